What follows belongs to an exercise in optimizing a design on an open flow for small area and a short achievable clock period; a production flow would make more cautious choices. At most, simulation tests tie the RTL to the original design; equivalence was not proved. The runs stand in the order in which they began. Some may have run side by side, so a run need not build on the results above it, and the first need not be the original design. Not every run is shown, and edits may drop behaviour that the tests do not exercise. Function not checked in runs 7 to 12 and 16 to 19: the RTL went through the layout flow alone.

File: flow/design.v
module ADC	#(parameter CODING = 1'b1, parameter RANGE = 1'b0) 
	(clock, reset, ADC_CS_N, ADC_DIN, ADC_SCLK, ADC_DOUT,serial_parallel_data); 
	input clock, reset;
	reg [11:0] data;         
	output reg ADC_CS_N;          
	output reg ADC_DIN;           
	output reg ADC_SCLK;          
	input ADC_DOUT;               
	integer temp;
	output reg [11:0] serial_parallel_data;
	parameter QUIET0 = 3'b000, QUIET1 = 3'b001, QUIET2 = 3'b010;
	parameter CYCLE0 = 3'b100, CYCLE1 = 3'b101, CYCLE2 = 3'b110, CYCLE3 = 3'b111;
	reg [2:0] state;    
	reg [2:0] addr;     
	reg [3:0] count;    
	reg [14:0] buffer;  
	integer counter_clk;
	reg clk;
	wire [3:0] count_incr;  
	reg ctrl;               
	assign count_incr = count + 1'b1;
	always @(*)
		case (count)
			4'b0000:  
				ctrl = 1'b1;
			4'b0001:  
				ctrl = 1'b0;
			4'b0010:  
				ctrl = 1'b0;
			4'b0011:  
				ctrl = 0;  
			4'b0100:  
				ctrl = 0;  
			4'b0101:  
				ctrl = 0;  
			4'b0110:  
				ctrl = 1'b1;
			4'b0111:  
				ctrl = 1'b1;
			4'b1000:  
				ctrl = 1'b0;
			4'b1001:  
				ctrl = 1'b0;
			4'b1010:  
				ctrl = RANGE;
			4'b1011:  
				ctrl = CODING;
			default:  
				ctrl = 1'b0;
		endcase
	always @(posedge clock) begin
		if (reset) begin
			counter_clk <= 'd0;
			clk <= 1'b0;
		end else if(counter_clk == 'd4) begin
			counter_clk <= 'd0;
			clk <= 1;
		end else begin
			counter_clk <= counter_clk + 1;
			clk <= 0;
		end
	end
	always @(posedge clock)
		if (reset)
			begin
				ADC_CS_N <= 1'b1;
				ADC_DIN <= 1'b0;
				ADC_SCLK <= 1'b1;
				state <= QUIET0;
				addr <= 3'b0;
				count <= 4'b0;
				buffer <= 15'b0;
				data <= 12'b0;
				serial_parallel_data <= 12'b0;
			end
		else if (clk)
			begin
				case (state)
					QUIET0:  
						begin
							state <= QUIET1;
							data <= buffer[11:0];
							serial_parallel_data <= data[11:0];
						end
					QUIET1:
						begin
							state <= QUIET2;
						end
					QUIET2:  
						begin
							state <= CYCLE0;
							ADC_CS_N <= 1'b0;
							ADC_DIN <= ctrl;
							count <= count_incr;
						end
					CYCLE0:  
						begin
							state <= CYCLE1;
							ADC_SCLK <= 1'b0;
						end
					CYCLE1:
						begin
							state <= CYCLE2;
						end
					CYCLE2:  
						begin
							state <= CYCLE3;
							ADC_SCLK <= 1'b1;
						end
					CYCLE3:  
						begin
							if (count == 4'b1111)  
								begin
									state <= QUIET0;
									ADC_CS_N <= 1'b1;
									addr <= addr + 1'b1;
								end
							else
								begin
									state <= CYCLE0;
								end
							ADC_DIN <= ctrl;
							buffer <= {buffer[13:0], ADC_DOUT};
							count <= count_incr;
						end
				endcase
			end
endmodule
module magnitude(voltage,clk,reset,amp,dc_offset);
input reset;
input [11:0] voltage; 
input clk;
output reg [11:0] amp;
integer counter;
output reg [11:0] dc_offset;
reg [11:0] max;
reg [11:0] min;
always @(posedge clk)
if (reset) begin
	amp <= 12'b0;
	max <= 12'b0;
	min <= 12'b111111111111;
	dc_offset <= 12'b0;
	counter <= 'd0;
end else
begin
	if(max<voltage) max<=voltage;
	else max<=max;
	if(min>voltage) min<=voltage;
	else min<=min;
	amp<=(max-min);
	dc_offset<=(max+min)/2;
	counter<=counter+1;
	if(counter==999999)
	begin
		amp <= 12'b0;
		max <= 12'b0;
		min <= 12'b111111111111;
		counter <= 'd0;
	end
end
endmodule
module frequency(clk,reset,data,mean,freq_out);
	input clk;
	input reset;
	input [11:0] mean;
	input [11:0] data;
	output reg [31:0] freq_out;
	reg [1:0] mode;
	integer counter;
	integer freq_int;
	wire signed [31:0] freq_const = 'd100000;   
	integer counter_clk;
	reg clk_en;
	always @(posedge clk) begin
		if (reset) begin
			counter <= 'd0;
			mode <= 2'b00;
			freq_out <= 32'b0;
			freq_int <= 'd0;
		end else if(data < mean && mode == 2'b00) begin
			counter <= counter + 'd1;
		end else if(data > mean && mode == 2'b00) begin
			freq_int <= (counter == 0) ? 'd0 : freq_const / counter;
			freq_out <= freq_int[31:0]; 
			counter <= 'd1;
			mode <= 2'b11;
		end else if(data > mean && mode == 2'b11) begin
			counter <= counter + 'd1;
			mode <= 2'b01;
		end else if(data > mean && mode == 2'b01) begin
			counter <= counter + 'd1;
		end else if(data < mean && mode == 2'b01) begin
			counter <= counter + 'd1;
			mode <= 2'b00;
		end
	end
endmodule
module hvsync_generator(
    input clk,
    input en,
    input reset,
    output vga_h_sync,
    output vga_v_sync,
    output reg inDisplayArea,
    output reg [9:0] CounterX,
    output reg [8:0] CounterY
  );
    reg vga_HS, vga_VS;
    wire CounterXmaxed = (CounterX == 800);  
    wire CounterYmaxed = (CounterY == 525);  
    always @(posedge clk)
    if (reset)
      CounterX <= 0;
    else if (!en)
      CounterX <= CounterX;
    else if (CounterXmaxed)
      CounterX <= 0;
    else
      CounterX <= CounterX + 1;
    always @(posedge clk)
    if (reset)
      CounterY <= 0;
    else if (en)
    begin
      if (CounterXmaxed)
      begin
        if(CounterYmaxed)
          CounterY <= 0;
        else
          CounterY <= CounterY + 1;
      end
    end
    always @(posedge clk)
    if (reset)
    begin
      vga_HS <= 1'b0;
      vga_VS <= 1'b0;
    end
    else if (en)
    begin
      vga_HS <= (CounterX > (640 + 16) && (CounterX < (640 + 16 + 96)));    
      vga_VS <= (CounterY > (480 + 10) && (CounterY < (480 + 10 + 2)));    
    end
    always @(posedge clk)
    if (reset)
        inDisplayArea <= 1'b0;
    else if (en)
    begin
        inDisplayArea <= (CounterX < 640) && (CounterY < 480);
    end
    assign vga_h_sync = ~vga_HS;
    assign vga_v_sync = ~vga_VS;
endmodule
module vga(vpp,offset,freq,clk,reset, vga_h_sync, vga_v_sync, vga_R, vga_G, vga_B, vga_clk, vga_blank, vga_sync);
input clk;
input reset;
input wire [11:0] vpp,offset,freq;
output vga_h_sync, vga_v_sync, vga_clk, vga_blank, vga_sync;
output reg [7:0] vga_R,vga_G,vga_B;
wire inDisplayArea;
wire [9:0] CounterX;
wire [8:0] CounterY;
reg bal;
reg [7:0] red,blue,green;
reg clk_25;
wire pix_en = ~clk_25;
integer vpp_sayi1;
integer vpp_sayi2;
integer vrms_sayi1;
integer vrms_sayi2;
integer offset_sayi1;
integer offset_sayi2;
integer freq_sayi1;
integer freq_sayi2;
integer freq_sayi3;
integer freq_sayi4;
integer freq_sayi5;
integer voltdiv1;
integer voltdiv2;
integer timediv1;
integer timediv2;
integer timediv3;
integer timediv4;
integer timediv5;
integer timediv6;
reg [31:0] vpp_reg;
reg [31:0] offset_reg;
reg [31:0] freq_reg;
integer a1, a2, a3,a4,a5,a6,a7,a8;
integer b1,b2,b3,b4,b5,b6,b7;
integer c1,c2,c3,c4,c5,c6,c7,c8;
integer d1,d2,d3,d4,d5,d6,d7;
integer e1,e2,e3,e4,e5,e6,e7,e8;
integer f1,f2,f3,f4,f5,f6,f7;
integer k1,k2,k3,k4,k5,k6,k7;
integer m1,m2,m3,m4,m5,m6,m7;
integer n1,n2,n3,n4,n5,n6,n7;
integer p1,p2,p3,p4,p5,p6,p7;
integer r1,r2,r3,r4,r5,r6,r7;
integer v1,v2,v3,v4,v5,v6,v7,v8;
integer S1,S2,S3,S4,S5,S6,S7;
integer t1,t2,t3,t4,t5,t6,t7;
integer g1,g2,g3,g4,g5,g6,g7;
integer h1,h2,h3,h4,h5,h6,h7;
integer y1,y2,y3,y4,y5,y6,y7;
integer l1,l2,l3,l4,l5,l6,l7;
integer u1,u2,u3,u4,u5,u6,u7;
integer dalgalar;
always @(posedge clk)
begin
	if (reset) clk_25 <= 1'b0;
	else clk_25 <= ~clk_25;
end
hvsync_generator sync_gen(.clk(clk), .en(pix_en), .reset(reset), .vga_h_sync(vga_h_sync), .vga_v_sync(vga_v_sync), 
                            .inDisplayArea(inDisplayArea), .CounterX(CounterX), .CounterY(CounterY));
always @(*) begin
	vrms_sayi1 = 0;
	vrms_sayi2 = 0;
	dalgalar = 0;
	{v1,v2,v3,v4,v5,v6,v7,v8} = 0;
	{S1,S2,S3,S4,S5,S6,S7} = 0;
	{t1,t2,t3,t4,t5,t6,t7} = 0;
	{g1,g2,g3,g4,g5,g6,g7} = 0;
	{h1,h2,h3,h4,h5,h6,h7} = 0;
	{y1,y2,y3,y4,y5,y6,y7} = 0;
	{l1,l2,l3,l4,l5,l6,l7} = 0;
	{u1,u2,u3,u4,u5,u6,u7} = 0;
	vpp_reg =(50*vpp)/4096;
	vpp_sayi1 = vpp_reg/10;
	vpp_sayi2 = vpp_reg%10;
	offset_reg = (50*offset)/4096;
	offset_sayi1 = offset_reg/10;
	offset_sayi2 = offset_reg%10;
	freq_sayi5 = freq%10;
	freq_sayi4 = (freq/10)%10;
	freq_sayi3 = (freq/100)%10;
	freq_sayi2 = (freq/1000);
	freq_sayi1 = (freq/10000);								 
end
always @(posedge clk)
if (reset) begin
  red <= 8'h00;green <= 8'h00;blue <= 8'h00;
  vga_R <= 8'h00;
  vga_G <= 8'h00;
  vga_B <= 8'h00;
end else if (pix_en)
begin
  if(inDisplayArea)begin
		if(CounterY==0 || CounterY==479) begin
			if(0<=CounterX && CounterX<680) begin
				green <= 8'h00;red <= 8'hFF;blue <= 8'h00;		 
			end
			else begin
				red <= 8'h00;green <= 8'h00;blue <= 8'h00;  end
		end
		if(CounterX==0 || CounterX==679) begin 					 
			if(0<=CounterY && CounterY<480) begin
				green <= 8'h00;red <= 8'hFF;blue <= 8'h00;
				end
			end
		else begin
			red <= 8'h00;green <= 8'h00;blue <= 8'h00;  end	
		if((CounterY ==439))
			begin
			if(50 < CounterX && CounterX< 601) begin
				green <= 8'hFF;red <= 8'hFF;blue <= 8'h00;
				end
			else begin
				red <= 8'h00;green <= 8'h00;blue <= 8'h00;
				end
			end
		if((CounterX == 41))		 
			begin
			if(40<CounterY && CounterY<440)
				begin
				green <= 8'hFF;red <= 8'hFF;blue <= 8'h00;
				end
			else begin
				red <= 8'h00;green <= 8'h00;blue <= 8'h00;  end
			end
		if(41<CounterX && CounterX<51)    
			begin
			if(CounterY==41 || CounterY==80 || CounterY==120 || CounterY==160 || CounterY==200 || CounterY==240 || CounterY==280
						|| CounterY==320 || CounterY==360 || CounterY==400 || CounterY==439)
						begin
						green <= 8'hFF;red <= 8'h00;blue <= 8'h00;
						end
			else begin
					red <= 8'h00;green <= 8'h00;blue <= 8'h00;
					end
			end
		if(430<CounterY && CounterY<439) begin    
			if(CounterX==41 || CounterX==80 || CounterX==120 || CounterX==160 || CounterX==200 || CounterX==240 || CounterX==280 ||
						CounterX==320 || CounterX==360 || CounterX==400 || CounterX==440 || CounterX==480 || CounterX==520 || CounterX==560 || CounterX==600)
						begin
							green <= 8'hFF;red <= 8'h00;blue <= 8'h00;
						end
				else begin
					red <= 8'h00;green <= 8'h00;blue <= 8'h00;
				end
		end
			case(vpp_sayi1)
			0: begin
				a1 = (CounterY==450 && (CounterX>79  && CounterX<91));
				a2 = (CounterX==90  && (CounterY>449 && CounterY<460));
				a3 = (CounterX==90  && (CounterY>459 && CounterY<471));
				a4 = (CounterY==470 && (CounterX>79  && CounterX<91));
				a5 = (CounterX==79  && (CounterY>459 && CounterY<471));
				a6 = (CounterX==79  && (CounterY>449 && CounterY<460));
				a7 = 0;
				a8 = ((468<CounterY && CounterY<471) && (CounterX>93 && CounterX<96));
			end
			1: begin
				a1 = 0;
				a2 = (CounterX==90  && (CounterY>449 && CounterY<460));
				a3 = (CounterX==90  && (CounterY>459 && CounterY<471));
				a4 = 0;
				a5 = 0;
				a6 = 0;
				a7 = 0;
				a8 = ((468<CounterY && CounterY<471) && (CounterX>93 && CounterX<96));
			end
			2: begin
				a1 = (CounterY==450 && (CounterX>79  && CounterX<91));
				a2 = (CounterX==90  && (CounterY>449 && CounterY<460));
				a3 = 0;
				a4 = (CounterY==470 && (CounterX>79  && CounterX<91));
				a5 = (CounterX==79  && (CounterY>459 && CounterY<471));
				a6 = 0;
				a7 = (CounterY==460 && (CounterX>79  && CounterX<91));
				a8 = ((468<CounterY && CounterY<471) && (CounterX>93 && CounterX<96));
			end
			3: begin
				a1 = (CounterY==450 && (CounterX>79  && CounterX<91));
				a2 = (CounterX==90  && (CounterY>449 && CounterY<460));
				a3 = (CounterX==90  && (CounterY>459 && CounterY<471));
				a4 = (CounterY==470 && (CounterX>79  && CounterX<91));
				a5 = 0;
				a6 = 0;
				a7 = (CounterY==460 && (CounterX>79  && CounterX<91));
				a8 = ((468<CounterY && CounterY<471) && (CounterX>93 && CounterX<96));
			end
			4: begin
				a1 = 0;
				a2 = (CounterX==90  && (CounterY>449 && CounterY<460));
				a3 = (CounterX==90  && (CounterY>459 && CounterY<471));
				a4 = 0;
				a5 = 0;
				a6 = (CounterX==79  && (CounterY>449 && CounterY<460));
				a7 = (CounterY==460 && (CounterX>79  && CounterX<91));
				a8 = ((468<CounterY && CounterY<471) && (CounterX>93 && CounterX<96));
			end
			5: begin
				a1 = (CounterY==450 && (CounterX>79  && CounterX<91));
				a2 = 0;
				a3 = (CounterX==90  && (CounterY>459 && CounterY<471));
				a4 = (CounterY==470 && (CounterX>79  && CounterX<91));
				a5 = 0;
				a6 = (CounterX==79  && (CounterY>449 && CounterY<460));
				a7 = (CounterY==460 && (CounterX>79  && CounterX<91));
				a8 = ((468<CounterY && CounterY<471) && (CounterX>93 && CounterX<96));
			end
			6: begin
				a1 = (CounterY==450 && (CounterX>79  && CounterX<91));
				a2 = 0;
				a3 = (CounterX==90  && (CounterY>459 && CounterY<471));
				a4 = (CounterY==470 && (CounterX>79  && CounterX<91));
				a5 = (CounterX==79  && (CounterY>459 && CounterY<471));
				a6 = (CounterX==79  && (CounterY>449 && CounterY<460));
				a7 = (CounterY==460 && (CounterX>79  && CounterX<91));
				a8 = ((468<CounterY && CounterY<471) && (CounterX>93 && CounterX<96));
			end
			7: begin
				a1 = (CounterY==450 && (CounterX>79  && CounterX<91));
				a2 = (CounterX==90  && (CounterY>449 && CounterY<460));
				a3 = (CounterX==90  && (CounterY>459 && CounterY<471));
				a4 = 0;
				a5 = 0;
				a6 = 0;
				a7 = 0;
				a8 = ((468<CounterY && CounterY<471) && (CounterX>93 && CounterX<96));
			end
			8: begin
				a1 = (CounterY==450 && (CounterX>79  && CounterX<91));
				a2 = (CounterX==90  && (CounterY>449 && CounterY<460));
				a3 = (CounterX==90  && (CounterY>459 && CounterY<471));
				a4 = (CounterY==470 && (CounterX>79  && CounterX<91));
				a5 = (CounterX==79  && (CounterY>459 && CounterY<471));
				a6 = (CounterX==79  && (CounterY>449 && CounterY<460));
				a7 = (CounterY==460 && (CounterX>79  && CounterX<91));
				a8 = ((468<CounterY && CounterY<471) && (CounterX>93 && CounterX<96));
			end
			9: begin
				a1 = (CounterY==450 && (CounterX>79 && CounterX<91));
				a2 = (CounterX==90 && (CounterY>449 && CounterY<460));
				a3 = (CounterX==90 && (CounterY>459 && CounterY<471));
				a4 = (CounterY==470 && (CounterX>79 && CounterX<91));
				a5 = 0;
				a6 = (CounterX==79 && (CounterY>449 && CounterY<460));
				a7 = (CounterY==460 && (CounterX>79  && CounterX<91));
				a8 = ((468<CounterY && CounterY<471) && (CounterX>93 && CounterX<96));
			end
			default: begin
				a1 = (CounterY==450 && (CounterX>79 && CounterX<91));
				a2 = (CounterX==90 && (CounterY>449 && CounterY<460));
				a3 = (CounterX==90 && (CounterY>459 && CounterY<471));
				a4 = (CounterY==470 && (CounterX>79 && CounterX<91));
				a5 = (CounterX==79 && (CounterY>459 && CounterY<471));
				a6 = (CounterX==79 && (CounterY>449 && CounterY<460));
				a7 = 0;
				a8 = ((468<CounterY && CounterY<471) && (CounterX>93 && CounterX<96));			
			end
		endcase
			case(vpp_sayi2)
			0: begin
				b1 = (CounterY==450 && (CounterX>98  && CounterX<108));
				b2 = (CounterX==108 && (CounterY>449 && CounterY<460));
				b3 = (CounterX==108 && (CounterY>459 && CounterY<471));
				b4 = (CounterY==470 && (CounterX>98 && CounterX<108));
				b5 = (CounterX==98 && (CounterY>459 && CounterY<471));
				b6 = (CounterX==98 && (CounterY>449 && CounterY<460));
				b7 = 0;
			end
			1: begin
				b1 = 0;
				b2 = (CounterX==108 && (CounterY>449 && CounterY<460));
				b3 = (CounterX==108 && (CounterY>459 && CounterY<471));
				b4 = 0;
				b5 = 0;
				b6 = 0;
				b7 = 0;
			end
			2: begin
				b1 = (CounterY==450 && (CounterX>98  && CounterX<108));
				b2 = (CounterX==108 && (CounterY>449 && CounterY<460));
				b3 = 0;
				b4 = (CounterY==470 && (CounterX>98 && CounterX<108));
				b5 = (CounterX==98 && (CounterY>459 && CounterY<471));
				b6 = 0;
				b7 = (CounterY==460 && (CounterX>98  && CounterX<108));
			end
			3: begin
				b1 = (CounterY==450 && (CounterX>98  && CounterX<108));
				b2 = (CounterX==108 && (CounterY>449 && CounterY<460));
				b3 = (CounterX==108 && (CounterY>459 && CounterY<471));
				b4 = (CounterY==470 && (CounterX>98 && CounterX<108));
				b5 = 0;
				b6 = 0;
				b7 = (CounterY==460 && (CounterX>98  && CounterX<108));
			end
			4: begin
				b1 = 0;
				b2 = (CounterX==108 && (CounterY>449 && CounterY<460));
				b3 = (CounterX==108 && (CounterY>459 && CounterY<471));
				b4 = 0;
				b5 = 0;
				b6 = (CounterX==98 && (CounterY>449 && CounterY<460));
				b7 = (CounterY==460 && (CounterX>98  && CounterX<108));
			end
			5: begin
				b1 = (CounterY==450 && (CounterX>98  && CounterX<108));
				b2 = 0;
				b3 = (CounterX==108 && (CounterY>459 && CounterY<471));
				b4 = (CounterY==470 && (CounterX>98 && CounterX<108));
				b5 = 0;
				b6 = (CounterX==98 && (CounterY>449 && CounterY<460));
				b7 = (CounterY==460 && (CounterX>98  && CounterX<108));
			end
			6: begin
				b1 = (CounterY==450 && (CounterX>98  && CounterX<108));
				b2 = 0;
				b3 = (CounterX==108 && (CounterY>459 && CounterY<471));
				b4 = (CounterY==470 && (CounterX>98 && CounterX<108));
				b5 = (CounterX==98 && (CounterY>459 && CounterY<471));
				b6 = (CounterX==98 && (CounterY>449 && CounterY<460));
				b7 = (CounterY==460 && (CounterX>98  && CounterX<108));
			end
			7: begin
				b1 = (CounterY==450 && (CounterX>98  && CounterX<108));
				b2 = (CounterX==108 && (CounterY>449 && CounterY<460));
				b3 = (CounterX==108 && (CounterY>459 && CounterY<471));
				b4 = 0;
				b5 = 0;
				b6 = 0;
				b7 = 0;
			end
			8: begin
				b1 = (CounterY==450 && (CounterX>98  && CounterX<108));
				b2 = (CounterX==108 && (CounterY>449 && CounterY<460));
				b3 = (CounterX==108 && (CounterY>459 && CounterY<471));
				b4 = (CounterY==470 && (CounterX>98 && CounterX<108));
				b5 = (CounterX==98 && (CounterY>459 && CounterY<471));
				b6 = (CounterX==98 && (CounterY>449 && CounterY<460));
				b7 = (CounterY==460 && (CounterX>98  && CounterX<108));
			end
			9: begin
				b1 = (CounterY==450 && (CounterX>98  && CounterX<108));
				b2 = (CounterX==108 && (CounterY>449 && CounterY<460));
				b3 = (CounterX==108 && (CounterY>459 && CounterY<471));
				b4 = (CounterY==470 && (CounterX>98 && CounterX<108));
				b5 = 0;
				b6 = (CounterX==98 && (CounterY>449 && CounterY<460));
				b7 = (CounterY==460 && (CounterX>98  && CounterX<108));
			end 
			default: begin
				b1 = (CounterY==450 && (CounterX>98  && CounterX<108));
				b2 = (CounterX==108 && (CounterY>449 && CounterY<460));
				b3 = (CounterX==108 && (CounterY>459 && CounterY<471));
				b4 = (CounterY==470 && (CounterX>98 && CounterX<108));
				b5 = (CounterX==98 && (CounterY>459 && CounterY<471));
				b6 = (CounterX==98 && (CounterY>449 && CounterY<460));
				b7 = (CounterY==460 && (CounterX>98  && CounterX<108));
			end
		endcase
		case(vrms_sayi1)
			0:begin
				c1 = (CounterY==450 && (CounterX>158  && CounterX<168));
				c2 = (CounterX==168 && (CounterY>449 && CounterY<460));
				c3 = (CounterX==168 && (CounterY>459 && CounterY<471));
				c4 = (CounterY==470 && (CounterX>158 && CounterX<168));
				c5 = (CounterX==158 && (CounterY>459 && CounterY<471));
				c6 = (CounterX==158 && (CounterY>449 && CounterY<460));
				c7 = 0;
				c8 = ((468<CounterY && CounterY<471) && (CounterX>170 && CounterX<173));						
			end
			1:begin
				c1 = 0;
				c2 = (CounterX==168 && (CounterY>449 && CounterY<460));
				c3 = (CounterX==168 && (CounterY>459 && CounterY<471));
				c4 = 0;
				c5 = 0;
				c6 = 0;
				c7 = 0;
				c8 = ((468<CounterY && CounterY<471) && (CounterX>170 && CounterX<173));						
			end
			2:begin
				c1 = (CounterY==450 && (CounterX>158  && CounterX<168));
				c2 = (CounterX==168 && (CounterY>449 && CounterY<460));
				c3 = 0;
				c4 = (CounterY==470 && (CounterX>158 && CounterX<168));
				c5 = (CounterX==158 && (CounterY>459 && CounterY<471));
				c6 = 0;
				c7 = (CounterY==460 && (CounterX>158  && CounterX<168));
				c8 = ((468<CounterY && CounterY<471) && (CounterX>170 && CounterX<173));						
			end
			3:begin
				c1 = (CounterY==450 && (CounterX>158  && CounterX<168));
				c2 = (CounterX==168 && (CounterY>449 && CounterY<460));
				c3 = (CounterX==168 && (CounterY>459 && CounterY<471));
				c4 = (CounterY==470 && (CounterX>158 && CounterX<168));
				c5 = 0;
				c6 = 0;
				c7 = (CounterY==460 && (CounterX>158  && CounterX<168));
				c8 = ((468<CounterY && CounterY<471) && (CounterX>170 && CounterX<173));						
			end
			4:begin
				c1 = 0;
				c2 = (CounterX==168 && (CounterY>449 && CounterY<460));
				c3 = (CounterX==168 && (CounterY>459 && CounterY<471));
				c4 = 0;
				c5 = 0;
				c6 = (CounterX==158 && (CounterY>449 && CounterY<460));
				c7 = (CounterY==460 && (CounterX>158  && CounterX<168));
				c8 = ((468<CounterY && CounterY<471) && (CounterX>170 && CounterX<173));						
			end			
			5:begin
				c1 = (CounterY==450 && (CounterX>158  && CounterX<168));
				c2 = 0;
				c3 = (CounterX==168 && (CounterY>459 && CounterY<471));
				c4 = (CounterY==470 && (CounterX>158 && CounterX<168));
				c5 = 0;
				c6 = (CounterX==158 && (CounterY>449 && CounterY<460));
				c7 = (CounterY==460 && (CounterX>158  && CounterX<168));
				c8 = ((468<CounterY && CounterY<471) && (CounterX>170 && CounterX<173));						
			end
			6:begin
				c1 = (CounterY==450 && (CounterX>158  && CounterX<168));
				c2 = 0;
				c3 = (CounterX==168 && (CounterY>459 && CounterY<471));
				c4 = (CounterY==470 && (CounterX>158 && CounterX<168));
				c5 = (CounterX==158 && (CounterY>459 && CounterY<471));
				c6 = (CounterX==158 && (CounterY>449 && CounterY<460));
				c7 = (CounterY==460 && (CounterX>158  && CounterX<168));
				c8 = ((468<CounterY && CounterY<471) && (CounterX>170 && CounterX<173));						
			end			
			7:begin
				c1 = (CounterY==450 && (CounterX>158  && CounterX<168));
				c2 = (CounterX==168 && (CounterY>449 && CounterY<460));
				c3 = (CounterX==168 && (CounterY>459 && CounterY<471));
				c4 = 0;
				c5 = 0;
				c6 = 0;
				c7 = 0;
				c8 = ((468<CounterY && CounterY<471) && (CounterX>170 && CounterX<173));						
			end			
			8:begin
				c1 = (CounterY==450 && (CounterX>158  && CounterX<168));
				c2 = (CounterX==168 && (CounterY>449 && CounterY<460));
				c3 = (CounterX==168 && (CounterY>459 && CounterY<471));
				c4 = (CounterY==470 && (CounterX>158 && CounterX<168));
				c5 = (CounterX==158 && (CounterY>459 && CounterY<471));
				c6 = (CounterX==158 && (CounterY>449 && CounterY<460));
				c7 = (CounterY==460 && (CounterX>158  && CounterX<168));
				c8 = ((468<CounterY && CounterY<471) && (CounterX>170 && CounterX<173));						
			end
			9:begin
				c1 = (CounterY==450 && (CounterX>158  && CounterX<168));
				c2 = (CounterX==168 && (CounterY>449 && CounterY<460));
				c3 = (CounterX==168 && (CounterY>459 && CounterY<471));
				c4 = (CounterY==470 && (CounterX>158 && CounterX<168));
				c5 = 0;
				c6 = (CounterX==158 && (CounterY>449 && CounterY<460));
				c7 = (CounterY==460 && (CounterX>158  && CounterX<168));
				c8 = ((468<CounterY && CounterY<471) && (CounterX>170 && CounterX<173));						
			end			
			default: begin
				c1 = (CounterY==450 && (CounterX>158  && CounterX<168));
				c2 = (CounterX==168 && (CounterY>449 && CounterY<460));
				c3 = (CounterX==168 && (CounterY>459 && CounterY<471));
				c4 = (CounterY==470 && (CounterX>158 && CounterX<168));
				c5 = (CounterX==158 && (CounterY>459 && CounterY<471));
				c6 = (CounterX==158 && (CounterY>449 && CounterY<460));
				c7 = 0;
				c8 = ((468<CounterY && CounterY<471) && (CounterX>170 && CounterX<173));				
				end		
		endcase
		case(vrms_sayi2)
			0: begin
				d1 = (CounterY==450 && (CounterX>177  && CounterX<187));
				d2 = (CounterX==187 && (CounterY>449  && CounterY<460));
				d3 = (CounterX==187 && (CounterY>459  && CounterY<471));
				d4 = (CounterY==470 && (CounterX>177  && CounterX<187));
				d5 = (CounterX==177 && (CounterY>459  && CounterY<471));
				d6 = (CounterX==177 && (CounterY>449  && CounterY<460));
				d7 = 0;			
				end
			1: begin
				d1 = 0;
				d2 = (CounterX==187 && (CounterY>449  && CounterY<460));
				d3 = (CounterX==187 && (CounterY>459  && CounterY<471));
				d4 = 0;
				d5 = 0;
				d6 = 0;
				d7 = 0;			
				end	
			2: begin
				d1 = (CounterY==450 && (CounterX>177  && CounterX<187));
				d2 = (CounterX==187 && (CounterY>449  && CounterY<460));
				d3 = 0;
				d4 = (CounterY==470 && (CounterX>177  && CounterX<187));
				d5 = (CounterX==177 && (CounterY>459  && CounterY<471));
				d6 = 0;
				d7 = (CounterY==460 && (CounterX>177  && CounterX<187));			
				end			
			3: begin
				d1 = (CounterY==450 && (CounterX>177  && CounterX<187));
				d2 = (CounterX==187 && (CounterY>449  && CounterY<460));
				d3 = (CounterX==187 && (CounterY>459  && CounterY<471));
				d4 = (CounterY==470 && (CounterX>177  && CounterX<187));
				d5 = 0;
				d6 = 0;
				d7 = (CounterY==460 && (CounterX>177  && CounterX<187));			
				end	
			4: begin
				d1 = 0;
				d2 = (CounterX==187 && (CounterY>449  && CounterY<460));
				d3 = (CounterX==187 && (CounterY>459  && CounterY<471));
				d4 = 0;
				d5 = 0;
				d6 = (CounterX==177 && (CounterY>449  && CounterY<460));
				d7 = (CounterY==460 && (CounterX>177  && CounterX<187));			
				end	
			5: begin
				d1 = (CounterY==450 && (CounterX>177  && CounterX<187));
				d2 = 0;
				d3 = (CounterX==187 && (CounterY>459  && CounterY<471));
				d4 = (CounterY==470 && (CounterX>177  && CounterX<187));
				d5 = 0;
				d6 = (CounterX==177 && (CounterY>449  && CounterY<460));
				d7 = (CounterY==460 && (CounterX>177  && CounterX<187));			
				end	
			6: begin
				d1 = (CounterY==450 && (CounterX>177  && CounterX<187));
				d2 = 0;
				d3 = (CounterX==187 && (CounterY>459  && CounterY<471));
				d4 = (CounterY==470 && (CounterX>177  && CounterX<187));
				d5 = (CounterX==177 && (CounterY>459  && CounterY<471));
				d6 = (CounterX==177 && (CounterY>449  && CounterY<460));
				d7 = (CounterY==460 && (CounterX>177  && CounterX<187));			
				end			
			7: begin
				d1 = (CounterY==450 && (CounterX>177  && CounterX<187));
				d2 = (CounterX==187 && (CounterY>449  && CounterY<460));
				d3 = (CounterX==187 && (CounterY>459  && CounterY<471));
				d4 = 0;
				d5 = 0;
				d6 = 0;
				d7 = 0;			
				end	
			8: begin
				d1 = (CounterY==450 && (CounterX>177  && CounterX<187));
				d2 = (CounterX==187 && (CounterY>449  && CounterY<460));
				d3 = (CounterX==187 && (CounterY>459  && CounterY<471));
				d4 = (CounterY==470 && (CounterX>177  && CounterX<187));
				d5 = (CounterX==177 && (CounterY>459  && CounterY<471));
				d6 = (CounterX==177 && (CounterY>449  && CounterY<460));
				d7 = (CounterY==460 && (CounterX>177  && CounterX<187));			
				end	
			9: begin
				d1 = (CounterY==450 && (CounterX>177  && CounterX<187));
				d2 = (CounterX==187 && (CounterY>449  && CounterY<460));
				d3 = (CounterX==187 && (CounterY>459  && CounterY<471));
				d4 = (CounterY==470 && (CounterX>177  && CounterX<187));
				d5 = 0;
				d6 = (CounterX==177 && (CounterY>449  && CounterY<460));
				d7 = (CounterY==460 && (CounterX>177  && CounterX<187));			
				end	
			default: begin
				d1 = (CounterY==450 && (CounterX>177  && CounterX<187));
				d2 = (CounterX==187 && (CounterY>449  && CounterY<460));
				d3 = (CounterX==187 && (CounterY>459  && CounterY<471));
				d4 = (CounterY==470 && (CounterX>177  && CounterX<187));
				d5 = (CounterX==177 && (CounterY>459  && CounterY<471));
				d6 = (CounterX==177 && (CounterY>449  && CounterY<460));
				d7 = (CounterY==460 && (CounterX>177  && CounterX<187));			
				end
		endcase
		case(offset_sayi1)
			0: begin
				e1 = (CounterY==450 && (CounterX>247  && CounterX<257));
				e2 = (CounterX==257 && (CounterY>449  && CounterY<460));
				e3 = (CounterX==257 && (CounterY>459  && CounterY<471));
				e4 = (CounterY==470 && (CounterX>247  && CounterX<257));
				e5 = (CounterX==247 && (CounterY>459  && CounterY<471));
				e6 = (CounterX==247 && (CounterY>449  && CounterY<460));
				e7 = 0;
				e8 = ((468<CounterY && CounterY<471)  && (CounterX>260 && CounterX<263));
			end
			1: begin
				e1 = 0;
				e2 = (CounterX==257 && (CounterY>449  && CounterY<460));
				e3 = (CounterX==257 && (CounterY>459  && CounterY<471));
				e4 = 0;
				e5 = 0;
				e6 = 0;
				e7 = 0;
				e8 = ((468<CounterY && CounterY<471)  && (CounterX>260 && CounterX<263));
			end
			2: begin
				e1 = (CounterY==450 && (CounterX>247  && CounterX<257));
				e2 = (CounterX==257 && (CounterY>449  && CounterY<460));
				e3 = 0;
				e4 = (CounterY==470 && (CounterX>247  && CounterX<257));
				e5 = (CounterX==247 && (CounterY>459  && CounterY<471));
				e6 = 0;
				e7 = (CounterY==460 && (CounterX>247  && CounterX<257));
				e8 = ((468<CounterY && CounterY<471)  && (CounterX>260 && CounterX<263));
			end
			3: begin
				e1 = (CounterY==450 && (CounterX>247  && CounterX<257));
				e2 = (CounterX==257 && (CounterY>449  && CounterY<460));
				e3 = (CounterX==257 && (CounterY>459  && CounterY<471));
				e4 = (CounterY==470 && (CounterX>247  && CounterX<257));
				e5 = 0;
				e6 = 0;
				e7 = (CounterY==460 && (CounterX>247  && CounterX<257));
				e8 = ((468<CounterY && CounterY<471)  && (CounterX>260 && CounterX<263));
			end			
			4: begin
				e1 = 0;
				e2 = (CounterX==257 && (CounterY>449  && CounterY<460));
				e3 = (CounterX==257 && (CounterY>459  && CounterY<471));
				e4 = 0;
				e5 = 0;
				e6 = (CounterX==247 && (CounterY>449  && CounterY<460));
				e7 = (CounterY==460 && (CounterX>247  && CounterX<257));
				e8 = ((468<CounterY && CounterY<471)  && (CounterX>260 && CounterX<263));
			end		
			5: begin
				e1 = (CounterY==450 && (CounterX>247  && CounterX<257));
				e2 = 0;
				e3 = (CounterX==257 && (CounterY>459  && CounterY<471));
				e4 = (CounterY==470 && (CounterX>247  && CounterX<257));
				e5 = 0;
				e6 = (CounterX==247 && (CounterY>449  && CounterY<460));
				e7 = (CounterY==460 && (CounterX>247  && CounterX<257));
				e8 = ((468<CounterY && CounterY<471)  && (CounterX>260 && CounterX<263));
			end		
			6: begin
				e1 = (CounterY==450 && (CounterX>247  && CounterX<257));
				e2 = 0;
				e3 = (CounterX==257 && (CounterY>459  && CounterY<471));
				e4 = (CounterY==470 && (CounterX>247  && CounterX<257));
				e5 = (CounterX==247 && (CounterY>459  && CounterY<471));
				e6 = (CounterX==247 && (CounterY>449  && CounterY<460));
				e7 = (CounterY==460 && (CounterX>247  && CounterX<257));
				e8 = ((468<CounterY && CounterY<471)  && (CounterX>260 && CounterX<263));
			end				
			7: begin
				e1 = (CounterY==450 && (CounterX>247  && CounterX<257));
				e2 = (CounterX==257 && (CounterY>449  && CounterY<460));
				e3 = (CounterX==257 && (CounterY>459  && CounterY<471));
				e4 = 0;
				e5 = 0;
				e6 = 0;
				e7 = 0;
				e8 = ((468<CounterY && CounterY<471)  && (CounterX>260 && CounterX<263));
			end			
			8: begin
				e1 = (CounterY==450 && (CounterX>247  && CounterX<257));
				e2 = (CounterX==257 && (CounterY>449  && CounterY<460));
				e3 = (CounterX==257 && (CounterY>459  && CounterY<471));
				e4 = (CounterY==470 && (CounterX>247  && CounterX<257));
				e5 = (CounterX==247 && (CounterY>459  && CounterY<471));
				e6 = (CounterX==247 && (CounterY>449  && CounterY<460));
				e7 = (CounterY==460 && (CounterX>247  && CounterX<257));
				e8 = ((468<CounterY && CounterY<471)  && (CounterX>260 && CounterX<263));
			end		
			9: begin
				e1 = (CounterY==450 && (CounterX>247  && CounterX<257));
				e2 = (CounterX==257 && (CounterY>449  && CounterY<460));
				e3 = (CounterX==257 && (CounterY>459  && CounterY<471));
				e4 = (CounterY==470 && (CounterX>247  && CounterX<257));
				e5 = 0;
				e6 = (CounterX==247 && (CounterY>449  && CounterY<460));
				e7 = (CounterY==460 && (CounterX>247  && CounterX<257));
				e8 = ((468<CounterY && CounterY<471)  && (CounterX>260 && CounterX<263));
			end			
			default: begin
				e1 = (CounterY==450 && (CounterX>247  && CounterX<257));
				e2 = (CounterX==257 && (CounterY>449  && CounterY<460));
				e3 = (CounterX==257 && (CounterY>459  && CounterY<471));
				e4 = (CounterY==470 && (CounterX>247  && CounterX<257));
				e5 = (CounterX==247 && (CounterY>459  && CounterY<471));
				e6 = (CounterX==247 && (CounterY>449  && CounterY<460));
				e7 = (CounterY==460 && (CounterX>247  && CounterX<257));
				e8 = ((468<CounterY && CounterY<471)  && (CounterX>260 && CounterX<263));
			end
		endcase
		case(offset_sayi2)
			0: begin
				f1 = (CounterY==450 && (CounterX>268  && CounterX<278));
				f2 = (CounterX==278 && (CounterY>449  && CounterY<460));
				f3 = (CounterX==278 && (CounterY>459  && CounterY<471));
				f4 = (CounterY==470 && (CounterX>268  && CounterX<278));
				f5 = (CounterX==268 && (CounterY>459  && CounterY<471));
				f6 = (CounterX==268 && (CounterY>449  && CounterY<460));
				f7 = 0;		
			end
			1: begin
				f1 = 0;
				f2 = (CounterX==278 && (CounterY>449  && CounterY<460));
				f3 = (CounterX==278 && (CounterY>459  && CounterY<471));
				f4 = 0;
				f5 = 0;
				f6 = 0;
				f7 = 0;		
			end		
			2: begin
				f1 = (CounterY==450 && (CounterX>268  && CounterX<278));
				f2 = (CounterX==278 && (CounterY>449  && CounterY<460));
				f3 = 0;
				f4 = (CounterY==470 && (CounterX>268  && CounterX<278));
				f5 = (CounterX==268 && (CounterY>459  && CounterY<471));
				f6 = 0;
				f7 = (CounterY==460 && (CounterX>268  && CounterX<278));		
			end		
			3: begin
				f1 = (CounterY==450 && (CounterX>268  && CounterX<278));
				f2 = (CounterX==278 && (CounterY>449  && CounterY<460));
				f3 = (CounterX==278 && (CounterY>459  && CounterY<471));
				f4 = 0;
				f5 = 0;
				f6 = (CounterX==268 && (CounterY>449  && CounterY<460));
				f7 = (CounterY==460 && (CounterX>268  && CounterX<278));		
			end		
			4: begin
				f1 = 0;
				f2 = (CounterX==278 && (CounterY>449  && CounterY<460));
				f3 = (CounterX==278 && (CounterY>459  && CounterY<471));
				f4 = 0;
				f5 = 0;
				f6 = (CounterX==268 && (CounterY>449  && CounterY<460));
				f7 = (CounterY==460 && (CounterX>268  && CounterX<278));		
			end		
			5: begin
				f1 = (CounterY==450 && (CounterX>268  && CounterX<278));
				f2 = 0;
				f3 = (CounterX==278 && (CounterY>459  && CounterY<471));
				f4 = (CounterY==470 && (CounterX>268  && CounterX<278));
				f5 = 0;
				f6 = (CounterX==268 && (CounterY>449  && CounterY<460));
				f7 = (CounterY==460 && (CounterX>268  && CounterX<278));		
			end		
			6: begin
				f1 = (CounterY==450 && (CounterX>268  && CounterX<278));
				f2 = 0;
				f3 = (CounterX==278 && (CounterY>459  && CounterY<471));
				f4 = (CounterY==470 && (CounterX>268  && CounterX<278));
				f5 = (CounterX==268 && (CounterY>459  && CounterY<471));
				f6 = (CounterX==268 && (CounterY>449  && CounterY<460));
				f7 = (CounterY==460 && (CounterX>268  && CounterX<278));		
			end		
			7: begin
				f1 = (CounterY==450 && (CounterX>268  && CounterX<278));
				f2 = (CounterX==278 && (CounterY>449  && CounterY<460));
				f3 = (CounterX==278 && (CounterY>459  && CounterY<471));
				f4 = 0;
				f5 = 0;
				f6 = 0;
				f7 = 0;		
			end		
			8: begin
				f1 = (CounterY==450 && (CounterX>268  && CounterX<278));
				f2 = (CounterX==278 && (CounterY>449  && CounterY<460));
				f3 = (CounterX==278 && (CounterY>459  && CounterY<471));
				f4 = (CounterY==470 && (CounterX>268  && CounterX<278));
				f5 = (CounterX==268 && (CounterY>459  && CounterY<471));
				f6 = (CounterX==268 && (CounterY>449  && CounterY<460));
				f7 = (CounterY==460 && (CounterX>268  && CounterX<278));		
			end		
			9: begin
				f1 = (CounterY==450 && (CounterX>268  && CounterX<278));
				f2 = (CounterX==278 && (CounterY>449  && CounterY<460));
				f3 = (CounterX==278 && (CounterY>459  && CounterY<471));
				f4 = (CounterY==470 && (CounterX>268  && CounterX<278));
				f5 = 0;
				f6 = (CounterX==268 && (CounterY>449  && CounterY<460));
				f7 = (CounterY==460 && (CounterX>268  && CounterX<278));		
			end		
			default: begin
				f1 = (CounterY==450 && (CounterX>268  && CounterX<278));
				f2 = (CounterX==278 && (CounterY>449  && CounterY<460));
				f3 = (CounterX==278 && (CounterY>459  && CounterY<471));
				f4 = (CounterY==470 && (CounterX>268  && CounterX<278));
				f5 = (CounterX==268 && (CounterY>459  && CounterY<471));
				f6 = (CounterX==268 && (CounterY>449  && CounterY<460));
				f7 = (CounterY==460 && (CounterX>268  && CounterX<278));		
			end
		endcase
		case(freq_sayi1)
	0:begin
		k1 = (CounterY==450 && (CounterX>398 && CounterX<411));	
		k2 = (CounterX==410 && (CounterY>449 && CounterY<460));
		k3 = (CounterX==410 && (CounterY>459 && CounterY<471));
		k4 = (CounterY==470 && (CounterX>398 && CounterX<411));
		k5 = (CounterX==399 && (CounterY>459 && CounterY<471));
		k6 = (CounterX==399 && (CounterY>449 && CounterY<460));
		k7 = 0;
		end
	1:begin
		k1 = 0;	
		k2 = (CounterX==410 && (CounterY>449 && CounterY<460));
		k3 = (CounterX==410 && (CounterY>459 && CounterY<471));
		k4 = 0;
		k5 = 0;
		k6 = 0;
		k7 = 0;
		end
	2:begin
		k1 = (CounterY==450 && (CounterX>398 && CounterX<411));	
		k2 = (CounterX==410 && (CounterY>449 && CounterY<460));
		k3 = 0;
		k4 = (CounterY==470 && (CounterX>398 && CounterX<411));
		k5 = (CounterX==399 && (CounterY>459 && CounterY<471));
		k6 = 0;
		k7 = (CounterY==460 && (CounterX>398 && CounterX<411));
		end
	3:begin
		k1 = (CounterY==450 && (CounterX>398 && CounterX<411));	
		k2 = (CounterX==410 && (CounterY>449 && CounterY<460));
		k3 = (CounterX==410 && (CounterY>459 && CounterY<471));
		k4 = (CounterY==470 && (CounterX>398 && CounterX<411));
		k5 = 0;
		k6 = 0;
		k7 = (CounterY==460 && (CounterX>398 && CounterX<411));
		end		
	default : begin
		k1 = (CounterY==450 && (CounterX>398 && CounterX<411));	
		k2 = (CounterX==410 && (CounterY>449 && CounterY<460));
		k3 = (CounterX==410 && (CounterY>459 && CounterY<471));
		k4 = (CounterY==470 && (CounterX>398 && CounterX<411));
		k5 = (CounterX==399 && (CounterY>459 && CounterY<471));
		k6 = (CounterX==399 && (CounterY>449 && CounterY<460));
		k7 = 0;
		end
endcase
		case(freq_sayi2)
	0:begin
		m1 = (CounterY==450 && (CounterX>413 && CounterX<425));	
		m2 = (CounterX==425 && (CounterY>449 && CounterY<460));
		m3 = (CounterX==425 && (CounterY>459 && CounterY<471));
		m4 = (CounterY==470 && (CounterX>413 && CounterX<425));
		m5 = (CounterX==413 && (CounterY>459 && CounterY<471));
		m6 = (CounterX==413 && (CounterY>449 && CounterY<460));
		m7 = 0;
		end
	1:begin
		m1 = 0;	
		m2 = (CounterX==425 && (CounterY>449 && CounterY<460));
		m3 = (CounterX==425 && (CounterY>459 && CounterY<471));
		m4 = 0;
		m5 = 0;
		m6 = 0;
		m7 = 0;		
		end
	2:begin
		m1 = (CounterY==450 && (CounterX>413 && CounterX<425));	
		m2 = (CounterX==425 && (CounterY>449 && CounterY<460));
		m3 = 0;
		m4 = (CounterY==470 && (CounterX>413 && CounterX<425));
		m5 = (CounterX==413 && (CounterY>459 && CounterY<471));
		m6 = 0;
		m7 = (CounterY==460 && (CounterX>413 && CounterX<425));
		end
	3:begin
		m1 = (CounterY==450 && (CounterX>413 && CounterX<425));	
		m2 = (CounterX==425 && (CounterY>449 && CounterY<460));
		m3 = (CounterX==425 && (CounterY>459 && CounterY<471));
		m4 = (CounterY==470 && (CounterX>413 && CounterX<425));
		m5 = 0;
		m6 = 0;
		m7 = (CounterY==460 && (CounterX>413 && CounterX<425));
		end
	4:begin
		m1 = 0;	
		m2 = (CounterX==425 && (CounterY>449 && CounterY<460));
		m3 = (CounterX==425 && (CounterY>459 && CounterY<471));
		m4 = 0;
		m5 = (CounterX==413 && (CounterY>459 && CounterY<471));
		m6 = 0;
		m7 = (CounterY==460 && (CounterX>413 && CounterX<425));
		end
	5:begin
		m1 = (CounterY==450 && (CounterX>413 && CounterX<425));	
		m2 = 0;
		m3 = (CounterX==425 && (CounterY>459 && CounterY<471));
		m4 = (CounterY==470 && (CounterX>413 && CounterX<425));
		m5 = 0;
		m6 = (CounterX==413 && (CounterY>449 && CounterY<460));
		m7 = (CounterY==460 && (CounterX>413 && CounterX<425));
		end
	6:begin
		m1 = (CounterY==450 && (CounterX>413 && CounterX<425));	
		m2 = 0;
		m3 = (CounterX==425 && (CounterY>459 && CounterY<471));
		m4 = (CounterY==470 && (CounterX>413 && CounterX<425));
		m5 = (CounterX==413 && (CounterY>459 && CounterY<471));
		m6 = (CounterX==413 && (CounterY>449 && CounterY<460));
		m7 = (CounterY==460 && (CounterX>413 && CounterX<425));
		end
	7:begin
		m1 = (CounterY==450 && (CounterX>413 && CounterX<425));	
		m2 = (CounterX==425 && (CounterY>449 && CounterY<460));
		m3 = (CounterX==425 && (CounterY>459 && CounterY<471));
		m4 = 0;
		m5 = 0;
		m6 = 0;
		m7 = 0;
		end
	8:begin
		m1 = (CounterY==450 && (CounterX>413 && CounterX<425));	
		m2 = (CounterX==425 && (CounterY>449 && CounterY<460));
		m3 = (CounterX==425 && (CounterY>459 && CounterY<471));
		m4 = (CounterY==470 && (CounterX>413 && CounterX<425));
		m5 = (CounterX==413 && (CounterY>459 && CounterY<471));
		m6 = (CounterX==413 && (CounterY>449 && CounterY<460));
		m7 = (CounterY==460 && (CounterX>413 && CounterX<425));
		end	
	9:begin
		m1 = (CounterY==450 && (CounterX>413 && CounterX<425));	
		m2 = (CounterX==425 && (CounterY>449 && CounterY<460));
		m3 = (CounterX==425 && (CounterY>459 && CounterY<471));
		m4 = (CounterY==470 && (CounterX>413 && CounterX<425));
		m5 = 0;
		m6 = (CounterX==413 && (CounterY>449 && CounterY<460));
		m7 = (CounterY==460 && (CounterX>413 && CounterX<425));
		end
	default:begin
		m1 = (CounterY==450 && (CounterX>413 && CounterX<425));	
		m2 = (CounterX==425 && (CounterY>449 && CounterY<460));
		m3 = (CounterX==425 && (CounterY>459 && CounterY<471));
		m4 = (CounterY==470 && (CounterX>413 && CounterX<425));
		m5 = (CounterX==413 && (CounterY>459 && CounterY<471));
		m6 = (CounterX==413 && (CounterY>449 && CounterY<460));
		m7 = 0;
		end
endcase		
		case(freq_sayi3)
	0:begin
		n1 = (CounterY==450 && (CounterX>428 && CounterX<440));	
		n2 = (CounterX==440 && (CounterY>449 && CounterY<460));
		n3 = (CounterX==440 && (CounterY>459 && CounterY<471));
		n4 = (CounterY==470 && (CounterX>428 && CounterX<440));
		n5 = (CounterX==428 && (CounterY>459 && CounterY<471));
		n6 = (CounterX==428 && (CounterY>449 && CounterY<460));
		n7 = 0;
		end
	1:begin
		n1 = 0;	
		n2 = (CounterX==440 && (CounterY>449 && CounterY<460));
		n3 = (CounterX==440 && (CounterY>459 && CounterY<471));
		n4 = 0;
		n5 = 0;
		n6 = 0;
		n7 = 0;
		end	
	2:begin
		n1 = (CounterY==450 && (CounterX>428 && CounterX<440));	
		n2 = (CounterX==440 && (CounterY>449 && CounterY<460));
		n3 = 0;
		n4 = (CounterY==470 && (CounterX>428 && CounterX<440));
		n5 = (CounterX==428 && (CounterY>459 && CounterY<471));
		n6 = 0;
		n7 = (CounterY==460 && (CounterX>428 && CounterX<440));
		end	
	3:begin
		n1 = (CounterY==450 && (CounterX>428 && CounterX<440));	
		n2 = (CounterX==440 && (CounterY>449 && CounterY<460));
		n3 = (CounterX==440 && (CounterY>459 && CounterY<471));
		n4 = (CounterY==470 && (CounterX>428 && CounterX<440));
		n5 = 0;
		n6 = 0;
		n7 = (CounterY==460 && (CounterX>428 && CounterX<440));
		end	
	4:begin
		n1 = 0;	
		n2 = (CounterX==440 && (CounterY>449 && CounterY<460));
		n3 = (CounterX==440 && (CounterY>459 && CounterY<471));
		n4 = 0;
		n5 = 0;
		n6 = (CounterX==428 && (CounterY>449 && CounterY<460));
		n7 = (CounterY==460 && (CounterX>428 && CounterX<440));
		end	
	5:begin
		n1 = (CounterY==450 && (CounterX>428 && CounterX<440));	
		n2 = 0;
		n3 = (CounterX==440 && (CounterY>459 && CounterY<471));
		n4 = (CounterY==470 && (CounterX>428 && CounterX<440));
		n5 = 0;
		n6 = (CounterX==428 && (CounterY>449 && CounterY<460));
		n7 = (CounterY==460 && (CounterX>428 && CounterX<440));
		end	
	6:begin
		n1 = (CounterY==450 && (CounterX>428 && CounterX<440));	
		n2 = 0;
		n3 = (CounterX==440 && (CounterY>459 && CounterY<471));
		n4 = (CounterY==470 && (CounterX>428 && CounterX<440));
		n5 = (CounterX==428 && (CounterY>459 && CounterY<471));
		n6 = (CounterX==428 && (CounterY>449 && CounterY<460));
		n7 = (CounterY==460 && (CounterX>428 && CounterX<440));
		end	
	7:begin
		n1 = (CounterY==450 && (CounterX>428 && CounterX<440));	
		n2 = (CounterX==440 && (CounterY>449 && CounterY<460));
		n3 = (CounterX==440 && (CounterY>459 && CounterY<471));
		n4 = 0;
		n5 = 0;
		n6 = 0;
		n7 = 0;
		end	
	8:begin
		n1 = (CounterY==450 && (CounterX>428 && CounterX<440));	
		n2 = (CounterX==440 && (CounterY>449 && CounterY<460));
		n3 = (CounterX==440 && (CounterY>459 && CounterY<471));
		n4 = (CounterY==470 && (CounterX>428 && CounterX<440));
		n5 = (CounterX==428 && (CounterY>459 && CounterY<471));
		n6 = (CounterX==428 && (CounterY>449 && CounterY<460));
		n7 = (CounterY==460 && (CounterX>428 && CounterX<440));
		end	
	9:begin
		n1 = (CounterY==450 && (CounterX>428 && CounterX<440));	
		n2 = (CounterX==440 && (CounterY>449 && CounterY<460));
		n3 = (CounterX==440 && (CounterY>459 && CounterY<471));
		n4 = (CounterY==470 && (CounterX>428 && CounterX<440));
		n5 = 0;
		n6 = (CounterX==428 && (CounterY>449 && CounterY<460));
		n7 = (CounterY==460 && (CounterX>428 && CounterX<440));
		end	
	default:begin
		n1 = (CounterY==450 && (CounterX>428 && CounterX<440));	
		n2 = (CounterX==440 && (CounterY>449 && CounterY<460));
		n3 = (CounterX==440 && (CounterY>459 && CounterY<471));
		n4 = (CounterY==470 && (CounterX>428 && CounterX<440));
		n5 = (CounterX==428 && (CounterY>459 && CounterY<471));
		n6 = (CounterX==428 && (CounterY>449 && CounterY<460));
		n7 = 0;
		end	
endcase	
		case(freq_sayi4)
		0:begin
			p1 = (CounterY==450 && (CounterX>444 && CounterX<456));	
			p2 = (CounterX==456 && (CounterY>449 && CounterY<460));
			p3 = (CounterX==456 && (CounterY>459 && CounterY<471));
			p4 = (CounterY==470 && (CounterX>444 && CounterX<456));
			p5 = (CounterX==444 && (CounterY>459 && CounterY<471));
			p6 = (CounterX==444 && (CounterY>449 && CounterY<460));
			p7 = 0;
		end					
		1:begin
			p1 = 0;	
			p2 = (CounterX==456 && (CounterY>449 && CounterY<460));
			p3 = (CounterX==456 && (CounterY>459 && CounterY<471));
			p4 = 0;
			p5 = 0;
			p6 = 0;
			p7 = 0;
		end					
		2:begin
			p1 = (CounterY==450 && (CounterX>444 && CounterX<456));	
			p2 = (CounterX==456 && (CounterY>449 && CounterY<460));
			p3 = 0;
			p4 = (CounterY==470 && (CounterX>444 && CounterX<456));
			p5 = (CounterX==444 && (CounterY>459 && CounterY<471));
			p6 = 0;
			p7 = (CounterY==460 && (CounterX>444 && CounterX<456));
		end					
		3:begin
			p1 = (CounterY==450 && (CounterX>444 && CounterX<456));	
			p2 = (CounterX==456 && (CounterY>449 && CounterY<460));
			p3 = (CounterX==456 && (CounterY>459 && CounterY<471));
			p4 = (CounterY==470 && (CounterX>444 && CounterX<456));
			p5 = 0;
			p6 = 0;
			p7 = (CounterY==460 && (CounterX>444 && CounterX<456));
		end					
		4:begin
			p1 = 0;	
			p2 = (CounterX==456 && (CounterY>449 && CounterY<460));
			p3 = (CounterX==456 && (CounterY>459 && CounterY<471));
			p4 = 0;
			p5 = 0;
			p6 = (CounterX==444 && (CounterY>449 && CounterY<460));
			p7 = (CounterY==460 && (CounterX>444 && CounterX<456));
		end					
		5:begin
			p1 = (CounterY==450 && (CounterX>444 && CounterX<456));	
			p2 = 0;
			p3 = (CounterX==456 && (CounterY>459 && CounterY<471));
			p4 = (CounterY==470 && (CounterX>444 && CounterX<456));
			p5 = 0;
			p6 = (CounterX==444 && (CounterY>449 && CounterY<460));
			p7 = (CounterY==460 && (CounterX>444 && CounterX<456));
		end	
		6:begin
			p1 = (CounterY==450 && (CounterX>444 && CounterX<456));	
			p2 = 0;
			p3 = (CounterX==456 && (CounterY>459 && CounterY<471));
			p4 = (CounterY==470 && (CounterX>444 && CounterX<456));
			p5 = (CounterX==444 && (CounterY>459 && CounterY<471));
			p6 = (CounterX==444 && (CounterY>449 && CounterY<460));
			p7 = (CounterY==460 && (CounterX>444 && CounterX<456));
		end			
		7:begin
			p1 = (CounterY==450 && (CounterX>444 && CounterX<456));	
			p2 = (CounterX==456 && (CounterY>449 && CounterY<460));
			p3 = (CounterX==456 && (CounterY>459 && CounterY<471));
			p4 = 0;
			p5 = 0;
			p6 = 0;
			p7 = 0;
		end			
		8:begin
			p1 = (CounterY==450 && (CounterX>444 && CounterX<456));	
			p2 = (CounterX==456 && (CounterY>449 && CounterY<460));
			p3 = (CounterX==456 && (CounterY>459 && CounterY<471));
			p4 = (CounterY==470 && (CounterX>444 && CounterX<456));
			p5 = (CounterX==444 && (CounterY>459 && CounterY<471));
			p6 = (CounterX==444 && (CounterY>449 && CounterY<460));
			p7 = (CounterY==460 && (CounterX>444 && CounterX<456));
		end			
		9:begin
			p1 = (CounterY==450 && (CounterX>444 && CounterX<456));	
			p2 = (CounterX==456 && (CounterY>449 && CounterY<460));
			p3 = (CounterX==456 && (CounterY>459 && CounterY<471));
			p4 = (CounterY==470 && (CounterX>444 && CounterX<456));
			p5 = 0;
			p6 = (CounterX==444 && (CounterY>449 && CounterY<460));
			p7 = (CounterY==460 && (CounterX>444 && CounterX<456));
		end			
		default:begin
			p1 = (CounterY==450 && (CounterX>444 && CounterX<456));	
			p2 = (CounterX==456 && (CounterY>449 && CounterY<460));
			p3 = (CounterX==456 && (CounterY>459 && CounterY<471));
			p4 = (CounterY==470 && (CounterX>444 && CounterX<456));
			p5 = (CounterX==444 && (CounterY>459 && CounterY<471));
			p6 = (CounterX==444 && (CounterY>449 && CounterY<460));
			p7 = 0;
		end				
		endcase
		case(freq_sayi5)
		0:begin
			r1 = (CounterY==450 && (CounterX>458 && CounterX<470));	
			r2 = (CounterX==470 && (CounterY>449 && CounterY<460));
			r3 = (CounterX==470 && (CounterY>459 && CounterY<471));
			r4 = (CounterY==470 && (CounterX>458 && CounterX<470));
			r5 = (CounterX==458 && (CounterY>459 && CounterY<471));
			r6 = (CounterX==458 && (CounterY>449 && CounterY<460));
			r7 = 0;
		end
		1:begin
			r1 = 0;	
			r2 = (CounterX==470 && (CounterY>449 && CounterY<460));
			r3 = (CounterX==470 && (CounterY>459 && CounterY<471));
			r4 = 0;
			r5 = 0;
			r6 = 0;
			r7 = 0;
		end					
		2:begin
			r1 = (CounterY==450 && (CounterX>458 && CounterX<470));	
			r2 = (CounterX==470 && (CounterY>449 && CounterY<460));
			r3 = 0;
			r4 = (CounterY==470 && (CounterX>458 && CounterX<470));
			r5 = (CounterX==458 && (CounterY>459 && CounterY<471));
			r6 = 0;
			r7 = (CounterY==460 && (CounterX>458 && CounterX<470));
		end					
		3:begin
			r1 = (CounterY==450 && (CounterX>458 && CounterX<470));	
			r2 = (CounterX==470 && (CounterY>449 && CounterY<460));
			r3 = (CounterX==470 && (CounterY>459 && CounterY<471));
			r4 = (CounterY==470 && (CounterX>458 && CounterX<470));
			r5 = 0;
			r6 = 0;
			r7 = (CounterY==460 && (CounterX>458 && CounterX<470));
		end					
		4:begin
			r1 = 0;	
			r2 = (CounterX==470 && (CounterY>449 && CounterY<460));
			r3 = (CounterX==470 && (CounterY>459 && CounterY<471));
			r4 = 0;
			r5 = 0;
			r6 = (CounterX==458 && (CounterY>449 && CounterY<460));
			r7 = (CounterY==460 && (CounterX>458 && CounterX<470));
		end					
		5:begin
			r1 = (CounterY==450 && (CounterX>458 && CounterX<470));	
			r2 = 0;
			r3 = (CounterX==470 && (CounterY>459 && CounterY<471));
			r4 = (CounterY==470 && (CounterX>458 && CounterX<470));
			r5 = 0;
			r6 = (CounterX==458 && (CounterY>449 && CounterY<460));
			r7 = (CounterY==460 && (CounterX>458 && CounterX<470));
		end					
		6:begin
			r1 = (CounterY==450 && (CounterX>458 && CounterX<470));	
			r2 = 0;
			r3 = (CounterX==470 && (CounterY>459 && CounterY<471));
			r4 = (CounterY==470 && (CounterX>458 && CounterX<470));
			r5 = (CounterX==458 && (CounterY>459 && CounterY<471));
			r6 = (CounterX==458 && (CounterY>449 && CounterY<460));
			r7 = (CounterY==460 && (CounterX>458 && CounterX<470));
		end					
		7:begin
			r1 = (CounterY==450 && (CounterX>458 && CounterX<470));	
			r2 = (CounterX==470 && (CounterY>449 && CounterY<460));
			r3 = (CounterX==470 && (CounterY>459 && CounterY<471));
			r4 = 0;
			r5 = 0;
			r6 = 0;
			r7 = 0;
		end					
		8:begin
			r1 = (CounterY==450 && (CounterX>458 && CounterX<470));	
			r2 = (CounterX==470 && (CounterY>449 && CounterY<460));
			r3 = (CounterX==470 && (CounterY>459 && CounterY<471));
			r4 = (CounterY==470 && (CounterX>458 && CounterX<470));
			r5 = (CounterX==458 && (CounterY>459 && CounterY<471));
			r6 = (CounterX==458 && (CounterY>449 && CounterY<460));
			r7 = (CounterY==460 && (CounterX>458 && CounterX<470));
		end					
		9:begin
			r1 = (CounterY==450 && (CounterX>458 && CounterX<470));	
			r2 = (CounterX==470 && (CounterY>449 && CounterY<460));
			r3 = (CounterX==470 && (CounterY>459 && CounterY<471));
			r4 = (CounterY==470 && (CounterX>458 && CounterX<470));
			r5 = 0;
			r6 = (CounterX==458 && (CounterY>449 && CounterY<460));
			r7 = (CounterY==460 && (CounterX>458 && CounterX<470));
		end							
		default:begin
			r1 = (CounterY==450 && (CounterX>458 && CounterX<470));	
			r2 = (CounterX==470 && (CounterY>449 && CounterY<460));
			r3 = (CounterX==470 && (CounterY>459 && CounterY<471));
			r4 = (CounterY==470 && (CounterX>458 && CounterX<470));
			r5 = (CounterX==458 && (CounterY>459 && CounterY<471));
			r6 = (CounterX==458 && (CounterY>449 && CounterY<460));
			r7 = 0;
		end					
		endcase
		case(dalgalar)
		1:begin
		if((CounterX == 80)||(CounterX==240)||(CounterX==400)||(CounterX==560))		
			begin
			if((121<CounterY && CounterY<279))
				begin
				green <= 8'hFF;red <= 8'h00;blue <= 8'h00;
				end
			end
		if((CounterY==121 ))		
			begin
			if((80 < CounterX && CounterX< 240)||(400< CounterX && CounterX< 560))begin
				green <= 8'hFF;red <= 8'h00;blue <= 8'h00;
				end
			end
		if((CounterY==279))
			begin
			if((52 < CounterX && CounterX< 80)||(240 < CounterX && CounterX< 400)||(560< CounterX && CounterX< 590))
				begin
				green <= 8'hFF;red <= 8'h00;blue <= 8'h00;
				end
		end		
		end
		2: begin 
			if(59<CounterX && CounterX<141 && 119< CounterY && CounterY<281) begin
				if(CounterY==(-2*CounterX+400)) begin
				green <= 8'hFF;red <= 8'h00;blue <= 8'h00; end
			end
			if(140<CounterX && CounterX<221 && 119< CounterY && CounterY<281)begin
				if(CounterY==(2*CounterX-160)) begin
				green <= 8'hFF;red <= 8'h00;blue <= 8'h00; end
			end
			if(220<CounterX && CounterX<301 && 119< CounterY && CounterY<281) begin
				if(CounterY==(-2*(CounterX-160)+400)) begin
				green <= 8'hFF;red <= 8'h00;blue <= 8'h00; end
			end
			if(300<CounterX && CounterX<381 && 119< CounterY && CounterY<281)begin
				if(CounterY==(2*(CounterX-160)-160))begin
				green <= 8'hFF;red <= 8'h00;blue <= 8'h00; end
			end
			if(380<CounterX && CounterX<461 && 119< CounterY && CounterY<281) begin
				if(CounterY==(-2*(CounterX-320)+400)) begin
				green <= 8'hFF;red <= 8'h00;blue <= 8'h00; end
			end
			if(460<CounterX && CounterX<541 && 119< CounterY && CounterY<281)begin
				if(CounterY==(2*(CounterX-320)-160))begin
				green <= 8'hFF;red <= 8'h00;blue <= 8'h00; end
			end
end
		3:begin 
			if(59<CounterX && CounterX<221 && 119< CounterY && CounterY<281) begin
				if(CounterY==(-CounterX+340)) begin
				green <= 8'hFF;red <= 8'h00;blue <= 8'h00; end
			end
			if(220<CounterX && CounterX<381 && 119< CounterY && CounterY<281)begin
				if(CounterY==(CounterX-100)) begin
				green <= 8'hFF;red <= 8'h00;blue <= 8'h00; end
			end
			if(380<CounterX && CounterX<541 && 119< CounterY && CounterY<281) begin
				if(CounterY==(-(CounterX-320)+340)) begin
				green <= 8'hFF;red <= 8'h00;blue <= 8'h00; end
			end
			if(540<CounterX && CounterX<580 && 119< CounterY && CounterY<281)begin
				if(CounterY==(2*(CounterX-320)-100))begin
				green <= 8'hFF;red <= 8'h00;blue <= 8'h00; end
			end
end	
		endcase
		vga_B <= (blue) ? 8'hFF : 0;
		vga_R <= (a1||a2||a3||a4||a5||a6||a7||a8||b1||b2||b3||b4||b5||b6||b7||c1||c2||c3||c4||c5||c6||c7||c8||d1||d2||d3||d4||d5||d6||d7
					||e1||e2||e3||e4||e5||e6||e7||e8||f1||f2||f3||f4||f5||f6||f7||k1||k2||k3||k4||k5||k6||k7||m1||m2||m3||m4||m5||m6||m7
					||n1||n2||n3||n4||n5||n6||n7||p1||p2||p3||p4||p5||p6||p7||r1||r2||r3||r4||r5||r6||r7||v1||v2||v3||v4||v5||v6||v7||v8
					||S1||S2||S3||S4||S5||S6||S7||t1||t2||t3||t4||t5||t6||t7||g1||g2||g3||g4||g5||g6||g7||h1||h2||h3||h4||h5||h6||h7
					||y1||y2||y3||y4||y5||y6||y7||l1||l2||l3||l4||l5||l6||l7||u1||u2||u3||u4||u5||u6||u7||red) ? 8'hFF : 0;
		vga_G <= (green) ? 8'hFF : 0;
  end else begin
  vga_R <= 8'h00;
  vga_G <= 8'h00;
  vga_B <= 8'h00;
  end
end
assign vga_blank = vga_h_sync&vga_v_sync;
assign vga_sync = (vga_h_sync&vga_v_sync);
assign vga_clk = clk_25;
endmodule 
module adc_to_vga(clock, reset, ADC_CS_N, ADC_DIN, ADC_SCLK, ADC_DOUT, vga_R, vga_G,
vga_B, vga_clk, vga_blank, vga_sync, vga_h_sync, vga_v_sync);
	output [7:0] vga_R, vga_G, vga_B;
	output wire vga_clk, vga_blank, vga_sync, vga_h_sync, vga_v_sync;
	input clock, reset;
	output wire ADC_CS_N;          
	output wire  ADC_DIN;           
	output wire ADC_SCLK;          
	input ADC_DOUT;               
	wire [11:0] serial_parallel_data;
	wire [11:0] signal_amp;
	wire  [11:0] signal_offset;
	wire  [31:0] signal_frequency;
ADC system_1(.clock(clock), .reset(reset), .ADC_CS_N(ADC_CS_N), .ADC_DIN(ADC_DIN), .ADC_SCLK(ADC_SCLK), .ADC_DOUT(ADC_DOUT), .serial_parallel_data(serial_parallel_data));
magnitude system_2(.voltage(serial_parallel_data), .clk(clock), .reset(reset), .dc_offset(signal_offset), .amp(signal_amp));
frequency system_3(.clk(clock), .reset(reset), .data(serial_parallel_data), .freq_out(signal_frequency),.mean(signal_offset));
vga system_4(.vpp(signal_amp), .offset(signal_offset), .freq(signal_frequency[11:0]),.clk(clock), .reset(reset), .vga_h_sync(vga_h_sync), .vga_v_sync(vga_v_sync),
.vga_R(vga_R), .vga_G(vga_G), .vga_B(vga_B), .vga_clk(vga_clk), .vga_blank(vga_blank), .vga_sync(vga_sync));
endmodule
File: flow/run.sh
#!/bin/bash
# synth_recipe.tcl (not shown) runs the flow's synth.tcl, then flattens the netlist and writes it again
# the make line also repeats each setting of config.mk as NAME=value (left out here)
make -C /OpenROAD-flow-scripts/flow DESIGN_CONFIG=/design/flow/config.mk WORK_HOME=/design/flow/orfs CLKGATE_MAP_FILE= SYNTH_SCRIPT=/design/flow/synth_recipe.tcl finish
File: flow/config.mk
export PLATFORM = sky130hd
export DESIGN_NAME = adc_to_vga
export DESIGN_NICKNAME = adc_to_vga
export VERILOG_FILES = /design/flow/design.v
export SDC_FILE = /design/flow/constraint.sdc
export NUM_CORES = 4
export LEC_CHECK = 0
export CAP_MARGIN = 20
export CORE_MARGIN = 2
export CORE_UTILIZATION = 40
export SLEW_MARGIN = 20
File: flow/constraint.sdc
create_clock -name core_clock -period 110.0 [get_ports {clock}]
set_input_delay 22.0000 -clock core_clock [delete_from_list [all_inputs] [get_ports {clock}]]
set_output_delay 22.0000 -clock core_clock [all_outputs]
set_load 0.01 [all_outputs]
==> key figures, run 1 <==
Die
  – Overall die height: ~360 um
  – Die area: ~0.13 mm2
  – Horiz. Die Dim: about 360 um
  – Starting density of the core: 40.16%
  – Top-Level Pins: 35
  – Num rows: between 100 and 150
  – Std-Cell Core Area: 0.1270 mm2

Final layout
  – Fraction of final layout cells sized beyond drive strength 1: under 10%
  – Signed area change from the synthesized netlist to the final layout: 6.311%
  – Antenna diode count: 0
  – Commonest cells after routing, fill and taps aside: nor2_1 (885), nand2_1 (726), ha_1 (678)
  – Filler instances: roughly 13000
  – Net total in the final layout: roughly 8000
  – Share of the core filled with cells: between 40% and 50%
  – Commonest non-fill, non-tap cell in the layout: nor2_1
  – Final instance area: between 0.05 and 0.06 mm2

Clocking
  – Reg clk slew, reported paths: approximately 60 ps
  – Hold-fix buffers, CTS: 0
  – CTS Buf Count: 31
  – Clock tree from TritonCTS: built
  – Buffer type at the clock tree root: clkbuf_16
  – Clock tree buffer depth: 3
  – Clock Sinks: 244
  – Clock latency at the later pin of the worst-skew pair: between 600 and 700 ps
  – H-tree depth reported by CTS: 1

Worst setup path
  – Cell family with most CP delay: compound AO/OA/AOI/OAI gates
  – Worst setup path category: flip-flop to flip-flop
  – Crit path top cell by count: o21ai_0
  – Largest stage delay on the critical path: roughly 650 ps
  – R2R Setup Slk: 10180 ps
  – Critical path fanouts, max: between 40 and 50
  – Cell with the biggest individual delay on the critical path: or4_1
  – Worst endpoint data arrival time: ~100000 ps
  – Path depth of the worst reg2reg path: just under 500
  – Critical Path Source Type: flip-flop
  – Origin of the worst setup path: system_3.counter[30]$_SDFFE_PP0P_
  – Startpoint of the worst-slack reg-to-reg timing path: system_3.counter[30]$_SDFFE_PP0P_
  – Critical Path Sink Type: flip-flop
  – Levels on crit path: approximately 500
  – Critical path data required time: around 110000 ps
  – Capture point of the worst path: system_3.freq_int[0]$_SDFFE_PP0P_
  – Number of buffer and inverter stages on the critical path: 14
  – Reg-to-reg endpoint: system_3.freq_int[0]$_SDFFE_PP0P_

Yosys
  – Count of flip-flops with a built-in enable after synthesis: 0
  – Yosys warning count: 5
  – Synth Area in Compound Gates: 29.48%
  – Most used flip-flop cell after synthesis: dfxtp_1
  – Post-synthesis simple-gate area fraction: between 20% and 30%
  – Flops & latches, synth: between 200 and 250
  – Fraction of synthesized cell area in xor and xnor cells: approximately 6%
  – Number of unique standard cell types used by synthesis: between 100 and 150
  – Fraction of registers with async set or reset after synthesis: 0%
  – Post-Synth Adder-Cell Area: between 10% and 20%
  – Post-synthesis instance area: 0.05101 mm2
  – Top-area cell type share of the netlist area: between 15 and 20%
  – Dominant combinational cell family by area after synthesis: compound AO/OA/AOI/OAI gates
  – Top area cells in the synthesized netlist: ha_1 (17%), dfxtp_1 (9.6%), nor2_1 (6.5%), o21ai_0 (5.8%), nand2_1 (5.3%)
  – Fraction of synthesized area in multiplexers: 4.768%
  – Cell taking the most area after synthesis: ha_1
  – Synthesized instance count: about 7500
  – Synthesized area per cell: about 6.8 um2
  – Sequential area share after synthesis: under 10%

Placed design
  – Port Buf Inserts: 26
  – Final RePlAce weighted congestion: 0.9356
  – Placed standard-cell area: 0.05285 mm2
  – Final HPWL DP: around 120000 um
  – Worst slack, placed: just over 7000 ps

Global routing
  – Pin count of the biggest net entering global routing: 67
  – Vias in the first global route: slightly below 50000
  – Total congestion overflow: 0
  – GRT Util Overall: between 20% and 30%
  – Antenna violations before repair: 0
  – First-pass GRT wire length: 260400 um

STA
  – Setup WS post-layout: between 10000 and 15000 ps
  – Worst Tran Pin Value: roughly 1100 ps
  – Minimum clock period: between 90000 and 100000 ps
  – Setup violation total in the final timing report: 0
  – Max Transition Viols Final: 0
  – Hold Vio Cnt, Final: 0
  – Maximum frequency from static timing analysis: 0.01002 GHz
  – Fin crit share: between 90% and 100%
  – Max transition margin: about 25%
  – Worst setup skew after layout: about 26 ps

Routing
  – Drt wl/cell: 18.21 um
  – Count of vias placed by the detailed router: 53643
  – Total Wirelength: around 160000 um
  – Pre-antenna DRT Iters: 6
  – Antenna-violating nets left: 0
  – Per-cell via count in the routed design: between 5 and 6
  – Post-route DRC: 0
  – Iteration-0 DRC count of the detailed router: between 4000 and 5000

Hold path
  – Hold Crit Start: system_1.data[7]$_SDFFE_PP0P_
  – Path type of the worst min-delay path: flip-flop to flip-flop
  – Cells on Worst Hold Path: 2
  – Hold worst-path end: system_1.serial_parallel_data[7]$_SDFFE_PP0P_

Status
  – Run status: complete, no violations

Flow run
  – MaxCap Viol Count: 0
[Yosys cell counts, types with 36 or more instances]
library cell / number
inv_1: 568
a211oi_1: 62
nand3_1: 228
o21a_1: 164
and2_1: 59
o31ai_1: 65
a31oi_1: 110
a21oi_1: 458
xnor2_1: 253
xor2_1: 105
nor2b_1: 73
nor4_1: 36
or2_2: 57
nand4_1: 90
and3_1: 83
o211ai_1: 73
nor2_1: 888
o21ai_0: 588
mux2_2: 128
nand2b_1: 98
dfxtp_1: 244
a21o_1: 126
mux2i_1: 93
clkbuf_1: 220
or3_1: 81
nand2_1: 726
a21boi_0: 161
ha_1: 678
nor3_1: 228
[through the flow]
| stage | hold slack, ps | setup TNS (ps) | std cells |
|---|---|---|---|
| floorplan | 424.8 | 0 | 7472 |
| global placement | 438.4 | 0 | 8944 |
| detailed placement | 445.0 | 0 | 8944 |
| CTS | 445.0 | 0 | 9000 |
| global route | 472.5 | -320.1 | 9023 |
| finish | 437.2 | 0 | 9023 |
[timing repair]
action	CTS	global route
resized for setup	0	52
setup buffers	0	21
endpoints found under the setup margin	0	2
[registers in the layout (all words and copies together) (netlist names), 2 cells and up]
| register | cells |
|---|---|
| system_1.counter_clk | 32 |
| system_2.counter | 32 |
| system_3.counter | 32 |
| system_1.buffer | 12 |
| system_1.data | 12 |
| system_1.serial_parallel_data | 12 |
| system_2.amp | 12 |
| system_2.dc_offset | 12 |
| system_2.max | 12 |
| system_2.min | 12 |
| system_3.freq_int | 12 |
| system_3.freq_out | 12 |
| system_4.sync_gen.CounterX | 10 |
| system_4.sync_gen.CounterY | 9 |
| system_1.count | 4 |
| system_1.state | 3 |
| system_3.mode | 2 |
[kinds of logic (layout without fill, tap and decap cells)]
family	Yosys count	count (layout)
buf+inv	885	773
other cells	1	8
fa+ha+maj	700	700
flops	244	244
compound gates	2269	2270
xor+xnor	358	358
simple gates	2784	2784
mux	224	224
[layer usage]
| metal | global-route usage (%) | share of wire (%) | vias to the layer above |
|---|---|---|---|
| li1 | - | - | 26761 |
| met1 | 33.97 | 47 | 24981 |
| met2 | 38.77 | 44 | 1637 |
| met3 | 1.586 | 5.6 | 264 |
| met4 | 6.949 | 3.1 | 0 |
| met5 | 0 | 0 | - |
[layout make-up]
cell class / instances / area (um2) / area share [%]
Inverter: 577 / 2172 / 4.005
Clock inverter: 12 / 136.4 / 0.2515
Timing Repair Buffer: 140 / 1126 / 2.076
Sequential cell: 244 / 4886 / 9.010
Clock buffer: 44 / 904.6 / 1.668
Tap cell: 1662 / 2079 / 3.835
Multi-Input combinational cell: 6344 / 42930 / 79.15
[worst max-delay path by stage]
stage / end / slack (ps) / cells past startpoint
after CTS: system_3.freq_int[0]$_SDFFE_PP0P_ / 6600 / 492
after global placement: system_3.freq_int[0]$_SDFFE_PP0P_ / 10120 / 492
after detailed placement: system_3.freq_int[0]$_SDFFE_PP0P_ / 7280 / 491
after floorplan: system_3.freq_int[0]$_SDFFE_PP0P_ / 15920 / 517
Power of run 1 is not shown: the default activity estimate is doubtful for this run.
==> run 2: changes to the inputs <==
==> flow/design.v (replaced) <==
module ADC(clock, reset, ADC_CS_N, ADC_DIN, ADC_SCLK, ADC_DOUT, serial_parallel_data, pre_last);
	input clock, reset;
	output reg ADC_CS_N;
	output reg ADC_DIN;
	output reg ADC_SCLK;
	input ADC_DOUT;
	output reg [11:0] serial_parallel_data;
	output pre_last;
	reg [2:0] pre;
	reg [5:0] j;
	reg [11:0] buffer;
	reg [11:0] data;
	wire tick = pre[2] & pre[0];
	assign pre_last = pre[2] & ~pre[0];
	wire [6:0] j_inc = {1'b0, j} + 7'd1;
	wire [5:0] j_next = j_inc[5:0] | {5'b0, j_inc[6]};
	wire [3:0] cnt_next = j_next[5:2];
	wire quiet_next = (cnt_next == 4'd0);
	always @(posedge clock)
		if (reset) pre <= 3'd0;
		else if (pre_last) pre <= 3'd5;
		else if (tick) pre <= 3'd1;
		else pre <= pre + 3'd1;
	always @(posedge clock)
		if (reset) begin
			j <= 6'd1;
			ADC_CS_N <= 1'b1;
			ADC_SCLK <= 1'b1;
			ADC_DIN <= 1'b0;
			buffer <= 12'd0;
			data <= 12'd0;
			serial_parallel_data <= 12'd0;
		end else if (tick) begin
			j <= j_next;
			ADC_CS_N <= quiet_next;
			ADC_SCLK <= quiet_next | ~(j_next[1] ^ j_next[0]);
			ADC_DIN <= (cnt_next == 4'd1) | (cnt_next == 4'd7) | (cnt_next == 4'd8) | (cnt_next == 4'd12);
			if (j == 6'd1) begin
				data <= buffer;
				serial_parallel_data <= data;
			end
			if (j[1:0] == 2'b11 && j[5:2] != 4'd0)
				buffer <= {buffer[10:0], ADC_DOUT};
		end
endmodule
module magnitude(voltage, clk, reset, pre_last, amp_t, amp_u, dc_offset);
input reset;
input [11:0] voltage;
input clk;
input pre_last;
output reg [2:0] amp_t;    
output reg [3:0] amp_u;    
output reg [11:0] dc_offset;
reg [11:0] max;
reg [11:0] min;
reg [17:0] T;
wire wend = pre_last & (T == 18'd199999);
wire [11:0] diff = max - min;
wire [2:0] dt;
wire [3:0] du;
conv50 cv(.x(diff), .t(dt), .u(du));
always @(posedge clk)
if (reset) begin
	amp_t <= 3'd0;
	amp_u <= 4'd0;
	max <= 12'd0;
	min <= 12'hFFF;
	dc_offset <= 12'd0;
	T <= 18'd0;
end else begin
	dc_offset <= ({1'b0, max} + {1'b0, min}) >> 1;
	if (wend) begin
		amp_t <= 3'd0;
		amp_u <= 4'd0;
		max <= 12'd0;
		min <= 12'hFFF;
		T <= 18'd0;
	end else begin
		amp_t <= dt;
		amp_u <= du;
		if (max < voltage) max <= voltage;
		if (min > voltage) min <= voltage;
		if (pre_last) T <= T + 18'd1;
	end
end
endmodule
module conv50(x, t, u);
input [11:0] x;
output [2:0] t;
output [3:0] u;
wire [16:0] p = {5'b0, x} * 17'd25;
wire [5:0] v = p[16:11];
assign t = v / 6'd10;
assign u = v % 6'd10;
endmodule
module frequency(clk, reset, data, mean, f_th, f_h, f_t, f_u);
	input clk;
	input reset;
	input [11:0] mean;
	input [11:0] data;
	output [2:0] f_th;
	output [3:0] f_h, f_t, f_u;
	reg [1:0] mode;
	reg [16:0] e;
	reg [16:0] D;
	reg [16:0] R;
	reg [4:0] s;
	reg [14:0] Q;
	reg [14:0] fout;
	assign f_th = fout[14:12];
	assign f_h = fout[11:8];
	assign f_t = fout[7:4];
	assign f_u = fout[3:0];
	wire lt = data < mean;
	wire gt = data > mean;
	wire xing = gt & ~mode[0];
	wire inc = (lt & ~mode[1]) | (gt & mode[0]);
	wire sat = e[16] & e[15] & ~e[14] & e[13];
	localparam [16:0] N = 17'd100000;
	wire nb = N[5'd16 - s];
	wire [17:0] rs = {R, nb};
	wire [18:0] sub = {1'b0, rs} + {2'b01, ~D};
	wire ge = sub[18];
	wire busy = (s != 5'd17);
	function [3:0] adj(input [3:0] d);
		adj = (d >= 4'd5) ? d + 4'd3 : d;
	endfunction
	wire [3:0] au = adj(Q[3:0]);
	wire [3:0] at = adj(Q[7:4]);
	wire [3:0] ah = adj(Q[11:8]);
	wire [14:0] Qn = {Q[13:12], ah[3], ah[2:0], at[3], at[2:0], au[3], au[2:0], ge};
	always @(posedge clk) begin
		if (reset) begin
			mode <= 2'b00;
			e <= 17'h1FFFF;
			s <= 5'd17;
			Q <= 15'd0;
			fout <= 15'd0;
		end else begin
			if (xing) begin
				fout <= Q;
				Q <= 15'd0;
				D <= e;
				R <= 17'd0;
				s <= 5'd0;
				e <= 17'd0;
				mode <= 2'b11;
			end else begin
				if (inc & ~sat) e <= e + 17'd1;
				if (gt & mode == 2'b11) mode <= 2'b01;
				if (lt & mode == 2'b01) mode <= 2'b00;
				if (busy) begin
					R <= ge ? sub[16:0] : rs[16:0];
					if (s >= 5'd5) Q <= Qn;
					s <= s + 5'd1;
				end
			end
		end
	end
endmodule
module hvsync_generator(
    input clk,
    input en,
    input reset,
    output vga_h_sync,
    output vga_v_sync,
    output reg [9:0] CounterX,
    output reg [8:0] CounterY
  );
    reg vga_HS, vga_VS;
    wire CounterXmaxed = (CounterX == 10'd800);
    always @(posedge clk)
    if (reset) begin
      CounterX <= 10'd0;
      CounterY <= 9'd0;
      vga_HS <= 1'b0;
      vga_VS <= 1'b0;
    end else if (en) begin
      CounterX <= CounterXmaxed ? 10'd0 : CounterX + 10'd1;
      if (CounterXmaxed) CounterY <= CounterY + 9'd1;
      vga_HS <= (CounterX > 10'd656) && (CounterX < 10'd752);
      vga_VS <= (CounterY == 9'd491);
    end
    assign vga_h_sync = ~vga_HS;
    assign vga_v_sync = ~vga_VS;
endmodule
module vga(vpp_t, vpp_u, off, f_th, f_h, f_t, f_u, clk, reset, vga_h_sync, vga_v_sync, vga_R, vga_G, vga_B, vga_clk, vga_blank, vga_sync);
input clk;
input reset;
input [2:0] vpp_t;
input [3:0] vpp_u;
input [11:0] off;
input [2:0] f_th;
input [3:0] f_h, f_t, f_u;
output vga_h_sync, vga_v_sync, vga_clk, vga_blank, vga_sync;
output [7:0] vga_R, vga_G, vga_B;
wire [9:0] X;
wire [8:0] Y;
reg clk_25;
reg r_q, g_q;
wire pix_en = ~clk_25;
always @(posedge clk)
	if (reset) clk_25 <= 1'b0;
	else clk_25 <= ~clk_25;
hvsync_generator sync_gen(.clk(clk), .en(pix_en), .reset(reset), .vga_h_sync(vga_h_sync), .vga_v_sync(vga_v_sync),
                            .CounterX(X), .CounterY(Y));
wire [2:0] off_t;
wire [3:0] off_u;
conv50 cvo(.x(off), .t(off_t), .u(off_u));
wire y40 = (Y == 9'd41) || (Y == 9'd80) || (Y == 9'd120) || (Y == 9'd160) || (Y == 9'd200) || (Y == 9'd240) ||
           (Y == 9'd280) || (Y == 9'd320) || (Y == 9'd360) || (Y == 9'd400) || (Y == 9'd439);
wire x40 = (X == 10'd42) || (X == 10'd81) || (X == 10'd121) || (X == 10'd161) || (X == 10'd201) || (X == 10'd241) ||
           (X == 10'd281) || (X == 10'd321) || (X == 10'd361) || (X == 10'd401) || (X == 10'd441) || (X == 10'd481) ||
           (X == 10'd521) || (X == 10'd561) || (X == 10'd601);
wire yellow = ((X == 10'd42) && (((Y >= 9'd41) && (Y <= 9'd430)) || (Y == 9'd439))) ||
              ((Y == 9'd439) && (X >= 10'd52) && (X <= 10'd601));
wire gonly = ((X >= 10'd43) && (X <= 10'd51) && y40) ||
             ((Y >= 9'd431) && (Y <= 9'd438) && x40);
reg isL, isR, inH;
reg [3:0] dg;
reg qf, qm;
always @(*) begin
	isL = 1'b0; isR = 1'b0; inH = 1'b0; dg = 4'd0; qf = 1'b0; qm = 1'b0;
	if (X < 10'd96) begin
		isL = (X == 10'd79); isR = (X == 10'd90); inH = (X >= 10'd80) && (X <= 10'd90); dg = {1'b0, vpp_t};
	end else if (X < 10'd128) begin
		isL = (X == 10'd98); isR = (X == 10'd108); inH = (X > 10'd98) && (X < 10'd108); dg = vpp_u;
	end else if (X < 10'd176) begin
		isL = (X == 10'd158); isR = (X == 10'd168); inH = (X > 10'd158) && (X < 10'd168);
	end else if (X < 10'd224) begin
		isL = (X == 10'd177); isR = (X == 10'd187); inH = (X > 10'd177) && (X < 10'd187);
	end else if (X < 10'd264) begin
		isL = (X == 10'd247); isR = (X == 10'd257); inH = (X > 10'd247) && (X < 10'd257); dg = {1'b0, off_t};
	end else if (X < 10'd320) begin
		isL = (X == 10'd268); isR = (X == 10'd278); inH = (X > 10'd268) && (X < 10'd278); dg = off_u; qf = 1'b1;
	end else if (X < 10'd412) begin
		isL = (X == 10'd399); isR = (X == 10'd410); inH = (X > 10'd399) && (X < 10'd410);
	end else if (X < 10'd427) begin
		isL = (X == 10'd413); isR = (X == 10'd425); inH = (X > 10'd413) && (X < 10'd425); dg = {1'b0, f_th}; qm = 1'b1;
	end else if (X < 10'd442) begin
		isL = (X == 10'd428); isR = (X == 10'd440); inH = (X > 10'd428) && (X < 10'd440); dg = f_h;
	end else if (X < 10'd457) begin
		isL = (X == 10'd444); isR = (X == 10'd456); inH = (X > 10'd444) && (X < 10'd456); dg = f_t;
	end else begin
		isL = (X == 10'd458); isR = (X == 10'd470); inH = (X > 10'd458) && (X < 10'd470); dg = f_u;
	end
end
reg [6:0] sg;
always @(*) begin
	case (dg)
		4'd0: sg = 7'b1111110;
		4'd1: sg = 7'b0110000;
		4'd2: sg = 7'b1101101;
		4'd3: sg = qf ? 7'b1110011 : 7'b1111001;
		4'd4: sg = qm ? 7'b0110101 : 7'b0110011;
		4'd5: sg = 7'b1011011;
		4'd6: sg = 7'b1011111;
		4'd7: sg = 7'b1110000;
		4'd8: sg = 7'b1111111;
		default: sg = 7'b1111011;
	endcase
end
wire yup = (Y >= 9'd450) && (Y <= 9'd459);
wire ylo = (Y >= 9'd460) && (Y <= 9'd470);
wire dp = ((Y == 9'd469) || (Y == 9'd470)) &&
          (((X == 10'd94) || (X == 10'd95)) || ((X == 10'd171) || (X == 10'd172)) || ((X == 10'd261) || (X == 10'd262)));
wire seg = (inH && (Y == 9'd450) && sg[6]) || (isR && yup && sg[5]) || (isR && ylo && sg[4]) ||
           (inH && (Y == 9'd470) && sg[3]) || (isL && ylo && sg[2]) || (isL && yup && sg[1]) ||
           (inH && (Y == 9'd460) && sg[0]) || dp;
always @(posedge clk)
	if (reset) begin
		r_q <= 1'b0;
		g_q <= 1'b0;
	end else if (pix_en) begin
		r_q <= seg | yellow;
		g_q <= yellow | gonly;
	end
assign vga_R = {8{r_q}};
assign vga_G = {8{g_q}};
assign vga_B = 8'h00;
assign vga_blank = vga_h_sync & vga_v_sync;
assign vga_sync = vga_h_sync & vga_v_sync;
assign vga_clk = clk_25;
endmodule
module adc_to_vga(clock, reset, ADC_CS_N, ADC_DIN, ADC_SCLK, ADC_DOUT, vga_R, vga_G,
vga_B, vga_clk, vga_blank, vga_sync, vga_h_sync, vga_v_sync);
	output [7:0] vga_R, vga_G, vga_B;
	output wire vga_clk, vga_blank, vga_sync, vga_h_sync, vga_v_sync;
	input clock, reset;
	output wire ADC_CS_N;
	output wire ADC_DIN;
	output wire ADC_SCLK;
	input ADC_DOUT;
	wire [11:0] serial_parallel_data;
	wire pre_last;
	wire [2:0] amp_t;
	wire [3:0] amp_u;
	wire [11:0] signal_offset;
	wire [2:0] f_th;
	wire [3:0] f_h, f_t, f_u;
ADC system_1(.clock(clock), .reset(reset), .ADC_CS_N(ADC_CS_N), .ADC_DIN(ADC_DIN), .ADC_SCLK(ADC_SCLK), .ADC_DOUT(ADC_DOUT),
	.serial_parallel_data(serial_parallel_data), .pre_last(pre_last));
magnitude system_2(.voltage(serial_parallel_data), .clk(clock), .reset(reset), .pre_last(pre_last),
	.amp_t(amp_t), .amp_u(amp_u), .dc_offset(signal_offset));
frequency system_3(.clk(clock), .reset(reset), .data(serial_parallel_data), .mean(signal_offset),
	.f_th(f_th), .f_h(f_h), .f_t(f_t), .f_u(f_u));
vga system_4(.vpp_t(amp_t), .vpp_u(amp_u), .off(signal_offset), .f_th(f_th), .f_h(f_h), .f_t(f_t), .f_u(f_u),
	.clk(clock), .reset(reset), .vga_h_sync(vga_h_sync), .vga_v_sync(vga_v_sync),
	.vga_R(vga_R), .vga_G(vga_G), .vga_B(vga_B), .vga_clk(vga_clk), .vga_blank(vga_blank), .vga_sync(vga_sync));
endmodule
==> key figures, run 2 <==
Status
  – Run status: complete, no violations

Yosys
  – Fraction of registers with async set or reset after synthesis: 0% (unchanged)
  – Number of unique standard cell types used by synthesis: 85 (-36%)
  – Post-synthesis instance area: 0.01622 mm2 (-68%)
  – Top area cells in the synthesized netlist: dfxtp_1 (23%), ha_1 (14%), edfxtp_1 (6.3%), nand2_1 (5.1%), a21oi_1 (4.8%)
  – Top-area cell type share of the netlist area: 23.08% (+6.4 points)
  – Synthesized area per cell: 8.051 um2 (+18%)
  – Most frequent cells after synthesis: nand2_1 (220), nor2_1 (208), dfxtp_1 (187), ha_1 (179)
  – Sequential area share after synthesis: 29.37% (+20 points)
  – Synthesized instance count: 2015 (-73%)
  – Flops & latches, synth: 221 (-9.4%)
  – Count leader, synth: nand2_1
  – Most used flip-flop cell after synthesis: dfxtp_1
  – Count of flip-flops with a built-in enable after synthesis: 34 (+34)
  – Cell taking the most area after synthesis: dfxtp_1
  – Yosys warning count: 5 (unchanged)

Worst setup path
  – Critical path data required time: 88000 ps (-22500 ps)
  – R2R Setup Slk: 102630 ps (+92450 ps)
  – Number of buffer and inverter stages on the critical path: 1 (-13)
  – Critical path fanouts, max: 13 (-72%)
  – Critical Path Sink Type: output pin
  – Worst endpoint data arrival time: 1870 ps (-98450 ps)
  – Largest stage delay on the critical path: 680 ps (+30 ps)
  – Reg-to-reg endpoint: system_2.amp_u[2]$_SDFF_PP0_
  – Path depth of the worst reg2reg path: 32 (-94%)
  – Cell-by-cell trace of the critical path: clkdlybuf4s50_1
  – Cell with the biggest individual delay on the critical path: dfxtp_1
  – Critical Path Source Type: flip-flop
  – Worst setup path category: flip-flop to output pin
  – Cell family with most CP delay: flip-flops
  – Startpoint of the worst-slack reg-to-reg timing path: system_2.min[1]$_SDFFE_PP1N_

Die
  – Starting density of the core: 40.64% (+0.49 points)
  – Top-Level Pins: 35 (unchanged)
  – Overall die height: 205.4 um (-43%)
  – Num rows: 73 (-44%)
  – Horiz. Die Dim: 205.4 um (-43%)
  – Die area: 0.04219 mm2 (-68%)
  – Std-Cell Core Area: 0.03991 mm2 (-69%)

Hold path
  – Path type of the worst min-delay path: flip-flop to flip-flop
  – Hold Crit Start: system_3.e[10]$_SDFFE_PP1P_
  – Hold worst-path end: system_3.D[10]$_DFFE_PP_
  – Cells on Worst Hold Path: 0 (-2)

Routing
  – Iteration-0 DRC count of the detailed router: 896 (-82%)
  – Count of vias placed by the detailed router: 13619 (-75%)
  – Antenna-violating nets left: 0 (unchanged)
  – Total Wirelength: 35970 um (-78%)
  – Drt wl/cell: 14.25 um (-22%)
  – Per-cell via count in the routed design: 5.396 (-9.2%)
  – Post-route DRC: 0 (unchanged)
  – Pre-antenna DRT Iters: 5 (-1)

Clocking
  – CTS Buf Count: 28 (-9.7%)
  – Clock tree from TritonCTS: built
  – Buffer type at the clock tree root: clkbuf_16
  – Post-CTS resize count: 0 (unchanged)
  – Reg clk slew, reported paths: 60 ps (about the same)
  – Clock tree buffer depth: 3 (unchanged)
  – Clock Sinks: 221 (-9.4%)
  – H-tree depth reported by CTS: 1 (unchanged)
  – Post-CTS setup buffer count: 0 (unchanged)
  – Clock latency at the later pin of the worst-skew pair: 550 ps (-80 ps)
  – Hold-fix buffers, CTS: 0 (unchanged)

STA
  – Max transition margin: 36.86% (+12 points)
  – Setup violation total in the final timing report: 0 (unchanged)
  – Worst Tran Pin Value: 923.2 ps (-192.3 ps)
  – Hold Vio Cnt, Final: 0 (unchanged)
  – Unrepaired setup endpoints after global routing: no
  – Setup TNS after final layout: 0 ps (unchanged)
  – Worst setup skew after layout: 14.54 ps (-11.93 ps)
  – Fin crit share: 21.70% (-69 points)
  – Hold_ws: 429.3 ps (-7.899 ps)
  – Minimum clock period: 23870 ps (-75950 ps)
  – Max Transition Viols Final: 0 (unchanged)
  – Maximum frequency from static timing analysis: 0.04189 GHz (+320%)

Final layout
  – Commonest non-fill, non-tap cell in the layout: nand2_1
  – Commonest cells after routing, fill and taps aside: nand2_1 (220), nor2_1 (207), dfxtp_1 (187)
  – Net total in the final layout: 2174 (-73%)
  – Fraction of final layout cells sized beyond drive strength 1: 4.852% (-2.0 points)
  – Signed area change from the synthesized netlist to the final layout: 9.587%
  – Antenna diode count: 0 (unchanged)
  – Register bank with the most flops: system_2.T
  – Flip-flop count of the largest register, all copies and words added: 18

Global routing
  – Pin count of the biggest net entering global routing: 72 (+7.5%)
  – GRT Util Overall: 17.32% (-6.6 points)
  – First-pass GRT wire length: 62310 um (-76%)
  – Antenna violations before repair: 0 (unchanged)
  – Vias in the first global route: 13013 (-73%)
  – Total congestion overflow: 0 (unchanged)

Flow run
  – MaxCap Viol Count: 0 (unchanged)

Placed design
  – Final RePlAce weighted congestion: 0.9244 (-1.2%)
  – Port Buf Inserts: 26 (unchanged)
  – Final HPWL DP: 25790 um (-79%)
## run 2: cell types whose count changed in the layout (fill, tap and decap cells not counted), sizes merged, moves of 103 or more
cell | previous run | this run
nand3 | 229 | 50
xnor2 | 253 | 55
o21ai | 607 | 73
nor2 | 890 | 209
inv | 573 | 158
nand2 | 731 | 220
mux2 | 129 | 1
a31oi | 113 | 10
a21boi | 167 | 5
o21a | 164 | 11
ha | 678 | 179
nor3 | 233 | 46
a21oi | 461 | 156
## run 2: worst max path at each step
| stage | startpoint | endpoint | cells past startpoint |
|---|---|---|---|
| floorplan | reset | system_3.R[0]$_SDFFCE_PP0P_ | 4 |
| global placement | reset | system_2.amp_t[1]$_SDFF_PP0_ | 4 |
| detailed placement | reset | system_2.amp_u[0]$_SDFF_PP0_ | 4 |
| CTS | system_4.clk_25$_SDFF_PP0_ | vga_clk | 1 |
| global route | reset | system_2.amp_u[0]$_SDFF_PP0_ | 4 |
| finish | system_4.clk_25$_SDFF_PP0_ | vga_clk | 1 |
## run 2: final cells by class
class	count	area, um2
multi-input cells	1525	10360
flip-flops and latches	221	4765
repair buffers	44	396.6
clock inverters	17	221.5
clock buffers	35	788.3
well taps	525	656.9
fillers	3915	22140
inverters	157	589.3
## run 2: cells by family after synthesis
| kind of cell | count (synthesis) | share of synthesized area (%) |
|---|---|---|
| compound gates | 464 | 18.70 |
| xor+xnor | 104 | 5.615 |
| flops | 221 | 29.37 |
| other cells | 1 | 0.02312 |
| fa+ha+maj | 194 | 15.66 |
| buf+inv | 276 | 7.126 |
| mux | 55 | 3.401 |
| simple gates | 700 | 20.11 |
## run 2: routing by layer
| metal | up-vias | wire [um] | track usage (%) |
|---|---|---|---|
| met5 | - | 0 | 0 |
| met4 | 0 | 922 | 5.190 |
| met2 | 287 | 16260 | 28.50 |
| li1 | 6960 | - | - |
| met1 | 6308 | 17120 | 23.58 |
| met3 | 64 | 1661 | 2.344 |
## run 2: metrics by stage
step | setup slack (ps) | std cells | instance area [um2] | utilization [%]
2_1_floorplan | 86220 | 2022 | 16250 | -
3_3_place_gp | 85700 | 2471 | 16750 | 41.96
3_5_place_dp | 85610 | 2472 | 16760 | 41.99
4_1_cts | 86110 | 2524 | 17770 | 44.52
5_1_grt | 86040 | 2524 | 17780 | 44.54
6_report | 86130 | 2524 | 17780 | 44.54
Power of run 2 is not shown: the default activity estimate is doubtful for this run.
==> run 3: changes to the inputs <==
--- a/flow/design.v
+++ b/flow/design.v
@@ -43,22 +43,61 @@
 				buffer <= {buffer[10:0], ADC_DOUT};
 		end
 endmodule
-module magnitude(voltage, clk, reset, pre_last, amp_t, amp_u, dc_offset);
+module magnitude(voltage, clk, reset, pre_last, sel, cv_x, cv_t, cv_u, amp_t, amp_u, dc_offset);
 input reset;
 input [11:0] voltage;
 input clk;
 input pre_last;
-output reg [2:0] amp_t;    
-output reg [3:0] amp_u;    
+input sel;
+output [11:0] cv_x;
+input [2:0] cv_t;
+input [3:0] cv_u;
+output reg [2:0] amp_t;
+output reg [3:0] amp_u;
 output reg [11:0] dc_offset;
 reg [11:0] max;
 reg [11:0] min;
 reg [17:0] T;
-wire wend = pre_last & (T == 18'd199999);
-wire [11:0] diff = max - min;
-wire [2:0] dt;
-wire [3:0] du;
-conv50 cv(.x(diff), .t(dt), .u(du));
+function lt12(input [11:0] a, input [11:0] b);
+	integer i;
+	reg l;
+	begin
+		l = 1'b0;
+		for (i = 0; i < 12; i = i + 1)
+			l = (~a[i] & b[i]) | (~(a[i] ^ b[i]) & l);
+		lt12 = l;
+	end
+endfunction
+function [12:0] add12(input [11:0] a, input [11:0] b, input ci);
+	integer i;
+	reg c;
+	begin
+		c = ci;
+		for (i = 0; i < 12; i = i + 1) begin
+			add12[i] = a[i] ^ b[i] ^ c;
+			c = (a[i] & b[i]) | (c & (a[i] ^ b[i]));
+		end
+		add12[12] = c;
+	end
+endfunction
+function [18:0] inc18(input [17:0] x, input ci);
+	integer i;
+	reg c;
+	begin
+		c = ci;
+		for (i = 0; i < 18; i = i + 1) begin
+			inc18[i] = x[i] ^ c;
+			c = c & x[i];
+		end
+		inc18[18] = c;
+	end
+endfunction
+localparam [17:0] T0 = 18'd62144;    
+wire [18:0] Tn = inc18(T, 1'b1);
+wire wend = pre_last & Tn[18];
+wire [12:0] sum = add12(max, min, 1'b0);
+wire [12:0] dif = add12(max, ~min, 1'b1);
+assign cv_x = sel ? dc_offset : dif[11:0];
 always @(posedge clk)
 if (reset) begin
 	amp_t <= 3'd0;
@@ -66,21 +105,23 @@
 	max <= 12'd0;
 	min <= 12'hFFF;
 	dc_offset <= 12'd0;
-	T <= 18'd0;
+	T <= T0;
 end else begin
-	dc_offset <= ({1'b0, max} + {1'b0, min}) >> 1;
+	dc_offset <= sum[12:1];
 	if (wend) begin
 		amp_t <= 3'd0;
 		amp_u <= 4'd0;
 		max <= 12'd0;
 		min <= 12'hFFF;
-		T <= 18'd0;
+		T <= T0;
 	end else begin
-		amp_t <= dt;
-		amp_u <= du;
-		if (max < voltage) max <= voltage;
-		if (min > voltage) min <= voltage;
-		if (pre_last) T <= T + 18'd1;
+		if (~sel) begin
+			amp_t <= cv_t;
+			amp_u <= cv_u;
+		end
+		if (lt12(max, voltage)) max <= voltage;
+		if (lt12(voltage, min)) min <= voltage;
+		if (pre_last) T <= Tn[17:0];
 	end
 end
 endmodule
@@ -88,10 +129,36 @@
 input [11:0] x;
 output [2:0] t;
 output [3:0] u;
-wire [16:0] p = {5'b0, x} * 17'd25;
-wire [5:0] v = p[16:11];
-assign t = v / 6'd10;
-assign u = v % 6'd10;
+function [13:0] add14(input [13:0] a, input [13:0] b);
+	integer i;
+	reg c;
+	begin
+		c = 1'b0;
+		for (i = 0; i < 14; i = i + 1) begin
+			add14[i] = a[i] ^ b[i] ^ c;
+			c = (a[i] & b[i]) | (c & (a[i] ^ b[i]));
+		end
+	end
+endfunction
+wire [13:0] p = add14(add14({1'b0, x, 1'b0}, {2'b0, x}), {5'b0, x[11:3]});
+wire [5:0] v = p[13:8];
+reg [6:0] tu;
+always @(*) begin
+	case (v)
+		6'd0: tu = 7'h00; 6'd1: tu = 7'h01; 6'd2: tu = 7'h02; 6'd3: tu = 7'h03; 6'd4: tu = 7'h04;
+		6'd5: tu = 7'h05; 6'd6: tu = 7'h06; 6'd7: tu = 7'h07; 6'd8: tu = 7'h08; 6'd9: tu = 7'h09;
+		6'd10: tu = 7'h10; 6'd11: tu = 7'h11; 6'd12: tu = 7'h12; 6'd13: tu = 7'h13; 6'd14: tu = 7'h14;
+		6'd15: tu = 7'h15; 6'd16: tu = 7'h16; 6'd17: tu = 7'h17; 6'd18: tu = 7'h18; 6'd19: tu = 7'h19;
+		6'd20: tu = 7'h20; 6'd21: tu = 7'h21; 6'd22: tu = 7'h22; 6'd23: tu = 7'h23; 6'd24: tu = 7'h24;
+		6'd25: tu = 7'h25; 6'd26: tu = 7'h26; 6'd27: tu = 7'h27; 6'd28: tu = 7'h28; 6'd29: tu = 7'h29;
+		6'd30: tu = 7'h30; 6'd31: tu = 7'h31; 6'd32: tu = 7'h32; 6'd33: tu = 7'h33; 6'd34: tu = 7'h34;
+		6'd35: tu = 7'h35; 6'd36: tu = 7'h36; 6'd37: tu = 7'h37; 6'd38: tu = 7'h38; 6'd39: tu = 7'h39;
+		6'd40: tu = 7'h40; 6'd41: tu = 7'h41; 6'd42: tu = 7'h42; 6'd43: tu = 7'h43; 6'd44: tu = 7'h44;
+		6'd45: tu = 7'h45; 6'd46: tu = 7'h46; 6'd47: tu = 7'h47; 6'd48: tu = 7'h48; default: tu = 7'h49;
+	endcase
+end
+assign t = tu[6:4];
+assign u = tu[3:0];
 endmodule
 module frequency(clk, reset, data, mean, f_th, f_h, f_t, f_u);
 	input clk;
@@ -102,7 +169,7 @@
 	output [3:0] f_h, f_t, f_u;
 	reg [1:0] mode;
 	reg [16:0] e;
-	reg [16:0] D;
+	reg [4:0] aux;
 	reg [16:0] R;
 	reg [4:0] s;
 	reg [14:0] Q;
@@ -111,24 +178,78 @@
 	assign f_h = fout[11:8];
 	assign f_t = fout[7:4];
 	assign f_u = fout[3:0];
-	wire lt = data < mean;
-	wire gt = data > mean;
+	function lt12(input [11:0] a, input [11:0] b);
+		integer i;
+		reg l;
+		begin
+			l = 1'b0;
+			for (i = 0; i < 12; i = i + 1)
+				l = (~a[i] & b[i]) | (~(a[i] ^ b[i]) & l);
+			lt12 = l;
+		end
+	endfunction
+	function [17:0] inc17(input [16:0] x, input ci);
+		integer i;
+		reg c;
+		begin
+			c = ci;
+			for (i = 0; i < 17; i = i + 1) begin
+				inc17[i] = x[i] ^ c;
+				c = c & x[i];
+			end
+			inc17[17] = c;
+		end
+	endfunction
+	function [18:0] sub18(input [17:0] a, input [17:0] b);
+		integer i;
+		reg c;
+		begin
+			c = 1'b0;
+			for (i = 0; i < 18; i = i + 1) begin
+				sub18[i] = a[i] ^ ~b[i] ^ c;
+				c = (a[i] & ~b[i]) | (c & (a[i] ^ ~b[i]));
+			end
+			sub18[18] = c;
+		end
+	endfunction
+	wire lt = lt12(data, mean);
+	wire eq = (data == mean);
+	wire gt = ~lt & ~eq;
 	wire xing = gt & ~mode[0];
 	wire inc = (lt & ~mode[1]) | (gt & mode[0]);
 	wire sat = e[16] & e[15] & ~e[14] & e[13];
-	localparam [16:0] N = 17'd100000;
-	wire nb = N[5'd16 - s];
+	wire [17:0] e1x = inc17(e, 1'b1);
+	wire [16:0] e1 = e1x[16:0];
+	wire [17:0] a1x = inc17({12'd0, aux}, inc);
+	wire [4:0] aux1 = a1x[4:0];
+	reg nb;
+	always @(*) begin
+		case (s)
+			5'd0, 5'd1, 5'd6, 5'd7, 5'd9, 5'd11: nb = 1'b1;
+			default: nb = 1'b0;
+		endcase
+	end
 	wire [17:0] rs = {R, nb};
-	wire [18:0] sub = {1'b0, rs} + {2'b01, ~D};
-	wire ge = sub[18];
-	wire busy = (s != 5'd17);
+	wire [18:0] dfx = sub18(rs, {1'b0, e});
+	wire [17:0] df = dfx[17:0];
+	wire ge = dfx[18];
+	wire busy = ~(s[4] & s[0]);    
+	wire last = s[4];
 	function [3:0] adj(input [3:0] d);
-		adj = (d >= 4'd5) ? d + 4'd3 : d;
+		case (d)
+			4'd5: adj = 4'd8;
+			4'd6: adj = 4'd9;
+			4'd7: adj = 4'd10;
+			4'd8: adj = 4'd11;
+			4'd9: adj = 4'd12;
+			default: adj = d;
+		endcase
 	endfunction
 	wire [3:0] au = adj(Q[3:0]);
 	wire [3:0] at = adj(Q[7:4]);
 	wire [3:0] ah = adj(Q[11:8]);
 	wire [14:0] Qn = {Q[13:12], ah[3], ah[2:0], at[3], at[2:0], au[3], au[2:0], ge};
+	wire qstep = (s >= 5'd5);
 	always @(posedge clk) begin
 		if (reset) begin
 			mode <= 2'b00;
@@ -140,20 +261,21 @@
 			if (xing) begin
 				fout <= Q;
 				Q <= 15'd0;
-				D <= e;
 				R <= 17'd0;
 				s <= 5'd0;
-				e <= 17'd0;
+				aux <= 5'd0;
 				mode <= 2'b11;
 			end else begin
-				if (inc & ~sat) e <= e + 17'd1;
 				if (gt & mode == 2'b11) mode <= 2'b01;
 				if (lt & mode == 2'b01) mode <= 2'b00;
 				if (busy) begin
-					R <= ge ? sub[16:0] : rs[16:0];
-					if (s >= 5'd5) Q <= Qn;
+					R <= ge ? df[16:0] : rs[16:0];
+					if (qstep) Q <= Qn;
 					s <= s + 5'd1;
-				end
+					aux <= aux1;
+					if (last) e <= {12'd0, aux1};
+				end else if (inc & ~sat)
+					e <= e1;
 			end
 		end
 	end
@@ -168,7 +290,20 @@
     output reg [8:0] CounterY
   );
     reg vga_HS, vga_VS;
+    function [9:0] inc10(input [9:0] x);
+      integer i;
+      reg c;
+      begin
+        c = 1'b1;
+        for (i = 0; i < 10; i = i + 1) begin
+          inc10[i] = x[i] ^ c;
+          c = c & x[i];
+        end
+      end
+    endfunction
     wire CounterXmaxed = (CounterX == 10'd800);
+    wire [9:0] xn = inc10(CounterX);
+    wire [9:0] yn = inc10({1'b0, CounterY});
     always @(posedge clk)
     if (reset) begin
       CounterX <= 10'd0;
@@ -176,20 +311,22 @@
       vga_HS <= 1'b0;
       vga_VS <= 1'b0;
     end else if (en) begin
-      CounterX <= CounterXmaxed ? 10'd0 : CounterX + 10'd1;
-      if (CounterXmaxed) CounterY <= CounterY + 9'd1;
+      CounterX <= CounterXmaxed ? 10'd0 : xn;
+      if (CounterXmaxed) CounterY <= yn[8:0];
       vga_HS <= (CounterX > 10'd656) && (CounterX < 10'd752);
       vga_VS <= (CounterY == 9'd491);
     end
     assign vga_h_sync = ~vga_HS;
     assign vga_v_sync = ~vga_VS;
 endmodule
-module vga(vpp_t, vpp_u, off, f_th, f_h, f_t, f_u, clk, reset, vga_h_sync, vga_v_sync, vga_R, vga_G, vga_B, vga_clk, vga_blank, vga_sync);
+module vga(vpp_t, vpp_u, off_t, off_u, sel, f_th, f_h, f_t, f_u, clk, reset, vga_h_sync, vga_v_sync, vga_R, vga_G, vga_B, vga_clk, vga_blank, vga_sync);
 input clk;
 input reset;
 input [2:0] vpp_t;
 input [3:0] vpp_u;
-input [11:0] off;
+input [2:0] off_t;
+input [3:0] off_u;
+output sel;
 input [2:0] f_th;
 input [3:0] f_h, f_t, f_u;
 output vga_h_sync, vga_v_sync, vga_clk, vga_blank, vga_sync;
@@ -204,9 +341,7 @@
 	else clk_25 <= ~clk_25;
 hvsync_generator sync_gen(.clk(clk), .en(pix_en), .reset(reset), .vga_h_sync(vga_h_sync), .vga_v_sync(vga_v_sync),
                             .CounterX(X), .CounterY(Y));
-wire [2:0] off_t;
-wire [3:0] off_u;
-conv50 cvo(.x(off), .t(off_t), .u(off_u));
+assign sel = (X >= 10'd240) && (X < 10'd320);
 wire y40 = (Y == 9'd41) || (Y == 9'd80) || (Y == 9'd120) || (Y == 9'd160) || (Y == 9'd200) || (Y == 9'd240) ||
            (Y == 9'd280) || (Y == 9'd320) || (Y == 9'd360) || (Y == 9'd400) || (Y == 9'd439);
 wire x40 = (X == 10'd42) || (X == 10'd81) || (X == 10'd121) || (X == 10'd161) || (X == 10'd201) || (X == 10'd241) ||
@@ -296,15 +431,20 @@
 	wire [2:0] amp_t;
 	wire [3:0] amp_u;
 	wire [11:0] signal_offset;
+	wire sel;
+	wire [11:0] cv_x;
+	wire [2:0] cv_t;
+	wire [3:0] cv_u;
 	wire [2:0] f_th;
 	wire [3:0] f_h, f_t, f_u;
 ADC system_1(.clock(clock), .reset(reset), .ADC_CS_N(ADC_CS_N), .ADC_DIN(ADC_DIN), .ADC_SCLK(ADC_SCLK), .ADC_DOUT(ADC_DOUT),
 	.serial_parallel_data(serial_parallel_data), .pre_last(pre_last));
-magnitude system_2(.voltage(serial_parallel_data), .clk(clock), .reset(reset), .pre_last(pre_last),
+magnitude system_2(.voltage(serial_parallel_data), .clk(clock), .reset(reset), .pre_last(pre_last), .sel(sel), .cv_x(cv_x), .cv_t(cv_t), .cv_u(cv_u),
 	.amp_t(amp_t), .amp_u(amp_u), .dc_offset(signal_offset));
+conv50 cv(.x(cv_x), .t(cv_t), .u(cv_u));
 frequency system_3(.clk(clock), .reset(reset), .data(serial_parallel_data), .mean(signal_offset),
 	.f_th(f_th), .f_h(f_h), .f_t(f_t), .f_u(f_u));
-vga system_4(.vpp_t(amp_t), .vpp_u(amp_u), .off(signal_offset), .f_th(f_th), .f_h(f_h), .f_t(f_t), .f_u(f_u),
+vga system_4(.vpp_t(amp_t), .vpp_u(amp_u), .off_t(cv_t), .off_u(cv_u), .sel(sel), .f_th(f_th), .f_h(f_h), .f_t(f_t), .f_u(f_u),
 	.clk(clock), .reset(reset), .vga_h_sync(vga_h_sync), .vga_v_sync(vga_v_sync),
 	.vga_R(vga_R), .vga_G(vga_G), .vga_B(vga_B), .vga_clk(vga_clk), .vga_blank(vga_blank), .vga_sync(vga_sync));
 endmodule
--- a/flow/config.mk
+++ b/flow/config.mk
@@ -5,6 +5,7 @@
 export SDC_FILE = /design/flow/constraint.sdc
 export NUM_CORES = 4
 export LEC_CHECK = 0
+export ABC_AREA = 1
 export CAP_MARGIN = 20
 export CORE_MARGIN = 2
 export CORE_UTILIZATION = 40
==> key figures, run 3 <==
Worst setup path
  – Critical Path Source Type: flip-flop
  – Cell-by-cell trace of the critical path: clkdlybuf4s50_1
  – Cell with the biggest individual delay on the critical path: dfxtp_1
  – Critical path fanouts, max: 22 (+9)
  – Cell family with most CP delay: flip-flops
  – Worst setup path category: flip-flop to output pin
  – Path depth of the worst reg2reg path: 27 (-16%)
  – Critical Path Sink Type: output pin
  – Levels on crit path: 1 (unchanged)
  – Worst endpoint data arrival time: 2160 ps (+290 ps)
  – Startpoint of the worst-slack reg-to-reg timing path: system_3.s[0]$_SDFFE_PP1N_
  – Critical path data required time: 88000 ps (about the same)
  – Origin of the worst setup path: system_4.clk_25$_SDFF_PP0_
  – Largest stage delay on the critical path: 950 ps (+270 ps)
  – Number of buffer and inverter stages on the critical path: 1 (unchanged)

Yosys
  – Post-Synth Adder-Cell Area: 17.46% (+1.8 points)
  – Count of flip-flops with a built-in enable after synthesis: 22 (-35%)
  – Most frequent cells after synthesis: nand2_1 (366), inv_1 (259), dfxtp_1 (187), nor2_1 (172), nand3_1 (131)
  – Most used flip-flop cell after synthesis: dfxtp_1
  – Cell taking the most area after synthesis: dfxtp_1
  – Synthesized instance count: 1901 (-5.7%)
  – Top area cells in the synthesized netlist: dfxtp_1 (27%), ha_1 (10%), nand2_1 (9.9%), fa_1 (7.0%), inv_1 (7.0%)
  – Yosys warning count: 6 (+1)
  – Top-area cell type share of the netlist area: 26.88% (+3.8 points)
  – Sequential area share after synthesis: 31.62% (+2.3 points)
  – Post-synthesis instance area: 0.01393 mm2 (-14%)
  – Flops & latches, synth: 209 (-5.4%)
  – Number of unique standard cell types used by synthesis: 55 (-35%)
  – Fraction of registers with async set or reset after synthesis: 0% (unchanged)
  – Synthesized area per cell: 7.326 um2 (-9.0%)
  – Synth Area in Compound Gates: 13.96% (-4.7 points)
  – Fraction of synthesized area in multiplexers: 0% (-3.4 points)
  – Post-synthesis simple-gate area fraction: 25.16% (+5.1 points)
  – Fraction of synthesized cell area in xor and xnor cells: 0.6918% (-4.9 points)
  – Count leader, synth: nand2_1
  – Dominant combinational cell family by area after synthesis: simple AND/OR/NAND/NOR gates

STA
  – Hold Vio Cnt, Final: 0 (unchanged)
  – Worst Tran Pin Value: 1080 ps (+156.6 ps)
  – Unrepaired setup endpoints after global routing: no
  – Setup TNS after final layout: 0 ps (unchanged)
  – Maximum frequency from static timing analysis: 0.04139 GHz (-1.2%)
  – Max transition margin: 26.15% (-11 points)
  – Setup violation total in the final timing report: 0 (unchanged)
  – Max Transition Viols Final: 0 (unchanged)
  – Minimum clock period: 24160 ps (+288.5 ps)
  – Worst setup skew after layout: 20.35 ps (+5.808 ps)
  – Fin crit share: 21.96% (+0.26 points)

Clocking
  – Reg clk slew, reported paths: 60 ps (about the same)
  – Clock latency at the later pin of the worst-skew pair: 540 ps (about the same)
  – Post-CTS setup buffer count: 0 (unchanged)
  – Post-CTS resize count: 0 (unchanged)
  – Clock tree from TritonCTS: built
  – Buffer type at the clock tree root: clkbuf_16
  – Hold-fix buffers, CTS: 0 (unchanged)
  – Clock Sinks: 209 (-5.4%)
  – Clock tree buffer depth: 3 (unchanged)
  – H-tree depth reported by CTS: 1 (unchanged)
  – CTS Buf Count: 26 (-7.1%)

Final layout
  – Signed area change from the synthesized netlist to the final layout: 9.334%
  – Registers with the most flip-flops: system_2.T x18, system_3.R x17, system_3.e x17
  – Flip-flop count of the largest register, all copies and words added: 18 (unchanged)
  – Register bank with the most flops: system_2.T
  – Commonest non-fill, non-tap cell in the layout: nand2_1
  – Commonest cells after routing, fill and taps aside: nand2_1 (365), inv_1 (258), dfxtp_1 (187)
  – Share of the core filled with cells: 44.30% (-0.24 points)
  – Antenna diode count: 0 (unchanged)
  – Fraction of final layout cells sized beyond drive strength 1: 6.589% (+1.7 points)
  – Net total in the final layout: 2047 (-5.8%)

Routing
  – Total Wirelength: 34630 um (-3.7%)
  – Routed length on met1: 16610 um (-3.0%)
  – Count of vias placed by the detailed router: 12186 (-11%)
  – Post-route DRC: 0 (unchanged)
  – Metal3 WL: 1753 um (+5.5%)
  – Pre-antenna DRT Iters: 5 (unchanged)
  – Met2 wire length: 15560 um (-4.3%)
  – Iteration-0 DRC count of the detailed router: 673 (-25%)
  – Per-cell via count in the routed design: 5.181 (-4.0%)
  – Drt wl/cell: 14.72 um (+3.3%)
  – Highest routed layer: met4
  – Antenna-violating nets left: 0 (unchanged)

Die
  – Top-Level Pins: 35 (unchanged)
  – Horiz. Die Dim: 190.6 um (-7.2%)
  – Starting density of the core: 40.52% (-0.13 points)
  – Num rows: 68 (-6.8%)
  – Die area: 0.03633 mm2 (-14%)
  – Overall die height: 190.6 um (-7.2%)
  – Std-Cell Core Area: 0.03437 mm2 (-14%)

Placed design
  – Final HPWL DP: 25080 um (-2.7%)
  – Final RePlAce weighted congestion: 0.9948 (+7.6%)
  – Port Buf Inserts: 26 (unchanged)

Hold path
  – Cells on Worst Hold Path: 1 (+1)
  – Path type of the worst min-delay path: flip-flop to flip-flop
  – Hold Crit Start: system_1.pre[2]$_SDFF_PP0_

Global routing
  – Antenna violations before repair: 0 (unchanged)
  – Total congestion overflow: 0 (unchanged)
  – Pin count of the biggest net entering global routing: 87 (+21%)
  – Vias in the first global route: 11559 (-11%)
  – First-pass GRT wire length: 57620 um (-7.5%)
  – GRT Util Overall: 19.09% (+1.8 points)

Status
  – Run status: complete, no violations

Flow run
  – MaxCap Viol Count: 0 (unchanged)
-- run 3: cell count changes after synthesis, sizes merged, moves of 41 or more --
cell   change
a21o      -48
ha        -63
inv      +122
mux2i     -54
nand2    +167
nand3     +85
o21ai     +57
xnor2     -52
xor2      -41
-- run 3: path summary, 6_finish.rpt --
| kind | end | slack (ps) |
|---|---|---|
| min reg2reg | system_1.pre[1]$_SDFF_PP0_ | 460 |
| min | system_1.pre[1]$_SDFF_PP0_ | 460 |
| max | vga_clk | 85840 |
| max reg2reg | system_3.R[6]$_SDFFCE_PP0P_ | 100320 |
-- run 3: logic make-up (layout without fill, tap and decap cells) --
| group | Yosys count | after routing |
|---|---|---|
| compound gates | 339 | 339 |
| xor+xnor | 11 | 11 |
| fa+ha+maj | 165 | 165 |
| buf+inv | 379 | 368 |
| flops | 209 | 209 |
| other cells | 1 | 8 |
| simple gates | 797 | 797 |
-- run 3: final cells by class --
class                           count  area (um2)
Fill cell                        3527       19150
Clock inverter                      8       82.58
Tap cell                          455       569.3
Sequential cell                   209        4404
Inverter                          287        1080
Timing Repair Buffer               35       322.8
Clock buffer                       38       745.7
Multi-Input combinational cell   1320        8023
-- run 3: routing by layer --
metal | up-vias | track usage, %
li1 | 6185 | -
met1 | 5688 | 26.20
met2 | 265 | 31.50
met3 | 48 | 2.926
met4 | 0 | 4.621
met5 | - | 0
-- run 3: stage by stage --
stage	area, um2	worst slack [ps]	std cells	hold WS (ps)
floorplan	13950	86260	1908	426.3
global placement	14390	85590	2306	436.3
detailed placement	14400	85480	2306	445.6
CTS	15230	85810	2352	464.3
global route	15230	85740	2352	492.3
finish	15230	85840	2352	461.2
Power of run 3 is not shown: the default activity estimate is doubtful for this run.
==> run 4: changes to the inputs <==
--- a/flow/design.v
+++ b/flow/design.v
@@ -12,8 +12,19 @@
 	reg [11:0] data;
 	wire tick = pre[2] & pre[0];
 	assign pre_last = pre[2] & ~pre[0];
-	wire [6:0] j_inc = {1'b0, j} + 7'd1;
-	wire [5:0] j_next = j_inc[5:0] | {5'b0, j_inc[6]};
+	function [5:0] jstep(input [5:0] x, input ci);
+		integer i;
+		reg c;
+		begin
+			c = ci;
+			for (i = 0; i < 6; i = i + 1) begin
+				jstep[i] = x[i] ^ c;
+				c = c & x[i];
+			end
+			jstep[0] = jstep[0] | c;
+		end
+	endfunction
+	wire [5:0] j_next = jstep(j, tick);
 	wire [3:0] cnt_next = j_next[5:2];
 	wire quiet_next = (cnt_next == 4'd0);
 	always @(posedge clock)
@@ -30,8 +41,9 @@
 			buffer <= 12'd0;
 			data <= 12'd0;
 			serial_parallel_data <= 12'd0;
-		end else if (tick) begin
+		end else begin
 			j <= j_next;
+			if (tick) begin
 			ADC_CS_N <= quiet_next;
 			ADC_SCLK <= quiet_next | ~(j_next[1] ^ j_next[0]);
 			ADC_DIN <= (cnt_next == 4'd1) | (cnt_next == 4'd7) | (cnt_next == 4'd8) | (cnt_next == 4'd12);
@@ -41,6 +53,7 @@
 			end
 			if (j[1:0] == 2'b11 && j[5:2] != 4'd0)
 				buffer <= {buffer[10:0], ADC_DOUT};
+			end
 		end
 endmodule
 module magnitude(voltage, clk, reset, pre_last, sel, cv_x, cv_t, cv_u, amp_t, amp_u, dc_offset);
@@ -93,8 +106,8 @@
 	end
 endfunction
 localparam [17:0] T0 = 18'd62144;    
-wire [18:0] Tn = inc18(T, 1'b1);
-wire wend = pre_last & Tn[18];
+wire [18:0] Tn = inc18(T, pre_last);
+wire wend = Tn[18];
 wire [12:0] sum = add12(max, min, 1'b0);
 wire [12:0] dif = add12(max, ~min, 1'b1);
 assign cv_x = sel ? dc_offset : dif[11:0];
@@ -121,7 +134,7 @@
 		end
 		if (lt12(max, voltage)) max <= voltage;
 		if (lt12(voltage, min)) min <= voltage;
-		if (pre_last) T <= Tn[17:0];
+		T <= Tn[17:0];
 	end
 end
 endmodule
@@ -218,7 +231,9 @@
 	wire xing = gt & ~mode[0];
 	wire inc = (lt & ~mode[1]) | (gt & mode[0]);
 	wire sat = e[16] & e[15] & ~e[14] & e[13];
-	wire [17:0] e1x = inc17(e, 1'b1);
+	wire busy = ~(s[4] & s[0]);    
+	wire last = s[4] & ~s[0];
+	wire [17:0] e1x = inc17(e, ~busy & inc & ~sat);
 	wire [16:0] e1 = e1x[16:0];
 	wire [17:0] a1x = inc17({12'd0, aux}, inc);
 	wire [4:0] aux1 = a1x[4:0];
@@ -233,8 +248,6 @@
 	wire [18:0] dfx = sub18(rs, {1'b0, e});
 	wire [17:0] df = dfx[17:0];
 	wire ge = dfx[18];
-	wire busy = ~(s[4] & s[0]);    
-	wire last = s[4];
 	function [3:0] adj(input [3:0] d);
 		case (d)
 			4'd5: adj = 4'd8;
@@ -271,53 +284,63 @@
 				if (busy) begin
 					R <= ge ? df[16:0] : rs[16:0];
 					if (qstep) Q <= Qn;
-					s <= s + 5'd1;
+					s <= s + 5'd1;   
 					aux <= aux1;
 					if (last) e <= {12'd0, aux1};
-				end else if (inc & ~sat)
-					e <= e1;
+				end
+				if (~last) e <= e1;
 			end
 		end
 	end
 endmodule
 module hvsync_generator(
     input clk,
-    input en,
     input reset,
-    output vga_h_sync,
-    output vga_v_sync,
+    output en,
+    output reg vga_h_sync,
+    output reg vga_v_sync,
+    output reg vga_blank,
     output reg [9:0] CounterX,
     output reg [8:0] CounterY
   );
-    reg vga_HS, vga_VS;
-    function [9:0] inc10(input [9:0] x);
+    reg b;
+    assign en = b;
+    function [9:0] inc10(input [9:0] x, input ci);
       integer i;
       reg c;
       begin
-        c = 1'b1;
+        c = ci;
         for (i = 0; i < 10; i = i + 1) begin
           inc10[i] = x[i] ^ c;
           c = c & x[i];
         end
       end
     endfunction
-    wire CounterXmaxed = (CounterX == 10'd800);
-    wire [9:0] xn = inc10(CounterX);
-    wire [9:0] yn = inc10({1'b0, CounterY});
+    wire wrap = b & (CounterX == 10'd800);
+    wire [9:0] xn = inc10(CounterX, b);
+    wire [9:0] yn = inc10({1'b0, CounterY}, wrap);
+    wire hs_n = ~((CounterX > 10'd656) && (CounterX < 10'd752));
+    wire vs_n = ~(CounterY == 9'd491);
     always @(posedge clk)
     if (reset) begin
+      b <= 1'b1;
       CounterX <= 10'd0;
       CounterY <= 9'd0;
-      vga_HS <= 1'b0;
-      vga_VS <= 1'b0;
-    end else if (en) begin
-      CounterX <= CounterXmaxed ? 10'd0 : xn;
-      if (CounterXmaxed) CounterY <= yn[8:0];
-      vga_HS <= (CounterX > 10'd656) && (CounterX < 10'd752);
-      vga_VS <= (CounterY == 9'd491);
+    end else begin
+      b <= ~b;
+      CounterX <= wrap ? 10'd0 : xn;
+      CounterY <= yn[8:0];
+    end
+    always @(posedge clk)
+    if (reset) begin
+      vga_h_sync <= 1'b1;
+      vga_v_sync <= 1'b1;
+      vga_blank <= 1'b1;
+    end else if (b) begin
+      vga_h_sync <= hs_n;
+      vga_v_sync <= vs_n;
+      vga_blank <= hs_n & vs_n;
     end
-    assign vga_h_sync = ~vga_HS;
-    assign vga_v_sync = ~vga_VS;
 endmodule
 module vga(vpp_t, vpp_u, off_t, off_u, sel, f_th, f_h, f_t, f_u, clk, reset, vga_h_sync, vga_v_sync, vga_R, vga_G, vga_B, vga_clk, vga_blank, vga_sync);
 input clk;
@@ -335,12 +358,13 @@
 wire [8:0] Y;
 reg clk_25;
 reg r_q, g_q;
-wire pix_en = ~clk_25;
+wire pix_en;
+wire blank;
 always @(posedge clk)
 	if (reset) clk_25 <= 1'b0;
 	else clk_25 <= ~clk_25;
-hvsync_generator sync_gen(.clk(clk), .en(pix_en), .reset(reset), .vga_h_sync(vga_h_sync), .vga_v_sync(vga_v_sync),
-                            .CounterX(X), .CounterY(Y));
+hvsync_generator sync_gen(.clk(clk), .reset(reset), .en(pix_en), .vga_h_sync(vga_h_sync), .vga_v_sync(vga_v_sync),
+                            .vga_blank(blank), .CounterX(X), .CounterY(Y));
 assign sel = (X >= 10'd240) && (X < 10'd320);
 wire y40 = (Y == 9'd41) || (Y == 9'd80) || (Y == 9'd120) || (Y == 9'd160) || (Y == 9'd200) || (Y == 9'd240) ||
            (Y == 9'd280) || (Y == 9'd320) || (Y == 9'd360) || (Y == 9'd400) || (Y == 9'd439);
@@ -351,34 +375,31 @@
               ((Y == 9'd439) && (X >= 10'd52) && (X <= 10'd601));
 wire gonly = ((X >= 10'd43) && (X <= 10'd51) && y40) ||
              ((Y >= 9'd431) && (Y <= 9'd438) && x40);
-reg isL, isR, inH;
+reg box;
+wire colL = (X == 10'd79) || (X == 10'd98) || (X == 10'd158) || (X == 10'd177) || (X == 10'd247) || (X == 10'd268) ||
+            (X == 10'd399) || (X == 10'd413) || (X == 10'd428) || (X == 10'd444) || (X == 10'd458);
+wire colRb = (X == 10'd108) || (X == 10'd168) || (X == 10'd187) || (X == 10'd257) || (X == 10'd278) ||
+            (X == 10'd410) || (X == 10'd425) || (X == 10'd440) || (X == 10'd456) || (X == 10'd470);
+wire colR = colRb || (X == 10'd90);
+wire isL = colL, isR = colR;
+wire inH = box & ~colRb;
+always @(posedge clk)
+	if (reset) box <= 1'b0;
+	else if (pix_en) box <= colL | (box & ~colR);
 reg [3:0] dg;
 reg qf, qm;
 always @(*) begin
-	isL = 1'b0; isR = 1'b0; inH = 1'b0; dg = 4'd0; qf = 1'b0; qm = 1'b0;
-	if (X < 10'd96) begin
-		isL = (X == 10'd79); isR = (X == 10'd90); inH = (X >= 10'd80) && (X <= 10'd90); dg = {1'b0, vpp_t};
-	end else if (X < 10'd128) begin
-		isL = (X == 10'd98); isR = (X == 10'd108); inH = (X > 10'd98) && (X < 10'd108); dg = vpp_u;
-	end else if (X < 10'd176) begin
-		isL = (X == 10'd158); isR = (X == 10'd168); inH = (X > 10'd158) && (X < 10'd168);
-	end else if (X < 10'd224) begin
-		isL = (X == 10'd177); isR = (X == 10'd187); inH = (X > 10'd177) && (X < 10'd187);
-	end else if (X < 10'd264) begin
-		isL = (X == 10'd247); isR = (X == 10'd257); inH = (X > 10'd247) && (X < 10'd257); dg = {1'b0, off_t};
-	end else if (X < 10'd320) begin
-		isL = (X == 10'd268); isR = (X == 10'd278); inH = (X > 10'd268) && (X < 10'd278); dg = off_u; qf = 1'b1;
-	end else if (X < 10'd412) begin
-		isL = (X == 10'd399); isR = (X == 10'd410); inH = (X > 10'd399) && (X < 10'd410);
-	end else if (X < 10'd427) begin
-		isL = (X == 10'd413); isR = (X == 10'd425); inH = (X > 10'd413) && (X < 10'd425); dg = {1'b0, f_th}; qm = 1'b1;
-	end else if (X < 10'd442) begin
-		isL = (X == 10'd428); isR = (X == 10'd440); inH = (X > 10'd428) && (X < 10'd440); dg = f_h;
-	end else if (X < 10'd457) begin
-		isL = (X == 10'd444); isR = (X == 10'd456); inH = (X > 10'd444) && (X < 10'd456); dg = f_t;
-	end else begin
-		isL = (X == 10'd458); isR = (X == 10'd470); inH = (X > 10'd458) && (X < 10'd470); dg = f_u;
-	end
+	dg = 4'd0; qf = 1'b0; qm = 1'b0;
+	if (X < 10'd96) dg = {1'b0, vpp_t};
+	else if (X < 10'd128) dg = vpp_u;
+	else if (X < 10'd240) dg = 4'd0;
+	else if (X < 10'd264) dg = {1'b0, off_t};
+	else if (X < 10'd320) begin dg = off_u; qf = 1'b1; end
+	else if (X < 10'd412) dg = 4'd0;
+	else if (X < 10'd427) begin dg = {1'b0, f_th}; qm = 1'b1; end
+	else if (X < 10'd442) dg = f_h;
+	else if (X < 10'd457) dg = f_t;
+	else dg = f_u;
 end
 reg [6:0] sg;
 always @(*) begin
@@ -413,8 +434,8 @@
 assign vga_R = {8{r_q}};
 assign vga_G = {8{g_q}};
 assign vga_B = 8'h00;
-assign vga_blank = vga_h_sync & vga_v_sync;
-assign vga_sync = vga_h_sync & vga_v_sync;
+assign vga_blank = blank;
+assign vga_sync = blank;
 assign vga_clk = clk_25;
 endmodule
 module adc_to_vga(clock, reset, ADC_CS_N, ADC_DIN, ADC_SCLK, ADC_DOUT, vga_R, vga_G,
==> key figures, run 4 <==
Yosys
  – Synthesized instance count: 1748 (-8.0%)
  – Synth Area in Compound Gates: 12.20% (-1.8 points)
  – Count of flip-flops with a built-in enable after synthesis: 22 (unchanged)
  – Post-Synth Adder-Cell Area: 18.99% (+1.5 points)
  – Most used flip-flop cell after synthesis: dfxtp_1
  – Post-synthesis simple-gate area fraction: 22.72% (-2.4 points)
  – Sequential area share after synthesis: 34.33% (+2.7 points)
  – Synthesized area per cell: 7.440 um2 (+1.6%)
  – Cell taking the most area after synthesis: dfxtp_1
  – Yosys warning count: 6 (unchanged)
  – Count leader, synth: nand2_1
  – Fraction of registers with async set or reset after synthesis: 0% (unchanged)
  – Fraction of synthesized cell area in xor and xnor cells: 0.4714% (-0.22 points)
  – Fraction of synthesized area in multiplexers: 0.08659% (+0.087 points)
  – Post-synthesis instance area: 0.01300 mm2 (-6.6%)
  – Flops & latches, synth: 212 (+1.4%)
  – Dominant combinational cell family by area after synthesis: simple AND/OR/NAND/NOR gates
  – Top-area cell type share of the netlist area: 29.25% (+2.4 points)
  – Top area cells in the synthesized netlist: dfxtp_1 (29%), ha_1 (11%), nand2_1 (9.2%), inv_1 (7.7%), fa_1 (7.5%)
  – Number of unique standard cell types used by synthesis: 53 (-3.6%)
  – Most frequent cells after synthesis: nand2_1 (318), inv_1 (267), nor2_1 (215), dfxtp_1 (190), o21ai_0 (128)

Global routing
  – Pin count of the biggest net entering global routing: 63 (-28%)
  – Total congestion overflow: 0 (unchanged)
  – GRT Util Overall: 16.52% (-2.6 points)
  – First-pass GRT wire length: 47130 um (-18%)
  – Vias in the first global route: 10185 (-12%)
  – Antenna violations before repair: 0 (unchanged)

Worst setup path
  – Critical Path Source Type: flip-flop
  – Cell-by-cell trace of the critical path: clkdlybuf4s50_1
  – Worst endpoint data arrival time: 1620 ps (-540 ps)
  – Critical Path Sink Type: output pin
  – Critical path fanouts, max: 9 (-59%)
  – Critical path data required time: 88000 ps (about the same)
  – Cell with the biggest individual delay on the critical path: clkdlybuf4s50_1
  – Startpoint of the worst-slack reg-to-reg timing path: system_2.max[0]$_SDFFE_PP0P_
  – Path depth of the worst reg2reg path: 42 (+56%)
  – Cell family with most CP delay: buffers and inverters
  – Worst setup path category: flip-flop to output pin
  – Reg-to-reg endpoint: system_4.r_q$_SDFFE_PP0P_
  – R2R Setup Slk: 101680 ps (+1360 ps)
  – Number of buffer and inverter stages on the critical path: 1 (unchanged)
  – Largest stage delay on the critical path: 600 ps (-350 ps)

Routing
  – Post-route DRC: 0 (unchanged)
  – Antenna-violating nets left: 0 (unchanged)
  – Total Wirelength: 27230 um (-21%)
  – Pre-antenna DRT Iters: 6 (+1)
  – Per-cell via count in the routed design: 4.818 (-7.0%)
  – Drt wl/cell: 12.38 um (-16%)
  – Iteration-0 DRC count of the detailed router: 574 (-15%)
  – Count of vias placed by the detailed router: 10595 (-13%)

Hold path
  – Hold worst-path end: system_4.clk_25$_SDFF_PP0_
  – Path type of the worst min-delay path: flip-flop to flip-flop
  – Cells on Worst Hold Path: 1 (unchanged)
  – Hold Crit Start: system_4.clk_25$_SDFF_PP0_

Die
  – Num rows: 66 (-2.9%)
  – Die area: 0.03397 mm2 (-6.5%)
  – Top-Level Pins: 35 (unchanged)
  – Horiz. Die Dim: 184.3 um (-3.3%)
  – Std-Cell Core Area: 0.03229 mm2 (-6.1%)
  – Overall die height: 184.3 um (-3.3%)
  – Starting density of the core: 40.28% (-0.24 points)

Final layout
  – Antenna diode count: 0 (unchanged)
  – Register bank with the most flops: system_2.T
  – Net total in the final layout: 1909 (-6.7%)
  – Signed area change from the synthesized netlist to the final layout: 10.16%
  – Flip-flop count of the largest register, all copies and words added: 18 (unchanged)
  – Fraction of final layout cells sized beyond drive strength 1: 4.781% (-1.8 points)
  – Share of the core filled with cells: 44.37% (+0.070 points)
  – Registers with the most flip-flops: system_2.T x18, system_3.R x17, system_3.e x17
  – Area occupied by multi-input gates: 0.007131 mm2 (-11%)
  – Filler instances: 3237 (-8.2%)
  – Area of all sequential standard cells: 0.004464 mm2 (+1.4%)
  – Commonest cells after routing, fill and taps aside: nand2_1 (318), inv_1 (267), nor2_1 (212)
  – Commonest non-fill, non-tap cell in the layout: nand2_1

STA
  – Minimum clock period: 23620 ps (-537.9 ps)
  – Hold Vio Cnt, Final: 0 (unchanged)
  – Worst Tran Pin Value: 805.6 ps (-274.2 ps)
  – Setup violation total in the final timing report: 0 (unchanged)
  – Max Transition Viols Final: 0 (unchanged)
  – Worst setup skew after layout: 18.42 ps (-1.931 ps)
  – Hold_ws: 408.6 ps (-52.65 ps)
  – Setup TNS after final layout: 0 ps (unchanged)
  – Unrepaired setup endpoints after global routing: no
  – Fin crit share: 21.47% (-0.49 points)
  – Max transition margin: 45.96% (+20 points)
  – Maximum frequency from static timing analysis: 0.04233 GHz (+2.3%)

Flow run
  – MaxCap Viol Count: 0 (unchanged)

Clocking
  – CTS Buf Count: 25 (-3.8%)
  – Post-CTS resize count: 0 (unchanged)
  – Post-CTS setup buffer count: 0 (unchanged)
  – Clock tree from TritonCTS: built
  – Buffer type at the clock tree root: clkbuf_16
  – Hold-fix buffers, CTS: 0 (unchanged)
  – Clock latency at the later pin of the worst-skew pair: 530 ps (about the same)
  – Clock Sinks: 212 (+1.4%)
  – H-tree depth reported by CTS: 1 (unchanged)
  – Reg clk slew, reported paths: 60 ps (about the same)
  – Clock tree buffer depth: 3 (unchanged)

Status
  – Run status: complete, no violations

Placed design
  – Final HPWL DP: 19900 um (-21%)
  – Final RePlAce weighted congestion: 0.8431 (-15%)
  – Port Buf Inserts: 26 (unchanged)
-- run 4: changes by cell type after synthesis, moves of 13 or more --
cell      delta
a21oi_1     -18
nand2_1     -48
nand2_2     -13
nand3_1     -21
nand4_1     -18
nor2_1      +43
nor3_1      -13
o211ai_1    -22
-- run 4: cells by family after synthesis --
family | after synthesis
compound gates | 287
xor+xnor | 7
fa+ha+maj | 168
buf+inv | 362
flops | 212
mux | 1
other cells | 1
simple gates | 710
-- run 4: worst reg2reg max path: cells and delay by family (launching register included) --
kind,cells,cell delay (ps)
and+or+nand+nor,15,1470
buffers and inverters,8,640
adders and majority gates,14,4960
AOI/OAI and AO/OA,5,840
DFF,1,310
-- run 4: worst max path at each step --
| stage | cells past startpoint | end | slack, ps | startpoint |
|---|---|---|---|---|
| global placement | 6 | system_2.T[7]$_SDFF_PP1_ | 86270 | reset |
| global route | 1 | vga_G[3] | 86290 | system_4.g_q$_SDFFE_PP0P_ |
| finish | 1 | vga_G[7] | 86380 | system_4.g_q$_SDFFE_PP0P_ |
| CTS | 1 | vga_G[3] | 86320 | system_4.g_q$_SDFFE_PP0P_ |
| floorplan | 3 | system_3.R[0]$_SDFFCE_PP0P_ | 86080 | reset |
| detailed placement | 6 | system_2.T[7]$_SDFF_PP1_ | 86240 | reset |
-- run 4: cell type report --
| cell class | count | share of cell area, % |
|---|---|---|
| clock buffers | 40 | 5.109 |
| clock inverters | 6 | 0.4541 |
| inverters | 284 | 7.441 |
| multi-input cells | 1181 | 49.77 |
| flip-flops and latches | 212 | 31.16 |
| well taps | 442 | 3.860 |
| repair buffers | 34 | 2.201 |
-- run 4: layer usage --
| layer | global-route usage (%) | vias up | wire, um |
|---|---|---|---|
| met4 | 4.736 | 0 | 697 |
| met2 | 28.81 | 198 | 12800 |
| met5 | 0 | - | 0 |
| li1 | - | 5572 | - |
| met3 | 2.055 | 48 | 975 |
| met1 | 21.41 | 4777 | 12760 |
-- run 4: metrics by stage --
step / cells / cell area (um2) / setup WS [ps]
6_report: 2199 / 14330 / 86380
5_1_grt: 2199 / 14330 / 86290
2_1_floorplan: 1755 / 13030 / 86080
4_1_cts: 2199 / 14330 / 86320
3_3_place_gp: 2153 / 13520 / 86270
3_5_place_dp: 2153 / 13530 / 86240
Power of run 4 is not shown: the default activity estimate is doubtful for this run.
==> run 5: changes to the inputs <==
--- a/flow/config.mk
+++ b/flow/config.mk
@@ -9,4 +9,5 @@
 export CAP_MARGIN = 20
 export CORE_MARGIN = 2
 export CORE_UTILIZATION = 40
+export CTS_BUF_LIST = sky130_fd_sc_hd__clkbuf_4
 export SLEW_MARGIN = 20
==> key figures, run 5 <==
Status
  – Run status: complete, no violations

Hold path
  – Path type of the worst min-delay path: flip-flop to flip-flop

STA
  – Maximum frequency from static timing analysis: 0.04208 GHz (-0.61%)
  – Fin crit share: 21.61% (+0.13 points)
  – Max transition margin: 46.09% (+0.12 points)
  – Worst setup skew after layout: 59.25 ps (+40.83 ps)
  – Minimum clock period: 23770 ps (+144.9 ps)
  – Setup violation total in the final timing report: 0 (unchanged)
  – Setup TNS after final layout: 0 ps (unchanged)
  – Unrepaired setup endpoints after global routing: no
  – Hold Vio Cnt, Final: 0 (unchanged)
  – Max Transition Viols Final: 0 (unchanged)
  – Worst Tran Pin Value: 803.7 ps (-1.837 ps)

Routing
  – Total Wirelength: 27540 um (+1.1%)
  – Count of vias placed by the detailed router: 10828 (+2.2%)
  – Post-route DRC: 0 (unchanged)
  – Per-cell via count in the routed design: 4.793 (-0.52%)
  – Pre-antenna DRT Iters: 6 (unchanged)
  – Iteration-0 DRC count of the detailed router: 540 (-5.9%)
  – Drt wl/cell: 12.19 um (-1.5%)
  – Antenna-violating nets left: 0 (unchanged)

Worst setup path
  – Critical path data required time: 88000 ps (about the same)
  – Worst setup path category: flip-flop to output pin
  – Origin of the worst setup path: system_4.g_q$_SDFFE_PP0P_
  – R2R Setup Slk: 101720 ps (+40 ps)
  – Largest stage delay on the critical path: 600 ps (about the same)
  – Capture point of the worst path: vga_G[7]
  – Reg-to-reg endpoint: system_4.r_q$_SDFFE_PP0P_
  – Cell with the biggest individual delay on the critical path: clkdlybuf4s50_1
  – Startpoint of the worst-slack reg-to-reg timing path: system_2.max[0]$_SDFFE_PP0P_
  – Critical Path Sink Type: output pin
  – Cell-by-cell trace of the critical path: clkdlybuf4s50_1
  – Critical Path Source Type: flip-flop
  – Worst endpoint data arrival time: 1770 ps (+150 ps)
  – Levels on crit path: 1 (unchanged)
  – Number of buffer and inverter stages on the critical path: 1 (unchanged)
  – Critical path fanouts, max: 9 (unchanged)
  – Cell family with most CP delay: buffers and inverters
  – Path depth of the worst reg2reg path: 42 (unchanged)

Global routing
  – Busiest metal layer after global routing: met2
  – Total congestion overflow: 0 (unchanged)
  – Met2 Usage GRT: 28.84% (+0.030 points)
  – First-pass GRT wire length: 47290 um (+0.34%)
  – Met3 usage: 2.707% (+0.65 points)
  – GRT Util Overall: 16.64% (+0.12 points)
  – Vias in the first global route: 10460 (+2.7%)
  – Met1 track demand over resource: 20.71% (-0.70 points)
  – Pin count of the biggest net entering global routing: 63 (unchanged)
  – Antenna violations before repair: 1 (+1)

Clocking
  – H-tree depth reported by CTS: 2 (+1)
  – Clock tree from TritonCTS: built
  – Reg clk slew, reported paths: 70 ps (about the same)
  – CTS Buf Count: 58 (+130%)
  – Buffer type at the clock tree root: clkbuf_4
  – Clock tree buffer depth: 3 (unchanged)
  – Hold-fix buffers, CTS: 0 (unchanged)
  – Post-CTS resize count: 0 (unchanged)
  – Clock Sinks: 212 (unchanged)
  – Clock latency at the later pin of the worst-skew pair: 700 ps (+170 ps)
  – Post-CTS setup buffer count: 0 (unchanged)

Die
  – Overall die height: 184.3 um (unchanged)
  – Top-Level Pins: 35 (unchanged)
  – Starting density of the core: 40.28% (unchanged)
  – Horiz. Die Dim: 184.3 um (unchanged)
  – Num rows: 66 (unchanged)
  – Std-Cell Core Area: 0.03229 mm2 (unchanged)
  – Die area: 0.03397 mm2 (unchanged)

Yosys
  – Sequential area share after synthesis: 34.33% (unchanged)
  – Number of unique standard cell types used by synthesis: 53 (unchanged)
  – Synthesized instance count: 1748 (unchanged)
  – Post-synthesis instance area: 0.01300 mm2 (unchanged)
  – Fraction of registers with async set or reset after synthesis: 0% (unchanged)
  – Yosys warning count: 6 (unchanged)
  – Count leader, synth: nand2_1
  – Synthesized area per cell: 7.440 um2 (unchanged)
  – Top-area cell type share of the netlist area: 29.25% (unchanged)
  – Cell taking the most area after synthesis: dfxtp_1
  – Most frequent cells after synthesis: nand2_1 (318), inv_1 (267), nor2_1 (215), dfxtp_1 (190), o21ai_0 (128)
  – Top area cells in the synthesized netlist: dfxtp_1 (29%), ha_1 (11%), nand2_1 (9.2%), inv_1 (7.7%), fa_1 (7.5%)
  – Count of flip-flops with a built-in enable after synthesis: 22 (unchanged)
  – Most used flip-flop cell after synthesis: dfxtp_1
  – Flops & latches, synth: 212 (unchanged)

Final layout
  – Fraction of final layout cells sized beyond drive strength 1: 7.819% (+3.0 points)
  – Register bank with the most flops: system_2.T
  – Commonest non-fill, non-tap cell in the layout: nand2_1
  – Signed area change from the synthesized netlist to the final layout: 9.707%
  – Share of the core filled with cells: 44.19% (-0.18 points)
  – Net total in the final layout: 1942 (+1.7%)
  – Final std cells w/o fill: 2259 (+2.7%)
  – Registers with the most flip-flops: system_2.T x18, system_3.R x17, system_3.e x17
  – Flip-flop count of the largest register, all copies and words added: 18 (unchanged)
  – Commonest cells after routing, fill and taps aside: nand2_1 (318), inv_1 (267), nor2_1 (212)

Flow run
  – MaxCap Viol Count: 0 (unchanged)

Placed design
  – Final HPWL DP: 19900 um (unchanged)
  – Final RePlAce weighted congestion: 0.8431 (unchanged)
  – Total instance count after detailed placement: 2153 (unchanged)
  – Port Buf Inserts: 26 (unchanged)
-- run 5: cell counts after synthesis --
No cell type changed its count.
-- run 5: cell type report --
| class | count | area (um2) |
|---|---|---|
| antenna | 1 | 2.502 |
| clock buffer | 87 | 653.1 |
| clock inverter | 18 | 82.58 |
| fill | 3272 | 18020 |
| inverter | 284 | 1066 |
| multi-input combinational | 1181 | 7131 |
| sequential | 212 | 4464 |
| tap | 442 | 553.0 |
| timing repair buffer | 34 | 315.3 |
-- run 5: worst reg2reg max path, delay by kind of cell, from the launching register on --
kind | cells | cell delay (ps)
compound gates | 5 | 840
fa+ha+maj | 14 | 4930
buf+inv | 8 | 630
flops | 1 | 310
simple gates | 15 | 1470
-- run 5: cells by family after synthesis --
family,share of synthesized area (%)
xor gates and xnor gates,0.4714
muxes,0.08658
buffers and inverters,11.17
AOI/OAI and AO/OA,12.20
other,0.02884
adders and majority gates,18.99
DFF,34.33
and+or+nand+nor,22.72
-- run 5: per-stage QoR --
stage,hold slack [ps],area (um2),worst slack [ps]
CTS,409.0,14260,86150
global route,425.0,14270,86110
global placement,398.4,13520,86270
finish,407.8,14270,86230
floorplan,426.3,13030,86080
detailed placement,399.3,13530,86240
-- run 5: per-layer routing --
layer / wire length, um / up-vias
met5: 0 / -
met4: 728 / 0
met3: 1068 / 61
met2: 12990 / 214
met1: 12760 / 4876
li1: - / 5677
-- run 5: how the worst min path moves through the flow --
stage	startpoint	endpoint	slack, ps	depth (start not counted)
2_1_floorplan	system_1.pre[2]$_SDFF_PP0_	system_1.pre[1]$_SDFF_PP0_	430	1
3_3_place_gp	system_4.clk_25$_SDFF_PP0_	system_4.clk_25$_SDFF_PP0_	400	1
3_5_place_dp	system_4.clk_25$_SDFF_PP0_	system_4.clk_25$_SDFF_PP0_	400	1
4_1_cts	system_4.clk_25$_SDFF_PP0_	system_4.clk_25$_SDFF_PP0_	410	1
5_1_grt	system_4.clk_25$_SDFF_PP0_	system_4.clk_25$_SDFF_PP0_	420	1
6_report	system_4.clk_25$_SDFF_PP0_	system_4.clk_25$_SDFF_PP0_	410	1
Power of run 5 is not shown: the default activity estimate is doubtful for this run.
==> run 6: changes to the inputs <==
--- a/flow/config.mk
+++ b/flow/config.mk
@@ -9,5 +9,6 @@
 export CAP_MARGIN = 20
 export CORE_MARGIN = 2
 export CORE_UTILIZATION = 40
-export CTS_BUF_LIST = sky130_fd_sc_hd__clkbuf_4
+export CTS_BUF_LIST = sky130_fd_sc_hd__clkbuf_2
+export CTS_CLUSTER_SIZE = 30
 export SLEW_MARGIN = 20
==> key figures, run 6 <==
STA
  – Max transition margin: 46.19% (+0.11 points)
  – Maximum frequency from static timing analysis: 0.04181 GHz (-0.64%)
  – Setup TNS after final layout: 0 ps (unchanged)
  – Setup violation total in the final timing report: 0 (unchanged)
  – Fin crit share: 21.75% (+0.14 points)
  – Hold Vio Cnt, Final: 0 (unchanged)
  – Unrepaired setup endpoints after global routing: no
  – Worst Tran Pin Value: 802.2 ps (-1.582 ps)
  – Worst setup skew after layout: 72.63 ps (+13.37 ps)
  – Max Transition Viols Final: 0 (unchanged)
  – Minimum clock period: 23920 ps (+153.4 ps)

Die
  – Die area: 0.03397 mm2 (unchanged)
  – Starting density of the core: 40.28% (unchanged)
  – Num rows: 66 (unchanged)
  – Top-Level Pins: 35 (unchanged)
  – Overall die height: 184.3 um (unchanged)
  – Horiz. Die Dim: 184.3 um (unchanged)
  – Std-Cell Core Area: 0.03229 mm2 (unchanged)

Worst setup path
  – Critical path fanouts, max: 9 (unchanged)
  – Cell family with most CP delay: buffers and inverters
  – Path depth of the worst reg2reg path: 42 (unchanged)
  – Number of buffer and inverter stages on the critical path: 1 (unchanged)
  – Cell-by-cell trace of the critical path: clkdlybuf4s50_1
  – Startpoint of the worst-slack reg-to-reg timing path: system_2.max[0]$_SDFFE_PP0P_
  – Worst setup path category: flip-flop to output pin
  – Largest stage delay on the critical path: 600 ps (about the same)
  – Worst endpoint data arrival time: 1920 ps (+150 ps)
  – Critical Path Sink Type: output pin
  – Critical Path Source Type: flip-flop
  – Critical path data required time: 88000 ps (about the same)
  – Cell with the biggest individual delay on the critical path: clkdlybuf4s50_1
  – Levels on crit path: 1 (unchanged)
  – Origin of the worst setup path: system_4.g_q$_SDFFE_PP0P_

Final layout
  – Registers with the most flip-flops: system_2.T x18, system_3.R x17, system_3.e x17
  – Net total in the final layout: 1941 (-0.051%)
  – Signed area change from the synthesized netlist to the final layout: 8.063%
  – Commonest cells after routing, fill and taps aside: nand2_1 (318), inv_1 (267), nor2_1 (212)
  – Commonest non-fill, non-tap cell in the layout: nand2_1
  – Flip-flop count of the largest register, all copies and words added: 18 (unchanged)
  – Share of the core filled with cells: 43.52% (-0.66 points)
  – Register bank with the most flops: system_2.T
  – Fraction of final layout cells sized beyond drive strength 1: 7.671% (-0.15 points)

Global routing
  – GRT Util Overall: 16.66% (+0.021 points)
  – Antenna violations before repair: 1 (unchanged)
  – First-pass GRT wire length: 47430 um (+0.31%)
  – Pin count of the biggest net entering global routing: 63 (unchanged)
  – Total congestion overflow: 0 (unchanged)
  – Vias in the first global route: 10463 (+0.029%)

Clocking
  – CTS Buf Count: 57 (-1.7%)
  – Clock tree buffer depth: 3 (unchanged)
  – Clock latency at the later pin of the worst-skew pair: 860 ps (+160 ps)
  – Buffer type at the clock tree root: clkbuf_2
  – Post-CTS resize count: 0 (unchanged)
  – Clock Sinks: 212 (unchanged)
  – H-tree depth reported by CTS: 2 (unchanged)
  – Clock tree from TritonCTS: built
  – Post-CTS setup buffer count: 0 (unchanged)
  – Reg clk slew, reported paths: 110 ps (+40 ps)
  – Hold-fix buffers, CTS: 0 (unchanged)

Hold path
  – Path type of the worst min-delay path: flip-flop to flip-flop
  – Cells on Worst Hold Path: 1 (unchanged)
  – Hold Crit Start: system_4.clk_25$_SDFF_PP0_

Routing
  – Metal3 WL: 1153 um (+8.0%)
  – Per-cell via count in the routed design: 4.795 (about the same)
  – Met2 wire length: 13020 um (+0.24%)
  – Routed length on met1: 12680 um (-0.67%)
  – Iteration-0 DRC count of the detailed router: 548 (+1.5%)
  – Drt wl/cell: 12.23 um (+0.28%)
  – Total Wirelength: 27570 um (+0.11%)
  – Antenna-violating nets left: 0 (unchanged)
  – Highest routed layer: met4
  – Count of vias placed by the detailed router: 10812 (-0.15%)
  – Pre-antenna DRT Iters: 5 (-1)
  – Post-route DRC: 0 (unchanged)

Yosys
  – Most frequent cells after synthesis: nand2_1 (318), inv_1 (267), nor2_1 (215), dfxtp_1 (190), o21ai_0 (128)
  – Fraction of registers with async set or reset after synthesis: 0% (unchanged)
  – Count leader, synth: nand2_1
  – Flops & latches, synth: 212 (unchanged)
  – Most used flip-flop cell after synthesis: dfxtp_1
  – Yosys warning count: 6 (unchanged)
  – Cell taking the most area after synthesis: dfxtp_1
  – Number of unique standard cell types used by synthesis: 53 (unchanged)
  – Top-area cell type share of the netlist area: 29.25% (unchanged)
  – Synthesized area per cell: 7.440 um2 (unchanged)
  – Post-synthesis instance area: 0.01300 mm2 (unchanged)
  – Synthesized instance count: 1748 (unchanged)
  – Top area cells in the synthesized netlist: dfxtp_1 (29%), ha_1 (11%), nand2_1 (9.2%), inv_1 (7.7%), fa_1 (7.5%)
  – Count of flip-flops with a built-in enable after synthesis: 22 (unchanged)
  – Sequential area share after synthesis: 34.33% (unchanged)

Placed design
  – Port Buf Inserts: 26 (unchanged)
  – Final RePlAce weighted congestion: 0.8431 (unchanged)
  – Final HPWL DP: 19900 um (unchanged)

Status
  – Run status: complete, no violations

Flow run
  – MaxCap Viol Count: 0 (unchanged)
[run 6: changes by cell type in the layout (fill, tap and decap cells not counted), sizes merged]
cell and change:
clkbuf -2, bufinv +1, clkinv -1, clkinvlp -1, inv -1
[run 6: final timing paths]
kind / end / slack (ps)
worst min-delay path: system_4.clk_25$_SDFF_PP0_ / 420
worst min register to register: system_4.clk_25$_SDFF_PP0_ / 420
worst max register to register: system_4.r_q$_SDFFE_PP0P_ / 101710
worst max-delay path: vga_G[7] / 86080
[run 6: metrics by stage]
stage	hold WS (ps)	worst slack, ps	instances	cell area [um2]
after floorplan	426.3	86080	1755	13030
after global placement	398.4	86270	2153	13520
after detailed placement	399.3	86240	2153	13530
after CTS	414.5	85970	2254	14050
after global routing	430.8	85940	2255	14050
final	415.5	86080	2255	14050
[run 6: final cells by class]
type	instances	area, um2
Sequential cell	212	4464
Multi-Input combinational cell	1181	7131
Inverter	284	1066
Fill cell	3320	18240
Tap cell	442	553.0
Antenna cell	1	2.502
Timing Repair Buffer	34	315.3
Clock inverter	16	96.34
Clock buffer	85	425.4
[run 6: cells by family after synthesis]
logic type      Yosys count  synth area share (%)
xor+xnor                  7                0.4714
fa+ha+maj               168                 18.99
mux                       1               0.08658
compound gates          287                 12.20
simple gates            710                 22.72
other cells               1               0.02884
buf+inv                 362                 11.17
flops                   212                 34.33
[run 6: routing by layer]
metal / global-route usage (%) / up-vias
met5: 0 / -
met4: 6.016 / 0
met3: 2.905 / 66
met2: 28.74 / 209
met1: 20.86 / 4871
li1: - / 5666
Power of run 6 is not shown: the default activity estimate is doubtful for this run.
==> run 7: changes to the inputs <==
--- a/flow/design.v
+++ b/flow/design.v
@@ -281,8 +281,8 @@
 			end else begin
 				if (gt & mode == 2'b11) mode <= 2'b01;
 				if (lt & mode == 2'b01) mode <= 2'b00;
+				R <= ge ? df[16:0] : rs[16:0];    
 				if (busy) begin
-					R <= ge ? df[16:0] : rs[16:0];
 					if (qstep) Q <= Qn;
 					s <= s + 5'd1;   
 					aux <= aux1;
==> flow/flow/run.sh (new file) <==
#!/bin/bash
# Standard layout; the only change is the cell used for the port buffers
# (a plain buf_2 instead of the one the resizer picks), so that the output
# and input paths are not slowed by a delay cell.
set -o pipefail
export BUFFER_PORTS_ARGS="-buffer_cell sky130_fd_sc_hd__buf_2"
bash standard.sh > standard.log 2>&1
==> flow/standard.sh (new file) <==
#!/bin/bash
# synth_recipe.tcl (not shown) runs the flow's synth.tcl, then flattens the netlist and writes it again
# the make line also repeats each setting of config.mk as NAME=value (left out here)
make -C /OpenROAD-flow-scripts/flow DESIGN_CONFIG=/design/flow/config.mk WORK_HOME=/design/flow/orfs CLKGATE_MAP_FILE= SYNTH_SCRIPT=/design/flow/synth_recipe.tcl "${@:-finish}"
--- a/flow/config.mk
+++ b/flow/config.mk
@@ -9,6 +9,5 @@
 export CAP_MARGIN = 20
 export CORE_MARGIN = 2
 export CORE_UTILIZATION = 40
-export CTS_BUF_LIST = sky130_fd_sc_hd__clkbuf_2
-export CTS_CLUSTER_SIZE = 30
+export CTS_BUF_LIST = sky130_fd_sc_hd__clkbuf_4
 export SLEW_MARGIN = 20
removed: flow/run.sh
==> key figures, run 7 <==
Clocking
  – Clock Sinks: 212 (unchanged)
  – Clock tree buffer depth: 3 (unchanged)
  – CTS Buf Count: 56 (-1.8%)
  – Reg clk slew, reported paths: 60 ps (-50 ps)
  – Hold-fix buffers, CTS: 0 (unchanged)
  – Buffer type at the clock tree root: clkbuf_4
  – Post-CTS resize count: 0 (unchanged)
  – Clock latency at the later pin of the worst-skew pair: 710 ps (-150 ps)
  – Post-CTS setup buffer count: 0 (unchanged)
  – H-tree depth reported by CTS: 2 (unchanged)
  – Clock tree from TritonCTS: built

Routing
  – Iteration-0 DRC count of the detailed router: 774 (+41%)
  – Pre-antenna DRT Iters: 6 (+1)
  – Post-route DRC: 0 (unchanged)
  – Per-cell via count in the routed design: 4.761 (-0.70%)
  – Total Wirelength: 27210 um (-1.3%)
  – Count of vias placed by the detailed router: 10717 (-0.88%)
  – Antenna-violating nets left: 0 (unchanged)
  – Drt wl/cell: 12.09 um (-1.1%)

Yosys
  – Yosys warning count: 6 (unchanged)
  – Number of unique standard cell types used by synthesis: 47 (-11%)
  – Flops & latches, synth: 212 (unchanged)
  – Cell taking the most area after synthesis: dfxtp_1
  – Count of flip-flops with a built-in enable after synthesis: 22 (unchanged)
  – Most used flip-flop cell after synthesis: dfxtp_1
  – Count leader, synth: nand2_1
  – Synthesized area per cell: 7.495 um2 (+0.74%)
  – Post-synthesis instance area: 0.01312 mm2 (+0.91%)
  – Fraction of registers with async set or reset after synthesis: 0% (unchanged)
  – Synthesized instance count: 1751 (+0.17%)
  – Sequential area share after synthesis: 34.02% (-0.31 points)
  – Most frequent cells after synthesis: nand2_1 (339), inv_1 (307), dfxtp_1 (190), nor2_1 (156), nand3_1 (130)
  – Top area cells in the synthesized netlist: dfxtp_1 (29%), ha_1 (11%), nand2_1 (9.7%), inv_1 (8.8%), fa_1 (7.5%)
  – Top-area cell type share of the netlist area: 28.98% (-0.26 points)

Worst setup path
  – Reg-to-reg endpoint: system_3.R[11]$_SDFFCE_PP0N_
  – Capture point of the worst path: system_3.Q[7]$_SDFFE_PP0P_
  – Worst setup path category: input pin to flip-flop
  – R2R Setup Slk: 101450 ps (-260 ps)
  – Critical Path Sink Type: flip-flop
  – Path depth of the worst reg2reg path: 27 (-36%)
  – Critical path fanouts, max: 58 (+49)
  – Origin of the worst setup path: reset
  – Worst endpoint data arrival time: 24860 ps (+22940 ps)
  – Startpoint of the worst-slack reg-to-reg timing path: system_3.s[0]$_SDFFE_PP1N_
  – Critical path data required time: 110540 ps (+22540 ps)
  – Critical Path Source Type: input pin

Global routing
  – Vias in the first global route: 9799 (-6.3%)
  – Antenna violations before repair: 1 (unchanged)
  – Pin count of the biggest net entering global routing: 65 (+3.2%)
  – First-pass GRT wire length: 46660 um (-1.6%)
  – Total congestion overflow: 0 (unchanged)
  – GRT Util Overall: 16.43% (-0.23 points)

Die
  – Starting density of the core: 40.44% (+0.16 points)
  – Overall die height: 185.1 um (+0.45%)
  – Std-Cell Core Area: 0.03245 mm2 (+0.51%)
  – Die area: 0.03428 mm2 (+0.90%)
  – Num rows: 66 (unchanged)
  – Horiz. Die Dim: 185.1 um (+0.45%)
  – Top-Level Pins: 35 (unchanged)

Hold path
  – Path type of the worst min-delay path: flip-flop to flip-flop
  – Cells on Worst Hold Path: 1 (unchanged)

STA
  – Setup violation total in the final timing report: 0 (unchanged)
  – Max transition margin: 37.00% (-9.2 points)
  – Worst setup skew after layout: 63.14 ps (-9.487 ps)
  – Setup TNS after final layout: 0 ps (unchanged)
  – Maximum frequency from static timing analysis: 0.04111 GHz (-1.7%)
  – Minimum clock period: 24320 ps (+403.1 ps)
  – Worst Tran Pin Value: 944.0 ps (+141.8 ps)
  – Max Transition Viols Final: 0 (unchanged)
  – Hold Vio Cnt, Final: 0 (unchanged)
  – Fin crit share: 22.11% (+0.37 points)
  – Unrepaired setup endpoints after global routing: no

Placed design
  – Port Buf Inserts: 26 (unchanged)
  – Final RePlAce weighted congestion: 0.8914 (+5.7%)
  – Final HPWL DP: 20030 um (+0.65%)

Final layout
  – Filler instances: 3279 (-1.2%)
  – Commonest cells after routing, fill and taps aside: nand2_1 (339), inv_1 (307), dfxtp_1 (190)
  – Fraction of final layout cells sized beyond drive strength 1: 8.794% (+1.1 points)
  – Registers with the most flip-flops: system_2.T x18, system_3.R x17, system_3.e x17
  – Net total in the final layout: 1941 (unchanged)
  – Signed area change from the synthesized netlist to the final layout: 8.151% (about the same)
  – Flip-flop count of the largest register, all copies and words added: 18 (unchanged)
  – Register bank with the most flops: system_2.T
  – Commonest non-fill, non-tap cell in the layout: nand2_1

Flow run
  – MaxCap Viol Count: 0 (unchanged)

Status
  – Run status: complete, no violations
run 7: per-layer routing:
layer / vias up / wire length (um) / track usage, %
met5: - / 0 / 0
met4: 0 / 684 / 5.841
met3: 56 / 1149 / 2.831
met2: 209 / 11580 / 25.09
met1: 4772 / 13790 / 23.30
li1: 5680 / - / -
run 7: cells by family after synthesis:
| family | count (synthesis) | share of synthesized area, % |
|---|---|---|
| buffers and inverters | 402 | 12.24 |
| AND/OR/NAND/NOR | 693 | 22.39 |
| adder cells (fa/ha/maj) | 168 | 18.82 |
| XOR/XNOR | 8 | 0.5338 |
| flip-flops | 212 | 34.02 |
| AO/OA/AOI/OAI | 267 | 11.97 |
| other | 1 | 0.02857 |
run 7: worst min-delay path by stage:
stage	from	slack, ps	endpoint
2_1_floorplan	system_1.pre[2]$_SDFF_PP0_	430	system_1.pre[1]$_SDFF_PP0_
3_3_place_gp	system_4.clk_25$_SDFF_PP0_	400	system_4.clk_25$_SDFF_PP0_
3_5_place_dp	system_4.clk_25$_SDFF_PP0_	390	system_4.clk_25$_SDFF_PP0_
4_1_cts	system_4.clk_25$_SDFF_PP0_	400	system_4.clk_25$_SDFF_PP0_
5_1_grt	system_4.clk_25$_SDFF_PP0_	420	system_4.clk_25$_SDFF_PP0_
6_report	system_4.clk_25$_SDFF_PP0_	400	system_4.clk_25$_SDFF_PP0_
run 7: stage by stage:
step | area (um2) | util (%) | worst slack, ps | std cells | hold slack [ps]
6_report | 14190 | 43.74 | 85680 | 2251 | 396.7
5_1_grt | 14190 | 43.74 | 85360 | 2251 | 422.3
4_1_cts | 14190 | 43.72 | 86050 | 2250 | 398.4
3_5_place_dp | 13490 | 41.57 | 85280 | 2154 | 389.7
3_3_place_gp | 13490 | 41.57 | 85300 | 2154 | 396.3
2_1_floorplan | 13150 | - | 86680 | 1758 | 426.3
run 7: layout make-up:
type / count / area, um2 / share of cell area [%]
repair buffers: 31 / 167.7 / 1.181
multi-input cells: 1144 / 7086 / 49.92
clock buffers: 82 / 615.6 / 4.337
well taps: 442 / 553.0 / 3.896
inverters: 325 / 1221 / 8.604
clock inverters: 14 / 83.83 / 0.5906
flip-flops and latches: 212 / 4464 / 31.45
diodes: 1 / 2.502 / 0.01763
run 7: worst max-delay path: stages:
cell,delay [ps]
buf_2,550
buf_4,560
clkinv_2,800
nand2_1,830
a21oi_1,90
Power of run 7 is not shown: the default activity estimate is doubtful for this run.
==> run 8: changes to the inputs <==
==> flow/run.sh (new file) <==
#!/bin/bash
# synth_recipe.tcl (not shown) runs the flow's synth.tcl, then flattens the netlist and writes it again
# the make line also repeats each setting of config.mk as NAME=value (left out here)
make -C /OpenROAD-flow-scripts/flow DESIGN_CONFIG=/design/flow/config.mk WORK_HOME=/design/flow/orfs CLKGATE_MAP_FILE= SYNTH_SCRIPT=/design/flow/synth_recipe.tcl finish
--- a/flow/config.mk
+++ b/flow/config.mk
@@ -9,5 +9,4 @@
 export CAP_MARGIN = 20
 export CORE_MARGIN = 2
 export CORE_UTILIZATION = 40
-export CTS_BUF_LIST = sky130_fd_sc_hd__clkbuf_4
 export SLEW_MARGIN = 20
removed: flow/flow/run.sh
removed: flow/standard.sh
==> key figures, run 8 <==
STA
  – Hold Vio Cnt, Final: 0 (unchanged)
  – Setup TNS after final layout: 0 ps (unchanged)
  – Minimum clock period: 23680 ps (-646.1 ps)
  – Setup WS post-layout: 86320 ps (+646.1 ps)
  – Worst Tran Pin Value: 1033 ps (+89.19 ps)
  – Max transition margin: 31.12% (-5.9 points)
  – Fin crit share: 21.52% (-0.59 points)
  – Hold_ws: 417.0 ps (+20.29 ps)
  – Worst setup skew after layout: 9.685 ps (-53.45 ps)
  – Maximum frequency from static timing analysis: 0.04223 GHz (+2.7%)
  – Setup violation total in the final timing report: 0 (unchanged)
  – Unrepaired setup endpoints after global routing: no
  – Max Transition Viols Final: 0 (unchanged)

Worst setup path
  – Cell family with most CP delay: buffers and inverters
  – Cell-by-cell trace of the critical path: clkdlybuf4s50_1
  – Critical path fanouts, max: 9 (-84%)
  – Critical path data required time: 88000 ps (-22540 ps)
  – Cell with the biggest individual delay on the critical path: clkdlybuf4s50_1
  – Reg-to-reg endpoint: system_3.R[11]$_SDFFCE_PP0N_
  – Startpoint of the worst-slack reg-to-reg timing path: system_3.s[0]$_SDFFE_PP1N_
  – Worst endpoint data arrival time: 1680 ps (-23180 ps)
  – Path depth of the worst reg2reg path: 27 (unchanged)
  – Origin of the worst setup path: system_4.r_q$_SDFFE_PP0P_
  – Critical Path Sink Type: output pin
  – Largest stage delay on the critical path: 610 ps (-220 ps)
  – R2R Setup Slk: 101410 ps (-40 ps)
  – Number of buffer and inverter stages on the critical path: 1 (-2)
  – Worst setup path category: flip-flop to output pin
  – Critical Path Source Type: flip-flop

Placed design
  – Worst slack, placed: 85920 ps (+633.2 ps)
  – Port Buf Inserts: 26 (unchanged)
  – Final RePlAce weighted congestion: 0.8880 (-0.38%)
  – Final HPWL DP: 20240 um (+1.1%)

Clocking
  – Clock latency at the later pin of the worst-skew pair: 520 ps (-190 ps)
  – H-tree depth reported by CTS: 1 (-1)
  – Buffer type at the clock tree root: clkbuf_16
  – Clock Sinks: 212 (unchanged)
  – Post-CTS resize count: 0 (unchanged)
  – Post-CTS setup buffer count: 0 (unchanged)
  – Reg clk slew, reported paths: 60 ps (about the same)
  – Clock tree from TritonCTS: built
  – Hold-fix buffers, CTS: 0 (unchanged)
  – Clock tree buffer depth: 3 (unchanged)
  – CTS Buf Count: 23 (-59%)

Routing
  – Total Wirelength: 27380 um (+0.62%)
  – Post-route DRC: 0 (unchanged)
  – Count of vias placed by the detailed router: 10623 (-0.88%)
  – Iteration-0 DRC count of the detailed router: 723 (-6.6%)
  – Drt wl/cell: 12.47 um (+3.1%)
  – Per-cell via count in the routed design: 4.837 (+1.6%)
  – Antenna-violating nets left: 0 (unchanged)
  – Pre-antenna DRT Iters: 5 (-1)

Flow run
  – MaxCap Viol Count: 0 (unchanged)

Global routing
  – GRT Util Overall: 16.50% (+0.066 points)
  – Antenna violations before repair: 0 (-1)
  – Vias in the first global route: 9894 (+0.97%)
  – Total congestion overflow: 0 (unchanged)
  – Pin count of the biggest net entering global routing: 69 (+6.2%)
  – First-pass GRT wire length: 47000 um (+0.72%)

Die
  – Starting density of the core: 40.44% (unchanged)
  – Num rows: 66 (unchanged)
  – Top-Level Pins: 35 (unchanged)
  – Horiz. Die Dim: 185.1 um (unchanged)
  – Std-Cell Core Area: 0.03245 mm2 (unchanged)
  – Die area: 0.03428 mm2 (unchanged)
  – Overall die height: 185.1 um (unchanged)

Yosys
  – Top-area cell type share of the netlist area: 28.98% (unchanged)
  – Yosys warning count: 6 (unchanged)
  – Flops & latches, synth: 212 (unchanged)
  – Cell taking the most area after synthesis: dfxtp_1
  – Most frequent cells after synthesis: nand2_1 (339), inv_1 (307), dfxtp_1 (190), nor2_1 (156), nand3_1 (130)
  – Fraction of registers with async set or reset after synthesis: 0% (unchanged)
  – Synthesized instance count: 1751 (unchanged)
  – Sequential area share after synthesis: 34.02% (unchanged)
  – Synthesized area per cell: 7.495 um2 (unchanged)
  – Post-synthesis instance area: 0.01312 mm2 (unchanged)
  – Count leader, synth: nand2_1
  – Number of unique standard cell types used by synthesis: 47 (unchanged)
  – Most used flip-flop cell after synthesis: dfxtp_1
  – Count of flip-flops with a built-in enable after synthesis: 22 (unchanged)
  – Top area cells in the synthesized netlist: dfxtp_1 (29%), ha_1 (11%), nand2_1 (9.7%), inv_1 (8.8%), fa_1 (7.5%)

Final layout
  – Signed area change from the synthesized netlist to the final layout: 9.133%
  – Antenna diode count: 0 (-1)
  – Flip-flop count of the largest register, all copies and words added: 18 (unchanged)
  – Commonest cells after routing, fill and taps aside: nand2_1 (339), inv_1 (307), dfxtp_1 (190)
  – Register bank with the most flops: system_2.T
  – Share of the core filled with cells: 44.13% (+0.40 points)
  – Filler instances: 3272 (-0.21%)
  – Net total in the final layout: 1908 (-1.7%)
  – Fraction of final layout cells sized beyond drive strength 1: 4.789% (-4.0 points)
  – Registers with the most flip-flops: system_2.T x18, system_3.R x17, system_3.e x17
  – Commonest non-fill, non-tap cell in the layout: nand2_1

Hold path
  – Path type of the worst min-delay path: flip-flop to flip-flop
  – Hold worst-path end: system_4.clk_25$_SDFF_PP0_
  – Hold Crit Start: system_4.clk_25$_SDFF_PP0_
  – Cells on Worst Hold Path: 1 (unchanged)

Status
  – Run status: complete, no violations
==> run 8: cell count changes in the layout (fill, tap and decap cells not counted), sizes merged <==
cell and change:
clkinv -5, diode -1, clkdlybuf4s50 +25, clkbuf -52, buf -25, bufinv -1, clkinvlp +3, inv +1
==> run 8: per-stage QoR <==
step	area (um2)	cells
after global placement	13620	2154
after global routing	14320	2196
final	14320	2196
after CTS	14320	2196
after detailed placement	13620	2154
after floorplan	13150	1758
==> run 8: logic make-up after synthesis <==
group / synth area share (%)
other: 0.02857
adders and majority gates: 18.82
AOI/OAI and AO/OA: 11.97
and+or+nand+nor: 22.39
xor gates and xnor gates: 0.5338
DFF: 34.02
buffers and inverters: 12.24
==> run 8: per-layer routing <==
| metal | GRT usage [%] | share of wire, % | wire [um] | vias to the layer above |
|---|---|---|---|---|
| li1 | - | - | - | 5577 |
| met1 | 23.23 | 50 | 13750 | 4812 |
| met2 | 26.32 | 44 | 11940 | 185 |
| met3 | 2.438 | 3.8 | 1049 | 49 |
| met4 | 4.571 | 2.3 | 641 | 0 |
| met5 | 0 | 0 | 0 | - |
==> run 8: worst max path at each step <==
stage               cells after the start                     endpoint  slack [ps]
finish                                  1                     vga_R[2]       86320
global route                            1                     vga_R[4]       86250
CTS                                     1                     vga_R[2]       86290
detailed placement                      4  system_3.Q[11]$_SDFFE_PP0P_       85920
global placement                        4   system_3.Q[9]$_SDFFE_PP0P_       85940
floorplan                               3  system_3.R[0]$_SDFFCE_PP0N_       86680
==> run 8: final cells by class <==
cell class	instances	area, um2	area share [%]
clock buffers	30	631.9	4.412
clock inverters	12	75.07	0.5242
inverters	325	1220	8.518
multi-input cells	1144	7086	49.47
flip-flops and latches	212	4464	31.17
well taps	442	553.0	3.861
repair buffers	31	292.8	2.044
Power of run 8 is not shown: the default activity estimate is doubtful for this run.
==> run 9: changes to the inputs <==
--- a/flow/config.mk
+++ b/flow/config.mk
@@ -6,7 +6,7 @@
 export NUM_CORES = 4
 export LEC_CHECK = 0
 export ABC_AREA = 1
-export CAP_MARGIN = 20
+export CAP_MARGIN = 50
 export CORE_MARGIN = 2
 export CORE_UTILIZATION = 40
-export SLEW_MARGIN = 20
+export SLEW_MARGIN = 70
==> key figures, run 9 <==
Yosys
  – Sequential area share after synthesis: 34.02% (unchanged)
  – Post-synthesis instance area: 0.01312 mm2 (unchanged)
  – Count leader, synth: nand2_1
  – Number of unique standard cell types used by synthesis: 47 (unchanged)
  – Top area cells in the synthesized netlist: dfxtp_1 (29%), ha_1 (11%), nand2_1 (9.7%), inv_1 (8.8%), fa_1 (7.5%)
  – Yosys warning count: 6 (unchanged)
  – Count of flip-flops with a built-in enable after synthesis: 22 (unchanged)
  – Synthesized area per cell: 7.495 um2 (unchanged)
  – Synthesized instance count: 1751 (unchanged)
  – Cell taking the most area after synthesis: dfxtp_1
  – Fraction of registers with async set or reset after synthesis: 0% (unchanged)
  – Most used flip-flop cell after synthesis: dfxtp_1
  – Top-area cell type share of the netlist area: 28.98% (unchanged)
  – Flops & latches, synth: 212 (unchanged)
  – Most frequent cells after synthesis: nand2_1 (339), inv_1 (307), dfxtp_1 (190), nor2_1 (156), nand3_1 (130)

Placed design
  – Final HPWL DP: 20410 um (+0.84%)
  – Port Buf Inserts: 26 (unchanged)
  – Final RePlAce weighted congestion: 0.8880 (unchanged)

STA
  – Max Transition Viols Final: 0 (unchanged)
  – Minimum clock period: 23640 ps (-38.20 ps)
  – Maximum frequency from static timing analysis: 0.04230 GHz (+0.16%)
  – Setup TNS after final layout: 0 ps (unchanged)
  – Unrepaired setup endpoints after global routing: no
  – Hold Vio Cnt, Final: 0 (unchanged)
  – Setup violation total in the final timing report: 0 (unchanged)
  – Fin crit share: 21.49% (-0.035 points)
  – Worst setup skew after layout: 9.250 ps (-0.4352 ps)

Status
  – Run status: complete, no violations

Clocking
  – H-tree depth reported by CTS: 1 (unchanged)
  – Post-CTS setup buffer count: 0 (unchanged)
  – Clock tree buffer depth: 3 (unchanged)
  – Post-CTS resize count: 0 (unchanged)
  – Buffer type at the clock tree root: clkbuf_16
  – Reg clk slew, reported paths: 60 ps (about the same)
  – CTS Buf Count: 24 (+4.3%)
  – Clock Sinks: 212 (unchanged)
  – Clock latency at the later pin of the worst-skew pair: 520 ps (about the same)
  – Hold-fix buffers, CTS: 0 (unchanged)
  – Clock tree from TritonCTS: built

Final layout
  – Signed area change from the synthesized netlist to the final layout: 10.51%
  – Fraction of final layout cells sized beyond drive strength 1: 5.805% (+1.0 points)
  – Net total in the final layout: 1912 (+0.21%)
  – Commonest non-fill, non-tap cell in the layout: nand2_1
  – Commonest cells after routing, fill and taps aside: nand2_1 (335), inv_1 (305), dfxtp_1 (189)
  – Filler instances: 3264 (-0.24%)
  – Registers with the most flip-flops: system_2.T x18, system_3.R x17, system_3.e x17
  – Register bank with the most flops: system_2.T
  – Share of the core filled with cells: 44.69% (+0.56 points)
  – Antenna diode count: 0 (unchanged)
  – Flip-flop count of the largest register, all copies and words added: 18 (unchanged)

Routing
  – Post-route DRC: 0 (unchanged)
  – Pre-antenna DRT Iters: 6 (+1)
  – Iteration-0 DRC count of the detailed router: 689 (-4.7%)
  – Per-cell via count in the routed design: 4.796 (-0.86%)
  – Count of vias placed by the detailed router: 10546 (-0.72%)
  – Total Wirelength: 27170 um (-0.74%)
  – Antenna-violating nets left: 0 (unchanged)
  – Drt wl/cell: 12.36 um (-0.88%)

Worst setup path
  – Number of buffer and inverter stages on the critical path: 1 (unchanged)
  – Critical Path Source Type: flip-flop
  – Cell-by-cell trace of the critical path: clkdlybuf4s50_1
  – Cell family with most CP delay: buffers and inverters
  – Critical Path Sink Type: output pin
  – Cell with the biggest individual delay on the critical path: clkdlybuf4s50_1
  – Critical path data required time: 88000 ps (about the same)
  – Worst endpoint data arrival time: 1640 ps (-40 ps)
  – Worst setup path category: flip-flop to output pin
  – Largest stage delay on the critical path: 610 ps (about the same)
  – Critical path fanouts, max: 9 (unchanged)

Global routing
  – Pin count of the biggest net entering global routing: 65 (-5.8%)
  – Total congestion overflow: 0 (unchanged)
  – Antenna violations before repair: 0 (unchanged)
  – First-pass GRT wire length: 46630 um (-0.78%)
  – GRT Util Overall: 16.32% (-0.17 points)
  – Vias in the first global route: 9915 (+0.21%)

Die
  – Horiz. Die Dim: 185.1 um (unchanged)
  – Die area: 0.03428 mm2 (unchanged)
  – Starting density of the core: 40.44% (unchanged)
  – Overall die height: 185.1 um (unchanged)
  – Std-Cell Core Area: 0.03245 mm2 (unchanged)
  – Num rows: 66 (unchanged)
  – Top-Level Pins: 35 (unchanged)

Hold path
  – Path type of the worst min-delay path: flip-flop to flip-flop

Flow run
  – MaxCap Viol Count: 0 (unchanged)
[run 9: per-stage QoR]
step / setup slack, ps / hold slack, ps / instances / instance area (um2)
floorplan: 86680 / 426.3 / 1758 / 13150
global placement: 85940 / 400.6 / 2154 / 13620
detailed placement: 86730 / 401.7 / 2157 / 13700
CTS: 86310 / 415.5 / 2199 / 14490
global route: 86270 / 442.3 / 2199 / 14500
finish: 86360 / 415.0 / 2199 / 14500
[run 9: worst reg2reg max path, delay by kind of cell (launching register included)]
family | cells | cell delay [ps]
adder cells (fa/ha/maj) | 14 | 4980
AND/OR/NAND/NOR | 12 | 1310
buffers and inverters | 10 | 890
AO/OA/AOI/OAI | 4 | 560
flip-flops | 1 | 400
[run 9: worst paths after layout]
path / start / end / slack (ps) / depth (start not counted)
worst max register to register: system_2.min[0]$_SDFFE_PP1P_ / system_4.r_q$_SDFFE_PP0P_ / 101730 / 40
worst max-delay path: system_4.r_q$_SDFFE_PP0P_ / vga_R[5] / 86360 / 1
worst min-delay path: system_4.clk_25$_SDFF_PP0_ / system_4.clk_25$_SDFF_PP0_ / 420 / 1
worst min register to register: system_4.clk_25$_SDFF_PP0_ / system_4.clk_25$_SDFF_PP0_ / 420 / 1
[run 9: cell type report]
class | instances | area [um2] | area share, %
clock inverters | 6 | 72.57 | 0.5004
multi-input cells | 1144 | 7116 | 49.06
flip-flops and latches | 212 | 4466 | 30.79
repair buffers | 34 | 341.6 | 2.355
clock buffers | 36 | 715.7 | 4.935
inverters | 325 | 1239 | 8.541
well taps | 442 | 553.0 | 3.813
[run 9: kinds of logic after synthesis]
group | after synthesis | share of synthesized area (%)
xor+xnor | 8 | 0.5338
other cells | 1 | 0.02857
flops | 212 | 34.02
fa+ha+maj | 168 | 18.82
simple gates | 693 | 22.39
compound gates | 267 | 11.97
buf+inv | 402 | 12.24
[run 9: routing by layer]
metal	up-vias	global-route usage (%)	share of wire (%)
met3	35	2.418	4.2
met1	4759	23.08	51
met5	-	0	0
li1	5579	-	-
met4	0	4.190	1.6
met2	173	26.08	43
Power of run 9 is not shown: the default activity estimate is doubtful for this run.
==> run 10: changes to the inputs <==
==> flow/flow/run.sh (new file) <==
#!/bin/bash
# Standard layout; the only change is the cell used for the port buffers
# (a plain buf_8 instead of the one the resizer picks), so that the output
# and input paths are not slowed by a delay cell.
set -o pipefail
export BUFFER_PORTS_ARGS="-buffer_cell sky130_fd_sc_hd__buf_8"
bash standard.sh > standard.log 2>&1
==> flow/standard.sh (new file) <==
#!/bin/bash
# synth_recipe.tcl (not shown) runs the flow's synth.tcl, then flattens the netlist and writes it again
# the make line also repeats each setting of config.mk as NAME=value (left out here)
make -C /OpenROAD-flow-scripts/flow DESIGN_CONFIG=/design/flow/config.mk WORK_HOME=/design/flow/orfs CLKGATE_MAP_FILE= SYNTH_SCRIPT=/design/flow/synth_recipe.tcl "${@:-finish}"
--- a/flow/config.mk
+++ b/flow/config.mk
@@ -6,7 +6,7 @@
 export NUM_CORES = 4
 export LEC_CHECK = 0
 export ABC_AREA = 1
-export CAP_MARGIN = 50
+export CAP_MARGIN = 20
 export CORE_MARGIN = 2
 export CORE_UTILIZATION = 40
-export SLEW_MARGIN = 70
+export SLEW_MARGIN = 20
removed: flow/run.sh
==> key figures, run 10 <==
Worst setup path
  – Cell with the biggest individual delay on the critical path: dfxtp_1
  – Critical path data required time: 88000 ps (about the same)
  – Reg-to-reg endpoint: system_3.R[12]$_SDFFCE_PP0N_
  – Largest stage delay on the critical path: 770 ps (+160 ps)
  – Cell-by-cell trace of the critical path: buf_8
  – Critical path fanouts, max: 9 (unchanged)
  – Cell family with most CP delay: flip-flops
  – Critical Path Sink Type: output pin
  – Worst endpoint data arrival time: 1470 ps (-170 ps)
  – Path depth of the worst reg2reg path: 27 (-33%)
  – R2R Setup Slk: 101360 ps (-370 ps)
  – Critical Path Source Type: flip-flop
  – Startpoint of the worst-slack reg-to-reg timing path: system_3.s[0]$_SDFFE_PP1N_
  – Worst setup path category: flip-flop to output pin
  – Number of buffer and inverter stages on the critical path: 1 (unchanged)

STA
  – Minimum clock period: 23470 ps (-164.6 ps)
  – Hold Vio Cnt, Final: 0 (unchanged)
  – Setup violation total in the final timing report: 0 (unchanged)
  – Fin crit share: 21.34% (-0.15 points)
  – Max Transition Viols Final: 0 (unchanged)
  – Worst setup skew after layout: 8.917 ps (-0.3333 ps)
  – Worst Tran Pin Value: between 900 and 1000 ps
  – Maximum frequency from static timing analysis: 0.04260 GHz (+0.70%)
  – Setup TNS after final layout: 0 ps (unchanged)
  – Max transition margin: between 30% and 40%
  – Unrepaired setup endpoints after global routing: no

Yosys
  – Synthesized area per cell: 7.495 um2 (unchanged)
  – Count of flip-flops with a built-in enable after synthesis: 22 (unchanged)
  – Top-area cell type share of the netlist area: 28.98% (unchanged)
  – Most used flip-flop cell after synthesis: dfxtp_1
  – Most frequent cells after synthesis: nand2_1 (339), inv_1 (307), dfxtp_1 (190), nor2_1 (156), nand3_1 (130)
  – Sequential area share after synthesis: 34.02% (unchanged)
  – Count leader, synth: nand2_1
  – Fraction of registers with async set or reset after synthesis: 0% (unchanged)
  – Flops & latches, synth: 212 (unchanged)
  – Synthesized instance count: 1751 (unchanged)
  – Cell taking the most area after synthesis: dfxtp_1
  – Post-synthesis instance area: 0.01312 mm2 (unchanged)
  – Number of unique standard cell types used by synthesis: 47 (unchanged)
  – Top area cells in the synthesized netlist: dfxtp_1 (29%), ha_1 (11%), nand2_1 (9.7%), inv_1 (8.8%), fa_1 (7.5%)
  – Yosys warning count: 6 (unchanged)

Clocking
  – CTS Buf Count: 25 (+4.2%)
  – Post-CTS setup buffer count: 0 (unchanged)
  – Post-CTS resize count: 0 (unchanged)
  – Clock Sinks: 212 (unchanged)
  – Clock tree from TritonCTS: built
  – Clock tree buffer depth: 3 (unchanged)
  – Clock latency at the later pin of the worst-skew pair: 520 ps (about the same)
  – Buffer type at the clock tree root: clkbuf_16
  – Hold-fix buffers, CTS: 0 (unchanged)
  – Reg clk slew, reported paths: 60 ps (about the same)
  – H-tree depth reported by CTS: 1 (unchanged)

Die
  – Horiz. Die Dim: 185.1 um (unchanged)
  – Die area: 0.03428 mm2 (unchanged)
  – Std-Cell Core Area: 0.03245 mm2 (unchanged)
  – Top-Level Pins: 35 (unchanged)
  – Starting density of the core: 40.44% (unchanged)
  – Num rows: 66 (unchanged)
  – Overall die height: 185.1 um (unchanged)

Global routing
  – Vias in the first global route: 10069 (+1.6%)
  – GRT Util Overall: 16.51% (+0.19 points)
  – Pin count of the biggest net entering global routing: 80 (+23%)
  – Antenna violations before repair: 0 (unchanged)
  – First-pass GRT wire length: 47470 um (+1.8%)
  – Total congestion overflow: 0 (unchanged)

Routing
  – Pre-antenna DRT Iters: 5 (-1)
  – Iteration-0 DRC count of the detailed router: 781 (+13%)
  – Count of vias placed by the detailed router: 10609 (+0.60%)
  – Post-route DRC: 0 (unchanged)
  – Drt wl/cell: 12.43 um (+0.58%)
  – Per-cell via count in the routed design: 4.822 (+0.55%)
  – Total Wirelength: 27340 um (+0.62%)
  – Antenna-violating nets left: 0 (unchanged)

Final layout
  – Filler instances: 3259 (-0.15%)
  – Commonest non-fill, non-tap cell in the layout: nand2_1
  – Signed area change from the synthesized netlist to the final layout: 11.10%
  – Commonest cells after routing, fill and taps aside: nand2_1 (339), inv_1 (307), dfxtp_1 (190)
  – Flip-flop count of the largest register, all copies and words added: 18 (unchanged)
  – Antenna diode count: 0 (unchanged)
  – Registers with the most flip-flops: system_2.T x18, system_3.R x17, system_3.e x17
  – Register bank with the most flops: system_2.T
  – Net total in the final layout: 1910 (-0.10%)
  – Fraction of final layout cells sized beyond drive strength 1: 6.655% (+0.85 points)

Placed design
  – Final HPWL DP: 20200 um (-1.1%)
  – Final RePlAce weighted congestion: 0.9331 (+5.1%)
  – Port Buf Inserts: 26 (unchanged)

Hold path
  – Hold Crit Start: system_4.clk_25$_SDFF_PP0_
  – Cells on Worst Hold Path: 1 (unchanged)
  – Path type of the worst min-delay path: flip-flop to flip-flop
  – Hold worst-path end: system_4.clk_25$_SDFF_PP0_

Flow run
  – MaxCap Viol Count: 0 (unchanged)

Status
  – Run status: complete, no violations
-- run 10: cells by family (layout without fill, tap and decap cells) --
group | Yosys count | in the layout | share of synthesized area (%)
DFF | 212 | 212 | 34.02
other | 1 | 8 | 0.02857
adders and majority gates | 168 | 168 | 18.82
xor gates and xnor gates | 8 | 8 | 0.5338
and+or+nand+nor | 693 | 693 | 22.39
AOI/OAI and AO/OA | 267 | 267 | 11.97
buffers and inverters | 402 | 402 | 12.24
-- run 10: routing by layer --
metal  GRT usage (%)  wire, um  vias to the layer above
met5               0         0                        -
met4           4.254       558                        0
met3           2.104      1126                       47
met2           26.44     11870                      202
met1           23.49     13790                     4780
li1                -         -                     5580
-- run 10: how the worst max path moves through the flow --
stage | startpoint | to | slack [ps] | cells past startpoint
2_1_floorplan | reset | system_3.R[0]$_SDFFCE_PP0N_ | 86680 | 3
3_3_place_gp | reset | system_3.Q[7]$_SDFFE_PP0P_ | 86150 | 5
3_5_place_dp | reset | system_3.Q[6]$_SDFFE_PP0P_ | 86120 | 5
4_1_cts | system_4.r_q$_SDFFE_PP0P_ | vga_R[7] | 86490 | 1
5_1_grt | system_4.r_q$_SDFFE_PP0P_ | vga_R[7] | 86460 | 1
6_report | system_4.g_q$_SDFFE_PP0P_ | vga_G[2] | 86530 | 1
-- run 10: cell type report --
type                            instances  area, um2  area share [%]
Sequential cell                       212       4464           30.62
Timing Repair Buffer                   31      427.9           2.935
Multi-Input combinational cell       1144       7086           48.60
Clock buffer                           31      688.2           4.720
Clock inverter                         15      141.4          0.9697
Inverter                              325       1220           8.367
Tap cell                              442      553.0           3.793
-- run 10: metrics by stage --
stage                     std cells  hold slack (ps)  worst slack (ps)  util [%]  area [um2]
after floorplan                1758            426.3             86680         -       13150
after global placement         2154            429.8             86150     42.37       13750
after detailed placement       2154            436.0             86120     42.37       13750
after CTS                      2200            448.9             86490     44.93       14580
after global routing           2200            464.7             86460     44.93       14580
final                          2200            438.4             86530     44.93       14580
Power of run 10 is not shown: the default activity estimate is doubtful for this run.
==> run 11: changes to the inputs <==
==> flow/flow/run.sh (replaced) <==
#!/bin/bash
# Standard layout; the only change is the cell used for the port buffers
# (a plain buf_4 instead of the one the resizer picks), so that the output
# and input paths are not slowed by a delay cell.
set -o pipefail
export BUFFER_PORTS_ARGS="-buffer_cell sky130_fd_sc_hd__buf_4"
bash standard.sh > standard.log 2>&1
==> key figures, run 11 <==
Final layout
  – Area of all sequential standard cells: 0.004464 mm2 (unchanged)
  – Fraction of final layout cells sized beyond drive strength 1: 6.424% (-0.23 points)
  – Register bank with the most flops: system_2.T
  – Registers with the most flip-flops: system_2.T x18, system_3.R x17, system_3.e x17
  – Filler instances: 3262 (+0.092%)
  – Net total in the final layout: 1911 (+0.052%)
  – Commonest cells after routing, fill and taps aside: nand2_1 (339), inv_1 (307), dfxtp_1 (190)
  – Commonest non-fill, non-tap cell in the layout: nand2_1
  – Area occupied by multi-input gates: 0.007086 mm2 (unchanged)
  – Antenna diode count: 0 (unchanged)
  – Flip-flop count of the largest register, all copies and words added: 18 (unchanged)
  – Signed area change from the synthesized netlist to the final layout: 9.457%

Worst setup path
  – Cell with the biggest individual delay on the critical path: buf_4
  – Critical Path Sink Type: flip-flop
  – Number of buffer and inverter stages on the critical path: 4 (+3)
  – Critical path fanouts, max: 58 (+49)
  – Worst endpoint data arrival time: 24020 ps (+22550 ps)
  – Cell family with most CP delay: buffers and inverters
  – Crit path top cell by count: buf_4
  – Worst setup path category: input pin to flip-flop
  – R2R Setup Slk: 101450 ps (+90 ps)
  – Cell-by-cell trace of the critical path: buf_4, buf_4, inv_2, buf_4, nand2_1, a21oi_1
  – Largest stage delay on the critical path: 530 ps (-240 ps)
  – Critical path data required time: 110430 ps (+22430 ps)
  – Critical Path Source Type: input pin

Yosys
  – Synthesized instance count: 1751 (unchanged)
  – Cell taking the most area after synthesis: dfxtp_1
  – Count of flip-flops with a built-in enable after synthesis: 22 (unchanged)
  – Fraction of registers with async set or reset after synthesis: 0% (unchanged)
  – Number of unique standard cell types used by synthesis: 47 (unchanged)
  – Top-area cell type share of the netlist area: 28.98% (unchanged)
  – Most used flip-flop cell after synthesis: dfxtp_1
  – Sequential area share after synthesis: 34.02% (unchanged)
  – Post-synthesis instance area: 0.01312 mm2 (unchanged)
  – Yosys warning count: 6 (unchanged)
  – Flops & latches, synth: 212 (unchanged)
  – Count leader, synth: nand2_1
  – Most frequent cells after synthesis: nand2_1 (339), inv_1 (307), dfxtp_1 (190), nor2_1 (156), nand3_1 (130)
  – Top area cells in the synthesized netlist: dfxtp_1 (29%), ha_1 (11%), nand2_1 (9.7%), inv_1 (8.8%), fa_1 (7.5%)
  – Synthesized area per cell: 7.495 um2 (unchanged)

Placed design
  – Port Buf Inserts: 26 (unchanged)
  – Final HPWL DP: 20440 um (+1.2%)
  – Final RePlAce weighted congestion: 0.8941 (-4.2%)

Global routing
  – Pin count of the biggest net entering global routing: 65 (-19%)
  – Total congestion overflow: 0 (unchanged)
  – Antenna violations before repair: 0 (unchanged)
  – Busiest metal layer after global routing: met2
  – Met2 Usage GRT: 27.70% (+1.3 points)
  – Met3 usage: 2.340% (+0.24 points)
  – Vias in the first global route: 10235 (+1.6%)
  – GRT Util Overall: 16.76% (+0.26 points)
  – Met1 track demand over resource: 23.22% (-0.27 points)
  – First-pass GRT wire length: 48000 um (+1.1%)

Routing
  – Drt wl/cell: 12.47 um (+0.36%)
  – Antenna-violating nets left: 0 (unchanged)
  – Post-route DRC: 0 (unchanged)
  – Iteration-0 DRC count of the detailed router: 632 (-19%)
  – Count of vias placed by the detailed router: 10562 (-0.44%)
  – Total Wirelength: 27460 um (+0.41%)
  – Pre-antenna DRT Iters: 5 (unchanged)
  – Per-cell via count in the routed design: 4.799 (-0.49%)

STA
  – Hold Vio Cnt, Final: 0 (unchanged)
  – Unrepaired setup endpoints after global routing: no
  – Setup violation total in the final timing report: 0 (unchanged)
  – Setup TNS after final layout: 0 ps (unchanged)
  – Max Transition Viols Final: 0 (unchanged)
  – Fin crit share: 21.45% (+0.11 points)
  – Minimum clock period: 23600 ps (+121.5 ps)
  – Worst Tran Pin Value: 934.1 ps (-10.36 ps)
  – Worst setup skew after layout: 14.23 ps (+5.317 ps)
  – Max transition margin: 37.65% (+0.69 points)
  – Maximum frequency from static timing analysis: 0.04238 GHz (-0.51%)

Status
  – Run status: complete, no violations

Clocking
  – Clock latency at the later pin of the worst-skew pair: 520 ps (about the same)
  – Hold-fix buffers, CTS: 0 (unchanged)
  – Post-CTS resize count: 0 (unchanged)
  – Clock tree buffer depth: 3 (unchanged)
  – H-tree depth reported by CTS: 1 (unchanged)
  – CTS Buf Count: 25 (unchanged)
  – Clock Sinks: 212 (unchanged)
  – Reg clk slew, reported paths: 50 ps (about the same)
  – Buffer type at the clock tree root: clkbuf_16
  – Clock tree from TritonCTS: built
  – Post-CTS setup buffer count: 0 (unchanged)

Die
  – Starting density of the core: 40.44% (unchanged)
  – Overall die height: 185.1 um (unchanged)
  – Die area: 0.03428 mm2 (unchanged)
  – Num rows: 66 (unchanged)
  – Horiz. Die Dim: 185.1 um (unchanged)
  – Std-Cell Core Area: 0.03245 mm2 (unchanged)
  – Top-Level Pins: 35 (unchanged)

Hold path
  – Path type of the worst min-delay path: flip-flop to flip-flop

Flow run
  – MaxCap Viol Count: 0 (unchanged)
[run 11: path summary, 6_finish.rpt]
path | start | to | cells after the start
worst max-delay path | reset | system_3.Q[8]$_SDFFE_PP0P_ | 6
worst min-delay path | system_4.clk_25$_SDFF_PP0_ | system_4.clk_25$_SDFF_PP0_ | 1
worst max register to register | system_3.s[0]$_SDFFE_PP1N_ | system_3.R[11]$_SDFFCE_PP0N_ | 27
worst min register to register | system_4.clk_25$_SDFF_PP0_ | system_4.clk_25$_SDFF_PP0_ | 1
[run 11: cells by family (layout without fill, tap and decap cells)]
| kind of cell | after synthesis | after routing | synth area share, % |
|---|---|---|---|
| DFF | 212 | 212 | 34.02 |
| AOI/OAI and AO/OA | 267 | 267 | 11.97 |
| xor gates and xnor gates | 8 | 8 | 0.5338 |
| adders and majority gates | 168 | 168 | 18.82 |
| other | 1 | 8 | 0.02857 |
| and+or+nand+nor | 693 | 693 | 22.39 |
| buffers and inverters | 402 | 403 | 12.24 |
[run 11: metal layers]
layer,part of all wire [%],vias up
met5,0,-
met1,50,4754
met2,44,194
li1,-,5575
met3,4.5,39
met4,1.7,0
[run 11: cell type report]
class	instances	share of cell area (%)
Clock inverter	6	0.2787
Multi-Input combinational cell	1144	49.33
Inverter	325	8.492
Timing Repair Buffer	32	1.672
Tap cell	442	3.850
Sequential cell	212	31.08
Clock buffer	40	5.304
[run 11: worst reg2reg max path: stages (launching register included)]
cell and delay (ps):
dfxtp_1 420, ha_1 260, o31ai_1 100, o21ai_0 260, ha_1 230, fa_1 170, inv_1 50, fa_1 400
fa_1 400, fa_1 390, fa_1 390, fa_1 400, fa_1 390, fa_1 390, fa_1 390, fa_1 390
fa_1 390, fa_1 390, fa_1 390, fa_1 400, fa_1 380, inv_1 80, fa_1 160, nor2_1 90
inv_1 680, nand2_1 130, o211ai_1 160, inv_1 70
[run 11: through the flow]
| stage | utilization, % | std cells | setup WS [ps] | area (um2) | hold WS (ps) |
|---|---|---|---|---|---|
| after floorplan | - | 1758 | 86680 | 13150 | 426.3 |
| after global placement | 41.79 | 2155 | 85880 | 13560 | 402.7 |
| after detailed placement | 41.79 | 2155 | 85810 | 13560 | 400.9 |
| after CTS | 44.26 | 2201 | 86350 | 14370 | 408.3 |
| after global routing | 44.26 | 2201 | 86140 | 14370 | 420.2 |
| final | 44.26 | 2201 | 86400 | 14370 | 405.0 |
Power of run 11 is not shown: the default activity estimate is doubtful for this run.
==> run 12: changes to the inputs <==
--- a/flow/design.v
+++ b/flow/design.v
@@ -70,7 +70,7 @@
 output reg [11:0] dc_offset;
 reg [11:0] max;
 reg [11:0] min;
-reg [17:0] T;
+reg [19:0] T;
 function lt12(input [11:0] a, input [11:0] b);
 	integer i;
 	reg l;
@@ -93,21 +93,9 @@
 		add12[12] = c;
 	end
 endfunction
-function [18:0] inc18(input [17:0] x, input ci);
-	integer i;
-	reg c;
-	begin
-		c = ci;
-		for (i = 0; i < 18; i = i + 1) begin
-			inc18[i] = x[i] ^ c;
-			c = c & x[i];
-		end
-		inc18[18] = c;
-	end
-endfunction
-localparam [17:0] T0 = 18'd62144;    
-wire [18:0] Tn = inc18(T, pre_last);
-wire wend = Tn[18];
+localparam [19:0] T0 = 20'd1;
+localparam [19:0] TEND = 20'h44F1F;
+wire wend = (T == TEND);
 wire [12:0] sum = add12(max, min, 1'b0);
 wire [12:0] dif = add12(max, ~min, 1'b1);
 assign cv_x = sel ? dc_offset : dif[11:0];
@@ -134,7 +122,7 @@
 		end
 		if (lt12(max, voltage)) max <= voltage;
 		if (lt12(voltage, min)) min <= voltage;
-		T <= Tn[17:0];
+		T <= {T[18:0], T[19] ^ T[16]};
 	end
 end
 endmodule
==> flow/run.sh (new file) <==
#!/bin/bash
# synth_recipe.tcl (not shown) runs the flow's synth.tcl, then flattens the netlist and writes it again
# the make line also repeats each setting of config.mk as NAME=value (left out here)
make -C /OpenROAD-flow-scripts/flow DESIGN_CONFIG=/design/flow/config.mk WORK_HOME=/design/flow/orfs CLKGATE_MAP_FILE= SYNTH_SCRIPT=/design/flow/synth_recipe.tcl finish
removed: flow/flow/run.sh
removed: flow/standard.sh
==> key figures, run 12 <==
Status
  – Run status: complete, no violations

Worst setup path
  – Critical path fanouts, max: 76 (+31%)
  – Worst endpoint data arrival time: 24980 ps (+960 ps)
  – Critical Path Source Type: input pin
  – Path depth of the worst reg2reg path: 27 (unchanged)
  – Critical Path Sink Type: flip-flop
  – Critical path data required time: 110440 ps (about the same)
  – Worst setup path category: input pin to flip-flop

Die
  – Num rows: 66 (unchanged)
  – Top-Level Pins: 35 (unchanged)
  – Starting density of the core: 40.30% (-0.14 points)
  – Overall die height: 184.4 um (-0.42%)
  – Die area: 0.03399 mm2 (-0.83%)
  – Std-Cell Core Area: 0.03229 mm2 (-0.51%)
  – Horiz. Die Dim: 184.4 um (-0.42%)

Final layout
  – Antenna diode count: 0 (unchanged)
  – Fraction of final layout cells sized beyond drive strength 1: 5.191% (-1.2 points)
  – Commonest cells after routing, fill and taps aside: nand2_1 (327), inv_1 (299), nor2_1 (195)
  – Net total in the final layout: 1887 (-1.3%)
  – Registers with the most flip-flops: system_2.T x20, system_3.R x17, system_3.e x17
  – Flip-flop count of the largest register, all copies and words added: 20 (+2)
  – Commonest non-fill, non-tap cell in the layout: nand2_1
  – Register bank with the most flops: system_2.T
  – Signed area change from the synthesized netlist to the final layout: 10.05%

STA
  – Setup violation total in the final timing report: 0 (unchanged)
  – Maximum frequency from static timing analysis: 0.04075 GHz (-3.9%)
  – Worst setup skew after layout: 15.27 ps (+1.040 ps)
  – Hold Vio Cnt, Final: 0 (unchanged)
  – Max Transition Viols Final: 0 (unchanged)
  – Worst Tran Pin Value: 948.9 ps (+14.70 ps)
  – Max transition margin: 36.67% (-0.98 points)
  – Hold_ws: 415.6 ps (+10.61 ps)
  – Fin crit share: 22.31% (+0.86 points)
  – Minimum clock period: 24540 ps (+945.8 ps)
  – Unrepaired setup endpoints after global routing: no
  – Setup TNS after final layout: 0 ps (unchanged)

Global routing
  – Vias in the first global route: 10018 (-2.1%)
  – First-pass GRT wire length: 47470 um (-1.1%)
  – Total congestion overflow: 0 (unchanged)
  – Antenna violations before repair: 0 (unchanged)
  – GRT Util Overall: 16.71% (-0.053 points)
  – Pin count of the biggest net entering global routing: 77 (+18%)

Yosys
  – Count of flip-flops with a built-in enable after synthesis: 22 (unchanged)
  – Post-synthesis instance area: 0.01301 mm2 (-0.85%)
  – Most used flip-flop cell after synthesis: dfxtp_1
  – Count leader, synth: nand2_1
  – Yosys warning count: 6 (unchanged)
  – Synthesized instance count: 1744 (-0.40%)
  – Cell taking the most area after synthesis: dfxtp_1
  – Number of unique standard cell types used by synthesis: 53 (+13%)
  – Most frequent cells after synthesis: nand2_1 (327), inv_1 (300), nor2_1 (196), dfxtp_1 (192), nand3_1 (106)
  – Sequential area share after synthesis: 34.62% (+0.60 points)
  – Fraction of registers with async set or reset after synthesis: 0% (unchanged)
  – Synthesized area per cell: 7.461 um2 (-0.45%)
  – Top area cells in the synthesized netlist: dfxtp_1 (30%), ha_1 (9.7%), nand2_1 (9.4%), inv_1 (8.7%), fa_1 (7.5%)
  – Flops & latches, synth: 214 (+0.94%)
  – Top-area cell type share of the netlist area: 29.54% (+0.56 points)

Routing
  – Pre-antenna DRT Iters: 4 (-1)
  – Per-cell via count in the routed design: 4.786 (-0.27%)
  – Antenna-violating nets left: 0 (unchanged)
  – Iteration-0 DRC count of the detailed router: 550 (-13%)
  – Post-route DRC: 0 (unchanged)
  – Drt wl/cell: 12.57 um (+0.80%)
  – Total Wirelength: 27600 um (+0.53%)
  – Count of vias placed by the detailed router: 10505 (-0.54%)

Clocking
  – Reg clk slew, reported paths: 60 ps (about the same)
  – Clock tree buffer depth: 3 (unchanged)
  – Clock tree from TritonCTS: built
  – Post-CTS resize count: 0 (unchanged)
  – Clock Sinks: 214 (+0.94%)
  – Post-CTS setup buffer count: 0 (unchanged)
  – CTS Buf Count: 25 (unchanged)
  – Clock latency at the later pin of the worst-skew pair: 520 ps (about the same)
  – Hold-fix buffers, CTS: 0 (unchanged)
  – Buffer type at the clock tree root: clkbuf_16
  – H-tree depth reported by CTS: 1 (unchanged)

Placed design
  – Port Buf Inserts: 26 (unchanged)
  – Final HPWL DP: 20260 um (-0.89%)
  – Final RePlAce weighted congestion: 0.8605 (-3.8%)

Hold path
  – Path type of the worst min-delay path: flip-flop to flip-flop
  – Cells on Worst Hold Path: 1 (unchanged)

Flow run
  – MaxCap Viol Count: 0 (unchanged)
[run 12: per-stage QoR]
step	utilization [%]	std cells	worst slack (ps)	instance area [um2]
3_5_place_dp	41.85	2149	84920	13510
2_1_floorplan	-	1751	86800	13040
3_3_place_gp	41.85	2149	84950	13510
5_1_grt	44.35	2195	85130	14320
4_1_cts	44.35	2195	85440	14320
6_report	44.35	2195	85460	14320
[run 12: worst max-delay path: stages]
cell     delay [ps]
buf_2            90
buf_4           370
inv_2           110
buf_4           530
nand2_1         550
inv_1           870
o21ai_0         230
a21oi_1         160
[run 12: cell type report]
type / instances / area [um2]
clock buffer: 35 / 693.2
clock inverter: 11 / 113.9
fill: 3245 / 17970
inverter: 317 / 1192
multi-input combinational: 1144 / 6963
sequential: 214 / 4504
tap: 442 / 553.0
timing repair buffer: 32 / 300.3
[run 12: cell families (layout without fill, tap and decap cells)]
family | Yosys count | count (layout) | share of synthesized area, %
simple gates | 703 | 703 | 22.96
compound gates | 274 | 274 | 12.39
fa+ha+maj | 150 | 150 | 17.25
buf+inv | 393 | 395 | 12.14
xor+xnor | 9 | 9 | 0.6057
flops | 214 | 214 | 34.62
other cells | 1 | 8 | 0.02882
[run 12: metal layers]
metal	vias up	track usage [%]	share of wire, %
li1	5521	-	-
met1	4758	23.11	50
met2	172	27.53	45
met3	54	1.857	3.4
met4	0	4.832	2.5
met5	-	0	0
[run 12: worst paths after layout]
path,start,to,slack [ps]
min reg2reg,system_4.clk_25$_SDFF_PP0_,system_4.clk_25$_SDFF_PP0_,420
max,reset,system_2.amp_t[1]$_SDFFE_PP0N_,85460
min,system_4.clk_25$_SDFF_PP0_,system_4.clk_25$_SDFF_PP0_,420
max reg2reg,system_3.s[0]$_SDFFE_PP1N_,system_3.R[13]$_SDFFCE_PP0N_,101460
Power of run 12 is not shown: the default activity estimate is doubtful for this run.
==> run 13: changes to the inputs <==
--- a/flow/design.v
+++ b/flow/design.v
@@ -94,8 +94,8 @@
 	end
 endfunction
 localparam [19:0] T0 = 20'd1;
-localparam [19:0] TEND = 20'h44F1F;
-wire wend = (T == TEND);
+localparam [19:0] TPRE = 20'hA278F;
+reg wend;
 wire [12:0] sum = add12(max, min, 1'b0);
 wire [12:0] dif = add12(max, ~min, 1'b1);
 assign cv_x = sel ? dc_offset : dif[11:0];
@@ -107,7 +107,9 @@
 	min <= 12'hFFF;
 	dc_offset <= 12'd0;
 	T <= T0;
+	wend <= 1'b0;
 end else begin
+	wend <= (T == TPRE);
 	dc_offset <= sum[12:1];
 	if (wend) begin
 		amp_t <= 3'd0;
==> key figures, run 13 <==
Status
  – Run status: complete, no violations

Hold path
  – Hold Crit Start: system_4.clk_25$_SDFF_PP0_
  – Path type of the worst min-delay path: flip-flop to flip-flop

Worst setup path
  – Critical path data required time: 110380 ps (-60 ps)
  – Startpoint of the worst-slack reg-to-reg timing path: system_3.s[0]$_SDFFE_PP1N_
  – Worst setup path category: input pin to flip-flop
  – Critical path fanouts, max: 44 (-42%)
  – Number of buffer and inverter stages on the critical path: 3 (-2)
  – Critical Path Source Type: input pin
  – Origin of the worst setup path: reset
  – Critical Path Sink Type: flip-flop
  – Cell with the biggest individual delay on the critical path: buf_4
  – Worst endpoint data arrival time: 24030 ps (-950 ps)
  – Cell-by-cell trace of the critical path: buf_2, buf_4, inv_2, nand2_1, a21oi_1
  – Cell family with most CP delay: buffers and inverters
  – Largest stage delay on the critical path: 590 ps (-280 ps)

Clocking
  – H-tree depth reported by CTS: 1 (unchanged)
  – Hold-fix buffers, CTS: 0 (unchanged)
  – Reg clk slew, reported paths: 60 ps (about the same)
  – Clock latency at the later pin of the worst-skew pair: 520 ps (about the same)
  – Buffer type at the clock tree root: clkbuf_16
  – Post-CTS setup buffer count: 0 (unchanged)
  – Clock Sinks: 215 (+0.47%)
  – Post-CTS resize count: 0 (unchanged)
  – Clock tree from TritonCTS: built
  – CTS Buf Count: 25 (unchanged)
  – Clock tree buffer depth: 3 (unchanged)

Yosys
  – Flops & latches, synth: 215 (+0.47%)
  – Post-synthesis instance area: 0.01306 mm2 (+0.38%)
  – Sequential area share after synthesis: 34.64% (about the same)
  – Number of unique standard cell types used by synthesis: 50 (-5.7%)
  – Synthesized instance count: 1770 (+1.5%)
  – Cell taking the most area after synthesis: dfxtp_1
  – Most frequent cells after synthesis: nand2_1 (336), inv_1 (310), nor2_1 (217), dfxtp_1 (193), nand3_1 (111)
  – Top area cells in the synthesized netlist: dfxtp_1 (30%), ha_1 (9.7%), nand2_1 (9.7%), inv_1 (8.9%), fa_1 (7.5%)
  – Fraction of registers with async set or reset after synthesis: 0% (unchanged)
  – Top-area cell type share of the netlist area: 29.58% (+0.040 points)
  – Count of flip-flops with a built-in enable after synthesis: 22 (unchanged)
  – Yosys warning count: 6 (unchanged)
  – Count leader, synth: nand2_1
  – Synthesized area per cell: 7.380 um2 (-1.1%)
  – Most used flip-flop cell after synthesis: dfxtp_1

Routing
  – Antenna-violating nets left: 0 (unchanged)
  – Pre-antenna DRT Iters: 5 (+1)
  – Count of vias placed by the detailed router: 10790 (+2.7%)
  – Iteration-0 DRC count of the detailed router: 613 (+11%)
  – Total Wirelength: 27680 um (+0.28%)
  – Per-cell via count in the routed design: 4.863 (+1.6%)
  – Drt wl/cell: 12.47 um (-0.81%)
  – Post-route DRC: 0 (unchanged)

Final layout
  – Registers with the most flip-flops: system_2.T x20, system_3.R x17, system_3.e x17
  – Flip-flop count of the largest register, all copies and words added: 20 (unchanged)
  – Antenna diode count: 0 (unchanged)
  – Commonest non-fill, non-tap cell in the layout: nand2_1
  – Register bank with the most flops: system_2.T
  – Commonest cells after routing, fill and taps aside: nand2_1 (336), inv_1 (310), nor2_1 (216)
  – Fraction of final layout cells sized beyond drive strength 1: 4.558% (-0.63 points)
  – Net total in the final layout: 1912 (+1.3%)
  – Signed area change from the synthesized netlist to the final layout: 9.866%

Die
  – Die area: 0.03412 mm2 (+0.37%)
  – Starting density of the core: 40.35% (+0.052 points)
  – Top-Level Pins: 35 (unchanged)
  – Num rows: 66 (unchanged)
  – Overall die height: 184.7 um (+0.19%)
  – Horiz. Die Dim: 184.7 um (+0.19%)
  – Std-Cell Core Area: 0.03237 mm2 (+0.26%)

Global routing
  – Pin count of the biggest net entering global routing: 49 (-36%)
  – First-pass GRT wire length: 48810 um (+2.8%)
  – GRT Util Overall: 17.01% (+0.30 points)
  – Vias in the first global route: 10374 (+3.6%)
  – Total congestion overflow: 0 (unchanged)
  – Antenna violations before repair: 0 (unchanged)

STA
  – Setup violation total in the final timing report: 0 (unchanged)
  – Maximum frequency from static timing analysis: 0.04228 GHz (+3.8%)
  – Fin crit share: 21.50% (-0.81 points)
  – Max transition margin: 37.77% (+1.1 points)
  – Worst setup skew after layout: 9.601 ps (-5.672 ps)
  – Worst Tran Pin Value: 932.4 ps (-16.45 ps)
  – Max Transition Viols Final: 0 (unchanged)
  – Minimum clock period: 23650 ps (-887.7 ps)
  – Hold Vio Cnt, Final: 0 (unchanged)
  – Setup TNS after final layout: 0 ps (unchanged)
  – Unrepaired setup endpoints after global routing: no

Placed design
  – Final RePlAce weighted congestion: 0.8386 (-2.5%)
  – Final HPWL DP: 20370 um (+0.53%)
  – Port Buf Inserts: 26 (unchanged)

Flow run
  – MaxCap Viol Count: 0 (unchanged)
run 13: cell types whose count changed in the layout (fill, tap and decap cells not counted), moves of 4 or more:
cell / change
nor2_1: +21
a21oi_1: -15
inv_1: +11
nand2_1: +9
o21ai_0: +6
o31ai_1: -6
nand3_1: +5
a31oi_1: +4
clkinv_1: -4
nor2_2: -4
run 13: layer usage:
metal	part of all wire [%]	vias up	global-route usage, %
li1	-	5605	-
met1	47	4978	22.41
met2	47	169	29.41
met3	3.2	38	2.075
met4	2.0	0	4.603
met5	0	-	0
run 13: layout make-up:
cell class,instances,area [um2]
Sequential cell,215,4524
Timing Repair Buffer,33,307.8
Clock inverter,12,118.9
Multi-Input combinational cell,1164,6970
Clock buffer,33,675.6
Fill cell,3317,18020
Inverter,320,1201
Tap cell,442,553.0
run 13: worst register-to-register path: stages, from the launching register on:
cell      delay (ps)
dfxtp_1          450
ha_1             270
o31ai_1           90
o21ai_0          230
ha_1             230
fa_1             170
inv_1             50
fa_1             380
fa_1             390
fa_1             390
fa_1             390
fa_1             400
fa_1             400
fa_1             400
fa_1             400
fa_1             410
fa_1             400
fa_1             400
fa_1             420
fa_1             390
fa_1             370
inv_1             80
fa_1             160
nor2_1            80
inv_1            690
nand2_1          130
o211ai_1         140
inv_1             60
run 13: stage by stage:
step	util [%]	setup slack, ps	cells	area, um2	hold WS, ps
global route	44.33	86080	2219	14350	423.9
detailed placement	41.88	85760	2174	13560	398.8
finish	44.33	86350	2219	14350	404.6
CTS	44.33	86310	2219	14350	408.1
global placement	41.88	85830	2174	13560	392.5
floorplan	-	86820	1777	13090	408.0
run 13: logic make-up (layout without fill, tap and decap cells):
family | Yosys count | count (layout) | share of synthesized area, %
other cells | 1 | 8 | 0.02871
xor+xnor | 8 | 8 | 0.5364
flops | 215 | 215 | 34.64
buf+inv | 398 | 398 | 12.27
simple gates | 731 | 731 | 23.40
fa+ha+maj | 150 | 150 | 17.18
compound gates | 267 | 267 | 11.94
run 13: final timing paths:
check / to / slack [ps] / cells past startpoint
setup reg to reg: system_3.R[12]$_SDFFCE_PP0N_ / 101380 / 27
hold / removal: system_4.clk_25$_SDFF_PP0_ / 400 / 1
hold reg to reg: system_4.clk_25$_SDFF_PP0_ / 400 / 1
setup / recovery: system_3.Q[14]$_SDFFE_PP0P_ / 86350 / 5
Power of run 13 is not shown: the default activity estimate is doubtful for this run.
==> run 14: changes to the inputs <==
==> flow/flow/run.sh (new file) <==
#!/bin/bash
# Standard layout; the only change is the cell used for the port buffers
# (a plain buf_4 instead of the one the resizer picks), so that the output
# and input paths are not slowed by a delay cell.
set -o pipefail
export BUFFER_PORTS_ARGS="-buffer_cell sky130_fd_sc_hd__buf_4"
bash standard.sh > standard.log 2>&1
==> flow/standard.sh (new file) <==
#!/bin/bash
# synth_recipe.tcl (not shown) runs the flow's synth.tcl, then flattens the netlist and writes it again
# the make line also repeats each setting of config.mk as NAME=value (left out here)
make -C /OpenROAD-flow-scripts/flow DESIGN_CONFIG=/design/flow/config.mk WORK_HOME=/design/flow/orfs CLKGATE_MAP_FILE= SYNTH_SCRIPT=/design/flow/synth_recipe.tcl "${@:-finish}"
--- a/flow/config.mk
+++ b/flow/config.mk
@@ -6,7 +6,7 @@
 export NUM_CORES = 4
 export LEC_CHECK = 0
 export ABC_AREA = 1
-export CAP_MARGIN = 20
+export CAP_MARGIN = 50
 export CORE_MARGIN = 2
 export CORE_UTILIZATION = 40
-export SLEW_MARGIN = 20
+export SLEW_MARGIN = 70
removed: flow/run.sh
==> key figures, run 14 <==
Worst setup path
  – Startpoint of the worst-slack reg-to-reg timing path: system_2.max[0]$_SDFFE_PP0P_
  – Critical Path Sink Type: output pin
  – Cell family with most CP delay: flip-flops
  – Cell-by-cell trace of the critical path: buf_4
  – Largest stage delay on the critical path: 480 ps (-110 ps)
  – Critical Path Source Type: flip-flop
  – Reg-to-reg endpoint: system_4.r_q$_SDFFE_PP0P_
  – R2R Setup Slk: 101890 ps (+510 ps)
  – Critical path fanouts, max: 9 (-80%)
  – Critical path data required time: 88000 ps (-22380 ps)
  – Worst setup path category: flip-flop to output pin
  – Worst endpoint data arrival time: 1200 ps (-22830 ps)
  – Cell with the biggest individual delay on the critical path: dfxtp_1
  – Number of buffer and inverter stages on the critical path: 1 (-2)
  – Path depth of the worst reg2reg path: 41 (+52%)

Status
  – Run status: complete, no violations

Routing
  – Iteration-0 DRC count of the detailed router: 501 (-18%)
  – Antenna-violating nets left: 0 (unchanged)
  – Per-cell via count in the routed design: 4.825 (-0.76%)
  – Count of vias placed by the detailed router: 10722 (-0.63%)
  – Post-route DRC: 0 (unchanged)
  – Pre-antenna DRT Iters: 5 (unchanged)
  – Total Wirelength: 27850 um (+0.62%)
  – Drt wl/cell: 12.53 um (+0.49%)

Placed design
  – Final RePlAce weighted congestion: 0.8758 (+4.4%)
  – Port Buf Inserts: 26 (unchanged)
  – Final HPWL DP: 20450 um (+0.40%)

Yosys
  – Fraction of registers with async set or reset after synthesis: 0% (unchanged)
  – Number of unique standard cell types used by synthesis: 50 (unchanged)
  – Top area cells in the synthesized netlist: dfxtp_1 (30%), ha_1 (9.7%), nand2_1 (9.7%), inv_1 (8.9%), fa_1 (7.5%)
  – Synthesized area per cell: 7.380 um2 (unchanged)
  – Yosys warning count: 6 (unchanged)
  – Top-area cell type share of the netlist area: 29.58% (unchanged)
  – Flops & latches, synth: 215 (unchanged)
  – Synthesized instance count: 1770 (unchanged)
  – Most frequent cells after synthesis: nand2_1 (336), inv_1 (310), nor2_1 (217), dfxtp_1 (193), nand3_1 (111)
  – Cell taking the most area after synthesis: dfxtp_1
  – Post-synthesis instance area: 0.01306 mm2 (unchanged)
  – Count leader, synth: nand2_1
  – Most used flip-flop cell after synthesis: dfxtp_1
  – Sequential area share after synthesis: 34.64% (unchanged)
  – Count of flip-flops with a built-in enable after synthesis: 22 (unchanged)

STA
  – Hold Vio Cnt, Final: 0 (unchanged)
  – Setup TNS after final layout: 0 ps (unchanged)
  – Worst setup skew after layout: 14.60 ps (+4.998 ps)
  – Hold_ws: 407.7 ps (+3.126 ps)
  – Unrepaired setup endpoints after global routing: no
  – Minimum clock period: 23200 ps (-452.7 ps)
  – Setup violation total in the final timing report: 0 (unchanged)
  – Maximum frequency from static timing analysis: 0.04310 GHz (+2.0%)
  – Fin crit share: 21.09% (-0.41 points)
  – Max Transition Viols Final: 0 (unchanged)

Clocking
  – Buffer type at the clock tree root: clkbuf_16
  – Post-CTS resize count: 0 (unchanged)
  – Clock latency at the later pin of the worst-skew pair: 540 ps (+20 ps)
  – H-tree depth reported by CTS: 1 (unchanged)
  – Reg clk slew, reported paths: 60 ps (about the same)
  – Clock tree buffer depth: 3 (unchanged)
  – Hold-fix buffers, CTS: 0 (unchanged)
  – Clock Sinks: 215 (unchanged)
  – CTS Buf Count: 25 (unchanged)
  – Clock tree from TritonCTS: built
  – Post-CTS setup buffer count: 0 (unchanged)

Final layout
  – Flip-flop count of the largest register, all copies and words added: 20 (unchanged)
  – Commonest non-fill, non-tap cell in the layout: nand2_1
  – Registers with the most flip-flops: system_2.T x20, system_3.R x17, system_3.e x17
  – Net total in the final layout: 1915 (+0.16%)
  – Commonest cells after routing, fill and taps aside: nand2_1 (331), inv_1 (305), nor2_1 (214)
  – Antenna diode count: 0 (unchanged)
  – Register bank with the most flops: system_2.T
  – Fraction of final layout cells sized beyond drive strength 1: 7.360% (+2.8 points)
  – Signed area change from the synthesized netlist to the final layout: 10.18%

Die
  – Horiz. Die Dim: 184.7 um (unchanged)
  – Starting density of the core: 40.35% (unchanged)
  – Die area: 0.03412 mm2 (unchanged)
  – Overall die height: 184.7 um (unchanged)
  – Std-Cell Core Area: 0.03237 mm2 (unchanged)
  – Num rows: 66 (unchanged)
  – Top-Level Pins: 35 (unchanged)

Hold path
  – Hold worst-path end: system_4.clk_25$_SDFF_PP0_
  – Path type of the worst min-delay path: flip-flop to flip-flop
  – Cells on Worst Hold Path: 1 (unchanged)
  – Hold Crit Start: system_4.clk_25$_SDFF_PP0_

Global routing
  – GRT Util Overall: 16.84% (-0.17 points)
  – Vias in the first global route: 10270 (-1.0%)
  – Pin count of the biggest net entering global routing: 61 (+24%)
  – Antenna violations before repair: 0 (unchanged)
  – Total congestion overflow: 0 (unchanged)
  – First-pass GRT wire length: 48110 um (-1.4%)

Flow run
  – MaxCap Viol Count: 0 (unchanged)
-- run 14: logic make-up (layout without fill, tap and decap cells) --
logic type	after synthesis	count (layout)	synth area share [%]
AND/OR/NAND/NOR	731	731	23.40
buffers and inverters	398	401	12.27
AO/OA/AOI/OAI	267	267	11.94
flip-flops	215	215	34.64
adder cells (fa/ha/maj)	150	150	17.18
XOR/XNOR	8	8	0.5364
other	1	8	0.02871
-- run 14: cell type report --
class                      instances  area (um2)
fill                            3352       17980
clock inverter                    10       96.34
inverter                         320        1206
tap                              442       553.0
timing repair buffer              36       287.8
clock buffer                      35       713.2
sequential                       215        4524
multi-input combinational       1164        7012
-- run 14: per-layer routing --
metal,GRT usage [%],wire (um)
met5,0,0
met4,3.905,588
met2,30.08,13360
met3,2.213,914
met1,21.56,12990
-- run 14: how the worst max path moves through the flow --
stage | startpoint | end | slack [ps] | depth (start not counted)
finish | system_4.r_q$_SDFFE_PP0P_ | vga_R[6] | 86800 | 1
global route | system_4.r_q$_SDFFE_PP0P_ | vga_R[5] | 86730 | 1
CTS | system_4.r_q$_SDFFE_PP0P_ | vga_R[5] | 86770 | 1
detailed placement | reset | system_2.amp_u[1]$_SDFFE_PP0N_ | 86540 | 6
global placement | reset | system_2.T[0]$_SDFF_PP1_ | 86340 | 6
floorplan | reset | system_3.R[0]$_SDFFCE_PP0N_ | 86820 | 2
-- run 14: through the flow --
step | instances | worst slack (ps) | util [%] | cell area (um2)
global placement | 2174 | 86340 | 41.69 | 13500
floorplan | 1777 | 86820 | - | 13090
finish | 2222 | 86800 | 44.46 | 14390
global route | 2222 | 86730 | 44.46 | 14390
CTS | 2222 | 86770 | 44.40 | 14370
detailed placement | 2177 | 86540 | 41.90 | 13560
Power of run 14 is not shown: the default activity estimate is doubtful for this run.
==> run 15: changes to the inputs <==
==> flow/flow/run.sh (replaced) <==
#!/bin/bash
# Standard layout; the only change is the cell used for the port buffers
# (a plain buf_2 instead of the one the resizer picks), so that the output
# and input paths are not slowed by a delay cell.
set -o pipefail
export BUFFER_PORTS_ARGS="-buffer_cell sky130_fd_sc_hd__buf_2"
bash standard.sh > standard.log 2>&1
==> key figures, run 15 <==
Placed design
  – Final RePlAce weighted congestion: 0.8775 (+0.19%)
  – Port Buf Inserts: 26 (unchanged)
  – Final HPWL DP: 20300 um (-0.71%)

Final layout
  – Area occupied by multi-input gates: 0.007017 mm2 (about the same)
  – Net total in the final layout: 1918 (+0.16%)
  – Fraction of final layout cells sized beyond drive strength 1: 7.235% (-0.12 points)
  – Registers with the most flip-flops: system_2.T x20, system_3.R x17, system_3.e x17
  – Area of all sequential standard cells: 0.004524 mm2 (unchanged)
  – Antenna diode count: 0 (unchanged)
  – Filler instances: 3318 (-1.0%)
  – Signed area change from the synthesized netlist to the final layout: 10.05%
  – Commonest cells after routing, fill and taps aside: nand2_1 (331), inv_1 (306), nor2_1 (215)
  – Commonest non-fill, non-tap cell in the layout: nand2_1
  – Register bank with the most flops: system_2.T
  – Flip-flop count of the largest register, all copies and words added: 20 (unchanged)

Clocking
  – Reg clk slew, reported paths: 60 ps (about the same)
  – Clock tree from TritonCTS: built
  – CTS Buf Count: 26 (+4.0%)
  – Clock Sinks: 215 (unchanged)
  – Post-CTS resize count: 0 (unchanged)
  – Buffer type at the clock tree root: clkbuf_16
  – Clock latency at the later pin of the worst-skew pair: 520 ps (-20 ps)
  – Clock tree buffer depth: 3 (unchanged)
  – Hold-fix buffers, CTS: 0 (unchanged)
  – H-tree depth reported by CTS: 1 (unchanged)
  – Post-CTS setup buffer count: 0 (unchanged)

Yosys
  – Number of unique standard cell types used by synthesis: 50 (unchanged)
  – Cell taking the most area after synthesis: dfxtp_1
  – Count of flip-flops with a built-in enable after synthesis: 22 (unchanged)
  – Post-synthesis simple-gate area fraction: 23.40% (unchanged)
  – Fraction of synthesized cell area in xor and xnor cells: 0.5364% (unchanged)
  – Post-synthesis instance area: 0.01306 mm2 (unchanged)
  – Synthesized area per cell: 7.380 um2 (unchanged)
  – Dominant combinational cell family by area after synthesis: simple AND/OR/NAND/NOR gates
  – Top area cells in the synthesized netlist: dfxtp_1 (30%), ha_1 (9.7%), nand2_1 (9.7%), inv_1 (8.9%), fa_1 (7.5%)
  – Fraction of synthesized area in multiplexers: 0% (unchanged)
  – Fraction of registers with async set or reset after synthesis: 0% (unchanged)
  – Synthesized instance count: 1770 (unchanged)
  – Yosys warning count: 6 (unchanged)
  – Count leader, synth: nand2_1
  – Most used flip-flop cell after synthesis: dfxtp_1
  – Sequential area share after synthesis: 34.64% (unchanged)
  – Synth Area in Compound Gates: 11.94% (unchanged)
  – Most frequent cells after synthesis: nand2_1 (336), inv_1 (310), nor2_1 (217), dfxtp_1 (193), nand3_1 (111)
  – Top-area cell type share of the netlist area: 29.58% (unchanged)
  – Post-Synth Adder-Cell Area: 17.18% (unchanged)
  – Flops & latches, synth: 215 (unchanged)

STA
  – Hold_ws: 400.5 ps (-7.197 ps)
  – Maximum frequency from static timing analysis: 0.04320 GHz (+0.22%)
  – Setup violation total in the final timing report: 0 (unchanged)
  – Fin crit share: 21.05% (-0.047 points)
  – Minimum clock period: 23150 ps (-51.60 ps)
  – Setup TNS after final layout: 0 ps (unchanged)
  – Unrepaired setup endpoints after global routing: no
  – Worst setup skew after layout: 9.532 ps (-5.066 ps)
  – Hold Vio Cnt, Final: 0 (unchanged)
  – Max Transition Viols Final: 0 (unchanged)

Worst setup path
  – Critical path fanouts, max: 9 (unchanged)
  – Startpoint of the worst-slack reg-to-reg timing path: system_3.s[0]$_SDFFE_PP1N_
  – Path depth of the worst reg2reg path: 27 (-34%)
  – Number of buffer and inverter stages on the critical path: 1 (unchanged)
  – Origin of the worst setup path: system_4.r_q$_SDFFE_PP0P_
  – Worst endpoint data arrival time: 1150 ps (-50 ps)
  – Worst setup path category: flip-flop to output pin
  – Critical Path Sink Type: output pin
  – Critical Path Source Type: flip-flop
  – Critical path data required time: 88000 ps (about the same)
  – Levels on crit path: 1 (unchanged)
  – Cell with the biggest individual delay on the critical path: dfxtp_1
  – Capture point of the worst path: vga_R[3]
  – Cell-by-cell trace of the critical path: buf_2
  – R2R Setup Slk: 101800 ps (-90 ps)
  – Cell family with most CP delay: flip-flops
  – Largest stage delay on the critical path: 450 ps (-30 ps)
  – Reg-to-reg endpoint: system_3.R[3]$_SDFFCE_PP0N_

Die
  – Starting density of the core: 40.35% (unchanged)
  – Num rows: 66 (unchanged)
  – Top-Level Pins: 35 (unchanged)
  – Std-Cell Core Area: 0.03237 mm2 (unchanged)
  – Die area: 0.03412 mm2 (unchanged)
  – Overall die height: 184.7 um (unchanged)
  – Horiz. Die Dim: 184.7 um (unchanged)

Global routing
  – Antenna violations before repair: 0 (unchanged)
  – First-pass GRT wire length: 48000 um (-0.21%)
  – Pin count of the biggest net entering global routing: 48 (-21%)
  – GRT Util Overall: 16.71% (-0.13 points)
  – Vias in the first global route: 10417 (+1.4%)
  – Total congestion overflow: 0 (unchanged)

Flow run
  – MaxCap Viol Count: 0 (unchanged)

Routing
  – Pre-antenna DRT Iters: 5 (unchanged)
  – Per-cell via count in the routed design: 4.817 (-0.17%)
  – Iteration-0 DRC count of the detailed router: 473 (-5.6%)
  – Post-route DRC: 0 (unchanged)
  – Antenna-violating nets left: 0 (unchanged)
  – Count of vias placed by the detailed router: 10718 (-0.037%)
  – Drt wl/cell: 12.42 um (-0.91%)
  – Total Wirelength: 27630 um (-0.78%)

Hold path
  – Path type of the worst min-delay path: flip-flop to flip-flop
  – Hold Crit Start: system_4.clk_25$_SDFF_PP0_

Status
  – Run status: complete, no violations
-- run 15: layout make-up --
cell class	instances	area share [%]
multi-input combinational	1164	48.81
tap	442	3.847
inverter	320	8.391
sequential	215	31.47
clock inverter	6	0.3917
clock buffer	40	5.388
timing repair buffer	38	1.697
-- run 15: kinds of logic (layout without fill, tap and decap cells) --
group           Yosys count  in the layout
simple gates            731            731
buf+inv                 398            404
compound gates          267            267
flops                   215            215
fa+ha+maj               150            150
xor+xnor                  8              8
other cells               1              8
-- run 15: worst min-delay path by stage --
| stage | slack [ps] | cells past startpoint | endpoint |
|---|---|---|---|
| after global placement | 410 | 1 | system_4.clk_25$_SDFF_PP0_ |
| after detailed placement | 400 | 1 | system_4.clk_25$_SDFF_PP0_ |
| after global routing | 440 | 1 | system_4.clk_25$_SDFF_PP0_ |
| after floorplan | 410 | 2 | system_2.T[7]$_SDFF_PP0_ |
| after CTS | 410 | 1 | system_4.clk_25$_SDFF_PP0_ |
| final | 400 | 1 | system_4.clk_25$_SDFF_PP0_ |
-- run 15: worst reg2reg max path: stages, from the launching register on --
cell	delay (ps)
dfxtp_1	440
ha_1	260
o31ai_1	90
o21ai_0	240
ha_1	220
fa_1	170
inv_1	50
fa_1	380
fa_1	390
fa_1	390
fa_1	410
fa_1	400
fa_1	400
fa_1	390
fa_1	400
fa_1	420
fa_1	410
fa_1	410
fa_1	420
fa_1	420
fa_1	370
inv_1	70
fa_1	160
nor2_1	100
inv_4	260
nand2_1	90
o211ai_1	120
inv_1	60
-- run 15: stage by stage --
step                      setup WS, ps  instance area (um2)  utilization (%)  std cells
after floorplan                  86820                13090                -       1777
after global routing             86770                14380            44.41       2225
final                            86850                14380            44.41       2225
after global placement           86420                13440            41.52       2175
after CTS                        86820                14360            44.37       2225
after detailed placement         86560                13530            41.80       2179
-- run 15: routing by layer --
metal | up-vias | track usage, % | wire length, um
met2 | 180 | 29.44 | 12970
met5 | - | 0 | 0
li1 | 5613 | - | -
met4 | 0 | 4.698 | 590
met1 | 4882 | 21.59 | 13180
met3 | 43 | 1.897 | 892
Power of run 15 is not shown: the default activity estimate is doubtful for this run.
==> run 16: changes to the inputs <==
--- a/flow/design.v
+++ b/flow/design.v
@@ -132,36 +132,21 @@
 input [11:0] x;
 output [2:0] t;
 output [3:0] u;
-function [13:0] add14(input [13:0] a, input [13:0] b);
+function [14:0] add15(input [14:0] a, input [14:0] b);
 	integer i;
 	reg c;
 	begin
 		c = 1'b0;
-		for (i = 0; i < 14; i = i + 1) begin
-			add14[i] = a[i] ^ b[i] ^ c;
+		for (i = 0; i < 15; i = i + 1) begin
+			add15[i] = a[i] ^ b[i] ^ c;
 			c = (a[i] & b[i]) | (c & (a[i] ^ b[i]));
 		end
 	end
 endfunction
-wire [13:0] p = add14(add14({1'b0, x, 1'b0}, {2'b0, x}), {5'b0, x[11:3]});
-wire [5:0] v = p[13:8];
-reg [6:0] tu;
-always @(*) begin
-	case (v)
-		6'd0: tu = 7'h00; 6'd1: tu = 7'h01; 6'd2: tu = 7'h02; 6'd3: tu = 7'h03; 6'd4: tu = 7'h04;
-		6'd5: tu = 7'h05; 6'd6: tu = 7'h06; 6'd7: tu = 7'h07; 6'd8: tu = 7'h08; 6'd9: tu = 7'h09;
-		6'd10: tu = 7'h10; 6'd11: tu = 7'h11; 6'd12: tu = 7'h12; 6'd13: tu = 7'h13; 6'd14: tu = 7'h14;
-		6'd15: tu = 7'h15; 6'd16: tu = 7'h16; 6'd17: tu = 7'h17; 6'd18: tu = 7'h18; 6'd19: tu = 7'h19;
-		6'd20: tu = 7'h20; 6'd21: tu = 7'h21; 6'd22: tu = 7'h22; 6'd23: tu = 7'h23; 6'd24: tu = 7'h24;
-		6'd25: tu = 7'h25; 6'd26: tu = 7'h26; 6'd27: tu = 7'h27; 6'd28: tu = 7'h28; 6'd29: tu = 7'h29;
-		6'd30: tu = 7'h30; 6'd31: tu = 7'h31; 6'd32: tu = 7'h32; 6'd33: tu = 7'h33; 6'd34: tu = 7'h34;
-		6'd35: tu = 7'h35; 6'd36: tu = 7'h36; 6'd37: tu = 7'h37; 6'd38: tu = 7'h38; 6'd39: tu = 7'h39;
-		6'd40: tu = 7'h40; 6'd41: tu = 7'h41; 6'd42: tu = 7'h42; 6'd43: tu = 7'h43; 6'd44: tu = 7'h44;
-		6'd45: tu = 7'h45; 6'd46: tu = 7'h46; 6'd47: tu = 7'h47; 6'd48: tu = 7'h48; default: tu = 7'h49;
-	endcase
-end
-assign t = tu[6:4];
-assign u = tu[3:0];
+wire [14:0] p = add15({1'b0, x, 2'b0}, {3'b0, x});
+wire [14:0] q = add15({1'b0, p[11:0], 2'b0}, {3'b0, p[11:0]});
+assign t = p[14:12];
+assign u = q[14:11];
 endmodule
 module frequency(clk, reset, data, mean, f_th, f_h, f_t, f_u);
 	input clk;
==> key figures, run 16 <==
Routing
  – Antenna-violating nets left: 0 (unchanged)
  – Per-cell via count in the routed design: 4.866 (+1.0%)
  – Iteration-0 DRC count of the detailed router: 626 (+32%)
  – Total Wirelength: 26700 um (-3.4%)
  – Drt wl/cell: 12.79 um (+3.0%)
  – Count of vias placed by the detailed router: 10160 (-5.2%)
  – Pre-antenna DRT Iters: 5 (unchanged)
  – Post-route DRC: 0 (unchanged)

Global routing
  – Antenna violations before repair: 0 (unchanged)
  – Total congestion overflow: 0 (unchanged)
  – Pin count of the biggest net entering global routing: 65 (+35%)
  – GRT Util Overall: 16.38% (-0.34 points)
  – First-pass GRT wire length: 45860 um (-4.5%)
  – Vias in the first global route: 9666 (-7.2%)

Worst setup path
  – Worst setup path category: flip-flop to output pin
  – Critical path fanouts, max: 9 (unchanged)
  – Critical Path Source Type: flip-flop
  – Critical path data required time: 88000 ps (about the same)
  – Cell family with most CP delay: flip-flops
  – Cell-by-cell trace of the critical path: buf_2
  – R2R Setup Slk: 101400 ps (-400 ps)
  – Cell with the biggest individual delay on the critical path: dfxtp_1
  – Largest stage delay on the critical path: 470 ps (+20 ps)
  – Path depth of the worst reg2reg path: 39 (+44%)
  – Startpoint of the worst-slack reg-to-reg timing path: system_4.sync_gen.CounterX[5]$_SDFF_PP0_
  – Number of buffer and inverter stages on the critical path: 1 (unchanged)
  – Reg-to-reg endpoint: system_4.r_q$_SDFFE_PP0P_
  – Worst endpoint data arrival time: 1180 ps (+30 ps)
  – Critical Path Sink Type: output pin

STA
  – Setup violation total in the final timing report: 0 (unchanged)
  – Maximum frequency from static timing analysis: 0.04315 GHz (-0.11%)
  – Unrepaired setup endpoints after global routing: no
  – Hold Vio Cnt, Final: 0 (unchanged)
  – Setup TNS after final layout: 0 ps (unchanged)
  – Worst setup skew after layout: 16.80 ps (+7.264 ps)
  – Minimum clock period: 23180 ps (+26.50 ps)
  – Fin crit share: 21.07% (+0.024 points)
  – Max Transition Viols Final: 0 (unchanged)

Clocking
  – Clock tree buffer depth: 3 (unchanged)
  – CTS Buf Count: 24 (-7.7%)
  – H-tree depth reported by CTS: 1 (unchanged)
  – Post-CTS setup buffer count: 0 (unchanged)
  – Reg clk slew, reported paths: 60 ps (about the same)
  – Buffer type at the clock tree root: clkbuf_16
  – Clock Sinks: 215 (unchanged)
  – Clock tree from TritonCTS: built
  – Clock latency at the later pin of the worst-skew pair: 520 ps (about the same)
  – Post-CTS resize count: 0 (unchanged)
  – Hold-fix buffers, CTS: 0 (unchanged)

Flow run
  – MaxCap Viol Count: 0 (unchanged)

Die
  – Horiz. Die Dim: 182.4 um (-1.3%)
  – Std-Cell Core Area: 0.03147 mm2 (-2.8%)
  – Num rows: 65 (-1.5%)
  – Overall die height: 182.4 um (-1.3%)
  – Top-Level Pins: 35 (unchanged)
  – Starting density of the core: 40.43% (+0.081 points)
  – Die area: 0.03326 mm2 (-2.5%)

Yosys
  – Number of unique standard cell types used by synthesis: 52 (+4.0%)
  – Flops & latches, synth: 215 (unchanged)
  – Cell taking the most area after synthesis: dfxtp_1
  – Post-synthesis instance area: 0.01273 mm2 (-2.6%)
  – Synthesized area per cell: 7.584 um2 (+2.8%)
  – Yosys warning count: 6 (unchanged)
  – Count leader, synth: inv_1
  – Sequential area share after synthesis: 35.55% (+0.92 points)
  – Most frequent cells after synthesis: inv_1 (296), nand2_1 (276), dfxtp_1 (193), nor2_1 (183), ha_1 (100)
  – Top-area cell type share of the netlist area: 30.36% (+0.78 points)
  – Count of flip-flops with a built-in enable after synthesis: 22 (unchanged)
  – Fraction of registers with async set or reset after synthesis: 0% (unchanged)
  – Synthesized instance count: 1678 (-5.2%)
  – Most used flip-flop cell after synthesis: dfxtp_1
  – Top area cells in the synthesized netlist: dfxtp_1 (30%), ha_1 (9.8%), inv_1 (8.7%), nand2_1 (8.1%), fa_1 (7.4%)

Final layout
  – Register bank with the most flops: system_2.T
  – Registers with the most flip-flops: system_2.T x20, system_3.R x17, system_3.e x17
  – Net total in the final layout: 1818 (-5.2%)
  – Signed area change from the synthesized netlist to the final layout: 9.960% (about the same)
  – Commonest cells after routing, fill and taps aside: inv_1 (289), nand2_1 (271), dfxtp_1 (192)
  – Fraction of final layout cells sized beyond drive strength 1: 8.304% (+1.1 points)
  – Flip-flop count of the largest register, all copies and words added: 20 (unchanged)
  – Commonest non-fill, non-tap cell in the layout: inv_1
  – Antenna diode count: 0 (unchanged)

Placed design
  – Final HPWL DP: 19730 um (-2.8%)
  – Port Buf Inserts: 26 (unchanged)
  – Final RePlAce weighted congestion: 0.8969 (+2.2%)

Status
  – Run status: complete, no violations

Hold path
  – Hold worst-path end: system_4.clk_25$_SDFF_PP0_
  – Path type of the worst min-delay path: flip-flop to flip-flop
  – Cells on Worst Hold Path: 1 (unchanged)
  – Hold Crit Start: system_4.clk_25$_SDFF_PP0_
-- run 16: cell count changes after synthesis, moves of 4 or more --
| cell | previous run | this run |
|---|---|---|
| nor2_1 | 217 | 183 |
| nand2_1 | 336 | 276 |
| nand4_1 | 21 | 25 |
| o211ai_1 | 27 | 33 |
| buf_2 | 6 | 1 |
| a31oi_1 | 7 | 2 |
| o21ai_0 | 90 | 96 |
| inv_1 | 310 | 296 |
| clkbuf_1 | 44 | 50 |
| a21oi_1 | 87 | 95 |
| inv_2 | 6 | 10 |
| nand3_1 | 111 | 88 |
-- run 16: area by class of cell --
class,instances,area [um2]
Clock buffer,26,608.1
Inverter,313,1179
Sequential cell,215,4526
Tap cell,402,503.0
Clock inverter,18,227.7
Multi-Input combinational cell,1076,6703
Timing Repair Buffer,38,247.7
Fill cell,3145,17480
-- run 16: per-layer routing --
metal	vias to the layer above	global-route usage [%]	wire length [um]
li1	5338	-	-
met1	4604	22.84	13290
met2	182	26.61	11720
met3	36	2.594	1130
met4	0	4.000	554
met5	-	0	0
-- run 16: how the worst max path moves through the flow --
stage                     slack (ps)                       from                        endpoint  cells after the start
after global placement         86460                      reset        system_2.T[0]$_SDFF_PP1_                      7
final                          86820  system_4.r_q$_SDFFE_PP0P_                        vga_R[1]                      1
after detailed placement       86650                      reset  system_2.amp_u[1]$_SDFFE_PP0N_                      6
after CTS                      86790  system_4.r_q$_SDFFE_PP0P_                        vga_R[1]                      1
after floorplan                86440                      reset     system_3.R[0]$_SDFFCE_PP0N_                      4
after global routing           86750  system_4.r_q$_SDFFE_PP0P_                        vga_R[4]                      1
-- run 16: stage by stage --
stage          hold WS, ps  utilization (%)  instance area (um2)  std cells  setup slack (ps)
4_1_cts              400.7            44.36                13960       2087             86790
5_1_grt              432.9            44.46                13990       2088             86750
6_report             398.7            44.46                13990       2088             86820
3_3_place_gp         389.5            41.44                13040       2039             86460
2_1_floorplan        408.0                -                12750       1685             86440
3_5_place_dp         392.4            41.71                13130       2043             86650
-- run 16: cells by family (layout without fill, tap and decap cells) --
kind of cell | Yosys count | in the layout | share of synthesized area [%]
AOI/OAI and AO/OA | 288 | 288 | 13.34
DFF | 215 | 215 | 35.55
xor gates and xnor gates | 8 | 8 | 0.5505
adders and majority gates | 147 | 147 | 17.23
and+or+nand+nor | 625 | 625 | 20.90
other | 1 | 8 | 0.02947
buffers and inverters | 394 | 395 | 12.40
Power of run 16 is not shown: the default activity estimate is doubtful for this run.
==> run 17: changes to the inputs <==
--- a/flow/config.mk
+++ b/flow/config.mk
@@ -9,4 +9,5 @@
 export CAP_MARGIN = 50
 export CORE_MARGIN = 2
 export CORE_UTILIZATION = 40
+export CTS_BUF_LIST = sky130_fd_sc_hd__clkbuf_8
 export SLEW_MARGIN = 70
==> key figures, run 17 <==
Routing
  – Antenna-violating nets left: 0 (unchanged)
  – Pre-antenna DRT Iters: 5 (unchanged)
  – Count of vias placed by the detailed router: 10297 (+1.3%)
  – Drt wl/cell: 12.82 um (+0.27%)
  – Per-cell via count in the routed design: 4.869 (about the same)
  – Total Wirelength: 27120 um (+1.6%)
  – Post-route DRC: 0 (unchanged)
  – Iteration-0 DRC count of the detailed router: 566 (-9.6%)

Worst setup path
  – Worst setup path category: flip-flop to output pin
  – Critical Path Source Type: flip-flop
  – Cell family with most CP delay: flip-flops
  – Cell with the biggest individual delay on the critical path: dfxtp_1
  – Largest stage delay on the critical path: 470 ps (about the same)
  – Critical Path Sink Type: output pin
  – Number of buffer and inverter stages on the critical path: 1 (unchanged)
  – Cell-by-cell trace of the critical path: buf_2
  – Worst endpoint data arrival time: 1190 ps (about the same)
  – Critical path fanouts, max: 9 (unchanged)
  – Critical path data required time: 88000 ps (about the same)

Global routing
  – Met2 Usage GRT: 26.67% (+0.061 points)
  – GRT Util Overall: 16.67% (+0.29 points)
  – Antenna violations before repair: 0 (unchanged)
  – Total congestion overflow: 0 (unchanged)
  – Met3 usage: 3.373% (+0.78 points)
  – Busiest metal layer after global routing: met2
  – First-pass GRT wire length: 46360 um (+1.1%)
  – Pin count of the biggest net entering global routing: 65 (unchanged)
  – Met1 track demand over resource: 22.75% (-0.094 points)
  – Vias in the first global route: 9807 (+1.5%)

Clocking
  – Reg clk slew, reported paths: 60 ps (about the same)
  – Clock tree from TritonCTS: built
  – Buffer type at the clock tree root: clkbuf_8
  – H-tree depth reported by CTS: 2 (+1)
  – CTS Buf Count: 40 (+67%)
  – Clock tree buffer depth: 3 (unchanged)
  – Post-CTS resize count: 0 (unchanged)
  – Hold-fix buffers, CTS: 0 (unchanged)
  – Clock Sinks: 215 (unchanged)
  – Clock latency at the later pin of the worst-skew pair: 550 ps (+30 ps)
  – Post-CTS setup buffer count: 0 (unchanged)

STA
  – Unrepaired setup endpoints after global routing: no
  – Hold Vio Cnt, Final: 0 (unchanged)
  – Max Transition Viols Final: 0 (unchanged)
  – Minimum clock period: 23190 ps (+18.60 ps)
  – Setup TNS after final layout: 0 ps (unchanged)
  – Setup violation total in the final timing report: 0 (unchanged)
  – Setup WS post-layout: 86810 ps (-18.60 ps)
  – Fin crit share: 21.09% (about the same)
  – Maximum frequency from static timing analysis: 0.04311 GHz (about the same)
  – Worst setup skew after layout: 30.07 ps (+13.27 ps)

Final layout
  – Registers with the most flip-flops: system_2.T x20, system_3.R x17, system_3.e x17
  – Register bank with the most flops: system_2.T
  – Commonest non-fill, non-tap cell in the layout: inv_1
  – Antenna diode count: 0 (unchanged)
  – Fraction of final layout cells sized beyond drive strength 1: 9.282% (+0.98 points)
  – Signed area change from the synthesized netlist to the final layout: 9.527%
  – Net total in the final layout: 1834 (+0.88%)
  – Flip-flop count of the largest register, all copies and words added: 20 (unchanged)
  – Final instance area: 0.01394 mm2 (-0.39%)
  – Commonest cells after routing, fill and taps aside: inv_1 (297), nand2_1 (271), dfxtp_1 (192)

Die
  – Top-Level Pins: 35 (unchanged)
  – Horiz. Die Dim: 182.4 um (unchanged)
  – Std-Cell Core Area: 0.03147 mm2 (unchanged)
  – Starting density of the core: 40.43% (unchanged)
  – Overall die height: 182.4 um (unchanged)
  – Num rows: 65 (unchanged)
  – Die area: 0.03326 mm2 (unchanged)

Yosys
  – Top area cells in the synthesized netlist: dfxtp_1 (30%), ha_1 (9.8%), inv_1 (8.7%), nand2_1 (8.1%), fa_1 (7.4%)
  – Most frequent cells after synthesis: inv_1 (296), nand2_1 (276), dfxtp_1 (193), nor2_1 (183), ha_1 (100)
  – Fraction of registers with async set or reset after synthesis: 0% (unchanged)
  – Sequential area share after synthesis: 35.55% (unchanged)
  – Yosys warning count: 6 (unchanged)
  – Number of unique standard cell types used by synthesis: 52 (unchanged)
  – Cell taking the most area after synthesis: dfxtp_1
  – Flops & latches, synth: 215 (unchanged)
  – Synthesized instance count: 1678 (unchanged)
  – Most used flip-flop cell after synthesis: dfxtp_1
  – Count leader, synth: inv_1
  – Count of flip-flops with a built-in enable after synthesis: 22 (unchanged)
  – Top-area cell type share of the netlist area: 30.36% (unchanged)
  – Post-synthesis instance area: 0.01273 mm2 (unchanged)
  – Synthesized area per cell: 7.584 um2 (unchanged)

Status
  – Run status: complete, no violations

Placed design
  – Final RePlAce weighted congestion: 0.8969 (unchanged)
  – Final HPWL DP: 19730 um (unchanged)
  – Placed standard-cell area: 0.01313 mm2 (unchanged)
  – Worst slack, placed: 86650 ps (unchanged)
  – Port Buf Inserts: 26 (unchanged)

Flow run
  – MaxCap Viol Count: 0 (unchanged)

Hold path
  – Path type of the worst min-delay path: flip-flop to flip-flop
-- run 17: cells by family (layout without fill, tap and decap cells) --
group	after synthesis	count (layout)	synth area share, %
and+or+nand+nor	625	625	20.90
buffers and inverters	394	422	12.40
AOI/OAI and AO/OA	288	288	13.34
other	1	8	0.02947
xor gates and xnor gates	8	8	0.5505
adders and majority gates	147	147	17.23
DFF	215	215	35.55
-- run 17: final cells by class --
class,instances,area [um2]
well taps,402,503.0
flip-flops and latches,215,4526
clock inverters,22,106.4
fillers,3167,17540
multi-input cells,1076,6703
inverters,313,1179
clock buffers,49,674.4
repair buffers,38,247.7
-- run 17: routing by layer --
metal,vias up,part of all wire [%]
li1,5386,-
met1,4680,50
met2,186,44
met3,45,4.8
met4,0,2.2
met5,-,0
-- run 17: final timing paths --
kind	cells past startpoint	startpoint	endpoint	slack [ps]
max	1	system_4.r_q$_SDFFE_PP0P_	vga_R[2]	86810
min	1	system_4.clk_25$_SDFF_PP0_	system_4.clk_25$_SDFF_PP0_	400
max reg2reg	39	system_4.sync_gen.CounterX[5]$_SDFF_PP0_	system_4.r_q$_SDFFE_PP0P_	101410
min reg2reg	1	system_4.clk_25$_SDFF_PP0_	system_4.clk_25$_SDFF_PP0_	400
-- run 17: worst register-to-register path: cells and delay by family (launching register included) --
family                     cells  cell delay [ps]
adders and majority gates     12             4610
and+or+nand+nor               17             1990
buffers and inverters          6              770
DFF                            1              530
AOI/OAI and AO/OA              3              390
xor gates and xnor gates       1              220
-- run 17: metrics by stage --
step	hold WS, ps	util [%]	instances
3_5_place_dp	392.4	41.71	2043
3_3_place_gp	389.5	41.44	2039
4_1_cts	400.7	44.19	2114
5_1_grt	433.0	44.29	2115
6_report	397.4	44.29	2115
2_1_floorplan	408.0	-	1685
Power of run 17 is not shown: the default activity estimate is doubtful for this run.
==> run 18: changes to the inputs <==
--- a/flow/design.v
+++ b/flow/design.v
@@ -98,7 +98,7 @@
 reg wend;
 wire [12:0] sum = add12(max, min, 1'b0);
 wire [12:0] dif = add12(max, ~min, 1'b1);
-assign cv_x = sel ? dc_offset : dif[11:0];
+assign cv_x = sel ? sum[12:1] : dif[11:0];
 always @(posedge clk)
 if (reset) begin
 	amp_t <= 3'd0;
@@ -111,17 +111,18 @@
 end else begin
 	wend <= (T == TPRE);
 	dc_offset <= sum[12:1];
-	if (wend) begin
+	if (wend & ~sel) begin
 		amp_t <= 3'd0;
 		amp_u <= 4'd0;
+	end else begin
+		amp_t <= cv_t;
+		amp_u <= cv_u;
+	end
+	if (wend) begin
 		max <= 12'd0;
 		min <= 12'hFFF;
 		T <= T0;
 	end else begin
-		if (~sel) begin
-			amp_t <= cv_t;
-			amp_u <= cv_u;
-		end
 		if (lt12(max, voltage)) max <= voltage;
 		if (lt12(voltage, min)) min <= voltage;
 		T <= {T[18:0], T[19] ^ T[16]};
@@ -317,13 +318,11 @@
       vga_blank <= hs_n & vs_n;
     end
 endmodule
-module vga(vpp_t, vpp_u, off_t, off_u, sel, f_th, f_h, f_t, f_u, clk, reset, vga_h_sync, vga_v_sync, vga_R, vga_G, vga_B, vga_clk, vga_blank, vga_sync);
+module vga(vpp_t, vpp_u, sel, f_th, f_h, f_t, f_u, clk, reset, vga_h_sync, vga_v_sync, vga_R, vga_G, vga_B, vga_clk, vga_blank, vga_sync);
 input clk;
 input reset;
 input [2:0] vpp_t;
 input [3:0] vpp_u;
-input [2:0] off_t;
-input [3:0] off_u;
 output sel;
 input [2:0] f_th;
 input [3:0] f_h, f_t, f_u;
@@ -368,8 +367,8 @@
 	if (X < 10'd96) dg = {1'b0, vpp_t};
 	else if (X < 10'd128) dg = vpp_u;
 	else if (X < 10'd240) dg = 4'd0;
-	else if (X < 10'd264) dg = {1'b0, off_t};
-	else if (X < 10'd320) begin dg = off_u; qf = 1'b1; end
+	else if (X < 10'd264) dg = {1'b0, vpp_t};
+	else if (X < 10'd320) begin dg = vpp_u; qf = 1'b1; end
 	else if (X < 10'd412) dg = 4'd0;
 	else if (X < 10'd427) begin dg = {1'b0, f_th}; qm = 1'b1; end
 	else if (X < 10'd442) dg = f_h;
@@ -440,7 +439,7 @@
 conv50 cv(.x(cv_x), .t(cv_t), .u(cv_u));
 frequency system_3(.clk(clock), .reset(reset), .data(serial_parallel_data), .mean(signal_offset),
 	.f_th(f_th), .f_h(f_h), .f_t(f_t), .f_u(f_u));
-vga system_4(.vpp_t(amp_t), .vpp_u(amp_u), .off_t(cv_t), .off_u(cv_u), .sel(sel), .f_th(f_th), .f_h(f_h), .f_t(f_t), .f_u(f_u),
+vga system_4(.vpp_t(amp_t), .vpp_u(amp_u), .sel(sel), .f_th(f_th), .f_h(f_h), .f_t(f_t), .f_u(f_u),
 	.clk(clock), .reset(reset), .vga_h_sync(vga_h_sync), .vga_v_sync(vga_v_sync),
 	.vga_R(vga_R), .vga_G(vga_G), .vga_B(vga_B), .vga_clk(vga_clk), .vga_blank(vga_blank), .vga_sync(vga_sync));
 endmodule
--- a/flow/config.mk
+++ b/flow/config.mk
@@ -9,5 +9,4 @@
 export CAP_MARGIN = 50
 export CORE_MARGIN = 2
 export CORE_UTILIZATION = 40
-export CTS_BUF_LIST = sky130_fd_sc_hd__clkbuf_8
 export SLEW_MARGIN = 70
==> key figures, run 18 <==
Worst setup path
  – Critical path fanouts, max: 9 (unchanged)
  – Levels on crit path: 1 (unchanged)
  – Capture point of the worst path: vga_R[4]
  – Origin of the worst setup path: system_4.r_q$_SDFFE_PP0P_
  – Startpoint of the worst-slack reg-to-reg timing path: system_3.s[0]$_SDFFE_PP1N_
  – Cell family with most CP delay: flip-flops
  – Worst setup path category: flip-flop to output pin
  – Largest stage delay on the critical path: 480 ps (about the same)
  – Path depth of the worst reg2reg path: 27 (-31%)
  – Critical Path Source Type: flip-flop
  – Cell-by-cell trace of the critical path: buf_2
  – R2R Setup Slk: 101370 ps (-40 ps)
  – Worst endpoint data arrival time: 1190 ps (about the same)
  – Critical Path Sink Type: output pin
  – Reg-to-reg endpoint: system_3.R[10]$_SDFFCE_PP0N_
  – Number of buffer and inverter stages on the critical path: 1 (unchanged)
  – Critical path data required time: 88000 ps (about the same)
  – Cell with the biggest individual delay on the critical path: dfxtp_1

Yosys
  – Post-synthesis simple-gate area fraction: 21.92% (+1.0 points)
  – Dominant combinational cell family by area after synthesis: simple AND/OR/NAND/NOR gates
  – Synthesized area per cell: 7.683 um2 (+1.3%)
  – Yosys warning count: 6 (unchanged)
  – Fraction of synthesized area in multiplexers: 0% (unchanged)
  – Sequential area share after synthesis: 35.73% (+0.18 points)
  – Top area cells in the synthesized netlist: dfxtp_1 (31%), ha_1 (9.9%), inv_1 (8.2%), fa_1 (7.4%), nand2_1 (7.2%)
  – Post-Synth Adder-Cell Area: 17.31% (+0.087 points)
  – Count of flip-flops with a built-in enable after synthesis: 22 (unchanged)
  – Post-synthesis instance area: 0.01266 mm2 (-0.50%)
  – Most used flip-flop cell after synthesis: dfxtp_1
  – Fraction of registers with async set or reset after synthesis: 0% (unchanged)
  – Top-area cell type share of the netlist area: 30.51% (+0.15 points)
  – Synthesized instance count: 1648 (-1.8%)
  – Synth Area in Compound Gates: 12.56% (-0.78 points)
  – Fraction of synthesized cell area in xor and xnor cells: 0.5534% (+0.0028 points)
  – Count leader, synth: inv_1
  – Most frequent cells after synthesis: inv_1 (278), nand2_1 (242), nor2_1 (199), dfxtp_1 (193), o21ai_0 (116)
  – Number of unique standard cell types used by synthesis: 55 (+5.8%)
  – Cell taking the most area after synthesis: dfxtp_1
  – Flops & latches, synth: 215 (unchanged)

Routing
  – Total Wirelength: 27280 um (+0.60%)
  – Antenna-violating nets left: 0 (unchanged)
  – Pre-antenna DRT Iters: 5 (unchanged)
  – Drt wl/cell: 13.23 um (+3.2%)
  – Iteration-0 DRC count of the detailed router: 576 (+1.8%)
  – Per-cell via count in the routed design: 4.980 (+2.3%)
  – Post-route DRC: 0 (unchanged)
  – Count of vias placed by the detailed router: 10269 (-0.27%)

STA
  – Setup TNS after final layout: 0 ps (unchanged)
  – Unrepaired setup endpoints after global routing: no
  – Worst setup skew after layout: 13.00 ps (-17.07 ps)
  – Max Transition Viols Final: 0 (unchanged)
  – Minimum clock period: 23190 ps (-1.600 ps)
  – Maximum frequency from static timing analysis: 0.04312 GHz (about the same)
  – Setup violation total in the final timing report: 0 (unchanged)
  – Hold Vio Cnt, Final: 0 (unchanged)
  – Fin crit share: 21.08% (about the same)

Die
  – Die area: 0.03309 mm2 (-0.49%)
  – Num rows: 65 (unchanged)
  – Starting density of the core: 40.33% (-0.099 points)
  – Horiz. Die Dim: 181.9 um (-0.24%)
  – Top-Level Pins: 35 (unchanged)
  – Std-Cell Core Area: 0.03139 mm2 (-0.26%)
  – Overall die height: 181.9 um (-0.24%)

Clocking
  – CTS Buf Count: 25 (-38%)
  – H-tree depth reported by CTS: 1 (-1)
  – Buffer type at the clock tree root: clkbuf_16
  – Reg clk slew, reported paths: 60 ps (about the same)
  – Hold-fix buffers, CTS: 0 (unchanged)
  – Post-CTS setup buffer count: 0 (unchanged)
  – Clock Sinks: 215 (unchanged)
  – Clock tree from TritonCTS: built
  – Clock tree buffer depth: 3 (unchanged)
  – Post-CTS resize count: 0 (unchanged)
  – Clock latency at the later pin of the worst-skew pair: 530 ps (-20 ps)

Placed design
  – Final RePlAce weighted congestion: 0.8842 (-1.4%)
  – Final HPWL DP: 19590 um (-0.70%)
  – Port Buf Inserts: 26 (unchanged)

Final layout
  – Register bank with the most flops: system_2.T
  – Flip-flop count of the largest register, all copies and words added: 20 (unchanged)
  – Registers with the most flip-flops: system_2.T x20, system_3.R x17, system_3.e x17
  – Antenna diode count: 0 (unchanged)
  – Commonest non-fill, non-tap cell in the layout: inv_1
  – Signed area change from the synthesized netlist to the final layout: 10.41%
  – Commonest cells after routing, fill and taps aside: inv_1 (268), nand2_1 (236), nor2_1 (197)
  – Fraction of final layout cells sized beyond drive strength 1: 9.759% (+0.48 points)
  – Net total in the final layout: 1792 (-2.3%)

Global routing
  – GRT Util Overall: 17.00% (+0.33 points)
  – Pin count of the biggest net entering global routing: 73 (+12%)
  – Total congestion overflow: 0 (unchanged)
  – First-pass GRT wire length: 47490 um (+2.4%)
  – Antenna violations before repair: 0 (unchanged)
  – Vias in the first global route: 9886 (+0.81%)

Flow run
  – MaxCap Viol Count: 0 (unchanged)

Status
  – Run status: complete, no violations

Hold path
  – Path type of the worst min-delay path: flip-flop to flip-flop
run 18: layout make-up:
| type | instances | area, um2 |
|---|---|---|
| Timing Repair Buffer | 38 | 264.0 |
| Tap cell | 402 | 503.0 |
| Sequential cell | 215 | 4526 |
| Fill cell | 3130 | 17410 |
| Clock buffer | 34 | 729.5 |
| Clock inverter | 11 | 108.9 |
| Inverter | 295 | 1121 |
| Multi-Input combinational cell | 1067 | 6728 |
run 18: cells by family (layout without fill, tap and decap cells):
family,Yosys count,count (layout)
fa+ha+maj,147,147
flops,215,215
xor+xnor,8,8
other cells,1,8
simple gates,632,632
buf+inv,373,378
compound gates,272,272
run 18: through the flow:
step           setup WS [ps]  cells  cell area [um2]  hold slack, ps  util, %
2_1_floorplan          86400   1655            12690           408.0        -
3_3_place_gp           85590   2010            12970           415.5    41.32
3_5_place_dp           86290   2016            13100           416.7    41.74
4_1_cts                86740   2061            13940           425.5    44.41
5_1_grt                86660   2062            13980           436.3    44.53
6_report               86810   2062            13980           423.7    44.53
run 18: tightest hold or removal path: cells and delay by family, from the launching register on:
| kind | cells | cell delay, ps |
|---|---|---|
| buffers and inverters | 1 | 50 |
| flip-flops | 1 | 300 |
| AND/OR/NAND/NOR | 1 | 30 |
run 18: worst min path at each step:
stage / cells past startpoint / to / start / slack [ps]
3_5_place_dp: 2 / system_2.T[16]$_SDFF_PP0_ / system_2.T[15]$_SDFF_PP0_ / 420
4_1_cts: 2 / system_2.T[16]$_SDFF_PP0_ / system_2.T[15]$_SDFF_PP0_ / 430
5_1_grt: 2 / system_2.T[16]$_SDFF_PP0_ / system_2.T[15]$_SDFF_PP0_ / 440
6_report: 2 / system_2.T[16]$_SDFF_PP0_ / system_2.T[15]$_SDFF_PP0_ / 420
2_1_floorplan: 2 / system_2.T[7]$_SDFF_PP0_ / system_2.T[6]$_SDFF_PP0_ / 410
3_3_place_gp: 2 / system_2.T[19]$_SDFF_PP0_ / system_2.T[18]$_SDFF_PP0_ / 420
run 18: per-layer routing:
layer / wire, um / part of all wire, % / vias up / global-route usage (%)
li1: - / - / 5305 / -
met5: 0 / 0 / - / 0
met2: 12530 / 46 / 193 / 28.57
met1: 13080 / 48 / 4717 / 22.91
met4: 755 / 2.8 / 0 / 5.097
met3: 921 / 3.4 / 54 / 2.146
Power of run 18 is not shown: the default activity estimate is doubtful for this run.
==> run 19: changes to the inputs <==
--- a/flow/design.v
+++ b/flow/design.v
@@ -98,7 +98,7 @@
 reg wend;
 wire [12:0] sum = add12(max, min, 1'b0);
 wire [12:0] dif = add12(max, ~min, 1'b1);
-assign cv_x = sel ? sum[12:1] : dif[11:0];
+assign cv_x = sel ? dc_offset : dif[11:0];
 always @(posedge clk)
 if (reset) begin
 	amp_t <= 3'd0;
@@ -111,18 +111,17 @@
 end else begin
 	wend <= (T == TPRE);
 	dc_offset <= sum[12:1];
-	if (wend & ~sel) begin
+	if (wend) begin
 		amp_t <= 3'd0;
 		amp_u <= 4'd0;
-	end else begin
-		amp_t <= cv_t;
-		amp_u <= cv_u;
-	end
-	if (wend) begin
 		max <= 12'd0;
 		min <= 12'hFFF;
 		T <= T0;
 	end else begin
+		if (~sel) begin
+			amp_t <= cv_t;
+			amp_u <= cv_u;
+		end
 		if (lt12(max, voltage)) max <= voltage;
 		if (lt12(voltage, min)) min <= voltage;
 		T <= {T[18:0], T[19] ^ T[16]};
@@ -318,11 +317,13 @@
       vga_blank <= hs_n & vs_n;
     end
 endmodule
-module vga(vpp_t, vpp_u, sel, f_th, f_h, f_t, f_u, clk, reset, vga_h_sync, vga_v_sync, vga_R, vga_G, vga_B, vga_clk, vga_blank, vga_sync);
+module vga(vpp_t, vpp_u, off_t, off_u, sel, f_th, f_h, f_t, f_u, clk, reset, vga_h_sync, vga_v_sync, vga_R, vga_G, vga_B, vga_clk, vga_blank, vga_sync);
 input clk;
 input reset;
 input [2:0] vpp_t;
 input [3:0] vpp_u;
+input [2:0] off_t;
+input [3:0] off_u;
 output sel;
 input [2:0] f_th;
 input [3:0] f_h, f_t, f_u;
@@ -367,8 +368,8 @@
 	if (X < 10'd96) dg = {1'b0, vpp_t};
 	else if (X < 10'd128) dg = vpp_u;
 	else if (X < 10'd240) dg = 4'd0;
-	else if (X < 10'd264) dg = {1'b0, vpp_t};
-	else if (X < 10'd320) begin dg = vpp_u; qf = 1'b1; end
+	else if (X < 10'd264) dg = {1'b0, off_t};
+	else if (X < 10'd320) begin dg = off_u; qf = 1'b1; end
 	else if (X < 10'd412) dg = 4'd0;
 	else if (X < 10'd427) begin dg = {1'b0, f_th}; qm = 1'b1; end
 	else if (X < 10'd442) dg = f_h;
@@ -439,7 +440,7 @@
 conv50 cv(.x(cv_x), .t(cv_t), .u(cv_u));
 frequency system_3(.clk(clock), .reset(reset), .data(serial_parallel_data), .mean(signal_offset),
 	.f_th(f_th), .f_h(f_h), .f_t(f_t), .f_u(f_u));
-vga system_4(.vpp_t(amp_t), .vpp_u(amp_u), .sel(sel), .f_th(f_th), .f_h(f_h), .f_t(f_t), .f_u(f_u),
+vga system_4(.vpp_t(amp_t), .vpp_u(amp_u), .off_t(cv_t), .off_u(cv_u), .sel(sel), .f_th(f_th), .f_h(f_h), .f_t(f_t), .f_u(f_u),
 	.clk(clock), .reset(reset), .vga_h_sync(vga_h_sync), .vga_v_sync(vga_v_sync),
 	.vga_R(vga_R), .vga_G(vga_G), .vga_B(vga_B), .vga_clk(vga_clk), .vga_blank(vga_blank), .vga_sync(vga_sync));
 endmodule
--- a/flow/config.mk
+++ b/flow/config.mk
@@ -9,4 +9,7 @@
 export CAP_MARGIN = 50
 export CORE_MARGIN = 2
 export CORE_UTILIZATION = 40
+export CTS_BUF_LIST = sky130_fd_sc_hd__clkbuf_8
+export CTS_CLUSTER_DIAMETER = 60
+export CTS_CLUSTER_SIZE = 25
 export SLEW_MARGIN = 70
==> key figures, run 19 <==
Global routing
  – Pin count of the biggest net entering global routing: 65 (-11%)
  – Total congestion overflow: 0 (unchanged)
  – Antenna violations before repair: 0 (unchanged)
  – GRT Util Overall: 16.31% (-0.69 points)
  – First-pass GRT wire length: 45680 um (-3.8%)
  – Vias in the first global route: 9631 (-2.6%)

Worst setup path
  – Critical path data required time: 88000 ps (about the same)
  – Cell with the biggest individual delay on the critical path: dfxtp_1
  – R2R Setup Slk: 101400 ps (+30 ps)
  – Origin of the worst setup path: system_4.r_q$_SDFFE_PP0P_
  – Largest stage delay on the critical path: 470 ps (about the same)
  – Critical Path Source Type: flip-flop
  – Path depth of the worst reg2reg path: 39 (+44%)
  – Reg-to-reg endpoint: system_4.r_q$_SDFFE_PP0P_
  – Worst setup path category: flip-flop to output pin
  – Critical Path Sink Type: output pin
  – Cell-by-cell trace of the critical path: buf_2
  – Worst endpoint data arrival time: 1200 ps (about the same)
  – Cell family with most CP delay: flip-flops
  – Critical path fanouts, max: 9 (unchanged)
  – Startpoint of the worst-slack reg-to-reg timing path: system_4.sync_gen.CounterX[5]$_SDFF_PP0_
  – Number of buffer and inverter stages on the critical path: 1 (unchanged)

Flow run
  – MaxCap Viol Count: 0 (unchanged)

Die
  – Overall die height: 182.4 um (+0.24%)
  – Starting density of the core: 40.43% (+0.099 points)
  – Num rows: 65 (unchanged)
  – Std-Cell Core Area: 0.03147 mm2 (+0.26%)
  – Horiz. Die Dim: 182.4 um (+0.24%)
  – Die area: 0.03326 mm2 (+0.49%)
  – Top-Level Pins: 35 (unchanged)

Clocking
  – CTS Buf Count: 23 (-8.0%)
  – Buffer type at the clock tree root: clkbuf_8
  – Clock tree from TritonCTS: built
  – Reg clk slew, reported paths: 110 ps (+50 ps)
  – Clock latency at the later pin of the worst-skew pair: 570 ps (+40 ps)
  – Clock Sinks: 215 (unchanged)
  – Hold-fix buffers, CTS: 0 (unchanged)
  – H-tree depth reported by CTS: 1 (unchanged)
  – Clock tree buffer depth: 3 (unchanged)
  – Post-CTS setup buffer count: 0 (unchanged)
  – Post-CTS resize count: 0 (unchanged)

Routing
  – Post-route DRC: 0 (unchanged)
  – Antenna-violating nets left: 0 (unchanged)
  – Pre-antenna DRT Iters: 5 (unchanged)
  – Drt wl/cell: 12.75 um (-3.6%)
  – Count of vias placed by the detailed router: 10143 (-1.2%)
  – Iteration-0 DRC count of the detailed router: 633 (+9.9%)
  – Total Wirelength: 26600 um (-2.5%)
  – Per-cell via count in the routed design: 4.862 (-2.4%)

STA
  – Hold Vio Cnt, Final: 0 (unchanged)
  – Fin crit share: 21.09% (about the same)
  – Worst setup skew after layout: 40.57 ps (+27.56 ps)
  – Setup violation total in the final timing report: 0 (unchanged)
  – Minimum clock period: 23200 ps (+6.200 ps)
  – Unrepaired setup endpoints after global routing: no
  – Max Transition Viols Final: 0 (unchanged)
  – Setup TNS after final layout: 0 ps (unchanged)
  – Maximum frequency from static timing analysis: 0.04310 GHz (about the same)

Yosys
  – Cell taking the most area after synthesis: dfxtp_1
  – Number of unique standard cell types used by synthesis: 52 (-5.5%)
  – Most used flip-flop cell after synthesis: dfxtp_1
  – Most frequent cells after synthesis: inv_1 (296), nand2_1 (276), dfxtp_1 (193), nor2_1 (183), ha_1 (100)
  – Top-area cell type share of the netlist area: 30.36% (-0.15 points)
  – Post-synthesis instance area: 0.01273 mm2 (+0.50%)
  – Top area cells in the synthesized netlist: dfxtp_1 (30%), ha_1 (9.8%), inv_1 (8.7%), nand2_1 (8.1%), fa_1 (7.4%)
  – Flops & latches, synth: 215 (unchanged)
  – Count leader, synth: inv_1
  – Synthesized area per cell: 7.584 um2 (-1.3%)
  – Synthesized instance count: 1678 (+1.8%)
  – Count of flip-flops with a built-in enable after synthesis: 22 (unchanged)
  – Fraction of registers with async set or reset after synthesis: 0% (unchanged)
  – Sequential area share after synthesis: 35.55% (-0.18 points)
  – Yosys warning count: 6 (unchanged)

Final layout
  – Flip-flop count of the largest register, all copies and words added: 20 (unchanged)
  – Antenna diode count: 0 (unchanged)
  – Commonest non-fill, non-tap cell in the layout: inv_1
  – Signed area change from the synthesized netlist to the final layout: 7.403%
  – Fraction of final layout cells sized beyond drive strength 1: 8.492% (-1.3 points)
  – Area occupied by multi-input gates: 0.006703 mm2 (-0.37%)
  – Net total in the final layout: 1817 (+1.4%)
  – Filler instances: 3170 (+1.3%)
  – Register bank with the most flops: system_2.T
  – Commonest cells after routing, fill and taps aside: inv_1 (289), nand2_1 (271), dfxtp_1 (192)
  – Registers with the most flip-flops: system_2.T x20, system_3.R x17, system_3.e x17
  – Area of all sequential standard cells: 0.004526 mm2 (unchanged)

Hold path
  – Hold Crit Start: system_4.clk_25$_SDFF_PP0_
  – Hold worst-path end: system_4.clk_25$_SDFF_PP0_
  – Path type of the worst min-delay path: flip-flop to flip-flop
  – Cells on Worst Hold Path: 1 (-1)

Status
  – Run status: complete, no violations

Placed design
  – Port Buf Inserts: 26 (unchanged)
  – Final RePlAce weighted congestion: 0.8969 (+1.4%)
  – Final HPWL DP: 19730 um (+0.71%)
## run 19: cell count changes in the layout (fill, tap and decap cells not counted), sizes merged, moves of 6 or more
cell    previous run  this run
nand3            103        90
clkbuf            34        24
a211oi             3        28
a21oi             82        98
nor3               7        13
inv              293       316
nand2            253       286
o21ai            121       105
nor2             208       188
## run 19: through the flow
| stage | cells | hold WS (ps) | utilization (%) | setup WS [ps] | area (um2) |
|---|---|---|---|---|---|
| finish | 2086 | 406.0 | 43.43 | 86800 | 13670 |
| global route | 2086 | 442.1 | 43.43 | 86700 | 13670 |
| CTS | 2085 | 408.4 | 43.33 | 86740 | 13640 |
| detailed placement | 2043 | 392.4 | 41.71 | 86650 | 13130 |
| global placement | 2039 | 389.5 | 41.44 | 86460 | 13040 |
| floorplan | 1685 | 408.0 | - | 86440 | 12750 |
## run 19: logic make-up (layout without fill, tap and decap cells)
family                   Yosys count  in the layout  synth area share, %
AO/OA/AOI/OAI                    288            288                13.34
buffers and inverters            394            393                12.40
AND/OR/NAND/NOR                  625            625                20.90
XOR/XNOR                           8              8               0.5505
other                              1              8              0.02947
adder cells (fa/ha/maj)          147            147                17.23
flip-flops                       215            215                35.55
## run 19: worst max-delay path by stage
stage,end,slack [ps],cells past startpoint
6_report,vga_R[2],86800,1
5_1_grt,vga_R[4],86700,1
4_1_cts,vga_R[1],86740,1
3_5_place_dp,system_2.amp_u[1]$_SDFFE_PP0N_,86650,6
3_3_place_gp,system_2.T[0]$_SDFF_PP1_,86460,7
2_1_floorplan,system_3.R[0]$_SDFFCE_PP0N_,86440,4
## run 19: layout make-up
| cell class | instances | area share [%] |
|---|---|---|
| Timing Repair Buffer | 38 | 1.813 |
| Clock buffer | 23 | 2.316 |
| Clock inverter | 19 | 1.419 |
| Tap cell | 402 | 3.680 |
| Multi-Input combinational cell | 1076 | 49.04 |
| Inverter | 313 | 8.623 |
| Sequential cell | 215 | 33.11 |
## run 19: layer usage
metal / up-vias / GRT usage, % / wire, um
met3: 37 / 2.534 / 1314
met5: - / 0 / 0
met1: 4583 / 22.67 / 13180
met4: 0 / 4.129 / 517
met2: 186 / 26.56 / 11590
li1: 5337 / - / -
Power of run 19 is not shown: the default activity estimate is doubtful for this run.
==> run 20: changes to the inputs <==
--- a/flow/design.v
+++ b/flow/design.v
@@ -98,7 +98,7 @@
 reg wend;
 wire [12:0] sum = add12(max, min, 1'b0);
 wire [12:0] dif = add12(max, ~min, 1'b1);
-assign cv_x = sel ? dc_offset : dif[11:0];
+assign cv_x = sel ? sum[12:1] : dif[11:0];
 always @(posedge clk)
 if (reset) begin
 	amp_t <= 3'd0;
@@ -111,17 +111,18 @@
 end else begin
 	wend <= (T == TPRE);
 	dc_offset <= sum[12:1];
-	if (wend) begin
+	if (wend & ~sel) begin
 		amp_t <= 3'd0;
 		amp_u <= 4'd0;
+	end else begin
+		amp_t <= cv_t;
+		amp_u <= cv_u;
+	end
+	if (wend) begin
 		max <= 12'd0;
 		min <= 12'hFFF;
 		T <= T0;
 	end else begin
-		if (~sel) begin
-			amp_t <= cv_t;
-			amp_u <= cv_u;
-		end
 		if (lt12(max, voltage)) max <= voltage;
 		if (lt12(voltage, min)) min <= voltage;
 		T <= {T[18:0], T[19] ^ T[16]};
@@ -239,6 +240,15 @@
 	wire [14:0] Qn = {Q[13:12], ah[3], ah[2:0], at[3], at[2:0], au[3], au[2:0], ge};
 	wire qstep = (s >= 5'd5);
 	always @(posedge clk) begin
+		if (xing) begin
+			R <= 17'd0;
+			aux <= 5'd0;
+		end else begin
+			R <= ge ? df[16:0] : rs[16:0];
+			aux <= aux1;
+		end
+	end
+	always @(posedge clk) begin
 		if (reset) begin
 			mode <= 2'b00;
 			e <= 17'h1FFFF;
@@ -249,18 +259,14 @@
 			if (xing) begin
 				fout <= Q;
 				Q <= 15'd0;
-				R <= 17'd0;
 				s <= 5'd0;
-				aux <= 5'd0;
 				mode <= 2'b11;
 			end else begin
 				if (gt & mode == 2'b11) mode <= 2'b01;
 				if (lt & mode == 2'b01) mode <= 2'b00;
-				R <= ge ? df[16:0] : rs[16:0];    
 				if (busy) begin
 					if (qstep) Q <= Qn;
 					s <= s + 5'd1;   
-					aux <= aux1;
 					if (last) e <= {12'd0, aux1};
 				end
 				if (~last) e <= e1;
@@ -317,13 +323,11 @@
       vga_blank <= hs_n & vs_n;
     end
 endmodule
-module vga(vpp_t, vpp_u, off_t, off_u, sel, f_th, f_h, f_t, f_u, clk, reset, vga_h_sync, vga_v_sync, vga_R, vga_G, vga_B, vga_clk, vga_blank, vga_sync);
+module vga(vpp_t, vpp_u, sel, f_th, f_h, f_t, f_u, clk, reset, vga_h_sync, vga_v_sync, vga_R, vga_G, vga_B, vga_clk, vga_blank, vga_sync);
 input clk;
 input reset;
 input [2:0] vpp_t;
 input [3:0] vpp_u;
-input [2:0] off_t;
-input [3:0] off_u;
 output sel;
 input [2:0] f_th;
 input [3:0] f_h, f_t, f_u;
@@ -368,8 +372,8 @@
 	if (X < 10'd96) dg = {1'b0, vpp_t};
 	else if (X < 10'd128) dg = vpp_u;
 	else if (X < 10'd240) dg = 4'd0;
-	else if (X < 10'd264) dg = {1'b0, off_t};
-	else if (X < 10'd320) begin dg = off_u; qf = 1'b1; end
+	else if (X < 10'd264) dg = {1'b0, vpp_t};
+	else if (X < 10'd320) begin dg = vpp_u; qf = 1'b1; end
 	else if (X < 10'd412) dg = 4'd0;
 	else if (X < 10'd427) begin dg = {1'b0, f_th}; qm = 1'b1; end
 	else if (X < 10'd442) dg = f_h;
@@ -440,7 +444,7 @@
 conv50 cv(.x(cv_x), .t(cv_t), .u(cv_u));
 frequency system_3(.clk(clock), .reset(reset), .data(serial_parallel_data), .mean(signal_offset),
 	.f_th(f_th), .f_h(f_h), .f_t(f_t), .f_u(f_u));
-vga system_4(.vpp_t(amp_t), .vpp_u(amp_u), .off_t(cv_t), .off_u(cv_u), .sel(sel), .f_th(f_th), .f_h(f_h), .f_t(f_t), .f_u(f_u),
+vga system_4(.vpp_t(amp_t), .vpp_u(amp_u), .sel(sel), .f_th(f_th), .f_h(f_h), .f_t(f_t), .f_u(f_u),
 	.clk(clock), .reset(reset), .vga_h_sync(vga_h_sync), .vga_v_sync(vga_v_sync),
 	.vga_R(vga_R), .vga_G(vga_G), .vga_B(vga_B), .vga_clk(vga_clk), .vga_blank(vga_blank), .vga_sync(vga_sync));
 endmodule
--- a/flow/config.mk
+++ b/flow/config.mk
@@ -10,6 +10,6 @@
 export CORE_MARGIN = 2
 export CORE_UTILIZATION = 40
 export CTS_BUF_LIST = sky130_fd_sc_hd__clkbuf_8
-export CTS_CLUSTER_DIAMETER = 60
-export CTS_CLUSTER_SIZE = 25
+export CTS_CLUSTER_DIAMETER = 50
+export CTS_CLUSTER_SIZE = 20
 export SLEW_MARGIN = 70
==> key figures, run 20 <==
Clocking
  – Clock tree from TritonCTS: built
  – Clock latency at the later pin of the worst-skew pair: 600 ps (+30 ps)
  – Clock Sinks: 215 (unchanged)
  – H-tree depth reported by CTS: 1 (unchanged)
  – CTS Buf Count: 28 (+22%)
  – Hold-fix buffers, CTS: 0 (unchanged)
  – Buffer type at the clock tree root: clkbuf_8
  – Post-CTS resize count: 0 (unchanged)
  – Clock tree buffer depth: 3 (unchanged)
  – Post-CTS setup buffer count: 0 (unchanged)
  – Reg clk slew, reported paths: 90 ps (-20 ps)

Routing
  – Per-cell via count in the routed design: 4.855 (-0.15%)
  – Iteration-0 DRC count of the detailed router: 496 (-22%)
  – Pre-antenna DRT Iters: 5 (unchanged)
  – Antenna-violating nets left: 0 (unchanged)
  – Drt wl/cell: 12.64 um (-0.83%)
  – Count of vias placed by the detailed router: 10181 (+0.37%)
  – Total Wirelength: 26520 um (-0.30%)
  – Post-route DRC: 0 (unchanged)

Global routing
  – Antenna violations before repair: 0 (unchanged)
  – GRT Util Overall: 16.25% (-0.060 points)
  – Total congestion overflow: 0 (unchanged)
  – Vias in the first global route: 9632 (+0.010%)
  – Pin count of the biggest net entering global routing: 79 (+22%)
  – First-pass GRT wire length: 45630 um (-0.11%)

Die
  – Overall die height: 180.6 um (-0.95%)
  – Num rows: 64 (-1.5%)
  – Horiz. Die Dim: 180.6 um (-0.95%)
  – Std-Cell Core Area: 0.03067 mm2 (-2.6%)
  – Top-Level Pins: 35 (unchanged)
  – Die area: 0.03263 mm2 (-1.9%)
  – Starting density of the core: 40.69% (+0.26 points)

Yosys
  – Count leader, synth: inv_1
  – Flops & latches, synth: 215 (unchanged)
  – Synthesized instance count: 1686 (+0.48%)
  – Cell taking the most area after synthesis: dfxtp_1
  – Most used flip-flop cell after synthesis: dfxtp_1
  – Post-synthesis simple-gate area fraction: 23.05% (+2.1 points)
  – Yosys warning count: 6 (unchanged)
  – Synth Area in Compound Gates: 12.12% (-1.2 points)
  – Sequential area share after synthesis: 34.49% (-1.1 points)
  – Top-area cell type share of the netlist area: 34.49% (+4.1 points)
  – Fraction of synthesized cell area in xor and xnor cells: 0.5614% (+0.011 points)
  – Number of unique standard cell types used by synthesis: 50 (-3.8%)
  – Post-Synth Adder-Cell Area: 17.56% (+0.34 points)
  – Fraction of synthesized area in multiplexers: 0.09023% (+0.090 points)
  – Fraction of registers with async set or reset after synthesis: 0% (unchanged)
  – Dominant combinational cell family by area after synthesis: simple AND/OR/NAND/NOR gates
  – Count of flip-flops with a built-in enable after synthesis: 0 (-100%)
  – Synthesized area per cell: 7.403 um2 (-2.4%)
  – Post-synthesis instance area: 0.01248 mm2 (-1.9%)
  – Top area cells in the synthesized netlist: dfxtp_1 (34%), ha_1 (10%), inv_1 (8.5%), nand2_1 (8.5%), fa_1 (7.5%)
  – Most frequent cells after synthesis: inv_1 (283), nand2_1 (281), dfxtp_1 (215), nor2_1 (205), o21ai_0 (122)

STA
  – Setup violation total in the final timing report: 0 (unchanged)
  – Setup TNS after final layout: 0 ps (unchanged)
  – Fin crit share: 21.09% (about the same)
  – Maximum frequency from static timing analysis: 0.04311 GHz (about the same)
  – Worst setup skew after layout: 38.08 ps (-2.483 ps)
  – Minimum clock period: 23190 ps (-4.400 ps)
  – Unrepaired setup endpoints after global routing: no
  – Hold Vio Cnt, Final: 0 (unchanged)
  – Max Transition Viols Final: 0 (unchanged)

Worst setup path
  – Cell with the biggest individual delay on the critical path: dfxtp_1
  – Critical path fanouts, max: 9 (unchanged)
  – Worst endpoint data arrival time: 1190 ps (about the same)
  – Cell family with most CP delay: flip-flops
  – Critical Path Sink Type: output pin
  – Worst setup path category: flip-flop to output pin
  – Critical path data required time: 88000 ps (about the same)
  – Cell-by-cell trace of the critical path: buf_2
  – Largest stage delay on the critical path: 450 ps (-20 ps)
  – Number of buffer and inverter stages on the critical path: 1 (unchanged)
  – Critical Path Source Type: flip-flop

Final layout
  – Registers with the most flip-flops: system_2.T x20, system_3.R x17, system_3.e x17
  – Net total in the final layout: 1829 (+0.66%)
  – Filler instances: 3105 (-2.1%)
  – Commonest cells after routing, fill and taps aside: nand2_1 (275), inv_1 (275), dfxtp_1 (213)
  – Register bank with the most flops: system_2.T
  – Antenna diode count: 0 (unchanged)
  – Fraction of final layout cells sized beyond drive strength 1: 9.583% (+1.1 points)
  – Signed area change from the synthesized netlist to the final layout: 8.982%
  – Flip-flop count of the largest register, all copies and words added: 20 (unchanged)

Status
  – Run status: complete, no violations

Placed design
  – Final RePlAce weighted congestion: 0.8802 (-1.9%)
  – Port Buf Inserts: 26 (unchanged)
  – Final HPWL DP: 19340 um (-2.0%)

Hold path
  – Path type of the worst min-delay path: flip-flop to flip-flop

Flow run
  – MaxCap Viol Count: 0 (unchanged)
-- run 20: stage by stage --
stage	setup WS (ps)	hold WS, ps	util (%)	cells	cell area, um2
3_3_place_gp	86160	388.7	41.73	2042	12800
2_1_floorplan	86980	408.0	-	1693	12510
5_1_grt	86710	433.4	44.35	2097	13600
3_5_place_dp	86700	395.4	41.91	2043	12850
4_1_cts	86750	409.0	44.14	2095	13540
6_report	86810	409.9	44.35	2097	13600
-- run 20: layout make-up --
class / count / area [um2] / area share (%)
inverter: 297 / 1120 / 8.233
tap: 396 / 495.5 / 3.643
sequential: 215 / 4307 / 31.66
multi-input combinational: 1101 / 6749 / 49.62
timing repair buffer: 36 / 245.2 / 1.803
clock inverter: 23 / 286.5 / 2.107
clock buffer: 29 / 399.1 / 2.934
-- run 20: cells by family (layout without fill, tap and decap cells) --
| kind of cell | Yosys count | in the layout |
|---|---|---|
| compound gates | 271 | 271 |
| xor+xnor | 8 | 8 |
| fa+ha+maj | 147 | 147 |
| buf+inv | 377 | 385 |
| flops | 215 | 215 |
| mux | 1 | 1 |
| other cells | 1 | 8 |
| simple gates | 666 | 666 |
-- run 20: final timing paths --
path              cells after the start                         end  slack [ps]                        from
setup / recovery                      1                    vga_R[2]       86810   system_4.r_q$_SDFFE_PP0P_
hold / removal                        1  system_4.clk_25$_SDFF_PP0_         410  system_4.clk_25$_SDFF_PP0_
setup reg to reg                     27    system_3.R[0]$_SDFF_PP0_      101870  system_3.s[0]$_SDFFE_PP1P_
hold reg to reg                       1  system_4.clk_25$_SDFF_PP0_         410  system_4.clk_25$_SDFF_PP0_
-- run 20: metal layers --
layer,GRT usage [%],part of all wire [%]
met1,21.69,48
met2,27.62,46
met5,0,0
met4,4.290,2.0
met3,2.183,3.9
Power of run 20 is not shown: the default activity estimate is doubtful for this run.
==> run 21: changes to the inputs <==
--- a/flow/config.mk
+++ b/flow/config.mk
@@ -10,6 +10,4 @@
 export CORE_MARGIN = 2
 export CORE_UTILIZATION = 40
 export CTS_BUF_LIST = sky130_fd_sc_hd__clkbuf_8
-export CTS_CLUSTER_DIAMETER = 50
-export CTS_CLUSTER_SIZE = 20
 export SLEW_MARGIN = 70
==> key figures, run 21 <==
Status
  – Run status: complete, no violations

Final layout
  – Net total in the final layout: 1841 (+0.66%)
  – Flip-flop count of the largest register, all copies and words added: 20 (unchanged)
  – Signed area change from the synthesized netlist to the final layout: 10.45%
  – Commonest cells after routing, fill and taps aside: inv_1 (284), nand2_1 (275), dfxtp_1 (213)
  – Filler instances: 3067 (-1.2%)
  – Area occupied by multi-input gates: 0.006749 mm2 (unchanged)
  – Final instance area: 0.01378 mm2 (+1.3%)
  – Registers with the most flip-flops: system_2.T x20, system_3.R x17, system_3.e x17
  – Area of all sequential standard cells: 0.004307 mm2 (unchanged)
  – Antenna diode count: 0 (unchanged)
  – Commonest non-fill, non-tap cell in the layout: inv_1
  – Register bank with the most flops: system_2.T
  – Fraction of final layout cells sized beyond drive strength 1: 10.06% (+0.48 points)

Worst setup path
  – Worst endpoint data arrival time: 1160 ps (-30 ps)
  – Critical path data required time: 88000 ps (about the same)
  – Critical Path Sink Type: output pin
  – Cell-by-cell trace of the critical path: buf_2
  – Cell with the biggest individual delay on the critical path: dfxtp_1
  – Largest stage delay on the critical path: 440 ps (about the same)
  – Critical Path Source Type: flip-flop
  – Number of buffer and inverter stages on the critical path: 1 (unchanged)
  – Cell family with most CP delay: flip-flops
  – Critical path fanouts, max: 9 (unchanged)
  – Worst setup path category: flip-flop to output pin

Die
  – Std-Cell Core Area: 0.03067 mm2 (unchanged)
  – Overall die height: 180.6 um (unchanged)
  – Die area: 0.03263 mm2 (unchanged)
  – Horiz. Die Dim: 180.6 um (unchanged)
  – Num rows: 64 (unchanged)
  – Starting density of the core: 40.69% (unchanged)
  – Top-Level Pins: 35 (unchanged)

Routing
  – Post-route DRC: 0 (unchanged)
  – Per-cell via count in the routed design: 4.849 (-0.13%)
  – Drt wl/cell: 12.63 um (about the same)
  – Iteration-0 DRC count of the detailed router: 532 (+7.3%)
  – Total Wirelength: 26740 um (+0.83%)
  – Pre-antenna DRT Iters: 5 (unchanged)
  – Antenna-violating nets left: 0 (unchanged)
  – Count of vias placed by the detailed router: 10260 (+0.78%)

Yosys
  – Number of unique standard cell types used by synthesis: 50 (unchanged)
  – Count of flip-flops with a built-in enable after synthesis: 0 (unchanged)
  – Yosys warning count: 6 (unchanged)
  – Top area cells in the synthesized netlist: dfxtp_1 (34%), ha_1 (10%), inv_1 (8.5%), nand2_1 (8.5%), fa_1 (7.5%)
  – Post-synthesis instance area: 0.01248 mm2 (unchanged)
  – Most used flip-flop cell after synthesis: dfxtp_1
  – Sequential area share after synthesis: 34.49% (unchanged)
  – Synthesized area per cell: 7.403 um2 (unchanged)
  – Cell taking the most area after synthesis: dfxtp_1
  – Top-area cell type share of the netlist area: 34.49% (unchanged)
  – Synthesized instance count: 1686 (unchanged)
  – Count leader, synth: inv_1
  – Flops & latches, synth: 215 (unchanged)
  – Fraction of registers with async set or reset after synthesis: 0% (unchanged)
  – Most frequent cells after synthesis: inv_1 (283), nand2_1 (281), dfxtp_1 (215), nor2_1 (205), o21ai_0 (122)

Clocking
  – Clock Sinks: 215 (unchanged)
  – Clock latency at the later pin of the worst-skew pair: 550 ps (-50 ps)
  – CTS Buf Count: 40 (+43%)
  – Reg clk slew, reported paths: 60 ps (-30 ps)
  – Clock tree buffer depth: 3 (unchanged)
  – Buffer type at the clock tree root: clkbuf_8
  – Post-CTS resize count: 0 (unchanged)
  – Clock tree from TritonCTS: built
  – Hold-fix buffers, CTS: 0 (unchanged)
  – H-tree depth reported by CTS: 2 (+1)
  – Post-CTS setup buffer count: 0 (unchanged)

Placed design
  – Placed standard-cell area: 0.01285 mm2 (unchanged)
  – Final RePlAce weighted congestion: 0.8802 (unchanged)
  – Port Buf Inserts: 26 (unchanged)
  – Final HPWL DP: 19340 um (unchanged)

Global routing
  – First-pass GRT wire length: 46200 um (+1.2%)
  – GRT Util Overall: 16.59% (+0.33 points)
  – Pin count of the biggest net entering global routing: 79 (unchanged)
  – Met2 Usage GRT: 27.91% (+0.29 points)
  – Total congestion overflow: 0 (unchanged)
  – Antenna violations before repair: 0 (unchanged)
  – Met3 usage: 2.668% (+0.49 points)
  – Busiest metal layer after global routing: met2
  – Vias in the first global route: 9788 (+1.6%)
  – Met1 track demand over resource: 21.77% (+0.083 points)

Flow run
  – MaxCap Viol Count: 0 (unchanged)

STA
  – Setup violation total in the final timing report: 0 (unchanged)
  – Worst setup skew after layout: 31.91 ps (-6.172 ps)
  – Setup TNS after final layout: 0 ps (unchanged)
  – Hold Vio Cnt, Final: 0 (unchanged)
  – Hold_ws: 405.2 ps (-4.716 ps)
  – Fin crit share: 21.06% (-0.029 points)
  – Minimum clock period: 23160 ps (-32.10 ps)
  – Unrepaired setup endpoints after global routing: no
  – Max Transition Viols Final: 0 (unchanged)
  – Maximum frequency from static timing analysis: 0.04317 GHz (+0.14%)

Hold path
  – Path type of the worst min-delay path: flip-flop to flip-flop
run 21: cell type report:
type | count | share of cell area (%)
sequential | 215 | 31.24
tap | 396 | 3.594
timing repair buffer | 36 | 1.779
inverter | 297 | 8.124
multi-input combinational | 1101 | 48.96
clock inverter | 16 | 0.8078
clock buffer | 55 | 5.492
run 21: path summary, 6_finish.rpt:
path                              startpoint                         end  slack [ps]  cells past startpoint
setup / recovery   system_4.g_q$_SDFFE_PP0P_                    vga_G[1]       86840                      1
hold / removal    system_4.clk_25$_SDFF_PP0_  system_4.clk_25$_SDFF_PP0_         410                      1
setup reg to reg  system_3.s[0]$_SDFFE_PP1P_    system_3.R[0]$_SDFF_PP0_      101900                     27
hold reg to reg   system_4.clk_25$_SDFF_PP0_  system_4.clk_25$_SDFF_PP0_         410                      1
run 21: kinds of logic (layout without fill, tap and decap cells):
| group | after synthesis | in the layout | share of synthesized area, % |
|---|---|---|---|
| flops | 215 | 215 | 34.49 |
| mux | 1 | 1 | 0.09022 |
| xor+xnor | 8 | 8 | 0.5614 |
| buf+inv | 377 | 404 | 12.10 |
| simple gates | 666 | 666 | 23.05 |
| other cells | 1 | 8 | 0.03005 |
| fa+ha+maj | 147 | 147 | 17.56 |
| compound gates | 271 | 271 | 12.12 |
run 21: metal layers:
layer	wire, um	vias up
li1	-	5352
met5	0	-
met4	519	0
met2	12570	172
met3	976	37
met1	12670	4699
run 21: per-stage QoR:
stage               cells  setup slack, ps  util, %
floorplan            1693            86980        -
global placement     2042            86160    41.73
detailed placement   2043            86700    41.91
CTS                  2114            86800    44.74
global route         2116            86770    44.95
finish               2116            86840    44.95
Power of run 21 is not shown: the default activity estimate is doubtful for this run.
==> run 22: changes to the inputs <==
--- a/flow/config.mk
+++ b/flow/config.mk
@@ -8,6 +8,8 @@
 export ABC_AREA = 1
 export CAP_MARGIN = 50
 export CORE_MARGIN = 2
-export CORE_UTILIZATION = 40
+export CORE_UTILIZATION = 65
 export CTS_BUF_LIST = sky130_fd_sc_hd__clkbuf_8
+export CTS_CLUSTER_DIAMETER = 50
+export CTS_CLUSTER_SIZE = 20
 export SLEW_MARGIN = 70
==> key figures, run 22 <==
Routing
  – Drt wl/cell: 13.49 um (+6.8%)
  – Iteration-0 DRC count of the detailed router: 700 (+32%)
  – Per-cell via count in the routed design: 5.309 (+9.5%)
  – Total Wirelength: 25950 um (-3.0%)
  – Antenna-violating nets left: 0 (unchanged)
  – Count of vias placed by the detailed router: 10209 (-0.50%)
  – Pre-antenna DRT Iters: 6 (+1)
  – Post-route DRC: 0 (unchanged)

Worst setup path
  – Critical path data required time: 88000 ps (about the same)
  – Cell-by-cell trace of the critical path: buf_2
  – Levels on crit path: 1 (unchanged)
  – Largest stage delay on the critical path: 470 ps (+30 ps)
  – Worst endpoint data arrival time: 1220 ps (+60 ps)
  – Critical Path Sink Type: output pin
  – Cell with the biggest individual delay on the critical path: dfxtp_1
  – Reg-to-reg endpoint: system_3.R[0]$_SDFF_PP0_
  – Critical Path Source Type: flip-flop
  – R2R Setup Slk: 101650 ps (-250 ps)
  – Startpoint of the worst-slack reg-to-reg timing path: system_3.s[0]$_SDFFE_PP1P_
  – Path depth of the worst reg2reg path: 28 (+3.7%)
  – Worst setup path category: flip-flop to output pin
  – Number of buffer and inverter stages on the critical path: 1 (unchanged)
  – Cell family with most CP delay: flip-flops
  – Capture point of the worst path: vga_R[1]
  – Critical path fanouts, max: 9 (unchanged)
  – Origin of the worst setup path: system_4.r_q$_SDFFE_PP0P_

Die
  – Num rows: 50 (-22%)
  – Overall die height: 142.6 um (-21%)
  – Starting density of the core: 66.50% (+26 points)
  – Std-Cell Core Area: 0.01877 mm2 (-39%)
  – Die area: 0.02033 mm2 (-38%)
  – Top-Level Pins: 35 (unchanged)
  – Horiz. Die Dim: 142.6 um (-21%)

STA
  – Hold Vio Cnt, Final: 0 (unchanged)
  – Setup violation total in the final timing report: 0 (unchanged)
  – Worst setup skew after layout: 39.59 ps (+7.677 ps)
  – Setup TNS after final layout: 0 ps (unchanged)
  – Max Transition Viols Final: 0 (unchanged)
  – Setup WS post-layout: 86780 ps (-54.70 ps)
  – Maximum frequency from static timing analysis: 0.04307 GHz (-0.23%)
  – Minimum clock period: 23220 ps (+54.70 ps)
  – Unrepaired setup endpoints after global routing: no
  – Fin crit share: 21.11% (+0.050 points)
  – Hold_ws: 400.6 ps (-4.615 ps)

Yosys
  – Sequential area share after synthesis: 34.49% (unchanged)
  – Count leader, synth: inv_1
  – Top-area cell type share of the netlist area: 34.49% (unchanged)
  – Fraction of registers with async set or reset after synthesis: 0% (unchanged)
  – Top area cells in the synthesized netlist: dfxtp_1 (34%), ha_1 (10%), inv_1 (8.5%), nand2_1 (8.5%), fa_1 (7.5%)
  – Cell taking the most area after synthesis: dfxtp_1
  – Post-synthesis instance area: 0.01248 mm2 (unchanged)
  – Number of unique standard cell types used by synthesis: 50 (unchanged)
  – Most used flip-flop cell after synthesis: dfxtp_1
  – Yosys warning count: 6 (unchanged)
  – Flops & latches, synth: 215 (unchanged)
  – Synthesized instance count: 1686 (unchanged)
  – Count of flip-flops with a built-in enable after synthesis: 0 (unchanged)
  – Synthesized area per cell: 7.403 um2 (unchanged)
  – Most frequent cells after synthesis: inv_1 (283), nand2_1 (281), dfxtp_1 (215), nor2_1 (205), o21ai_0 (122)

Final layout
  – Register bank with the most flops: system_2.T
  – Net total in the final layout: 1822 (-1.0%)
  – Antenna diode count: 0 (unchanged)
  – Flip-flop count of the largest register, all copies and words added: 20 (unchanged)
  – Signed area change from the synthesized netlist to the final layout: 6.156%
  – Commonest cells after routing, fill and taps aside: inv_1 (277), nand2_1 (275), dfxtp_1 (213)
  – Final std cells w/o fill: 1923 (-9.1%)
  – Fraction of final layout cells sized beyond drive strength 1: 8.999% (-1.1 points)
  – Commonest non-fill, non-tap cell in the layout: inv_1
  – Registers with the most flip-flops: system_2.T x20, system_3.R x17, system_3.e x17

Clocking
  – Hold-fix buffers, CTS: 0 (unchanged)
  – CTS Buf Count: 24 (-40%)
  – Clock tree from TritonCTS: built
  – Clock latency at the later pin of the worst-skew pair: 580 ps (+30 ps)
  – Clock tree buffer depth: 3 (unchanged)
  – Buffer type at the clock tree root: clkbuf_8
  – Clock Sinks: 215 (unchanged)
  – Reg clk slew, reported paths: 80 ps (+20 ps)
  – H-tree depth reported by CTS: 1 (-1)
  – Post-CTS resize count: 0 (unchanged)
  – Post-CTS setup buffer count: 0 (unchanged)

Global routing
  – Vias in the first global route: 9812 (+0.25%)
  – Total congestion overflow: 0 (unchanged)
  – Antenna violations before repair: 0 (unchanged)
  – Pin count of the biggest net entering global routing: 74 (-6.3%)
  – GRT Util Overall: 26.54% (+10 points)
  – First-pass GRT wire length: 44820 um (-3.0%)

Placed design
  – Final RePlAce weighted congestion: 0.9476 (+7.7%)
  – Total instance count after detailed placement: 1880 (-8.0%)
  – Worst slack, placed: 86490 ps (-209.9 ps)
  – Port Buf Inserts: 26 (unchanged)
  – Final HPWL DP: 19310 um (-0.16%)

Hold path
  – Path type of the worst min-delay path: flip-flop to flip-flop

Flow run
  – MaxCap Viol Count: 0 (unchanged)

Status
  – Run status: complete, no violations
==> run 22: cell counts after synthesis <==
No cell type changed its count.
==> run 22: kinds of logic (layout without fill, tap and decap cells) <==
family / after synthesis / in the layout / synth area share (%)
AO/OA/AOI/OAI: 271 / 271 / 12.12
XOR/XNOR: 8 / 8 / 0.5614
adder cells (fa/ha/maj): 147 / 147 / 17.56
buffers and inverters: 377 / 373 / 12.10
flip-flops: 215 / 215 / 34.49
multiplexers: 1 / 1 / 0.09022
other: 1 / 8 / 0.03005
AND/OR/NAND/NOR: 666 / 666 / 23.05
==> run 22: worst min-delay path by stage <==
stage,cells past startpoint,slack [ps],to,from
finish,1,400,system_4.clk_25$_SDFF_PP0_,system_4.clk_25$_SDFF_PP0_
global route,1,420,system_4.clk_25$_SDFF_PP0_,system_4.clk_25$_SDFF_PP0_
CTS,1,410,system_4.clk_25$_SDFF_PP0_,system_4.clk_25$_SDFF_PP0_
detailed placement,1,390,system_4.clk_25$_SDFF_PP0_,system_4.clk_25$_SDFF_PP0_
global placement,1,390,system_4.clk_25$_SDFF_PP0_,system_4.clk_25$_SDFF_PP0_
floorplan,2,410,system_2.T[7]$_SDFF_PP0_,system_2.T[6]$_SDFF_PP0_
==> run 22: metal layers <==
layer  track usage [%]  up-vias  routed length (um)
li1                  -     5312                   -
met1             35.05     4651               11930
met2             45.22      183               12270
met3             3.499       63                 943
met4             8.650        0                 795
met5                 0        -                   0
==> run 22: cell type report <==
class,count,area [um2]
repair buffers,33,197.7
multi-input cells,1101,6755
fillers,1593,5519
well taps,234,292.8
inverters,297,1121
clock buffers,26,357.8
clock inverters,17,217.7
flip-flops and latches,215,4307
==> run 22: metrics by stage <==
step | instance area, um2 | utilization (%)
3_3_place_gp | 12580 | 67.04
2_1_floorplan | 12510 | -
6_report | 13250 | 70.59
5_1_grt | 13250 | 70.59
3_5_place_dp | 12650 | 67.41
4_1_cts | 13230 | 70.48
Power of run 22 is not shown: the default activity estimate is doubtful for this run.
==> run 23: changes to the inputs <==
--- a/flow/config.mk
+++ b/flow/config.mk
@@ -8,7 +8,7 @@
 export ABC_AREA = 1
 export CAP_MARGIN = 50
 export CORE_MARGIN = 2
-export CORE_UTILIZATION = 65
+export CORE_UTILIZATION = 80
 export CTS_BUF_LIST = sky130_fd_sc_hd__clkbuf_8
 export CTS_CLUSTER_DIAMETER = 50
 export CTS_CLUSTER_SIZE = 20
==> key figures, run 23 <==
Status
  – Run status: complete, no violations

Placed design
  – Worst slack, placed: 86470 ps (-12.90 ps)
  – Placed standard-cell area: 0.01259 mm2 (-0.45%)
  – Final RePlAce weighted congestion: 0.9157 (-3.4%)
  – Final HPWL DP: 20400 um (+5.6%)
  – Port Buf Inserts: 26 (unchanged)

Final layout
  – Commonest cells after routing, fill and taps aside: nand2_1 (275), inv_1 (275), dfxtp_1 (213)
  – Filler instances: 802 (-50%)
  – Signed area change from the synthesized netlist to the final layout: 5.463%
  – Fraction of final layout cells sized beyond drive strength 1: 8.843% (-0.16 points)
  – Antenna diode count: 0 (unchanged)
  – Share of the core filled with cells: 86.58% (+16 points)
  – Final instance area: 0.01316 mm2 (-0.65%)
  – Area occupied by multi-input gates: 0.006761 mm2 (about the same)
  – Registers with the most flip-flops: system_2.T x20, system_3.R x17, system_3.e x17
  – Flip-flop count of the largest register, all copies and words added: 20 (unchanged)
  – Register bank with the most flops: system_2.T
  – Area of all sequential standard cells: 0.004307 mm2 (unchanged)
  – Net total in the final layout: 1820 (-0.11%)

Yosys
  – Most frequent cells after synthesis: inv_1 (283), nand2_1 (281), dfxtp_1 (215), nor2_1 (205), o21ai_0 (122)
  – Post-Synth Adder-Cell Area: 17.56% (unchanged)
  – Count of flip-flops with a built-in enable after synthesis: 0 (unchanged)
  – Number of unique standard cell types used by synthesis: 50 (unchanged)
  – Count leader, synth: inv_1
  – Fraction of synthesized area in multiplexers: 0.09023% (unchanged)
  – Cell taking the most area after synthesis: dfxtp_1
  – Top-area cell type share of the netlist area: 34.49% (unchanged)
  – Synth Area in Compound Gates: 12.12% (unchanged)
  – Sequential area share after synthesis: 34.49% (unchanged)
  – Most used flip-flop cell after synthesis: dfxtp_1
  – Dominant combinational cell family by area after synthesis: simple AND/OR/NAND/NOR gates
  – Top area cells in the synthesized netlist: dfxtp_1 (34%), ha_1 (10%), inv_1 (8.5%), nand2_1 (8.5%), fa_1 (7.5%)
  – Flops & latches, synth: 215 (unchanged)
  – Yosys warning count: 6 (unchanged)
  – Fraction of synthesized cell area in xor and xnor cells: 0.5614% (unchanged)
  – Post-synthesis simple-gate area fraction: 23.05% (unchanged)
  – Synthesized area per cell: 7.403 um2 (unchanged)
  – Fraction of registers with async set or reset after synthesis: 0% (unchanged)
  – Synthesized instance count: 1686 (unchanged)
  – Post-synthesis instance area: 0.01248 mm2 (unchanged)

Worst setup path
  – Critical path data required time: 88000 ps (about the same)
  – Critical Path Sink Type: output pin
  – Critical path fanouts, max: 9 (unchanged)
  – Cell with the biggest individual delay on the critical path: dfxtp_1
  – Cell-by-cell trace of the critical path: buf_2
  – Cell family with most CP delay: flip-flops
  – Number of buffer and inverter stages on the critical path: 1 (unchanged)
  – Critical Path Source Type: flip-flop
  – Worst setup path category: flip-flop to output pin
  – Largest stage delay on the critical path: 470 ps (about the same)
  – Worst endpoint data arrival time: 1190 ps (-30 ps)

Clocking
  – Post-CTS resize count: 0 (unchanged)
  – H-tree depth reported by CTS: 1 (unchanged)
  – Clock tree buffer depth: 3 (unchanged)
  – Clock latency at the later pin of the worst-skew pair: 540 ps (-40 ps)
  – Clock tree from TritonCTS: built
  – Hold-fix buffers, CTS: 0 (unchanged)
  – Reg clk slew, reported paths: 100 ps (+20 ps)
  – CTS Buf Count: 21 (-13%)
  – Clock Sinks: 215 (unchanged)
  – Buffer type at the clock tree root: clkbuf_8
  – Post-CTS setup buffer count: 0 (unchanged)

STA
  – Hold Vio Cnt, Final: 0 (unchanged)
  – Setup violation total in the final timing report: 0 (unchanged)
  – Maximum frequency from static timing analysis: 0.04312 GHz (+0.12%)
  – Worst setup skew after layout: 23.13 ps (-16.46 ps)
  – Minimum clock period: 23190 ps (-27.30 ps)
  – Max Transition Viols Final: 0 (unchanged)
  – Fin crit share: 21.08% (-0.025 points)
  – Unrepaired setup endpoints after global routing: no
  – Setup WS post-layout: 86810 ps (+27.30 ps)
  – Setup TNS after final layout: 0 ps (unchanged)

Die
  – Die area: 0.01662 mm2 (-18%)
  – Starting density of the core: 82.10% (+16 points)
  – Std-Cell Core Area: 0.01520 mm2 (-19%)
  – Overall die height: 128.9 um (-9.6%)
  – Top-Level Pins: 35 (unchanged)
  – Horiz. Die Dim: 128.9 um (-9.6%)
  – Num rows: 45 (-10%)

Global routing
  – Antenna violations before repair: 0 (unchanged)
  – Pin count of the biggest net entering global routing: 79 (+6.8%)
  – GRT Util Overall: 36.22% (+9.7 points)
  – Total congestion overflow: 0 (unchanged)
  – First-pass GRT wire length: 49360 um (+10%)
  – Vias in the first global route: 10898 (+11%)

Routing
  – Drt wl/cell: 15.89 um (+18%)
  – Antenna-violating nets left: 0 (unchanged)
  – Count of vias placed by the detailed router: 11121 (+8.9%)
  – Pre-antenna DRT Iters: 7 (+1)
  – Iteration-0 DRC count of the detailed router: 1141 (+63%)
  – Total Wirelength: 29760 um (+15%)
  – Post-route DRC: 0 (unchanged)
  – Per-cell via count in the routed design: 5.938 (+12%)

Flow run
  – MaxCap Viol Count: 0 (unchanged)

Hold path
  – Path type of the worst min-delay path: flip-flop to flip-flop
==> run 23: cell counts after synthesis <==
No cell type changed its count.
==> run 23: final cells by class <==
class	instances	share of cell area [%]
inverters	297	8.498
clock buffers	24	2.510
flip-flops and latches	215	32.72
repair buffers	34	1.683
multi-input cells	1101	51.37
well taps	188	1.787
clock inverters	14	1.435
==> run 23: path summary, 6_finish.rpt <==
kind / startpoint / end / slack [ps] / cells past startpoint
max: system_4.r_q$_SDFFE_PP0P_ / vga_R[5] / 86810 / 1
min: system_4.clk_25$_SDFF_PP0_ / system_4.clk_25$_SDFF_PP0_ / 410 / 1
max reg2reg: system_3.s[0]$_SDFFE_PP1P_ / system_3.R[0]$_SDFF_PP0_ / 101690 / 27
min reg2reg: system_4.clk_25$_SDFF_PP0_ / system_4.clk_25$_SDFF_PP0_ / 410 / 1
==> run 23: cells by family after synthesis <==
logic type | count (synthesis)
AND/OR/NAND/NOR | 666
buffers and inverters | 377
AO/OA/AOI/OAI | 271
flip-flops | 215
adder cells (fa/ha/maj) | 147
XOR/XNOR | 8
other | 1
multiplexers | 1
==> run 23: metrics by stage <==
step           instances  hold WS [ps]
2_1_floorplan       1693         408.0
3_3_place_gp        1832         391.1
3_5_place_dp        1834         395.3
4_1_cts             1872         410.1
5_1_grt             1873         439.0
6_report            1873         408.5
==> run 23: worst reg2reg max path, delay by kind of cell (launching register included) <==
kind	cells	cell delay [ps]
buffers and inverters	4	390
flip-flops	1	460
multiplexers	1	280
AO/OA/AOI/OAI	2	320
adder cells (fa/ha/maj)	18	6670
AND/OR/NAND/NOR	2	130
==> run 23: per-layer routing <==
metal  up-vias  global-route usage [%]  wire (um)
met1      5157                   42.90      11760
met5         -                       0          0
met4         0                   15.09       1256
li1       5307                       -          -
met2       532                   65.76      15020
met3       125                   5.281       1722
Power of run 23 is not shown: the default activity estimate is doubtful for this run.
==> run 24: changes to the inputs <==
--- a/flow/config.mk
+++ b/flow/config.mk
@@ -6,10 +6,10 @@
 export NUM_CORES = 4
 export LEC_CHECK = 0
 export ABC_AREA = 1
-export CAP_MARGIN = 50
+export CAP_MARGIN = 20
 export CORE_MARGIN = 2
-export CORE_UTILIZATION = 80
+export CORE_UTILIZATION = 65
 export CTS_BUF_LIST = sky130_fd_sc_hd__clkbuf_8
 export CTS_CLUSTER_DIAMETER = 50
 export CTS_CLUSTER_SIZE = 20
-export SLEW_MARGIN = 70
+export SLEW_MARGIN = 20
==> key figures, run 24 <==
Die
  – Top-Level Pins: 35 (unchanged)
  – Die area: 0.02033 mm2 (+22%)
  – Std-Cell Core Area: 0.01877 mm2 (+23%)
  – Num rows: 50 (+11%)
  – Overall die height: 142.6 um (+11%)
  – Horiz. Die Dim: 142.6 um (+11%)
  – Starting density of the core: 66.50% (-16 points)

Clocking
  – Clock Sinks: 215 (unchanged)
  – Clock tree from TritonCTS: built
  – Buffer type at the clock tree root: clkbuf_8
  – H-tree depth reported by CTS: 1 (unchanged)
  – Post-CTS setup buffer count: 0 (unchanged)
  – CTS Buf Count: 24 (+14%)
  – Clock tree buffer depth: 3 (unchanged)
  – Reg clk slew, reported paths: 100 ps (about the same)
  – Hold-fix buffers, CTS: 0 (unchanged)
  – Post-CTS resize count: 0 (unchanged)
  – Clock latency at the later pin of the worst-skew pair: 580 ps (+40 ps)

Worst setup path
  – Worst setup path category: input pin to flip-flop
  – Critical Path Source Type: input pin
  – Cell with the biggest individual delay on the critical path: a21oi_1
  – Cell-by-cell trace of the critical path: buf_2, buf_4, inv_2, buf_4, a21oi_1, nor2_1
  – R2R Setup Slk: 101920 ps (+230 ps)
  – Worst endpoint data arrival time: 23760 ps (+22570 ps)
  – Critical path fanouts, max: 56 (+47)
  – Critical Path Sink Type: flip-flop
  – Number of buffer and inverter stages on the critical path: 4 (+3)
  – Cell family with most CP delay: buffers and inverters
  – Critical path data required time: 110460 ps (+22460 ps)
  – Crit path top cell by count: buf_4
  – Largest stage delay on the critical path: 500 ps (+30 ps)

Routing
  – Count of vias placed by the detailed router: 10228 (-8.0%)
  – Antenna-violating nets left: 0 (unchanged)
  – Total Wirelength: 25630 um (-14%)
  – Iteration-0 DRC count of the detailed router: 708 (-38%)
  – Drt wl/cell: 13.34 um (-16%)
  – Post-route DRC: 0 (unchanged)
  – Per-cell via count in the routed design: 5.322 (-10%)
  – Pre-antenna DRT Iters: 5 (-2)

Final layout
  – Net total in the final layout: 1820 (unchanged)
  – Area occupied by multi-input gates: 0.006708 mm2 (-0.80%)
  – Registers with the most flip-flops: system_2.T x20, system_3.R x17, system_3.e x17
  – Commonest non-fill, non-tap cell in the layout: inv_1
  – Fraction of final layout cells sized beyond drive strength 1: 7.701% (-1.1 points)
  – Area of all sequential standard cells: 0.004304 mm2 (about the same)
  – Register bank with the most flops: system_2.T
  – Filler instances: 1576 (+97%)
  – Antenna diode count: 0 (unchanged)
  – Signed area change from the synthesized netlist to the final layout: 5.534% (about the same)
  – Flip-flop count of the largest register, all copies and words added: 20 (unchanged)
  – Commonest cells after routing, fill and taps aside: inv_1 (283), nand2_1 (281), dfxtp_1 (215)

Global routing
  – Met2 Usage GRT: 44.91% (-21 points)
  – Met1 track demand over resource: 34.98% (-7.9 points)
  – First-pass GRT wire length: 44440 um (-10%)
  – Pin count of the biggest net entering global routing: 74 (-6.3%)
  – Antenna violations before repair: 0 (unchanged)
  – Total congestion overflow: 0 (unchanged)
  – GRT Util Overall: 26.25% (-10 points)
  – Vias in the first global route: 9668 (-11%)
  – Met3 usage: 3.297% (-2.0 points)
  – Busiest metal layer after global routing: met2

STA
  – Hold Vio Cnt, Final: 0 (unchanged)
  – Fin crit share: 21.18% (+0.095 points)
  – Maximum frequency from static timing analysis: 0.04293 GHz (-0.45%)
  – Setup violation total in the final timing report: 0 (unchanged)
  – Setup TNS after final layout: 0 ps (unchanged)
  – Unrepaired setup endpoints after global routing: no
  – Worst setup skew after layout: 37.45 ps (+14.32 ps)
  – Max transition margin: around 46%
  – Worst Tran Pin Value: between 800 and 900 ps
  – Minimum clock period: 23300 ps (+104.7 ps)
  – Max Transition Viols Final: 0 (unchanged)

Yosys
  – Cell taking the most area after synthesis: dfxtp_1
  – Synthesized area per cell: 7.403 um2 (unchanged)
  – Fraction of registers with async set or reset after synthesis: 0% (unchanged)
  – Post-synthesis instance area: 0.01248 mm2 (unchanged)
  – Synthesized instance count: 1686 (unchanged)
  – Most frequent cells after synthesis: inv_1 (283), nand2_1 (281), dfxtp_1 (215), nor2_1 (205), o21ai_0 (122)
  – Flops & latches, synth: 215 (unchanged)
  – Most used flip-flop cell after synthesis: dfxtp_1
  – Count leader, synth: inv_1
  – Top area cells in the synthesized netlist: dfxtp_1 (34%), ha_1 (10%), inv_1 (8.5%), nand2_1 (8.5%), fa_1 (7.5%)
  – Number of unique standard cell types used by synthesis: 50 (unchanged)
  – Sequential area share after synthesis: 34.49% (unchanged)
  – Yosys warning count: 6 (unchanged)
  – Count of flip-flops with a built-in enable after synthesis: 0 (unchanged)
  – Top-area cell type share of the netlist area: 34.49% (unchanged)

Placed design
  – Final HPWL DP: 19120 um (-6.3%)
  – Final RePlAce weighted congestion: 0.9476 (+3.5%)
  – Port Buf Inserts: 26 (unchanged)

Flow run
  – MaxCap Viol Count: 0 (unchanged)

Hold path
  – Path type of the worst min-delay path: flip-flop to flip-flop

Status
  – Run status: complete, no violations
run 24: cell counts after synthesis:
Identical to the previous run, type by type.
run 24: per-layer routing:
metal | wire [um] | part of all wire, %
met1 | 11640 | 45
met2 | 12230 | 48
met3 | 995 | 3.9
met4 | 768 | 3.0
met5 | 0 | 0
run 24: path summary, 6_finish.rpt:
kind,startpoint,end,cells past startpoint
worst min-delay path,system_4.clk_25$_SDFF_PP0_,system_4.clk_25$_SDFF_PP0_,1
worst min register to register,system_4.clk_25$_SDFF_PP0_,system_4.clk_25$_SDFF_PP0_,1
worst max-delay path,reset,system_2.amp_t[2]$_SDFF_PP0_,6
worst max register to register,system_3.s[0]$_SDFFE_PP1P_,system_3.R[0]$_SDFF_PP0_,26
run 24: stage by stage:
step | setup WS (ps) | cell area [um2] | util (%) | hold WS, ps | std cells
after floorplan | 86980 | 12510 | - | 408.0 | 1693
after global placement | 86150 | 12580 | 67.04 | 390.3 | 1878
after detailed placement | 86110 | 12580 | 67.04 | 394.1 | 1878
after CTS | 86720 | 13170 | 70.15 | 408.5 | 1922
after global routing | 86540 | 13170 | 70.18 | 419.2 | 1922
final | 86710 | 13170 | 70.18 | 403.9 | 1922
run 24: kinds of logic (layout without fill, tap and decap cells):
| logic type | Yosys count | count (layout) | synth area share (%) |
|---|---|---|---|
| simple gates | 666 | 666 | 23.05 |
| buf+inv | 377 | 372 | 12.10 |
| compound gates | 271 | 271 | 12.12 |
| flops | 215 | 215 | 34.49 |
| fa+ha+maj | 147 | 147 | 17.56 |
| xor+xnor | 8 | 8 | 0.5614 |
| other cells | 1 | 8 | 0.03005 |
| mux | 1 | 1 | 0.09022 |
run 24: cell type report:
type / count / share of cell area (%)
multi-input combinational: 1101 / 50.93
sequential: 215 / 32.68
inverter: 297 / 8.464
clock buffer: 27 / 2.821
tap: 234 / 2.223
clock inverter: 17 / 1.615
timing repair buffer: 31 / 1.273
Power of run 24 is not shown: the default activity estimate is doubtful for this run.
==> run 25: changes to the inputs <==
--- a/flow/design.v
+++ b/flow/design.v
@@ -93,8 +93,8 @@
 		add12[12] = c;
 	end
 endfunction
-localparam [19:0] T0 = 20'd1;
-localparam [19:0] TPRE = 20'hA278F;
+localparam [19:0] T0 = ~20'd1;
+localparam [19:0] TPRE = ~20'hA278F;
 reg wend;
 wire [12:0] sum = add12(max, min, 1'b0);
 wire [12:0] dif = add12(max, ~min, 1'b1);
@@ -125,7 +125,7 @@
 	end else begin
 		if (lt12(max, voltage)) max <= voltage;
 		if (lt12(voltage, min)) min <= voltage;
-		T <= {T[18:0], T[19] ^ T[16]};
+		T <= {T[18:0], ~(T[19] ^ T[16])};
 	end
 end
 endmodule
@@ -159,7 +159,8 @@
 	reg [1:0] mode;
 	reg [16:0] e;
 	reg [4:0] aux;
-	reg [16:0] R;
+	reg [16:0] Rn;    
+	wire [16:0] R = ~Rn;
 	reg [4:0] s;
 	reg [14:0] Q;
 	reg [14:0] fout;
@@ -241,10 +242,10 @@
 	wire qstep = (s >= 5'd5);
 	always @(posedge clk) begin
 		if (xing) begin
-			R <= 17'd0;
+			Rn <= 17'h1FFFF;
 			aux <= 5'd0;
 		end else begin
-			R <= ge ? df[16:0] : rs[16:0];
+			Rn <= ~(ge ? df[16:0] : rs[16:0]);
 			aux <= aux1;
 		end
 	end
--- a/flow/config.mk
+++ b/flow/config.mk
@@ -6,10 +6,10 @@
 export NUM_CORES = 4
 export LEC_CHECK = 0
 export ABC_AREA = 1
-export CAP_MARGIN = 20
+export CAP_MARGIN = 50
 export CORE_MARGIN = 2
 export CORE_UTILIZATION = 65
 export CTS_BUF_LIST = sky130_fd_sc_hd__clkbuf_8
 export CTS_CLUSTER_DIAMETER = 50
 export CTS_CLUSTER_SIZE = 20
-export SLEW_MARGIN = 20
+export SLEW_MARGIN = 70
==> key figures, run 25 <==
Worst setup path
  – Number of buffer and inverter stages on the critical path: 1 (-3)
  – Reg-to-reg endpoint: system_3.Rn[0]$_SDFF_PP1_
  – Cell-by-cell trace of the critical path: buf_2
  – Cell with the biggest individual delay on the critical path: dfxtp_1
  – Critical Path Source Type: flip-flop
  – Critical path data required time: 88000 ps (-22460 ps)
  – R2R Setup Slk: 100790 ps (-1130 ps)
  – Worst endpoint data arrival time: 1240 ps (-22520 ps)
  – Worst setup path category: flip-flop to output pin
  – Critical Path Sink Type: output pin
  – Startpoint of the worst-slack reg-to-reg timing path: system_3.s[0]$_SDFFE_PP1P_
  – Critical path fanouts, max: 9 (-84%)
  – Path depth of the worst reg2reg path: 24 (-7.7%)
  – Cell family with most CP delay: flip-flops
  – Largest stage delay on the critical path: 490 ps (about the same)

Clocking
  – Clock Sinks: 215 (unchanged)
  – Clock tree from TritonCTS: built
  – Post-CTS setup buffer count: 0 (unchanged)
  – Reg clk slew, reported paths: 110 ps (about the same)
  – CTS Buf Count: 25 (+4.2%)
  – Post-CTS resize count: 0 (unchanged)
  – H-tree depth reported by CTS: 1 (unchanged)
  – Hold-fix buffers, CTS: 0 (unchanged)
  – Clock tree buffer depth: 3 (unchanged)
  – Buffer type at the clock tree root: clkbuf_8
  – Clock latency at the later pin of the worst-skew pair: 590 ps (about the same)

STA
  – Maximum frequency from static timing analysis: 0.04303 GHz (+0.23%)
  – Hold Vio Cnt, Final: 0 (unchanged)
  – Minimum clock period: 23240 ps (-53.20 ps)
  – Max Transition Viols Final: 0 (unchanged)
  – Setup violation total in the final timing report: 0 (unchanged)
  – Fin crit share: 21.13% (-0.048 points)
  – Worst setup skew after layout: 44.16 ps (+6.707 ps)
  – Setup TNS after final layout: 0 ps (unchanged)
  – Unrepaired setup endpoints after global routing: no

Placed design
  – Final HPWL DP: 18330 um (-4.2%)
  – Port Buf Inserts: 26 (unchanged)
  – Final RePlAce weighted congestion: 0.8884 (-6.2%)

Die
  – Num rows: 50 (unchanged)
  – Starting density of the core: 65.82% (-0.68 points)
  – Horiz. Die Dim: 141.4 um (-0.82%)
  – Top-Level Pins: 35 (unchanged)
  – Std-Cell Core Area: 0.01864 mm2 (-0.67%)
  – Die area: 0.01999 mm2 (-1.6%)
  – Overall die height: 141.4 um (-0.82%)

Routing
  – Pre-antenna DRT Iters: 5 (unchanged)
  – Post-route DRC: 0 (unchanged)
  – Met2 wire length: 11030 um (-9.8%)
  – Total Wirelength: 25090 um (-2.1%)
  – Per-cell via count in the routed design: 5.369 (+0.89%)
  – Antenna-violating nets left: 0 (unchanged)
  – Count of vias placed by the detailed router: 10104 (-1.2%)
  – Iteration-0 DRC count of the detailed router: 745 (+5.2%)
  – Routed length on met1: 12260 um (+5.3%)
  – Metal3 WL: 1277 um (+28%)
  – Drt wl/cell: 13.33 um (about the same)
  – Highest routed layer: met4

Yosys
  – Number of unique standard cell types used by synthesis: 50 (unchanged)
  – Top area cells in the synthesized netlist: dfxtp_1 (35%), ha_1 (10%), nand2_1 (9.3%), fa_1 (7.7%), inv_1 (7.5%)
  – Most frequent cells after synthesis: nand2_1 (305), inv_1 (244), dfxtp_1 (215), nor2_1 (170), nand3_1 (118)
  – Yosys warning count: 6 (unchanged)
  – Synthesized instance count: 1638 (-2.8%)
  – Count of flip-flops with a built-in enable after synthesis: 0 (unchanged)
  – Most used flip-flop cell after synthesis: dfxtp_1
  – Cell taking the most area after synthesis: dfxtp_1
  – Sequential area share after synthesis: 35.08% (+0.59 points)
  – Top-area cell type share of the netlist area: 35.08% (+0.59 points)
  – Synthesized area per cell: 7.491 um2 (+1.2%)
  – Fraction of registers with async set or reset after synthesis: 0% (unchanged)
  – Flops & latches, synth: 215 (unchanged)
  – Count leader, synth: nand2_1
  – Post-synthesis instance area: 0.01227 mm2 (-1.7%)

Flow run
  – MaxCap Viol Count: 0 (unchanged)

Hold path
  – Path type of the worst min-delay path: flip-flop to flip-flop
  – Hold worst-path end: system_2.T[9]$_SDFF_PP1_
  – Cells on Worst Hold Path: 2 (+1)
  – Hold Crit Start: system_2.T[8]$_SDFF_PP1_

Global routing
  – First-pass GRT wire length: 43950 um (-1.1%)
  – Vias in the first global route: 9661 (-0.072%)
  – Pin count of the biggest net entering global routing: 71 (-4.1%)
  – Antenna violations before repair: 0 (unchanged)
  – Total congestion overflow: 0 (unchanged)
  – GRT Util Overall: 26.04% (-0.20 points)

Final layout
  – Signed area change from the synthesized netlist to the final layout: 6.863%
  – Commonest non-fill, non-tap cell in the layout: nand2_1
  – Net total in the final layout: 1779 (-2.3%)
  – Register bank with the most flops: system_2.T
  – Registers with the most flip-flops: system_2.T x20, system_3.Rn x17, system_3.e x17
  – Flip-flop count of the largest register, all copies and words added: 20 (unchanged)
  – Commonest cells after routing, fill and taps aside: nand2_1 (298), inv_1 (241), dfxtp_1 (213)
  – Fraction of final layout cells sized beyond drive strength 1: 8.677% (+0.98 points)
  – Antenna diode count: 0 (unchanged)

Status
  – Run status: complete, no violations
## run 25: changes by cell type after synthesis, sizes merged, moves of 10 or more
| cell | delta |
|---|---|
| a211oi | +26 |
| a21oi | +17 |
| inv | -39 |
| nand2 | +19 |
| nand3 | +28 |
| nand4 | -13 |
| nor2 | -35 |
| o211ai | -10 |
| o21ai | -30 |
## run 25: cells by family (layout without fill, tap and decap cells)
logic type | count (synthesis) | in the layout | share of synthesized area (%)
other cells | 1 | 8 | 0.03056
buf+inv | 334 | 337 | 11.06
simple gates | 662 | 662 | 22.83
fa+ha+maj | 147 | 147 | 17.86
compound gates | 270 | 270 | 12.47
mux | 1 | 1 | 0.09176
flops | 215 | 215 | 35.08
xor+xnor | 8 | 8 | 0.5710
## run 25: metrics by stage
stage / setup WS, ps / hold slack, ps / utilization (%) / cells / cell area [um2]
after global placement: 86000 / 391.7 / 66.33 / 1831 / 12370
after detailed placement: 86450 / 403.4 / 66.85 / 1836 / 12460
after global routing: 86680 / 441.0 / 70.34 / 1882 / 13110
after CTS: 86730 / 412.9 / 70.17 / 1882 / 13080
after floorplan: 87120 / 393.5 / - / 1645 / 12300
final: 86760 / 414.0 / 70.34 / 1882 / 13110
## run 25: cell type report
class	instances	area, um2
Clock buffer	27	371.6
Timing Repair Buffer	36	229.0
Inverter	255	957.2
Sequential cell	215	4307
Clock inverter	19	247.7
Tap cell	234	292.8
Fill cell	1601	5530
Multi-Input combinational cell	1096	6708
## run 25: how the worst max path moves through the flow
stage / end / slack [ps] / cells after the start / from
2_1_floorplan: system_2.T[12]$_SDFF_PP1_ / 87120 / 3 / reset
3_3_place_gp: system_3.Q[13]$_SDFFE_PP0P_ / 86000 / 6 / reset
3_5_place_dp: system_3.Q[0]$_SDFFE_PP0P_ / 86450 / 7 / reset
4_1_cts: vga_R[2] / 86730 / 1 / system_4.r_q$_SDFFE_PP0P_
5_1_grt: vga_R[2] / 86680 / 1 / system_4.r_q$_SDFFE_PP0P_
6_report: vga_R[2] / 86760 / 1 / system_4.r_q$_SDFFE_PP0P_
## run 25: routing by layer
metal / up-vias / global-route usage [%]
met1: 4561 / 36.99
met2: 254 / 42.62
met5: - / 0
met3: 44 / 3.206
met4: 0 / 6.474
li1: 5245 / -
Power of run 25 is not shown: the default activity estimate is doubtful for this run.
==> run 26: changes to the inputs <==
--- a/flow/config.mk
+++ b/flow/config.mk
@@ -9,7 +9,7 @@
 export CAP_MARGIN = 50
 export CORE_MARGIN = 2
 export CORE_UTILIZATION = 65
-export CTS_BUF_LIST = sky130_fd_sc_hd__clkbuf_8
+export CTS_BUF_LIST = sky130_fd_sc_hd__clkbuf_4 sky130_fd_sc_hd__clkbuf_8
 export CTS_CLUSTER_DIAMETER = 50
 export CTS_CLUSTER_SIZE = 20
 export SLEW_MARGIN = 70
==> key figures, run 26 <==
Status
  – Run status: complete, no violations

Yosys
  – Count of flip-flops with a built-in enable after synthesis: 0 (unchanged)
  – Top area cells in the synthesized netlist: dfxtp_1 (35%), ha_1 (10%), nand2_1 (9.3%), fa_1 (7.7%), inv_1 (7.5%)
  – Post-Synth Adder-Cell Area: 17.86% (unchanged)
  – Number of unique standard cell types used by synthesis: 50 (unchanged)
  – Synth Area in Compound Gates: 12.47% (unchanged)
  – Fraction of synthesized cell area in xor and xnor cells: 0.5710% (unchanged)
  – Most frequent cells after synthesis: nand2_1 (305), inv_1 (244), dfxtp_1 (215), nor2_1 (170), nand3_1 (118)
  – Most used flip-flop cell after synthesis: dfxtp_1
  – Count leader, synth: nand2_1
  – Fraction of synthesized area in multiplexers: 0.09177% (unchanged)
  – Post-synthesis simple-gate area fraction: 22.83% (unchanged)
  – Post-synthesis instance area: 0.01227 mm2 (unchanged)
  – Fraction of registers with async set or reset after synthesis: 0% (unchanged)
  – Top-area cell type share of the netlist area: 35.08% (unchanged)
  – Synthesized instance count: 1638 (unchanged)
  – Synthesized area per cell: 7.491 um2 (unchanged)
  – Yosys warning count: 6 (unchanged)
  – Dominant combinational cell family by area after synthesis: simple AND/OR/NAND/NOR gates
  – Cell taking the most area after synthesis: dfxtp_1
  – Sequential area share after synthesis: 35.08% (unchanged)
  – Flops & latches, synth: 215 (unchanged)

STA
  – Fin crit share: 21.13% (about the same)
  – Unrepaired setup endpoints after global routing: no
  – Max Transition Viols Final: 0 (unchanged)
  – Worst setup skew after layout: 47.52 ps (+3.360 ps)
  – Setup TNS after final layout: 0 ps (unchanged)
  – Hold Vio Cnt, Final: 0 (unchanged)
  – Maximum frequency from static timing analysis: 0.04302 GHz (about the same)
  – Setup WS post-layout: 86760 ps (-2.800 ps)
  – Setup violation total in the final timing report: 0 (unchanged)
  – Minimum clock period: 23240 ps (+2.800 ps)

Routing
  – Total Wirelength: 25070 um (about the same)
  – Antenna-violating nets left: 0 (unchanged)
  – Per-cell via count in the routed design: 5.354 (-0.27%)
  – Iteration-0 DRC count of the detailed router: 707 (-5.1%)
  – Drt wl/cell: 13.32 um (about the same)
  – Pre-antenna DRT Iters: 7 (+2)
  – Count of vias placed by the detailed router: 10077 (-0.27%)
  – Post-route DRC: 0 (unchanged)

Global routing
  – Total congestion overflow: 0 (unchanged)
  – Antenna violations before repair: 0 (unchanged)
  – GRT Util Overall: 26.05% (about the same)
  – Pin count of the biggest net entering global routing: 71 (unchanged)
  – First-pass GRT wire length: 43960 um (about the same)
  – Vias in the first global route: 9664 (+0.031%)

Worst setup path
  – Cell-by-cell trace of the critical path: buf_2
  – Origin of the worst setup path: system_4.r_q$_SDFFE_PP0P_
  – Cell family with most CP delay: flip-flops
  – Critical path data required time: 88000 ps (about the same)
  – Critical Path Sink Type: output pin
  – Largest stage delay on the critical path: 500 ps (about the same)
  – Worst setup path category: flip-flop to output pin
  – Startpoint of the worst-slack reg-to-reg timing path: system_3.s[0]$_SDFFE_PP1P_
  – Cell with the biggest individual delay on the critical path: dfxtp_1
  – Worst endpoint data arrival time: 1240 ps (about the same)
  – Critical Path Source Type: flip-flop
  – Critical path fanouts, max: 9 (unchanged)
  – Number of buffer and inverter stages on the critical path: 1 (unchanged)

Clocking
  – Clock Sinks: 215 (unchanged)
  – CTS Buf Count: 25 (unchanged)
  – Post-CTS setup buffer count: 0 (unchanged)
  – Hold-fix buffers, CTS: 0 (unchanged)
  – Clock tree from TritonCTS: built
  – Clock latency at the later pin of the worst-skew pair: 590 ps (about the same)
  – Post-CTS resize count: 0 (unchanged)
  – H-tree depth reported by CTS: 1 (unchanged)
  – Buffer type at the clock tree root: clkbuf_8
  – Clock tree buffer depth: 3 (unchanged)
  – Reg clk slew, reported paths: 110 ps (about the same)

Flow run
  – MaxCap Viol Count: 0 (unchanged)

Final layout
  – Registers with the most flip-flops: system_2.T x20, system_3.Rn x17, system_3.e x17
  – Net total in the final layout: 1779 (unchanged)
  – Share of the core filled with cells: 70.38% (about the same)
  – Commonest cells after routing, fill and taps aside: nand2_1 (298), inv_1 (239), dfxtp_1 (213)
  – Fraction of final layout cells sized beyond drive strength 1: 8.799% (+0.12 points)
  – Antenna diode count: 0 (unchanged)
  – Filler instances: 1600 (-0.062%)
  – Commonest non-fill, non-tap cell in the layout: nand2_1
  – Signed area change from the synthesized netlist to the final layout: 6.924% (about the same)
  – Flip-flop count of the largest register, all copies and words added: 20 (unchanged)
  – Register bank with the most flops: system_2.T

Die
  – Top-Level Pins: 35 (unchanged)
  – Std-Cell Core Area: 0.01864 mm2 (unchanged)
  – Die area: 0.01999 mm2 (unchanged)
  – Num rows: 50 (unchanged)
  – Horiz. Die Dim: 141.4 um (unchanged)
  – Overall die height: 141.4 um (unchanged)
  – Starting density of the core: 65.82% (unchanged)

Hold path
  – Path type of the worst min-delay path: flip-flop to flip-flop
  – Hold Crit Start: system_2.T[8]$_SDFF_PP1_

Placed design
  – Worst slack, placed: 86450 ps (unchanged)
  – Port Buf Inserts: 26 (unchanged)
  – Final HPWL DP: 18330 um (unchanged)
  – Final RePlAce weighted congestion: 0.8884 (unchanged)
run 26: cell count changes in the layout (fill, tap and decap cells not counted), sizes merged:
cell    previous run  this run
clkbuf            27        29
inv              263       261
run 26: routing by layer:
| metal | wire (um) | track usage [%] | part of all wire [%] |
|---|---|---|---|
| met1 | 12370 | 37.01 | 49 |
| met2 | 11020 | 42.62 | 44 |
| met3 | 1180 | 3.206 | 4.7 |
| met4 | 498 | 6.474 | 2.0 |
| met5 | 0 | 0 | 0 |
run 26: cell families after synthesis:
family / count (synthesis)
muxes: 1
buffers and inverters: 334
AOI/OAI and AO/OA: 270
DFF: 215
adders and majority gates: 147
and+or+nand+nor: 662
xor gates and xnor gates: 8
other: 1
run 26: layout make-up:
class	instances	area (um2)	area share, %
Clock inverter	17	240.2	1.831
Sequential cell	215	4307	32.82
Clock buffer	29	386.6	2.947
Tap cell	234	292.8	2.232
Timing Repair Buffer	36	229.0	1.745
Multi-Input combinational cell	1096	6708	51.13
Inverter	255	957.2	7.295
run 26: path summary, 6_finish.rpt:
path,depth (start not counted),slack (ps),endpoint
min reg2reg,2,410,system_2.T[9]$_SDFF_PP1_
max reg2reg,24,100800,system_3.Rn[0]$_SDFF_PP1_
min,2,410,system_2.T[9]$_SDFF_PP1_
max,1,86760,vga_R[2]
run 26: metrics by stage:
| stage | instance area [um2] | hold WS, ps | std cells |
|---|---|---|---|
| 2_1_floorplan | 12300 | 393.5 | 1645 |
| 3_3_place_gp | 12370 | 391.7 | 1831 |
| 3_5_place_dp | 12460 | 403.4 | 1836 |
| 4_1_cts | 13090 | 413.8 | 1882 |
| 5_1_grt | 13120 | 441.0 | 1882 |
| 6_report | 13120 | 412.7 | 1882 |
Power of run 26 is not shown: the default activity estimate is doubtful for this run.
==> run 27: changes to the inputs <==
--- a/flow/config.mk
+++ b/flow/config.mk
@@ -9,7 +9,5 @@
 export CAP_MARGIN = 50
 export CORE_MARGIN = 2
 export CORE_UTILIZATION = 65
-export CTS_BUF_LIST = sky130_fd_sc_hd__clkbuf_4 sky130_fd_sc_hd__clkbuf_8
-export CTS_CLUSTER_DIAMETER = 50
-export CTS_CLUSTER_SIZE = 20
+export CTS_BUF_LIST = sky130_fd_sc_hd__clkbuf_8
 export SLEW_MARGIN = 70
==> key figures, run 27 <==
Yosys
  – Post-synthesis instance area: 0.01227 mm2 (unchanged)
  – Top area cells in the synthesized netlist: dfxtp_1 (35%), ha_1 (10%), nand2_1 (9.3%), fa_1 (7.7%), inv_1 (7.5%)
  – Synthesized instance count: 1638 (unchanged)
  – Flops & latches, synth: 215 (unchanged)
  – Cell taking the most area after synthesis: dfxtp_1
  – Number of unique standard cell types used by synthesis: 50 (unchanged)
  – Sequential area share after synthesis: 35.08% (unchanged)
  – Yosys warning count: 6 (unchanged)
  – Top-area cell type share of the netlist area: 35.08% (unchanged)
  – Most frequent cells after synthesis: nand2_1 (305), inv_1 (244), dfxtp_1 (215), nor2_1 (170), nand3_1 (118)
  – Fraction of registers with async set or reset after synthesis: 0% (unchanged)
  – Count leader, synth: nand2_1
  – Count of flip-flops with a built-in enable after synthesis: 0 (unchanged)
  – Most used flip-flop cell after synthesis: dfxtp_1
  – Synthesized area per cell: 7.491 um2 (unchanged)

STA
  – Setup TNS after final layout: 0 ps (unchanged)
  – Minimum clock period: 23220 ps (-23.30 ps)
  – Fin crit share: 21.11% (-0.021 points)
  – Maximum frequency from static timing analysis: 0.04306 GHz (+0.10%)
  – Max Transition Viols Final: 0 (unchanged)
  – Worst setup skew after layout: 14.47 ps (-33.05 ps)
  – Hold Vio Cnt, Final: 0 (unchanged)
  – Setup violation total in the final timing report: 0 (unchanged)
  – Unrepaired setup endpoints after global routing: no

Routing
  – Post-route DRC: 0 (unchanged)
  – Drt wl/cell: 13.26 um (-0.49%)
  – Per-cell via count in the routed design: 5.345 (-0.18%)
  – Antenna-violating nets left: 0 (unchanged)
  – Total Wirelength: 25190 um (+0.46%)
  – Iteration-0 DRC count of the detailed router: 688 (-2.7%)
  – Count of vias placed by the detailed router: 10155 (+0.77%)
  – Pre-antenna DRT Iters: 5 (-2)

Placed design
  – Final HPWL DP: 18330 um (unchanged)
  – Final RePlAce weighted congestion: 0.8884 (unchanged)
  – Port Buf Inserts: 26 (unchanged)

Worst setup path
  – Worst endpoint data arrival time: 1220 ps (-20 ps)
  – Largest stage delay on the critical path: 490 ps (about the same)
  – Cell with the biggest individual delay on the critical path: dfxtp_1
  – Worst setup path category: flip-flop to output pin
  – Critical path fanouts, max: 9 (unchanged)
  – Critical Path Sink Type: output pin
  – Cell family with most CP delay: flip-flops
  – Critical path data required time: 88000 ps (about the same)
  – Critical Path Source Type: flip-flop
  – Number of buffer and inverter stages on the critical path: 1 (unchanged)
  – Cell-by-cell trace of the critical path: buf_2

Clocking
  – H-tree depth reported by CTS: 2 (+1)
  – Clock Sinks: 215 (unchanged)
  – Clock tree buffer depth: 3 (unchanged)
  – Hold-fix buffers, CTS: 0 (unchanged)
  – Post-CTS resize count: 0 (unchanged)
  – Clock latency at the later pin of the worst-skew pair: 530 ps (-60 ps)
  – Buffer type at the clock tree root: clkbuf_8
  – Reg clk slew, reported paths: 60 ps (-50 ps)
  – Post-CTS setup buffer count: 0 (unchanged)
  – CTS Buf Count: 38 (+52%)
  – Clock tree from TritonCTS: built

Final layout
  – Commonest cells after routing, fill and taps aside: nand2_1 (298), inv_1 (247), dfxtp_1 (213)
  – Fraction of final layout cells sized beyond drive strength 1: 9.304% (+0.51 points)
  – Area of all sequential standard cells: 0.004307 mm2 (unchanged)
  – Signed area change from the synthesized netlist to the final layout: 8.188%
  – Filler instances: 1603 (+0.19%)
  – Commonest non-fill, non-tap cell in the layout: nand2_1
  – Registers with the most flip-flops: system_2.T x20, system_3.Rn x17, system_3.e x17
  – Flip-flop count of the largest register, all copies and words added: 20 (unchanged)
  – Net total in the final layout: 1792 (+0.73%)
  – Antenna diode count: 0 (unchanged)
  – Register bank with the most flops: system_2.T
  – Area occupied by multi-input gates: 0.006708 mm2 (unchanged)

Global routing
  – Antenna violations before repair: 0 (unchanged)
  – Vias in the first global route: 9761 (+1.0%)
  – Total congestion overflow: 0 (unchanged)
  – GRT Util Overall: 26.44% (+0.39 points)
  – Pin count of the biggest net entering global routing: 71 (unchanged)
  – First-pass GRT wire length: 44340 um (+0.86%)

Die
  – Top-Level Pins: 35 (unchanged)
  – Die area: 0.01999 mm2 (unchanged)
  – Starting density of the core: 65.82% (unchanged)
  – Std-Cell Core Area: 0.01864 mm2 (unchanged)
  – Overall die height: 141.4 um (unchanged)
  – Num rows: 50 (unchanged)
  – Horiz. Die Dim: 141.4 um (unchanged)

Flow run
  – MaxCap Viol Count: 0 (unchanged)

Status
  – Run status: complete, no violations

Hold path
  – Path type of the worst min-delay path: flip-flop to flip-flop
## run 27: cell count changes in the layout (fill, tap and decap cells not counted), moves of 2 or more
| cell | before | now |
|---|---|---|
| clkinv_2 | 0 | 5 |
| inv_1 | 239 | 247 |
| clkbuf_4 | 2 | 0 |
| clkinv_8 | 5 | 0 |
| clkbuf_8 | 27 | 47 |
| inv_6 | 5 | 1 |
## run 27: final cells by class
cell class | count | share of cell area (%)
clock inverter | 17 | 1.018
tap | 234 | 2.205
clock buffer | 47 | 4.873
multi-input combinational | 1096 | 50.53
sequential | 215 | 32.44
timing repair buffer | 36 | 1.725
inverter | 255 | 7.210
## run 27: cells by family (layout without fill, tap and decap cells)
| family | count (synthesis) | in the layout | share of synthesized area, % |
|---|---|---|---|
| buffers and inverters | 334 | 355 | 11.06 |
| muxes | 1 | 1 | 0.09176 |
| xor gates and xnor gates | 8 | 8 | 0.5710 |
| and+or+nand+nor | 662 | 662 | 22.83 |
| DFF | 215 | 215 | 35.08 |
| AOI/OAI and AO/OA | 270 | 270 | 12.47 |
| other | 1 | 8 | 0.03056 |
| adders and majority gates | 147 | 147 | 17.86 |
## run 27: final timing paths
kind | start | to | slack, ps | cells after the start
hold / removal | system_4.clk_25$_SDFF_PP0_ | system_4.clk_25$_SDFF_PP0_ | 420 | 1
hold reg to reg | system_4.clk_25$_SDFF_PP0_ | system_4.clk_25$_SDFF_PP0_ | 420 | 1
setup reg to reg | system_3.s[0]$_SDFFE_PP1P_ | system_3.Rn[0]$_SDFF_PP1_ | 100810 | 24
setup / recovery | system_4.g_q$_SDFFE_PP0P_ | vga_G[6] | 86780 | 1
## run 27: routing by layer
metal | wire length (um) | vias to the layer above | share of wire, % | global-route usage [%]
li1 | - | 5258 | - | -
met1 | 12340 | 4574 | 49 | 36.87
met2 | 11030 | 278 | 44 | 42.80
met3 | 1366 | 45 | 5.4 | 4.185
met4 | 447 | 0 | 1.8 | 7.737
met5 | 0 | - | 0 | 0
## run 27: worst register-to-register path, cell delays in order, from the launching register on
cell and delay [ps]:
dfxtp_1 420, ha_1 250, nor2_1 80, o41ai_2 300
ha_1 210, inv_1 50, fa_1 440, fa_1 460
fa_1 470, fa_1 470, fa_1 490, fa_1 460
fa_1 460, fa_1 440, fa_1 400, fa_1 400
fa_1 400, fa_1 420, fa_1 410, fa_1 390
fa_1 400, fa_2 520, nand2_2 370, mux2_2 380
nand2_1 60
## run 27: stage by stage
step                setup WS (ps)  hold slack, ps  util, %  area [um2]  std cells
global placement            86000           391.7    66.33       12370       1831
finish                      86780           417.8    71.21       13280       1900
global route                86710           433.4    71.21       13280       1900
CTS                         86760           417.3    71.05       13250       1900
floorplan                   87120           393.5        -       12300       1645
detailed placement          86450           403.4    66.85       12460       1836
Power of run 27 is not shown: the default activity estimate is doubtful for this run.
==> run 28: changes to the inputs <==
--- a/flow/config.mk
+++ b/flow/config.mk
@@ -10,4 +10,6 @@
 export CORE_MARGIN = 2
 export CORE_UTILIZATION = 65
 export CTS_BUF_LIST = sky130_fd_sc_hd__clkbuf_8
+export CTS_CLUSTER_DIAMETER = 40
+export CTS_CLUSTER_SIZE = 15
 export SLEW_MARGIN = 70
==> key figures, run 28 <==
Global routing
  – Antenna violations before repair: 0 (unchanged)
  – Total congestion overflow: 0 (unchanged)
  – GRT Util Overall: 26.05% (-0.39 points)
  – First-pass GRT wire length: 43960 um (-0.86%)
  – Vias in the first global route: 9635 (-1.3%)
  – Pin count of the biggest net entering global routing: 71 (unchanged)

STA
  – Worst setup skew after layout: 34.81 ps (+20.35 ps)
  – Hold Vio Cnt, Final: 0 (unchanged)
  – Max Transition Viols Final: 0 (unchanged)
  – Fin crit share: 21.16% (+0.052 points)
  – Unrepaired setup endpoints after global routing: no
  – Setup TNS after final layout: 0 ps (unchanged)
  – Maximum frequency from static timing analysis: 0.04296 GHz (-0.25%)
  – Minimum clock period: 23280 ps (+57.50 ps)
  – Setup violation total in the final timing report: 0 (unchanged)

Flow run
  – MaxCap Viol Count: 0 (unchanged)

Yosys
  – Number of unique standard cell types used by synthesis: 50 (unchanged)
  – Post-synthesis instance area: 0.01227 mm2 (unchanged)
  – Count leader, synth: nand2_1
  – Flops & latches, synth: 215 (unchanged)
  – Cell taking the most area after synthesis: dfxtp_1
  – Top area cells in the synthesized netlist: dfxtp_1 (35%), ha_1 (10%), nand2_1 (9.3%), fa_1 (7.7%), inv_1 (7.5%)
  – Synthesized instance count: 1638 (unchanged)
  – Sequential area share after synthesis: 35.08% (unchanged)
  – Most used flip-flop cell after synthesis: dfxtp_1
  – Count of flip-flops with a built-in enable after synthesis: 0 (unchanged)
  – Fraction of registers with async set or reset after synthesis: 0% (unchanged)
  – Most frequent cells after synthesis: nand2_1 (305), inv_1 (244), dfxtp_1 (215), nor2_1 (170), nand3_1 (118)
  – Synthesized area per cell: 7.491 um2 (unchanged)
  – Yosys warning count: 6 (unchanged)
  – Top-area cell type share of the netlist area: 35.08% (unchanged)

Routing
  – Total Wirelength: 25160 um (-0.12%)
  – Antenna-violating nets left: 0 (unchanged)
  – Drt wl/cell: 13.30 um (+0.30%)
  – Per-cell via count in the routed design: 5.331 (-0.26%)
  – Iteration-0 DRC count of the detailed router: 683 (-0.73%)
  – Count of vias placed by the detailed router: 10086 (-0.68%)
  – Post-route DRC: 0 (unchanged)
  – Pre-antenna DRT Iters: 5 (unchanged)

Clocking
  – Clock tree buffer depth: 3 (unchanged)
  – H-tree depth reported by CTS: 1 (-1)
  – CTS Buf Count: 30 (-21%)
  – Hold-fix buffers, CTS: 0 (unchanged)
  – Clock tree from TritonCTS: built
  – Clock latency at the later pin of the worst-skew pair: 600 ps (+70 ps)
  – Clock Sinks: 215 (unchanged)
  – Buffer type at the clock tree root: clkbuf_8
  – Post-CTS setup buffer count: 0 (unchanged)
  – Reg clk slew, reported paths: 80 ps (+20 ps)
  – Post-CTS resize count: 0 (unchanged)

Worst setup path
  – Cell family with most CP delay: flip-flops
  – Path depth of the worst reg2reg path: 24 (unchanged)
  – Critical Path Sink Type: output pin
  – Worst setup path category: flip-flop to output pin
  – Largest stage delay on the critical path: 490 ps (about the same)
  – Levels on crit path: 1 (unchanged)
  – Worst endpoint data arrival time: 1280 ps (+60 ps)
  – Critical Path Source Type: flip-flop
  – Cell-by-cell trace of the critical path: buf_2
  – Critical path fanouts, max: 9 (unchanged)
  – Critical path data required time: 88000 ps (about the same)
  – Cell with the biggest individual delay on the critical path: dfxtp_1
  – Number of buffer and inverter stages on the critical path: 1 (unchanged)

Die
  – Overall die height: 141.4 um (unchanged)
  – Die area: 0.01999 mm2 (unchanged)
  – Top-Level Pins: 35 (unchanged)
  – Std-Cell Core Area: 0.01864 mm2 (unchanged)
  – Starting density of the core: 65.82% (unchanged)
  – Horiz. Die Dim: 141.4 um (unchanged)
  – Num rows: 50 (unchanged)

Final layout
  – Fraction of final layout cells sized beyond drive strength 1: 9.228% (-0.076 points)
  – Register bank with the most flops: system_2.T
  – Signed area change from the synthesized netlist to the final layout: 7.647%
  – Commonest cells after routing, fill and taps aside: nand2_1 (298), inv_1 (241), dfxtp_1 (213)
  – Registers with the most flip-flops: system_2.T x20, system_3.Rn x17, system_3.e x17
  – Flip-flop count of the largest register, all copies and words added: 20 (unchanged)
  – Antenna diode count: 0 (unchanged)
  – Net total in the final layout: 1784 (-0.45%)
  – Commonest non-fill, non-tap cell in the layout: nand2_1

Placed design
  – Port Buf Inserts: 26 (unchanged)
  – Final RePlAce weighted congestion: 0.8884 (unchanged)
  – Final HPWL DP: 18330 um (unchanged)

Hold path
  – Path type of the worst min-delay path: flip-flop to flip-flop
  – Cells on Worst Hold Path: 1 (unchanged)

Status
  – Run status: complete, no violations
==> run 28: cell counts after synthesis <==
No cell type changed its count.
==> run 28: per-stage QoR <==
stage / util, % / cells / setup WS [ps] / hold slack, ps / instance area, um2
2_1_floorplan: - / 1645 / 87120 / 393.5 / 12300
3_3_place_gp: 66.33 / 1831 / 86000 / 391.7 / 12370
3_5_place_dp: 66.85 / 1836 / 86450 / 403.4 / 12460
4_1_cts: 70.69 / 1892 / 86680 / 419.5 / 13180
5_1_grt: 70.85 / 1892 / 86640 / 435.7 / 13210
6_report: 70.85 / 1892 / 86720 / 419.2 / 13210
==> run 28: logic make-up (layout without fill, tap and decap cells) <==
kind of cell	count (synthesis)	in the layout	synth area share, %
AND/OR/NAND/NOR	662	662	22.83
buffers and inverters	334	347	11.06
AO/OA/AOI/OAI	270	270	12.47
flip-flops	215	215	35.08
adder cells (fa/ha/maj)	147	147	17.86
XOR/XNOR	8	8	0.5710
other	1	8	0.03056
multiplexers	1	1	0.09176
==> run 28: cell type report <==
type                            instances  area, um2
Multi-Input combinational cell       1096       6708
Fill cell                            1584       5434
Sequential cell                       215       4307
Inverter                              255      957.2
Clock buffer                           35      481.7
Tap cell                              234      292.8
Clock inverter                         21      234.0
Timing Repair Buffer                   36      229.0
==> run 28: routing by layer <==
layer | GRT usage (%) | routed length (um) | up-vias
li1 | - | - | 5248
met4 | 6.474 | 453 | 0
met2 | 42.49 | 11000 | 248
met3 | 3.375 | 1263 | 38
met5 | 0 | 0 | -
met1 | 37.02 | 12450 | 4552
==> run 28: path summary, 6_finish.rpt <==
kind / start / to / slack, ps
min: system_4.clk_25$_SDFF_PP0_ / system_4.clk_25$_SDFF_PP0_ / 420
max reg2reg: system_3.s[0]$_SDFFE_PP1P_ / system_3.Rn[0]$_SDFF_PP1_ / 100830
max: system_4.r_q$_SDFFE_PP0P_ / vga_R[2] / 86720
min reg2reg: system_4.clk_25$_SDFF_PP0_ / system_4.clk_25$_SDFF_PP0_ / 420
Power of run 28 is not shown: the default activity estimate is doubtful for this run.
==> run 29: changes to the inputs <==
--- a/flow/config.mk
+++ b/flow/config.mk
@@ -8,8 +8,8 @@
 export ABC_AREA = 1
 export CAP_MARGIN = 50
 export CORE_MARGIN = 2
-export CORE_UTILIZATION = 65
+export CORE_UTILIZATION = 75
 export CTS_BUF_LIST = sky130_fd_sc_hd__clkbuf_8
-export CTS_CLUSTER_DIAMETER = 40
-export CTS_CLUSTER_SIZE = 15
+export CTS_CLUSTER_DIAMETER = 50
+export CTS_CLUSTER_SIZE = 20
 export SLEW_MARGIN = 70
==> key figures, run 29 <==
Global routing
  – GRT Util Overall: 31.05% (+5.0 points)
  – First-pass GRT wire length: 45420 um (+3.3%)
  – Vias in the first global route: 9836 (+2.1%)
  – Pin count of the biggest net entering global routing: 71 (unchanged)
  – Total congestion overflow: 0 (unchanged)
  – Antenna violations before repair: 0 (unchanged)

Clocking
  – H-tree depth reported by CTS: 1 (unchanged)
  – Hold-fix buffers, CTS: 0 (unchanged)
  – Buffer type at the clock tree root: clkbuf_8
  – Clock latency at the later pin of the worst-skew pair: 590 ps (about the same)
  – Reg clk slew, reported paths: 100 ps (+20 ps)
  – Post-CTS resize count: 0 (unchanged)
  – Post-CTS setup buffer count: 0 (unchanged)
  – Clock tree buffer depth: 3 (unchanged)
  – Clock Sinks: 215 (unchanged)
  – Clock tree from TritonCTS: built
  – CTS Buf Count: 22 (-27%)

Routing
  – Per-cell via count in the routed design: 5.662 (+6.2%)
  – Antenna-violating nets left: 0 (unchanged)
  – Post-route DRC: 0 (unchanged)
  – Count of vias placed by the detailed router: 10520 (+4.3%)
  – Drt wl/cell: 14.54 um (+9.3%)
  – Iteration-0 DRC count of the detailed router: 848 (+24%)
  – Total Wirelength: 27010 um (+7.3%)
  – Pre-antenna DRT Iters: 6 (+1)

Placed design
  – Final HPWL DP: 19650 um (+7.2%)
  – Port Buf Inserts: 26 (unchanged)
  – Final RePlAce weighted congestion: 0.9643 (+8.5%)

Yosys
  – Top area cells in the synthesized netlist: dfxtp_1 (35%), ha_1 (10%), nand2_1 (9.3%), fa_1 (7.7%), inv_1 (7.5%)
  – Yosys warning count: 6 (unchanged)
  – Number of unique standard cell types used by synthesis: 50 (unchanged)
  – Fraction of synthesized area in multiplexers: 0.09177% (unchanged)
  – Post-synthesis simple-gate area fraction: 22.83% (unchanged)
  – Synthesized area per cell: 7.491 um2 (unchanged)
  – Fraction of synthesized cell area in xor and xnor cells: 0.5710% (unchanged)
  – Synthesized instance count: 1638 (unchanged)
  – Cell taking the most area after synthesis: dfxtp_1
  – Post-Synth Adder-Cell Area: 17.86% (unchanged)
  – Count of flip-flops with a built-in enable after synthesis: 0 (unchanged)
  – Sequential area share after synthesis: 35.08% (unchanged)
  – Most used flip-flop cell after synthesis: dfxtp_1
  – Fraction of registers with async set or reset after synthesis: 0% (unchanged)
  – Top-area cell type share of the netlist area: 35.08% (unchanged)
  – Synth Area in Compound Gates: 12.47% (unchanged)
  – Dominant combinational cell family by area after synthesis: simple AND/OR/NAND/NOR gates
  – Flops & latches, synth: 215 (unchanged)
  – Post-synthesis instance area: 0.01227 mm2 (unchanged)
  – Count leader, synth: nand2_1
  – Most frequent cells after synthesis: nand2_1 (305), inv_1 (244), dfxtp_1 (215), nor2_1 (170), nand3_1 (118)

Worst setup path
  – Cell with the biggest individual delay on the critical path: dfxtp_1
  – Largest stage delay on the critical path: 490 ps (about the same)
  – Critical Path Sink Type: output pin
  – Worst setup path category: flip-flop to output pin
  – Path depth of the worst reg2reg path: 24 (unchanged)
  – Number of buffer and inverter stages on the critical path: 1 (unchanged)
  – Critical path fanouts, max: 9 (unchanged)
  – Critical Path Source Type: flip-flop
  – Cell family with most CP delay: flip-flops
  – Levels on crit path: 1 (unchanged)
  – Worst endpoint data arrival time: 1220 ps (-60 ps)
  – Critical path data required time: 88000 ps (about the same)
  – Cell-by-cell trace of the critical path: buf_2

Final layout
  – Commonest non-fill, non-tap cell in the layout: nand2_1
  – Fraction of final layout cells sized beyond drive strength 1: 8.343% (-0.88 points)
  – Signed area change from the synthesized netlist to the final layout: 5.588%
  – Area occupied by multi-input gates: 0.006705 mm2 (about the same)
  – Area of all sequential standard cells: 0.004307 mm2 (unchanged)
  – Antenna diode count: 0 (unchanged)
  – Commonest cells after routing, fill and taps aside: nand2_1 (299), inv_1 (242), dfxtp_1 (213)
  – Registers with the most flip-flops: system_2.T x20, system_3.Rn x17, system_3.e x17
  – Net total in the final layout: 1776 (-0.45%)
  – Register bank with the most flops: system_2.T
  – Filler instances: 1075 (-32%)
  – Flip-flop count of the largest register, all copies and words added: 20 (unchanged)

Flow run
  – MaxCap Viol Count: 0 (unchanged)

Die
  – Std-Cell Core Area: 0.01594 mm2 (-14%)
  – Starting density of the core: 76.97% (+11 points)
  – Overall die height: 131.9 um (-6.7%)
  – Top-Level Pins: 35 (unchanged)
  – Num rows: 46 (-8.0%)
  – Die area: 0.01740 mm2 (-13%)
  – Horiz. Die Dim: 131.9 um (-6.7%)

STA
  – Minimum clock period: 23220 ps (-58.20 ps)
  – Fin crit share: 21.11% (-0.053 points)
  – Hold Vio Cnt, Final: 0 (unchanged)
  – Maximum frequency from static timing analysis: 0.04307 GHz (+0.25%)
  – Worst setup skew after layout: 57.10 ps (+22.29 ps)
  – Unrepaired setup endpoints after global routing: no
  – Setup TNS after final layout: 0 ps (unchanged)
  – Max Transition Viols Final: 0 (unchanged)
  – Setup violation total in the final timing report: 0 (unchanged)

Hold path
  – Cells on Worst Hold Path: 1 (unchanged)
  – Path type of the worst min-delay path: flip-flop to flip-flop

Status
  – Run status: complete, no violations
## run 29: cell counts after synthesis
Identical to the previous run, type by type.
## run 29: cell type report
cell class / instances / area share [%]
multi-input combinational: 1096 / 51.75
sequential: 215 / 33.24
clock inverter: 18 / 1.458
inverter: 255 / 7.397
clock buffer: 22 / 2.337
timing repair buffer: 36 / 1.729
tap: 216 / 2.086
## run 29: path summary, 6_finish.rpt
path              slack, ps                         end                  startpoint
hold reg to reg         420  system_4.clk_25$_SDFF_PP0_  system_4.clk_25$_SDFF_PP0_
setup reg to reg     100670   system_3.Rn[0]$_SDFF_PP1_  system_3.s[0]$_SDFFE_PP1P_
hold / removal          420  system_4.clk_25$_SDFF_PP0_  system_4.clk_25$_SDFF_PP0_
setup / recovery      86780                    vga_G[4]   system_4.g_q$_SDFFE_PP0P_
## run 29: per-layer routing
metal	vias to the layer above	GRT usage [%]	wire, um
li1	5235	-	-
met1	4834	40.71	11570
met2	381	53.99	13030
met3	70	4.383	1663
met4	0	8.454	744
met5	-	0	0
## run 29: cells by family after synthesis
logic type      Yosys count
simple gates            662
buf+inv                 334
compound gates          270
flops                   215
fa+ha+maj               147
xor+xnor                  8
other cells               1
mux                       1
## run 29: per-stage QoR
step                area [um2]  hold slack [ps]  instances  setup slack, ps  utilization, %
CTS                      12910            419.5       1857            86750           80.98
global route             12960            448.1       1858            86730           81.27
detailed placement       12420            397.8       1817            86610           77.90
finish                   12960            419.6       1858            86780           81.27
floorplan                12300            393.5       1645            87120               -
global placement         12340            390.9       1813            86220           77.42
Power of run 29 is not shown: the default activity estimate is doubtful for this run.

[re-timing with driven ports]
Ports are ideal in the flow. The routed layouts listed here were re-timed in OpenROAD. Step 1 (the two cells are an assumption about what drives the block):
set clk [get_ports {clock}]
set_driving_cell -lib_cell sky130_fd_sc_hd__clkbuf_16 $clk
set_driving_cell -lib_cell sky130_fd_sc_hd__buf_2 [delete_from_list [all_inputs] $clk]
Step 2 adds t to the input delays and takes it off the output delays; t is the mean of the earliest and latest rising clock arrival at the registers after step 1. Input paths then give back, and output paths get back, about the clock's delay inside the block. Three values: no drivers, after step 1, after step 2; two values: the first two.
run | shift t [ns] | slack for setup (ns) | worst register clock-pin slew, ns
run 1 | 0.681 | 10.182 / 10.182 / 10.182 | 0.07 / 0.07
run 2 | 0.593 | 86.129 / 86.079 / 85.699 | 0.06 / 0.06
run 3 | 0.579 | 85.840 / 85.790 / 85.493 | 0.06 / 0.06
run 4 | 0.564 | 86.378 / 86.331 / 86.274 | 0.06 / 0.06
run 5 | 0.711 | 86.233 / 86.190 / 86.299 | 0.08 / 0.08
run 6 | 0.865 | 86.080 / 86.035 / 86.288 | 0.12 / 0.12
run 7 | 0.717 | 85.677 / 85.695 / 84.978 | 0.08 / 0.08
run 8 | 0.560 | 86.323 / 86.274 / 85.992 | 0.07 / 0.07
run 9 | 0.562 | 86.361 / 86.311 / 86.749 | 0.06 / 0.06
run 10 | 0.567 | 86.526 / 86.478 / 86.145 | 0.06 / 0.06
run 11 | 0.559 | 86.404 / 86.431 / 85.872 | 0.06 / 0.06
run 12 | 0.564 | 85.458 / 85.489 / 84.925 | 0.06 / 0.06
run 13 | 0.569 | 86.346 / 86.354 / 85.806 | 0.06 / 0.06
run 14 | 0.577 | 86.799 / 86.752 / 86.550 | 0.06 / 0.06
run 15 | 0.569 | 86.850 / 86.800 / 86.570 | 0.06 / 0.06
run 16 | 0.559 | 86.824 / 86.776 / 86.647 | 0.06 / 0.06
run 17 | 0.583 | 86.805 / 86.760 / 86.635 | 0.06 / 0.06
run 18 | 0.573 | 86.807 / 86.754 / 86.303 | 0.06 / 0.06
run 19 | 0.592 | 86.801 / 86.758 / 86.670 | 0.12 / 0.12
run 20 | 0.621 | 86.805 / 86.764 / 86.873 | 0.10 / 0.10
run 21 | 0.575 | 86.837 / 86.797 / 86.859 | 0.07 / 0.07
run 22 | 0.603 | 86.782 / 86.742 / 86.337 | 0.11 / 0.11
run 23 | 0.573 | 86.810 / 86.768 / 86.563 | 0.11 / 0.11
run 24 | 0.606 | 86.705 / 86.726 / 86.120 | 0.11 / 0.11
run 25 | 0.609 | 86.758 / 86.715 / 86.445 | 0.11 / 0.11
run 26 | 0.609 | 86.755 / 86.713 / 86.456 | 0.11 / 0.11
run 27 | 0.570 | 86.779 / 86.735 / 86.441 | 0.06 / 0.06
run 28 | 0.618 | 86.721 / 86.680 / 86.460 | 0.08 / 0.08
run 29 | 0.599 | 86.779 / 86.738 / 86.582 | 0.12 / 0.12
After both steps setup and hold are still met in every run listed. The setup slack of run 7, which loses most, moves by +0.018 ns with the drivers and by -0.699 ns with both steps.
